What follows belongs to an exercise in optimizing a design on an open flow for small area, a short achievable clock period and few clock cycles per item; a production flow would make more cautious choices. Only simulation tests tie the RTL to the original design; equivalence was not proved. Order is by start time. A run may have started before the one above it ended, and the first run may already hold edits. The series may have gaps, and a smaller design here may also do less where the tests do not look. Power is estimated from default activity; no workload was simulated.

$ cat design/flow/run.sh
#!/bin/bash
# synth_recipe.tcl (not shown) runs the flow's synth.tcl, then flattens the netlist and writes it again
# the make line also repeats each setting of config.mk as NAME=value (left out here)
make -C /OpenROAD-flow-scripts/flow DESIGN_CONFIG=/design/flow/config.mk WORK_HOME=/design/flow/orfs CLKGATE_MAP_FILE= SYNTH_SCRIPT=/design/flow/synth_recipe.tcl finish
$ cat design/flow/config.mk
export PLATFORM = sky130hd
export DESIGN_NAME = lenet5_conv2
export DESIGN_NICKNAME = lenet5_conv2
export VERILOG_FILES = /design/flow/design.v
export SDC_FILE = /design/flow/constraint.sdc
export NUM_CORES = 4
export LEC_CHECK = 0
export CAP_MARGIN = 20
export CORE_MARGIN = 2
export CORE_UTILIZATION = 45
export PLACE_DENSITY = 0.6
export SLEW_MARGIN = 20
$ cat design/flow/constraint.sdc
create_clock -name core_clock -period 10.0 [get_ports {clk}]
set_input_delay 2.0000 -clock core_clock [delete_from_list [all_inputs] [get_ports {clk}]]
set_output_delay 2.0000 -clock core_clock [all_outputs]
set_load 0.01 [all_outputs]
$ cat design/flow/design.v
module c2_dot5 (
    input  [7:0]  p0, p1, p2, p3, p4,
    input  [19:0] one, two, neg,
    input  [22:0] acc_in,
    output [22:0] r0,
    output [22:0] r1
);
wire pp1;
wire pp2;
wire pp3;
wire pp4;
wire pp5;
wire pp6;
wire pp7;
wire pp8;
wire pp9;
wire pn10;
wire pp11;
wire pp12;
wire pp13;
wire pp14;
wire pp15;
wire pp16;
wire pp17;
wire pp18;
wire pp19;
wire pn20;
wire pp21;
wire pp22;
wire pp23;
wire pp24;
wire pp25;
wire pp26;
wire pp27;
wire pp28;
wire pp29;
wire pn30;
wire pp31;
wire pp32;
wire pp33;
wire pp34;
wire pp35;
wire pp36;
wire pp37;
wire pp38;
wire pp39;
wire pn40;
wire pp41;
wire pp42;
wire pp43;
wire pp44;
wire pp45;
wire pp46;
wire pp47;
wire pp48;
wire pp49;
wire pn50;
wire pp51;
wire pp52;
wire pp53;
wire pp54;
wire pp55;
wire pp56;
wire pp57;
wire pp58;
wire pp59;
wire pn60;
wire pp61;
wire pp62;
wire pp63;
wire pp64;
wire pp65;
wire pp66;
wire pp67;
wire pp68;
wire pp69;
wire pn70;
wire pp71;
wire pp72;
wire pp73;
wire pp74;
wire pp75;
wire pp76;
wire pp77;
wire pp78;
wire pp79;
wire pn80;
wire pp81;
wire pp82;
wire pp83;
wire pp84;
wire pp85;
wire pp86;
wire pp87;
wire pp88;
wire pp89;
wire pn90;
wire pp91;
wire pp92;
wire pp93;
wire pp94;
wire pp95;
wire pp96;
wire pp97;
wire pp98;
wire pp99;
wire pn100;
wire pp101;
wire pp102;
wire pp103;
wire pp104;
wire pp105;
wire pp106;
wire pp107;
wire pp108;
wire pp109;
wire pn110;
wire pp111;
wire pp112;
wire pp113;
wire pp114;
wire pp115;
wire pp116;
wire pp117;
wire pp118;
wire pp119;
wire pn120;
wire pp121;
wire pp122;
wire pp123;
wire pp124;
wire pp125;
wire pp126;
wire pp127;
wire pp128;
wire pp129;
wire pn130;
wire pp131;
wire pp132;
wire pp133;
wire pp134;
wire pp135;
wire pp136;
wire pp137;
wire pp138;
wire pp139;
wire pn140;
wire pp141;
wire pp142;
wire pp143;
wire pp144;
wire pp145;
wire pp146;
wire pp147;
wire pp148;
wire pp149;
wire pn150;
wire pp151;
wire pp152;
wire pp153;
wire pp154;
wire pp155;
wire pp156;
wire pp157;
wire pp158;
wire pp159;
wire pn160;
wire pp161;
wire pp162;
wire pp163;
wire pp164;
wire pp165;
wire pp166;
wire pp167;
wire pp168;
wire pp169;
wire pn170;
wire pp171;
wire pp172;
wire pp173;
wire pp174;
wire pp175;
wire pp176;
wire pp177;
wire pp178;
wire pp179;
wire pn180;
wire pp181;
wire pp182;
wire pp183;
wire pp184;
wire pp185;
wire pp186;
wire pp187;
wire pp188;
wire pp189;
wire pn190;
wire pp191;
wire pp192;
wire pp193;
wire pp194;
wire pp195;
wire pp196;
wire pp197;
wire pp198;
wire pp199;
wire pn200;
wire fs201;
wire fc202;
wire fs203;
wire fc204;
wire fs205;
wire fc206;
wire fs207;
wire fc208;
wire hs209;
wire hc210;
wire fs211;
wire fc212;
wire fs213;
wire fc214;
wire fs215;
wire fc216;
wire fs217;
wire fc218;
wire hs219;
wire hc220;
wire fs221;
wire fc222;
wire fs223;
wire fc224;
wire fs225;
wire fc226;
wire fs227;
wire fc228;
wire fs229;
wire fc230;
wire fs231;
wire fc232;
wire fs233;
wire fc234;
wire fs235;
wire fc236;
wire fs237;
wire fc238;
wire hs239;
wire hc240;
wire fs241;
wire fc242;
wire fs243;
wire fc244;
wire fs245;
wire fc246;
wire fs247;
wire fc248;
wire fs249;
wire fc250;
wire fs251;
wire fc252;
wire fs253;
wire fc254;
wire fs255;
wire fc256;
wire fs257;
wire fc258;
wire hs259;
wire hc260;
wire fs261;
wire fc262;
wire fs263;
wire fc264;
wire fs265;
wire fc266;
wire fs267;
wire fc268;
wire fs269;
wire fc270;
wire fs271;
wire fc272;
wire fs273;
wire fc274;
wire fs275;
wire fc276;
wire fs277;
wire fc278;
wire fs279;
wire fc280;
wire fs281;
wire fc282;
wire fs283;
wire fc284;
wire fs285;
wire fc286;
wire fs287;
wire fc288;
wire hs289;
wire hc290;
wire fs291;
wire fc292;
wire fs293;
wire fc294;
wire fs295;
wire fc296;
wire fs297;
wire fc298;
wire fs299;
wire fc300;
wire fs301;
wire fc302;
wire fs303;
wire fc304;
wire fs305;
wire fc306;
wire fs307;
wire fc308;
wire fs309;
wire fc310;
wire fs311;
wire fc312;
wire fs313;
wire fc314;
wire fs315;
wire fc316;
wire fs317;
wire fc318;
wire hs319;
wire hc320;
wire fs321;
wire fc322;
wire fs323;
wire fc324;
wire fs325;
wire fc326;
wire fs327;
wire fc328;
wire fs329;
wire fc330;
wire fs331;
wire fc332;
wire fs333;
wire fc334;
wire fs335;
wire fc336;
wire fs337;
wire fc338;
wire fs339;
wire fc340;
wire fs341;
wire fc342;
wire fs343;
wire fc344;
wire fs345;
wire fc346;
wire fs347;
wire fc348;
wire fs349;
wire fc350;
wire fs351;
wire fc352;
wire fs353;
wire fc354;
wire fs355;
wire fc356;
wire fs357;
wire fc358;
wire hs359;
wire hc360;
wire fs361;
wire fc362;
wire fs363;
wire fc364;
wire fs365;
wire fc366;
wire fs367;
wire fc368;
wire fs369;
wire fc370;
wire fs371;
wire fc372;
wire fs373;
wire fc374;
wire fs375;
wire fc376;
wire fs377;
wire fc378;
wire fs379;
wire fc380;
wire fs381;
wire fc382;
wire fs383;
wire fc384;
wire fs385;
wire fc386;
wire fs387;
wire fc388;
wire fs389;
wire fc390;
wire fs391;
wire fc392;
wire fs393;
wire fc394;
wire fs395;
wire fc396;
wire fs397;
wire fc398;
wire fs399;
wire fc400;
wire fs401;
wire fc402;
wire fs403;
wire fc404;
wire fs405;
wire fc406;
wire fs407;
wire fc408;
wire fs409;
wire fc410;
wire fs411;
wire fc412;
wire fs413;
wire fc414;
wire fs415;
wire fc416;
wire fs417;
wire fc418;
wire fs419;
wire fc420;
wire fs421;
wire fc422;
wire fs423;
wire fc424;
wire fs425;
wire fc426;
wire fs427;
wire fc428;
wire fs429;
wire fc430;
wire fs431;
wire fc432;
wire fs433;
wire fc434;
wire fs435;
wire fc436;
wire fs437;
wire fc438;
wire hs439;
wire hc440;
wire fs441;
wire fc442;
wire fs443;
wire fc444;
wire fs445;
wire fc446;
wire fs447;
wire fc448;
wire fs449;
wire fc450;
wire fs451;
wire fc452;
wire fs453;
wire fc454;
wire fs455;
wire fc456;
wire fs457;
wire fc458;
wire fs459;
wire fc460;
wire fs461;
wire fc462;
wire fs463;
wire fc464;
wire fs465;
wire fc466;
wire fs467;
wire fc468;
wire fs469;
wire fc470;
wire fs471;
wire fc472;
wire fs473;
wire fc474;
wire hs475;
wire hc476;
wire fs477;
wire fc478;
wire fs479;
wire fc480;
wire fs481;
wire fc482;
wire fs483;
wire fc484;
wire fs485;
wire fc486;
wire fs487;
wire fc488;
wire fs489;
wire fc490;
wire fs491;
wire fc492;
wire fs493;
wire fc494;
wire fs495;
wire fc496;
wire fs497;
wire fc498;
wire fs499;
wire fc500;
wire fs501;
wire fc502;
wire fs503;
wire fc504;
wire fs505;
wire fc506;
wire fs507;
wire fc508;
wire hs509;
wire hc510;
wire fs511;
wire fc512;
wire fs513;
wire fc514;
wire fs515;
wire fc516;
wire fs517;
wire fc518;
wire fs519;
wire fc520;
wire fs521;
wire fc522;
wire fs523;
wire fc524;
wire fs525;
wire fc526;
wire fs527;
wire fc528;
wire fs529;
wire fc530;
wire fs531;
wire fc532;
wire fs533;
wire fc534;
wire fs535;
wire fc536;
wire hs537;
wire hc538;
wire fs539;
wire fc540;
wire fs541;
wire fc542;
wire fs543;
wire fc544;
wire fs545;
wire fc546;
wire fs547;
wire fc548;
wire fs549;
wire fc550;
wire fs551;
wire fc552;
wire fs553;
wire fc554;
wire fs555;
wire fc556;
wire fs557;
wire fc558;
wire fs559;
wire fc560;
wire hs561;
wire hc562;
wire fs563;
wire fc564;
wire fs565;
wire fc566;
wire fs567;
wire fc568;
wire fs569;
wire fc570;
wire fs571;
wire fc572;
wire fs573;
wire fc574;
wire fs575;
wire fc576;
wire fs577;
wire fc578;
wire fs579;
wire fc580;
wire fs581;
wire fc582;
wire fs583;
wire fc584;
wire fs585;
wire fc586;
wire fs587;
wire fc588;
wire fs589;
wire fc590;
wire hs591;
wire hc592;
wire fs593;
wire fc594;
wire fs595;
wire fc596;
wire fs597;
wire fc598;
wire hs599;
wire hc600;
wire fs601;
wire fc602;
wire fs603;
wire fc604;
wire hs605;
wire hc606;
wire hs607;
wire hc608;
assign pp1 = (one[0] & p0[0]) ^ neg[0];
assign pp2 = ((one[0] & p0[1]) | (two[0] & p0[0])) ^ neg[0];
assign pp3 = ((one[0] & p0[2]) | (two[0] & p0[1])) ^ neg[0];
assign pp4 = ((one[0] & p0[3]) | (two[0] & p0[2])) ^ neg[0];
assign pp5 = ((one[0] & p0[4]) | (two[0] & p0[3])) ^ neg[0];
assign pp6 = ((one[0] & p0[5]) | (two[0] & p0[4])) ^ neg[0];
assign pp7 = ((one[0] & p0[6]) | (two[0] & p0[5])) ^ neg[0];
assign pp8 = ((one[0] & p0[7]) | (two[0] & p0[6])) ^ neg[0];
assign pp9 = ((one[0] & p0[7]) | (two[0] & p0[7])) ^ neg[0];
assign pn10 = ~pp9;
assign pp11 = (one[1] & p0[0]) ^ neg[1];
assign pp12 = ((one[1] & p0[1]) | (two[1] & p0[0])) ^ neg[1];
assign pp13 = ((one[1] & p0[2]) | (two[1] & p0[1])) ^ neg[1];
assign pp14 = ((one[1] & p0[3]) | (two[1] & p0[2])) ^ neg[1];
assign pp15 = ((one[1] & p0[4]) | (two[1] & p0[3])) ^ neg[1];
assign pp16 = ((one[1] & p0[5]) | (two[1] & p0[4])) ^ neg[1];
assign pp17 = ((one[1] & p0[6]) | (two[1] & p0[5])) ^ neg[1];
assign pp18 = ((one[1] & p0[7]) | (two[1] & p0[6])) ^ neg[1];
assign pp19 = ((one[1] & p0[7]) | (two[1] & p0[7])) ^ neg[1];
assign pn20 = ~pp19;
assign pp21 = (one[2] & p0[0]) ^ neg[2];
assign pp22 = ((one[2] & p0[1]) | (two[2] & p0[0])) ^ neg[2];
assign pp23 = ((one[2] & p0[2]) | (two[2] & p0[1])) ^ neg[2];
assign pp24 = ((one[2] & p0[3]) | (two[2] & p0[2])) ^ neg[2];
assign pp25 = ((one[2] & p0[4]) | (two[2] & p0[3])) ^ neg[2];
assign pp26 = ((one[2] & p0[5]) | (two[2] & p0[4])) ^ neg[2];
assign pp27 = ((one[2] & p0[6]) | (two[2] & p0[5])) ^ neg[2];
assign pp28 = ((one[2] & p0[7]) | (two[2] & p0[6])) ^ neg[2];
assign pp29 = ((one[2] & p0[7]) | (two[2] & p0[7])) ^ neg[2];
assign pn30 = ~pp29;
assign pp31 = (one[3] & p0[0]) ^ neg[3];
assign pp32 = ((one[3] & p0[1]) | (two[3] & p0[0])) ^ neg[3];
assign pp33 = ((one[3] & p0[2]) | (two[3] & p0[1])) ^ neg[3];
assign pp34 = ((one[3] & p0[3]) | (two[3] & p0[2])) ^ neg[3];
assign pp35 = ((one[3] & p0[4]) | (two[3] & p0[3])) ^ neg[3];
assign pp36 = ((one[3] & p0[5]) | (two[3] & p0[4])) ^ neg[3];
assign pp37 = ((one[3] & p0[6]) | (two[3] & p0[5])) ^ neg[3];
assign pp38 = ((one[3] & p0[7]) | (two[3] & p0[6])) ^ neg[3];
assign pp39 = ((one[3] & p0[7]) | (two[3] & p0[7])) ^ neg[3];
assign pn40 = ~pp39;
assign pp41 = (one[4] & p1[0]) ^ neg[4];
assign pp42 = ((one[4] & p1[1]) | (two[4] & p1[0])) ^ neg[4];
assign pp43 = ((one[4] & p1[2]) | (two[4] & p1[1])) ^ neg[4];
assign pp44 = ((one[4] & p1[3]) | (two[4] & p1[2])) ^ neg[4];
assign pp45 = ((one[4] & p1[4]) | (two[4] & p1[3])) ^ neg[4];
assign pp46 = ((one[4] & p1[5]) | (two[4] & p1[4])) ^ neg[4];
assign pp47 = ((one[4] & p1[6]) | (two[4] & p1[5])) ^ neg[4];
assign pp48 = ((one[4] & p1[7]) | (two[4] & p1[6])) ^ neg[4];
assign pp49 = ((one[4] & p1[7]) | (two[4] & p1[7])) ^ neg[4];
assign pn50 = ~pp49;
assign pp51 = (one[5] & p1[0]) ^ neg[5];
assign pp52 = ((one[5] & p1[1]) | (two[5] & p1[0])) ^ neg[5];
assign pp53 = ((one[5] & p1[2]) | (two[5] & p1[1])) ^ neg[5];
assign pp54 = ((one[5] & p1[3]) | (two[5] & p1[2])) ^ neg[5];
assign pp55 = ((one[5] & p1[4]) | (two[5] & p1[3])) ^ neg[5];
assign pp56 = ((one[5] & p1[5]) | (two[5] & p1[4])) ^ neg[5];
assign pp57 = ((one[5] & p1[6]) | (two[5] & p1[5])) ^ neg[5];
assign pp58 = ((one[5] & p1[7]) | (two[5] & p1[6])) ^ neg[5];
assign pp59 = ((one[5] & p1[7]) | (two[5] & p1[7])) ^ neg[5];
assign pn60 = ~pp59;
assign pp61 = (one[6] & p1[0]) ^ neg[6];
assign pp62 = ((one[6] & p1[1]) | (two[6] & p1[0])) ^ neg[6];
assign pp63 = ((one[6] & p1[2]) | (two[6] & p1[1])) ^ neg[6];
assign pp64 = ((one[6] & p1[3]) | (two[6] & p1[2])) ^ neg[6];
assign pp65 = ((one[6] & p1[4]) | (two[6] & p1[3])) ^ neg[6];
assign pp66 = ((one[6] & p1[5]) | (two[6] & p1[4])) ^ neg[6];
assign pp67 = ((one[6] & p1[6]) | (two[6] & p1[5])) ^ neg[6];
assign pp68 = ((one[6] & p1[7]) | (two[6] & p1[6])) ^ neg[6];
assign pp69 = ((one[6] & p1[7]) | (two[6] & p1[7])) ^ neg[6];
assign pn70 = ~pp69;
assign pp71 = (one[7] & p1[0]) ^ neg[7];
assign pp72 = ((one[7] & p1[1]) | (two[7] & p1[0])) ^ neg[7];
assign pp73 = ((one[7] & p1[2]) | (two[7] & p1[1])) ^ neg[7];
assign pp74 = ((one[7] & p1[3]) | (two[7] & p1[2])) ^ neg[7];
assign pp75 = ((one[7] & p1[4]) | (two[7] & p1[3])) ^ neg[7];
assign pp76 = ((one[7] & p1[5]) | (two[7] & p1[4])) ^ neg[7];
assign pp77 = ((one[7] & p1[6]) | (two[7] & p1[5])) ^ neg[7];
assign pp78 = ((one[7] & p1[7]) | (two[7] & p1[6])) ^ neg[7];
assign pp79 = ((one[7] & p1[7]) | (two[7] & p1[7])) ^ neg[7];
assign pn80 = ~pp79;
assign pp81 = (one[8] & p2[0]) ^ neg[8];
assign pp82 = ((one[8] & p2[1]) | (two[8] & p2[0])) ^ neg[8];
assign pp83 = ((one[8] & p2[2]) | (two[8] & p2[1])) ^ neg[8];
assign pp84 = ((one[8] & p2[3]) | (two[8] & p2[2])) ^ neg[8];
assign pp85 = ((one[8] & p2[4]) | (two[8] & p2[3])) ^ neg[8];
assign pp86 = ((one[8] & p2[5]) | (two[8] & p2[4])) ^ neg[8];
assign pp87 = ((one[8] & p2[6]) | (two[8] & p2[5])) ^ neg[8];
assign pp88 = ((one[8] & p2[7]) | (two[8] & p2[6])) ^ neg[8];
assign pp89 = ((one[8] & p2[7]) | (two[8] & p2[7])) ^ neg[8];
assign pn90 = ~pp89;
assign pp91 = (one[9] & p2[0]) ^ neg[9];
assign pp92 = ((one[9] & p2[1]) | (two[9] & p2[0])) ^ neg[9];
assign pp93 = ((one[9] & p2[2]) | (two[9] & p2[1])) ^ neg[9];
assign pp94 = ((one[9] & p2[3]) | (two[9] & p2[2])) ^ neg[9];
assign pp95 = ((one[9] & p2[4]) | (two[9] & p2[3])) ^ neg[9];
assign pp96 = ((one[9] & p2[5]) | (two[9] & p2[4])) ^ neg[9];
assign pp97 = ((one[9] & p2[6]) | (two[9] & p2[5])) ^ neg[9];
assign pp98 = ((one[9] & p2[7]) | (two[9] & p2[6])) ^ neg[9];
assign pp99 = ((one[9] & p2[7]) | (two[9] & p2[7])) ^ neg[9];
assign pn100 = ~pp99;
assign pp101 = (one[10] & p2[0]) ^ neg[10];
assign pp102 = ((one[10] & p2[1]) | (two[10] & p2[0])) ^ neg[10];
assign pp103 = ((one[10] & p2[2]) | (two[10] & p2[1])) ^ neg[10];
assign pp104 = ((one[10] & p2[3]) | (two[10] & p2[2])) ^ neg[10];
assign pp105 = ((one[10] & p2[4]) | (two[10] & p2[3])) ^ neg[10];
assign pp106 = ((one[10] & p2[5]) | (two[10] & p2[4])) ^ neg[10];
assign pp107 = ((one[10] & p2[6]) | (two[10] & p2[5])) ^ neg[10];
assign pp108 = ((one[10] & p2[7]) | (two[10] & p2[6])) ^ neg[10];
assign pp109 = ((one[10] & p2[7]) | (two[10] & p2[7])) ^ neg[10];
assign pn110 = ~pp109;
assign pp111 = (one[11] & p2[0]) ^ neg[11];
assign pp112 = ((one[11] & p2[1]) | (two[11] & p2[0])) ^ neg[11];
assign pp113 = ((one[11] & p2[2]) | (two[11] & p2[1])) ^ neg[11];
assign pp114 = ((one[11] & p2[3]) | (two[11] & p2[2])) ^ neg[11];
assign pp115 = ((one[11] & p2[4]) | (two[11] & p2[3])) ^ neg[11];
assign pp116 = ((one[11] & p2[5]) | (two[11] & p2[4])) ^ neg[11];
assign pp117 = ((one[11] & p2[6]) | (two[11] & p2[5])) ^ neg[11];
assign pp118 = ((one[11] & p2[7]) | (two[11] & p2[6])) ^ neg[11];
assign pp119 = ((one[11] & p2[7]) | (two[11] & p2[7])) ^ neg[11];
assign pn120 = ~pp119;
assign pp121 = (one[12] & p3[0]) ^ neg[12];
assign pp122 = ((one[12] & p3[1]) | (two[12] & p3[0])) ^ neg[12];
assign pp123 = ((one[12] & p3[2]) | (two[12] & p3[1])) ^ neg[12];
assign pp124 = ((one[12] & p3[3]) | (two[12] & p3[2])) ^ neg[12];
assign pp125 = ((one[12] & p3[4]) | (two[12] & p3[3])) ^ neg[12];
assign pp126 = ((one[12] & p3[5]) | (two[12] & p3[4])) ^ neg[12];
assign pp127 = ((one[12] & p3[6]) | (two[12] & p3[5])) ^ neg[12];
assign pp128 = ((one[12] & p3[7]) | (two[12] & p3[6])) ^ neg[12];
assign pp129 = ((one[12] & p3[7]) | (two[12] & p3[7])) ^ neg[12];
assign pn130 = ~pp129;
assign pp131 = (one[13] & p3[0]) ^ neg[13];
assign pp132 = ((one[13] & p3[1]) | (two[13] & p3[0])) ^ neg[13];
assign pp133 = ((one[13] & p3[2]) | (two[13] & p3[1])) ^ neg[13];
assign pp134 = ((one[13] & p3[3]) | (two[13] & p3[2])) ^ neg[13];
assign pp135 = ((one[13] & p3[4]) | (two[13] & p3[3])) ^ neg[13];
assign pp136 = ((one[13] & p3[5]) | (two[13] & p3[4])) ^ neg[13];
assign pp137 = ((one[13] & p3[6]) | (two[13] & p3[5])) ^ neg[13];
assign pp138 = ((one[13] & p3[7]) | (two[13] & p3[6])) ^ neg[13];
assign pp139 = ((one[13] & p3[7]) | (two[13] & p3[7])) ^ neg[13];
assign pn140 = ~pp139;
assign pp141 = (one[14] & p3[0]) ^ neg[14];
assign pp142 = ((one[14] & p3[1]) | (two[14] & p3[0])) ^ neg[14];
assign pp143 = ((one[14] & p3[2]) | (two[14] & p3[1])) ^ neg[14];
assign pp144 = ((one[14] & p3[3]) | (two[14] & p3[2])) ^ neg[14];
assign pp145 = ((one[14] & p3[4]) | (two[14] & p3[3])) ^ neg[14];
assign pp146 = ((one[14] & p3[5]) | (two[14] & p3[4])) ^ neg[14];
assign pp147 = ((one[14] & p3[6]) | (two[14] & p3[5])) ^ neg[14];
assign pp148 = ((one[14] & p3[7]) | (two[14] & p3[6])) ^ neg[14];
assign pp149 = ((one[14] & p3[7]) | (two[14] & p3[7])) ^ neg[14];
assign pn150 = ~pp149;
assign pp151 = (one[15] & p3[0]) ^ neg[15];
assign pp152 = ((one[15] & p3[1]) | (two[15] & p3[0])) ^ neg[15];
assign pp153 = ((one[15] & p3[2]) | (two[15] & p3[1])) ^ neg[15];
assign pp154 = ((one[15] & p3[3]) | (two[15] & p3[2])) ^ neg[15];
assign pp155 = ((one[15] & p3[4]) | (two[15] & p3[3])) ^ neg[15];
assign pp156 = ((one[15] & p3[5]) | (two[15] & p3[4])) ^ neg[15];
assign pp157 = ((one[15] & p3[6]) | (two[15] & p3[5])) ^ neg[15];
assign pp158 = ((one[15] & p3[7]) | (two[15] & p3[6])) ^ neg[15];
assign pp159 = ((one[15] & p3[7]) | (two[15] & p3[7])) ^ neg[15];
assign pn160 = ~pp159;
assign pp161 = (one[16] & p4[0]) ^ neg[16];
assign pp162 = ((one[16] & p4[1]) | (two[16] & p4[0])) ^ neg[16];
assign pp163 = ((one[16] & p4[2]) | (two[16] & p4[1])) ^ neg[16];
assign pp164 = ((one[16] & p4[3]) | (two[16] & p4[2])) ^ neg[16];
assign pp165 = ((one[16] & p4[4]) | (two[16] & p4[3])) ^ neg[16];
assign pp166 = ((one[16] & p4[5]) | (two[16] & p4[4])) ^ neg[16];
assign pp167 = ((one[16] & p4[6]) | (two[16] & p4[5])) ^ neg[16];
assign pp168 = ((one[16] & p4[7]) | (two[16] & p4[6])) ^ neg[16];
assign pp169 = ((one[16] & p4[7]) | (two[16] & p4[7])) ^ neg[16];
assign pn170 = ~pp169;
assign pp171 = (one[17] & p4[0]) ^ neg[17];
assign pp172 = ((one[17] & p4[1]) | (two[17] & p4[0])) ^ neg[17];
assign pp173 = ((one[17] & p4[2]) | (two[17] & p4[1])) ^ neg[17];
assign pp174 = ((one[17] & p4[3]) | (two[17] & p4[2])) ^ neg[17];
assign pp175 = ((one[17] & p4[4]) | (two[17] & p4[3])) ^ neg[17];
assign pp176 = ((one[17] & p4[5]) | (two[17] & p4[4])) ^ neg[17];
assign pp177 = ((one[17] & p4[6]) | (two[17] & p4[5])) ^ neg[17];
assign pp178 = ((one[17] & p4[7]) | (two[17] & p4[6])) ^ neg[17];
assign pp179 = ((one[17] & p4[7]) | (two[17] & p4[7])) ^ neg[17];
assign pn180 = ~pp179;
assign pp181 = (one[18] & p4[0]) ^ neg[18];
assign pp182 = ((one[18] & p4[1]) | (two[18] & p4[0])) ^ neg[18];
assign pp183 = ((one[18] & p4[2]) | (two[18] & p4[1])) ^ neg[18];
assign pp184 = ((one[18] & p4[3]) | (two[18] & p4[2])) ^ neg[18];
assign pp185 = ((one[18] & p4[4]) | (two[18] & p4[3])) ^ neg[18];
assign pp186 = ((one[18] & p4[5]) | (two[18] & p4[4])) ^ neg[18];
assign pp187 = ((one[18] & p4[6]) | (two[18] & p4[5])) ^ neg[18];
assign pp188 = ((one[18] & p4[7]) | (two[18] & p4[6])) ^ neg[18];
assign pp189 = ((one[18] & p4[7]) | (two[18] & p4[7])) ^ neg[18];
assign pn190 = ~pp189;
assign pp191 = (one[19] & p4[0]) ^ neg[19];
assign pp192 = ((one[19] & p4[1]) | (two[19] & p4[0])) ^ neg[19];
assign pp193 = ((one[19] & p4[2]) | (two[19] & p4[1])) ^ neg[19];
assign pp194 = ((one[19] & p4[3]) | (two[19] & p4[2])) ^ neg[19];
assign pp195 = ((one[19] & p4[4]) | (two[19] & p4[3])) ^ neg[19];
assign pp196 = ((one[19] & p4[5]) | (two[19] & p4[4])) ^ neg[19];
assign pp197 = ((one[19] & p4[6]) | (two[19] & p4[5])) ^ neg[19];
assign pp198 = ((one[19] & p4[7]) | (two[19] & p4[6])) ^ neg[19];
assign pp199 = ((one[19] & p4[7]) | (two[19] & p4[7])) ^ neg[19];
assign pn200 = ~pp199;
assign fs201 = neg[0] ^ neg[4] ^ neg[8];
assign fc202 = (neg[0] & neg[4]) | (neg[0] & neg[8]) | (neg[4] & neg[8]);
assign fs203 = neg[12] ^ neg[16] ^ acc_in[0];
assign fc204 = (neg[12] & neg[16]) | (neg[12] & acc_in[0]) | (neg[16] & acc_in[0]);
assign fs205 = pp1 ^ pp41 ^ pp81;
assign fc206 = (pp1 & pp41) | (pp1 & pp81) | (pp41 & pp81);
assign fs207 = pp121 ^ pp161 ^ fs201;
assign fc208 = (pp121 & pp161) | (pp121 & fs201) | (pp161 & fs201);
assign hs209 = fs203 ^ fs205;
assign hc210 = fs203 & fs205;
assign fs211 = acc_in[1] ^ pp2 ^ pp42;
assign fc212 = (acc_in[1] & pp2) | (acc_in[1] & pp42) | (pp2 & pp42);
assign fs213 = pp82 ^ pp122 ^ pp162;
assign fc214 = (pp82 & pp122) | (pp82 & pp162) | (pp122 & pp162);
assign fs215 = fc202 ^ fc204 ^ fc206;
assign fc216 = (fc202 & fc204) | (fc202 & fc206) | (fc204 & fc206);
assign fs217 = fs211 ^ fs213 ^ fc208;
assign fc218 = (fs211 & fs213) | (fs211 & fc208) | (fs213 & fc208);
assign hs219 = hc210 ^ fs215;
assign hc220 = hc210 & fs215;
assign fs221 = neg[1] ^ neg[5] ^ neg[9];
assign fc222 = (neg[1] & neg[5]) | (neg[1] & neg[9]) | (neg[5] & neg[9]);
assign fs223 = neg[13] ^ neg[17] ^ acc_in[2];
assign fc224 = (neg[13] & neg[17]) | (neg[13] & acc_in[2]) | (neg[17] & acc_in[2]);
assign fs225 = pp3 ^ pp11 ^ pp43;
assign fc226 = (pp3 & pp11) | (pp3 & pp43) | (pp11 & pp43);
assign fs227 = pp51 ^ pp83 ^ pp91;
assign fc228 = (pp51 & pp83) | (pp51 & pp91) | (pp83 & pp91);
assign fs229 = pp123 ^ pp131 ^ pp163;
assign fc230 = (pp123 & pp131) | (pp123 & pp163) | (pp131 & pp163);
assign fs231 = pp171 ^ fs221 ^ fs223;
assign fc232 = (pp171 & fs221) | (pp171 & fs223) | (fs221 & fs223);
assign fs233 = fc212 ^ fc214 ^ fs225;
assign fc234 = (fc212 & fc214) | (fc212 & fs225) | (fc214 & fs225);
assign fs235 = fs227 ^ fs229 ^ fs231;
assign fc236 = (fs227 & fs229) | (fs227 & fs231) | (fs229 & fs231);
assign fs237 = fc216 ^ fs233 ^ fc218;
assign fc238 = (fc216 & fs233) | (fc216 & fc218) | (fs233 & fc218);
assign hs239 = hc220 ^ fs235;
assign hc240 = hc220 & fs235;
assign fs241 = acc_in[3] ^ pp4 ^ pp12;
assign fc242 = (acc_in[3] & pp4) | (acc_in[3] & pp12) | (pp4 & pp12);
assign fs243 = pp44 ^ pp52 ^ pp84;
assign fc244 = (pp44 & pp52) | (pp44 & pp84) | (pp52 & pp84);
assign fs245 = pp92 ^ pp124 ^ pp132;
assign fc246 = (pp92 & pp124) | (pp92 & pp132) | (pp124 & pp132);
assign fs247 = pp164 ^ pp172 ^ fc222;
assign fc248 = (pp164 & pp172) | (pp164 & fc222) | (pp172 & fc222);
assign fs249 = fc224 ^ fc226 ^ fc228;
assign fc250 = (fc224 & fc226) | (fc224 & fc228) | (fc226 & fc228);
assign fs251 = fc230 ^ fs241 ^ fs243;
assign fc252 = (fc230 & fs241) | (fc230 & fs243) | (fs241 & fs243);
assign fs253 = fs245 ^ fs247 ^ fc232;
assign fc254 = (fs245 & fs247) | (fs245 & fc232) | (fs247 & fc232);
assign fs255 = fc234 ^ fs249 ^ fs251;
assign fc256 = (fc234 & fs249) | (fc234 & fs251) | (fs249 & fs251);
assign fs257 = fc236 ^ fs253 ^ hc240;
assign fc258 = (fc236 & fs253) | (fc236 & hc240) | (fs253 & hc240);
assign hs259 = fc238 ^ fs255;
assign hc260 = fc238 & fs255;
assign fs261 = neg[2] ^ neg[6] ^ neg[10];
assign fc262 = (neg[2] & neg[6]) | (neg[2] & neg[10]) | (neg[6] & neg[10]);
assign fs263 = neg[14] ^ neg[18] ^ acc_in[4];
assign fc264 = (neg[14] & neg[18]) | (neg[14] & acc_in[4]) | (neg[18] & acc_in[4]);
assign fs265 = pp5 ^ pp13 ^ pp21;
assign fc266 = (pp5 & pp13) | (pp5 & pp21) | (pp13 & pp21);
assign fs267 = pp45 ^ pp53 ^ pp61;
assign fc268 = (pp45 & pp53) | (pp45 & pp61) | (pp53 & pp61);
assign fs269 = pp85 ^ pp93 ^ pp101;
assign fc270 = (pp85 & pp93) | (pp85 & pp101) | (pp93 & pp101);
assign fs271 = pp125 ^ pp133 ^ pp141;
assign fc272 = (pp125 & pp133) | (pp125 & pp141) | (pp133 & pp141);
assign fs273 = pp165 ^ pp173 ^ pp181;
assign fc274 = (pp165 & pp173) | (pp165 & pp181) | (pp173 & pp181);
assign fs275 = fs261 ^ fs263 ^ fc242;
assign fc276 = (fs261 & fs263) | (fs261 & fc242) | (fs263 & fc242);
assign fs277 = fc244 ^ fc246 ^ fs265;
assign fc278 = (fc244 & fc246) | (fc244 & fs265) | (fc246 & fs265);
assign fs279 = fs267 ^ fs269 ^ fs271;
assign fc280 = (fs267 & fs269) | (fs267 & fs271) | (fs269 & fs271);
assign fs281 = fs273 ^ fc248 ^ fc250;
assign fc282 = (fs273 & fc248) | (fs273 & fc250) | (fc248 & fc250);
assign fs283 = fc252 ^ fs275 ^ fs277;
assign fc284 = (fc252 & fs275) | (fc252 & fs277) | (fs275 & fs277);
assign fs285 = fs279 ^ fc254 ^ fs281;
assign fc286 = (fs279 & fc254) | (fs279 & fs281) | (fc254 & fs281);
assign fs287 = fc256 ^ fs283 ^ hc260;
assign fc288 = (fc256 & fs283) | (fc256 & hc260) | (fs283 & hc260);
assign hs289 = fc258 ^ fs285;
assign hc290 = fc258 & fs285;
assign fs291 = acc_in[5] ^ pp6 ^ pp14;
assign fc292 = (acc_in[5] & pp6) | (acc_in[5] & pp14) | (pp6 & pp14);
assign fs293 = pp22 ^ pp46 ^ pp54;
assign fc294 = (pp22 & pp46) | (pp22 & pp54) | (pp46 & pp54);
assign fs295 = pp62 ^ pp86 ^ pp94;
assign fc296 = (pp62 & pp86) | (pp62 & pp94) | (pp86 & pp94);
assign fs297 = pp102 ^ pp126 ^ pp134;
assign fc298 = (pp102 & pp126) | (pp102 & pp134) | (pp126 & pp134);
assign fs299 = pp142 ^ pp166 ^ pp174;
assign fc300 = (pp142 & pp166) | (pp142 & pp174) | (pp166 & pp174);
assign fs301 = pp182 ^ fc262 ^ fc264;
assign fc302 = (pp182 & fc262) | (pp182 & fc264) | (fc262 & fc264);
assign fs303 = fc266 ^ fc268 ^ fc270;
assign fc304 = (fc266 & fc268) | (fc266 & fc270) | (fc268 & fc270);
assign fs305 = fc272 ^ fc274 ^ fs291;
assign fc306 = (fc272 & fc274) | (fc272 & fs291) | (fc274 & fs291);
assign fs307 = fs293 ^ fs295 ^ fs297;
assign fc308 = (fs293 & fs295) | (fs293 & fs297) | (fs295 & fs297);
assign fs309 = fs299 ^ fs301 ^ fc276;
assign fc310 = (fs299 & fs301) | (fs299 & fc276) | (fs301 & fc276);
assign fs311 = fc278 ^ fc280 ^ fs303;
assign fc312 = (fc278 & fc280) | (fc278 & fs303) | (fc280 & fs303);
assign fs313 = fs305 ^ fs307 ^ fc282;
assign fc314 = (fs305 & fs307) | (fs305 & fc282) | (fs307 & fc282);
assign fs315 = fs309 ^ fc284 ^ fs311;
assign fc316 = (fs309 & fc284) | (fs309 & fs311) | (fc284 & fs311);
assign fs317 = fc286 ^ fs313 ^ fs315;
assign fc318 = (fc286 & fs313) | (fc286 & fs315) | (fs313 & fs315);
assign hs319 = hc290 ^ fc288;
assign hc320 = hc290 & fc288;
assign fs321 = neg[3] ^ neg[7] ^ neg[11];
assign fc322 = (neg[3] & neg[7]) | (neg[3] & neg[11]) | (neg[7] & neg[11]);
assign fs323 = neg[15] ^ neg[19] ^ acc_in[6];
assign fc324 = (neg[15] & neg[19]) | (neg[15] & acc_in[6]) | (neg[19] & acc_in[6]);
assign fs325 = pp7 ^ pp15 ^ pp23;
assign fc326 = (pp7 & pp15) | (pp7 & pp23) | (pp15 & pp23);
assign fs327 = pp31 ^ pp47 ^ pp55;
assign fc328 = (pp31 & pp47) | (pp31 & pp55) | (pp47 & pp55);
assign fs329 = pp63 ^ pp71 ^ pp87;
assign fc330 = (pp63 & pp71) | (pp63 & pp87) | (pp71 & pp87);
assign fs331 = pp95 ^ pp103 ^ pp111;
assign fc332 = (pp95 & pp103) | (pp95 & pp111) | (pp103 & pp111);
assign fs333 = pp127 ^ pp135 ^ pp143;
assign fc334 = (pp127 & pp135) | (pp127 & pp143) | (pp135 & pp143);
assign fs335 = pp151 ^ pp167 ^ pp175;
assign fc336 = (pp151 & pp167) | (pp151 & pp175) | (pp167 & pp175);
assign fs337 = pp183 ^ pp191 ^ fs321;
assign fc338 = (pp183 & pp191) | (pp183 & fs321) | (pp191 & fs321);
assign fs339 = fs323 ^ fc292 ^ fc294;
assign fc340 = (fs323 & fc292) | (fs323 & fc294) | (fc292 & fc294);
assign fs341 = fc296 ^ fc298 ^ fc300;
assign fc342 = (fc296 & fc298) | (fc296 & fc300) | (fc298 & fc300);
assign fs343 = fs325 ^ fs327 ^ fs329;
assign fc344 = (fs325 & fs327) | (fs325 & fs329) | (fs327 & fs329);
assign fs345 = fs331 ^ fs333 ^ fs335;
assign fc346 = (fs331 & fs333) | (fs331 & fs335) | (fs333 & fs335);
assign fs347 = fc302 ^ fs337 ^ fc304;
assign fc348 = (fc302 & fs337) | (fc302 & fc304) | (fs337 & fc304);
assign fs349 = fc306 ^ fc308 ^ fs339;
assign fc350 = (fc306 & fc308) | (fc306 & fs339) | (fc308 & fs339);
assign fs351 = fs341 ^ fs343 ^ fs345;
assign fc352 = (fs341 & fs343) | (fs341 & fs345) | (fs343 & fs345);
assign fs353 = fc310 ^ fc312 ^ fs347;
assign fc354 = (fc310 & fc312) | (fc310 & fs347) | (fc312 & fs347);
assign fs355 = fs349 ^ fs351 ^ fc314;
assign fc356 = (fs349 & fs351) | (fs349 & fc314) | (fs351 & fc314);
assign fs357 = fc316 ^ fs353 ^ fs355;
assign fc358 = (fc316 & fs353) | (fc316 & fs355) | (fs353 & fs355);
assign hs359 = fc318 ^ hc320;
assign hc360 = fc318 & hc320;
assign fs361 = 1'b1 ^ acc_in[7] ^ pp8;
assign fc362 = (1'b1 & acc_in[7]) | (1'b1 & pp8) | (acc_in[7] & pp8);
assign fs363 = pp16 ^ pp24 ^ pp32;
assign fc364 = (pp16 & pp24) | (pp16 & pp32) | (pp24 & pp32);
assign fs365 = pp48 ^ pp56 ^ pp64;
assign fc366 = (pp48 & pp56) | (pp48 & pp64) | (pp56 & pp64);
assign fs367 = pp72 ^ pp88 ^ pp96;
assign fc368 = (pp72 & pp88) | (pp72 & pp96) | (pp88 & pp96);
assign fs369 = pp104 ^ pp112 ^ pp128;
assign fc370 = (pp104 & pp112) | (pp104 & pp128) | (pp112 & pp128);
assign fs371 = pp136 ^ pp144 ^ pp152;
assign fc372 = (pp136 & pp144) | (pp136 & pp152) | (pp144 & pp152);
assign fs373 = pp168 ^ pp176 ^ pp184;
assign fc374 = (pp168 & pp176) | (pp168 & pp184) | (pp176 & pp184);
assign fs375 = pp192 ^ fc322 ^ fc324;
assign fc376 = (pp192 & fc322) | (pp192 & fc324) | (fc322 & fc324);
assign fs377 = fc326 ^ fc328 ^ fc330;
assign fc378 = (fc326 & fc328) | (fc326 & fc330) | (fc328 & fc330);
assign fs379 = fc332 ^ fc334 ^ fc336;
assign fc380 = (fc332 & fc334) | (fc332 & fc336) | (fc334 & fc336);
assign fs381 = fs361 ^ fs363 ^ fs365;
assign fc382 = (fs361 & fs363) | (fs361 & fs365) | (fs363 & fs365);
assign fs383 = fs367 ^ fs369 ^ fs371;
assign fc384 = (fs367 & fs369) | (fs367 & fs371) | (fs369 & fs371);
assign fs385 = fs373 ^ fs375 ^ fc338;
assign fc386 = (fs373 & fs375) | (fs373 & fc338) | (fs375 & fc338);
assign fs387 = fc340 ^ fc342 ^ fc344;
assign fc388 = (fc340 & fc342) | (fc340 & fc344) | (fc342 & fc344);
assign fs389 = fc346 ^ fs377 ^ fs379;
assign fc390 = (fc346 & fs377) | (fc346 & fs379) | (fs377 & fs379);
assign fs391 = fs381 ^ fs383 ^ fs385;
assign fc392 = (fs381 & fs383) | (fs381 & fs385) | (fs383 & fs385);
assign fs393 = fc348 ^ fc350 ^ fc352;
assign fc394 = (fc348 & fc350) | (fc348 & fc352) | (fc350 & fc352);
assign fs395 = fs387 ^ fs389 ^ fs391;
assign fc396 = (fs387 & fs389) | (fs387 & fs391) | (fs389 & fs391);
assign fs397 = fc354 ^ fs393 ^ fs395;
assign fc398 = (fc354 & fs393) | (fc354 & fs395) | (fs393 & fs395);
assign fs399 = fc356 ^ hc360 ^ fs397;
assign fc400 = (fc356 & hc360) | (fc356 & fs397) | (hc360 & fs397);
assign fs401 = acc_in[8] ^ pn10 ^ pp17;
assign fc402 = (acc_in[8] & pn10) | (acc_in[8] & pp17) | (pn10 & pp17);
assign fs403 = pp25 ^ pp33 ^ pn50;
assign fc404 = (pp25 & pp33) | (pp25 & pn50) | (pp33 & pn50);
assign fs405 = pp57 ^ pp65 ^ pp73;
assign fc406 = (pp57 & pp65) | (pp57 & pp73) | (pp65 & pp73);
assign fs407 = pn90 ^ pp97 ^ pp105;
assign fc408 = (pn90 & pp97) | (pn90 & pp105) | (pp97 & pp105);
assign fs409 = pp113 ^ pn130 ^ pp137;
assign fc410 = (pp113 & pn130) | (pp113 & pp137) | (pn130 & pp137);
assign fs411 = pp145 ^ pp153 ^ pn170;
assign fc412 = (pp145 & pp153) | (pp145 & pn170) | (pp153 & pn170);
assign fs413 = pp177 ^ pp185 ^ pp193;
assign fc414 = (pp177 & pp185) | (pp177 & pp193) | (pp185 & pp193);
assign fs415 = fc362 ^ fc364 ^ fc366;
assign fc416 = (fc362 & fc364) | (fc362 & fc366) | (fc364 & fc366);
assign fs417 = fc368 ^ fc370 ^ fc372;
assign fc418 = (fc368 & fc370) | (fc368 & fc372) | (fc370 & fc372);
assign fs419 = fc374 ^ fs401 ^ fs403;
assign fc420 = (fc374 & fs401) | (fc374 & fs403) | (fs401 & fs403);
assign fs421 = fs405 ^ fs407 ^ fs409;
assign fc422 = (fs405 & fs407) | (fs405 & fs409) | (fs407 & fs409);
assign fs423 = fs411 ^ fs413 ^ fc376;
assign fc424 = (fs411 & fs413) | (fs411 & fc376) | (fs413 & fc376);
assign fs425 = fc378 ^ fc380 ^ fc382;
assign fc426 = (fc378 & fc380) | (fc378 & fc382) | (fc380 & fc382);
assign fs427 = fc384 ^ fs415 ^ fs417;
assign fc428 = (fc384 & fs415) | (fc384 & fs417) | (fs415 & fs417);
assign fs429 = fs419 ^ fs421 ^ fc386;
assign fc430 = (fs419 & fs421) | (fs419 & fc386) | (fs421 & fc386);
assign fs431 = fs423 ^ fc388 ^ fc390;
assign fc432 = (fs423 & fc388) | (fs423 & fc390) | (fc388 & fc390);
assign fs433 = fs425 ^ fs427 ^ fc392;
assign fc434 = (fs425 & fs427) | (fs425 & fc392) | (fs427 & fc392);
assign fs435 = fs429 ^ fc394 ^ fs431;
assign fc436 = (fs429 & fc394) | (fs429 & fs431) | (fc394 & fs431);
assign fs437 = fc396 ^ fs433 ^ fs435;
assign fc438 = (fc396 & fs433) | (fc396 & fs435) | (fs433 & fs435);
assign hs439 = fc398 ^ fs437;
assign hc440 = fc398 & fs437;
assign fs441 = 1'b1 ^ acc_in[9] ^ pp18;
assign fc442 = (1'b1 & acc_in[9]) | (1'b1 & pp18) | (acc_in[9] & pp18);
assign fs443 = pp26 ^ pp34 ^ pp58;
assign fc444 = (pp26 & pp34) | (pp26 & pp58) | (pp34 & pp58);
assign fs445 = pp66 ^ pp74 ^ pp98;
assign fc446 = (pp66 & pp74) | (pp66 & pp98) | (pp74 & pp98);
assign fs447 = pp106 ^ pp114 ^ pp138;
assign fc448 = (pp106 & pp114) | (pp106 & pp138) | (pp114 & pp138);
assign fs449 = pp146 ^ pp154 ^ pp178;
assign fc450 = (pp146 & pp154) | (pp146 & pp178) | (pp154 & pp178);
assign fs451 = pp186 ^ pp194 ^ fc402;
assign fc452 = (pp186 & pp194) | (pp186 & fc402) | (pp194 & fc402);
assign fs453 = fc404 ^ fc406 ^ fc408;
assign fc454 = (fc404 & fc406) | (fc404 & fc408) | (fc406 & fc408);
assign fs455 = fc410 ^ fc412 ^ fc414;
assign fc456 = (fc410 & fc412) | (fc410 & fc414) | (fc412 & fc414);
assign fs457 = fs441 ^ fs443 ^ fs445;
assign fc458 = (fs441 & fs443) | (fs441 & fs445) | (fs443 & fs445);
assign fs459 = fs447 ^ fs449 ^ fc416;
assign fc460 = (fs447 & fs449) | (fs447 & fc416) | (fs449 & fc416);
assign fs461 = fc418 ^ fc420 ^ fc422;
assign fc462 = (fc418 & fc420) | (fc418 & fc422) | (fc420 & fc422);
assign fs463 = fs451 ^ fs453 ^ fs455;
assign fc464 = (fs451 & fs453) | (fs451 & fs455) | (fs453 & fs455);
assign fs465 = fc424 ^ fs457 ^ fc426;
assign fc466 = (fc424 & fs457) | (fc424 & fc426) | (fs457 & fc426);
assign fs467 = fc428 ^ fs459 ^ fs461;
assign fc468 = (fc428 & fs459) | (fc428 & fs461) | (fs459 & fs461);
assign fs469 = fs463 ^ fc430 ^ fc432;
assign fc470 = (fs463 & fc430) | (fs463 & fc432) | (fc430 & fc432);
assign fs471 = fs465 ^ fs467 ^ fc434;
assign fc472 = (fs465 & fs467) | (fs465 & fc434) | (fs467 & fc434);
assign fs473 = fc436 ^ fs469 ^ fs471;
assign fc474 = (fc436 & fs469) | (fc436 & fs471) | (fs469 & fs471);
assign hs475 = fc438 ^ fs473;
assign hc476 = fc438 & fs473;
assign fs477 = 1'b1 ^ acc_in[10] ^ pn20;
assign fc478 = (1'b1 & acc_in[10]) | (1'b1 & pn20) | (acc_in[10] & pn20);
assign fs479 = pp27 ^ pp35 ^ pn60;
assign fc480 = (pp27 & pp35) | (pp27 & pn60) | (pp35 & pn60);
assign fs481 = pp67 ^ pp75 ^ pn100;
assign fc482 = (pp67 & pp75) | (pp67 & pn100) | (pp75 & pn100);
assign fs483 = pp107 ^ pp115 ^ pn140;
assign fc484 = (pp107 & pp115) | (pp107 & pn140) | (pp115 & pn140);
assign fs485 = pp147 ^ pp155 ^ pn180;
assign fc486 = (pp147 & pp155) | (pp147 & pn180) | (pp155 & pn180);
assign fs487 = pp187 ^ pp195 ^ fc442;
assign fc488 = (pp187 & pp195) | (pp187 & fc442) | (pp195 & fc442);
assign fs489 = fc444 ^ fc446 ^ fc448;
assign fc490 = (fc444 & fc446) | (fc444 & fc448) | (fc446 & fc448);
assign fs491 = fc450 ^ fs477 ^ fs479;
assign fc492 = (fc450 & fs477) | (fc450 & fs479) | (fs477 & fs479);
assign fs493 = fs481 ^ fs483 ^ fs485;
assign fc494 = (fs481 & fs483) | (fs481 & fs485) | (fs483 & fs485);
assign fs495 = fc452 ^ fc454 ^ fc456;
assign fc496 = (fc452 & fc454) | (fc452 & fc456) | (fc454 & fc456);
assign fs497 = fc458 ^ fs487 ^ fs489;
assign fc498 = (fc458 & fs487) | (fc458 & fs489) | (fs487 & fs489);
assign fs499 = fs491 ^ fs493 ^ fc460;
assign fc500 = (fs491 & fs493) | (fs491 & fc460) | (fs493 & fc460);
assign fs501 = fc462 ^ fc464 ^ fs495;
assign fc502 = (fc462 & fc464) | (fc462 & fs495) | (fc464 & fs495);
assign fs503 = fs497 ^ fc466 ^ fs499;
assign fc504 = (fs497 & fc466) | (fs497 & fs499) | (fc466 & fs499);
assign fs505 = fc468 ^ fs501 ^ fc470;
assign fc506 = (fc468 & fs501) | (fc468 & fc470) | (fs501 & fc470);
assign fs507 = fs503 ^ fc472 ^ fs505;
assign fc508 = (fs503 & fc472) | (fs503 & fs505) | (fc472 & fs505);
assign hs509 = fc474 ^ hc476;
assign hc510 = fc474 & hc476;
assign fs511 = 1'b1 ^ acc_in[11] ^ pp28;
assign fc512 = (1'b1 & acc_in[11]) | (1'b1 & pp28) | (acc_in[11] & pp28);
assign fs513 = pp36 ^ pp68 ^ pp76;
assign fc514 = (pp36 & pp68) | (pp36 & pp76) | (pp68 & pp76);
assign fs515 = pp108 ^ pp116 ^ pp148;
assign fc516 = (pp108 & pp116) | (pp108 & pp148) | (pp116 & pp148);
assign fs517 = pp156 ^ pp188 ^ pp196;
assign fc518 = (pp156 & pp188) | (pp156 & pp196) | (pp188 & pp196);
assign fs519 = fc478 ^ fc480 ^ fc482;
assign fc520 = (fc478 & fc480) | (fc478 & fc482) | (fc480 & fc482);
assign fs521 = fc484 ^ fc486 ^ fs511;
assign fc522 = (fc484 & fc486) | (fc484 & fs511) | (fc486 & fs511);
assign fs523 = fs513 ^ fs515 ^ fs517;
assign fc524 = (fs513 & fs515) | (fs513 & fs517) | (fs515 & fs517);
assign fs525 = fc488 ^ fc490 ^ fc492;
assign fc526 = (fc488 & fc490) | (fc488 & fc492) | (fc490 & fc492);
assign fs527 = fc494 ^ fs519 ^ fs521;
assign fc528 = (fc494 & fs519) | (fc494 & fs521) | (fs519 & fs521);
assign fs529 = fs523 ^ fc496 ^ fc498;
assign fc530 = (fs523 & fc496) | (fs523 & fc498) | (fc496 & fc498);
assign fs531 = fs525 ^ fs527 ^ fc500;
assign fc532 = (fs525 & fs527) | (fs525 & fc500) | (fs527 & fc500);
assign fs533 = fc502 ^ fs529 ^ fc504;
assign fc534 = (fc502 & fs529) | (fc502 & fc504) | (fs529 & fc504);
assign fs535 = fs531 ^ fc506 ^ fs533;
assign fc536 = (fs531 & fc506) | (fs531 & fs533) | (fc506 & fs533);
assign hs537 = fc508 ^ fs535;
assign hc538 = fc508 & fs535;
assign fs539 = acc_in[12] ^ pn30 ^ pp37;
assign fc540 = (acc_in[12] & pn30) | (acc_in[12] & pp37) | (pn30 & pp37);
assign fs541 = pn70 ^ pp77 ^ pn110;
assign fc542 = (pn70 & pp77) | (pn70 & pn110) | (pp77 & pn110);
assign fs543 = pp117 ^ pn150 ^ pp157;
assign fc544 = (pp117 & pn150) | (pp117 & pp157) | (pn150 & pp157);
assign fs545 = pn190 ^ pp197 ^ fc512;
assign fc546 = (pn190 & pp197) | (pn190 & fc512) | (pp197 & fc512);
assign fs547 = fc514 ^ fc516 ^ fc518;
assign fc548 = (fc514 & fc516) | (fc514 & fc518) | (fc516 & fc518);
assign fs549 = fs539 ^ fs541 ^ fs543;
assign fc550 = (fs539 & fs541) | (fs539 & fs543) | (fs541 & fs543);
assign fs551 = fc520 ^ fc522 ^ fc524;
assign fc552 = (fc520 & fc522) | (fc520 & fc524) | (fc522 & fc524);
assign fs553 = fs545 ^ fs547 ^ fs549;
assign fc554 = (fs545 & fs547) | (fs545 & fs549) | (fs547 & fs549);
assign fs555 = fc526 ^ fc528 ^ fs551;
assign fc556 = (fc526 & fc528) | (fc526 & fs551) | (fc528 & fs551);
assign fs557 = fs553 ^ fc530 ^ fs555;
assign fc558 = (fs553 & fc530) | (fs553 & fs555) | (fc530 & fs555);
assign fs559 = fc532 ^ fs557 ^ fc534;
assign fc560 = (fc532 & fs557) | (fc532 & fc534) | (fs557 & fc534);
assign hs561 = fc536 ^ fs559;
assign hc562 = fc536 & fs559;
assign fs563 = acc_in[13] ^ pp38 ^ pp78;
assign fc564 = (acc_in[13] & pp38) | (acc_in[13] & pp78) | (pp38 & pp78);
assign fs565 = pp118 ^ pp158 ^ pp198;
assign fc566 = (pp118 & pp158) | (pp118 & pp198) | (pp158 & pp198);
assign fs567 = fc540 ^ fc542 ^ fc544;
assign fc568 = (fc540 & fc542) | (fc540 & fc544) | (fc542 & fc544);
assign fs569 = fs563 ^ fs565 ^ fc546;
assign fc570 = (fs563 & fs565) | (fs563 & fc546) | (fs565 & fc546);
assign fs571 = fc548 ^ fc550 ^ fs567;
assign fc572 = (fc548 & fc550) | (fc548 & fs567) | (fc550 & fs567);
assign fs573 = fc552 ^ fs569 ^ fc554;
assign fc574 = (fc552 & fs569) | (fc552 & fc554) | (fs569 & fc554);
assign fs575 = fs571 ^ fc556 ^ fs573;
assign fc576 = (fs571 & fc556) | (fs571 & fs573) | (fc556 & fs573);
assign fs577 = fc558 ^ fs575 ^ fc560;
assign fc578 = (fc558 & fs575) | (fc558 & fc560) | (fs575 & fc560);
assign fs579 = 1'b1 ^ acc_in[14] ^ pn40;
assign fc580 = (1'b1 & acc_in[14]) | (1'b1 & pn40) | (acc_in[14] & pn40);
assign fs581 = pn80 ^ pn120 ^ pn160;
assign fc582 = (pn80 & pn120) | (pn80 & pn160) | (pn120 & pn160);
assign fs583 = pn200 ^ fc564 ^ fc566;
assign fc584 = (pn200 & fc564) | (pn200 & fc566) | (fc564 & fc566);
assign fs585 = fs579 ^ fs581 ^ fc568;
assign fc586 = (fs579 & fs581) | (fs579 & fc568) | (fs581 & fc568);
assign fs587 = fs583 ^ fc570 ^ fc572;
assign fc588 = (fs583 & fc570) | (fs583 & fc572) | (fc570 & fc572);
assign fs589 = fs585 ^ fc574 ^ fs587;
assign fc590 = (fs585 & fc574) | (fs585 & fs587) | (fc574 & fs587);
assign hs591 = fc576 ^ fs589;
assign hc592 = fc576 & fs589;
assign fs593 = 1'b1 ^ acc_in[15] ^ fc580;
assign fc594 = (1'b1 & acc_in[15]) | (1'b1 & fc580) | (acc_in[15] & fc580);
assign fs595 = fc582 ^ fc584 ^ fs593;
assign fc596 = (fc582 & fc584) | (fc582 & fs593) | (fc584 & fs593);
assign fs597 = fc586 ^ fs595 ^ fc588;
assign fc598 = (fc586 & fs595) | (fc586 & fc588) | (fs595 & fc588);
assign hs599 = fc590 ^ fs597;
assign hc600 = fc590 & fs597;
assign fs601 = 1'b1 ^ acc_in[16] ^ fc594;
assign fc602 = (1'b1 & acc_in[16]) | (1'b1 & fc594) | (acc_in[16] & fc594);
assign fs603 = fc596 ^ fs601 ^ fc598;
assign fc604 = (fc596 & fs601) | (fc596 & fc598) | (fs601 & fc598);
assign hs605 = acc_in[17] ^ fc602;
assign hc606 = acc_in[17] & fc602;
assign hs607 = 1'b1 ^ acc_in[18];
assign hc608 = 1'b1 & acc_in[18];
assign r0 = {acc_in[22], acc_in[21], acc_in[20], acc_in[19], hc606, fc604, hc600, hc592, fc578, hc562, hc538, hc510, fs507, hc440, fc400, fc358, fs357, fs317, fs287, fs257, fs237, fs217, fs207};
assign r1 = {1'b0, 1'b1, 1'b1, hc608, hs607, hs605, fs603, hs599, hs591, fs577, hs561, hs537, hs509, hs475, hs439, fs399, hs359, hs319, hs289, hs259, hs239, hs219, hs209};
endmodule
 `timescale 1ns/10ps
module lenet5_conv2 (
    input          clk               ,
    input          areset            ,
    input          i_run             ,
    output         o_idle            ,
    output         o_run             ,
    output         o_en_err          ,
    output         o_n_ready         ,
    output         o_ot_done         ,
    output         o_ot_valid        ,
    output [0 : 0] o_ot_ox_b_idx     ,
    output [2 : 0] o_ot_ox_t_idx     ,
    output [3 : 0] o_ot_oy_idx       ,
    output [1 : 0] o_ot_och_b_idx    ,
    output [31: 0] o_ot_och_t_otfmap ,
    output [8 : 0] b_o_infmap_addr   ,
    output         b_o_infmap_ce     ,
    output         b_o_infmap_we     ,
    input  [31: 0] b_i_infmap_q      ,
    output [8 : 0] b_o_weight_addr   ,
    output         b_o_weight_ce     ,
    output         b_o_weight_we     ,
    input  [39: 0] b_i_weight_q      ,
    output [3 : 0] b_o_bias_addr     ,
    output         b_o_bias_ce       ,
    output         b_o_bias_we       ,
    input  [15: 0] b_i_bias_q
);
reg r_run;
reg r_en_err;
reg r_done;
reg r_n_ready;
always @(posedge clk) begin
    if (areset)
        r_run <= 1'b0;
    else if (i_run)
        r_run <= 1'b1;
    else if (r_done)
        r_run <= 1'b0;
end
always @(posedge clk) begin
    if (areset)
        r_en_err <= 1'b0;
    else if (r_run && i_run && !r_done)
        r_en_err <= 1'b1;
end
reg       pf_act;
reg [1:0] pf_j;
reg [2:0] pf_ky;
reg [2:0] pf_c;
reg [1:0] pf_b;
reg [3:0] pf_y;
reg [2:0] st_d;      
reg       wf_act;
reg [1:0] wf_j;
reg [2:0] wf_ky;
reg [2:0] wf_c;
reg [1:0] wf_b;
reg [3:0] wf_y;
wire pf_end = (pf_j == 2'd3) && (pf_ky == 3'd4) && (pf_c == 3'd5) &&
              (pf_b == 2'd3) && (pf_y == 4'd9);
wire wf_end = (wf_j == 2'd3) && (wf_ky == 3'd4) && (wf_c == 3'd5) &&
              (wf_b == 2'd3) && (wf_y == 4'd9);
always @(posedge clk) begin
    if (areset)
        pf_act <= 1'b0;
    else if (i_run)
        pf_act <= 1'b1;
    else if (pf_end)
        pf_act <= 1'b0;
end
always @(posedge clk) begin
    if (i_run || !pf_act) begin
        pf_j <= 2'd0; pf_ky <= 3'd0; pf_c <= 3'd0; pf_b <= 2'd0; pf_y <= 4'd0;
    end else begin
        pf_j <= pf_j + 2'd1;
        if (pf_j == 2'd3) begin
            pf_ky <= (pf_ky == 3'd4) ? 3'd0 : pf_ky + 3'd1;
            if (pf_ky == 3'd4) begin
                pf_c <= (pf_c == 3'd5) ? 3'd0 : pf_c + 3'd1;
                if (pf_c == 3'd5) begin
                    pf_b <= pf_b + 2'd1;
                    if (pf_b == 2'd3)
                        pf_y <= pf_y + 4'd1;
                end
            end
        end
    end
end
always @(posedge clk) begin
    if (areset)
        st_d <= 3'd0;
    else
        st_d <= {st_d[1:0], i_run};
end
always @(posedge clk) begin
    if (areset)
        wf_act <= 1'b0;
    else if (st_d[2])
        wf_act <= 1'b1;
    else if (wf_end)
        wf_act <= 1'b0;
end
always @(posedge clk) begin
    if (st_d[2] || !wf_act) begin
        wf_j <= 2'd0; wf_ky <= 3'd0; wf_c <= 3'd0; wf_b <= 2'd0; wf_y <= 4'd0;
    end else begin
        wf_j <= wf_j + 2'd1;
        if (wf_j == 2'd3) begin
            wf_ky <= (wf_ky == 3'd4) ? 3'd0 : wf_ky + 3'd1;
            if (wf_ky == 3'd4) begin
                wf_c <= (wf_c == 3'd5) ? 3'd0 : wf_c + 3'd1;
                if (wf_c == 3'd5) begin
                    wf_b <= wf_b + 2'd1;
                    if (wf_b == 2'd3)
                        wf_y <= wf_y + 4'd1;
                end
            end
        end
    end
end
wire [3:0] pf_r    = pf_y + {1'b0, pf_ky};
wire [6:0] pf_r7   = {pf_r, 3'b000} - {3'b000, pf_r};
wire [8:0] pf_addr = pf_c * 9'd49 + {3'b0, pf_r7[6:1]} + {7'b0, pf_j};
reg [8:0] r_i_addr;
reg       r_i_ce;
always @(posedge clk) begin
    r_i_addr <= pf_addr;
    if (areset)
        r_i_ce <= 1'b0;
    else
        r_i_ce <= pf_act;
end
wire [3:0] wf_o    = {wf_b, wf_j};
wire [8:0] wf_addr = wf_o * 9'd30 + wf_c * 9'd5 + {6'b0, wf_ky};
reg [8:0] r_w_addr;
reg       r_w_ce;
reg [3:0] r_b_addr;
reg       r_b_ce;
always @(posedge clk) begin
    r_w_addr <= wf_addr;
    r_b_addr <= wf_o;
    if (areset) begin
        r_w_ce <= 1'b0;
        r_b_ce <= 1'b0;
    end else begin
        r_w_ce <= wf_act;
        r_b_ce <= wf_act && (wf_c == 3'd0) && (wf_ky == 3'd0);
    end
end
assign b_o_infmap_addr = r_i_addr;
assign b_o_infmap_ce   = r_i_ce;
assign b_o_infmap_we   = 1'b0;
assign b_o_weight_addr = r_w_addr;
assign b_o_weight_ce   = r_w_ce;
assign b_o_weight_we   = 1'b0;
assign b_o_bias_addr   = r_b_addr;
assign b_o_bias_ce     = r_b_ce;
assign b_o_bias_we     = 1'b0;
reg [31:0] stg0, stg1, stg2;
always @(posedge clk) begin
    stg0 <= b_i_infmap_q;
    stg1 <= stg0;
    stg2 <= stg1;
end
reg [1:0] rl_d;      
reg [1:0] ro_d;      
always @(posedge clk) begin
    if (areset)
        rl_d <= 2'd0;
    else
        rl_d <= {rl_d[0], pf_act && (pf_j == 2'd3)};
    ro_d <= {ro_d[0], pf_r[0]};
end
reg  [111:0] row_r;
wire [127:0] row_w = {b_i_infmap_q, stg0, stg1, stg2};
always @(posedge clk) begin
    if (rl_d[1])
        row_r <= ro_d[1] ? row_w[127:16] : row_w[111:0];
end
reg [19:0] bo_one, bo_two, bo_neg;
reg [15:0] bias_r;
integer t, k;
reg b2, b1, b0;
always @(posedge clk) begin
    for (t = 0; t < 5; t = t + 1) begin
        for (k = 0; k < 4; k = k + 1) begin
            b2 = b_i_weight_q[8*t + 2*k + 1];
            b1 = b_i_weight_q[8*t + 2*k];
            b0 = (k == 0) ? 1'b0 : b_i_weight_q[8*t + 2*k - 1];
            bo_one[t*4+k] <= b1 ^ b0;
            bo_two[t*4+k] <= (b2 & ~b1 & ~b0) | (~b2 & b1 & b0);
            bo_neg[t*4+k] <= b2;
        end
    end
    bias_r <= b_i_bias_q;
end
reg [2:0] cf_d;      
reg [2:0] cl_d;      
reg [1:0] cj_d0, cj_d1, cj_d2;
always @(posedge clk) begin
    cf_d  <= {cf_d[1:0], (wf_c == 3'd0) && (wf_ky == 3'd0)};
    cj_d0 <= wf_j;
    cj_d1 <= cj_d0;
    cj_d2 <= cj_d1;
    if (areset)
        cl_d <= 3'd0;
    else
        cl_d <= {cl_d[1:0], wf_act && (wf_c == 3'd5) && (wf_ky == 3'd4)};
end
wire       c_first = cf_d[2];
wire       c_last  = cl_d[2];
wire [1:0] c_j     = cj_d2;
reg       cap_last_d1, cap_last_d2;
reg [1:0] cap_j_d1, cap_j_d2;
always @(posedge clk) begin
    if (areset) begin
        cap_last_d1 <= 1'b0;
        cap_last_d2 <= 1'b0;
    end else begin
        cap_last_d1 <= c_last;
        cap_last_d2 <= cap_last_d1;
    end
    cap_j_d1 <= c_j;
    cap_j_d2 <= cap_j_d1;
end
wire [22:0] bias_x = {{7{bias_r[15]}}, bias_r};
wire [7:0]  q_x [0:9];
genvar gx;
generate
for (gx = 0; gx < 10; gx = gx + 1) begin : u
    reg  [22:0] cs_s, cs_c, acc_a, acc_b, acc_c;
    wire [22:0] t_s, t_c;
    wire [22:0] acc_in = c_first ? bias_x : acc_c;
    c2_dot5 u_t (
        .p0 (row_r[8*gx      +: 8]),
        .p1 (row_r[8*gx +  8 +: 8]),
        .p2 (row_r[8*gx + 16 +: 8]),
        .p3 (row_r[8*gx + 24 +: 8]),
        .p4 (row_r[8*gx + 32 +: 8]),
        .one (bo_one), .two (bo_two), .neg (bo_neg),
        .acc_in (acc_in),
        .r0 (t_s), .r1 (t_c)
    );
    always @(posedge clk) begin
        cs_s  <= t_s;
        cs_c  <= t_c;
        acc_a <= cs_s + cs_c;
        acc_b <= acc_a;
        acc_c <= acc_b;
    end
    assign q_x[gx] = acc_a[22] ? 8'd0 :
                     (|acc_a[21:16]) ? 8'd127 : {1'b0, acc_a[15:9]};
end
endgenerate
reg [7:0] ln0 [0:9];
reg [7:0] ln1 [0:9];
reg [7:0] ln2 [0:9];
reg [7:0] ln3 [0:9];
reg [7:0] d0a, d0b, d0c, d1a, d1b, d2a;
wire cap0 = cap_last_d2 && (cap_j_d2 == 2'd0);
wire cap1 = cap_last_d2 && (cap_j_d2 == 2'd1);
wire cap2 = cap_last_d2 && (cap_j_d2 == 2'd2);
wire cap3 = cap_last_d2 && (cap_j_d2 == 2'd3);
integer x;
always @(posedge clk) begin
    for (x = 0; x < 10; x = x + 1) begin
        ln0[x] <= (cap0 || x == 9) ? q_x[x] : ln0[(x + 1) % 10];
        ln1[x] <= (cap1 || x == 9) ? q_x[x] : ln1[(x + 1) % 10];
        ln2[x] <= (cap2 || x == 9) ? q_x[x] : ln2[(x + 1) % 10];
        ln3[x] <= (cap3 || x == 9) ? q_x[x] : ln3[(x + 1) % 10];
    end
    d0a <= ln0[0]; d0b <= d0a; d0c <= d0b;
    d1a <= ln1[0]; d1b <= d1a;
    d2a <= ln2[0];
end
reg       r_valid;
reg [3:0] e_cnt;
reg       e_oxb;
reg [2:0] e_oxt;
reg [1:0] e_b;
reg [3:0] e_y;
wire e_lasttile = (e_b == 2'd3) && (e_y == 4'd9);
always @(posedge clk) begin
    if (areset) begin
        r_valid   <= 1'b0;
        e_cnt     <= 4'd0;
        e_oxb     <= 1'b0;
        e_oxt     <= 3'd0;
        e_b       <= 2'd0;
        e_y       <= 4'd0;
        r_done    <= 1'b0;
        r_n_ready <= 1'b0;
    end else begin
        r_done    <= r_valid && (e_cnt == 4'd8) && e_lasttile;
        r_n_ready <= r_valid && (e_cnt == 4'd7) && e_lasttile;
        if (cap3) begin
            r_valid <= 1'b1;
            e_cnt   <= 4'd0;
            e_oxb   <= 1'b0;
            e_oxt   <= 3'd0;
        end else if (r_valid) begin
            e_cnt <= e_cnt + 4'd1;
            e_oxt <= (e_oxt == 3'd4) ? 3'd0 : e_oxt + 3'd1;
            if (e_oxt == 3'd4)
                e_oxb <= ~e_oxb;
            if (e_cnt == 4'd9)
                r_valid <= 1'b0;
        end
        if (i_run) begin
            e_b <= 2'd0;
            e_y <= 4'd0;
        end else if (r_valid && (e_cnt == 4'd9)) begin
            e_b <= e_b + 2'd1;
            if (e_b == 2'd3)
                e_y <= e_y + 4'd1;
        end
    end
end
assign o_idle            = ~r_run;
assign o_run             = r_run;
assign o_en_err          = r_en_err;
assign o_n_ready         = r_n_ready;
assign o_ot_done         = r_done;
assign o_ot_valid        = r_valid;
assign o_ot_ox_b_idx     = e_oxb;
assign o_ot_ox_t_idx     = e_oxt;
assign o_ot_oy_idx       = e_y;
assign o_ot_och_b_idx    = e_b;
assign o_ot_och_t_otfmap = {ln3[0], d2a, d1b, d0c};
endmodule
`timescale 1ns/10ps
==> impl_metrics.yaml, run 1 <==
cells_and_area:
  nNetsFinal: 15146
  area_delta_synth_final_pct: 9.25
  final_area_sq_mm: 0.146
  drive_gt1_share_pct: 6.63
placement:
  dp_hpwl_um: 337000
  place.port_buffers: 159
  placed_area_sq_mm: 0.138
  gp_congestion: 0.939
critical_path:
  cp.arrival_ns: 7.30
  cp-start-kind: "flip-flop"
  crit_type: "flip-flop to flip-flop"
  rrSetupSlack_ns: 3.52
  worstPathRequired_ns: 10.81
  cp-end-kind: "flip-flop"
  worst-path-max-fanout: 24
floorplan:
  die-area_sq_mm: 0.301
  die_y_um: 548
  core_sq_mm: 0.295
  num_rows: 199
  ioPinCount: 167
  start_util_pct: 45.3
  dieWidth_um: 548
timing:
  grt_setup_unrepaired: "false"
  finalHoldViolations: 0
  min_period_over_period_pct: 64.8
  max_freq_mhz: 154
  post-route-min-period_ns: 6.48
  clock_skew_ns: 0.0557
  setup_viol: 0
  worst_pin_slew_ns: 1.34
  maxSlewHeadroom_pct: 9.15
  setup_tns_ns: 0
  finalMaxSlewViolations: 0
synthesis:
  syn_area_per_cell_sq_um: 10.1
  ys_seq_elements: 1802
  synth_largest_area_cell: "fa_1"
  synth_top_area_share_pct: 27.0
  ys.flop_type: "dfxtp_1"
  synth_common_cells: "inv_1, fa_1, dfxtp_1, a22oi_1, xnor2_1"
  ys_types: 91
  ys_async_sr_fraction_pct: 0
  yosysWarnings: 5
  synth_edf_count: 112
  syn_area_sq_mm: 0.133
  synthCells: 13177
  yosysMostFrequentCell: "inv_1"
  ys_seq_area_share_pct: 27.9
  synth_area_leaders: "fa_1, dfxtp_1, a22oi_1"
power:
  clkPwrFrac_pct: 15.1
  total_power_mw: 53.9
  power_density_mw_per_mm2: 370
  p_seq_share_pct: 22.6
  swShare_pct: 45.5
  p_leak_nw: 64.2
  pwr-share-comb_pct: 62.3
  p_int_mw: 29.4
  p_switching_mw: 24.5
  irDropWorstVdd_uv: 253
cts:
  cts.sinks: 1802
  cts_buffers: 209
  clkTransAtPathRegs_ns: 0.06
  htreeDepth: 4
  cts_hold_buf: 0
  cts_setup_buffers: 0
  ctsLongestPathBuffers: 4
  cts_tree: "built"
  cts_resized: 0
  clock_latency_ns: 0.94
  cts_root_buffer: "clkbuf_16"
detailed_routing:
  totalWireLength_um: 536000
  drt_iter0_drc: 12104
  routed_via_density: 6.06
  vias: 102434
  first_pass_iters: 8
  drtAntennaViolNets: 0
  wl_per_cell_um: 31.7
  drc: 0
global_route:
  grt_pass1_wl_um: 764000
  grt_pass1_vias: 108741
  antenna_found_initial: 18
  grt_start_max_net_pins: 83
  groute.usage.overall_pct: 35.3
  overflow: 0
job:
  drv_cap: 0
worst_hold_path:
  hold_class: "flip-flop to flip-flop"
run_status:
  status: "finished clean"
==> cells in the final DEF (no fill, tap or decap), types with 18 or more instances in the layout <==
cell / instances
a31oi_1: 22
dfxtp_4: 60
nand2_1: 764
clkdlybuf4s50_1: 159
fa_1: 1794
buf_12: 18
clkbuf_8: 26
nor2_1: 167
inv_1: 2064
nand4_1: 20
bufinv_16: 25
mux2_2: 113
nand3b_1: 18
o21bai_1: 97
nand3_1: 42
ha_1: 483
nor2b_1: 45
o21a_1: 30
or2_2: 27
a21o_1: 137
a211oi_1: 35
dfxtp_1: 1629
o21ai_0: 397
clkbuf_1: 27
a22oi_1: 1400
and3_1: 21
xor2_1: 1008
nand2b_1: 40
clkbuf_16: 213
xnor2_1: 1036
a21oi_1: 327
diode_2: 24
edfxtp_1: 112
buf_4: 230
clkinv_2: 41
nor3_1: 26
==> stage by stage <==
step	instances	hold slack, ns	setup slack [ns]	util, %
after floorplan	13183	0.310	4.56	-
after CTS	16868	0.296	3.69	49.4
after global routing	16878	0.311	3.51	49.5
final	16893	0.299	3.52	49.5
after global placement	16481	0.310	3.72	47.0
after detailed placement	16483	0.312	3.64	47.0
==> power groups by stage <==
| stage | combinational, mW | clock, mW | sequential, mW |
|---|---|---|---|
| 5_1_grt | 38.2 | 8.53 | 12.4 |
| 3_3_place_gp | 32.8 | 0 | 12.3 |
| 4_1_cts | 33.6 | 8.25 | 12.2 |
| 3_5_place_dp | 33.2 | 0 | 12.3 |
| 6_report | 33.6 | 8.13 | 12.2 |
| 2_1_floorplan | 22.6 | 0 | 11.5 |
==> final cells by class <==
class / count / area [sq um]
Fill cell: 26648 / 149000
Multi-Input combinational cell: 8282 / 84600
Sequential cell: 1802 / 37400
Inverter: 2071 / 7790
Clock buffer: 265 / 5760
Tap cell: 3919 / 4900
Timing Repair Buffer: 410 / 3720
Clock inverter: 120 / 1490
Antenna cell: 24 / 60.1
==> kinds of logic after synthesis <==
kind of cell / Yosys count / synth area share [%]
XOR/XNOR: 2045 / 13.4
other: 1 / 0.00281
AND/OR/NAND/NOR: 1250 / 4.12
adder cells (fa/ha/maj): 2279 / 31.5
buffers and inverters: 3099 / 8.77
AO/OA/AOI/OAI: 2578 / 13.3
multiplexers: 123 / 1.03
flip-flops: 1802 / 27.9
==> per-layer routing <==
| layer | vias up | track usage (%) | part of all wire, % |
|---|---|---|---|
| li1 | 41161 | - | - |
| met4 | 10 | 24.6 | 8.7 |
| met1 | 51078 | 42.1 | 35 |
| met3 | 2637 | 10.3 | 12 |
| met2 | 7548 | 54.8 | 44 |
| met5 | - | 0.0950 | 0.014 |
==> sequential cells by signal, indices dropped and copies added (netlist names), 32 cells and up <==
signal   count
u.acc_a    230
u.acc_c    230
stg1        32
u.cs_s     230
u.acc_b    230
row_r      112
ln0         70
stg2        32
ln2         63
ln1         63
ln3         63
u.cs_c     200
stg0        32
==> path summary, 6_finish.rpt <==
kind	to	depth (start not counted)	start
worst max register to register	u[4].cs_c[10]$_DFF_P_	11	bo_neg[3]$_DFF_P_
worst max-delay path	u[4].cs_c[10]$_DFF_P_	11	bo_neg[3]$_DFF_P_
worst min-delay path	u[3].acc_c[13]$_DFF_P_	0	u[3].acc_b[13]$_DFF_P_
worst min register to register	u[3].acc_c[13]$_DFF_P_	0	u[3].acc_b[13]$_DFF_P_
==> worst max-delay path: stages, from the launching register on <==
cell and delay [ns]:
dfxtp_4 0.77, fa_1 0.52, clkinv_1 1.02, fa_1 0.96
fa_1 0.47, fa_1 0.48, fa_1 0.51, fa_1 0.53
fa_1 0.55, inv_1 0.04, ha_1 0.19, ha_1 0.29
Testbench counts, summed over its fixed seeds: cycles 231,264, images 48.
==> run 2, diff against run 1 <==
==> design/flow/design.v (replaced) <==
module c2_dot5 (
    input  [7:0]  p0, p1, p2, p3, p4,
    input  [19:0] one, two, neg, negb,
    input  [22:0] acc_in,
    output [22:0] r0,
    output [22:0] r1,
    output [22:0] r2,
    output [22:0] r3
);
wire pp1;
wire pp2;
wire pp3;
wire pp4;
wire pp5;
wire pp6;
wire pp7;
wire pp8;
wire pp9;
wire pp10;
wire pp11;
wire pp12;
wire pp13;
wire pp14;
wire pp15;
wire pp16;
wire pp17;
wire pp18;
wire pp19;
wire pp20;
wire pp21;
wire pp22;
wire pp23;
wire pp24;
wire pp25;
wire pp26;
wire pp27;
wire pp28;
wire pp29;
wire pp30;
wire pp31;
wire pp32;
wire pp33;
wire pp34;
wire pp35;
wire pp36;
wire pp37;
wire pp38;
wire pp39;
wire pp40;
wire pp41;
wire pp42;
wire pp43;
wire pp44;
wire pp45;
wire pp46;
wire pp47;
wire pp48;
wire pp49;
wire pp50;
wire pp51;
wire pp52;
wire pp53;
wire pp54;
wire pp55;
wire pp56;
wire pp57;
wire pp58;
wire pp59;
wire pp60;
wire pp61;
wire pp62;
wire pp63;
wire pp64;
wire pp65;
wire pp66;
wire pp67;
wire pp68;
wire pp69;
wire pp70;
wire pp71;
wire pp72;
wire pp73;
wire pp74;
wire pp75;
wire pp76;
wire pp77;
wire pp78;
wire pp79;
wire pp80;
wire pp81;
wire pp82;
wire pp83;
wire pp84;
wire pp85;
wire pp86;
wire pp87;
wire pp88;
wire pp89;
wire pp90;
wire pp91;
wire pp92;
wire pp93;
wire pp94;
wire pp95;
wire pp96;
wire pp97;
wire pp98;
wire pp99;
wire pp100;
wire pp101;
wire pp102;
wire pp103;
wire pp104;
wire pp105;
wire pp106;
wire pp107;
wire pp108;
wire pp109;
wire pp110;
wire pp111;
wire pp112;
wire pp113;
wire pp114;
wire pp115;
wire pp116;
wire pp117;
wire pp118;
wire pp119;
wire pp120;
wire pp121;
wire pp122;
wire pp123;
wire pp124;
wire pp125;
wire pp126;
wire pp127;
wire pp128;
wire pp129;
wire pp130;
wire pp131;
wire pp132;
wire pp133;
wire pp134;
wire pp135;
wire pp136;
wire pp137;
wire pp138;
wire pp139;
wire pp140;
wire pp141;
wire pp142;
wire pp143;
wire pp144;
wire pp145;
wire pp146;
wire pp147;
wire pp148;
wire pp149;
wire pp150;
wire pp151;
wire pp152;
wire pp153;
wire pp154;
wire pp155;
wire pp156;
wire pp157;
wire pp158;
wire pp159;
wire pp160;
wire pp161;
wire pp162;
wire pp163;
wire pp164;
wire pp165;
wire pp166;
wire pp167;
wire pp168;
wire pp169;
wire pp170;
wire pp171;
wire pp172;
wire pp173;
wire pp174;
wire pp175;
wire pp176;
wire pp177;
wire pp178;
wire pp179;
wire pp180;
wire fs181;
wire fc182;
wire fs183;
wire fc184;
wire fs185;
wire fc186;
wire hs187;
wire hc188;
wire fs189;
wire fc190;
wire fs191;
wire fc192;
wire fs193;
wire fc194;
wire fs195;
wire fc196;
wire fs197;
wire fc198;
wire fs199;
wire fc200;
wire fs201;
wire fc202;
wire fs203;
wire fc204;
wire fs205;
wire fc206;
wire fs207;
wire fc208;
wire hs209;
wire hc210;
wire fs211;
wire fc212;
wire fs213;
wire fc214;
wire fs215;
wire fc216;
wire fs217;
wire fc218;
wire fs219;
wire fc220;
wire fs221;
wire fc222;
wire fs223;
wire fc224;
wire hs225;
wire hc226;
wire fs227;
wire fc228;
wire fs229;
wire fc230;
wire fs231;
wire fc232;
wire fs233;
wire fc234;
wire fs235;
wire fc236;
wire fs237;
wire fc238;
wire fs239;
wire fc240;
wire fs241;
wire fc242;
wire fs243;
wire fc244;
wire fs245;
wire fc246;
wire fs247;
wire fc248;
wire fs249;
wire fc250;
wire hs251;
wire hc252;
wire fs253;
wire fc254;
wire fs255;
wire fc256;
wire fs257;
wire fc258;
wire fs259;
wire fc260;
wire fs261;
wire fc262;
wire fs263;
wire fc264;
wire fs265;
wire fc266;
wire fs267;
wire fc268;
wire fs269;
wire fc270;
wire fs271;
wire fc272;
wire fs273;
wire fc274;
wire fs275;
wire fc276;
wire hs277;
wire hc278;
wire fs279;
wire fc280;
wire fs281;
wire fc282;
wire fs283;
wire fc284;
wire fs285;
wire fc286;
wire fs287;
wire fc288;
wire fs289;
wire fc290;
wire fs291;
wire fc292;
wire fs293;
wire fc294;
wire fs295;
wire fc296;
wire fs297;
wire fc298;
wire fs299;
wire fc300;
wire fs301;
wire fc302;
wire fs303;
wire fc304;
wire fs305;
wire fc306;
wire fs307;
wire fc308;
wire fs309;
wire fc310;
wire fs311;
wire fc312;
wire hs313;
wire hc314;
wire fs315;
wire fc316;
wire fs317;
wire fc318;
wire fs319;
wire fc320;
wire fs321;
wire fc322;
wire fs323;
wire fc324;
wire fs325;
wire fc326;
wire fs327;
wire fc328;
wire fs329;
wire fc330;
wire fs331;
wire fc332;
wire fs333;
wire fc334;
wire fs335;
wire fc336;
wire fs337;
wire fc338;
wire fs339;
wire fc340;
wire fs341;
wire fc342;
wire fs343;
wire fc344;
wire fs345;
wire fc346;
wire fs347;
wire fc348;
wire hs349;
wire hc350;
wire fs351;
wire fc352;
wire fs353;
wire fc354;
wire fs355;
wire fc356;
wire fs357;
wire fc358;
wire fs359;
wire fc360;
wire fs361;
wire fc362;
wire fs363;
wire fc364;
wire fs365;
wire fc366;
wire fs367;
wire fc368;
wire fs369;
wire fc370;
wire fs371;
wire fc372;
wire fs373;
wire fc374;
wire fs375;
wire fc376;
wire fs377;
wire fc378;
wire fs379;
wire fc380;
wire fs381;
wire fc382;
wire fs383;
wire fc384;
wire hs385;
wire hc386;
wire fs387;
wire fc388;
wire fs389;
wire fc390;
wire fs391;
wire fc392;
wire fs393;
wire fc394;
wire fs395;
wire fc396;
wire fs397;
wire fc398;
wire fs399;
wire fc400;
wire fs401;
wire fc402;
wire fs403;
wire fc404;
wire fs405;
wire fc406;
wire fs407;
wire fc408;
wire fs409;
wire fc410;
wire fs411;
wire fc412;
wire fs413;
wire fc414;
wire fs415;
wire fc416;
wire fs417;
wire fc418;
wire fs419;
wire fc420;
wire fs421;
wire fc422;
wire fs423;
wire fc424;
wire fs425;
wire fc426;
wire fs427;
wire fc428;
wire fs429;
wire fc430;
wire fs431;
wire fc432;
wire fs433;
wire fc434;
wire fs435;
wire fc436;
wire fs437;
wire fc438;
wire fs439;
wire fc440;
wire fs441;
wire fc442;
wire hs443;
wire hc444;
wire fs445;
wire fc446;
wire fs447;
wire fc448;
wire fs449;
wire fc450;
wire fs451;
wire fc452;
wire fs453;
wire fc454;
wire fs455;
wire fc456;
wire fs457;
wire fc458;
wire fs459;
wire fc460;
wire fs461;
wire fc462;
wire fs463;
wire fc464;
wire hs465;
wire hc466;
wire fs467;
wire fc468;
wire fs469;
wire fc470;
wire fs471;
wire fc472;
wire fs473;
wire fc474;
wire fs475;
wire fc476;
wire fs477;
wire fc478;
wire fs479;
wire fc480;
wire fs481;
wire fc482;
wire fs483;
wire fc484;
wire fs485;
wire fc486;
wire fs487;
wire fc488;
wire fs489;
wire fc490;
wire fs491;
wire fc492;
wire fs493;
wire fc494;
wire hs495;
wire hc496;
wire fs497;
wire fc498;
wire fs499;
wire fc500;
wire fs501;
wire fc502;
wire fs503;
wire fc504;
wire hs505;
wire hc506;
assign pp1 = (one[0] & p0[0]) ^ neg[0];
assign pp2 = ((one[0] & p0[1]) | (two[0] & p0[0])) ^ neg[0];
assign pp3 = ((one[0] & p0[2]) | (two[0] & p0[1])) ^ neg[0];
assign pp4 = ((one[0] & p0[3]) | (two[0] & p0[2])) ^ neg[0];
assign pp5 = ((one[0] & p0[4]) | (two[0] & p0[3])) ^ neg[0];
assign pp6 = ((one[0] & p0[5]) | (two[0] & p0[4])) ^ neg[0];
assign pp7 = ((one[0] & p0[6]) | (two[0] & p0[5])) ^ neg[0];
assign pp8 = ((one[0] & p0[7]) | (two[0] & p0[6])) ^ neg[0];
assign pp9 = ((one[0] & p0[7]) | (two[0] & p0[7])) ^ negb[0];
assign pp10 = (one[1] & p0[0]) ^ neg[1];
assign pp11 = ((one[1] & p0[1]) | (two[1] & p0[0])) ^ neg[1];
assign pp12 = ((one[1] & p0[2]) | (two[1] & p0[1])) ^ neg[1];
assign pp13 = ((one[1] & p0[3]) | (two[1] & p0[2])) ^ neg[1];
assign pp14 = ((one[1] & p0[4]) | (two[1] & p0[3])) ^ neg[1];
assign pp15 = ((one[1] & p0[5]) | (two[1] & p0[4])) ^ neg[1];
assign pp16 = ((one[1] & p0[6]) | (two[1] & p0[5])) ^ neg[1];
assign pp17 = ((one[1] & p0[7]) | (two[1] & p0[6])) ^ neg[1];
assign pp18 = ((one[1] & p0[7]) | (two[1] & p0[7])) ^ negb[1];
assign pp19 = (one[2] & p0[0]) ^ neg[2];
assign pp20 = ((one[2] & p0[1]) | (two[2] & p0[0])) ^ neg[2];
assign pp21 = ((one[2] & p0[2]) | (two[2] & p0[1])) ^ neg[2];
assign pp22 = ((one[2] & p0[3]) | (two[2] & p0[2])) ^ neg[2];
assign pp23 = ((one[2] & p0[4]) | (two[2] & p0[3])) ^ neg[2];
assign pp24 = ((one[2] & p0[5]) | (two[2] & p0[4])) ^ neg[2];
assign pp25 = ((one[2] & p0[6]) | (two[2] & p0[5])) ^ neg[2];
assign pp26 = ((one[2] & p0[7]) | (two[2] & p0[6])) ^ neg[2];
assign pp27 = ((one[2] & p0[7]) | (two[2] & p0[7])) ^ negb[2];
assign pp28 = (one[3] & p0[0]) ^ neg[3];
assign pp29 = ((one[3] & p0[1]) | (two[3] & p0[0])) ^ neg[3];
assign pp30 = ((one[3] & p0[2]) | (two[3] & p0[1])) ^ neg[3];
assign pp31 = ((one[3] & p0[3]) | (two[3] & p0[2])) ^ neg[3];
assign pp32 = ((one[3] & p0[4]) | (two[3] & p0[3])) ^ neg[3];
assign pp33 = ((one[3] & p0[5]) | (two[3] & p0[4])) ^ neg[3];
assign pp34 = ((one[3] & p0[6]) | (two[3] & p0[5])) ^ neg[3];
assign pp35 = ((one[3] & p0[7]) | (two[3] & p0[6])) ^ neg[3];
assign pp36 = ((one[3] & p0[7]) | (two[3] & p0[7])) ^ negb[3];
assign pp37 = (one[4] & p1[0]) ^ neg[4];
assign pp38 = ((one[4] & p1[1]) | (two[4] & p1[0])) ^ neg[4];
assign pp39 = ((one[4] & p1[2]) | (two[4] & p1[1])) ^ neg[4];
assign pp40 = ((one[4] & p1[3]) | (two[4] & p1[2])) ^ neg[4];
assign pp41 = ((one[4] & p1[4]) | (two[4] & p1[3])) ^ neg[4];
assign pp42 = ((one[4] & p1[5]) | (two[4] & p1[4])) ^ neg[4];
assign pp43 = ((one[4] & p1[6]) | (two[4] & p1[5])) ^ neg[4];
assign pp44 = ((one[4] & p1[7]) | (two[4] & p1[6])) ^ neg[4];
assign pp45 = ((one[4] & p1[7]) | (two[4] & p1[7])) ^ negb[4];
assign pp46 = (one[5] & p1[0]) ^ neg[5];
assign pp47 = ((one[5] & p1[1]) | (two[5] & p1[0])) ^ neg[5];
assign pp48 = ((one[5] & p1[2]) | (two[5] & p1[1])) ^ neg[5];
assign pp49 = ((one[5] & p1[3]) | (two[5] & p1[2])) ^ neg[5];
assign pp50 = ((one[5] & p1[4]) | (two[5] & p1[3])) ^ neg[5];
assign pp51 = ((one[5] & p1[5]) | (two[5] & p1[4])) ^ neg[5];
assign pp52 = ((one[5] & p1[6]) | (two[5] & p1[5])) ^ neg[5];
assign pp53 = ((one[5] & p1[7]) | (two[5] & p1[6])) ^ neg[5];
assign pp54 = ((one[5] & p1[7]) | (two[5] & p1[7])) ^ negb[5];
assign pp55 = (one[6] & p1[0]) ^ neg[6];
assign pp56 = ((one[6] & p1[1]) | (two[6] & p1[0])) ^ neg[6];
assign pp57 = ((one[6] & p1[2]) | (two[6] & p1[1])) ^ neg[6];
assign pp58 = ((one[6] & p1[3]) | (two[6] & p1[2])) ^ neg[6];
assign pp59 = ((one[6] & p1[4]) | (two[6] & p1[3])) ^ neg[6];
assign pp60 = ((one[6] & p1[5]) | (two[6] & p1[4])) ^ neg[6];
assign pp61 = ((one[6] & p1[6]) | (two[6] & p1[5])) ^ neg[6];
assign pp62 = ((one[6] & p1[7]) | (two[6] & p1[6])) ^ neg[6];
assign pp63 = ((one[6] & p1[7]) | (two[6] & p1[7])) ^ negb[6];
assign pp64 = (one[7] & p1[0]) ^ neg[7];
assign pp65 = ((one[7] & p1[1]) | (two[7] & p1[0])) ^ neg[7];
assign pp66 = ((one[7] & p1[2]) | (two[7] & p1[1])) ^ neg[7];
assign pp67 = ((one[7] & p1[3]) | (two[7] & p1[2])) ^ neg[7];
assign pp68 = ((one[7] & p1[4]) | (two[7] & p1[3])) ^ neg[7];
assign pp69 = ((one[7] & p1[5]) | (two[7] & p1[4])) ^ neg[7];
assign pp70 = ((one[7] & p1[6]) | (two[7] & p1[5])) ^ neg[7];
assign pp71 = ((one[7] & p1[7]) | (two[7] & p1[6])) ^ neg[7];
assign pp72 = ((one[7] & p1[7]) | (two[7] & p1[7])) ^ negb[7];
assign pp73 = (one[8] & p2[0]) ^ neg[8];
assign pp74 = ((one[8] & p2[1]) | (two[8] & p2[0])) ^ neg[8];
assign pp75 = ((one[8] & p2[2]) | (two[8] & p2[1])) ^ neg[8];
assign pp76 = ((one[8] & p2[3]) | (two[8] & p2[2])) ^ neg[8];
assign pp77 = ((one[8] & p2[4]) | (two[8] & p2[3])) ^ neg[8];
assign pp78 = ((one[8] & p2[5]) | (two[8] & p2[4])) ^ neg[8];
assign pp79 = ((one[8] & p2[6]) | (two[8] & p2[5])) ^ neg[8];
assign pp80 = ((one[8] & p2[7]) | (two[8] & p2[6])) ^ neg[8];
assign pp81 = ((one[8] & p2[7]) | (two[8] & p2[7])) ^ negb[8];
assign pp82 = (one[9] & p2[0]) ^ neg[9];
assign pp83 = ((one[9] & p2[1]) | (two[9] & p2[0])) ^ neg[9];
assign pp84 = ((one[9] & p2[2]) | (two[9] & p2[1])) ^ neg[9];
assign pp85 = ((one[9] & p2[3]) | (two[9] & p2[2])) ^ neg[9];
assign pp86 = ((one[9] & p2[4]) | (two[9] & p2[3])) ^ neg[9];
assign pp87 = ((one[9] & p2[5]) | (two[9] & p2[4])) ^ neg[9];
assign pp88 = ((one[9] & p2[6]) | (two[9] & p2[5])) ^ neg[9];
assign pp89 = ((one[9] & p2[7]) | (two[9] & p2[6])) ^ neg[9];
assign pp90 = ((one[9] & p2[7]) | (two[9] & p2[7])) ^ negb[9];
assign pp91 = (one[10] & p2[0]) ^ neg[10];
assign pp92 = ((one[10] & p2[1]) | (two[10] & p2[0])) ^ neg[10];
assign pp93 = ((one[10] & p2[2]) | (two[10] & p2[1])) ^ neg[10];
assign pp94 = ((one[10] & p2[3]) | (two[10] & p2[2])) ^ neg[10];
assign pp95 = ((one[10] & p2[4]) | (two[10] & p2[3])) ^ neg[10];
assign pp96 = ((one[10] & p2[5]) | (two[10] & p2[4])) ^ neg[10];
assign pp97 = ((one[10] & p2[6]) | (two[10] & p2[5])) ^ neg[10];
assign pp98 = ((one[10] & p2[7]) | (two[10] & p2[6])) ^ neg[10];
assign pp99 = ((one[10] & p2[7]) | (two[10] & p2[7])) ^ negb[10];
assign pp100 = (one[11] & p2[0]) ^ neg[11];
assign pp101 = ((one[11] & p2[1]) | (two[11] & p2[0])) ^ neg[11];
assign pp102 = ((one[11] & p2[2]) | (two[11] & p2[1])) ^ neg[11];
assign pp103 = ((one[11] & p2[3]) | (two[11] & p2[2])) ^ neg[11];
assign pp104 = ((one[11] & p2[4]) | (two[11] & p2[3])) ^ neg[11];
assign pp105 = ((one[11] & p2[5]) | (two[11] & p2[4])) ^ neg[11];
assign pp106 = ((one[11] & p2[6]) | (two[11] & p2[5])) ^ neg[11];
assign pp107 = ((one[11] & p2[7]) | (two[11] & p2[6])) ^ neg[11];
assign pp108 = ((one[11] & p2[7]) | (two[11] & p2[7])) ^ negb[11];
assign pp109 = (one[12] & p3[0]) ^ neg[12];
assign pp110 = ((one[12] & p3[1]) | (two[12] & p3[0])) ^ neg[12];
assign pp111 = ((one[12] & p3[2]) | (two[12] & p3[1])) ^ neg[12];
assign pp112 = ((one[12] & p3[3]) | (two[12] & p3[2])) ^ neg[12];
assign pp113 = ((one[12] & p3[4]) | (two[12] & p3[3])) ^ neg[12];
assign pp114 = ((one[12] & p3[5]) | (two[12] & p3[4])) ^ neg[12];
assign pp115 = ((one[12] & p3[6]) | (two[12] & p3[5])) ^ neg[12];
assign pp116 = ((one[12] & p3[7]) | (two[12] & p3[6])) ^ neg[12];
assign pp117 = ((one[12] & p3[7]) | (two[12] & p3[7])) ^ negb[12];
assign pp118 = (one[13] & p3[0]) ^ neg[13];
assign pp119 = ((one[13] & p3[1]) | (two[13] & p3[0])) ^ neg[13];
assign pp120 = ((one[13] & p3[2]) | (two[13] & p3[1])) ^ neg[13];
assign pp121 = ((one[13] & p3[3]) | (two[13] & p3[2])) ^ neg[13];
assign pp122 = ((one[13] & p3[4]) | (two[13] & p3[3])) ^ neg[13];
assign pp123 = ((one[13] & p3[5]) | (two[13] & p3[4])) ^ neg[13];
assign pp124 = ((one[13] & p3[6]) | (two[13] & p3[5])) ^ neg[13];
assign pp125 = ((one[13] & p3[7]) | (two[13] & p3[6])) ^ neg[13];
assign pp126 = ((one[13] & p3[7]) | (two[13] & p3[7])) ^ negb[13];
assign pp127 = (one[14] & p3[0]) ^ neg[14];
assign pp128 = ((one[14] & p3[1]) | (two[14] & p3[0])) ^ neg[14];
assign pp129 = ((one[14] & p3[2]) | (two[14] & p3[1])) ^ neg[14];
assign pp130 = ((one[14] & p3[3]) | (two[14] & p3[2])) ^ neg[14];
assign pp131 = ((one[14] & p3[4]) | (two[14] & p3[3])) ^ neg[14];
assign pp132 = ((one[14] & p3[5]) | (two[14] & p3[4])) ^ neg[14];
assign pp133 = ((one[14] & p3[6]) | (two[14] & p3[5])) ^ neg[14];
assign pp134 = ((one[14] & p3[7]) | (two[14] & p3[6])) ^ neg[14];
assign pp135 = ((one[14] & p3[7]) | (two[14] & p3[7])) ^ negb[14];
assign pp136 = (one[15] & p3[0]) ^ neg[15];
assign pp137 = ((one[15] & p3[1]) | (two[15] & p3[0])) ^ neg[15];
assign pp138 = ((one[15] & p3[2]) | (two[15] & p3[1])) ^ neg[15];
assign pp139 = ((one[15] & p3[3]) | (two[15] & p3[2])) ^ neg[15];
assign pp140 = ((one[15] & p3[4]) | (two[15] & p3[3])) ^ neg[15];
assign pp141 = ((one[15] & p3[5]) | (two[15] & p3[4])) ^ neg[15];
assign pp142 = ((one[15] & p3[6]) | (two[15] & p3[5])) ^ neg[15];
assign pp143 = ((one[15] & p3[7]) | (two[15] & p3[6])) ^ neg[15];
assign pp144 = ((one[15] & p3[7]) | (two[15] & p3[7])) ^ negb[15];
assign pp145 = (one[16] & p4[0]) ^ neg[16];
assign pp146 = ((one[16] & p4[1]) | (two[16] & p4[0])) ^ neg[16];
assign pp147 = ((one[16] & p4[2]) | (two[16] & p4[1])) ^ neg[16];
assign pp148 = ((one[16] & p4[3]) | (two[16] & p4[2])) ^ neg[16];
assign pp149 = ((one[16] & p4[4]) | (two[16] & p4[3])) ^ neg[16];
assign pp150 = ((one[16] & p4[5]) | (two[16] & p4[4])) ^ neg[16];
assign pp151 = ((one[16] & p4[6]) | (two[16] & p4[5])) ^ neg[16];
assign pp152 = ((one[16] & p4[7]) | (two[16] & p4[6])) ^ neg[16];
assign pp153 = ((one[16] & p4[7]) | (two[16] & p4[7])) ^ negb[16];
assign pp154 = (one[17] & p4[0]) ^ neg[17];
assign pp155 = ((one[17] & p4[1]) | (two[17] & p4[0])) ^ neg[17];
assign pp156 = ((one[17] & p4[2]) | (two[17] & p4[1])) ^ neg[17];
assign pp157 = ((one[17] & p4[3]) | (two[17] & p4[2])) ^ neg[17];
assign pp158 = ((one[17] & p4[4]) | (two[17] & p4[3])) ^ neg[17];
assign pp159 = ((one[17] & p4[5]) | (two[17] & p4[4])) ^ neg[17];
assign pp160 = ((one[17] & p4[6]) | (two[17] & p4[5])) ^ neg[17];
assign pp161 = ((one[17] & p4[7]) | (two[17] & p4[6])) ^ neg[17];
assign pp162 = ((one[17] & p4[7]) | (two[17] & p4[7])) ^ negb[17];
assign pp163 = (one[18] & p4[0]) ^ neg[18];
assign pp164 = ((one[18] & p4[1]) | (two[18] & p4[0])) ^ neg[18];
assign pp165 = ((one[18] & p4[2]) | (two[18] & p4[1])) ^ neg[18];
assign pp166 = ((one[18] & p4[3]) | (two[18] & p4[2])) ^ neg[18];
assign pp167 = ((one[18] & p4[4]) | (two[18] & p4[3])) ^ neg[18];
assign pp168 = ((one[18] & p4[5]) | (two[18] & p4[4])) ^ neg[18];
assign pp169 = ((one[18] & p4[6]) | (two[18] & p4[5])) ^ neg[18];
assign pp170 = ((one[18] & p4[7]) | (two[18] & p4[6])) ^ neg[18];
assign pp171 = ((one[18] & p4[7]) | (two[18] & p4[7])) ^ negb[18];
assign pp172 = (one[19] & p4[0]) ^ neg[19];
assign pp173 = ((one[19] & p4[1]) | (two[19] & p4[0])) ^ neg[19];
assign pp174 = ((one[19] & p4[2]) | (two[19] & p4[1])) ^ neg[19];
assign pp175 = ((one[19] & p4[3]) | (two[19] & p4[2])) ^ neg[19];
assign pp176 = ((one[19] & p4[4]) | (two[19] & p4[3])) ^ neg[19];
assign pp177 = ((one[19] & p4[5]) | (two[19] & p4[4])) ^ neg[19];
assign pp178 = ((one[19] & p4[6]) | (two[19] & p4[5])) ^ neg[19];
assign pp179 = ((one[19] & p4[7]) | (two[19] & p4[6])) ^ neg[19];
assign pp180 = ((one[19] & p4[7]) | (two[19] & p4[7])) ^ negb[19];
assign {fc182, fs181} = {1'b0, neg[0]} + {1'b0, neg[4]} + {1'b0, neg[8]};
assign {fc184, fs183} = {1'b0, neg[12]} + {1'b0, neg[16]} + {1'b0, acc_in[0]};
assign {fc186, fs185} = {1'b0, pp1} + {1'b0, pp37} + {1'b0, pp73};
assign {hc188, hs187} = {1'b0, pp109} + {1'b0, pp145};
assign {fc190, fs189} = {1'b0, acc_in[1]} + {1'b0, pp2} + {1'b0, pp38};
assign {fc192, fs191} = {1'b0, pp74} + {1'b0, pp110} + {1'b0, pp146};
assign {fc194, fs193} = {1'b0, fc182} + {1'b0, fc184} + {1'b0, hc188};
assign {fc196, fs195} = {1'b0, neg[1]} + {1'b0, neg[5]} + {1'b0, neg[9]};
assign {fc198, fs197} = {1'b0, neg[13]} + {1'b0, neg[17]} + {1'b0, acc_in[2]};
assign {fc200, fs199} = {1'b0, pp3} + {1'b0, pp10} + {1'b0, pp39};
assign {fc202, fs201} = {1'b0, pp46} + {1'b0, pp75} + {1'b0, pp82};
assign {fc204, fs203} = {1'b0, pp111} + {1'b0, pp118} + {1'b0, pp147};
assign {fc206, fs205} = {1'b0, pp154} + {1'b0, fs195} + {1'b0, fs197};
assign {fc208, fs207} = {1'b0, fc190} + {1'b0, fc192} + {1'b0, fs199};
assign {hc210, hs209} = {1'b0, fs201} + {1'b0, fs203};
assign {fc212, fs211} = {1'b0, acc_in[3]} + {1'b0, pp4} + {1'b0, pp11};
assign {fc214, fs213} = {1'b0, pp40} + {1'b0, pp47} + {1'b0, pp76};
assign {fc216, fs215} = {1'b0, pp83} + {1'b0, pp112} + {1'b0, pp119};
assign {fc218, fs217} = {1'b0, pp148} + {1'b0, pp155} + {1'b0, fc196};
assign {fc220, fs219} = {1'b0, fc198} + {1'b0, fc200} + {1'b0, fc202};
assign {fc222, fs221} = {1'b0, fc204} + {1'b0, fs211} + {1'b0, fs213};
assign {fc224, fs223} = {1'b0, fs215} + {1'b0, fc206} + {1'b0, hc210};
assign {hc226, hs225} = {1'b0, fs217} + {1'b0, fc208};
assign {fc228, fs227} = {1'b0, neg[2]} + {1'b0, neg[6]} + {1'b0, neg[10]};
assign {fc230, fs229} = {1'b0, neg[14]} + {1'b0, neg[18]} + {1'b0, acc_in[4]};
assign {fc232, fs231} = {1'b0, pp5} + {1'b0, pp12} + {1'b0, pp19};
assign {fc234, fs233} = {1'b0, pp41} + {1'b0, pp48} + {1'b0, pp55};
assign {fc236, fs235} = {1'b0, pp77} + {1'b0, pp84} + {1'b0, pp91};
assign {fc238, fs237} = {1'b0, pp113} + {1'b0, pp120} + {1'b0, pp127};
assign {fc240, fs239} = {1'b0, pp149} + {1'b0, pp156} + {1'b0, pp163};
assign {fc242, fs241} = {1'b0, fs227} + {1'b0, fs229} + {1'b0, fc212};
assign {fc244, fs243} = {1'b0, fc214} + {1'b0, fc216} + {1'b0, fs231};
assign {fc246, fs245} = {1'b0, fs233} + {1'b0, fs235} + {1'b0, fs237};
assign {fc248, fs247} = {1'b0, fs239} + {1'b0, fc218} + {1'b0, fc220};
assign {fc250, fs249} = {1'b0, fc222} + {1'b0, fs241} + {1'b0, fs243};
assign {hc252, hs251} = {1'b0, fs245} + {1'b0, fc224};
assign {fc254, fs253} = {1'b0, acc_in[5]} + {1'b0, pp6} + {1'b0, pp13};
assign {fc256, fs255} = {1'b0, pp20} + {1'b0, pp42} + {1'b0, pp49};
assign {fc258, fs257} = {1'b0, pp56} + {1'b0, pp78} + {1'b0, pp85};
assign {fc260, fs259} = {1'b0, pp92} + {1'b0, pp114} + {1'b0, pp121};
assign {fc262, fs261} = {1'b0, pp128} + {1'b0, pp150} + {1'b0, pp157};
assign {fc264, fs263} = {1'b0, pp164} + {1'b0, fc228} + {1'b0, fc230};
assign {fc266, fs265} = {1'b0, fc232} + {1'b0, fc234} + {1'b0, fc236};
assign {fc268, fs267} = {1'b0, fc238} + {1'b0, fc240} + {1'b0, fs253};
assign {fc270, fs269} = {1'b0, fs255} + {1'b0, fs257} + {1'b0, fs259};
assign {fc272, fs271} = {1'b0, fs261} + {1'b0, fs263} + {1'b0, fc242};
assign {fc274, fs273} = {1'b0, fc244} + {1'b0, fc246} + {1'b0, fs265};
assign {fc276, fs275} = {1'b0, fs267} + {1'b0, fs269} + {1'b0, fc248};
assign {hc278, hs277} = {1'b0, hc252} + {1'b0, fs271};
assign {fc280, fs279} = {1'b0, neg[3]} + {1'b0, neg[7]} + {1'b0, neg[11]};
assign {fc282, fs281} = {1'b0, neg[15]} + {1'b0, neg[19]} + {1'b0, acc_in[6]};
assign {fc284, fs283} = {1'b0, pp7} + {1'b0, pp14} + {1'b0, pp21};
assign {fc286, fs285} = {1'b0, pp28} + {1'b0, pp43} + {1'b0, pp50};
assign {fc288, fs287} = {1'b0, pp57} + {1'b0, pp64} + {1'b0, pp79};
assign {fc290, fs289} = {1'b0, pp86} + {1'b0, pp93} + {1'b0, pp100};
assign {fc292, fs291} = {1'b0, pp115} + {1'b0, pp122} + {1'b0, pp129};
assign {fc294, fs293} = {1'b0, pp136} + {1'b0, pp151} + {1'b0, pp158};
assign {fc296, fs295} = {1'b0, pp165} + {1'b0, pp172} + {1'b0, fs279};
assign {fc298, fs297} = {1'b0, fs281} + {1'b0, fc254} + {1'b0, fc256};
assign {fc300, fs299} = {1'b0, fc258} + {1'b0, fc260} + {1'b0, fc262};
assign {fc302, fs301} = {1'b0, fs283} + {1'b0, fs285} + {1'b0, fs287};
assign {fc304, fs303} = {1'b0, fs289} + {1'b0, fs291} + {1'b0, fs293};
assign {fc306, fs305} = {1'b0, fc264} + {1'b0, fs295} + {1'b0, fc266};
assign {fc308, fs307} = {1'b0, fc268} + {1'b0, fc270} + {1'b0, fs297};
assign {fc310, fs309} = {1'b0, fs299} + {1'b0, fs301} + {1'b0, fs303};
assign {fc312, fs311} = {1'b0, fc272} + {1'b0, fc274} + {1'b0, fs305};
assign {hc314, hs313} = {1'b0, fs307} + {1'b0, fs309};
assign {fc316, fs315} = {1'b0, acc_in[7]} + {1'b0, pp8} + {1'b0, pp15};
assign {fc318, fs317} = {1'b0, pp22} + {1'b0, pp29} + {1'b0, pp44};
assign {fc320, fs319} = {1'b0, pp51} + {1'b0, pp58} + {1'b0, pp65};
assign {fc322, fs321} = {1'b0, pp80} + {1'b0, pp87} + {1'b0, pp94};
assign {fc324, fs323} = {1'b0, pp101} + {1'b0, pp116} + {1'b0, pp123};
assign {fc326, fs325} = {1'b0, pp130} + {1'b0, pp137} + {1'b0, pp152};
assign {fc328, fs327} = {1'b0, pp159} + {1'b0, pp166} + {1'b0, pp173};
assign {fc330, fs329} = {1'b0, fc280} + {1'b0, fc282} + {1'b0, fc284};
assign {fc332, fs331} = {1'b0, fc286} + {1'b0, fc288} + {1'b0, fc290};
assign {fc334, fs333} = {1'b0, fc292} + {1'b0, fc294} + {1'b0, fs315};
assign {fc336, fs335} = {1'b0, fs317} + {1'b0, fs319} + {1'b0, fs321};
assign {fc338, fs337} = {1'b0, fs323} + {1'b0, fs325} + {1'b0, fs327};
assign {fc340, fs339} = {1'b0, fc296} + {1'b0, fc298} + {1'b0, fc300};
assign {fc342, fs341} = {1'b0, fc302} + {1'b0, fc304} + {1'b0, fs329};
assign {fc344, fs343} = {1'b0, fs331} + {1'b0, fs333} + {1'b0, fs335};
assign {fc346, fs345} = {1'b0, fs337} + {1'b0, fc306} + {1'b0, fc308};
assign {fc348, fs347} = {1'b0, fs339} + {1'b0, fc310} + {1'b0, fs341};
assign {hc350, hs349} = {1'b0, fs343} + {1'b0, hc314};
assign {fc352, fs351} = {1'b0, acc_in[8]} + {1'b0, pp9} + {1'b0, pp16};
assign {fc354, fs353} = {1'b0, pp23} + {1'b0, pp30} + {1'b0, pp45};
assign {fc356, fs355} = {1'b0, pp52} + {1'b0, pp59} + {1'b0, pp66};
assign {fc358, fs357} = {1'b0, pp81} + {1'b0, pp88} + {1'b0, pp95};
assign {fc360, fs359} = {1'b0, pp102} + {1'b0, pp117} + {1'b0, pp124};
assign {fc362, fs361} = {1'b0, pp131} + {1'b0, pp138} + {1'b0, pp153};
assign {fc364, fs363} = {1'b0, pp160} + {1'b0, pp167} + {1'b0, pp174};
assign {fc366, fs365} = {1'b0, fc316} + {1'b0, fc318} + {1'b0, fc320};
assign {fc368, fs367} = {1'b0, fc322} + {1'b0, fc324} + {1'b0, fc326};
assign {fc370, fs369} = {1'b0, fc328} + {1'b0, fs351} + {1'b0, fs353};
assign {fc372, fs371} = {1'b0, fs355} + {1'b0, fs357} + {1'b0, fs359};
assign {fc374, fs373} = {1'b0, fs361} + {1'b0, fs363} + {1'b0, fc330};
assign {fc376, fs375} = {1'b0, fc332} + {1'b0, fc334} + {1'b0, fc336};
assign {fc378, fs377} = {1'b0, fc338} + {1'b0, fs365} + {1'b0, fs367};
assign {fc380, fs379} = {1'b0, fs369} + {1'b0, fs371} + {1'b0, fc340};
assign {fc382, fs381} = {1'b0, fc342} + {1'b0, fs373} + {1'b0, fc344};
assign {fc384, fs383} = {1'b0, fs375} + {1'b0, fs377} + {1'b0, fc346};
assign {hc386, hs385} = {1'b0, fs379} + {1'b0, fc348};
assign {fc388, fs387} = {1'b0, acc_in[9]} + {1'b0, pp17} + {1'b0, pp24};
assign {fc390, fs389} = {1'b0, pp31} + {1'b0, pp53} + {1'b0, pp60};
assign {fc392, fs391} = {1'b0, pp67} + {1'b0, pp89} + {1'b0, pp96};
assign {fc394, fs393} = {1'b0, pp103} + {1'b0, pp125} + {1'b0, pp132};
assign {fc396, fs395} = {1'b0, pp139} + {1'b0, pp161} + {1'b0, pp168};
assign {fc398, fs397} = {1'b0, pp175} + {1'b0, fc352} + {1'b0, fc354};
assign {fc400, fs399} = {1'b0, fc356} + {1'b0, fc358} + {1'b0, fc360};
assign {fc402, fs401} = {1'b0, fc362} + {1'b0, fc364} + {1'b0, fs387};
assign {fc404, fs403} = {1'b0, fs389} + {1'b0, fs391} + {1'b0, fs393};
assign {fc406, fs405} = {1'b0, fs395} + {1'b0, fc366} + {1'b0, fc368};
assign {fc408, fs407} = {1'b0, fc370} + {1'b0, fc372} + {1'b0, fs397};
assign {fc410, fs409} = {1'b0, fs399} + {1'b0, fs401} + {1'b0, fs403};
assign {fc412, fs411} = {1'b0, fc374} + {1'b0, fc376} + {1'b0, fc378};
assign {fc414, fs413} = {1'b0, fs405} + {1'b0, fs407} + {1'b0, fs409};
assign {fc416, fs415} = {1'b0, fc380} + {1'b0, fc382} + {1'b0, fs411};
assign {fc418, fs417} = {1'b0, acc_in[10]} + {1'b0, pp18} + {1'b0, pp25};
assign {fc420, fs419} = {1'b0, pp32} + {1'b0, pp54} + {1'b0, pp61};
assign {fc422, fs421} = {1'b0, pp68} + {1'b0, pp90} + {1'b0, pp97};
assign {fc424, fs423} = {1'b0, pp104} + {1'b0, pp126} + {1'b0, pp133};
assign {fc426, fs425} = {1'b0, pp140} + {1'b0, pp162} + {1'b0, pp169};
assign {fc428, fs427} = {1'b0, pp176} + {1'b0, fc388} + {1'b0, fc390};
assign {fc430, fs429} = {1'b0, fc392} + {1'b0, fc394} + {1'b0, fc396};
assign {fc432, fs431} = {1'b0, fs417} + {1'b0, fs419} + {1'b0, fs421};
assign {fc434, fs433} = {1'b0, fs423} + {1'b0, fs425} + {1'b0, fc398};
assign {fc436, fs435} = {1'b0, fc400} + {1'b0, fc402} + {1'b0, fc404};
assign {fc438, fs437} = {1'b0, fs427} + {1'b0, fs429} + {1'b0, fs431};
assign {fc440, fs439} = {1'b0, fc406} + {1'b0, fc408} + {1'b0, fs433};
assign {fc442, fs441} = {1'b0, fc410} + {1'b0, fs435} + {1'b0, fs437};
assign {hc444, hs443} = {1'b0, fc412} + {1'b0, fs439};
assign {fc446, fs445} = {1'b0, acc_in[11]} + {1'b0, pp26} + {1'b0, pp33};
assign {fc448, fs447} = {1'b0, pp62} + {1'b0, pp69} + {1'b0, pp98};
assign {fc450, fs449} = {1'b0, pp105} + {1'b0, pp134} + {1'b0, pp141};
assign {fc452, fs451} = {1'b0, pp170} + {1'b0, pp177} + {1'b0, fc418};
assign {fc454, fs453} = {1'b0, fc420} + {1'b0, fc422} + {1'b0, fc424};
assign {fc456, fs455} = {1'b0, fc426} + {1'b0, fs445} + {1'b0, fs447};
assign {fc458, fs457} = {1'b0, fs449} + {1'b0, fc428} + {1'b0, fc430};
assign {fc460, fs459} = {1'b0, fc432} + {1'b0, fs451} + {1'b0, fs453};
assign {fc462, fs461} = {1'b0, fs455} + {1'b0, fc434} + {1'b0, fc436};
assign {fc464, fs463} = {1'b0, fs457} + {1'b0, fc438} + {1'b0, fs459};
assign {hc466, hs465} = {1'b0, fc440} + {1'b0, fs461};
assign {fc468, fs467} = {1'b0, acc_in[12]} + {1'b0, pp27} + {1'b0, pp34};
assign {fc470, fs469} = {1'b0, pp63} + {1'b0, pp70} + {1'b0, pp99};
assign {fc472, fs471} = {1'b0, pp106} + {1'b0, pp135} + {1'b0, pp142};
assign {fc474, fs473} = {1'b0, pp171} + {1'b0, pp178} + {1'b0, fc446};
assign {fc476, fs475} = {1'b0, fc448} + {1'b0, fc450} + {1'b0, fs467};
assign {fc478, fs477} = {1'b0, fs469} + {1'b0, fs471} + {1'b0, fc452};
assign {fc480, fs479} = {1'b0, fc454} + {1'b0, fc456} + {1'b0, fs473};
assign {fc482, fs481} = {1'b0, fs475} + {1'b0, fc458} + {1'b0, fc460};
assign {fc484, fs483} = {1'b0, fs477} + {1'b0, fs479} + {1'b0, fc462};
assign {fc486, fs485} = {1'b0, acc_in[13]} + {1'b0, pp35} + {1'b0, pp71};
assign {fc488, fs487} = {1'b0, pp107} + {1'b0, pp143} + {1'b0, pp179};
assign {fc490, fs489} = {1'b0, fc468} + {1'b0, fc470} + {1'b0, fc472};
assign {fc492, fs491} = {1'b0, fs485} + {1'b0, fs487} + {1'b0, fc474};
assign {fc494, fs493} = {1'b0, fc476} + {1'b0, fs489} + {1'b0, fc478};
assign {hc496, hs495} = {1'b0, fc480} + {1'b0, fs491};
assign {fc498, fs497} = {1'b0, acc_in[14]} + {1'b0, pp36} + {1'b0, pp72};
assign {fc500, fs499} = {1'b0, pp108} + {1'b0, pp144} + {1'b0, pp180};
assign {fc502, fs501} = {1'b0, fc486} + {1'b0, fc488} + {1'b0, fs497};
assign {fc504, fs503} = {1'b0, fs499} + {1'b0, fc490} + {1'b0, fs501};
assign {hc506, hs505} = {1'b0, acc_in[15]} + {1'b0, fc498};
assign r0 = {acc_in[22], acc_in[21], acc_in[20], acc_in[19], acc_in[18], acc_in[17], acc_in[16], fc500, fc492, fc482, fc464, fc442, fc414, fs413, hc350, fc312, hc278, fc250, hc226, fs219, fc194, fc186, fs181};
assign r1 = {1'b0, 1'b0, 1'b0, 1'b0, 1'b0, 1'b0, hc506, fc502, hc496, fs493, fs481, fs463, fs441, hc386, fs381, fs345, fc276, fs273, fs247, fs221, fs205, fs189, fs183};
assign r2 = {1'b0, 1'b0, 1'b0, 1'b0, 1'b0, 1'b0, 1'b0, fc504, fc494, fc484, hc466, hc444, fc416, fc384, fs383, fs347, fs311, fs275, fs249, fs223, fs207, fs191, fs185};
assign r3 = {1'b0, 1'b0, 1'b0, 1'b0, 1'b0, 1'b0, 1'b0, hs505, fs503, hs495, fs483, hs465, hs443, fs415, hs385, hs349, hs313, hs277, hs251, hs225, hs209, fs193, hs187};
endmodule
module c2_addn (
    input  [22:0] r0,
    input  [22:0] r1,
    input  [22:0] r2,
    input  [22:0] r3,
    output [22:0] s
);
wire afs1;
wire afc2;
wire afs3;
wire afc4;
wire ahs5;
wire ahc6;
wire afs7;
wire afc8;
wire afs9;
wire afc10;
wire afs11;
wire afc12;
wire afs13;
wire afc14;
wire afs15;
wire afc16;
wire afs17;
wire afc18;
wire afs19;
wire afc20;
wire afs21;
wire afc22;
wire afs23;
wire afc24;
wire afs25;
wire afc26;
wire afs27;
wire afc28;
wire afs29;
wire afc30;
wire afs31;
wire afc32;
wire afs33;
wire afc34;
wire afs35;
wire afc36;
wire afs37;
wire afc38;
wire afs39;
wire afc40;
wire afs41;
wire afc42;
wire afs43;
wire afc44;
wire afs45;
wire afc46;
wire afs47;
wire afc48;
wire afs49;
wire afc50;
wire afs51;
wire afc52;
wire afs53;
wire afc54;
wire afs55;
wire afc56;
wire afs57;
wire afc58;
wire afs59;
wire afc60;
wire afs61;
wire afc62;
wire afs63;
wire afc64;
assign {afc2, afs1} = {1'b0, r0[0]} + {1'b0, r1[0]} + {1'b0, r2[0]};
assign {afc4, afs3} = {1'b0, r0[1]} + {1'b0, r1[1]} + {1'b0, r2[1]};
assign {ahc6, ahs5} = {1'b0, r3[1]} + {1'b0, afc2};
assign {afc8, afs7} = {1'b0, r0[2]} + {1'b0, r1[2]} + {1'b0, r2[2]};
assign {afc10, afs9} = {1'b0, r3[2]} + {1'b0, afc4} + {1'b0, afs7};
assign {afc12, afs11} = {1'b0, r0[3]} + {1'b0, r1[3]} + {1'b0, r2[3]};
assign {afc14, afs13} = {1'b0, r3[3]} + {1'b0, afc8} + {1'b0, afs11};
assign {afc16, afs15} = {1'b0, r0[4]} + {1'b0, r1[4]} + {1'b0, r2[4]};
assign {afc18, afs17} = {1'b0, r3[4]} + {1'b0, afc12} + {1'b0, afs15};
assign {afc20, afs19} = {1'b0, r0[5]} + {1'b0, r1[5]} + {1'b0, r2[5]};
assign {afc22, afs21} = {1'b0, r3[5]} + {1'b0, afc16} + {1'b0, afs19};
assign {afc24, afs23} = {1'b0, r0[6]} + {1'b0, r1[6]} + {1'b0, r2[6]};
assign {afc26, afs25} = {1'b0, r3[6]} + {1'b0, afc20} + {1'b0, afs23};
assign {afc28, afs27} = {1'b0, r0[7]} + {1'b0, r1[7]} + {1'b0, r2[7]};
assign {afc30, afs29} = {1'b0, r3[7]} + {1'b0, afc24} + {1'b0, afs27};
assign {afc32, afs31} = {1'b0, r0[8]} + {1'b0, r1[8]} + {1'b0, r2[8]};
assign {afc34, afs33} = {1'b0, r3[8]} + {1'b0, afc28} + {1'b0, afs31};
assign {afc36, afs35} = {1'b0, r0[9]} + {1'b0, r1[9]} + {1'b0, r2[9]};
assign {afc38, afs37} = {1'b0, r3[9]} + {1'b0, afc32} + {1'b0, afs35};
assign {afc40, afs39} = {1'b0, r0[10]} + {1'b0, r1[10]} + {1'b0, r2[10]};
assign {afc42, afs41} = {1'b0, r3[10]} + {1'b0, afc36} + {1'b0, afs39};
assign {afc44, afs43} = {1'b0, r0[11]} + {1'b0, r1[11]} + {1'b0, r2[11]};
assign {afc46, afs45} = {1'b0, r3[11]} + {1'b0, afc40} + {1'b0, afs43};
assign {afc48, afs47} = {1'b0, r0[12]} + {1'b0, r1[12]} + {1'b0, r2[12]};
assign {afc50, afs49} = {1'b0, r3[12]} + {1'b0, afc44} + {1'b0, afs47};
assign {afc52, afs51} = {1'b0, r0[13]} + {1'b0, r1[13]} + {1'b0, r2[13]};
assign {afc54, afs53} = {1'b0, r3[13]} + {1'b0, afc48} + {1'b0, afs51};
assign {afc56, afs55} = {1'b0, r0[14]} + {1'b0, r1[14]} + {1'b0, r2[14]};
assign {afc58, afs57} = {1'b0, r3[14]} + {1'b0, afc52} + {1'b0, afs55};
assign {afc60, afs59} = {1'b0, r0[15]} + {1'b0, r1[15]} + {1'b0, r2[15]};
assign {afc62, afs61} = {1'b0, r3[15]} + {1'b0, afc56} + {1'b0, afs59};
assign {afc64, afs63} = {1'b0, r0[16]} + {1'b0, r1[16]} + {1'b0, afc60};
assign s = {r0[22], r0[21], r0[20], r0[19], r0[18], r0[17], afc62, afc58, afc54, afc50, afc46, afc42, afc38, afc34, afc30, afc26, afc22, afc18, afc14, afc10, ahc6, afs3, r3[0]} + {1'b0, 1'b0, 1'b0, 1'b0, 1'b0, afc64, afs63, afs61, afs57, afs53, afs49, afs45, afs41, afs37, afs33, afs29, afs25, afs21, afs17, afs13, afs9, ahs5, afs1};
endmodule
 `timescale 1ns/10ps
module lenet5_conv2 (
    input          clk               ,
    input          areset            ,
    input          i_run             ,
    output         o_idle            ,
    output         o_run             ,
    output         o_en_err          ,
    output         o_n_ready         ,
    output         o_ot_done         ,
    output         o_ot_valid        ,
    output [0 : 0] o_ot_ox_b_idx     ,
    output [2 : 0] o_ot_ox_t_idx     ,
    output [3 : 0] o_ot_oy_idx       ,
    output [1 : 0] o_ot_och_b_idx    ,
    output [31: 0] o_ot_och_t_otfmap ,
    output [8 : 0] b_o_infmap_addr   ,
    output         b_o_infmap_ce     ,
    output         b_o_infmap_we     ,
    input  [31: 0] b_i_infmap_q      ,
    output [8 : 0] b_o_weight_addr   ,
    output         b_o_weight_ce     ,
    output         b_o_weight_we     ,
    input  [39: 0] b_i_weight_q      ,
    output [3 : 0] b_o_bias_addr     ,
    output         b_o_bias_ce       ,
    output         b_o_bias_we       ,
    input  [15: 0] b_i_bias_q
);
reg r_run;
reg r_en_err;
reg r_done;
reg r_n_ready;
always @(posedge clk) begin
    if (areset)
        r_run <= 1'b0;
    else if (i_run)
        r_run <= 1'b1;
    else if (r_done)
        r_run <= 1'b0;
end
always @(posedge clk) begin
    if (areset)
        r_en_err <= 1'b0;
    else if (r_run && i_run && !r_done)
        r_en_err <= 1'b1;
end
reg       pf_act;
reg [1:0] pf_j;
reg [2:0] pf_ky;
reg [2:0] pf_c;
reg [1:0] pf_b;
reg [3:0] pf_y;
reg [1:0] st_d;      
reg       wf_act;
reg [1:0] wf_j;
reg [2:0] wf_ky;
reg [2:0] wf_c;
reg [1:0] wf_b;
reg [3:0] wf_y;
wire pf_end = (pf_j == 2'd3) && (pf_ky == 3'd4) && (pf_c == 3'd5) &&
              (pf_b == 2'd3) && (pf_y == 4'd9);
wire wf_end = (wf_j == 2'd3) && (wf_ky == 3'd4) && (wf_c == 3'd5) &&
              (wf_b == 2'd3) && (wf_y == 4'd9);
always @(posedge clk) begin
    if (areset)
        pf_act <= 1'b0;
    else if (i_run)
        pf_act <= 1'b1;
    else if (pf_end)
        pf_act <= 1'b0;
end
always @(posedge clk) begin
    if (i_run || !pf_act) begin
        pf_j <= 2'd0; pf_ky <= 3'd0; pf_c <= 3'd0; pf_b <= 2'd0; pf_y <= 4'd0;
    end else begin
        pf_j <= pf_j + 2'd1;
        if (pf_j == 2'd3) begin
            pf_ky <= (pf_ky == 3'd4) ? 3'd0 : pf_ky + 3'd1;
            if (pf_ky == 3'd4) begin
                pf_c <= (pf_c == 3'd5) ? 3'd0 : pf_c + 3'd1;
                if (pf_c == 3'd5) begin
                    pf_b <= pf_b + 2'd1;
                    if (pf_b == 2'd3)
                        pf_y <= pf_y + 4'd1;
                end
            end
        end
    end
end
always @(posedge clk) begin
    if (areset)
        st_d <= 2'd0;
    else
        st_d <= {st_d[0], i_run};
end
always @(posedge clk) begin
    if (areset)
        wf_act <= 1'b0;
    else if (st_d[1])
        wf_act <= 1'b1;
    else if (wf_end)
        wf_act <= 1'b0;
end
always @(posedge clk) begin
    if (st_d[1] || !wf_act) begin
        wf_j <= 2'd0; wf_ky <= 3'd0; wf_c <= 3'd0; wf_b <= 2'd0; wf_y <= 4'd0;
    end else begin
        wf_j <= wf_j + 2'd1;
        if (wf_j == 2'd3) begin
            wf_ky <= (wf_ky == 3'd4) ? 3'd0 : wf_ky + 3'd1;
            if (wf_ky == 3'd4) begin
                wf_c <= (wf_c == 3'd5) ? 3'd0 : wf_c + 3'd1;
                if (wf_c == 3'd5) begin
                    wf_b <= wf_b + 2'd1;
                    if (wf_b == 2'd3)
                        wf_y <= wf_y + 4'd1;
                end
            end
        end
    end
end
wire [3:0] pf_r    = pf_y + {1'b0, pf_ky};
wire [6:0] pf_r7   = {pf_r, 3'b000} - {3'b000, pf_r};
wire [8:0] pf_addr = pf_c * 9'd49 + {3'b0, pf_r7[6:1]} + {7'b0, pf_j};
reg [8:0] r_i_addr;
reg       r_i_ce;
always @(posedge clk) begin
    r_i_addr <= pf_addr;
    if (areset)
        r_i_ce <= 1'b0;
    else
        r_i_ce <= pf_act;
end
wire [3:0] wf_o    = {wf_b, wf_j};
wire [8:0] wf_addr = wf_o * 9'd30 + wf_c * 9'd5 + {6'b0, wf_ky};
reg [8:0] r_w_addr1, r_w_addr;
reg       r_w_ce1, r_w_ce;
reg [3:0] r_b_addr;
reg       r_b_ce;
always @(posedge clk) begin
    r_w_addr1 <= wf_addr;
    r_w_addr  <= r_w_addr1;
    r_b_addr  <= wf_o;
    if (areset) begin
        r_w_ce1 <= 1'b0;
        r_w_ce  <= 1'b0;
        r_b_ce  <= 1'b0;
    end else begin
        r_w_ce1 <= wf_act;
        r_w_ce  <= r_w_ce1;
        r_b_ce  <= wf_act && (wf_c == 3'd0) && (wf_ky == 3'd0);
    end
end
assign b_o_infmap_addr = r_i_addr;
assign b_o_infmap_ce   = r_i_ce;
assign b_o_infmap_we   = 1'b0;
assign b_o_weight_addr = r_w_addr;
assign b_o_weight_ce   = r_w_ce;
assign b_o_weight_we   = 1'b0;
assign b_o_bias_addr   = r_b_addr;
assign b_o_bias_ce     = r_b_ce;
assign b_o_bias_we     = 1'b0;
reg [31:0] stg0, stg1, stg2;
always @(posedge clk) begin
    stg0 <= b_i_infmap_q;
    stg1 <= stg0;
    stg2 <= stg1;
end
reg [1:0] rl_d;      
reg [1:0] ro_d;      
always @(posedge clk) begin
    if (areset)
        rl_d <= 2'd0;
    else
        rl_d <= {rl_d[0], pf_act && (pf_j == 2'd3)};
    ro_d <= {ro_d[0], pf_r[0]};
end
reg  [111:0] row_r;
wire [127:0] row_w = {b_i_infmap_q, stg0, stg1, stg2};
always @(posedge clk) begin
    if (rl_d[1])
        row_r <= ro_d[1] ? row_w[127:16] : row_w[111:0];
end
reg [19:0] bo_one, bo_two, bo_neg, bo_negb;
reg [15:0] bias_r;
integer t, k;
reg b2, b1, b0;
always @(posedge clk) begin
    for (t = 0; t < 5; t = t + 1) begin
        for (k = 0; k < 4; k = k + 1) begin
            b2 = b_i_weight_q[8*t + 2*k + 1];
            b1 = b_i_weight_q[8*t + 2*k];
            b0 = (k == 0) ? 1'b0 : b_i_weight_q[8*t + 2*k - 1];
            bo_one[t*4+k] <= b1 ^ b0;
            bo_two[t*4+k] <= (b2 & ~b1 & ~b0) | (~b2 & b1 & b0);
            bo_neg[t*4+k] <= b2;
            bo_negb[t*4+k] <= ~b2;
        end
    end
    bias_r <= b_i_bias_q;
end
reg [2:0] cf_d;      
reg [3:0] cl_d;      
reg [1:0] cj_d0, cj_d1, cj_d2, cj_d3;
always @(posedge clk) begin
    cf_d  <= {cf_d[1:0], (wf_c == 3'd0) && (wf_ky == 3'd0)};
    cj_d0 <= wf_j;
    cj_d1 <= cj_d0;
    cj_d2 <= cj_d1;
    cj_d3 <= cj_d2;
    if (areset)
        cl_d <= 4'd0;
    else
        cl_d <= {cl_d[2:0], wf_act && (wf_c == 3'd5) && (wf_ky == 3'd4)};
end
wire       c_first_m1 = cf_d[2];
wire       c_last     = cl_d[3];
wire [1:0] c_j        = cj_d3;
reg       cap_last_d1, cap_last_d2;
reg [1:0] cap_j_d1, cap_j_d2;
always @(posedge clk) begin
    if (areset) begin
        cap_last_d1 <= 1'b0;
        cap_last_d2 <= 1'b0;
    end else begin
        cap_last_d1 <= c_last;
        cap_last_d2 <= cap_last_d1;
    end
    cap_j_d1 <= c_j;
    cap_j_d2 <= cap_j_d1;
end
localparam [22:0] INIT_K = 23'd5124864;
wire [22:0] init_v = {{7{bias_r[15]}}, bias_r} + INIT_K;
wire [7:0]  q_x [0:9];
genvar gx;
generate
for (gx = 0; gx < 10; gx = gx + 1) begin : u
    reg  [22:0] cs0, cs1, cs2, cs3, acc_a, acc_b, acc_c;
    wire [22:0] t0, t1, t2, t3, t_sum;
    c2_dot5 u_t (
        .p0 (row_r[8*gx      +: 8]),
        .p1 (row_r[8*gx +  8 +: 8]),
        .p2 (row_r[8*gx + 16 +: 8]),
        .p3 (row_r[8*gx + 24 +: 8]),
        .p4 (row_r[8*gx + 32 +: 8]),
        .one (bo_one), .two (bo_two), .neg (bo_neg), .negb (bo_negb),
        .acc_in (acc_c),
        .r0 (t0), .r1 (t1), .r2 (t2), .r3 (t3)
    );
    c2_addn u_a (
        .r0 (cs0), .r1 (cs1), .r2 (cs2), .r3 (cs3),
        .s  (t_sum)
    );
    always @(posedge clk) begin
        cs0   <= t0;
        cs1   <= t1;
        cs2   <= t2;
        cs3   <= t3;
        acc_a <= t_sum;
        acc_b <= acc_a;
        acc_c <= c_first_m1 ? init_v : acc_b;
    end
    assign q_x[gx] = acc_a[22] ? 8'd0 :
                     (|acc_a[21:16]) ? 8'd127 : {1'b0, acc_a[15:9]};
end
endgenerate
reg [7:0] ln0 [0:9];
reg [7:0] ln1 [0:9];
reg [7:0] ln2 [0:9];
reg [7:0] ln3 [0:9];
reg [7:0] d0a, d0b, d0c, d1a, d1b, d2a;
wire cap0 = cap_last_d2 && (cap_j_d2 == 2'd0);
wire cap1 = cap_last_d2 && (cap_j_d2 == 2'd1);
wire cap2 = cap_last_d2 && (cap_j_d2 == 2'd2);
wire cap3 = cap_last_d2 && (cap_j_d2 == 2'd3);
integer x;
always @(posedge clk) begin
    for (x = 0; x < 10; x = x + 1) begin
        ln0[x] <= (cap0 || x == 9) ? q_x[x] : ln0[(x + 1) % 10];
        ln1[x] <= (cap1 || x == 9) ? q_x[x] : ln1[(x + 1) % 10];
        ln2[x] <= (cap2 || x == 9) ? q_x[x] : ln2[(x + 1) % 10];
        ln3[x] <= (cap3 || x == 9) ? q_x[x] : ln3[(x + 1) % 10];
    end
    d0a <= ln0[0]; d0b <= d0a; d0c <= d0b;
    d1a <= ln1[0]; d1b <= d1a;
    d2a <= ln2[0];
end
reg       r_valid;
reg [3:0] e_cnt;
reg       e_oxb;
reg [2:0] e_oxt;
reg [1:0] e_b;
reg [3:0] e_y;
wire e_lasttile = (e_b == 2'd3) && (e_y == 4'd9);
always @(posedge clk) begin
    if (areset) begin
        r_valid   <= 1'b0;
        e_cnt     <= 4'd0;
        e_oxb     <= 1'b0;
        e_oxt     <= 3'd0;
        e_b       <= 2'd0;
        e_y       <= 4'd0;
        r_done    <= 1'b0;
        r_n_ready <= 1'b0;
    end else begin
        r_done    <= r_valid && (e_cnt == 4'd8) && e_lasttile;
        r_n_ready <= r_valid && (e_cnt == 4'd7) && e_lasttile;
        if (cap3) begin
            r_valid <= 1'b1;
            e_cnt   <= 4'd0;
            e_oxb   <= 1'b0;
            e_oxt   <= 3'd0;
        end else if (r_valid) begin
            e_cnt <= e_cnt + 4'd1;
            e_oxt <= (e_oxt == 3'd4) ? 3'd0 : e_oxt + 3'd1;
            if (e_oxt == 3'd4)
                e_oxb <= ~e_oxb;
            if (e_cnt == 4'd9)
                r_valid <= 1'b0;
        end
        if (i_run) begin
            e_b <= 2'd0;
            e_y <= 4'd0;
        end else if (r_valid && (e_cnt == 4'd9)) begin
            e_b <= e_b + 2'd1;
            if (e_b == 2'd3)
                e_y <= e_y + 4'd1;
        end
    end
end
assign o_idle            = ~r_run;
assign o_run             = r_run;
assign o_en_err          = r_en_err;
assign o_n_ready         = r_n_ready;
assign o_ot_done         = r_done;
assign o_ot_valid        = r_valid;
assign o_ot_ox_b_idx     = e_oxb;
assign o_ot_ox_t_idx     = e_oxt;
assign o_ot_oy_idx       = e_y;
assign o_ot_och_b_idx    = e_b;
assign o_ot_och_t_otfmap = {ln3[0], d2a, d1b, d0c};
endmodule
`timescale 1ns/10ps
==> run 2 against run 1 <==
Compared with the run above:
- still clean on timing, DRC and antenna
- worst setup slack improved by 1.4 ns
- critical path depth fell by 1
- clock-buffer cell count rose by 53
- via count fell by 1.6%
- register-to-register slack improved by 1.4 ns
- die area rose by 1.6%
- sequential share of layout area rose by 3.7 points
- non-clock buffer count fell by 1
- utilization rose by 0.19 points
==> impl_metrics.yaml, run 2 <==
floorplan:
  dieWidth_um: 553
  num_rows: 201
  core_sq_mm: 0.300
  ioPinCount: 167
  die-area_sq_mm: 0.306
  die_y_um: 553
  start_util_pct: 45.2
cts:
  cts_root_buffer: "clkbuf_16"
  cts.sinks: 2115
  cts_setup_buffers: 0
  cts_tree: "built"
  clock_latency_ns: 0.98
  clkTransAtPathRegs_ns: 0.06
  cts_buffers: 236
  cts_resized: 0
  htreeDepth: 4
  cts_hold_buf: 0
  ctsLongestPathBuffers: 4
cells_and_area:
  layout_commonest_cell: "dfxtp_1"
  layout.cells.non_filler: 16572
  top_regs: "u.acc_a (230), u.acc_b (230), u.acc_c (230)"
  layout_common_cells: "dfxtp_1, fa_1, inv_1, a22oi_1, xor2_1"
  area_delta_synth_final_pct: 9.86
  drive_gt1_share_pct: 7.20
  n_fill_cell: 26892
  nNetsFinal: 14670
detailed_routing:
  first_pass_iters: 8
  drt_iter0_drc: 12974
  routed_via_density: 6.08
  drtAntennaViolNets: 0
  wl_per_cell_um: 33.5
  drc: 0
  totalWireLength_um: 555000
  vias: 100772
synthesis:
  yosysWarnings: 5
  synth_common_cells: "dfxtp_1, fa_1, inv_1, a22oi_1, xor2_1"
  syn_area_sq_mm: 0.136
  ys_async_sr_fraction_pct: 0
  ys_types: 80
  syn_area_per_cell_sq_um: 10.6
  ys_seq_elements: 2115
  yosysMostFrequentCell: "dfxtp_1"
  synth_area_leaders: "dfxtp_1, fa_1, a22oi_1"
  synth_edf_count: 112
  synthCells: 12745
  synth_largest_area_cell: "dfxtp_1"
  synth_top_area_share_pct: 29.6
  ys_seq_area_share_pct: 32.1
  ys.flop_type: "dfxtp_1"
timing:
  finalHoldViolations: 0
  grt_setup_unrepaired: "false"
  maxSlewHeadroom_pct: 12.3
  setup_tns_ns: 0
  min_period_over_period_pct: 51.2
  post-route-min-period_ns: 5.12
  worst_pin_slew_ns: 1.32
  fin_ws_ns: 4.88
  finalMaxSlewViolations: 0
  setup_viol: 0
  clock_skew_ns: 0.105
  max_freq_mhz: 195
critical_path:
  worst-path-max-fanout: 33
  crit_type: "flip-flop to flip-flop"
  cp-start-kind: "flip-flop"
  worstPathRequired_ns: 10.78
  cp-end-kind: "flip-flop"
  cp.arrival_ns: 5.90
run_status:
  status: "finished clean"
global_route:
  grt_pass1_vias: 107357
  antenna_found_initial: 22
  grt_pass1_wl_um: 782000
  grt_start_max_net_pins: 82
  groute.usage.overall_pct: 35.7
  overflow: 0
placement:
  gp_congestion: 0.994
  dp_hpwl_um: 364000
  dpl.cell_count: 16117
  place.port_buffers: 159
  pre_cts_ws_ns: 5.02
job:
  drv_cap: 0
worst_hold_path:
  hold_class: "flip-flop to flip-flop"
## run 2: cell types whose count changed in the layout (fill, tap and decap cells not counted), sizes merged, moves of 52 or more
cell,previous run,this run
xnor2,1036,929
ha,483,375
clkbuf,266,318
xor2,1008,1112
inv,2090,1531
a21o,138,69
a21oi,330,174
dfxtp,1690,2003
o21ai,404,533
## run 2: area by class of cell
cell class / count / area (sq um) / share of cell area [%]
Multi-Input combinational cell: 8111 / 82600 / 55.5
Timing Repair Buffer: 409 / 3650 / 2.45
Sequential cell: 2115 / 43700 / 29.3
Antenna cell: 15 / 37.5 / 0.0252
Clock inverter: 121 / 1390 / 0.934
Inverter: 1525 / 5750 / 3.86
Tap cell: 3958 / 4950 / 3.33
Clock buffer: 318 / 6810 / 4.58
## run 2: through the flow
stage	utilization (%)	hold WS (ns)	cell area [sq um]
after floorplan	-	0.310	136000
after global placement	46.9	0.310	141000
after detailed placement	46.9	0.312	141000
after CTS	49.6	0.296	149000
after global routing	49.7	0.309	149000
final	49.7	0.301	149000
## run 2: routing by layer
metal | global-route usage, % | vias to the layer above | share of wire, %
met5 | 0.0625 | - | 0.0092
met4 | 22.8 | 8 | 7.7
met3 | 10.4 | 2159 | 12
met2 | 54.9 | 7359 | 44
met1 | 44.0 | 50902 | 37
li1 | - | 40344 | -
## run 2: cells by family (layout without fill, tap and decap cells)
family / count (synthesis) / after routing / synth area share [%]
buffers and inverters: 2525 / 2373 / 7.02
AO/OA/AOI/OAI: 2454 / 2454 / 12.4
adder cells (fa/ha/maj): 2181 / 2181 / 30.1
flip-flops: 2115 / 2115 / 32.1
XOR/XNOR: 2042 / 2042 / 13.2
AND/OR/NAND/NOR: 1309 / 1309 / 4.23
multiplexers: 118 / 118 / 0.975
other: 1 / 22 / 0.00277
## run 2: worst paths after layout
| path | startpoint | end | slack [ns] | cells after the start |
|---|---|---|---|---|
| min reg2reg | u[5].acc_a[1]$_DFF_P_ | u[5].acc_b[1]$_DFF_P_ | 0.30 | 0 |
| min | u[5].acc_a[1]$_DFF_P_ | u[5].acc_b[1]$_DFF_P_ | 0.30 | 0 |
| max | bo_one[10]$_DFF_P_ | u[6].cs3[9]$_DFF_P_ | 4.88 | 10 |
| max reg2reg | bo_one[10]$_DFF_P_ | u[6].cs3[9]$_DFF_P_ | 4.88 | 10 |
## run 2: worst max-delay path: stages (launching register included)
cell and delay [ns]:
dfxtp_4 0.58, buf_4 0.59, buf_4 0.69, a22oi_1 0.22, xor2_1 0.20, fa_1 0.56, fa_1 0.56, inv_1 0.06
fa_1 0.45, fa_1 0.47, fa_1 0.46
Testbench counts for the RTL of run 2, summed over its fixed seeds: cycles 231,264, images 48.
Power of run 2 is not shown: the default activity estimate is doubtful for this run.
==> run 3, diff against run 2 <==
--- a/design/flow/design.v
+++ b/design/flow/design.v
@@ -3,2 +3,3 @@
     input  [19:0] one, two, neg, negb,
+    input  [8:0]  nsum,
     input  [22:0] acc_in,
@@ -191,10 +192,10 @@
 wire fc182;
-wire fs183;
-wire fc184;
+wire hs183;
+wire hc184;
 wire fs185;
 wire fc186;
-wire hs187;
-wire hc188;
-wire fs189;
-wire fc190;
+wire fs187;
+wire fc188;
+wire hs189;
+wire hc190;
 wire fs191;
@@ -209,4 +210,4 @@
 wire fc200;
-wire fs201;
-wire fc202;
+wire hs201;
+wire hc202;
 wire fs203;
@@ -217,4 +218,4 @@
 wire fc208;
-wire hs209;
-wire hc210;
+wire fs209;
+wire fc210;
 wire fs211;
@@ -233,4 +234,4 @@
 wire fc224;
-wire hs225;
-wire hc226;
+wire fs225;
+wire fc226;
 wire fs227;
@@ -259,4 +260,4 @@
 wire fc250;
-wire hs251;
-wire hc252;
+wire fs251;
+wire fc252;
 wire fs253;
@@ -267,4 +268,4 @@
 wire fc258;
-wire fs259;
-wire fc260;
+wire hs259;
+wire hc260;
 wire fs261;
@@ -285,4 +286,4 @@
 wire fc276;
-wire hs277;
-wire hc278;
+wire fs277;
+wire fc278;
 wire fs279;
@@ -321,4 +322,4 @@
 wire fc312;
-wire hs313;
-wire hc314;
+wire fs313;
+wire fc314;
 wire fs315;
@@ -331,4 +332,4 @@
 wire fc322;
-wire fs323;
-wire fc324;
+wire hs323;
+wire hc324;
 wire fs325;
@@ -357,4 +358,4 @@
 wire fc348;
-wire hs349;
-wire hc350;
+wire fs349;
+wire fc350;
 wire fs351;
@@ -367,4 +368,4 @@
 wire fc358;
-wire fs359;
-wire fc360;
+wire hs359;
+wire hc360;
 wire fs361;
@@ -393,4 +394,4 @@
 wire fc384;
-wire hs385;
-wire hc386;
+wire fs385;
+wire fc386;
 wire fs387;
@@ -425,4 +426,4 @@
 wire fc416;
-wire fs417;
-wire fc418;
+wire hs417;
+wire hc418;
 wire fs419;
@@ -447,8 +448,8 @@
 wire fc438;
-wire fs439;
-wire fc440;
+wire hs439;
+wire hc440;
 wire fs441;
 wire fc442;
-wire hs443;
-wire hc444;
+wire fs443;
+wire fc444;
 wire fs445;
@@ -473,8 +474,8 @@
 wire fc464;
-wire hs465;
-wire hc466;
+wire fs465;
+wire fc466;
 wire fs467;
 wire fc468;
-wire fs469;
-wire fc470;
+wire hs469;
+wire hc470;
 wire fs471;
@@ -487,30 +488,4 @@
 wire fc478;
-wire fs479;
-wire fc480;
-wire fs481;
-wire fc482;
-wire fs483;
-wire fc484;
-wire fs485;
-wire fc486;
-wire fs487;
-wire fc488;
-wire fs489;
-wire fc490;
-wire fs491;
-wire fc492;
-wire fs493;
-wire fc494;
-wire hs495;
-wire hc496;
-wire fs497;
-wire fc498;
-wire fs499;
-wire fc500;
-wire fs501;
-wire fc502;
-wire fs503;
-wire fc504;
-wire hs505;
-wire hc506;
+wire hs479;
+wire hc480;
 assign pp1 = (one[0] & p0[0]) ^ neg[0];
@@ -695,169 +670,156 @@
 assign pp180 = ((one[19] & p4[7]) | (two[19] & p4[7])) ^ negb[19];
-assign {fc182, fs181} = {1'b0, neg[0]} + {1'b0, neg[4]} + {1'b0, neg[8]};
-assign {fc184, fs183} = {1'b0, neg[12]} + {1'b0, neg[16]} + {1'b0, acc_in[0]};
-assign {fc186, fs185} = {1'b0, pp1} + {1'b0, pp37} + {1'b0, pp73};
-assign {hc188, hs187} = {1'b0, pp109} + {1'b0, pp145};
-assign {fc190, fs189} = {1'b0, acc_in[1]} + {1'b0, pp2} + {1'b0, pp38};
-assign {fc192, fs191} = {1'b0, pp74} + {1'b0, pp110} + {1'b0, pp146};
-assign {fc194, fs193} = {1'b0, fc182} + {1'b0, fc184} + {1'b0, hc188};
-assign {fc196, fs195} = {1'b0, neg[1]} + {1'b0, neg[5]} + {1'b0, neg[9]};
-assign {fc198, fs197} = {1'b0, neg[13]} + {1'b0, neg[17]} + {1'b0, acc_in[2]};
-assign {fc200, fs199} = {1'b0, pp3} + {1'b0, pp10} + {1'b0, pp39};
-assign {fc202, fs201} = {1'b0, pp46} + {1'b0, pp75} + {1'b0, pp82};
-assign {fc204, fs203} = {1'b0, pp111} + {1'b0, pp118} + {1'b0, pp147};
-assign {fc206, fs205} = {1'b0, pp154} + {1'b0, fs195} + {1'b0, fs197};
-assign {fc208, fs207} = {1'b0, fc190} + {1'b0, fc192} + {1'b0, fs199};
-assign {hc210, hs209} = {1'b0, fs201} + {1'b0, fs203};
-assign {fc212, fs211} = {1'b0, acc_in[3]} + {1'b0, pp4} + {1'b0, pp11};
-assign {fc214, fs213} = {1'b0, pp40} + {1'b0, pp47} + {1'b0, pp76};
-assign {fc216, fs215} = {1'b0, pp83} + {1'b0, pp112} + {1'b0, pp119};
-assign {fc218, fs217} = {1'b0, pp148} + {1'b0, pp155} + {1'b0, fc196};
-assign {fc220, fs219} = {1'b0, fc198} + {1'b0, fc200} + {1'b0, fc202};
-assign {fc222, fs221} = {1'b0, fc204} + {1'b0, fs211} + {1'b0, fs213};
-assign {fc224, fs223} = {1'b0, fs215} + {1'b0, fc206} + {1'b0, hc210};
-assign {hc226, hs225} = {1'b0, fs217} + {1'b0, fc208};
-assign {fc228, fs227} = {1'b0, neg[2]} + {1'b0, neg[6]} + {1'b0, neg[10]};
-assign {fc230, fs229} = {1'b0, neg[14]} + {1'b0, neg[18]} + {1'b0, acc_in[4]};
-assign {fc232, fs231} = {1'b0, pp5} + {1'b0, pp12} + {1'b0, pp19};
-assign {fc234, fs233} = {1'b0, pp41} + {1'b0, pp48} + {1'b0, pp55};
-assign {fc236, fs235} = {1'b0, pp77} + {1'b0, pp84} + {1'b0, pp91};
-assign {fc238, fs237} = {1'b0, pp113} + {1'b0, pp120} + {1'b0, pp127};
-assign {fc240, fs239} = {1'b0, pp149} + {1'b0, pp156} + {1'b0, pp163};
-assign {fc242, fs241} = {1'b0, fs227} + {1'b0, fs229} + {1'b0, fc212};
-assign {fc244, fs243} = {1'b0, fc214} + {1'b0, fc216} + {1'b0, fs231};
-assign {fc246, fs245} = {1'b0, fs233} + {1'b0, fs235} + {1'b0, fs237};
-assign {fc248, fs247} = {1'b0, fs239} + {1'b0, fc218} + {1'b0, fc220};
-assign {fc250, fs249} = {1'b0, fc222} + {1'b0, fs241} + {1'b0, fs243};
-assign {hc252, hs251} = {1'b0, fs245} + {1'b0, fc224};
-assign {fc254, fs253} = {1'b0, acc_in[5]} + {1'b0, pp6} + {1'b0, pp13};
-assign {fc256, fs255} = {1'b0, pp20} + {1'b0, pp42} + {1'b0, pp49};
-assign {fc258, fs257} = {1'b0, pp56} + {1'b0, pp78} + {1'b0, pp85};
-assign {fc260, fs259} = {1'b0, pp92} + {1'b0, pp114} + {1'b0, pp121};
-assign {fc262, fs261} = {1'b0, pp128} + {1'b0, pp150} + {1'b0, pp157};
-assign {fc264, fs263} = {1'b0, pp164} + {1'b0, fc228} + {1'b0, fc230};
-assign {fc266, fs265} = {1'b0, fc232} + {1'b0, fc234} + {1'b0, fc236};
-assign {fc268, fs267} = {1'b0, fc238} + {1'b0, fc240} + {1'b0, fs253};
-assign {fc270, fs269} = {1'b0, fs255} + {1'b0, fs257} + {1'b0, fs259};
-assign {fc272, fs271} = {1'b0, fs261} + {1'b0, fs263} + {1'b0, fc242};
-assign {fc274, fs273} = {1'b0, fc244} + {1'b0, fc246} + {1'b0, fs265};
-assign {fc276, fs275} = {1'b0, fs267} + {1'b0, fs269} + {1'b0, fc248};
-assign {hc278, hs277} = {1'b0, hc252} + {1'b0, fs271};
-assign {fc280, fs279} = {1'b0, neg[3]} + {1'b0, neg[7]} + {1'b0, neg[11]};
-assign {fc282, fs281} = {1'b0, neg[15]} + {1'b0, neg[19]} + {1'b0, acc_in[6]};
-assign {fc284, fs283} = {1'b0, pp7} + {1'b0, pp14} + {1'b0, pp21};
-assign {fc286, fs285} = {1'b0, pp28} + {1'b0, pp43} + {1'b0, pp50};
-assign {fc288, fs287} = {1'b0, pp57} + {1'b0, pp64} + {1'b0, pp79};
-assign {fc290, fs289} = {1'b0, pp86} + {1'b0, pp93} + {1'b0, pp100};
-assign {fc292, fs291} = {1'b0, pp115} + {1'b0, pp122} + {1'b0, pp129};
-assign {fc294, fs293} = {1'b0, pp136} + {1'b0, pp151} + {1'b0, pp158};
-assign {fc296, fs295} = {1'b0, pp165} + {1'b0, pp172} + {1'b0, fs279};
-assign {fc298, fs297} = {1'b0, fs281} + {1'b0, fc254} + {1'b0, fc256};
-assign {fc300, fs299} = {1'b0, fc258} + {1'b0, fc260} + {1'b0, fc262};
-assign {fc302, fs301} = {1'b0, fs283} + {1'b0, fs285} + {1'b0, fs287};
-assign {fc304, fs303} = {1'b0, fs289} + {1'b0, fs291} + {1'b0, fs293};
-assign {fc306, fs305} = {1'b0, fc264} + {1'b0, fs295} + {1'b0, fc266};
-assign {fc308, fs307} = {1'b0, fc268} + {1'b0, fc270} + {1'b0, fs297};
-assign {fc310, fs309} = {1'b0, fs299} + {1'b0, fs301} + {1'b0, fs303};
-assign {fc312, fs311} = {1'b0, fc272} + {1'b0, fc274} + {1'b0, fs305};
-assign {hc314, hs313} = {1'b0, fs307} + {1'b0, fs309};
-assign {fc316, fs315} = {1'b0, acc_in[7]} + {1'b0, pp8} + {1'b0, pp15};
-assign {fc318, fs317} = {1'b0, pp22} + {1'b0, pp29} + {1'b0, pp44};
-assign {fc320, fs319} = {1'b0, pp51} + {1'b0, pp58} + {1'b0, pp65};
-assign {fc322, fs321} = {1'b0, pp80} + {1'b0, pp87} + {1'b0, pp94};
-assign {fc324, fs323} = {1'b0, pp101} + {1'b0, pp116} + {1'b0, pp123};
-assign {fc326, fs325} = {1'b0, pp130} + {1'b0, pp137} + {1'b0, pp152};
-assign {fc328, fs327} = {1'b0, pp159} + {1'b0, pp166} + {1'b0, pp173};
-assign {fc330, fs329} = {1'b0, fc280} + {1'b0, fc282} + {1'b0, fc284};
-assign {fc332, fs331} = {1'b0, fc286} + {1'b0, fc288} + {1'b0, fc290};
-assign {fc334, fs333} = {1'b0, fc292} + {1'b0, fc294} + {1'b0, fs315};
-assign {fc336, fs335} = {1'b0, fs317} + {1'b0, fs319} + {1'b0, fs321};
-assign {fc338, fs337} = {1'b0, fs323} + {1'b0, fs325} + {1'b0, fs327};
-assign {fc340, fs339} = {1'b0, fc296} + {1'b0, fc298} + {1'b0, fc300};
-assign {fc342, fs341} = {1'b0, fc302} + {1'b0, fc304} + {1'b0, fs329};
-assign {fc344, fs343} = {1'b0, fs331} + {1'b0, fs333} + {1'b0, fs335};
-assign {fc346, fs345} = {1'b0, fs337} + {1'b0, fc306} + {1'b0, fc308};
-assign {fc348, fs347} = {1'b0, fs339} + {1'b0, fc310} + {1'b0, fs341};
-assign {hc350, hs349} = {1'b0, fs343} + {1'b0, hc314};
-assign {fc352, fs351} = {1'b0, acc_in[8]} + {1'b0, pp9} + {1'b0, pp16};
-assign {fc354, fs353} = {1'b0, pp23} + {1'b0, pp30} + {1'b0, pp45};
-assign {fc356, fs355} = {1'b0, pp52} + {1'b0, pp59} + {1'b0, pp66};
-assign {fc358, fs357} = {1'b0, pp81} + {1'b0, pp88} + {1'b0, pp95};
-assign {fc360, fs359} = {1'b0, pp102} + {1'b0, pp117} + {1'b0, pp124};
-assign {fc362, fs361} = {1'b0, pp131} + {1'b0, pp138} + {1'b0, pp153};
-assign {fc364, fs363} = {1'b0, pp160} + {1'b0, pp167} + {1'b0, pp174};
-assign {fc366, fs365} = {1'b0, fc316} + {1'b0, fc318} + {1'b0, fc320};
-assign {fc368, fs367} = {1'b0, fc322} + {1'b0, fc324} + {1'b0, fc326};
-assign {fc370, fs369} = {1'b0, fc328} + {1'b0, fs351} + {1'b0, fs353};
-assign {fc372, fs371} = {1'b0, fs355} + {1'b0, fs357} + {1'b0, fs359};
-assign {fc374, fs373} = {1'b0, fs361} + {1'b0, fs363} + {1'b0, fc330};
-assign {fc376, fs375} = {1'b0, fc332} + {1'b0, fc334} + {1'b0, fc336};
-assign {fc378, fs377} = {1'b0, fc338} + {1'b0, fs365} + {1'b0, fs367};
-assign {fc380, fs379} = {1'b0, fs369} + {1'b0, fs371} + {1'b0, fc340};
-assign {fc382, fs381} = {1'b0, fc342} + {1'b0, fs373} + {1'b0, fc344};
-assign {fc384, fs383} = {1'b0, fs375} + {1'b0, fs377} + {1'b0, fc346};
-assign {hc386, hs385} = {1'b0, fs379} + {1'b0, fc348};
-assign {fc388, fs387} = {1'b0, acc_in[9]} + {1'b0, pp17} + {1'b0, pp24};
-assign {fc390, fs389} = {1'b0, pp31} + {1'b0, pp53} + {1'b0, pp60};
-assign {fc392, fs391} = {1'b0, pp67} + {1'b0, pp89} + {1'b0, pp96};
-assign {fc394, fs393} = {1'b0, pp103} + {1'b0, pp125} + {1'b0, pp132};
-assign {fc396, fs395} = {1'b0, pp139} + {1'b0, pp161} + {1'b0, pp168};
-assign {fc398, fs397} = {1'b0, pp175} + {1'b0, fc352} + {1'b0, fc354};
-assign {fc400, fs399} = {1'b0, fc356} + {1'b0, fc358} + {1'b0, fc360};
-assign {fc402, fs401} = {1'b0, fc362} + {1'b0, fc364} + {1'b0, fs387};
-assign {fc404, fs403} = {1'b0, fs389} + {1'b0, fs391} + {1'b0, fs393};
-assign {fc406, fs405} = {1'b0, fs395} + {1'b0, fc366} + {1'b0, fc368};
-assign {fc408, fs407} = {1'b0, fc370} + {1'b0, fc372} + {1'b0, fs397};
-assign {fc410, fs409} = {1'b0, fs399} + {1'b0, fs401} + {1'b0, fs403};
-assign {fc412, fs411} = {1'b0, fc374} + {1'b0, fc376} + {1'b0, fc378};
-assign {fc414, fs413} = {1'b0, fs405} + {1'b0, fs407} + {1'b0, fs409};
-assign {fc416, fs415} = {1'b0, fc380} + {1'b0, fc382} + {1'b0, fs411};
-assign {fc418, fs417} = {1'b0, acc_in[10]} + {1'b0, pp18} + {1'b0, pp25};
-assign {fc420, fs419} = {1'b0, pp32} + {1'b0, pp54} + {1'b0, pp61};
-assign {fc422, fs421} = {1'b0, pp68} + {1'b0, pp90} + {1'b0, pp97};
-assign {fc424, fs423} = {1'b0, pp104} + {1'b0, pp126} + {1'b0, pp133};
-assign {fc426, fs425} = {1'b0, pp140} + {1'b0, pp162} + {1'b0, pp169};
-assign {fc428, fs427} = {1'b0, pp176} + {1'b0, fc388} + {1'b0, fc390};
-assign {fc430, fs429} = {1'b0, fc392} + {1'b0, fc394} + {1'b0, fc396};
-assign {fc432, fs431} = {1'b0, fs417} + {1'b0, fs419} + {1'b0, fs421};
-assign {fc434, fs433} = {1'b0, fs423} + {1'b0, fs425} + {1'b0, fc398};
-assign {fc436, fs435} = {1'b0, fc400} + {1'b0, fc402} + {1'b0, fc404};
-assign {fc438, fs437} = {1'b0, fs427} + {1'b0, fs429} + {1'b0, fs431};
-assign {fc440, fs439} = {1'b0, fc406} + {1'b0, fc408} + {1'b0, fs433};
-assign {fc442, fs441} = {1'b0, fc410} + {1'b0, fs435} + {1'b0, fs437};
-assign {hc444, hs443} = {1'b0, fc412} + {1'b0, fs439};
-assign {fc446, fs445} = {1'b0, acc_in[11]} + {1'b0, pp26} + {1'b0, pp33};
-assign {fc448, fs447} = {1'b0, pp62} + {1'b0, pp69} + {1'b0, pp98};
-assign {fc450, fs449} = {1'b0, pp105} + {1'b0, pp134} + {1'b0, pp141};
-assign {fc452, fs451} = {1'b0, pp170} + {1'b0, pp177} + {1'b0, fc418};
-assign {fc454, fs453} = {1'b0, fc420} + {1'b0, fc422} + {1'b0, fc424};
-assign {fc456, fs455} = {1'b0, fc426} + {1'b0, fs445} + {1'b0, fs447};
-assign {fc458, fs457} = {1'b0, fs449} + {1'b0, fc428} + {1'b0, fc430};
-assign {fc460, fs459} = {1'b0, fc432} + {1'b0, fs451} + {1'b0, fs453};
-assign {fc462, fs461} = {1'b0, fs455} + {1'b0, fc434} + {1'b0, fc436};
-assign {fc464, fs463} = {1'b0, fs457} + {1'b0, fc438} + {1'b0, fs459};
-assign {hc466, hs465} = {1'b0, fc440} + {1'b0, fs461};
-assign {fc468, fs467} = {1'b0, acc_in[12]} + {1'b0, pp27} + {1'b0, pp34};
-assign {fc470, fs469} = {1'b0, pp63} + {1'b0, pp70} + {1'b0, pp99};
-assign {fc472, fs471} = {1'b0, pp106} + {1'b0, pp135} + {1'b0, pp142};
-assign {fc474, fs473} = {1'b0, pp171} + {1'b0, pp178} + {1'b0, fc446};
-assign {fc476, fs475} = {1'b0, fc448} + {1'b0, fc450} + {1'b0, fs467};
-assign {fc478, fs477} = {1'b0, fs469} + {1'b0, fs471} + {1'b0, fc452};
-assign {fc480, fs479} = {1'b0, fc454} + {1'b0, fc456} + {1'b0, fs473};
-assign {fc482, fs481} = {1'b0, fs475} + {1'b0, fc458} + {1'b0, fc460};
-assign {fc484, fs483} = {1'b0, fs477} + {1'b0, fs479} + {1'b0, fc462};
-assign {fc486, fs485} = {1'b0, acc_in[13]} + {1'b0, pp35} + {1'b0, pp71};
-assign {fc488, fs487} = {1'b0, pp107} + {1'b0, pp143} + {1'b0, pp179};
-assign {fc490, fs489} = {1'b0, fc468} + {1'b0, fc470} + {1'b0, fc472};
-assign {fc492, fs491} = {1'b0, fs485} + {1'b0, fs487} + {1'b0, fc474};
-assign {fc494, fs493} = {1'b0, fc476} + {1'b0, fs489} + {1'b0, fc478};
-assign {hc496, hs495} = {1'b0, fc480} + {1'b0, fs491};
-assign {fc498, fs497} = {1'b0, acc_in[14]} + {1'b0, pp36} + {1'b0, pp72};
-assign {fc500, fs499} = {1'b0, pp108} + {1'b0, pp144} + {1'b0, pp180};
-assign {fc502, fs501} = {1'b0, fc486} + {1'b0, fc488} + {1'b0, fs497};
-assign {fc504, fs503} = {1'b0, fs499} + {1'b0, fc490} + {1'b0, fs501};
-assign {hc506, hs505} = {1'b0, acc_in[15]} + {1'b0, fc498};
-assign r0 = {acc_in[22], acc_in[21], acc_in[20], acc_in[19], acc_in[18], acc_in[17], acc_in[16], fc500, fc492, fc482, fc464, fc442, fc414, fs413, hc350, fc312, hc278, fc250, hc226, fs219, fc194, fc186, fs181};
-assign r1 = {1'b0, 1'b0, 1'b0, 1'b0, 1'b0, 1'b0, hc506, fc502, hc496, fs493, fs481, fs463, fs441, hc386, fs381, fs345, fc276, fs273, fs247, fs221, fs205, fs189, fs183};
-assign r2 = {1'b0, 1'b0, 1'b0, 1'b0, 1'b0, 1'b0, 1'b0, fc504, fc494, fc484, hc466, hc444, fc416, fc384, fs383, fs347, fs311, fs275, fs249, fs223, fs207, fs191, fs185};
-assign r3 = {1'b0, 1'b0, 1'b0, 1'b0, 1'b0, 1'b0, 1'b0, hs505, fs503, hs495, fs483, hs465, hs443, fs415, hs385, hs349, hs313, hs277, hs251, hs225, hs209, fs193, hs187};
+assign {fc182, fs181} = {1'b0, nsum[0]} + {1'b0, acc_in[0]} + {1'b0, pp1};
+assign {hc184, hs183} = {1'b0, pp37} + {1'b0, pp73};
+assign {fc186, fs185} = {1'b0, nsum[1]} + {1'b0, acc_in[1]} + {1'b0, pp2};
+assign {fc188, fs187} = {1'b0, pp38} + {1'b0, pp74} + {1'b0, pp110};
+assign {hc190, hs189} = {1'b0, pp146} + {1'b0, hc184};
+assign {fc192, fs191} = {1'b0, nsum[2]} + {1'b0, acc_in[2]} + {1'b0, pp3};
+assign {fc194, fs193} = {1'b0, pp10} + {1'b0, pp39} + {1'b0, pp46};
+assign {fc196, fs195} = {1'b0, pp75} + {1'b0, pp82} + {1'b0, pp111};
+assign {fc198, fs197} = {1'b0, pp118} + {1'b0, pp147} + {1'b0, pp154};
+assign {fc200, fs199} = {1'b0, hc190} + {1'b0, fc186} + {1'b0, fc188};
+assign {hc202, hs201} = {1'b0, fs191} + {1'b0, fs193};
+assign {fc204, fs203} = {1'b0, nsum[3]} + {1'b0, acc_in[3]} + {1'b0, pp4};
+assign {fc206, fs205} = {1'b0, pp11} + {1'b0, pp40} + {1'b0, pp47};
+assign {fc208, fs207} = {1'b0, pp76} + {1'b0, pp83} + {1'b0, pp112};
+assign {fc210, fs209} = {1'b0, pp119} + {1'b0, pp148} + {1'b0, pp155};
+assign {fc212, fs211} = {1'b0, fc192} + {1'b0, fc194} + {1'b0, fc196};
+assign {fc214, fs213} = {1'b0, fc198} + {1'b0, fs203} + {1'b0, fs205};
+assign {fc216, fs215} = {1'b0, fs207} + {1'b0, fs209} + {1'b0, hc202};
+assign {fc218, fs217} = {1'b0, nsum[4]} + {1'b0, acc_in[4]} + {1'b0, pp5};
+assign {fc220, fs219} = {1'b0, pp12} + {1'b0, pp19} + {1'b0, pp41};
+assign {fc222, fs221} = {1'b0, pp48} + {1'b0, pp55} + {1'b0, pp77};
+assign {fc224, fs223} = {1'b0, pp84} + {1'b0, pp91} + {1'b0, pp113};
+assign {fc226, fs225} = {1'b0, pp120} + {1'b0, pp127} + {1'b0, pp149};
+assign {fc228, fs227} = {1'b0, pp156} + {1'b0, pp163} + {1'b0, fc204};
+assign {fc230, fs229} = {1'b0, fc206} + {1'b0, fc208} + {1'b0, fc210};
+assign {fc232, fs231} = {1'b0, fs217} + {1'b0, fs219} + {1'b0, fs221};
+assign {fc234, fs233} = {1'b0, fs223} + {1'b0, fs225} + {1'b0, fc212};
+assign {fc236, fs235} = {1'b0, fc214} + {1'b0, fs227} + {1'b0, fs229};
+assign {fc238, fs237} = {1'b0, nsum[5]} + {1'b0, acc_in[5]} + {1'b0, pp6};
+assign {fc240, fs239} = {1'b0, pp13} + {1'b0, pp20} + {1'b0, pp42};
+assign {fc242, fs241} = {1'b0, pp49} + {1'b0, pp56} + {1'b0, pp78};
+assign {fc244, fs243} = {1'b0, pp85} + {1'b0, pp92} + {1'b0, pp114};
+assign {fc246, fs245} = {1'b0, pp121} + {1'b0, pp128} + {1'b0, pp150};
+assign {fc248, fs247} = {1'b0, pp157} + {1'b0, pp164} + {1'b0, fc218};
+assign {fc250, fs249} = {1'b0, fc220} + {1'b0, fc222} + {1'b0, fc224};
+assign {fc252, fs251} = {1'b0, fc226} + {1'b0, fs237} + {1'b0, fs239};
+assign {fc254, fs253} = {1'b0, fs241} + {1'b0, fs243} + {1'b0, fs245};
+assign {fc256, fs255} = {1'b0, fc228} + {1'b0, fc230} + {1'b0, fc232};
+assign {fc258, fs257} = {1'b0, fs247} + {1'b0, fs249} + {1'b0, fs251};
+assign {hc260, hs259} = {1'b0, fs253} + {1'b0, fc234};
+assign {fc262, fs261} = {1'b0, nsum[6]} + {1'b0, acc_in[6]} + {1'b0, pp7};
+assign {fc264, fs263} = {1'b0, pp14} + {1'b0, pp21} + {1'b0, pp28};
+assign {fc266, fs265} = {1'b0, pp43} + {1'b0, pp50} + {1'b0, pp57};
+assign {fc268, fs267} = {1'b0, pp64} + {1'b0, pp79} + {1'b0, pp86};
+assign {fc270, fs269} = {1'b0, pp93} + {1'b0, pp100} + {1'b0, pp115};
+assign {fc272, fs271} = {1'b0, pp122} + {1'b0, pp129} + {1'b0, pp136};
+assign {fc274, fs273} = {1'b0, pp151} + {1'b0, pp158} + {1'b0, pp165};
+assign {fc276, fs275} = {1'b0, pp172} + {1'b0, fc238} + {1'b0, fc240};
+assign {fc278, fs277} = {1'b0, fc242} + {1'b0, fc244} + {1'b0, fc246};
+assign {fc280, fs279} = {1'b0, fs261} + {1'b0, fs263} + {1'b0, fs265};
+assign {fc282, fs281} = {1'b0, fs267} + {1'b0, fs269} + {1'b0, fs271};
+assign {fc284, fs283} = {1'b0, fs273} + {1'b0, fc248} + {1'b0, fc250};
+assign {fc286, fs285} = {1'b0, fc252} + {1'b0, fc254} + {1'b0, fs275};
+assign {fc288, fs287} = {1'b0, fs277} + {1'b0, fs279} + {1'b0, fs281};
+assign {fc290, fs289} = {1'b0, fc256} + {1'b0, fs283} + {1'b0, fc258};
+assign {fc292, fs291} = {1'b0, nsum[7]} + {1'b0, acc_in[7]} + {1'b0, pp8};
+assign {fc294, fs293} = {1'b0, pp15} + {1'b0, pp22} + {1'b0, pp29};
+assign {fc296, fs295} = {1'b0, pp44} + {1'b0, pp51} + {1'b0, pp58};
+assign {fc298, fs297} = {1'b0, pp65} + {1'b0, pp80} + {1'b0, pp87};
+assign {fc300, fs299} = {1'b0, pp94} + {1'b0, pp101} + {1'b0, pp116};
+assign {fc302, fs301} = {1'b0, pp123} + {1'b0, pp130} + {1'b0, pp137};
+assign {fc304, fs303} = {1'b0, pp152} + {1'b0, pp159} + {1'b0, pp166};
+assign {fc306, fs305} = {1'b0, pp173} + {1'b0, fc262} + {1'b0, fc264};
+assign {fc308, fs307} = {1'b0, fc266} + {1'b0, fc268} + {1'b0, fc270};
+assign {fc310, fs309} = {1'b0, fc272} + {1'b0, fc274} + {1'b0, fs291};
+assign {fc312, fs311} = {1'b0, fs293} + {1'b0, fs295} + {1'b0, fs297};
+assign {fc314, fs313} = {1'b0, fs299} + {1'b0, fs301} + {1'b0, fs303};
+assign {fc316, fs315} = {1'b0, fc276} + {1'b0, fc278} + {1'b0, fc280};
+assign {fc318, fs317} = {1'b0, fc282} + {1'b0, fs305} + {1'b0, fs307};
+assign {fc320, fs319} = {1'b0, fs309} + {1'b0, fs311} + {1'b0, fs313};
+assign {fc322, fs321} = {1'b0, fc284} + {1'b0, fc286} + {1'b0, fc288};
+assign {hc324, hs323} = {1'b0, fs315} + {1'b0, fs317};
+assign {fc326, fs325} = {1'b0, nsum[8]} + {1'b0, acc_in[8]} + {1'b0, pp9};
+assign {fc328, fs327} = {1'b0, pp16} + {1'b0, pp23} + {1'b0, pp30};
+assign {fc330, fs329} = {1'b0, pp45} + {1'b0, pp52} + {1'b0, pp59};
+assign {fc332, fs331} = {1'b0, pp66} + {1'b0, pp81} + {1'b0, pp88};
+assign {fc334, fs333} = {1'b0, pp95} + {1'b0, pp102} + {1'b0, pp117};
+assign {fc336, fs335} = {1'b0, pp124} + {1'b0, pp131} + {1'b0, pp138};
+assign {fc338, fs337} = {1'b0, pp153} + {1'b0, pp160} + {1'b0, pp167};
+assign {fc340, fs339} = {1'b0, pp174} + {1'b0, fc292} + {1'b0, fc294};
+assign {fc342, fs341} = {1'b0, fc296} + {1'b0, fc298} + {1'b0, fc300};
+assign {fc344, fs343} = {1'b0, fc302} + {1'b0, fc304} + {1'b0, fs325};
+assign {fc346, fs345} = {1'b0, fs327} + {1'b0, fs329} + {1'b0, fs331};
+assign {fc348, fs347} = {1'b0, fs333} + {1'b0, fs335} + {1'b0, fs337};
+assign {fc350, fs349} = {1'b0, fc306} + {1'b0, fc308} + {1'b0, fc310};
+assign {fc352, fs351} = {1'b0, fc312} + {1'b0, fc314} + {1'b0, fs339};
+assign {fc354, fs353} = {1'b0, fs341} + {1'b0, fs343} + {1'b0, fs345};
+assign {fc356, fs355} = {1'b0, fs347} + {1'b0, fc316} + {1'b0, fc318};
+assign {fc358, fs357} = {1'b0, fc320} + {1'b0, fs349} + {1'b0, fs351};
+assign {hc360, hs359} = {1'b0, fs353} + {1'b0, hc324};
+assign {fc362, fs361} = {1'b0, acc_in[9]} + {1'b0, pp17} + {1'b0, pp24};
+assign {fc364, fs363} = {1'b0, pp31} + {1'b0, pp53} + {1'b0, pp60};
+assign {fc366, fs365} = {1'b0, pp67} + {1'b0, pp89} + {1'b0, pp96};
+assign {fc368, fs367} = {1'b0, pp103} + {1'b0, pp125} + {1'b0, pp132};
+assign {fc370, fs369} = {1'b0, pp139} + {1'b0, pp161} + {1'b0, pp168};
+assign {fc372, fs371} = {1'b0, pp175} + {1'b0, fc326} + {1'b0, fc328};
+assign {fc374, fs373} = {1'b0, fc330} + {1'b0, fc332} + {1'b0, fc334};
+assign {fc376, fs375} = {1'b0, fc336} + {1'b0, fc338} + {1'b0, fs361};
+assign {fc378, fs377} = {1'b0, fs363} + {1'b0, fs365} + {1'b0, fs367};
+assign {fc380, fs379} = {1'b0, fs369} + {1'b0, fc340} + {1'b0, fc342};
+assign {fc382, fs381} = {1'b0, fc344} + {1'b0, fc346} + {1'b0, fc348};
+assign {fc384, fs383} = {1'b0, fs371} + {1'b0, fs373} + {1'b0, fs375};
+assign {fc386, fs385} = {1'b0, fs377} + {1'b0, fc350} + {1'b0, fc352};
+assign {fc388, fs387} = {1'b0, fs379} + {1'b0, fc354} + {1'b0, fs381};
+assign {fc390, fs389} = {1'b0, fs383} + {1'b0, fc356} + {1'b0, hc360};
+assign {fc392, fs391} = {1'b0, acc_in[10]} + {1'b0, pp18} + {1'b0, pp25};
+assign {fc394, fs393} = {1'b0, pp32} + {1'b0, pp54} + {1'b0, pp61};
+assign {fc396, fs395} = {1'b0, pp68} + {1'b0, pp90} + {1'b0, pp97};
+assign {fc398, fs397} = {1'b0, pp104} + {1'b0, pp126} + {1'b0, pp133};
+assign {fc400, fs399} = {1'b0, pp140} + {1'b0, pp162} + {1'b0, pp169};
+assign {fc402, fs401} = {1'b0, pp176} + {1'b0, fc362} + {1'b0, fc364};
+assign {fc404, fs403} = {1'b0, fc366} + {1'b0, fc368} + {1'b0, fc370};
+assign {fc406, fs405} = {1'b0, fs391} + {1'b0, fs393} + {1'b0, fs395};
+assign {fc408, fs407} = {1'b0, fs397} + {1'b0, fs399} + {1'b0, fc372};
+assign {fc410, fs409} = {1'b0, fc374} + {1'b0, fc376} + {1'b0, fc378};
+assign {fc412, fs411} = {1'b0, fs401} + {1'b0, fs403} + {1'b0, fs405};
+assign {fc414, fs413} = {1'b0, fc380} + {1'b0, fc382} + {1'b0, fs407};
+assign {fc416, fs415} = {1'b0, fc384} + {1'b0, fs409} + {1'b0, fs411};
+assign {hc418, hs417} = {1'b0, fc386} + {1'b0, fc388};
+assign {fc420, fs419} = {1'b0, acc_in[11]} + {1'b0, pp26} + {1'b0, pp33};
+assign {fc422, fs421} = {1'b0, pp62} + {1'b0, pp69} + {1'b0, pp98};
+assign {fc424, fs423} = {1'b0, pp105} + {1'b0, pp134} + {1'b0, pp141};
+assign {fc426, fs425} = {1'b0, pp170} + {1'b0, pp177} + {1'b0, fc392};
+assign {fc428, fs427} = {1'b0, fc394} + {1'b0, fc396} + {1'b0, fc398};
+assign {fc430, fs429} = {1'b0, fc400} + {1'b0, fs419} + {1'b0, fs421};
+assign {fc432, fs431} = {1'b0, fs423} + {1'b0, fc402} + {1'b0, fc404};
+assign {fc434, fs433} = {1'b0, fc406} + {1'b0, fs425} + {1'b0, fs427};
+assign {fc436, fs435} = {1'b0, fs429} + {1'b0, fc408} + {1'b0, fc410};
+assign {fc438, fs437} = {1'b0, fs431} + {1'b0, fc412} + {1'b0, fs433};
+assign {hc440, hs439} = {1'b0, fc414} + {1'b0, fs435};
+assign {fc442, fs441} = {1'b0, acc_in[12]} + {1'b0, pp27} + {1'b0, pp34};
+assign {fc444, fs443} = {1'b0, pp63} + {1'b0, pp70} + {1'b0, pp99};
+assign {fc446, fs445} = {1'b0, pp106} + {1'b0, pp135} + {1'b0, pp142};
+assign {fc448, fs447} = {1'b0, pp171} + {1'b0, pp178} + {1'b0, fc420};
+assign {fc450, fs449} = {1'b0, fc422} + {1'b0, fc424} + {1'b0, fs441};
+assign {fc452, fs451} = {1'b0, fs443} + {1'b0, fs445} + {1'b0, fc426};
+assign {fc454, fs453} = {1'b0, fc428} + {1'b0, fc430} + {1'b0, fs447};
+assign {fc456, fs455} = {1'b0, fs449} + {1'b0, fc432} + {1'b0, fc434};
+assign {fc458, fs457} = {1'b0, fs451} + {1'b0, fs453} + {1'b0, fc436};
+assign {fc460, fs459} = {1'b0, acc_in[13]} + {1'b0, pp35} + {1'b0, pp71};
+assign {fc462, fs461} = {1'b0, pp107} + {1'b0, pp143} + {1'b0, pp179};
+assign {fc464, fs463} = {1'b0, fc442} + {1'b0, fc444} + {1'b0, fc446};
+assign {fc466, fs465} = {1'b0, fs459} + {1'b0, fs461} + {1'b0, fc448};
+assign {fc468, fs467} = {1'b0, fc450} + {1'b0, fs463} + {1'b0, fc452};
+assign {hc470, hs469} = {1'b0, fc454} + {1'b0, fs465};
+assign {fc472, fs471} = {1'b0, acc_in[14]} + {1'b0, pp36} + {1'b0, pp72};
+assign {fc474, fs473} = {1'b0, pp108} + {1'b0, pp144} + {1'b0, pp180};
+assign {fc476, fs475} = {1'b0, fc460} + {1'b0, fc462} + {1'b0, fs471};
+assign {fc478, fs477} = {1'b0, fs473} + {1'b0, fc464} + {1'b0, fs475};
+assign {hc480, hs479} = {1'b0, acc_in[15]} + {1'b0, fc472};
+assign r0 = {acc_in[22], acc_in[21], acc_in[20], acc_in[19], acc_in[18], acc_in[17], acc_in[16], fc474, fc466, fc456, fc438, fc416, fs413, fc358, fc322, fs319, fs285, fc236, fs231, fc200, fs195, fc182, pp109};
+assign r1 = {1'b0, 1'b0, 1'b0, 1'b0, 1'b0, 1'b0, hc480, fc476, hc470, fs467, fs455, fs437, fs415, fs385, fs355, fc290, fs287, fs255, fc216, fs211, fs197, fs185, pp145};
+assign r2 = {1'b0, 1'b0, 1'b0, 1'b0, 1'b0, 1'b0, 1'b0, fc478, fc468, fc458, hc440, hc418, fc390, fs387, fs357, fs321, hc260, fs257, fs233, fs213, fs199, fs187, fs181};
+assign r3 = {1'b0, 1'b0, 1'b0, 1'b0, 1'b0, 1'b0, 1'b0, hs479, fs477, hs469, fs457, hs439, hs417, fs389, hs359, hs323, fs289, hs259, fs235, fs215, hs201, hs189, hs183};
 endmodule
@@ -1154,2 +1116,3 @@
 reg [15:0] bias_r;
+reg [8:0]  bo_nsum;      
 integer t, k;
@@ -1169,2 +1132,7 @@
     bias_r <= b_i_bias_q;
+    bo_nsum <= {2'b0, b_i_weight_q[ 7], 1'b0, b_i_weight_q[ 5], 1'b0, b_i_weight_q[ 3], 1'b0, b_i_weight_q[ 1]}
+             + {2'b0, b_i_weight_q[15], 1'b0, b_i_weight_q[13], 1'b0, b_i_weight_q[11], 1'b0, b_i_weight_q[ 9]}
+             + {2'b0, b_i_weight_q[23], 1'b0, b_i_weight_q[21], 1'b0, b_i_weight_q[19], 1'b0, b_i_weight_q[17]}
+             + {2'b0, b_i_weight_q[31], 1'b0, b_i_weight_q[29], 1'b0, b_i_weight_q[27], 1'b0, b_i_weight_q[25]}
+             + {2'b0, b_i_weight_q[39], 1'b0, b_i_weight_q[37], 1'b0, b_i_weight_q[35], 1'b0, b_i_weight_q[33]};
 end
@@ -1215,2 +1183,3 @@
         .one (bo_one), .two (bo_two), .neg (bo_neg), .negb (bo_negb),
+        .nsum (bo_nsum),
         .acc_in (acc_c),
@@ -1262,2 +1231,3 @@
 reg [3:0] e_y;
+wire e_act      = (e_cnt != 4'd15);
 wire e_lasttile = (e_b == 2'd3) && (e_y == 4'd9);
@@ -1266,3 +1236,3 @@
         r_valid   <= 1'b0;
-        e_cnt     <= 4'd0;
+        e_cnt     <= 4'd15;
         e_oxb     <= 1'b0;
@@ -1274,6 +1244,6 @@
     end else begin
-        r_done    <= r_valid && (e_cnt == 4'd8) && e_lasttile;
-        r_n_ready <= r_valid && (e_cnt == 4'd7) && e_lasttile;
+        r_done    <= e_act && (e_cnt == 4'd8) && e_lasttile;
+        r_n_ready <= e_act && (e_cnt == 4'd7) && e_lasttile;
+        r_valid   <= cap3 || (e_act && (e_cnt != 4'd9));
         if (cap3) begin
-            r_valid <= 1'b1;
             e_cnt   <= 4'd0;
@@ -1281,4 +1251,4 @@
             e_oxt   <= 3'd0;
-        end else if (r_valid) begin
-            e_cnt <= e_cnt + 4'd1;
+        end else if (e_act) begin
+            e_cnt <= (e_cnt == 4'd9) ? 4'd15 : e_cnt + 4'd1;
             e_oxt <= (e_oxt == 3'd4) ? 3'd0 : e_oxt + 3'd1;
@@ -1286,4 +1256,2 @@
                 e_oxb <= ~e_oxb;
-            if (e_cnt == 4'd9)
-                r_valid <= 1'b0;
         end
@@ -1292,3 +1260,3 @@
             e_y <= 4'd0;
-        end else if (r_valid && (e_cnt == 4'd9)) begin
+        end else if (e_act && (e_cnt == 4'd9)) begin
             e_b <= e_b + 2'd1;
==> design/flow/flow/run.sh (new file) <==
#!/bin/bash
# The standard layout (standard.sh: ORFS synthesis to finish, unchanged),
# with a larger setup repair margin so that the resizer works on paths down
# to a 3.8 ns cycle instead of stopping at the 10 ns clock.  The clock and
# constraints are the standard flow's; only the repair target changes.  make's output
# goes to make.log here, each ORFS step's log to orfs/logs/.
set -euo pipefail
bash standard.sh SETUP_SLACK_MARGIN=6.2 finish > make.log 2>&1
==> design/flow/standard.sh (new file) <==
#!/bin/bash
# synth_recipe.tcl (not shown) runs the flow's synth.tcl, then flattens the netlist and writes it again
# the make line also repeats each setting of config.mk as NAME=value (left out here)
make -C /OpenROAD-flow-scripts/flow DESIGN_CONFIG=/design/flow/config.mk WORK_HOME=/design/flow/orfs CLKGATE_MAP_FILE= SYNTH_SCRIPT=/design/flow/synth_recipe.tcl "${@:-finish}"
--- a/design/flow/config.mk
+++ b/design/flow/config.mk
@@ -9,3 +9,3 @@
 export CORE_MARGIN = 2
-export CORE_UTILIZATION = 45
+export CORE_UTILIZATION = 40
 export PLACE_DENSITY = 0.6
removed: design/flow/run.sh
==> run 3 against run 2 <==
Compared with the run above:
- synthesized area shrank 1.3%
- final cell count grew 3.5%
- worst setup slack gained 1.2 ns
- maximum frequency grew 30%
- synthesized cell count shrank 1.6%
- die area grew 11%
- via count grew 1.9%
- hold slack gained 0.0036 ns
- critical path type unchanged
- critical endpoint is now u[8].cs1[11]$_DFF_P_
- highest routed layer unchanged
==> impl_metrics.yaml, run 3 <==
synthesis:
  synth_area_leaders: "dfxtp_1, fa_1, xor2_1"
  synth_largest_area_cell: "dfxtp_1"
  syn_area_per_cell_sq_um: 10.7
  synth_common_cells: "dfxtp_1, fa_1, xor2_1, a22oi_1, inv_1"
  synth_top_area_share_pct: 30.2
  synth_edf_count: 112
  syn_area_sq_mm: 0.134
  ys_seq_area_share_pct: 32.7
  ys_async_sr_fraction_pct: 0
  yosysWarnings: 5
  synthCells: 12537
  ys.flop_type: "dfxtp_1"
  ys_types: 74
  ys_seq_elements: 2133
  yosysMostFrequentCell: "dfxtp_1"
placement:
  gp_congestion: 0.940
  dp_hpwl_um: 330000
  place.port_buffers: 159
  dpl.cell_count: 16339
  pre_cts_ws_ns: 4.95
global_route:
  grt_pass1_vias: 105001
  antenna_found_initial: 37
  grt_start_max_net_pins: 117
  grt_pass1_wl_um: 772000
  groute.usage.overall_pct: 32.2
  overflow: 0
critical_path:
  critPathMaxStageDelay_ns: 0.69
  worstPathRequired_ns: 10.84
  critPathBufInv: 3
  crit_chain: "buf_4 > buf_4 > xor2_1 > fa_1 > fa_1 > fa_1 > inv_1"
  cpMostUsedCell: "fa_1"
  cp-start-kind: "flip-flop"
  cp-end-kind: "flip-flop"
  crit_type: "flip-flop to flip-flop"
  worst-path-max-fanout: 23
  critical-path-slowest-cell: "buf_4"
  critPathTopFamily: "adder cells"
  cp.arrival_ns: 4.76
cells_and_area:
  nNetsFinal: 14718
  area_delta_synth_final_pct: 15.2
  layout.cells.non_filler: 17144
  multi_input_area_sq_mm: 0.0822
  n_fill_cell: 30730
  drive_gt1_share_pct: 10.7
  ff_latch_area_sq_mm: 0.0441
  layout_common_cells: "dfxtp_1, fa_1, xor2_1, a22oi_1, inv_1"
  layout_commonest_cell: "dfxtp_1"
floorplan:
  start_util_pct: 40.2
  die-area_sq_mm: 0.339
  core_sq_mm: 0.333
  ioPinCount: 167
  die_y_um: 582
  dieWidth_um: 582
  num_rows: 212
detailed_routing:
  wl_per_cell_um: 32.6
  routed_via_density: 5.99
  drt_iter0_drc: 13959
  wl_met1_um: 196000
  route.met3.wl_um: 83300
  vias: 102732
  totalWireLength_um: 558000
  drc: 0
  dr_wl_met2_um: 230000
  drtAntennaViolNets: 0
  first_pass_iters: 10
  routed.top_layer: "met5"
timing:
  grt_setup_unrepaired: "true"
  post-route-min-period_ns: 3.93
  max_freq_mhz: 255
  setup_viol: 0
  maxSlewHeadroom_pct: 19.0
  clock_skew_ns: 0.0664
  setup_tns_ns: 0
  fin_ws_ns: 6.07
  finalMaxSlewViolations: 0
  worst_pin_slew_ns: 1.21
  finalHoldViolations: 0
  whs_ns: 0.304
  min_period_over_period_pct: 39.3
cts:
  cts_tree: "built"
  clkTransAtPathRegs_ns: 0.07
  cts_root_buffer: "clkbuf_16"
  ctsLongestPathBuffers: 4
  cts.sinks: 2133
  clock_latency_ns: 0.96
  cts_buffers: 234
  cts_hold_buf: 0
  htreeDepth: 4
worst_hold_path:
  hold_class: "flip-flop to flip-flop"
run_status:
  status: "finished clean"
job:
  drv_cap: 0
==> run 3: path summary, 6_finish.rpt <==
kind	startpoint	end	slack [ns]	cells after the start
max reg2reg	bo_neg[19]$_DFF_P_	u[8].cs1[11]$_DFF_P_	6.07	7
min reg2reg	u[0].acc_a[3]$_DFF_P_	u[0].acc_b[3]$_DFF_P_	0.30	0
max	bo_neg[19]$_DFF_P_	u[8].cs1[11]$_DFF_P_	6.07	7
min	u[0].acc_a[3]$_DFF_P_	u[0].acc_b[3]$_DFF_P_	0.30	0
==> run 3: metal layers <==
metal	vias to the layer above	GRT usage (%)
li1	40508	-
met1	50638	38.2
met2	8541	47.0
met3	3020	13.8
met4	25	21.9
met5	-	0.283
==> run 3: final cells by class <==
cell class	instances	area share (%)
well taps	4387	3.56
multi-input cells	8045	53.3
clock buffers	324	4.37
inverters	1372	3.34
diodes	50	0.0812
repair buffers	730	6.15
flip-flops and latches	2133	28.6
clock inverters	103	0.601
==> run 3: through the flow <==
step	area (sq um)	util, %
after floorplan	134000	-
after global placement	139000	41.8
after detailed placement	139000	41.8
after CTS	152000	45.7
after global routing	154000	46.2
final	154000	46.3
==> run 3: kinds of logic after synthesis <==
family	after synthesis	share of synthesized area [%]
simple gates	1327	4.30
fa+ha+maj	2111	29.5
xor+xnor	2051	13.4
other cells	1	0.00280
buf+inv	2369	6.68
compound gates	2427	12.4
flops	2133	32.7
mux	118	0.989
==> run 3: what timing repair did <==
action	4_1_cts	5_1_grt
pin swaps	30	67
setup endpoints to repair	535	121
gates resized for setup	505	215
endpoints found under the hold margin	0	0
buffers inserted	223	71
cloned	19	15
Testbench counts for the RTL of run 3, summed over its fixed seeds: cycles 231,264, images 48.
Power of run 3 is not shown: the default activity estimate is doubtful for this run.
==> run 4, diff against run 3 <==
--- a/design/flow/design.v
+++ b/design/flow/design.v
@@ -8,3 +8,4 @@
     output [22:0] r2,
-    output [22:0] r3
+    output [22:0] r3,
+    output [22:0] r4
 );
@@ -192,300 +193,268 @@
 wire fc182;
-wire hs183;
-wire hc184;
-wire fs185;
-wire fc186;
-wire fs187;
-wire fc188;
-wire hs189;
-wire hc190;
-wire fs191;
-wire fc192;
+wire fs184;
+wire fc185;
+wire hs187;
+wire hc188;
+wire fs190;
+wire fc191;
 wire fs193;
 wire fc194;
-wire fs195;
-wire fc196;
-wire fs197;
-wire fc198;
+wire fs196;
+wire fc197;
 wire fs199;
 wire fc200;
-wire hs201;
-wire hc202;
-wire fs203;
-wire fc204;
+wire hs202;
+wire hc203;
 wire fs205;
 wire fc206;
-wire fs207;
-wire fc208;
-wire fs209;
-wire fc210;
+wire fs208;
+wire fc209;
 wire fs211;
 wire fc212;
-wire fs213;
-wire fc214;
-wire fs215;
-wire fc216;
+wire fs214;
+wire fc215;
 wire fs217;
 wire fc218;
-wire fs219;
-wire fc220;
-wire fs221;
-wire fc222;
+wire fs220;
+wire fc221;
 wire fs223;
 wire fc224;
-wire fs225;
-wire fc226;
-wire fs227;
-wire fc228;
+wire fs226;
+wire fc227;
 wire fs229;
 wire fc230;
-wire fs231;
-wire fc232;
-wire fs233;
-wire fc234;
+wire fs232;
+wire fc233;
 wire fs235;
 wire fc236;
-wire fs237;
-wire fc238;
-wire fs239;
-wire fc240;
+wire fs238;
+wire fc239;
 wire fs241;
 wire fc242;
-wire fs243;
-wire fc244;
-wire fs245;
-wire fc246;
+wire fs244;
+wire fc245;
 wire fs247;
 wire fc248;
-wire fs249;
-wire fc250;
-wire fs251;
-wire fc252;
+wire fs250;
+wire fc251;
 wire fs253;
 wire fc254;
-wire fs255;
-wire fc256;
-wire fs257;
-wire fc258;
-wire hs259;
-wire hc260;
-wire fs261;
-wire fc262;
-wire fs263;
-wire fc264;
+wire fs256;
+wire fc257;
+wire fs259;
+wire fc260;
+wire fs262;
+wire fc263;
 wire fs265;
 wire fc266;
-wire fs267;
-wire fc268;
-wire fs269;
-wire fc270;
+wire fs268;
+wire fc269;
 wire fs271;
 wire fc272;
-wire fs273;
-wire fc274;
-wire fs275;
-wire fc276;
+wire fs274;
+wire fc275;
 wire fs277;
 wire fc278;
-wire fs279;
-wire fc280;
-wire fs281;
-wire fc282;
+wire hs280;
+wire hc281;
 wire fs283;
 wire fc284;
-wire fs285;
-wire fc286;
-wire fs287;
-wire fc288;
+wire fs286;
+wire fc287;
 wire fs289;
 wire fc290;
-wire fs291;
-wire fc292;
-wire fs293;
-wire fc294;
+wire fs292;
+wire fc293;
 wire fs295;
 wire fc296;
-wire fs297;
-wire fc298;
-wire fs299;
-wire fc300;
+wire fs298;
+wire fc299;
 wire fs301;
 wire fc302;
-wire fs303;
-wire fc304;
-wire fs305;
-wire fc306;
+wire fs304;
+wire fc305;
 wire fs307;
 wire fc308;
-wire fs309;
-wire fc310;
-wire fs311;
-wire fc312;
+wire fs310;
+wire fc311;
 wire fs313;
 wire fc314;
-wire fs315;
-wire fc316;
-wire fs317;
-wire fc318;
+wire fs316;
+wire fc317;
 wire fs319;
 wire fc320;
-wire fs321;
-wire fc322;
-wire hs323;
-wire hc324;
+wire fs322;
+wire fc323;
 wire fs325;
 wire fc326;
-wire fs327;
-wire fc328;
-wire fs329;
-wire fc330;
+wire fs328;
+wire fc329;
 wire fs331;
 wire fc332;
-wire fs333;
-wire fc334;
-wire fs335;
-wire fc336;
+wire fs334;
+wire fc335;
 wire fs337;
 wire fc338;
-wire fs339;
-wire fc340;
-wire fs341;
-wire fc342;
+wire fs340;
+wire fc341;
 wire fs343;
 wire fc344;
-wire fs345;
-wire fc346;
-wire fs347;
-wire fc348;
+wire fs346;
+wire fc347;
 wire fs349;
 wire fc350;
-wire fs351;
-wire fc352;
-wire fs353;
-wire fc354;
+wire fs352;
+wire fc353;
 wire fs355;
 wire fc356;
-wire fs357;
-wire fc358;
-wire hs359;
-wire hc360;
+wire fs358;
+wire fc359;
 wire fs361;
 wire fc362;
-wire fs363;
-wire fc364;
-wire fs365;
-wire fc366;
+wire fs364;
+wire fc365;
 wire fs367;
 wire fc368;
-wire fs369;
-wire fc370;
-wire fs371;
-wire fc372;
+wire hs370;
+wire hc371;
 wire fs373;
 wire fc374;
-wire fs375;
-wire fc376;
-wire fs377;
-wire fc378;
+wire fs376;
+wire fc377;
 wire fs379;
 wire fc380;
-wire fs381;
-wire fc382;
-wire fs383;
-wire fc384;
+wire fs382;
+wire fc383;
 wire fs385;
 wire fc386;
-wire fs387;
-wire fc388;
-wire fs389;
-wire fc390;
+wire fs388;
+wire fc389;
 wire fs391;
 wire fc392;
-wire fs393;
-wire fc394;
-wire fs395;
-wire fc396;
+wire fs394;
+wire fc395;
 wire fs397;
 wire fc398;
-wire fs399;
-wire fc400;
-wire fs401;
-wire fc402;
+wire fs400;
+wire fc401;
 wire fs403;
 wire fc404;
-wire fs405;
-wire fc406;
-wire fs407;
-wire fc408;
+wire fs406;
+wire fc407;
 wire fs409;
 wire fc410;
-wire fs411;
-wire fc412;
-wire fs413;
-wire fc414;
+wire fs412;
+wire fc413;
 wire fs415;
 wire fc416;
-wire hs417;
-wire hc418;
-wire fs419;
-wire fc420;
-wire fs421;
-wire fc422;
-wire fs423;
-wire fc424;
-wire fs425;
-wire fc426;
+wire fs418;
+wire fc419;
+wire hs421;
+wire hc422;
+wire fs424;
+wire fc425;
 wire fs427;
 wire fc428;
-wire fs429;
-wire fc430;
-wire fs431;
-wire fc432;
+wire fs430;
+wire fc431;
 wire fs433;
 wire fc434;
-wire fs435;
-wire fc436;
-wire fs437;
-wire fc438;
-wire hs439;
-wire hc440;
-wire fs441;
-wire fc442;
-wire fs443;
-wire fc444;
+wire fs436;
+wire fc437;
+wire fs439;
+wire fc440;
+wire fs442;
+wire fc443;
 wire fs445;
 wire fc446;
-wire fs447;
-wire fc448;
-wire fs449;
-wire fc450;
+wire fs448;
+wire fc449;
 wire fs451;
 wire fc452;
-wire fs453;
-wire fc454;
-wire fs455;
-wire fc456;
+wire fs454;
+wire fc455;
 wire fs457;
 wire fc458;
-wire fs459;
-wire fc460;
-wire fs461;
-wire fc462;
+wire fs460;
+wire fc461;
 wire fs463;
 wire fc464;
-wire fs465;
-wire fc466;
-wire fs467;
-wire fc468;
-wire hs469;
-wire hc470;
-wire fs471;
-wire fc472;
-wire fs473;
-wire fc474;
+wire fs466;
+wire fc467;
+wire fs469;
+wire fc470;
+wire fs472;
+wire fc473;
 wire fs475;
 wire fc476;
-wire fs477;
-wire fc478;
-wire hs479;
-wire hc480;
+wire fs478;
+wire fc479;
+wire fs481;
+wire fc482;
+wire fs484;
+wire fc485;
+wire fs487;
+wire fc488;
+wire fs490;
+wire fc491;
+wire fs493;
+wire fc494;
+wire fs496;
+wire fc497;
+wire fs499;
+wire fc500;
+wire hs502;
+wire hc503;
+wire fs505;
+wire fc506;
+wire fs508;
+wire fc509;
+wire fs511;
+wire fc512;
+wire fs514;
+wire fc515;
+wire fs517;
+wire fc518;
+wire fs520;
+wire fc521;
+wire fs523;
+wire fc524;
+wire fs526;
+wire fc527;
+wire fs529;
+wire fc530;
+wire hs532;
+wire hc533;
+wire fs535;
+wire fc536;
+wire fs538;
+wire fc539;
+wire fs541;
+wire fc542;
+wire fs544;
+wire fc545;
+wire fs547;
+wire fc548;
+wire fs550;
+wire fc551;
+wire fs553;
+wire fc554;
+wire fs556;
+wire fc557;
+wire fs559;
+wire fc560;
+wire fs562;
+wire fc563;
+wire fs565;
+wire fc566;
+wire fs568;
+wire fc569;
+wire hs571;
+wire hc572;
+wire fs574;
+wire fc575;
+wire fs577;
+wire fc578;
+wire fs580;
+wire fc581;
 assign pp1 = (one[0] & p0[0]) ^ neg[0];
@@ -670,156 +639,141 @@
 assign pp180 = ((one[19] & p4[7]) | (two[19] & p4[7])) ^ negb[19];
-assign {fc182, fs181} = {1'b0, nsum[0]} + {1'b0, acc_in[0]} + {1'b0, pp1};
-assign {hc184, hs183} = {1'b0, pp37} + {1'b0, pp73};
-assign {fc186, fs185} = {1'b0, nsum[1]} + {1'b0, acc_in[1]} + {1'b0, pp2};
-assign {fc188, fs187} = {1'b0, pp38} + {1'b0, pp74} + {1'b0, pp110};
-assign {hc190, hs189} = {1'b0, pp146} + {1'b0, hc184};
-assign {fc192, fs191} = {1'b0, nsum[2]} + {1'b0, acc_in[2]} + {1'b0, pp3};
-assign {fc194, fs193} = {1'b0, pp10} + {1'b0, pp39} + {1'b0, pp46};
-assign {fc196, fs195} = {1'b0, pp75} + {1'b0, pp82} + {1'b0, pp111};
-assign {fc198, fs197} = {1'b0, pp118} + {1'b0, pp147} + {1'b0, pp154};
-assign {fc200, fs199} = {1'b0, hc190} + {1'b0, fc186} + {1'b0, fc188};
-assign {hc202, hs201} = {1'b0, fs191} + {1'b0, fs193};
-assign {fc204, fs203} = {1'b0, nsum[3]} + {1'b0, acc_in[3]} + {1'b0, pp4};
-assign {fc206, fs205} = {1'b0, pp11} + {1'b0, pp40} + {1'b0, pp47};
-assign {fc208, fs207} = {1'b0, pp76} + {1'b0, pp83} + {1'b0, pp112};
-assign {fc210, fs209} = {1'b0, pp119} + {1'b0, pp148} + {1'b0, pp155};
-assign {fc212, fs211} = {1'b0, fc192} + {1'b0, fc194} + {1'b0, fc196};
-assign {fc214, fs213} = {1'b0, fc198} + {1'b0, fs203} + {1'b0, fs205};
-assign {fc216, fs215} = {1'b0, fs207} + {1'b0, fs209} + {1'b0, hc202};
-assign {fc218, fs217} = {1'b0, nsum[4]} + {1'b0, acc_in[4]} + {1'b0, pp5};
-assign {fc220, fs219} = {1'b0, pp12} + {1'b0, pp19} + {1'b0, pp41};
-assign {fc222, fs221} = {1'b0, pp48} + {1'b0, pp55} + {1'b0, pp77};
-assign {fc224, fs223} = {1'b0, pp84} + {1'b0, pp91} + {1'b0, pp113};
-assign {fc226, fs225} = {1'b0, pp120} + {1'b0, pp127} + {1'b0, pp149};
-assign {fc228, fs227} = {1'b0, pp156} + {1'b0, pp163} + {1'b0, fc204};
-assign {fc230, fs229} = {1'b0, fc206} + {1'b0, fc208} + {1'b0, fc210};
-assign {fc232, fs231} = {1'b0, fs217} + {1'b0, fs219} + {1'b0, fs221};
-assign {fc234, fs233} = {1'b0, fs223} + {1'b0, fs225} + {1'b0, fc212};
-assign {fc236, fs235} = {1'b0, fc214} + {1'b0, fs227} + {1'b0, fs229};
-assign {fc238, fs237} = {1'b0, nsum[5]} + {1'b0, acc_in[5]} + {1'b0, pp6};
-assign {fc240, fs239} = {1'b0, pp13} + {1'b0, pp20} + {1'b0, pp42};
-assign {fc242, fs241} = {1'b0, pp49} + {1'b0, pp56} + {1'b0, pp78};
-assign {fc244, fs243} = {1'b0, pp85} + {1'b0, pp92} + {1'b0, pp114};
-assign {fc246, fs245} = {1'b0, pp121} + {1'b0, pp128} + {1'b0, pp150};
-assign {fc248, fs247} = {1'b0, pp157} + {1'b0, pp164} + {1'b0, fc218};
-assign {fc250, fs249} = {1'b0, fc220} + {1'b0, fc222} + {1'b0, fc224};
-assign {fc252, fs251} = {1'b0, fc226} + {1'b0, fs237} + {1'b0, fs239};
-assign {fc254, fs253} = {1'b0, fs241} + {1'b0, fs243} + {1'b0, fs245};
-assign {fc256, fs255} = {1'b0, fc228} + {1'b0, fc230} + {1'b0, fc232};
-assign {fc258, fs257} = {1'b0, fs247} + {1'b0, fs249} + {1'b0, fs251};
-assign {hc260, hs259} = {1'b0, fs253} + {1'b0, fc234};
-assign {fc262, fs261} = {1'b0, nsum[6]} + {1'b0, acc_in[6]} + {1'b0, pp7};
-assign {fc264, fs263} = {1'b0, pp14} + {1'b0, pp21} + {1'b0, pp28};
-assign {fc266, fs265} = {1'b0, pp43} + {1'b0, pp50} + {1'b0, pp57};
-assign {fc268, fs267} = {1'b0, pp64} + {1'b0, pp79} + {1'b0, pp86};
-assign {fc270, fs269} = {1'b0, pp93} + {1'b0, pp100} + {1'b0, pp115};
-assign {fc272, fs271} = {1'b0, pp122} + {1'b0, pp129} + {1'b0, pp136};
-assign {fc274, fs273} = {1'b0, pp151} + {1'b0, pp158} + {1'b0, pp165};
-assign {fc276, fs275} = {1'b0, pp172} + {1'b0, fc238} + {1'b0, fc240};
-assign {fc278, fs277} = {1'b0, fc242} + {1'b0, fc244} + {1'b0, fc246};
-assign {fc280, fs279} = {1'b0, fs261} + {1'b0, fs263} + {1'b0, fs265};
-assign {fc282, fs281} = {1'b0, fs267} + {1'b0, fs269} + {1'b0, fs271};
-assign {fc284, fs283} = {1'b0, fs273} + {1'b0, fc248} + {1'b0, fc250};
-assign {fc286, fs285} = {1'b0, fc252} + {1'b0, fc254} + {1'b0, fs275};
-assign {fc288, fs287} = {1'b0, fs277} + {1'b0, fs279} + {1'b0, fs281};
-assign {fc290, fs289} = {1'b0, fc256} + {1'b0, fs283} + {1'b0, fc258};
-assign {fc292, fs291} = {1'b0, nsum[7]} + {1'b0, acc_in[7]} + {1'b0, pp8};
-assign {fc294, fs293} = {1'b0, pp15} + {1'b0, pp22} + {1'b0, pp29};
-assign {fc296, fs295} = {1'b0, pp44} + {1'b0, pp51} + {1'b0, pp58};
-assign {fc298, fs297} = {1'b0, pp65} + {1'b0, pp80} + {1'b0, pp87};
-assign {fc300, fs299} = {1'b0, pp94} + {1'b0, pp101} + {1'b0, pp116};
-assign {fc302, fs301} = {1'b0, pp123} + {1'b0, pp130} + {1'b0, pp137};
-assign {fc304, fs303} = {1'b0, pp152} + {1'b0, pp159} + {1'b0, pp166};
-assign {fc306, fs305} = {1'b0, pp173} + {1'b0, fc262} + {1'b0, fc264};
-assign {fc308, fs307} = {1'b0, fc266} + {1'b0, fc268} + {1'b0, fc270};
-assign {fc310, fs309} = {1'b0, fc272} + {1'b0, fc274} + {1'b0, fs291};
-assign {fc312, fs311} = {1'b0, fs293} + {1'b0, fs295} + {1'b0, fs297};
-assign {fc314, fs313} = {1'b0, fs299} + {1'b0, fs301} + {1'b0, fs303};
-assign {fc316, fs315} = {1'b0, fc276} + {1'b0, fc278} + {1'b0, fc280};
-assign {fc318, fs317} = {1'b0, fc282} + {1'b0, fs305} + {1'b0, fs307};
-assign {fc320, fs319} = {1'b0, fs309} + {1'b0, fs311} + {1'b0, fs313};
-assign {fc322, fs321} = {1'b0, fc284} + {1'b0, fc286} + {1'b0, fc288};
-assign {hc324, hs323} = {1'b0, fs315} + {1'b0, fs317};
-assign {fc326, fs325} = {1'b0, nsum[8]} + {1'b0, acc_in[8]} + {1'b0, pp9};
-assign {fc328, fs327} = {1'b0, pp16} + {1'b0, pp23} + {1'b0, pp30};
-assign {fc330, fs329} = {1'b0, pp45} + {1'b0, pp52} + {1'b0, pp59};
-assign {fc332, fs331} = {1'b0, pp66} + {1'b0, pp81} + {1'b0, pp88};
-assign {fc334, fs333} = {1'b0, pp95} + {1'b0, pp102} + {1'b0, pp117};
-assign {fc336, fs335} = {1'b0, pp124} + {1'b0, pp131} + {1'b0, pp138};
-assign {fc338, fs337} = {1'b0, pp153} + {1'b0, pp160} + {1'b0, pp167};
-assign {fc340, fs339} = {1'b0, pp174} + {1'b0, fc292} + {1'b0, fc294};
-assign {fc342, fs341} = {1'b0, fc296} + {1'b0, fc298} + {1'b0, fc300};
-assign {fc344, fs343} = {1'b0, fc302} + {1'b0, fc304} + {1'b0, fs325};
-assign {fc346, fs345} = {1'b0, fs327} + {1'b0, fs329} + {1'b0, fs331};
-assign {fc348, fs347} = {1'b0, fs333} + {1'b0, fs335} + {1'b0, fs337};
-assign {fc350, fs349} = {1'b0, fc306} + {1'b0, fc308} + {1'b0, fc310};
-assign {fc352, fs351} = {1'b0, fc312} + {1'b0, fc314} + {1'b0, fs339};
-assign {fc354, fs353} = {1'b0, fs341} + {1'b0, fs343} + {1'b0, fs345};
-assign {fc356, fs355} = {1'b0, fs347} + {1'b0, fc316} + {1'b0, fc318};
-assign {fc358, fs357} = {1'b0, fc320} + {1'b0, fs349} + {1'b0, fs351};
-assign {hc360, hs359} = {1'b0, fs353} + {1'b0, hc324};
-assign {fc362, fs361} = {1'b0, acc_in[9]} + {1'b0, pp17} + {1'b0, pp24};
-assign {fc364, fs363} = {1'b0, pp31} + {1'b0, pp53} + {1'b0, pp60};
-assign {fc366, fs365} = {1'b0, pp67} + {1'b0, pp89} + {1'b0, pp96};
-assign {fc368, fs367} = {1'b0, pp103} + {1'b0, pp125} + {1'b0, pp132};
-assign {fc370, fs369} = {1'b0, pp139} + {1'b0, pp161} + {1'b0, pp168};
-assign {fc372, fs371} = {1'b0, pp175} + {1'b0, fc326} + {1'b0, fc328};
-assign {fc374, fs373} = {1'b0, fc330} + {1'b0, fc332} + {1'b0, fc334};
-assign {fc376, fs375} = {1'b0, fc336} + {1'b0, fc338} + {1'b0, fs361};
-assign {fc378, fs377} = {1'b0, fs363} + {1'b0, fs365} + {1'b0, fs367};
-assign {fc380, fs379} = {1'b0, fs369} + {1'b0, fc340} + {1'b0, fc342};
-assign {fc382, fs381} = {1'b0, fc344} + {1'b0, fc346} + {1'b0, fc348};
-assign {fc384, fs383} = {1'b0, fs371} + {1'b0, fs373} + {1'b0, fs375};
-assign {fc386, fs385} = {1'b0, fs377} + {1'b0, fc350} + {1'b0, fc352};
-assign {fc388, fs387} = {1'b0, fs379} + {1'b0, fc354} + {1'b0, fs381};
-assign {fc390, fs389} = {1'b0, fs383} + {1'b0, fc356} + {1'b0, hc360};
-assign {fc392, fs391} = {1'b0, acc_in[10]} + {1'b0, pp18} + {1'b0, pp25};
-assign {fc394, fs393} = {1'b0, pp32} + {1'b0, pp54} + {1'b0, pp61};
-assign {fc396, fs395} = {1'b0, pp68} + {1'b0, pp90} + {1'b0, pp97};
-assign {fc398, fs397} = {1'b0, pp104} + {1'b0, pp126} + {1'b0, pp133};
-assign {fc400, fs399} = {1'b0, pp140} + {1'b0, pp162} + {1'b0, pp169};
-assign {fc402, fs401} = {1'b0, pp176} + {1'b0, fc362} + {1'b0, fc364};
-assign {fc404, fs403} = {1'b0, fc366} + {1'b0, fc368} + {1'b0, fc370};
-assign {fc406, fs405} = {1'b0, fs391} + {1'b0, fs393} + {1'b0, fs395};
-assign {fc408, fs407} = {1'b0, fs397} + {1'b0, fs399} + {1'b0, fc372};
-assign {fc410, fs409} = {1'b0, fc374} + {1'b0, fc376} + {1'b0, fc378};
-assign {fc412, fs411} = {1'b0, fs401} + {1'b0, fs403} + {1'b0, fs405};
-assign {fc414, fs413} = {1'b0, fc380} + {1'b0, fc382} + {1'b0, fs407};
-assign {fc416, fs415} = {1'b0, fc384} + {1'b0, fs409} + {1'b0, fs411};
-assign {hc418, hs417} = {1'b0, fc386} + {1'b0, fc388};
-assign {fc420, fs419} = {1'b0, acc_in[11]} + {1'b0, pp26} + {1'b0, pp33};
-assign {fc422, fs421} = {1'b0, pp62} + {1'b0, pp69} + {1'b0, pp98};
-assign {fc424, fs423} = {1'b0, pp105} + {1'b0, pp134} + {1'b0, pp141};
-assign {fc426, fs425} = {1'b0, pp170} + {1'b0, pp177} + {1'b0, fc392};
-assign {fc428, fs427} = {1'b0, fc394} + {1'b0, fc396} + {1'b0, fc398};
-assign {fc430, fs429} = {1'b0, fc400} + {1'b0, fs419} + {1'b0, fs421};
-assign {fc432, fs431} = {1'b0, fs423} + {1'b0, fc402} + {1'b0, fc404};
-assign {fc434, fs433} = {1'b0, fc406} + {1'b0, fs425} + {1'b0, fs427};
-assign {fc436, fs435} = {1'b0, fs429} + {1'b0, fc408} + {1'b0, fc410};
-assign {fc438, fs437} = {1'b0, fs431} + {1'b0, fc412} + {1'b0, fs433};
-assign {hc440, hs439} = {1'b0, fc414} + {1'b0, fs435};
-assign {fc442, fs441} = {1'b0, acc_in[12]} + {1'b0, pp27} + {1'b0, pp34};
-assign {fc444, fs443} = {1'b0, pp63} + {1'b0, pp70} + {1'b0, pp99};
-assign {fc446, fs445} = {1'b0, pp106} + {1'b0, pp135} + {1'b0, pp142};
-assign {fc448, fs447} = {1'b0, pp171} + {1'b0, pp178} + {1'b0, fc420};
-assign {fc450, fs449} = {1'b0, fc422} + {1'b0, fc424} + {1'b0, fs441};
-assign {fc452, fs451} = {1'b0, fs443} + {1'b0, fs445} + {1'b0, fc426};
-assign {fc454, fs453} = {1'b0, fc428} + {1'b0, fc430} + {1'b0, fs447};
-assign {fc456, fs455} = {1'b0, fs449} + {1'b0, fc432} + {1'b0, fc434};
-assign {fc458, fs457} = {1'b0, fs451} + {1'b0, fs453} + {1'b0, fc436};
-assign {fc460, fs459} = {1'b0, acc_in[13]} + {1'b0, pp35} + {1'b0, pp71};
-assign {fc462, fs461} = {1'b0, pp107} + {1'b0, pp143} + {1'b0, pp179};
-assign {fc464, fs463} = {1'b0, fc442} + {1'b0, fc444} + {1'b0, fc446};
-assign {fc466, fs465} = {1'b0, fs459} + {1'b0, fs461} + {1'b0, fc448};
-assign {fc468, fs467} = {1'b0, fc450} + {1'b0, fs463} + {1'b0, fc452};
-assign {hc470, hs469} = {1'b0, fc454} + {1'b0, fs465};
-assign {fc472, fs471} = {1'b0, acc_in[14]} + {1'b0, pp36} + {1'b0, pp72};
-assign {fc474, fs473} = {1'b0, pp108} + {1'b0, pp144} + {1'b0, pp180};
-assign {fc476, fs475} = {1'b0, fc460} + {1'b0, fc462} + {1'b0, fs471};
-assign {fc478, fs477} = {1'b0, fs473} + {1'b0, fc464} + {1'b0, fs475};
-assign {hc480, hs479} = {1'b0, acc_in[15]} + {1'b0, fc472};
-assign r0 = {acc_in[22], acc_in[21], acc_in[20], acc_in[19], acc_in[18], acc_in[17], acc_in[16], fc474, fc466, fc456, fc438, fc416, fs413, fc358, fc322, fs319, fs285, fc236, fs231, fc200, fs195, fc182, pp109};
-assign r1 = {1'b0, 1'b0, 1'b0, 1'b0, 1'b0, 1'b0, hc480, fc476, hc470, fs467, fs455, fs437, fs415, fs385, fs355, fc290, fs287, fs255, fc216, fs211, fs197, fs185, pp145};
-assign r2 = {1'b0, 1'b0, 1'b0, 1'b0, 1'b0, 1'b0, 1'b0, fc478, fc468, fc458, hc440, hc418, fc390, fs387, fs357, fs321, hc260, fs257, fs233, fs213, fs199, fs187, fs181};
-assign r3 = {1'b0, 1'b0, 1'b0, 1'b0, 1'b0, 1'b0, 1'b0, hs479, fs477, hs469, fs457, hs439, hs417, fs389, hs359, hs323, fs289, hs259, fs235, fs215, hs201, hs189, hs183};
+c2_fa f183 (.a(nsum[0]), .b(acc_in[0]), .c(pp1), .s(fs181), .co(fc182));
+c2_fa f186 (.a(nsum[1]), .b(acc_in[1]), .c(pp2), .s(fs184), .co(fc185));
+c2_ha h189 (.a(pp38), .b(pp74), .s(hs187), .co(hc188));
+c2_fa f192 (.a(nsum[2]), .b(acc_in[2]), .c(pp3), .s(fs190), .co(fc191));
+c2_fa f195 (.a(pp10), .b(pp39), .c(pp46), .s(fs193), .co(fc194));
+c2_fa f198 (.a(pp75), .b(pp82), .c(pp111), .s(fs196), .co(fc197));
+c2_fa f201 (.a(pp118), .b(pp147), .c(pp154), .s(fs199), .co(fc200));
+c2_ha h204 (.a(hc188), .b(fc185), .s(hs202), .co(hc203));
+c2_fa f207 (.a(nsum[3]), .b(acc_in[3]), .c(pp4), .s(fs205), .co(fc206));
+c2_fa f210 (.a(pp11), .b(pp40), .c(pp47), .s(fs208), .co(fc209));
+c2_fa f213 (.a(pp76), .b(pp83), .c(pp112), .s(fs211), .co(fc212));
+c2_fa f216 (.a(pp119), .b(pp148), .c(pp155), .s(fs214), .co(fc215));
+c2_fa f219 (.a(fc191), .b(fc194), .c(fc197), .s(fs217), .co(fc218));
+c2_fa f222 (.a(fc200), .b(fs205), .c(fs208), .s(fs220), .co(fc221));
+c2_fa f225 (.a(nsum[4]), .b(acc_in[4]), .c(pp5), .s(fs223), .co(fc224));
+c2_fa f228 (.a(pp12), .b(pp19), .c(pp41), .s(fs226), .co(fc227));
+c2_fa f231 (.a(pp48), .b(pp55), .c(pp77), .s(fs229), .co(fc230));
+c2_fa f234 (.a(pp84), .b(pp91), .c(pp113), .s(fs232), .co(fc233));
+c2_fa f237 (.a(pp120), .b(pp127), .c(pp149), .s(fs235), .co(fc236));
+c2_fa f240 (.a(pp156), .b(pp163), .c(fc206), .s(fs238), .co(fc239));
+c2_fa f243 (.a(fc209), .b(fc212), .c(fc215), .s(fs241), .co(fc242));
+c2_fa f246 (.a(fs223), .b(fs226), .c(fs229), .s(fs244), .co(fc245));
+c2_fa f249 (.a(fs232), .b(fs235), .c(fc218), .s(fs247), .co(fc248));
+c2_fa f252 (.a(nsum[5]), .b(acc_in[5]), .c(pp6), .s(fs250), .co(fc251));
+c2_fa f255 (.a(pp13), .b(pp20), .c(pp42), .s(fs253), .co(fc254));
+c2_fa f258 (.a(pp49), .b(pp56), .c(pp78), .s(fs256), .co(fc257));
+c2_fa f261 (.a(pp85), .b(pp92), .c(pp114), .s(fs259), .co(fc260));
+c2_fa f264 (.a(pp121), .b(pp128), .c(pp150), .s(fs262), .co(fc263));
+c2_fa f267 (.a(pp157), .b(pp164), .c(fc224), .s(fs265), .co(fc266));
+c2_fa f270 (.a(fc227), .b(fc230), .c(fc233), .s(fs268), .co(fc269));
+c2_fa f273 (.a(fc236), .b(fs250), .c(fs253), .s(fs271), .co(fc272));
+c2_fa f276 (.a(fs256), .b(fs259), .c(fs262), .s(fs274), .co(fc275));
+c2_fa f279 (.a(fc239), .b(fc242), .c(fc245), .s(fs277), .co(fc278));
+c2_ha h282 (.a(fs265), .b(fs268), .s(hs280), .co(hc281));
+c2_fa f285 (.a(nsum[6]), .b(acc_in[6]), .c(pp7), .s(fs283), .co(fc284));
+c2_fa f288 (.a(pp14), .b(pp21), .c(pp28), .s(fs286), .co(fc287));
+c2_fa f291 (.a(pp43), .b(pp50), .c(pp57), .s(fs289), .co(fc290));
+c2_fa f294 (.a(pp64), .b(pp79), .c(pp86), .s(fs292), .co(fc293));
+c2_fa f297 (.a(pp93), .b(pp100), .c(pp115), .s(fs295), .co(fc296));
+c2_fa f300 (.a(pp122), .b(pp129), .c(pp136), .s(fs298), .co(fc299));
+c2_fa f303 (.a(pp151), .b(pp158), .c(pp165), .s(fs301), .co(fc302));
+c2_fa f306 (.a(pp172), .b(fc251), .c(fc254), .s(fs304), .co(fc305));
+c2_fa f309 (.a(fc257), .b(fc260), .c(fc263), .s(fs307), .co(fc308));
+c2_fa f312 (.a(fs283), .b(fs286), .c(fs289), .s(fs310), .co(fc311));
+c2_fa f315 (.a(fs292), .b(fs295), .c(fs298), .s(fs313), .co(fc314));
+c2_fa f318 (.a(fs301), .b(fc266), .c(fc269), .s(fs316), .co(fc317));
+c2_fa f321 (.a(fc272), .b(fc275), .c(fs304), .s(fs319), .co(fc320));
+c2_fa f324 (.a(fs307), .b(fs310), .c(fs313), .s(fs322), .co(fc323));
+c2_fa f327 (.a(nsum[7]), .b(acc_in[7]), .c(pp8), .s(fs325), .co(fc326));
+c2_fa f330 (.a(pp15), .b(pp22), .c(pp29), .s(fs328), .co(fc329));
+c2_fa f333 (.a(pp44), .b(pp51), .c(pp58), .s(fs331), .co(fc332));
+c2_fa f336 (.a(pp65), .b(pp80), .c(pp87), .s(fs334), .co(fc335));
+c2_fa f339 (.a(pp94), .b(pp101), .c(pp116), .s(fs337), .co(fc338));
+c2_fa f342 (.a(pp123), .b(pp130), .c(pp137), .s(fs340), .co(fc341));
+c2_fa f345 (.a(pp152), .b(pp159), .c(pp166), .s(fs343), .co(fc344));
+c2_fa f348 (.a(pp173), .b(fc284), .c(fc287), .s(fs346), .co(fc347));
+c2_fa f351 (.a(fc290), .b(fc293), .c(fc296), .s(fs349), .co(fc350));
+c2_fa f354 (.a(fc299), .b(fc302), .c(fs325), .s(fs352), .co(fc353));
+c2_fa f357 (.a(fs328), .b(fs331), .c(fs334), .s(fs355), .co(fc356));
+c2_fa f360 (.a(fs337), .b(fs340), .c(fs343), .s(fs358), .co(fc359));
+c2_fa f363 (.a(fc305), .b(fc308), .c(fc311), .s(fs361), .co(fc362));
+c2_fa f366 (.a(fc314), .b(fs346), .c(fs349), .s(fs364), .co(fc365));
+c2_fa f369 (.a(fs352), .b(fs355), .c(fs358), .s(fs367), .co(fc368));
+c2_ha h372 (.a(fc317), .b(fc320), .s(hs370), .co(hc371));
+c2_fa f375 (.a(nsum[8]), .b(acc_in[8]), .c(pp9), .s(fs373), .co(fc374));
+c2_fa f378 (.a(pp16), .b(pp23), .c(pp30), .s(fs376), .co(fc377));
+c2_fa f381 (.a(pp45), .b(pp52), .c(pp59), .s(fs379), .co(fc380));
+c2_fa f384 (.a(pp66), .b(pp81), .c(pp88), .s(fs382), .co(fc383));
+c2_fa f387 (.a(pp95), .b(pp102), .c(pp117), .s(fs385), .co(fc386));
+c2_fa f390 (.a(pp124), .b(pp131), .c(pp138), .s(fs388), .co(fc389));
+c2_fa f393 (.a(pp153), .b(pp160), .c(pp167), .s(fs391), .co(fc392));
+c2_fa f396 (.a(pp174), .b(fc326), .c(fc329), .s(fs394), .co(fc395));
+c2_fa f399 (.a(fc332), .b(fc335), .c(fc338), .s(fs397), .co(fc398));
+c2_fa f402 (.a(fc341), .b(fc344), .c(fs373), .s(fs400), .co(fc401));
+c2_fa f405 (.a(fs376), .b(fs379), .c(fs382), .s(fs403), .co(fc404));
+c2_fa f408 (.a(fs385), .b(fs388), .c(fs391), .s(fs406), .co(fc407));
+c2_fa f411 (.a(fc347), .b(fc350), .c(fc353), .s(fs409), .co(fc410));
+c2_fa f414 (.a(fc356), .b(fc359), .c(fs394), .s(fs412), .co(fc413));
+c2_fa f417 (.a(fs397), .b(fs400), .c(fs403), .s(fs415), .co(fc416));
+c2_fa f420 (.a(fs406), .b(fc362), .c(fc365), .s(fs418), .co(fc419));
+c2_ha h423 (.a(fc368), .b(fs409), .s(hs421), .co(hc422));
+c2_fa f426 (.a(acc_in[9]), .b(pp17), .c(pp24), .s(fs424), .co(fc425));
+c2_fa f429 (.a(pp31), .b(pp53), .c(pp60), .s(fs427), .co(fc428));
+c2_fa f432 (.a(pp67), .b(pp89), .c(pp96), .s(fs430), .co(fc431));
+c2_fa f435 (.a(pp103), .b(pp125), .c(pp132), .s(fs433), .co(fc434));
+c2_fa f438 (.a(pp139), .b(pp161), .c(pp168), .s(fs436), .co(fc437));
+c2_fa f441 (.a(pp175), .b(fc374), .c(fc377), .s(fs439), .co(fc440));
+c2_fa f444 (.a(fc380), .b(fc383), .c(fc386), .s(fs442), .co(fc443));
+c2_fa f447 (.a(fc389), .b(fc392), .c(fs424), .s(fs445), .co(fc446));
+c2_fa f450 (.a(fs427), .b(fs430), .c(fs433), .s(fs448), .co(fc449));
+c2_fa f453 (.a(fs436), .b(fc395), .c(fc398), .s(fs451), .co(fc452));
+c2_fa f456 (.a(fc401), .b(fc404), .c(fc407), .s(fs454), .co(fc455));
+c2_fa f459 (.a(fs439), .b(fs442), .c(fs445), .s(fs457), .co(fc458));
+c2_fa f462 (.a(fs448), .b(fc410), .c(fc413), .s(fs460), .co(fc461));
+c2_fa f465 (.a(fs451), .b(fc416), .c(fs454), .s(fs463), .co(fc464));
+c2_fa f468 (.a(acc_in[10]), .b(pp18), .c(pp25), .s(fs466), .co(fc467));
+c2_fa f471 (.a(pp32), .b(pp54), .c(pp61), .s(fs469), .co(fc470));
+c2_fa f474 (.a(pp68), .b(pp90), .c(pp97), .s(fs472), .co(fc473));
+c2_fa f477 (.a(pp104), .b(pp126), .c(pp133), .s(fs475), .co(fc476));
+c2_fa f480 (.a(pp140), .b(pp162), .c(pp169), .s(fs478), .co(fc479));
+c2_fa f483 (.a(pp176), .b(fc425), .c(fc428), .s(fs481), .co(fc482));
+c2_fa f486 (.a(fc431), .b(fc434), .c(fc437), .s(fs484), .co(fc485));
+c2_fa f489 (.a(fs466), .b(fs469), .c(fs472), .s(fs487), .co(fc488));
+c2_fa f492 (.a(fs475), .b(fs478), .c(fc440), .s(fs490), .co(fc491));
+c2_fa f495 (.a(fc443), .b(fc446), .c(fc449), .s(fs493), .co(fc494));
+c2_fa f498 (.a(fs481), .b(fs484), .c(fs487), .s(fs496), .co(fc497));
+c2_fa f501 (.a(fc452), .b(fc455), .c(fs490), .s(fs499), .co(fc500));
+c2_ha h504 (.a(fc458), .b(fs493), .s(hs502), .co(hc503));
+c2_fa f507 (.a(acc_in[11]), .b(pp26), .c(pp33), .s(fs505), .co(fc506));
+c2_fa f510 (.a(pp62), .b(pp69), .c(pp98), .s(fs508), .co(fc509));
+c2_fa f513 (.a(pp105), .b(pp134), .c(pp141), .s(fs511), .co(fc512));
+c2_fa f516 (.a(pp170), .b(pp177), .c(fc467), .s(fs514), .co(fc515));
+c2_fa f519 (.a(fc470), .b(fc473), .c(fc476), .s(fs517), .co(fc518));
+c2_fa f522 (.a(fc479), .b(fs505), .c(fs508), .s(fs520), .co(fc521));
+c2_fa f525 (.a(fs511), .b(fc482), .c(fc485), .s(fs523), .co(fc524));
+c2_fa f528 (.a(fc488), .b(fs514), .c(fs517), .s(fs526), .co(fc527));
+c2_fa f531 (.a(fs520), .b(fc491), .c(fc494), .s(fs529), .co(fc530));
+c2_ha h534 (.a(fs523), .b(fc497), .s(hs532), .co(hc533));
+c2_fa f537 (.a(acc_in[12]), .b(pp27), .c(pp34), .s(fs535), .co(fc536));
+c2_fa f540 (.a(pp63), .b(pp70), .c(pp99), .s(fs538), .co(fc539));
+c2_fa f543 (.a(pp106), .b(pp135), .c(pp142), .s(fs541), .co(fc542));
+c2_fa f546 (.a(pp171), .b(pp178), .c(fc506), .s(fs544), .co(fc545));
+c2_fa f549 (.a(fc509), .b(fc512), .c(fs535), .s(fs547), .co(fc548));
+c2_fa f552 (.a(fs538), .b(fs541), .c(fc515), .s(fs550), .co(fc551));
+c2_fa f555 (.a(fc518), .b(fc521), .c(fs544), .s(fs553), .co(fc554));
+c2_fa f558 (.a(fs547), .b(fc524), .c(fc527), .s(fs556), .co(fc557));
+c2_fa f561 (.a(acc_in[13]), .b(pp35), .c(pp71), .s(fs559), .co(fc560));
+c2_fa f564 (.a(pp107), .b(pp143), .c(pp179), .s(fs562), .co(fc563));
+c2_fa f567 (.a(fc536), .b(fc539), .c(fc542), .s(fs565), .co(fc566));
+c2_fa f570 (.a(fs559), .b(fs562), .c(fc545), .s(fs568), .co(fc569));
+c2_ha h573 (.a(fc548), .b(fs565), .s(hs571), .co(hc572));
+c2_fa f576 (.a(acc_in[14]), .b(pp36), .c(pp72), .s(fs574), .co(fc575));
+c2_fa f579 (.a(pp108), .b(pp144), .c(pp180), .s(fs577), .co(fc578));
+c2_fa f582 (.a(fc560), .b(fc563), .c(fs574), .s(fs580), .co(fc581));
+assign r0 = {acc_in[22], acc_in[21], acc_in[20], acc_in[19], acc_in[18], acc_in[17], acc_in[16], acc_in[15], fs577, fc551, fs550, fs526, fs496, fs457, fs412, fc323, hc281, fs271, fc221, fs211, fs190, pp110, pp37};
+assign r1 = {1'b0, 1'b0, 1'b0, 1'b0, 1'b0, 1'b0, 1'b0, fc575, fc566, fc554, fs553, hc503, fc461, hc422, fs415, fs361, fc278, fs274, fs238, fs214, fs193, pp146, pp73};
+assign r2 = {1'b0, 1'b0, 1'b0, 1'b0, 1'b0, 1'b0, 1'b0, fc578, hc572, fs568, hc533, fc500, fc464, fc419, hc371, fs364, fs316, fc248, fs241, hc203, fs196, fc182, pp109};
+assign r3 = {1'b0, 1'b0, 1'b0, 1'b0, 1'b0, 1'b0, 1'b0, fc581, fc569, fc557, fc530, fs529, fs499, fs460, fs418, fs367, fs319, fs277, fs244, fs217, fs199, fs184, pp145};
+assign r4 = {1'b0, 1'b0, 1'b0, 1'b0, 1'b0, 1'b0, 1'b0, 1'b0, fs580, hs571, fs556, hs532, hs502, fs463, hs421, hs370, fs322, hs280, fs247, fs220, hs202, hs187, fs181};
 endmodule
@@ -830,2 +784,3 @@
     input  [22:0] r3,
+    input  [22:0] r4,
     output [22:0] s
@@ -834,97 +789,153 @@
 wire afc2;
-wire afs3;
-wire afc4;
-wire ahs5;
-wire ahc6;
+wire ahs4;
+wire ahc5;
 wire afs7;
 wire afc8;
-wire afs9;
-wire afc10;
-wire afs11;
-wire afc12;
-wire afs13;
-wire afc14;
-wire afs15;
-wire afc16;
-wire afs17;
-wire afc18;
+wire afs10;
+wire afc11;
+wire ahs13;
+wire ahc14;
+wire afs16;
+wire afc17;
 wire afs19;
 wire afc20;
-wire afs21;
-wire afc22;
-wire afs23;
-wire afc24;
+wire afs22;
+wire afc23;
 wire afs25;
 wire afc26;
-wire afs27;
-wire afc28;
-wire afs29;
-wire afc30;
+wire afs28;
+wire afc29;
 wire afs31;
 wire afc32;
-wire afs33;
-wire afc34;
-wire afs35;
-wire afc36;
+wire afs34;
+wire afc35;
 wire afs37;
 wire afc38;
-wire afs39;
-wire afc40;
-wire afs41;
-wire afc42;
+wire afs40;
+wire afc41;
 wire afs43;
 wire afc44;
-wire afs45;
-wire afc46;
-wire afs47;
-wire afc48;
+wire afs46;
+wire afc47;
 wire afs49;
 wire afc50;
-wire afs51;
-wire afc52;
-wire afs53;
-wire afc54;
+wire afs52;
+wire afc53;
 wire afs55;
 wire afc56;
-wire afs57;
-wire afc58;
-wire afs59;
-wire afc60;
+wire afs58;
+wire afc59;
 wire afs61;
 wire afc62;
-wire afs63;
-wire afc64;
-assign {afc2, afs1} = {1'b0, r0[0]} + {1'b0, r1[0]} + {1'b0, r2[0]};
-assign {afc4, afs3} = {1'b0, r0[1]} + {1'b0, r1[1]} + {1'b0, r2[1]};
-assign {ahc6, ahs5} = {1'b0, r3[1]} + {1'b0, afc2};
-assign {afc8, afs7} = {1'b0, r0[2]} + {1'b0, r1[2]} + {1'b0, r2[2]};
-assign {afc10, afs9} = {1'b0, r3[2]} + {1'b0, afc4} + {1'b0, afs7};
-assign {afc12, afs11} = {1'b0, r0[3]} + {1'b0, r1[3]} + {1'b0, r2[3]};
-assign {afc14, afs13} = {1'b0, r3[3]} + {1'b0, afc8} + {1'b0, afs11};
-assign {afc16, afs15} = {1'b0, r0[4]} + {1'b0, r1[4]} + {1'b0, r2[4]};
-assign {afc18, afs17} = {1'b0, r3[4]} + {1'b0, afc12} + {1'b0, afs15};
-assign {afc20, afs19} = {1'b0, r0[5]} + {1'b0, r1[5]} + {1'b0, r2[5]};
-assign {afc22, afs21} = {1'b0, r3[5]} + {1'b0, afc16} + {1'b0, afs19};
-assign {afc24, afs23} = {1'b0, r0[6]} + {1'b0, r1[6]} + {1'b0, r2[6]};
-assign {afc26, afs25} = {1'b0, r3[6]} + {1'b0, afc20} + {1'b0, afs23};
-assign {afc28, afs27} = {1'b0, r0[7]} + {1'b0, r1[7]} + {1'b0, r2[7]};
-assign {afc30, afs29} = {1'b0, r3[7]} + {1'b0, afc24} + {1'b0, afs27};
-assign {afc32, afs31} = {1'b0, r0[8]} + {1'b0, r1[8]} + {1'b0, r2[8]};
-assign {afc34, afs33} = {1'b0, r3[8]} + {1'b0, afc28} + {1'b0, afs31};
-assign {afc36, afs35} = {1'b0, r0[9]} + {1'b0, r1[9]} + {1'b0, r2[9]};
-assign {afc38, afs37} = {1'b0, r3[9]} + {1'b0, afc32} + {1'b0, afs35};
-assign {afc40, afs39} = {1'b0, r0[10]} + {1'b0, r1[10]} + {1'b0, r2[10]};
-assign {afc42, afs41} = {1'b0, r3[10]} + {1'b0, afc36} + {1'b0, afs39};
-assign {afc44, afs43} = {1'b0, r0[11]} + {1'b0, r1[11]} + {1'b0, r2[11]};
-assign {afc46, afs45} = {1'b0, r3[11]} + {1'b0, afc40} + {1'b0, afs43};
-assign {afc48, afs47} = {1'b0, r0[12]} + {1'b0, r1[12]} + {1'b0, r2[12]};
-assign {afc50, afs49} = {1'b0, r3[12]} + {1'b0, afc44} + {1'b0, afs47};
-assign {afc52, afs51} = {1'b0, r0[13]} + {1'b0, r1[13]} + {1'b0, r2[13]};
-assign {afc54, afs53} = {1'b0, r3[13]} + {1'b0, afc48} + {1'b0, afs51};
-assign {afc56, afs55} = {1'b0, r0[14]} + {1'b0, r1[14]} + {1'b0, r2[14]};
-assign {afc58, afs57} = {1'b0, r3[14]} + {1'b0, afc52} + {1'b0, afs55};
-assign {afc60, afs59} = {1'b0, r0[15]} + {1'b0, r1[15]} + {1'b0, r2[15]};
-assign {afc62, afs61} = {1'b0, r3[15]} + {1'b0, afc56} + {1'b0, afs59};
-assign {afc64, afs63} = {1'b0, r0[16]} + {1'b0, r1[16]} + {1'b0, afc60};
-assign s = {r0[22], r0[21], r0[20], r0[19], r0[18], r0[17], afc62, afc58, afc54, afc50, afc46, afc42, afc38, afc34, afc30, afc26, afc22, afc18, afc14, afc10, ahc6, afs3, r3[0]} + {1'b0, 1'b0, 1'b0, 1'b0, 1'b0, afc64, afs63, afs61, afs57, afs53, afs49, afs45, afs41, afs37, afs33, afs29, afs25, afs21, afs17, afs13, afs9, ahs5, afs1};
+wire afs64;
+wire afc65;
+wire afs67;
+wire afc68;
+wire afs70;
+wire afc71;
+wire afs73;
+wire afc74;
+wire afs76;
+wire afc77;
+wire afs79;
+wire afc80;
+wire afs82;
+wire afc83;
+wire afs85;
+wire afc86;
+wire afs88;
+wire afc89;
+wire afs91;
+wire afc92;
+wire afs94;
+wire afc95;
+wire afs97;
+wire afc98;
+wire afs100;
+wire afc101;
+wire afs103;
+wire afc104;
+wire afs106;
+wire afc107;
+wire afs109;
+wire afc110;
+wire afs112;
+wire afc113;
+wire afs115;
+wire afc116;
+wire afs118;
+wire afc119;
+wire afs121;
+wire afc122;
+wire afs124;
+wire afc125;
+wire afs127;
+wire afc128;
+wire afs130;
+wire afc131;
+wire afs133;
+wire afc134;
+wire afs136;
+wire afc137;
+wire ahs139;
+wire ahc140;
+wire afs142;
+wire afc143;
+c2_fa af3 (.a(r0[0]), .b(r1[0]), .c(r2[0]), .s(afs1), .co(afc2));
+c2_ha ah6 (.a(r3[0]), .b(r4[0]), .s(ahs4), .co(ahc5));
+c2_fa af9 (.a(r0[1]), .b(r1[1]), .c(r2[1]), .s(afs7), .co(afc8));
+c2_fa af12 (.a(r3[1]), .b(r4[1]), .c(ahc5), .s(afs10), .co(afc11));
+c2_ha ah15 (.a(afc2), .b(afs7), .s(ahs13), .co(ahc14));
+c2_fa af18 (.a(r0[2]), .b(r1[2]), .c(r2[2]), .s(afs16), .co(afc17));
+c2_fa af21 (.a(r3[2]), .b(r4[2]), .c(afc8), .s(afs19), .co(afc20));
+c2_fa af24 (.a(afs16), .b(afc11), .c(ahc14), .s(afs22), .co(afc23));
+c2_fa af27 (.a(r0[3]), .b(r1[3]), .c(r2[3]), .s(afs25), .co(afc26));
+c2_fa af30 (.a(r3[3]), .b(r4[3]), .c(afc17), .s(afs28), .co(afc29));
+c2_fa af33 (.a(afs25), .b(afc20), .c(afs28), .s(afs31), .co(afc32));
+c2_fa af36 (.a(r0[4]), .b(r1[4]), .c(r2[4]), .s(afs34), .co(afc35));
+c2_fa af39 (.a(r3[4]), .b(r4[4]), .c(afc26), .s(afs37), .co(afc38));
+c2_fa af42 (.a(afs34), .b(afc29), .c(afs37), .s(afs40), .co(afc41));
+c2_fa af45 (.a(r0[5]), .b(r1[5]), .c(r2[5]), .s(afs43), .co(afc44));
+c2_fa af48 (.a(r3[5]), .b(r4[5]), .c(afc35), .s(afs46), .co(afc47));
+c2_fa af51 (.a(afs43), .b(afc38), .c(afs46), .s(afs49), .co(afc50));
+c2_fa af54 (.a(r0[6]), .b(r1[6]), .c(r2[6]), .s(afs52), .co(afc53));
+c2_fa af57 (.a(r3[6]), .b(r4[6]), .c(afc44), .s(afs55), .co(afc56));
+c2_fa af60 (.a(afs52), .b(afc47), .c(afs55), .s(afs58), .co(afc59));
+c2_fa af63 (.a(r0[7]), .b(r1[7]), .c(r2[7]), .s(afs61), .co(afc62));
+c2_fa af66 (.a(r3[7]), .b(r4[7]), .c(afc53), .s(afs64), .co(afc65));
+c2_fa af69 (.a(afs61), .b(afc56), .c(afs64), .s(afs67), .co(afc68));
+c2_fa af72 (.a(r0[8]), .b(r1[8]), .c(r2[8]), .s(afs70), .co(afc71));
+c2_fa af75 (.a(r3[8]), .b(r4[8]), .c(afc62), .s(afs73), .co(afc74));
+c2_fa af78 (.a(afs70), .b(afc65), .c(afs73), .s(afs76), .co(afc77));
+c2_fa af81 (.a(r0[9]), .b(r1[9]), .c(r2[9]), .s(afs79), .co(afc80));
+c2_fa af84 (.a(r3[9]), .b(r4[9]), .c(afc71), .s(afs82), .co(afc83));
+c2_fa af87 (.a(afs79), .b(afc74), .c(afs82), .s(afs85), .co(afc86));
+c2_fa af90 (.a(r0[10]), .b(r1[10]), .c(r2[10]), .s(afs88), .co(afc89));
+c2_fa af93 (.a(r3[10]), .b(r4[10]), .c(afc80), .s(afs91), .co(afc92));
+c2_fa af96 (.a(afs88), .b(afc83), .c(afs91), .s(afs94), .co(afc95));
+c2_fa af99 (.a(r0[11]), .b(r1[11]), .c(r2[11]), .s(afs97), .co(afc98));
+c2_fa af102 (.a(r3[11]), .b(r4[11]), .c(afc89), .s(afs100), .co(afc101));
+c2_fa af105 (.a(afs97), .b(afc92), .c(afs100), .s(afs103), .co(afc104));
+c2_fa af108 (.a(r0[12]), .b(r1[12]), .c(r2[12]), .s(afs106), .co(afc107));
+c2_fa af111 (.a(r3[12]), .b(r4[12]), .c(afc98), .s(afs109), .co(afc110));
+c2_fa af114 (.a(afs106), .b(afc101), .c(afs109), .s(afs112), .co(afc113));
+c2_fa af117 (.a(r0[13]), .b(r1[13]), .c(r2[13]), .s(afs115), .co(afc116));
+c2_fa af120 (.a(r3[13]), .b(r4[13]), .c(afc107), .s(afs118), .co(afc119));
+c2_fa af123 (.a(afs115), .b(afc110), .c(afs118), .s(afs121), .co(afc122));
+c2_fa af126 (.a(r0[14]), .b(r1[14]), .c(r2[14]), .s(afs124), .co(afc125));
+c2_fa af129 (.a(r3[14]), .b(r4[14]), .c(afc116), .s(afs127), .co(afc128));
+c2_fa af132 (.a(afs124), .b(afc119), .c(afs127), .s(afs130), .co(afc131));
+c2_fa af135 (.a(r0[15]), .b(r1[15]), .c(r2[15]), .s(afs133), .co(afc134));
+c2_fa af138 (.a(r3[15]), .b(afc125), .c(afs133), .s(afs136), .co(afc137));
+c2_ha ah141 (.a(afc128), .b(afs136), .s(ahs139), .co(ahc140));
+c2_fa af144 (.a(r0[16]), .b(afc134), .c(afc137), .s(afs142), .co(afc143));
+assign s = {r0[22], r0[21], r0[20], r0[19], r0[18], r0[17], ahc140, afc131, afc122, afc113, afc104, afc95, afc86, afc77, afc68, afc59, afc50, afc41, afc32, afc23, afs19, afs10, afs1} + {1'b0, 1'b0, 1'b0, 1'b0, 1'b0, afc143, afs142, ahs139, afs130, afs121, afs112, afs103, afs94, afs85, afs76, afs67, afs58, afs49, afs40, afs31, afs22, ahs13, ahs4};
+endmodule
+module c2_fa (input a, b, c, output s, co);
+assign s  = a ^ b ^ c;
+assign co = (a & b) | (a & c) | (b & c);
+endmodule
+module c2_ha (input a, b, output s, co);
+assign s  = a ^ b;
+assign co = a & b;
 endmodule
@@ -1170,3 +1181,3 @@
 wire [22:0] init_v = {{7{bias_r[15]}}, bias_r} + INIT_K;
-wire [7:0]  q_x [0:9];
+wire [6:0]  q_x [0:9];      
 genvar gx;
@@ -1174,4 +1185,4 @@
 for (gx = 0; gx < 10; gx = gx + 1) begin : u
-    reg  [22:0] cs0, cs1, cs2, cs3, acc_a, acc_b, acc_c;
-    wire [22:0] t0, t1, t2, t3, t_sum;
+    reg  [22:0] cs0, cs1, cs2, cs3, cs4, acc_a, acc_b, acc_c;
+    wire [22:0] t0, t1, t2, t3, t4, t_sum;
     c2_dot5 u_t (
@@ -1185,6 +1196,6 @@
         .acc_in (acc_c),
-        .r0 (t0), .r1 (t1), .r2 (t2), .r3 (t3)
+        .r0 (t0), .r1 (t1), .r2 (t2), .r3 (t3), .r4 (t4)
     );
     c2_addn u_a (
-        .r0 (cs0), .r1 (cs1), .r2 (cs2), .r3 (cs3),
+        .r0 (cs0), .r1 (cs1), .r2 (cs2), .r3 (cs3), .r4 (cs4),
         .s  (t_sum)
@@ -1193,5 +1204,6 @@
         cs0   <= t0;
-        cs1   <= t1;
-        cs2   <= t2;
-        cs3   <= t3;
+        cs1   <= t1 & 23'h00ffff;
+        cs2   <= t2 & 23'h00ffff;
+        cs3   <= t3 & 23'h00ffff;
+        cs4   <= t4 & 23'h007fff;
         acc_a <= t_sum;
@@ -1200,11 +1212,11 @@
     end
-    assign q_x[gx] = acc_a[22] ? 8'd0 :
-                     (|acc_a[21:16]) ? 8'd127 : {1'b0, acc_a[15:9]};
+    assign q_x[gx] = acc_a[22] ? 7'd0 :
+                     (|acc_a[21:16]) ? 7'd127 : acc_a[15:9];
 end
 endgenerate
-reg [7:0] ln0 [0:9];
-reg [7:0] ln1 [0:9];
-reg [7:0] ln2 [0:9];
-reg [7:0] ln3 [0:9];
-reg [7:0] d0a, d0b, d0c, d1a, d1b, d2a;
+reg [6:0] ln0 [0:9];
+reg [6:0] ln1 [0:9];
+reg [6:0] ln2 [0:9];
+reg [6:0] ln3 [0:9];
+reg [6:0] d0a, d0b, d0c, d1a, d1b, d2a;
 wire cap0 = cap_last_d2 && (cap_j_d2 == 2'd0);
@@ -1277,3 +1289,3 @@
 assign o_ot_och_b_idx    = e_b;
-assign o_ot_och_t_otfmap = {ln3[0], d2a, d1b, d0c};
+assign o_ot_och_t_otfmap = {1'b0, ln3[0], 1'b0, d2a, 1'b0, d1b, 1'b0, d0c};
 endmodule
==> design/flow/flow/run.sh (replaced) <==
#!/bin/bash
# The standard layout (standard.sh: ORFS synthesis to finish, unchanged),
# with a larger setup repair margin so that the resizer works on paths down
# to a 3.5 ns cycle instead of stopping at the 10 ns clock.  The clock and
# constraints are the standard flow's; only the repair target changes.  make's output
# goes to make.log here, each ORFS step's log to orfs/logs/.
set -euo pipefail
bash standard.sh SETUP_SLACK_MARGIN=6.5 finish > make.log 2>&1
--- a/design/flow/config.mk
+++ b/design/flow/config.mk
@@ -12 +12,3 @@
 export SLEW_MARGIN = 20
+export SYNTH_HIERARCHICAL = 1
+export SYNTH_MINIMUM_KEEP_SIZE = 0
==> run 4 against run 3 <==
Compared with the run above:
- global-route usage down 1.4 points
- via count up 0.49%
- worst setup slack better by 0.24 ns
- first-iteration DRC count up 3.5%
- clock-buffer cell count up 55
- flip-flop and latch count up 140
- critical path depth up 5
- maximum frequency up 6.5%
- final cell count down 2.1%
- register-to-register slack better by 0.24 ns
- largest cell class unchanged
==> impl_metrics.yaml, run 4 <==
run_status:
  status: "finished clean"
global_route:
  grt_start_max_net_pins: 81
  grt_pass1_vias: 103892
  overflow: 0
  grt_pass1_wl_um: 794000
  groute.usage.overall_pct: 30.8
  antenna_found_initial: 57
placement:
  place.port_buffers: 159
  dp_hpwl_um: 328000
  gp_congestion: 0.966
timing:
  setup_tns_ns: 0
  finalMaxSlewViolations: 0
  max_freq_mhz: 271
  maxSlewHeadroom_pct: 14.1
  setup_viol: 0
  finalHoldViolations: 0
  worst_pin_slew_ns: 1.29
  post-route-min-period_ns: 3.69
  grt_setup_unrepaired: "true"
  clock_skew_ns: 0.105
  min_period_over_period_pct: 36.9
floorplan:
  die-area_sq_mm: 0.367
  num_rows: 221
  die_y_um: 606
  core_sq_mm: 0.362
  start_util_pct: 40.1
  dieWidth_um: 606
  ioPinCount: 167
cts:
  clock_latency_ns: 0.99
  ctsLongestPathBuffers: 4
  cts_buffers: 262
  cts_tree: "built"
  htreeDepth: 5
  cts.sinks: 2273
  clkTransAtPathRegs_ns: 0.06
  cts_root_buffer: "clkbuf_16"
job:
  drv_cap: 0
critical_path:
  crit_chain: "fa_2 > fa_1 > fa_1 > ha_4 > a21o_4 > a21oi_4 > buf_12 > a211oi_4 > buf_6 > o311ai_4 > nand2_1 > xor2_1"
  worst-path-max-fanout: 4
  worstPathRequired_ns: 10.77
  r2r-end: "u[4].acc_a[18]$_DFF_P_"
  critical-path-slowest-cell: "fa_1"
  cp-start-kind: "flip-flop"
  rrSetupSlack_ns: 6.31
  cp-end-kind: "flip-flop"
  cp.arrival_ns: 4.45
  rr_startpoint: "u[4].cs2[3]$_DFF_P_"
  crit_type: "flip-flop to flip-flop"
  cpMostUsedCell: "fa_1"
  crit_end: "u[4].acc_a[18]$_DFF_P_"
  critPathLaunch: "u[4].cs2[3]$_DFF_P_"
  critPathMaxStageDelay_ns: 0.59
  rr_worst_depth: 12
detailed_routing:
  drtAntennaViolNets: 0
  routed_via_density: 6.15
  first_pass_iters: 9
  dr_wl_met2_um: 244000
  totalWireLength_um: 582000
  vias: 103239
  wl_met1_um: 199000
  route.met3.wl_um: 81400
  routed.top_layer: "met5"
  drc: 0
  drt_iter0_drc: 14446
  wl_per_cell_um: 34.7
cells_and_area:
  multi_input_area_sq_mm: 0.0864
  ff_latch_area_sq_mm: 0.0470
  area_delta_synth_final_pct: 9.16
  n_fill_cell: 33348
  layout_common_cells: "dfxtp_1, xnor2_1, fa_1, a22oi_1, o21ai_0"
  nNetsFinal: 13936
  drive_gt1_share_pct: 16.2
  layout_commonest_cell: "dfxtp_1"
synthesis:
  synthCells: 12668
  syn_area_sq_mm: 0.145
  yosysWarnings: 11
  syn_area_per_cell_sq_um: 11.4
worst_hold_path:
  hold_class: "flip-flop to flip-flop"
-- run 4: metal layers --
metal / vias up / global-route usage [%]
li1: 39606 / -
met1: 51553 / 35.3
met2: 8838 / 45.2
met3: 3208 / 12.8
met4: 34 / 24.5
met5: - / 0.444
-- run 4: worst min-delay path by stage --
stage | from | to | slack, ns | cells after the start
4_1_cts | u[7].acc_c[22]$_DFF_P_ | u[7].cs0[22]$_DFF_P_ | 0.29 | 0
6_report | u[7].acc_c[22]$_DFF_P_ | u[7].cs0[22]$_DFF_P_ | 0.29 | 0
2_1_floorplan | cj_d3[0]$_DFF_P_ | cap_j_d1[0]$_DFF_P_ | 0.31 | 0
5_1_grt | u[7].acc_c[22]$_DFF_P_ | u[7].cs0[22]$_DFF_P_ | 0.30 | 0
3_3_place_gp | u[1].acc_a[5]$_DFF_P_ | u[1].acc_b[5]$_DFF_P_ | 0.31 | 0
3_5_place_dp | u[4].acc_c[19]$_DFF_P_ | u[4].cs0[19]$_DFF_P_ | 0.31 | 0
-- run 4: area by class of cell --
class / count / share of cell area (%)
Antenna cell: 54 / 0.0853
Clock buffer: 379 / 4.94
Clock inverter: 89 / 0.699
Tap cell: 4794 / 3.79
Timing Repair Buffer: 739 / 5.56
Sequential cell: 2273 / 29.7
Multi-Input combinational cell: 8159 / 54.6
Inverter: 300 / 0.711
-- run 4: what timing repair did --
action / 4_1_cts / 5_1_grt
buffers inserted: 207 / 142
hold buffers: 0 / 0
setup endpoints to repair: 680 / 277
cloned: 4 / 7
pin swaps: 129 / 216
hold endpoints to repair: 0 / 0
gates resized for setup: 910 / 331
-- run 4: metrics by stage --
| step | utilization, % | hold WS (ns) | instance area (sq um) | cells | setup WS, ns |
|---|---|---|---|---|---|
| finish | 43.8 | 0.293 | 158000 | 16787 | 6.31 |
| floorplan | - | 0.310 | 145000 | 12674 | 5.86 |
| global route | 43.7 | 0.304 | 158000 | 16748 | 6.23 |
| detailed placement | 38.8 | 0.312 | 140000 | 15905 | 5.10 |
| global placement | 38.8 | 0.310 | 140000 | 15905 | 4.99 |
| CTS | 42.9 | 0.288 | 155000 | 16584 | 6.35 |
-- run 4: worst max-delay path, delay by kind of cell, from the launching register on --
kind	cells	cell delay, ns
buffers and inverters	2	0.31
DFF	1	0.34
AOI/OAI and AO/OA	4	0.83
xor gates and xnor gates	1	0.16
and+or+nand+nor	1	0.11
adders and majority gates	4	1.77
Testbench counts for the RTL of run 4, summed over its fixed seeds: cycles 231,264, images 48.
Power of run 4 is left out: the tool's default activity adds up to more than one toggle a clock period on the data nets, which glitch-free logic cannot reach.
==> run 5, diff against run 4 <==
--- a/design/flow/design.v
+++ b/design/flow/design.v
@@ -994,3 +994,3 @@
 reg [3:0] pf_y;
-reg [1:0] st_d;      
+reg [2:0] st_d;      
 reg       wf_act;
@@ -1033,5 +1033,5 @@
     if (areset)
-        st_d <= 2'd0;
+        st_d <= 3'd0;
     else
-        st_d <= {st_d[0], i_run};
+        st_d <= {st_d[1:0], i_run};
 end
@@ -1040,3 +1040,3 @@
         wf_act <= 1'b0;
-    else if (st_d[1])
+    else if (st_d[2])
         wf_act <= 1'b1;
@@ -1046,3 +1046,3 @@
 always @(posedge clk) begin
-    if (st_d[1] || !wf_act) begin
+    if (st_d[2] || !wf_act) begin
         wf_j <= 2'd0; wf_ky <= 3'd0; wf_c <= 3'd0; wf_b <= 2'd0; wf_y <= 4'd0;
@@ -1065,15 +1065,22 @@
 wire [6:0] pf_r7   = {pf_r, 3'b000} - {3'b000, pf_r};
-wire [8:0] pf_addr = pf_c * 9'd49 + {3'b0, pf_r7[6:1]} + {7'b0, pf_j};
+reg [8:0] pa_c;
+reg [5:0] pa_r;
 reg [8:0] r_i_addr;
-reg       r_i_ce;
+reg       pa_ce, r_i_ce;
 always @(posedge clk) begin
-    r_i_addr <= pf_addr;
-    if (areset)
+    pa_c     <= pf_c * 9'd49 + {7'b0, pf_j};
+    pa_r     <= pf_r7[6:1];
+    r_i_addr <= pa_c + {3'b0, pa_r};
+    if (areset) begin
+        pa_ce  <= 1'b0;
         r_i_ce <= 1'b0;
-    else
-        r_i_ce <= pf_act;
+    end else begin
+        pa_ce  <= pf_act;
+        r_i_ce <= pa_ce;
+    end
 end
 wire [3:0] wf_o    = {wf_b, wf_j};
-wire [8:0] wf_addr = wf_o * 9'd30 + wf_c * 9'd5 + {6'b0, wf_ky};
-reg [8:0] r_w_addr1, r_w_addr;
+reg [8:0] wa_o;
+reg [4:0] wa_ck;
+reg [8:0] r_w_addr;
 reg       r_w_ce1, r_w_ce;
@@ -1082,4 +1089,5 @@
 always @(posedge clk) begin
-    r_w_addr1 <= wf_addr;
-    r_w_addr  <= r_w_addr1;
+    wa_o      <= wf_o * 9'd30;
+    wa_ck     <= wf_c * 5'd5 + {2'b0, wf_ky};
+    r_w_addr  <= wa_o + {4'b0, wa_ck};
     r_b_addr  <= wf_o;
@@ -1110,10 +1118,10 @@
 end
-reg [1:0] rl_d;      
-reg [1:0] ro_d;      
+reg [2:0] rl_d;      
+reg [2:0] ro_d;      
 always @(posedge clk) begin
     if (areset)
-        rl_d <= 2'd0;
+        rl_d <= 3'd0;
     else
-        rl_d <= {rl_d[0], pf_act && (pf_j == 2'd3)};
-    ro_d <= {ro_d[0], pf_r[0]};
+        rl_d <= {rl_d[1:0], pf_act && (pf_j == 2'd3)};
+    ro_d <= {ro_d[1:0], pf_r[0]};
 end
@@ -1122,4 +1130,4 @@
 always @(posedge clk) begin
-    if (rl_d[1])
-        row_r <= ro_d[1] ? row_w[127:16] : row_w[111:0];
+    if (rl_d[2])
+        row_r <= ro_d[2] ? row_w[127:16] : row_w[111:0];
 end
--- a/design/flow/config.mk
+++ b/design/flow/config.mk
@@ -10,3 +10,3 @@
 export CORE_UTILIZATION = 40
-export PLACE_DENSITY = 0.6
+export PLACE_DENSITY = 0.5
 export SLEW_MARGIN = 20
==> run 5 against run 4 <==
Compared with the run above:
- still clean on timing, DRC and antenna
- die area rose by 0.30%
- synthesized area is 0.30% higher
- register-to-register slack gained 0.06 ns
- cell area is 1.5% higher
- via count is 0.59% higher
- critical path type unchanged
==> impl_metrics.yaml, run 5 <==
run_status:
  status: "finished clean"
floorplan:
  dieWidth_um: 607
  core_sq_mm: 0.362
  start_util_pct: 40.2
  die-area_sq_mm: 0.369
  num_rows: 221
  die_y_um: 607
  ioPinCount: 167
timing:
  min_period_over_period_pct: 36.2
  clock_skew_ns: 0.0692
  grt_setup_unrepaired: "true"
  setup_viol: 0
  max_freq_mhz: 276
  finalHoldViolations: 0
  finalMaxSlewViolations: 0
  worst_pin_slew_ns: 1.25
  post-route-min-period_ns: 3.62
  maxSlewHeadroom_pct: 16.8
  setup_tns_ns: 0
critical_path:
  cp-end-kind: "flip-flop"
  crit_type: "flip-flop to flip-flop"
  cp.arrival_ns: 4.40
  worstPathRequired_ns: 10.78
  cp-start-kind: "flip-flop"
  worst-path-max-fanout: 4
detailed_routing:
  first_pass_iters: 10
  drt_iter0_drc: 13559
  wl_met1_um: 233000
  drc: 0
  drtAntennaViolNets: 0
  routed.top_layer: "met5"
  vias: 103851
  dr_wl_met2_um: 275000
  route.met3.wl_um: 78500
  wl_per_cell_um: 38.2
  totalWireLength_um: 645000
  routed_via_density: 6.15
placement:
  dp_hpwl_um: 366000
  gp_congestion: 0.948
  place.port_buffers: 159
cts:
  clkTransAtPathRegs_ns: 0.06
  htreeDepth: 5
  clock_latency_ns: 0.95
  cts_tree: "built"
  cts_hold_buf: 0
  cts.sinks: 2295
  cts_buffers: 277
  cts_root_buffer: "clkbuf_16"
  ctsLongestPathBuffers: 4
cells_and_area:
  layout_commonest_cell: "dfxtp_1"
  nNetsFinal: 14049
  layout_common_cells: "dfxtp_1, xnor2_1, fa_1, a22oi_1, nand2_1"
  area_delta_synth_final_pct: 10.5
  drive_gt1_share_pct: 16.9
  ff_latch_area_sq_mm: 0.0474
  n_fill_cell: 33037
  multi_input_area_sq_mm: 0.0862
global_route:
  antenna_found_initial: 54
  grt_start_max_net_pins: 108
  grt_pass1_wl_um: 868000
  overflow: 0
  grt_pass1_vias: 108065
  groute.usage.overall_pct: 34.2
job:
  drv_cap: 0
synthesis:
  syn_area_sq_mm: 0.145
  syn_area_per_cell_sq_um: 11.5
  synthCells: 12674
  yosysWarnings: 11
worst_hold_path:
  hold_class: "flip-flop to flip-flop"
## run 5: what timing repair did
item	4_1_cts	5_1_grt
setup buffers	268	111
endpoints found under the setup margin	787	226
gates resized for setup	1039	277
endpoints found under the hold margin	0	0
cloned	26	11
pin swaps	167	188
## run 5: stage by stage
stage	cells	util [%]	worst slack (ns)	area [sq um]	hold slack, ns
CTS	16737	43.7	6.40	158000	0.274
detailed placement	15947	39.0	4.86	141000	0.312
floorplan	12680	-	5.80	146000	0.310
global route	16871	44.4	6.39	161000	0.287
global placement	15947	39.0	4.65	141000	0.310
finish	16899	44.4	6.38	161000	0.279
## run 5: critical path, cell delays in order (launching register included)
cell and delay (ns):
dfxtp_2 0.33, fa_2 0.40, fa_1 0.51, fa_1 0.52, ha_4 0.34, nand4_1 0.27
or3_4 0.47, o211ai_4 0.18, buf_12 0.16, a41oi_2 0.13, xnor2_1 0.15
## run 5: final timing paths
path	depth (start not counted)	slack, ns	endpoint	startpoint
worst max-delay path	10	6.38	u[3].acc_a[19]$_DFF_P_	u[3].cs1[8]$_DFF_P_
worst min-delay path	0	0.28	u[8].cs0[22]$_DFF_P_	u[8].acc_c[22]$_DFF_P_
worst max register to register	10	6.38	u[3].acc_a[19]$_DFF_P_	u[3].cs1[8]$_DFF_P_
worst min register to register	0	0.28	u[8].cs0[22]$_DFF_P_	u[8].acc_c[22]$_DFF_P_
## run 5: layout make-up
| cell class | instances | share of cell area, % |
|---|---|---|
| Multi-Input combinational cell | 8174 | 53.6 |
| Sequential cell | 2295 | 29.5 |
| Timing Repair Buffer | 833 | 6.50 |
| Clock buffer | 378 | 4.96 |
| Tap cell | 4794 | 3.73 |
| Clock inverter | 118 | 1.03 |
| Inverter | 270 | 0.638 |
| Antenna cell | 37 | 0.0576 |
## run 5: layer usage
metal | global-route usage (%) | vias up
li1 | - | 39896
met1 | 40.7 | 53023
met2 | 51.7 | 8156
met3 | 11.4 | 2756
met4 | 24.3 | 20
met5 | 0.405 | -
Testbench counts for the RTL of run 5, summed over its fixed seeds: cycles 231,312, images 48.
Power of run 5 is left out for the same reason.
==> run 6, diff against run 5 <==
--- a/design/flow/design.v
+++ b/design/flow/design.v
@@ -8,4 +8,3 @@
     output [22:0] r2,
-    output [22:0] r3,
-    output [22:0] r4
+    output [22:0] r3
 );
@@ -193,10 +192,10 @@
 wire fc182;
-wire fs184;
-wire fc185;
-wire hs187;
-wire hc188;
+wire hs184;
+wire hc185;
+wire fs187;
+wire fc188;
 wire fs190;
 wire fc191;
-wire fs193;
-wire fc194;
+wire hs193;
+wire hc194;
 wire fs196;
@@ -205,4 +204,4 @@
 wire fc200;
-wire hs202;
-wire hc203;
+wire fs202;
+wire fc203;
 wire fs205;
@@ -211,4 +210,4 @@
 wire fc209;
-wire fs211;
-wire fc212;
+wire hs211;
+wire hc212;
 wire fs214;
@@ -257,4 +256,4 @@
 wire fc278;
-wire hs280;
-wire hc281;
+wire fs280;
+wire fc281;
 wire fs283;
@@ -269,4 +268,4 @@
 wire fc296;
-wire fs298;
-wire fc299;
+wire hs298;
+wire hc299;
 wire fs301;
@@ -317,4 +316,4 @@
 wire fc368;
-wire hs370;
-wire hc371;
+wire fs370;
+wire fc371;
 wire fs373;
@@ -333,4 +332,4 @@
 wire fc392;
-wire fs394;
-wire fc395;
+wire hs394;
+wire hc395;
 wire fs397;
@@ -351,4 +350,4 @@
 wire fc419;
-wire hs421;
-wire hc422;
+wire fs421;
+wire fc422;
 wire fs424;
@@ -369,4 +368,4 @@
 wire fc446;
-wire fs448;
-wire fc449;
+wire hs448;
+wire hc449;
 wire fs451;
@@ -405,4 +404,4 @@
 wire fc500;
-wire hs502;
-wire hc503;
+wire fs502;
+wire fc503;
 wire fs505;
@@ -425,6 +424,6 @@
 wire fc530;
-wire hs532;
-wire hc533;
-wire fs535;
-wire fc536;
+wire fs532;
+wire fc533;
+wire hs535;
+wire hc536;
 wire fs538;
@@ -449,6 +448,6 @@
 wire fc566;
-wire fs568;
-wire fc569;
-wire hs571;
-wire hc572;
+wire hs568;
+wire hc569;
+wire fs571;
+wire fc572;
 wire fs574;
@@ -459,2 +458,34 @@
 wire fc581;
+wire fs583;
+wire fc584;
+wire fs586;
+wire fc587;
+wire fs589;
+wire fc590;
+wire fs592;
+wire fc593;
+wire fs595;
+wire fc596;
+wire fs598;
+wire fc599;
+wire fs601;
+wire fc602;
+wire fs604;
+wire fc605;
+wire fs607;
+wire fc608;
+wire fs610;
+wire fc611;
+wire hs613;
+wire hc614;
+wire fs616;
+wire fc617;
+wire fs619;
+wire fc620;
+wire fs622;
+wire fc623;
+wire fs625;
+wire fc626;
+wire hs628;
+wire hc629;
 assign pp1 = (one[0] & p0[0]) ^ neg[0];
@@ -640,140 +671,155 @@
 c2_fa f183 (.a(nsum[0]), .b(acc_in[0]), .c(pp1), .s(fs181), .co(fc182));
-c2_fa f186 (.a(nsum[1]), .b(acc_in[1]), .c(pp2), .s(fs184), .co(fc185));
-c2_ha h189 (.a(pp38), .b(pp74), .s(hs187), .co(hc188));
-c2_fa f192 (.a(nsum[2]), .b(acc_in[2]), .c(pp3), .s(fs190), .co(fc191));
-c2_fa f195 (.a(pp10), .b(pp39), .c(pp46), .s(fs193), .co(fc194));
-c2_fa f198 (.a(pp75), .b(pp82), .c(pp111), .s(fs196), .co(fc197));
-c2_fa f201 (.a(pp118), .b(pp147), .c(pp154), .s(fs199), .co(fc200));
-c2_ha h204 (.a(hc188), .b(fc185), .s(hs202), .co(hc203));
-c2_fa f207 (.a(nsum[3]), .b(acc_in[3]), .c(pp4), .s(fs205), .co(fc206));
-c2_fa f210 (.a(pp11), .b(pp40), .c(pp47), .s(fs208), .co(fc209));
-c2_fa f213 (.a(pp76), .b(pp83), .c(pp112), .s(fs211), .co(fc212));
-c2_fa f216 (.a(pp119), .b(pp148), .c(pp155), .s(fs214), .co(fc215));
-c2_fa f219 (.a(fc191), .b(fc194), .c(fc197), .s(fs217), .co(fc218));
-c2_fa f222 (.a(fc200), .b(fs205), .c(fs208), .s(fs220), .co(fc221));
-c2_fa f225 (.a(nsum[4]), .b(acc_in[4]), .c(pp5), .s(fs223), .co(fc224));
-c2_fa f228 (.a(pp12), .b(pp19), .c(pp41), .s(fs226), .co(fc227));
-c2_fa f231 (.a(pp48), .b(pp55), .c(pp77), .s(fs229), .co(fc230));
-c2_fa f234 (.a(pp84), .b(pp91), .c(pp113), .s(fs232), .co(fc233));
-c2_fa f237 (.a(pp120), .b(pp127), .c(pp149), .s(fs235), .co(fc236));
-c2_fa f240 (.a(pp156), .b(pp163), .c(fc206), .s(fs238), .co(fc239));
-c2_fa f243 (.a(fc209), .b(fc212), .c(fc215), .s(fs241), .co(fc242));
-c2_fa f246 (.a(fs223), .b(fs226), .c(fs229), .s(fs244), .co(fc245));
-c2_fa f249 (.a(fs232), .b(fs235), .c(fc218), .s(fs247), .co(fc248));
-c2_fa f252 (.a(nsum[5]), .b(acc_in[5]), .c(pp6), .s(fs250), .co(fc251));
-c2_fa f255 (.a(pp13), .b(pp20), .c(pp42), .s(fs253), .co(fc254));
-c2_fa f258 (.a(pp49), .b(pp56), .c(pp78), .s(fs256), .co(fc257));
-c2_fa f261 (.a(pp85), .b(pp92), .c(pp114), .s(fs259), .co(fc260));
-c2_fa f264 (.a(pp121), .b(pp128), .c(pp150), .s(fs262), .co(fc263));
-c2_fa f267 (.a(pp157), .b(pp164), .c(fc224), .s(fs265), .co(fc266));
-c2_fa f270 (.a(fc227), .b(fc230), .c(fc233), .s(fs268), .co(fc269));
-c2_fa f273 (.a(fc236), .b(fs250), .c(fs253), .s(fs271), .co(fc272));
-c2_fa f276 (.a(fs256), .b(fs259), .c(fs262), .s(fs274), .co(fc275));
-c2_fa f279 (.a(fc239), .b(fc242), .c(fc245), .s(fs277), .co(fc278));
-c2_ha h282 (.a(fs265), .b(fs268), .s(hs280), .co(hc281));
-c2_fa f285 (.a(nsum[6]), .b(acc_in[6]), .c(pp7), .s(fs283), .co(fc284));
-c2_fa f288 (.a(pp14), .b(pp21), .c(pp28), .s(fs286), .co(fc287));
-c2_fa f291 (.a(pp43), .b(pp50), .c(pp57), .s(fs289), .co(fc290));
-c2_fa f294 (.a(pp64), .b(pp79), .c(pp86), .s(fs292), .co(fc293));
-c2_fa f297 (.a(pp93), .b(pp100), .c(pp115), .s(fs295), .co(fc296));
-c2_fa f300 (.a(pp122), .b(pp129), .c(pp136), .s(fs298), .co(fc299));
-c2_fa f303 (.a(pp151), .b(pp158), .c(pp165), .s(fs301), .co(fc302));
-c2_fa f306 (.a(pp172), .b(fc251), .c(fc254), .s(fs304), .co(fc305));
-c2_fa f309 (.a(fc257), .b(fc260), .c(fc263), .s(fs307), .co(fc308));
-c2_fa f312 (.a(fs283), .b(fs286), .c(fs289), .s(fs310), .co(fc311));
-c2_fa f315 (.a(fs292), .b(fs295), .c(fs298), .s(fs313), .co(fc314));
-c2_fa f318 (.a(fs301), .b(fc266), .c(fc269), .s(fs316), .co(fc317));
-c2_fa f321 (.a(fc272), .b(fc275), .c(fs304), .s(fs319), .co(fc320));
-c2_fa f324 (.a(fs307), .b(fs310), .c(fs313), .s(fs322), .co(fc323));
-c2_fa f327 (.a(nsum[7]), .b(acc_in[7]), .c(pp8), .s(fs325), .co(fc326));
-c2_fa f330 (.a(pp15), .b(pp22), .c(pp29), .s(fs328), .co(fc329));
-c2_fa f333 (.a(pp44), .b(pp51), .c(pp58), .s(fs331), .co(fc332));
-c2_fa f336 (.a(pp65), .b(pp80), .c(pp87), .s(fs334), .co(fc335));
-c2_fa f339 (.a(pp94), .b(pp101), .c(pp116), .s(fs337), .co(fc338));
-c2_fa f342 (.a(pp123), .b(pp130), .c(pp137), .s(fs340), .co(fc341));
-c2_fa f345 (.a(pp152), .b(pp159), .c(pp166), .s(fs343), .co(fc344));
-c2_fa f348 (.a(pp173), .b(fc284), .c(fc287), .s(fs346), .co(fc347));
-c2_fa f351 (.a(fc290), .b(fc293), .c(fc296), .s(fs349), .co(fc350));
-c2_fa f354 (.a(fc299), .b(fc302), .c(fs325), .s(fs352), .co(fc353));
-c2_fa f357 (.a(fs328), .b(fs331), .c(fs334), .s(fs355), .co(fc356));
-c2_fa f360 (.a(fs337), .b(fs340), .c(fs343), .s(fs358), .co(fc359));
-c2_fa f363 (.a(fc305), .b(fc308), .c(fc311), .s(fs361), .co(fc362));
-c2_fa f366 (.a(fc314), .b(fs346), .c(fs349), .s(fs364), .co(fc365));
-c2_fa f369 (.a(fs352), .b(fs355), .c(fs358), .s(fs367), .co(fc368));
-c2_ha h372 (.a(fc317), .b(fc320), .s(hs370), .co(hc371));
-c2_fa f375 (.a(nsum[8]), .b(acc_in[8]), .c(pp9), .s(fs373), .co(fc374));
-c2_fa f378 (.a(pp16), .b(pp23), .c(pp30), .s(fs376), .co(fc377));
-c2_fa f381 (.a(pp45), .b(pp52), .c(pp59), .s(fs379), .co(fc380));
-c2_fa f384 (.a(pp66), .b(pp81), .c(pp88), .s(fs382), .co(fc383));
-c2_fa f387 (.a(pp95), .b(pp102), .c(pp117), .s(fs385), .co(fc386));
-c2_fa f390 (.a(pp124), .b(pp131), .c(pp138), .s(fs388), .co(fc389));
-c2_fa f393 (.a(pp153), .b(pp160), .c(pp167), .s(fs391), .co(fc392));
-c2_fa f396 (.a(pp174), .b(fc326), .c(fc329), .s(fs394), .co(fc395));
-c2_fa f399 (.a(fc332), .b(fc335), .c(fc338), .s(fs397), .co(fc398));
-c2_fa f402 (.a(fc341), .b(fc344), .c(fs373), .s(fs400), .co(fc401));
-c2_fa f405 (.a(fs376), .b(fs379), .c(fs382), .s(fs403), .co(fc404));
-c2_fa f408 (.a(fs385), .b(fs388), .c(fs391), .s(fs406), .co(fc407));
-c2_fa f411 (.a(fc347), .b(fc350), .c(fc353), .s(fs409), .co(fc410));
-c2_fa f414 (.a(fc356), .b(fc359), .c(fs394), .s(fs412), .co(fc413));
-c2_fa f417 (.a(fs397), .b(fs400), .c(fs403), .s(fs415), .co(fc416));
-c2_fa f420 (.a(fs406), .b(fc362), .c(fc365), .s(fs418), .co(fc419));
-c2_ha h423 (.a(fc368), .b(fs409), .s(hs421), .co(hc422));
-c2_fa f426 (.a(acc_in[9]), .b(pp17), .c(pp24), .s(fs424), .co(fc425));
-c2_fa f429 (.a(pp31), .b(pp53), .c(pp60), .s(fs427), .co(fc428));
-c2_fa f432 (.a(pp67), .b(pp89), .c(pp96), .s(fs430), .co(fc431));
-c2_fa f435 (.a(pp103), .b(pp125), .c(pp132), .s(fs433), .co(fc434));
-c2_fa f438 (.a(pp139), .b(pp161), .c(pp168), .s(fs436), .co(fc437));
-c2_fa f441 (.a(pp175), .b(fc374), .c(fc377), .s(fs439), .co(fc440));
-c2_fa f444 (.a(fc380), .b(fc383), .c(fc386), .s(fs442), .co(fc443));
-c2_fa f447 (.a(fc389), .b(fc392), .c(fs424), .s(fs445), .co(fc446));
-c2_fa f450 (.a(fs427), .b(fs430), .c(fs433), .s(fs448), .co(fc449));
-c2_fa f453 (.a(fs436), .b(fc395), .c(fc398), .s(fs451), .co(fc452));
-c2_fa f456 (.a(fc401), .b(fc404), .c(fc407), .s(fs454), .co(fc455));
-c2_fa f459 (.a(fs439), .b(fs442), .c(fs445), .s(fs457), .co(fc458));
-c2_fa f462 (.a(fs448), .b(fc410), .c(fc413), .s(fs460), .co(fc461));
-c2_fa f465 (.a(fs451), .b(fc416), .c(fs454), .s(fs463), .co(fc464));
-c2_fa f468 (.a(acc_in[10]), .b(pp18), .c(pp25), .s(fs466), .co(fc467));
-c2_fa f471 (.a(pp32), .b(pp54), .c(pp61), .s(fs469), .co(fc470));
-c2_fa f474 (.a(pp68), .b(pp90), .c(pp97), .s(fs472), .co(fc473));
-c2_fa f477 (.a(pp104), .b(pp126), .c(pp133), .s(fs475), .co(fc476));
-c2_fa f480 (.a(pp140), .b(pp162), .c(pp169), .s(fs478), .co(fc479));
-c2_fa f483 (.a(pp176), .b(fc425), .c(fc428), .s(fs481), .co(fc482));
-c2_fa f486 (.a(fc431), .b(fc434), .c(fc437), .s(fs484), .co(fc485));
-c2_fa f489 (.a(fs466), .b(fs469), .c(fs472), .s(fs487), .co(fc488));
-c2_fa f492 (.a(fs475), .b(fs478), .c(fc440), .s(fs490), .co(fc491));
-c2_fa f495 (.a(fc443), .b(fc446), .c(fc449), .s(fs493), .co(fc494));
-c2_fa f498 (.a(fs481), .b(fs484), .c(fs487), .s(fs496), .co(fc497));
-c2_fa f501 (.a(fc452), .b(fc455), .c(fs490), .s(fs499), .co(fc500));
-c2_ha h504 (.a(fc458), .b(fs493), .s(hs502), .co(hc503));
-c2_fa f507 (.a(acc_in[11]), .b(pp26), .c(pp33), .s(fs505), .co(fc506));
-c2_fa f510 (.a(pp62), .b(pp69), .c(pp98), .s(fs508), .co(fc509));
-c2_fa f513 (.a(pp105), .b(pp134), .c(pp141), .s(fs511), .co(fc512));
-c2_fa f516 (.a(pp170), .b(pp177), .c(fc467), .s(fs514), .co(fc515));
-c2_fa f519 (.a(fc470), .b(fc473), .c(fc476), .s(fs517), .co(fc518));
-c2_fa f522 (.a(fc479), .b(fs505), .c(fs508), .s(fs520), .co(fc521));
-c2_fa f525 (.a(fs511), .b(fc482), .c(fc485), .s(fs523), .co(fc524));
-c2_fa f528 (.a(fc488), .b(fs514), .c(fs517), .s(fs526), .co(fc527));
-c2_fa f531 (.a(fs520), .b(fc491), .c(fc494), .s(fs529), .co(fc530));
-c2_ha h534 (.a(fs523), .b(fc497), .s(hs532), .co(hc533));
-c2_fa f537 (.a(acc_in[12]), .b(pp27), .c(pp34), .s(fs535), .co(fc536));
-c2_fa f540 (.a(pp63), .b(pp70), .c(pp99), .s(fs538), .co(fc539));
-c2_fa f543 (.a(pp106), .b(pp135), .c(pp142), .s(fs541), .co(fc542));
-c2_fa f546 (.a(pp171), .b(pp178), .c(fc506), .s(fs544), .co(fc545));
-c2_fa f549 (.a(fc509), .b(fc512), .c(fs535), .s(fs547), .co(fc548));
-c2_fa f552 (.a(fs538), .b(fs541), .c(fc515), .s(fs550), .co(fc551));
-c2_fa f555 (.a(fc518), .b(fc521), .c(fs544), .s(fs553), .co(fc554));
-c2_fa f558 (.a(fs547), .b(fc524), .c(fc527), .s(fs556), .co(fc557));
-c2_fa f561 (.a(acc_in[13]), .b(pp35), .c(pp71), .s(fs559), .co(fc560));
-c2_fa f564 (.a(pp107), .b(pp143), .c(pp179), .s(fs562), .co(fc563));
-c2_fa f567 (.a(fc536), .b(fc539), .c(fc542), .s(fs565), .co(fc566));
-c2_fa f570 (.a(fs559), .b(fs562), .c(fc545), .s(fs568), .co(fc569));
-c2_ha h573 (.a(fc548), .b(fs565), .s(hs571), .co(hc572));
-c2_fa f576 (.a(acc_in[14]), .b(pp36), .c(pp72), .s(fs574), .co(fc575));
-c2_fa f579 (.a(pp108), .b(pp144), .c(pp180), .s(fs577), .co(fc578));
-c2_fa f582 (.a(fc560), .b(fc563), .c(fs574), .s(fs580), .co(fc581));
-assign r0 = {acc_in[22], acc_in[21], acc_in[20], acc_in[19], acc_in[18], acc_in[17], acc_in[16], acc_in[15], fs577, fc551, fs550, fs526, fs496, fs457, fs412, fc323, hc281, fs271, fc221, fs211, fs190, pp110, pp37};
-assign r1 = {1'b0, 1'b0, 1'b0, 1'b0, 1'b0, 1'b0, 1'b0, fc575, fc566, fc554, fs553, hc503, fc461, hc422, fs415, fs361, fc278, fs274, fs238, fs214, fs193, pp146, pp73};
-assign r2 = {1'b0, 1'b0, 1'b0, 1'b0, 1'b0, 1'b0, 1'b0, fc578, hc572, fs568, hc533, fc500, fc464, fc419, hc371, fs364, fs316, fc248, fs241, hc203, fs196, fc182, pp109};
-assign r3 = {1'b0, 1'b0, 1'b0, 1'b0, 1'b0, 1'b0, 1'b0, fc581, fc569, fc557, fc530, fs529, fs499, fs460, fs418, fs367, fs319, fs277, fs244, fs217, fs199, fs184, pp145};
-assign r4 = {1'b0, 1'b0, 1'b0, 1'b0, 1'b0, 1'b0, 1'b0, 1'b0, fs580, hs571, fs556, hs532, hs502, fs463, hs421, hs370, fs322, hs280, fs247, fs220, hs202, hs187, fs181};
+c2_ha h186 (.a(pp37), .b(pp73), .s(hs184), .co(hc185));
+c2_fa f189 (.a(nsum[1]), .b(acc_in[1]), .c(pp2), .s(fs187), .co(fc188));
+c2_fa f192 (.a(pp38), .b(pp74), .c(pp110), .s(fs190), .co(fc191));
+c2_ha h195 (.a(pp146), .b(hc185), .s(hs193), .co(hc194));
+c2_fa f198 (.a(nsum[2]), .b(acc_in[2]), .c(pp3), .s(fs196), .co(fc197));
+c2_fa f201 (.a(pp10), .b(pp39), .c(pp46), .s(fs199), .co(fc200));
+c2_fa f204 (.a(pp75), .b(pp82), .c(pp111), .s(fs202), .co(fc203));
+c2_fa f207 (.a(pp118), .b(pp147), .c(pp154), .s(fs205), .co(fc206));
+c2_fa f210 (.a(hc194), .b(fc188), .c(fc191), .s(fs208), .co(fc209));
+c2_ha h213 (.a(fs196), .b(fs199), .s(hs211), .co(hc212));
+c2_fa f216 (.a(nsum[3]), .b(acc_in[3]), .c(pp4), .s(fs214), .co(fc215));
+c2_fa f219 (.a(pp11), .b(pp40), .c(pp47), .s(fs217), .co(fc218));
+c2_fa f222 (.a(pp76), .b(pp83), .c(pp112), .s(fs220), .co(fc221));
+c2_fa f225 (.a(pp119), .b(pp148), .c(pp155), .s(fs223), .co(fc224));
+c2_fa f228 (.a(fc197), .b(fc200), .c(fc203), .s(fs226), .co(fc227));
+c2_fa f231 (.a(fc206), .b(fs214), .c(fs217), .s(fs229), .co(fc230));
+c2_fa f234 (.a(fs220), .b(fs223), .c(hc212), .s(fs232), .co(fc233));
+c2_fa f237 (.a(nsum[4]), .b(acc_in[4]), .c(pp5), .s(fs235), .co(fc236));
+c2_fa f240 (.a(pp12), .b(pp19), .c(pp41), .s(fs238), .co(fc239));
+c2_fa f243 (.a(pp48), .b(pp55), .c(pp77), .s(fs241), .co(fc242));
+c2_fa f246 (.a(pp84), .b(pp91), .c(pp113), .s(fs244), .co(fc245));
+c2_fa f249 (.a(pp120), .b(pp127), .c(pp149), .s(fs247), .co(fc248));
+c2_fa f252 (.a(pp156), .b(pp163), .c(fc215), .s(fs250), .co(fc251));
+c2_fa f255 (.a(fc218), .b(fc221), .c(fc224), .s(fs253), .co(fc254));
+c2_fa f258 (.a(fs235), .b(fs238), .c(fs241), .s(fs256), .co(fc257));
+c2_fa f261 (.a(fs244), .b(fs247), .c(fc227), .s(fs259), .co(fc260));
+c2_fa f264 (.a(fc230), .b(fs250), .c(fs253), .s(fs262), .co(fc263));
+c2_fa f267 (.a(nsum[5]), .b(acc_in[5]), .c(pp6), .s(fs265), .co(fc266));
+c2_fa f270 (.a(pp13), .b(pp20), .c(pp42), .s(fs268), .co(fc269));
+c2_fa f273 (.a(pp49), .b(pp56), .c(pp78), .s(fs271), .co(fc272));
+c2_fa f276 (.a(pp85), .b(pp92), .c(pp114), .s(fs274), .co(fc275));
+c2_fa f279 (.a(pp121), .b(pp128), .c(pp150), .s(fs277), .co(fc278));
+c2_fa f282 (.a(pp157), .b(pp164), .c(fc236), .s(fs280), .co(fc281));
+c2_fa f285 (.a(fc239), .b(fc242), .c(fc245), .s(fs283), .co(fc284));
+c2_fa f288 (.a(fc248), .b(fs265), .c(fs268), .s(fs286), .co(fc287));
+c2_fa f291 (.a(fs271), .b(fs274), .c(fs277), .s(fs289), .co(fc290));
+c2_fa f294 (.a(fc251), .b(fc254), .c(fc257), .s(fs292), .co(fc293));
+c2_fa f297 (.a(fs280), .b(fs283), .c(fs286), .s(fs295), .co(fc296));
+c2_ha h300 (.a(fs289), .b(fc260), .s(hs298), .co(hc299));
+c2_fa f303 (.a(nsum[6]), .b(acc_in[6]), .c(pp7), .s(fs301), .co(fc302));
+c2_fa f306 (.a(pp14), .b(pp21), .c(pp28), .s(fs304), .co(fc305));
+c2_fa f309 (.a(pp43), .b(pp50), .c(pp57), .s(fs307), .co(fc308));
+c2_fa f312 (.a(pp64), .b(pp79), .c(pp86), .s(fs310), .co(fc311));
+c2_fa f315 (.a(pp93), .b(pp100), .c(pp115), .s(fs313), .co(fc314));
+c2_fa f318 (.a(pp122), .b(pp129), .c(pp136), .s(fs316), .co(fc317));
+c2_fa f321 (.a(pp151), .b(pp158), .c(pp165), .s(fs319), .co(fc320));
+c2_fa f324 (.a(pp172), .b(fc266), .c(fc269), .s(fs322), .co(fc323));
+c2_fa f327 (.a(fc272), .b(fc275), .c(fc278), .s(fs325), .co(fc326));
+c2_fa f330 (.a(fs301), .b(fs304), .c(fs307), .s(fs328), .co(fc329));
+c2_fa f333 (.a(fs310), .b(fs313), .c(fs316), .s(fs331), .co(fc332));
+c2_fa f336 (.a(fs319), .b(fc281), .c(fc284), .s(fs334), .co(fc335));
+c2_fa f339 (.a(fc287), .b(fc290), .c(fs322), .s(fs337), .co(fc338));
+c2_fa f342 (.a(fs325), .b(fs328), .c(fs331), .s(fs340), .co(fc341));
+c2_fa f345 (.a(fc293), .b(fs334), .c(fc296), .s(fs343), .co(fc344));
+c2_fa f348 (.a(nsum[7]), .b(acc_in[7]), .c(pp8), .s(fs346), .co(fc347));
+c2_fa f351 (.a(pp15), .b(pp22), .c(pp29), .s(fs349), .co(fc350));
+c2_fa f354 (.a(pp44), .b(pp51), .c(pp58), .s(fs352), .co(fc353));
+c2_fa f357 (.a(pp65), .b(pp80), .c(pp87), .s(fs355), .co(fc356));
+c2_fa f360 (.a(pp94), .b(pp101), .c(pp116), .s(fs358), .co(fc359));
+c2_fa f363 (.a(pp123), .b(pp130), .c(pp137), .s(fs361), .co(fc362));
+c2_fa f366 (.a(pp152), .b(pp159), .c(pp166), .s(fs364), .co(fc365));
+c2_fa f369 (.a(pp173), .b(fc302), .c(fc305), .s(fs367), .co(fc368));
+c2_fa f372 (.a(fc308), .b(fc311), .c(fc314), .s(fs370), .co(fc371));
+c2_fa f375 (.a(fc317), .b(fc320), .c(fs346), .s(fs373), .co(fc374));
+c2_fa f378 (.a(fs349), .b(fs352), .c(fs355), .s(fs376), .co(fc377));
+c2_fa f381 (.a(fs358), .b(fs361), .c(fs364), .s(fs379), .co(fc380));
+c2_fa f384 (.a(fc323), .b(fc326), .c(fc329), .s(fs382), .co(fc383));
+c2_fa f387 (.a(fc332), .b(fs367), .c(fs370), .s(fs385), .co(fc386));
+c2_fa f390 (.a(fs373), .b(fs376), .c(fs379), .s(fs388), .co(fc389));
+c2_fa f393 (.a(fc335), .b(fc338), .c(fc341), .s(fs391), .co(fc392));
+c2_ha h396 (.a(fs382), .b(fs385), .s(hs394), .co(hc395));
+c2_fa f399 (.a(nsum[8]), .b(acc_in[8]), .c(pp9), .s(fs397), .co(fc398));
+c2_fa f402 (.a(pp16), .b(pp23), .c(pp30), .s(fs400), .co(fc401));
+c2_fa f405 (.a(pp45), .b(pp52), .c(pp59), .s(fs403), .co(fc404));
+c2_fa f408 (.a(pp66), .b(pp81), .c(pp88), .s(fs406), .co(fc407));
+c2_fa f411 (.a(pp95), .b(pp102), .c(pp117), .s(fs409), .co(fc410));
+c2_fa f414 (.a(pp124), .b(pp131), .c(pp138), .s(fs412), .co(fc413));
+c2_fa f417 (.a(pp153), .b(pp160), .c(pp167), .s(fs415), .co(fc416));
+c2_fa f420 (.a(pp174), .b(fc347), .c(fc350), .s(fs418), .co(fc419));
+c2_fa f423 (.a(fc353), .b(fc356), .c(fc359), .s(fs421), .co(fc422));
+c2_fa f426 (.a(fc362), .b(fc365), .c(fs397), .s(fs424), .co(fc425));
+c2_fa f429 (.a(fs400), .b(fs403), .c(fs406), .s(fs427), .co(fc428));
+c2_fa f432 (.a(fs409), .b(fs412), .c(fs415), .s(fs430), .co(fc431));
+c2_fa f435 (.a(fc368), .b(fc371), .c(fc374), .s(fs433), .co(fc434));
+c2_fa f438 (.a(fc377), .b(fc380), .c(fs418), .s(fs436), .co(fc437));
+c2_fa f441 (.a(fs421), .b(fs424), .c(fs427), .s(fs439), .co(fc440));
+c2_fa f444 (.a(fs430), .b(fc383), .c(fc386), .s(fs442), .co(fc443));
+c2_fa f447 (.a(fc389), .b(fs433), .c(fs436), .s(fs445), .co(fc446));
+c2_ha h450 (.a(fs439), .b(hc395), .s(hs448), .co(hc449));
+c2_fa f453 (.a(acc_in[9]), .b(pp17), .c(pp24), .s(fs451), .co(fc452));
+c2_fa f456 (.a(pp31), .b(pp53), .c(pp60), .s(fs454), .co(fc455));
+c2_fa f459 (.a(pp67), .b(pp89), .c(pp96), .s(fs457), .co(fc458));
+c2_fa f462 (.a(pp103), .b(pp125), .c(pp132), .s(fs460), .co(fc461));
+c2_fa f465 (.a(pp139), .b(pp161), .c(pp168), .s(fs463), .co(fc464));
+c2_fa f468 (.a(pp175), .b(fc398), .c(fc401), .s(fs466), .co(fc467));
+c2_fa f471 (.a(fc404), .b(fc407), .c(fc410), .s(fs469), .co(fc470));
+c2_fa f474 (.a(fc413), .b(fc416), .c(fs451), .s(fs472), .co(fc473));
+c2_fa f477 (.a(fs454), .b(fs457), .c(fs460), .s(fs475), .co(fc476));
+c2_fa f480 (.a(fs463), .b(fc419), .c(fc422), .s(fs478), .co(fc479));
+c2_fa f483 (.a(fc425), .b(fc428), .c(fc431), .s(fs481), .co(fc482));
+c2_fa f486 (.a(fs466), .b(fs469), .c(fs472), .s(fs484), .co(fc485));
+c2_fa f489 (.a(fs475), .b(fc434), .c(fc437), .s(fs487), .co(fc488));
+c2_fa f492 (.a(fs478), .b(fc440), .c(fs481), .s(fs490), .co(fc491));
+c2_fa f495 (.a(fs484), .b(fc443), .c(hc449), .s(fs493), .co(fc494));
+c2_fa f498 (.a(acc_in[10]), .b(pp18), .c(pp25), .s(fs496), .co(fc497));
+c2_fa f501 (.a(pp32), .b(pp54), .c(pp61), .s(fs499), .co(fc500));
+c2_fa f504 (.a(pp68), .b(pp90), .c(pp97), .s(fs502), .co(fc503));
+c2_fa f507 (.a(pp104), .b(pp126), .c(pp133), .s(fs505), .co(fc506));
+c2_fa f510 (.a(pp140), .b(pp162), .c(pp169), .s(fs508), .co(fc509));
+c2_fa f513 (.a(pp176), .b(fc452), .c(fc455), .s(fs511), .co(fc512));
+c2_fa f516 (.a(fc458), .b(fc461), .c(fc464), .s(fs514), .co(fc515));
+c2_fa f519 (.a(fs496), .b(fs499), .c(fs502), .s(fs517), .co(fc518));
+c2_fa f522 (.a(fs505), .b(fs508), .c(fc467), .s(fs520), .co(fc521));
+c2_fa f525 (.a(fc470), .b(fc473), .c(fc476), .s(fs523), .co(fc524));
+c2_fa f528 (.a(fs511), .b(fs514), .c(fs517), .s(fs526), .co(fc527));
+c2_fa f531 (.a(fc479), .b(fc482), .c(fs520), .s(fs529), .co(fc530));
+c2_fa f534 (.a(fc485), .b(fs523), .c(fs526), .s(fs532), .co(fc533));
+c2_ha h537 (.a(fc488), .b(fc491), .s(hs535), .co(hc536));
+c2_fa f540 (.a(acc_in[11]), .b(pp26), .c(pp33), .s(fs538), .co(fc539));
+c2_fa f543 (.a(pp62), .b(pp69), .c(pp98), .s(fs541), .co(fc542));
+c2_fa f546 (.a(pp105), .b(pp134), .c(pp141), .s(fs544), .co(fc545));
+c2_fa f549 (.a(pp170), .b(pp177), .c(fc497), .s(fs547), .co(fc548));
+c2_fa f552 (.a(fc500), .b(fc503), .c(fc506), .s(fs550), .co(fc551));
+c2_fa f555 (.a(fc509), .b(fs538), .c(fs541), .s(fs553), .co(fc554));
+c2_fa f558 (.a(fs544), .b(fc512), .c(fc515), .s(fs556), .co(fc557));
+c2_fa f561 (.a(fc518), .b(fs547), .c(fs550), .s(fs559), .co(fc560));
+c2_fa f564 (.a(fs553), .b(fc521), .c(fc524), .s(fs562), .co(fc563));
+c2_fa f567 (.a(fs556), .b(fc527), .c(fs559), .s(fs565), .co(fc566));
+c2_ha h570 (.a(fc530), .b(fs562), .s(hs568), .co(hc569));
+c2_fa f573 (.a(acc_in[12]), .b(pp27), .c(pp34), .s(fs571), .co(fc572));
+c2_fa f576 (.a(pp63), .b(pp70), .c(pp99), .s(fs574), .co(fc575));
+c2_fa f579 (.a(pp106), .b(pp135), .c(pp142), .s(fs577), .co(fc578));
+c2_fa f582 (.a(pp171), .b(pp178), .c(fc539), .s(fs580), .co(fc581));
+c2_fa f585 (.a(fc542), .b(fc545), .c(fs571), .s(fs583), .co(fc584));
+c2_fa f588 (.a(fs574), .b(fs577), .c(fc548), .s(fs586), .co(fc587));
+c2_fa f591 (.a(fc551), .b(fc554), .c(fs580), .s(fs589), .co(fc590));
+c2_fa f594 (.a(fs583), .b(fc557), .c(fc560), .s(fs592), .co(fc593));
+c2_fa f597 (.a(fs586), .b(fs589), .c(fc563), .s(fs595), .co(fc596));
+c2_fa f600 (.a(acc_in[13]), .b(pp35), .c(pp71), .s(fs598), .co(fc599));
+c2_fa f603 (.a(pp107), .b(pp143), .c(pp179), .s(fs601), .co(fc602));
+c2_fa f606 (.a(fc572), .b(fc575), .c(fc578), .s(fs604), .co(fc605));
+c2_fa f609 (.a(fs598), .b(fs601), .c(fc581), .s(fs607), .co(fc608));
+c2_fa f612 (.a(fc584), .b(fs604), .c(fc587), .s(fs610), .co(fc611));
+c2_ha h615 (.a(fc590), .b(fs607), .s(hs613), .co(hc614));
+c2_fa f618 (.a(acc_in[14]), .b(pp36), .c(pp72), .s(fs616), .co(fc617));
+c2_fa f621 (.a(pp108), .b(pp144), .c(pp180), .s(fs619), .co(fc620));
+c2_fa f624 (.a(fc599), .b(fc602), .c(fs616), .s(fs622), .co(fc623));
+c2_fa f627 (.a(fs619), .b(fc605), .c(fs622), .s(fs625), .co(fc626));
+c2_ha h630 (.a(acc_in[15]), .b(fc617), .s(hs628), .co(hc629));
+assign r0 = {acc_in[22], acc_in[21], acc_in[20], acc_in[19], acc_in[18], acc_in[17], acc_in[16], fc620, fc608, fc593, fc566, fc533, fs529, fc446, fc392, fs388, fs337, fc263, fs256, fc209, fs202, fc182, pp109};
+assign r1 = {1'b0, 1'b0, 1'b0, 1'b0, 1'b0, 1'b0, hc629, fc623, hc614, fs610, fs592, fs565, fs532, fs487, fs442, fc344, fs340, fs292, fc233, fs226, fs205, fs187, pp145};
+assign r2 = {1'b0, 1'b0, 1'b0, 1'b0, 1'b0, 1'b0, 1'b0, fc626, fc611, fc596, hc569, hc536, fc494, fs490, fs445, fs391, hc299, fs295, fs259, fs229, fs208, fs190, fs181};
+assign r3 = {1'b0, 1'b0, 1'b0, 1'b0, 1'b0, 1'b0, 1'b0, hs628, fs625, hs613, fs595, hs568, hs535, fs493, hs448, hs394, fs343, hs298, fs262, fs232, hs211, hs193, hs184};
 endmodule
@@ -784,3 +830,2 @@
     input  [22:0] r3,
-    input  [22:0] r4,
     output [22:0] s
@@ -789,10 +834,10 @@
 wire afc2;
-wire ahs4;
-wire ahc5;
-wire afs7;
-wire afc8;
+wire afs4;
+wire afc5;
+wire ahs7;
+wire ahc8;
 wire afs10;
 wire afc11;
-wire ahs13;
-wire ahc14;
+wire afs13;
+wire afc14;
 wire afs16;
@@ -851,83 +896,35 @@
 wire afc95;
-wire afs97;
-wire afc98;
-wire afs100;
-wire afc101;
-wire afs103;
-wire afc104;
-wire afs106;
-wire afc107;
-wire afs109;
-wire afc110;
-wire afs112;
-wire afc113;
-wire afs115;
-wire afc116;
-wire afs118;
-wire afc119;
-wire afs121;
-wire afc122;
-wire afs124;
-wire afc125;
-wire afs127;
-wire afc128;
-wire afs130;
-wire afc131;
-wire afs133;
-wire afc134;
-wire afs136;
-wire afc137;
-wire ahs139;
-wire ahc140;
-wire afs142;
-wire afc143;
 c2_fa af3 (.a(r0[0]), .b(r1[0]), .c(r2[0]), .s(afs1), .co(afc2));
-c2_ha ah6 (.a(r3[0]), .b(r4[0]), .s(ahs4), .co(ahc5));
-c2_fa af9 (.a(r0[1]), .b(r1[1]), .c(r2[1]), .s(afs7), .co(afc8));
-c2_fa af12 (.a(r3[1]), .b(r4[1]), .c(ahc5), .s(afs10), .co(afc11));
-c2_ha ah15 (.a(afc2), .b(afs7), .s(ahs13), .co(ahc14));
-c2_fa af18 (.a(r0[2]), .b(r1[2]), .c(r2[2]), .s(afs16), .co(afc17));
-c2_fa af21 (.a(r3[2]), .b(r4[2]), .c(afc8), .s(afs19), .co(afc20));
-c2_fa af24 (.a(afs16), .b(afc11), .c(ahc14), .s(afs22), .co(afc23));
-c2_fa af27 (.a(r0[3]), .b(r1[3]), .c(r2[3]), .s(afs25), .co(afc26));
-c2_fa af30 (.a(r3[3]), .b(r4[3]), .c(afc17), .s(afs28), .co(afc29));
-c2_fa af33 (.a(afs25), .b(afc20), .c(afs28), .s(afs31), .co(afc32));
-c2_fa af36 (.a(r0[4]), .b(r1[4]), .c(r2[4]), .s(afs34), .co(afc35));
-c2_fa af39 (.a(r3[4]), .b(r4[4]), .c(afc26), .s(afs37), .co(afc38));
-c2_fa af42 (.a(afs34), .b(afc29), .c(afs37), .s(afs40), .co(afc41));
-c2_fa af45 (.a(r0[5]), .b(r1[5]), .c(r2[5]), .s(afs43), .co(afc44));
-c2_fa af48 (.a(r3[5]), .b(r4[5]), .c(afc35), .s(afs46), .co(afc47));
-c2_fa af51 (.a(afs43), .b(afc38), .c(afs46), .s(afs49), .co(afc50));
-c2_fa af54 (.a(r0[6]), .b(r1[6]), .c(r2[6]), .s(afs52), .co(afc53));
-c2_fa af57 (.a(r3[6]), .b(r4[6]), .c(afc44), .s(afs55), .co(afc56));
-c2_fa af60 (.a(afs52), .b(afc47), .c(afs55), .s(afs58), .co(afc59));
-c2_fa af63 (.a(r0[7]), .b(r1[7]), .c(r2[7]), .s(afs61), .co(afc62));
-c2_fa af66 (.a(r3[7]), .b(r4[7]), .c(afc53), .s(afs64), .co(afc65));
-c2_fa af69 (.a(afs61), .b(afc56), .c(afs64), .s(afs67), .co(afc68));
-c2_fa af72 (.a(r0[8]), .b(r1[8]), .c(r2[8]), .s(afs70), .co(afc71));
-c2_fa af75 (.a(r3[8]), .b(r4[8]), .c(afc62), .s(afs73), .co(afc74));
-c2_fa af78 (.a(afs70), .b(afc65), .c(afs73), .s(afs76), .co(afc77));
-c2_fa af81 (.a(r0[9]), .b(r1[9]), .c(r2[9]), .s(afs79), .co(afc80));
-c2_fa af84 (.a(r3[9]), .b(r4[9]), .c(afc71), .s(afs82), .co(afc83));
-c2_fa af87 (.a(afs79), .b(afc74), .c(afs82), .s(afs85), .co(afc86));
-c2_fa af90 (.a(r0[10]), .b(r1[10]), .c(r2[10]), .s(afs88), .co(afc89));
-c2_fa af93 (.a(r3[10]), .b(r4[10]), .c(afc80), .s(afs91), .co(afc92));
-c2_fa af96 (.a(afs88), .b(afc83), .c(afs91), .s(afs94), .co(afc95));
-c2_fa af99 (.a(r0[11]), .b(r1[11]), .c(r2[11]), .s(afs97), .co(afc98));
-c2_fa af102 (.a(r3[11]), .b(r4[11]), .c(afc89), .s(afs100), .co(afc101));
-c2_fa af105 (.a(afs97), .b(afc92), .c(afs100), .s(afs103), .co(afc104));
-c2_fa af108 (.a(r0[12]), .b(r1[12]), .c(r2[12]), .s(afs106), .co(afc107));
-c2_fa af111 (.a(r3[12]), .b(r4[12]), .c(afc98), .s(afs109), .co(afc110));
-c2_fa af114 (.a(afs106), .b(afc101), .c(afs109), .s(afs112), .co(afc113));
-c2_fa af117 (.a(r0[13]), .b(r1[13]), .c(r2[13]), .s(afs115), .co(afc116));
-c2_fa af120 (.a(r3[13]), .b(r4[13]), .c(afc107), .s(afs118), .co(afc119));
-c2_fa af123 (.a(afs115), .b(afc110), .c(afs118), .s(afs121), .co(afc122));
-c2_fa af126 (.a(r0[14]), .b(r1[14]), .c(r2[14]), .s(afs124), .co(afc125));
-c2_fa af129 (.a(r3[14]), .b(r4[14]), .c(afc116), .s(afs127), .co(afc128));
-c2_fa af132 (.a(afs124), .b(afc119), .c(afs127), .s(afs130), .co(afc131));
-c2_fa af135 (.a(r0[15]), .b(r1[15]), .c(r2[15]), .s(afs133), .co(afc134));
-c2_fa af138 (.a(r3[15]), .b(afc125), .c(afs133), .s(afs136), .co(afc137));
-c2_ha ah141 (.a(afc128), .b(afs136), .s(ahs139), .co(ahc140));
-c2_fa af144 (.a(r0[16]), .b(afc134), .c(afc137), .s(afs142), .co(afc143));
-assign s = {r0[22], r0[21], r0[20], r0[19], r0[18], r0[17], ahc140, afc131, afc122, afc113, afc104, afc95, afc86, afc77, afc68, afc59, afc50, afc41, afc32, afc23, afs19, afs10, afs1} + {1'b0, 1'b0, 1'b0, 1'b0, 1'b0, afc143, afs142, ahs139, afs130, afs121, afs112, afs103, afs94, afs85, afs76, afs67, afs58, afs49, afs40, afs31, afs22, ahs13, ahs4};
+c2_fa af6 (.a(r0[1]), .b(r1[1]), .c(r2[1]), .s(afs4), .co(afc5));
+c2_ha ah9 (.a(r3[1]), .b(afc2), .s(ahs7), .co(ahc8));
+c2_fa af12 (.a(r0[2]), .b(r1[2]), .c(r2[2]), .s(afs10), .co(afc11));
+c2_fa af15 (.a(r3[2]), .b(afc5), .c(afs10), .s(afs13), .co(afc14));
+c2_fa af18 (.a(r0[3]), .b(r1[3]), .c(r2[3]), .s(afs16), .co(afc17));
+c2_fa af21 (.a(r3[3]), .b(afc11), .c(afs16), .s(afs19), .co(afc20));
+c2_fa af24 (.a(r0[4]), .b(r1[4]), .c(r2[4]), .s(afs22), .co(afc23));
+c2_fa af27 (.a(r3[4]), .b(afc17), .c(afs22), .s(afs25), .co(afc26));
+c2_fa af30 (.a(r0[5]), .b(r1[5]), .c(r2[5]), .s(afs28), .co(afc29));
+c2_fa af33 (.a(r3[5]), .b(afc23), .c(afs28), .s(afs31), .co(afc32));
+c2_fa af36 (.a(r0[6]), .b(r1[6]), .c(r2[6]), .s(afs34), .co(afc35));
+c2_fa af39 (.a(r3[6]), .b(afc29), .c(afs34), .s(afs37), .co(afc38));
+c2_fa af42 (.a(r0[7]), .b(r1[7]), .c(r2[7]), .s(afs40), .co(afc41));
+c2_fa af45 (.a(r3[7]), .b(afc35), .c(afs40), .s(afs43), .co(afc44));
+c2_fa af48 (.a(r0[8]), .b(r1[8]), .c(r2[8]), .s(afs46), .co(afc47));
+c2_fa af51 (.a(r3[8]), .b(afc41), .c(afs46), .s(afs49), .co(afc50));
+c2_fa af54 (.a(r0[9]), .b(r1[9]), .c(r2[9]), .s(afs52), .co(afc53));
+c2_fa af57 (.a(r3[9]), .b(afc47), .c(afs52), .s(afs55), .co(afc56));
+c2_fa af60 (.a(r0[10]), .b(r1[10]), .c(r2[10]), .s(afs58), .co(afc59));
+c2_fa af63 (.a(r3[10]), .b(afc53), .c(afs58), .s(afs61), .co(afc62));
+c2_fa af66 (.a(r0[11]), .b(r1[11]), .c(r2[11]), .s(afs64), .co(afc65));
+c2_fa af69 (.a(r3[11]), .b(afc59), .c(afs64), .s(afs67), .co(afc68));
+c2_fa af72 (.a(r0[12]), .b(r1[12]), .c(r2[12]), .s(afs70), .co(afc71));
+c2_fa af75 (.a(r3[12]), .b(afc65), .c(afs70), .s(afs73), .co(afc74));
+c2_fa af78 (.a(r0[13]), .b(r1[13]), .c(r2[13]), .s(afs76), .co(afc77));
+c2_fa af81 (.a(r3[13]), .b(afc71), .c(afs76), .s(afs79), .co(afc80));
+c2_fa af84 (.a(r0[14]), .b(r1[14]), .c(r2[14]), .s(afs82), .co(afc83));
+c2_fa af87 (.a(r3[14]), .b(afc77), .c(afs82), .s(afs85), .co(afc86));
+c2_fa af90 (.a(r0[15]), .b(r1[15]), .c(r2[15]), .s(afs88), .co(afc89));
+c2_fa af93 (.a(r3[15]), .b(afc83), .c(afs88), .s(afs91), .co(afc92));
+c2_fa af96 (.a(r0[16]), .b(r1[16]), .c(afc89), .s(afs94), .co(afc95));
+assign s = {r0[22], r0[21], r0[20], r0[19], r0[18], r0[17], afc92, afc86, afc80, afc74, afc68, afc62, afc56, afc50, afc44, afc38, afc32, afc26, afc20, afc14, ahc8, afs4, r3[0]} + {1'b0, 1'b0, 1'b0, 1'b0, 1'b0, afc95, afs94, afs91, afs85, afs79, afs73, afs67, afs61, afs55, afs49, afs43, afs37, afs31, afs25, afs19, afs13, ahs7, afs1};
 endmodule
@@ -1193,4 +1190,4 @@
 for (gx = 0; gx < 10; gx = gx + 1) begin : u
-    reg  [22:0] cs0, cs1, cs2, cs3, cs4, acc_a, acc_b, acc_c;
-    wire [22:0] t0, t1, t2, t3, t4, t_sum;
+    reg  [22:0] cs0, cs1, cs2, cs3, acc_a, acc_b, acc_c;
+    wire [22:0] t0, t1, t2, t3, t_sum;
     c2_dot5 u_t (
@@ -1204,6 +1201,6 @@
         .acc_in (acc_c),
-        .r0 (t0), .r1 (t1), .r2 (t2), .r3 (t3), .r4 (t4)
+        .r0 (t0), .r1 (t1), .r2 (t2), .r3 (t3)
     );
     c2_addn u_a (
-        .r0 (cs0), .r1 (cs1), .r2 (cs2), .r3 (cs3), .r4 (cs4),
+        .r0 (cs0), .r1 (cs1), .r2 (cs2), .r3 (cs3),
         .s  (t_sum)
@@ -1212,6 +1209,5 @@
         cs0   <= t0;
-        cs1   <= t1 & 23'h00ffff;
+        cs1   <= t1 & 23'h01ffff;
         cs2   <= t2 & 23'h00ffff;
         cs3   <= t3 & 23'h00ffff;
-        cs4   <= t4 & 23'h007fff;
         acc_a <= t_sum;
==> run 6 against run 5 <==
Compared with the run above:
- still clean
- sequential share of layout area fell by 2.3 points
- non-clock buffer count is 203 higher
- final cell count up 0.27%
- register-to-register slack lost 0.24 ns
- synthesized area is 2.6% lower
- flip-flop and latch count fell by 140
- clock-buffer cell count decreased by 26
- critical endpoint is now u[5].cs3[9]$_DFF_P_
==> impl_metrics.yaml, run 6 <==
cells_and_area:
  area_delta_synth_final_pct: 15.6
  final_area_sq_mm: 0.164
  drive_gt1_share_pct: 21.2
  layout_commonest_cell: "dfxtp_1"
  nNetsFinal: 14134
  layout_common_cells: "dfxtp_1, xnor2_1, fa_1, a22oi_1, nand2_1"
floorplan:
  start_util_pct: 40.2
  die_y_um: 599
  die-area_sq_mm: 0.359
  num_rows: 218
  ioPinCount: 167
  core_sq_mm: 0.353
  dieWidth_um: 599
synthesis:
  syn_area_sq_mm: 0.142
  yosysWarnings: 11
  synthCells: 12428
  syn_area_per_cell_sq_um: 11.4
critical_path:
  critPathMaxStageDelay_ns: 0.57
  cp-end-kind: "flip-flop"
  worst-path-max-fanout: 7
  critical-path-slowest-cell: "dfxtp_4"
  crit_chain: "buf_16 > buf_6 > buf_16 > a22oi_2 > xnor2_1 > fa_1 > fa_2 > fa_1 > ha_4 > ha_4 > fa_2"
  worstPathRequired_ns: 10.95
  cp.arrival_ns: 4.81
  cp-start-kind: "flip-flop"
  crit_type: "flip-flop to flip-flop"
cts:
  cts.sinks: 2155
  cts_hold_buf: 0
  cts_root_buffer: "clkbuf_16"
  htreeDepth: 5
  ctsLongestPathBuffers: 4
  clock_latency_ns: 1.00
  cts_tree: "built"
  cts_buffers: 263
  clkTransAtPathRegs_ns: 0.06
worst_hold_path:
  hold_class: "flip-flop to flip-flop"
global_route:
  grt_pass1_wl_um: 923000
  groute.usage.overall_pct: 37.8
  grt_pass1_vias: 109461
  grt_start_max_net_pins: 103
  overflow: 0
  antenna_found_initial: 70
detailed_routing:
  wl_per_cell_um: 41.0
  first_pass_iters: 14
  vias: 108875
  drc: 0
  drtAntennaViolNets: 0
  drt_iter0_drc: 17152
  routed_via_density: 6.43
  totalWireLength_um: 695000
run_status:
  status: "finished clean"
job:
  drv_cap: 0
timing:
  setup_viol: 0
  maxSlewHeadroom_pct: 22.1
  finalMaxSlewViolations: 0
  min_period_over_period_pct: 38.6
  finalHoldViolations: 0
  whs_ns: 0.311
  grt_setup_unrepaired: "true"
  max_freq_mhz: 259
  post-route-min-period_ns: 3.86
  setup_tns_ns: 0
  worst_pin_slew_ns: 1.17
  clock_skew_ns: 0.107
placement:
  gp_congestion: 0.950
  dp_hpwl_um: 360000
  placed_area_sq_mm: 0.139
  place.port_buffers: 159
run 6: cell types whose count changed in the layout (fill, tap and decap cells not counted), moves of 69 or more:
cell     change
a21oi_1     +69
a22oi_1    -177
a22oi_2    +177
buf_12     +133
buf_16      +89
dfxtp_1    -133
fa_1       -301
fa_2       +301
xnor2_1     -73
xnor2_2     +72
run 6: critical path: cells and delay by family, from the launching register on:
kind	cells	cell delay [ns]
buffers and inverters	3	0.52
adder cells (fa/ha/maj)	6	2.30
AO/OA/AOI/OAI	1	0.09
flip-flops	1	0.57
XOR/XNOR	1	0.29
run 6: worst paths after layout:
| kind | start | endpoint | slack [ns] | cells after the start |
|---|---|---|---|---|
| max reg2reg | bo_one[10]$_DFF_P_ | u[5].cs3[9]$_DFF_P_ | 6.14 | 11 |
| max | bo_one[10]$_DFF_P_ | u[5].cs3[9]$_DFF_P_ | 6.14 | 11 |
| min reg2reg | u[1].acc_c[16]$_DFF_P_ | u[1].cs0[16]$_DFF_P_ | 0.31 | 0 |
| min | u[1].acc_c[16]$_DFF_P_ | u[1].cs0[16]$_DFF_P_ | 0.31 | 0 |
run 6: routing by layer:
metal | vias to the layer above | share of wire (%) | track usage (%)
met5 | - | 0.20 | 1.71
met4 | 72 | 10 | 29.9
met3 | 3862 | 15 | 19.4
met2 | 10270 | 40 | 52.7
met1 | 54609 | 34 | 43.2
li1 | 40062 | - | -
run 6: what timing repair did:
item	4_1_cts	5_1_grt
endpoints found under the setup margin	622	267
gates resized for setup	1199	562
cloned	105	18
setup buffers	403	114
pin swaps	234	385
run 6: cell type report:
cell class	count	area (sq um)
diodes	69	173
clock buffers	352	7520
clock inverters	122	1770
fillers	31550	189000
inverters	291	1100
multi-input cells	8189	86500
flip-flops and latches	2155	44600
well taps	4730	5920
repair buffers	1036	16300
run 6: through the flow:
| step | setup slack, ns | utilization, % | std cells |
|---|---|---|---|
| final | 6.14 | 46.5 | 16944 |
| after global placement | 4.99 | 39.3 | 15759 |
| after CTS | 6.34 | 45.3 | 16743 |
| after global routing | 6.20 | 46.4 | 16894 |
| after detailed placement | 4.98 | 39.3 | 15761 |
| after floorplan | 5.96 | - | 12434 |
Testbench counts for the RTL of run 6, summed over its fixed seeds: cycles 231,312, images 48.
Power of run 6 is not shown: the default activity estimate is doubtful for this run.
==> run 7, diff against run 6 <==
--- a/design/flow/design.v
+++ b/design/flow/design.v
@@ -3,3 +3,2 @@
     input  [19:0] one, two, neg, negb,
-    input  [8:0]  nsum,
     input  [22:0] acc_in,
@@ -8,3 +7,4 @@
     output [22:0] r2,
-    output [22:0] r3
+    output [22:0] r3,
+    output [22:0] r4
 );
@@ -192,4 +192,4 @@
 wire fc182;
-wire hs184;
-wire hc185;
+wire fs184;
+wire fc185;
 wire fs187;
@@ -198,4 +198,4 @@
 wire fc191;
-wire hs193;
-wire hc194;
+wire fs193;
+wire fc194;
 wire fs196;
@@ -210,6 +210,6 @@
 wire fc209;
-wire hs211;
-wire hc212;
-wire fs214;
-wire fc215;
+wire fs211;
+wire fc212;
+wire hs214;
+wire hc215;
 wire fs217;
@@ -226,4 +226,4 @@
 wire fc233;
-wire fs235;
-wire fc236;
+wire hs235;
+wire hc236;
 wire fs238;
@@ -250,4 +250,4 @@
 wire fc269;
-wire fs271;
-wire fc272;
+wire hs271;
+wire hc272;
 wire fs274;
@@ -268,4 +268,4 @@
 wire fc296;
-wire hs298;
-wire hc299;
+wire fs298;
+wire fc299;
 wire fs301;
@@ -274,4 +274,4 @@
 wire fc305;
-wire fs307;
-wire fc308;
+wire hs307;
+wire hc308;
 wire fs310;
@@ -308,4 +308,4 @@
 wire fc356;
-wire fs358;
-wire fc359;
+wire hs358;
+wire hc359;
 wire fs361;
@@ -332,4 +332,4 @@
 wire fc392;
-wire hs394;
-wire hc395;
+wire fs394;
+wire fc395;
 wire fs397;
@@ -342,4 +342,4 @@
 wire fc407;
-wire fs409;
-wire fc410;
+wire hs409;
+wire hc410;
 wire fs412;
@@ -368,4 +368,4 @@
 wire fc446;
-wire hs448;
-wire hc449;
+wire fs448;
+wire fc449;
 wire fs451;
@@ -376,4 +376,4 @@
 wire fc458;
-wire fs460;
-wire fc461;
+wire hs460;
+wire hc461;
 wire fs463;
@@ -426,8 +426,8 @@
 wire fc533;
-wire hs535;
-wire hc536;
+wire fs535;
+wire fc536;
 wire fs538;
 wire fc539;
-wire fs541;
-wire fc542;
+wire hs541;
+wire hc542;
 wire fs544;
@@ -448,6 +448,6 @@
 wire fc566;
-wire hs568;
-wire hc569;
-wire fs571;
-wire fc572;
+wire fs568;
+wire fc569;
+wire hs571;
+wire hc572;
 wire fs574;
@@ -476,6 +476,6 @@
 wire fc608;
-wire fs610;
-wire fc611;
-wire hs613;
-wire hc614;
+wire hs610;
+wire hc611;
+wire fs613;
+wire fc614;
 wire fs616;
@@ -484,8 +484,2 @@
 wire fc620;
-wire fs622;
-wire fc623;
-wire fs625;
-wire fc626;
-wire hs628;
-wire hc629;
 assign pp1 = (one[0] & p0[0]) ^ neg[0];
@@ -670,156 +664,154 @@
 assign pp180 = ((one[19] & p4[7]) | (two[19] & p4[7])) ^ negb[19];
-c2_fa f183 (.a(nsum[0]), .b(acc_in[0]), .c(pp1), .s(fs181), .co(fc182));
-c2_ha h186 (.a(pp37), .b(pp73), .s(hs184), .co(hc185));
-c2_fa f189 (.a(nsum[1]), .b(acc_in[1]), .c(pp2), .s(fs187), .co(fc188));
-c2_fa f192 (.a(pp38), .b(pp74), .c(pp110), .s(fs190), .co(fc191));
-c2_ha h195 (.a(pp146), .b(hc185), .s(hs193), .co(hc194));
-c2_fa f198 (.a(nsum[2]), .b(acc_in[2]), .c(pp3), .s(fs196), .co(fc197));
-c2_fa f201 (.a(pp10), .b(pp39), .c(pp46), .s(fs199), .co(fc200));
-c2_fa f204 (.a(pp75), .b(pp82), .c(pp111), .s(fs202), .co(fc203));
-c2_fa f207 (.a(pp118), .b(pp147), .c(pp154), .s(fs205), .co(fc206));
-c2_fa f210 (.a(hc194), .b(fc188), .c(fc191), .s(fs208), .co(fc209));
-c2_ha h213 (.a(fs196), .b(fs199), .s(hs211), .co(hc212));
-c2_fa f216 (.a(nsum[3]), .b(acc_in[3]), .c(pp4), .s(fs214), .co(fc215));
-c2_fa f219 (.a(pp11), .b(pp40), .c(pp47), .s(fs217), .co(fc218));
-c2_fa f222 (.a(pp76), .b(pp83), .c(pp112), .s(fs220), .co(fc221));
-c2_fa f225 (.a(pp119), .b(pp148), .c(pp155), .s(fs223), .co(fc224));
-c2_fa f228 (.a(fc197), .b(fc200), .c(fc203), .s(fs226), .co(fc227));
-c2_fa f231 (.a(fc206), .b(fs214), .c(fs217), .s(fs229), .co(fc230));
-c2_fa f234 (.a(fs220), .b(fs223), .c(hc212), .s(fs232), .co(fc233));
-c2_fa f237 (.a(nsum[4]), .b(acc_in[4]), .c(pp5), .s(fs235), .co(fc236));
-c2_fa f240 (.a(pp12), .b(pp19), .c(pp41), .s(fs238), .co(fc239));
-c2_fa f243 (.a(pp48), .b(pp55), .c(pp77), .s(fs241), .co(fc242));
-c2_fa f246 (.a(pp84), .b(pp91), .c(pp113), .s(fs244), .co(fc245));
-c2_fa f249 (.a(pp120), .b(pp127), .c(pp149), .s(fs247), .co(fc248));
-c2_fa f252 (.a(pp156), .b(pp163), .c(fc215), .s(fs250), .co(fc251));
-c2_fa f255 (.a(fc218), .b(fc221), .c(fc224), .s(fs253), .co(fc254));
-c2_fa f258 (.a(fs235), .b(fs238), .c(fs241), .s(fs256), .co(fc257));
-c2_fa f261 (.a(fs244), .b(fs247), .c(fc227), .s(fs259), .co(fc260));
-c2_fa f264 (.a(fc230), .b(fs250), .c(fs253), .s(fs262), .co(fc263));
-c2_fa f267 (.a(nsum[5]), .b(acc_in[5]), .c(pp6), .s(fs265), .co(fc266));
-c2_fa f270 (.a(pp13), .b(pp20), .c(pp42), .s(fs268), .co(fc269));
-c2_fa f273 (.a(pp49), .b(pp56), .c(pp78), .s(fs271), .co(fc272));
-c2_fa f276 (.a(pp85), .b(pp92), .c(pp114), .s(fs274), .co(fc275));
-c2_fa f279 (.a(pp121), .b(pp128), .c(pp150), .s(fs277), .co(fc278));
-c2_fa f282 (.a(pp157), .b(pp164), .c(fc236), .s(fs280), .co(fc281));
-c2_fa f285 (.a(fc239), .b(fc242), .c(fc245), .s(fs283), .co(fc284));
-c2_fa f288 (.a(fc248), .b(fs265), .c(fs268), .s(fs286), .co(fc287));
-c2_fa f291 (.a(fs271), .b(fs274), .c(fs277), .s(fs289), .co(fc290));
-c2_fa f294 (.a(fc251), .b(fc254), .c(fc257), .s(fs292), .co(fc293));
-c2_fa f297 (.a(fs280), .b(fs283), .c(fs286), .s(fs295), .co(fc296));
-c2_ha h300 (.a(fs289), .b(fc260), .s(hs298), .co(hc299));
-c2_fa f303 (.a(nsum[6]), .b(acc_in[6]), .c(pp7), .s(fs301), .co(fc302));
-c2_fa f306 (.a(pp14), .b(pp21), .c(pp28), .s(fs304), .co(fc305));
-c2_fa f309 (.a(pp43), .b(pp50), .c(pp57), .s(fs307), .co(fc308));
-c2_fa f312 (.a(pp64), .b(pp79), .c(pp86), .s(fs310), .co(fc311));
-c2_fa f315 (.a(pp93), .b(pp100), .c(pp115), .s(fs313), .co(fc314));
-c2_fa f318 (.a(pp122), .b(pp129), .c(pp136), .s(fs316), .co(fc317));
-c2_fa f321 (.a(pp151), .b(pp158), .c(pp165), .s(fs319), .co(fc320));
-c2_fa f324 (.a(pp172), .b(fc266), .c(fc269), .s(fs322), .co(fc323));
-c2_fa f327 (.a(fc272), .b(fc275), .c(fc278), .s(fs325), .co(fc326));
-c2_fa f330 (.a(fs301), .b(fs304), .c(fs307), .s(fs328), .co(fc329));
-c2_fa f333 (.a(fs310), .b(fs313), .c(fs316), .s(fs331), .co(fc332));
-c2_fa f336 (.a(fs319), .b(fc281), .c(fc284), .s(fs334), .co(fc335));
-c2_fa f339 (.a(fc287), .b(fc290), .c(fs322), .s(fs337), .co(fc338));
-c2_fa f342 (.a(fs325), .b(fs328), .c(fs331), .s(fs340), .co(fc341));
-c2_fa f345 (.a(fc293), .b(fs334), .c(fc296), .s(fs343), .co(fc344));
-c2_fa f348 (.a(nsum[7]), .b(acc_in[7]), .c(pp8), .s(fs346), .co(fc347));
-c2_fa f351 (.a(pp15), .b(pp22), .c(pp29), .s(fs349), .co(fc350));
-c2_fa f354 (.a(pp44), .b(pp51), .c(pp58), .s(fs352), .co(fc353));
-c2_fa f357 (.a(pp65), .b(pp80), .c(pp87), .s(fs355), .co(fc356));
-c2_fa f360 (.a(pp94), .b(pp101), .c(pp116), .s(fs358), .co(fc359));
-c2_fa f363 (.a(pp123), .b(pp130), .c(pp137), .s(fs361), .co(fc362));
-c2_fa f366 (.a(pp152), .b(pp159), .c(pp166), .s(fs364), .co(fc365));
-c2_fa f369 (.a(pp173), .b(fc302), .c(fc305), .s(fs367), .co(fc368));
-c2_fa f372 (.a(fc308), .b(fc311), .c(fc314), .s(fs370), .co(fc371));
-c2_fa f375 (.a(fc317), .b(fc320), .c(fs346), .s(fs373), .co(fc374));
-c2_fa f378 (.a(fs349), .b(fs352), .c(fs355), .s(fs376), .co(fc377));
-c2_fa f381 (.a(fs358), .b(fs361), .c(fs364), .s(fs379), .co(fc380));
-c2_fa f384 (.a(fc323), .b(fc326), .c(fc329), .s(fs382), .co(fc383));
-c2_fa f387 (.a(fc332), .b(fs367), .c(fs370), .s(fs385), .co(fc386));
-c2_fa f390 (.a(fs373), .b(fs376), .c(fs379), .s(fs388), .co(fc389));
-c2_fa f393 (.a(fc335), .b(fc338), .c(fc341), .s(fs391), .co(fc392));
-c2_ha h396 (.a(fs382), .b(fs385), .s(hs394), .co(hc395));
-c2_fa f399 (.a(nsum[8]), .b(acc_in[8]), .c(pp9), .s(fs397), .co(fc398));
-c2_fa f402 (.a(pp16), .b(pp23), .c(pp30), .s(fs400), .co(fc401));
-c2_fa f405 (.a(pp45), .b(pp52), .c(pp59), .s(fs403), .co(fc404));
-c2_fa f408 (.a(pp66), .b(pp81), .c(pp88), .s(fs406), .co(fc407));
-c2_fa f411 (.a(pp95), .b(pp102), .c(pp117), .s(fs409), .co(fc410));
-c2_fa f414 (.a(pp124), .b(pp131), .c(pp138), .s(fs412), .co(fc413));
-c2_fa f417 (.a(pp153), .b(pp160), .c(pp167), .s(fs415), .co(fc416));
-c2_fa f420 (.a(pp174), .b(fc347), .c(fc350), .s(fs418), .co(fc419));
-c2_fa f423 (.a(fc353), .b(fc356), .c(fc359), .s(fs421), .co(fc422));
-c2_fa f426 (.a(fc362), .b(fc365), .c(fs397), .s(fs424), .co(fc425));
-c2_fa f429 (.a(fs400), .b(fs403), .c(fs406), .s(fs427), .co(fc428));
-c2_fa f432 (.a(fs409), .b(fs412), .c(fs415), .s(fs430), .co(fc431));
-c2_fa f435 (.a(fc368), .b(fc371), .c(fc374), .s(fs433), .co(fc434));
-c2_fa f438 (.a(fc377), .b(fc380), .c(fs418), .s(fs436), .co(fc437));
-c2_fa f441 (.a(fs421), .b(fs424), .c(fs427), .s(fs439), .co(fc440));
-c2_fa f444 (.a(fs430), .b(fc383), .c(fc386), .s(fs442), .co(fc443));
-c2_fa f447 (.a(fc389), .b(fs433), .c(fs436), .s(fs445), .co(fc446));
-c2_ha h450 (.a(fs439), .b(hc395), .s(hs448), .co(hc449));
-c2_fa f453 (.a(acc_in[9]), .b(pp17), .c(pp24), .s(fs451), .co(fc452));
-c2_fa f456 (.a(pp31), .b(pp53), .c(pp60), .s(fs454), .co(fc455));
-c2_fa f459 (.a(pp67), .b(pp89), .c(pp96), .s(fs457), .co(fc458));
-c2_fa f462 (.a(pp103), .b(pp125), .c(pp132), .s(fs460), .co(fc461));
-c2_fa f465 (.a(pp139), .b(pp161), .c(pp168), .s(fs463), .co(fc464));
-c2_fa f468 (.a(pp175), .b(fc398), .c(fc401), .s(fs466), .co(fc467));
-c2_fa f471 (.a(fc404), .b(fc407), .c(fc410), .s(fs469), .co(fc470));
-c2_fa f474 (.a(fc413), .b(fc416), .c(fs451), .s(fs472), .co(fc473));
-c2_fa f477 (.a(fs454), .b(fs457), .c(fs460), .s(fs475), .co(fc476));
-c2_fa f480 (.a(fs463), .b(fc419), .c(fc422), .s(fs478), .co(fc479));
-c2_fa f483 (.a(fc425), .b(fc428), .c(fc431), .s(fs481), .co(fc482));
-c2_fa f486 (.a(fs466), .b(fs469), .c(fs472), .s(fs484), .co(fc485));
-c2_fa f489 (.a(fs475), .b(fc434), .c(fc437), .s(fs487), .co(fc488));
-c2_fa f492 (.a(fs478), .b(fc440), .c(fs481), .s(fs490), .co(fc491));
-c2_fa f495 (.a(fs484), .b(fc443), .c(hc449), .s(fs493), .co(fc494));
-c2_fa f498 (.a(acc_in[10]), .b(pp18), .c(pp25), .s(fs496), .co(fc497));
-c2_fa f501 (.a(pp32), .b(pp54), .c(pp61), .s(fs499), .co(fc500));
-c2_fa f504 (.a(pp68), .b(pp90), .c(pp97), .s(fs502), .co(fc503));
-c2_fa f507 (.a(pp104), .b(pp126), .c(pp133), .s(fs505), .co(fc506));
-c2_fa f510 (.a(pp140), .b(pp162), .c(pp169), .s(fs508), .co(fc509));
-c2_fa f513 (.a(pp176), .b(fc452), .c(fc455), .s(fs511), .co(fc512));
-c2_fa f516 (.a(fc458), .b(fc461), .c(fc464), .s(fs514), .co(fc515));
-c2_fa f519 (.a(fs496), .b(fs499), .c(fs502), .s(fs517), .co(fc518));
-c2_fa f522 (.a(fs505), .b(fs508), .c(fc467), .s(fs520), .co(fc521));
+c2_fa f183 (.a(neg[0]), .b(neg[4]), .c(neg[8]), .s(fs181), .co(fc182));
+c2_fa f186 (.a(neg[12]), .b(neg[16]), .c(acc_in[0]), .s(fs184), .co(fc185));
+c2_fa f189 (.a(pp1), .b(pp37), .c(pp73), .s(fs187), .co(fc188));
+c2_fa f192 (.a(acc_in[1]), .b(pp2), .c(pp38), .s(fs190), .co(fc191));
+c2_fa f195 (.a(pp74), .b(pp110), .c(pp146), .s(fs193), .co(fc194));
+c2_fa f198 (.a(neg[1]), .b(neg[5]), .c(neg[9]), .s(fs196), .co(fc197));
+c2_fa f201 (.a(neg[13]), .b(neg[17]), .c(acc_in[2]), .s(fs199), .co(fc200));
+c2_fa f204 (.a(pp3), .b(pp10), .c(pp39), .s(fs202), .co(fc203));
+c2_fa f207 (.a(pp46), .b(pp75), .c(pp82), .s(fs205), .co(fc206));
+c2_fa f210 (.a(pp111), .b(pp118), .c(pp147), .s(fs208), .co(fc209));
+c2_fa f213 (.a(pp154), .b(fs196), .c(fs199), .s(fs211), .co(fc212));
+c2_ha h216 (.a(fc191), .b(fc194), .s(hs214), .co(hc215));
+c2_fa f219 (.a(acc_in[3]), .b(pp4), .c(pp11), .s(fs217), .co(fc218));
+c2_fa f222 (.a(pp40), .b(pp47), .c(pp76), .s(fs220), .co(fc221));
+c2_fa f225 (.a(pp83), .b(pp112), .c(pp119), .s(fs223), .co(fc224));
+c2_fa f228 (.a(pp148), .b(pp155), .c(fc197), .s(fs226), .co(fc227));
+c2_fa f231 (.a(fc200), .b(fc203), .c(fc206), .s(fs229), .co(fc230));
+c2_fa f234 (.a(fc209), .b(fs217), .c(fs220), .s(fs232), .co(fc233));
+c2_ha h237 (.a(fs223), .b(hc215), .s(hs235), .co(hc236));
+c2_fa f240 (.a(neg[2]), .b(neg[6]), .c(neg[10]), .s(fs238), .co(fc239));
+c2_fa f243 (.a(neg[14]), .b(neg[18]), .c(acc_in[4]), .s(fs241), .co(fc242));
+c2_fa f246 (.a(pp5), .b(pp12), .c(pp19), .s(fs244), .co(fc245));
+c2_fa f249 (.a(pp41), .b(pp48), .c(pp55), .s(fs247), .co(fc248));
+c2_fa f252 (.a(pp77), .b(pp84), .c(pp91), .s(fs250), .co(fc251));
+c2_fa f255 (.a(pp113), .b(pp120), .c(pp127), .s(fs253), .co(fc254));
+c2_fa f258 (.a(pp149), .b(pp156), .c(pp163), .s(fs256), .co(fc257));
+c2_fa f261 (.a(fs238), .b(fs241), .c(fc218), .s(fs259), .co(fc260));
+c2_fa f264 (.a(fc221), .b(fc224), .c(fs244), .s(fs262), .co(fc263));
+c2_fa f267 (.a(fs247), .b(fs250), .c(fs253), .s(fs265), .co(fc266));
+c2_fa f270 (.a(fs256), .b(fc227), .c(hc236), .s(fs268), .co(fc269));
+c2_ha h273 (.a(fc230), .b(fc233), .s(hs271), .co(hc272));
+c2_fa f276 (.a(acc_in[5]), .b(pp6), .c(pp13), .s(fs274), .co(fc275));
+c2_fa f279 (.a(pp20), .b(pp42), .c(pp49), .s(fs277), .co(fc278));
+c2_fa f282 (.a(pp56), .b(pp78), .c(pp85), .s(fs280), .co(fc281));
+c2_fa f285 (.a(pp92), .b(pp114), .c(pp121), .s(fs283), .co(fc284));
+c2_fa f288 (.a(pp128), .b(pp150), .c(pp157), .s(fs286), .co(fc287));
+c2_fa f291 (.a(pp164), .b(fc239), .c(fc242), .s(fs289), .co(fc290));
+c2_fa f294 (.a(fc245), .b(fc248), .c(fc251), .s(fs292), .co(fc293));
+c2_fa f297 (.a(fc254), .b(fc257), .c(fs274), .s(fs295), .co(fc296));
+c2_fa f300 (.a(fs277), .b(fs280), .c(fs283), .s(fs298), .co(fc299));
+c2_fa f303 (.a(fs286), .b(fs289), .c(fc260), .s(fs301), .co(fc302));
+c2_fa f306 (.a(fc263), .b(fc266), .c(fs292), .s(fs304), .co(fc305));
+c2_ha h309 (.a(fs295), .b(fs298), .s(hs307), .co(hc308));
+c2_fa f312 (.a(neg[3]), .b(neg[7]), .c(neg[11]), .s(fs310), .co(fc311));
+c2_fa f315 (.a(neg[15]), .b(neg[19]), .c(acc_in[6]), .s(fs313), .co(fc314));
+c2_fa f318 (.a(pp7), .b(pp14), .c(pp21), .s(fs316), .co(fc317));
+c2_fa f321 (.a(pp28), .b(pp43), .c(pp50), .s(fs319), .co(fc320));
+c2_fa f324 (.a(pp57), .b(pp64), .c(pp79), .s(fs322), .co(fc323));
+c2_fa f327 (.a(pp86), .b(pp93), .c(pp100), .s(fs325), .co(fc326));
+c2_fa f330 (.a(pp115), .b(pp122), .c(pp129), .s(fs328), .co(fc329));
+c2_fa f333 (.a(pp136), .b(pp151), .c(pp158), .s(fs331), .co(fc332));
+c2_fa f336 (.a(pp165), .b(pp172), .c(fs310), .s(fs334), .co(fc335));
+c2_fa f339 (.a(fs313), .b(fc275), .c(fc278), .s(fs337), .co(fc338));
+c2_fa f342 (.a(fc281), .b(fc284), .c(fc287), .s(fs340), .co(fc341));
+c2_fa f345 (.a(fs316), .b(fs319), .c(fs322), .s(fs343), .co(fc344));
+c2_fa f348 (.a(fs325), .b(fs328), .c(fs331), .s(fs346), .co(fc347));
+c2_fa f351 (.a(fc290), .b(fs334), .c(fc293), .s(fs349), .co(fc350));
+c2_fa f354 (.a(fc296), .b(fc299), .c(fs337), .s(fs352), .co(fc353));
+c2_fa f357 (.a(fs340), .b(fs343), .c(fs346), .s(fs355), .co(fc356));
+c2_ha h360 (.a(hc308), .b(fc302), .s(hs358), .co(hc359));
+c2_fa f363 (.a(acc_in[7]), .b(pp8), .c(pp15), .s(fs361), .co(fc362));
+c2_fa f366 (.a(pp22), .b(pp29), .c(pp44), .s(fs364), .co(fc365));
+c2_fa f369 (.a(pp51), .b(pp58), .c(pp65), .s(fs367), .co(fc368));
+c2_fa f372 (.a(pp80), .b(pp87), .c(pp94), .s(fs370), .co(fc371));
+c2_fa f375 (.a(pp101), .b(pp116), .c(pp123), .s(fs373), .co(fc374));
+c2_fa f378 (.a(pp130), .b(pp137), .c(pp152), .s(fs376), .co(fc377));
+c2_fa f381 (.a(pp159), .b(pp166), .c(pp173), .s(fs379), .co(fc380));
+c2_fa f384 (.a(fc311), .b(fc314), .c(fc317), .s(fs382), .co(fc383));
+c2_fa f387 (.a(fc320), .b(fc323), .c(fc326), .s(fs385), .co(fc386));
+c2_fa f390 (.a(fc329), .b(fc332), .c(fs361), .s(fs388), .co(fc389));
+c2_fa f393 (.a(fs364), .b(fs367), .c(fs370), .s(fs391), .co(fc392));
+c2_fa f396 (.a(fs373), .b(fs376), .c(fs379), .s(fs394), .co(fc395));
+c2_fa f399 (.a(fc335), .b(fc338), .c(fc341), .s(fs397), .co(fc398));
+c2_fa f402 (.a(fc344), .b(fc347), .c(fs382), .s(fs400), .co(fc401));
+c2_fa f405 (.a(fs385), .b(fs388), .c(fs391), .s(fs403), .co(fc404));
+c2_fa f408 (.a(fs394), .b(fc350), .c(fc353), .s(fs406), .co(fc407));
+c2_ha h411 (.a(fs397), .b(fc356), .s(hs409), .co(hc410));
+c2_fa f414 (.a(acc_in[8]), .b(pp9), .c(pp16), .s(fs412), .co(fc413));
+c2_fa f417 (.a(pp23), .b(pp30), .c(pp45), .s(fs415), .co(fc416));
+c2_fa f420 (.a(pp52), .b(pp59), .c(pp66), .s(fs418), .co(fc419));
+c2_fa f423 (.a(pp81), .b(pp88), .c(pp95), .s(fs421), .co(fc422));
+c2_fa f426 (.a(pp102), .b(pp117), .c(pp124), .s(fs424), .co(fc425));
+c2_fa f429 (.a(pp131), .b(pp138), .c(pp153), .s(fs427), .co(fc428));
+c2_fa f432 (.a(pp160), .b(pp167), .c(pp174), .s(fs430), .co(fc431));
+c2_fa f435 (.a(fc362), .b(fc365), .c(fc368), .s(fs433), .co(fc434));
+c2_fa f438 (.a(fc371), .b(fc374), .c(fc377), .s(fs436), .co(fc437));
+c2_fa f441 (.a(fc380), .b(fs412), .c(fs415), .s(fs439), .co(fc440));
+c2_fa f444 (.a(fs418), .b(fs421), .c(fs424), .s(fs442), .co(fc443));
+c2_fa f447 (.a(fs427), .b(fs430), .c(fc383), .s(fs445), .co(fc446));
+c2_fa f450 (.a(fc386), .b(fc389), .c(fc392), .s(fs448), .co(fc449));
+c2_fa f453 (.a(fc395), .b(fs433), .c(fs436), .s(fs451), .co(fc452));
+c2_fa f456 (.a(fs439), .b(fs442), .c(fc398), .s(fs454), .co(fc455));
+c2_fa f459 (.a(fc401), .b(fs445), .c(fc404), .s(fs457), .co(fc458));
+c2_ha h462 (.a(fs448), .b(fs451), .s(hs460), .co(hc461));
+c2_fa f465 (.a(acc_in[9]), .b(pp17), .c(pp24), .s(fs463), .co(fc464));
+c2_fa f468 (.a(pp31), .b(pp53), .c(pp60), .s(fs466), .co(fc467));
+c2_fa f471 (.a(pp67), .b(pp89), .c(pp96), .s(fs469), .co(fc470));
+c2_fa f474 (.a(pp103), .b(pp125), .c(pp132), .s(fs472), .co(fc473));
+c2_fa f477 (.a(pp139), .b(pp161), .c(pp168), .s(fs475), .co(fc476));
+c2_fa f480 (.a(pp175), .b(fc413), .c(fc416), .s(fs478), .co(fc479));
+c2_fa f483 (.a(fc419), .b(fc422), .c(fc425), .s(fs481), .co(fc482));
+c2_fa f486 (.a(fc428), .b(fc431), .c(fs463), .s(fs484), .co(fc485));
+c2_fa f489 (.a(fs466), .b(fs469), .c(fs472), .s(fs487), .co(fc488));
+c2_fa f492 (.a(fs475), .b(fc434), .c(fc437), .s(fs490), .co(fc491));
+c2_fa f495 (.a(fc440), .b(fc443), .c(fs478), .s(fs493), .co(fc494));
+c2_fa f498 (.a(fs481), .b(fs484), .c(fs487), .s(fs496), .co(fc497));
+c2_fa f501 (.a(fc446), .b(fc449), .c(fc452), .s(fs499), .co(fc500));
+c2_fa f504 (.a(fs490), .b(fs493), .c(fs496), .s(fs502), .co(fc503));
+c2_fa f507 (.a(acc_in[10]), .b(pp18), .c(pp25), .s(fs505), .co(fc506));
+c2_fa f510 (.a(pp32), .b(pp54), .c(pp61), .s(fs508), .co(fc509));
+c2_fa f513 (.a(pp68), .b(pp90), .c(pp97), .s(fs511), .co(fc512));
+c2_fa f516 (.a(pp104), .b(pp126), .c(pp133), .s(fs514), .co(fc515));
+c2_fa f519 (.a(pp140), .b(pp162), .c(pp169), .s(fs517), .co(fc518));
+c2_fa f522 (.a(pp176), .b(fc464), .c(fc467), .s(fs520), .co(fc521));
 c2_fa f525 (.a(fc470), .b(fc473), .c(fc476), .s(fs523), .co(fc524));
-c2_fa f528 (.a(fs511), .b(fs514), .c(fs517), .s(fs526), .co(fc527));
-c2_fa f531 (.a(fc479), .b(fc482), .c(fs520), .s(fs529), .co(fc530));
-c2_fa f534 (.a(fc485), .b(fs523), .c(fs526), .s(fs532), .co(fc533));
-c2_ha h537 (.a(fc488), .b(fc491), .s(hs535), .co(hc536));
-c2_fa f540 (.a(acc_in[11]), .b(pp26), .c(pp33), .s(fs538), .co(fc539));
-c2_fa f543 (.a(pp62), .b(pp69), .c(pp98), .s(fs541), .co(fc542));
-c2_fa f546 (.a(pp105), .b(pp134), .c(pp141), .s(fs544), .co(fc545));
-c2_fa f549 (.a(pp170), .b(pp177), .c(fc497), .s(fs547), .co(fc548));
-c2_fa f552 (.a(fc500), .b(fc503), .c(fc506), .s(fs550), .co(fc551));
-c2_fa f555 (.a(fc509), .b(fs538), .c(fs541), .s(fs553), .co(fc554));
-c2_fa f558 (.a(fs544), .b(fc512), .c(fc515), .s(fs556), .co(fc557));
-c2_fa f561 (.a(fc518), .b(fs547), .c(fs550), .s(fs559), .co(fc560));
-c2_fa f564 (.a(fs553), .b(fc521), .c(fc524), .s(fs562), .co(fc563));
-c2_fa f567 (.a(fs556), .b(fc527), .c(fs559), .s(fs565), .co(fc566));
-c2_ha h570 (.a(fc530), .b(fs562), .s(hs568), .co(hc569));
-c2_fa f573 (.a(acc_in[12]), .b(pp27), .c(pp34), .s(fs571), .co(fc572));
-c2_fa f576 (.a(pp63), .b(pp70), .c(pp99), .s(fs574), .co(fc575));
-c2_fa f579 (.a(pp106), .b(pp135), .c(pp142), .s(fs577), .co(fc578));
-c2_fa f582 (.a(pp171), .b(pp178), .c(fc539), .s(fs580), .co(fc581));
-c2_fa f585 (.a(fc542), .b(fc545), .c(fs571), .s(fs583), .co(fc584));
-c2_fa f588 (.a(fs574), .b(fs577), .c(fc548), .s(fs586), .co(fc587));
-c2_fa f591 (.a(fc551), .b(fc554), .c(fs580), .s(fs589), .co(fc590));
-c2_fa f594 (.a(fs583), .b(fc557), .c(fc560), .s(fs592), .co(fc593));
-c2_fa f597 (.a(fs586), .b(fs589), .c(fc563), .s(fs595), .co(fc596));
+c2_fa f528 (.a(fs505), .b(fs508), .c(fs511), .s(fs526), .co(fc527));
+c2_fa f531 (.a(fs514), .b(fs517), .c(fc479), .s(fs529), .co(fc530));
+c2_fa f534 (.a(fc482), .b(fc485), .c(fc488), .s(fs532), .co(fc533));
+c2_fa f537 (.a(fs520), .b(fs523), .c(fs526), .s(fs535), .co(fc536));
+c2_fa f540 (.a(fc491), .b(fc494), .c(fs529), .s(fs538), .co(fc539));
+c2_ha h543 (.a(fc497), .b(fs532), .s(hs541), .co(hc542));
+c2_fa f546 (.a(acc_in[11]), .b(pp26), .c(pp33), .s(fs544), .co(fc545));
+c2_fa f549 (.a(pp62), .b(pp69), .c(pp98), .s(fs547), .co(fc548));
+c2_fa f552 (.a(pp105), .b(pp134), .c(pp141), .s(fs550), .co(fc551));
+c2_fa f555 (.a(pp170), .b(pp177), .c(fc506), .s(fs553), .co(fc554));
+c2_fa f558 (.a(fc509), .b(fc512), .c(fc515), .s(fs556), .co(fc557));
+c2_fa f561 (.a(fc518), .b(fs544), .c(fs547), .s(fs559), .co(fc560));
+c2_fa f564 (.a(fs550), .b(fc521), .c(fc524), .s(fs562), .co(fc563));
+c2_fa f567 (.a(fc527), .b(fs553), .c(fs556), .s(fs565), .co(fc566));
+c2_fa f570 (.a(fs559), .b(fc530), .c(fc533), .s(fs568), .co(fc569));
+c2_ha h573 (.a(fs562), .b(fc536), .s(hs571), .co(hc572));
+c2_fa f576 (.a(acc_in[12]), .b(pp27), .c(pp34), .s(fs574), .co(fc575));
+c2_fa f579 (.a(pp63), .b(pp70), .c(pp99), .s(fs577), .co(fc578));
+c2_fa f582 (.a(pp106), .b(pp135), .c(pp142), .s(fs580), .co(fc581));
+c2_fa f585 (.a(pp171), .b(pp178), .c(fc545), .s(fs583), .co(fc584));
+c2_fa f588 (.a(fc548), .b(fc551), .c(fs574), .s(fs586), .co(fc587));
+c2_fa f591 (.a(fs577), .b(fs580), .c(fc554), .s(fs589), .co(fc590));
+c2_fa f594 (.a(fc557), .b(fc560), .c(fs583), .s(fs592), .co(fc593));
+c2_fa f597 (.a(fs586), .b(fc563), .c(fc566), .s(fs595), .co(fc596));
 c2_fa f600 (.a(acc_in[13]), .b(pp35), .c(pp71), .s(fs598), .co(fc599));
 c2_fa f603 (.a(pp107), .b(pp143), .c(pp179), .s(fs601), .co(fc602));
-c2_fa f606 (.a(fc572), .b(fc575), .c(fc578), .s(fs604), .co(fc605));
-c2_fa f609 (.a(fs598), .b(fs601), .c(fc581), .s(fs607), .co(fc608));
-c2_fa f612 (.a(fc584), .b(fs604), .c(fc587), .s(fs610), .co(fc611));
-c2_ha h615 (.a(fc590), .b(fs607), .s(hs613), .co(hc614));
-c2_fa f618 (.a(acc_in[14]), .b(pp36), .c(pp72), .s(fs616), .co(fc617));
-c2_fa f621 (.a(pp108), .b(pp144), .c(pp180), .s(fs619), .co(fc620));
-c2_fa f624 (.a(fc599), .b(fc602), .c(fs616), .s(fs622), .co(fc623));
-c2_fa f627 (.a(fs619), .b(fc605), .c(fs622), .s(fs625), .co(fc626));
-c2_ha h630 (.a(acc_in[15]), .b(fc617), .s(hs628), .co(hc629));
-assign r0 = {acc_in[22], acc_in[21], acc_in[20], acc_in[19], acc_in[18], acc_in[17], acc_in[16], fc620, fc608, fc593, fc566, fc533, fs529, fc446, fc392, fs388, fs337, fc263, fs256, fc209, fs202, fc182, pp109};
-assign r1 = {1'b0, 1'b0, 1'b0, 1'b0, 1'b0, 1'b0, hc629, fc623, hc614, fs610, fs592, fs565, fs532, fs487, fs442, fc344, fs340, fs292, fc233, fs226, fs205, fs187, pp145};
-assign r2 = {1'b0, 1'b0, 1'b0, 1'b0, 1'b0, 1'b0, 1'b0, fc626, fc611, fc596, hc569, hc536, fc494, fs490, fs445, fs391, hc299, fs295, fs259, fs229, fs208, fs190, fs181};
-assign r3 = {1'b0, 1'b0, 1'b0, 1'b0, 1'b0, 1'b0, 1'b0, hs628, fs625, hs613, fs595, hs568, hs535, fs493, hs448, hs394, fs343, hs298, fs262, fs232, hs211, hs193, hs184};
+c2_fa f606 (.a(fc575), .b(fc578), .c(fc581), .s(fs604), .co(fc605));
+c2_fa f609 (.a(fs598), .b(fs601), .c(fc584), .s(fs607), .co(fc608));
+c2_ha h612 (.a(fc587), .b(fs604), .s(hs610), .co(hc611));
+c2_fa f615 (.a(acc_in[14]), .b(pp36), .c(pp72), .s(fs613), .co(fc614));
+c2_fa f618 (.a(pp108), .b(pp144), .c(pp180), .s(fs616), .co(fc617));
+c2_fa f621 (.a(fc599), .b(fc602), .c(fs613), .s(fs619), .co(fc620));
+assign r0 = {acc_in[22], acc_in[21], acc_in[20], acc_in[19], acc_in[18], acc_in[17], acc_in[16], acc_in[15], fs616, fc590, fs589, fs565, fs535, hc461, hc410, fs400, fc305, hc272, fs259, fc212, fs202, fc182, pp109};
+assign r1 = {1'b0, 1'b0, 1'b0, 1'b0, 1'b0, 1'b0, 1'b0, fc614, fc605, fc593, fs592, hc542, fc500, fc455, fc407, fs403, fs349, fc269, fs262, fs226, fs205, fc185, pp145};
+assign r2 = {1'b0, 1'b0, 1'b0, 1'b0, 1'b0, 1'b0, 1'b0, fc617, hc611, fs607, hc572, fc539, fs538, fc458, fs454, hc359, fs352, fs301, fs265, fs229, fs208, fc188, fs181};
+assign r3 = {1'b0, 1'b0, 1'b0, 1'b0, 1'b0, 1'b0, 1'b0, fc620, fc608, fc596, fc569, fs568, fc503, fs499, fs457, fs406, fs355, fs304, fs268, fs232, fs211, fs190, fs184};
+assign r4 = {1'b0, 1'b0, 1'b0, 1'b0, 1'b0, 1'b0, 1'b0, 1'b0, fs619, hs610, fs595, hs571, hs541, fs502, hs460, hs409, hs358, hs307, hs271, hs235, hs214, fs193, fs187};
 endmodule
@@ -830,2 +822,3 @@
     input  [22:0] r3,
+    input  [22:0] r4,
     output [22:0] s
@@ -834,10 +827,10 @@
 wire afc2;
-wire afs4;
-wire afc5;
-wire ahs7;
-wire ahc8;
+wire ahs4;
+wire ahc5;
+wire afs7;
+wire afc8;
 wire afs10;
 wire afc11;
-wire afs13;
-wire afc14;
+wire ahs13;
+wire ahc14;
 wire afs16;
@@ -896,35 +889,83 @@
 wire afc95;
+wire afs97;
+wire afc98;
+wire afs100;
+wire afc101;
+wire afs103;
+wire afc104;
+wire afs106;
+wire afc107;
+wire afs109;
+wire afc110;
+wire afs112;
+wire afc113;
+wire afs115;
+wire afc116;
+wire afs118;
+wire afc119;
+wire afs121;
+wire afc122;
+wire afs124;
+wire afc125;
+wire afs127;
+wire afc128;
+wire afs130;
+wire afc131;
+wire afs133;
+wire afc134;
+wire afs136;
+wire afc137;
+wire ahs139;
+wire ahc140;
+wire afs142;
+wire afc143;
 c2_fa af3 (.a(r0[0]), .b(r1[0]), .c(r2[0]), .s(afs1), .co(afc2));
-c2_fa af6 (.a(r0[1]), .b(r1[1]), .c(r2[1]), .s(afs4), .co(afc5));
-c2_ha ah9 (.a(r3[1]), .b(afc2), .s(ahs7), .co(ahc8));
-c2_fa af12 (.a(r0[2]), .b(r1[2]), .c(r2[2]), .s(afs10), .co(afc11));
-c2_fa af15 (.a(r3[2]), .b(afc5), .c(afs10), .s(afs13), .co(afc14));
-c2_fa af18 (.a(r0[3]), .b(r1[3]), .c(r2[3]), .s(afs16), .co(afc17));
-c2_fa af21 (.a(r3[3]), .b(afc11), .c(afs16), .s(afs19), .co(afc20));
-c2_fa af24 (.a(r0[4]), .b(r1[4]), .c(r2[4]), .s(afs22), .co(afc23));
-c2_fa af27 (.a(r3[4]), .b(afc17), .c(afs22), .s(afs25), .co(afc26));
-c2_fa af30 (.a(r0[5]), .b(r1[5]), .c(r2[5]), .s(afs28), .co(afc29));
-c2_fa af33 (.a(r3[5]), .b(afc23), .c(afs28), .s(afs31), .co(afc32));
-c2_fa af36 (.a(r0[6]), .b(r1[6]), .c(r2[6]), .s(afs34), .co(afc35));
-c2_fa af39 (.a(r3[6]), .b(afc29), .c(afs34), .s(afs37), .co(afc38));
-c2_fa af42 (.a(r0[7]), .b(r1[7]), .c(r2[7]), .s(afs40), .co(afc41));
-c2_fa af45 (.a(r3[7]), .b(afc35), .c(afs40), .s(afs43), .co(afc44));
-c2_fa af48 (.a(r0[8]), .b(r1[8]), .c(r2[8]), .s(afs46), .co(afc47));
-c2_fa af51 (.a(r3[8]), .b(afc41), .c(afs46), .s(afs49), .co(afc50));
-c2_fa af54 (.a(r0[9]), .b(r1[9]), .c(r2[9]), .s(afs52), .co(afc53));
-c2_fa af57 (.a(r3[9]), .b(afc47), .c(afs52), .s(afs55), .co(afc56));
-c2_fa af60 (.a(r0[10]), .b(r1[10]), .c(r2[10]), .s(afs58), .co(afc59));
-c2_fa af63 (.a(r3[10]), .b(afc53), .c(afs58), .s(afs61), .co(afc62));
-c2_fa af66 (.a(r0[11]), .b(r1[11]), .c(r2[11]), .s(afs64), .co(afc65));
-c2_fa af69 (.a(r3[11]), .b(afc59), .c(afs64), .s(afs67), .co(afc68));
-c2_fa af72 (.a(r0[12]), .b(r1[12]), .c(r2[12]), .s(afs70), .co(afc71));
-c2_fa af75 (.a(r3[12]), .b(afc65), .c(afs70), .s(afs73), .co(afc74));
-c2_fa af78 (.a(r0[13]), .b(r1[13]), .c(r2[13]), .s(afs76), .co(afc77));
-c2_fa af81 (.a(r3[13]), .b(afc71), .c(afs76), .s(afs79), .co(afc80));
-c2_fa af84 (.a(r0[14]), .b(r1[14]), .c(r2[14]), .s(afs82), .co(afc83));
-c2_fa af87 (.a(r3[14]), .b(afc77), .c(afs82), .s(afs85), .co(afc86));
-c2_fa af90 (.a(r0[15]), .b(r1[15]), .c(r2[15]), .s(afs88), .co(afc89));
-c2_fa af93 (.a(r3[15]), .b(afc83), .c(afs88), .s(afs91), .co(afc92));
-c2_fa af96 (.a(r0[16]), .b(r1[16]), .c(afc89), .s(afs94), .co(afc95));
-assign s = {r0[22], r0[21], r0[20], r0[19], r0[18], r0[17], afc92, afc86, afc80, afc74, afc68, afc62, afc56, afc50, afc44, afc38, afc32, afc26, afc20, afc14, ahc8, afs4, r3[0]} + {1'b0, 1'b0, 1'b0, 1'b0, 1'b0, afc95, afs94, afs91, afs85, afs79, afs73, afs67, afs61, afs55, afs49, afs43, afs37, afs31, afs25, afs19, afs13, ahs7, afs1};
+c2_ha ah6 (.a(r3[0]), .b(r4[0]), .s(ahs4), .co(ahc5));
+c2_fa af9 (.a(r0[1]), .b(r1[1]), .c(r2[1]), .s(afs7), .co(afc8));
+c2_fa af12 (.a(r3[1]), .b(r4[1]), .c(ahc5), .s(afs10), .co(afc11));
+c2_ha ah15 (.a(afc2), .b(afs7), .s(ahs13), .co(ahc14));
+c2_fa af18 (.a(r0[2]), .b(r1[2]), .c(r2[2]), .s(afs16), .co(afc17));
+c2_fa af21 (.a(r3[2]), .b(r4[2]), .c(afc8), .s(afs19), .co(afc20));
+c2_fa af24 (.a(afs16), .b(afc11), .c(ahc14), .s(afs22), .co(afc23));
+c2_fa af27 (.a(r0[3]), .b(r1[3]), .c(r2[3]), .s(afs25), .co(afc26));
+c2_fa af30 (.a(r3[3]), .b(r4[3]), .c(afc17), .s(afs28), .co(afc29));
+c2_fa af33 (.a(afs25), .b(afc20), .c(afs28), .s(afs31), .co(afc32));
+c2_fa af36 (.a(r0[4]), .b(r1[4]), .c(r2[4]), .s(afs34), .co(afc35));
+c2_fa af39 (.a(r3[4]), .b(r4[4]), .c(afc26), .s(afs37), .co(afc38));
+c2_fa af42 (.a(afs34), .b(afc29), .c(afs37), .s(afs40), .co(afc41));
+c2_fa af45 (.a(r0[5]), .b(r1[5]), .c(r2[5]), .s(afs43), .co(afc44));
+c2_fa af48 (.a(r3[5]), .b(r4[5]), .c(afc35), .s(afs46), .co(afc47));
+c2_fa af51 (.a(afs43), .b(afc38), .c(afs46), .s(afs49), .co(afc50));
+c2_fa af54 (.a(r0[6]), .b(r1[6]), .c(r2[6]), .s(afs52), .co(afc53));
+c2_fa af57 (.a(r3[6]), .b(r4[6]), .c(afc44), .s(afs55), .co(afc56));
+c2_fa af60 (.a(afs52), .b(afc47), .c(afs55), .s(afs58), .co(afc59));
+c2_fa af63 (.a(r0[7]), .b(r1[7]), .c(r2[7]), .s(afs61), .co(afc62));
+c2_fa af66 (.a(r3[7]), .b(r4[7]), .c(afc53), .s(afs64), .co(afc65));
+c2_fa af69 (.a(afs61), .b(afc56), .c(afs64), .s(afs67), .co(afc68));
+c2_fa af72 (.a(r0[8]), .b(r1[8]), .c(r2[8]), .s(afs70), .co(afc71));
+c2_fa af75 (.a(r3[8]), .b(r4[8]), .c(afc62), .s(afs73), .co(afc74));
+c2_fa af78 (.a(afs70), .b(afc65), .c(afs73), .s(afs76), .co(afc77));
+c2_fa af81 (.a(r0[9]), .b(r1[9]), .c(r2[9]), .s(afs79), .co(afc80));
+c2_fa af84 (.a(r3[9]), .b(r4[9]), .c(afc71), .s(afs82), .co(afc83));
+c2_fa af87 (.a(afs79), .b(afc74), .c(afs82), .s(afs85), .co(afc86));
+c2_fa af90 (.a(r0[10]), .b(r1[10]), .c(r2[10]), .s(afs88), .co(afc89));
+c2_fa af93 (.a(r3[10]), .b(r4[10]), .c(afc80), .s(afs91), .co(afc92));
+c2_fa af96 (.a(afs88), .b(afc83), .c(afs91), .s(afs94), .co(afc95));
+c2_fa af99 (.a(r0[11]), .b(r1[11]), .c(r2[11]), .s(afs97), .co(afc98));
+c2_fa af102 (.a(r3[11]), .b(r4[11]), .c(afc89), .s(afs100), .co(afc101));
+c2_fa af105 (.a(afs97), .b(afc92), .c(afs100), .s(afs103), .co(afc104));
+c2_fa af108 (.a(r0[12]), .b(r1[12]), .c(r2[12]), .s(afs106), .co(afc107));
+c2_fa af111 (.a(r3[12]), .b(r4[12]), .c(afc98), .s(afs109), .co(afc110));
+c2_fa af114 (.a(afs106), .b(afc101), .c(afs109), .s(afs112), .co(afc113));
+c2_fa af117 (.a(r0[13]), .b(r1[13]), .c(r2[13]), .s(afs115), .co(afc116));
+c2_fa af120 (.a(r3[13]), .b(r4[13]), .c(afc107), .s(afs118), .co(afc119));
+c2_fa af123 (.a(afs115), .b(afc110), .c(afs118), .s(afs121), .co(afc122));
+c2_fa af126 (.a(r0[14]), .b(r1[14]), .c(r2[14]), .s(afs124), .co(afc125));
+c2_fa af129 (.a(r3[14]), .b(r4[14]), .c(afc116), .s(afs127), .co(afc128));
+c2_fa af132 (.a(afs124), .b(afc119), .c(afs127), .s(afs130), .co(afc131));
+c2_fa af135 (.a(r0[15]), .b(r1[15]), .c(r2[15]), .s(afs133), .co(afc134));
+c2_fa af138 (.a(r3[15]), .b(afc125), .c(afs133), .s(afs136), .co(afc137));
+c2_ha ah141 (.a(afc128), .b(afs136), .s(ahs139), .co(ahc140));
+c2_fa af144 (.a(r0[16]), .b(afc134), .c(afc137), .s(afs142), .co(afc143));
+assign s = {r0[22], r0[21], r0[20], r0[19], r0[18], r0[17], ahc140, afc131, afc122, afc113, afc104, afc95, afc86, afc77, afc68, afc59, afc50, afc41, afc32, afc23, afs19, afs10, afs1} + {1'b0, 1'b0, 1'b0, 1'b0, 1'b0, afc143, afs142, ahs139, afs130, afs121, afs112, afs103, afs94, afs85, afs76, afs67, afs58, afs49, afs40, afs31, afs22, ahs13, ahs4};
 endmodule
@@ -1132,3 +1173,2 @@
 reg [15:0] bias_r;
-reg [8:0]  bo_nsum;      
 integer t, k;
@@ -1148,7 +1188,2 @@
     bias_r <= b_i_bias_q;
-    bo_nsum <= {2'b0, b_i_weight_q[ 7], 1'b0, b_i_weight_q[ 5], 1'b0, b_i_weight_q[ 3], 1'b0, b_i_weight_q[ 1]}
-             + {2'b0, b_i_weight_q[15], 1'b0, b_i_weight_q[13], 1'b0, b_i_weight_q[11], 1'b0, b_i_weight_q[ 9]}
-             + {2'b0, b_i_weight_q[23], 1'b0, b_i_weight_q[21], 1'b0, b_i_weight_q[19], 1'b0, b_i_weight_q[17]}
-             + {2'b0, b_i_weight_q[31], 1'b0, b_i_weight_q[29], 1'b0, b_i_weight_q[27], 1'b0, b_i_weight_q[25]}
-             + {2'b0, b_i_weight_q[39], 1'b0, b_i_weight_q[37], 1'b0, b_i_weight_q[35], 1'b0, b_i_weight_q[33]};
 end
@@ -1190,4 +1225,4 @@
 for (gx = 0; gx < 10; gx = gx + 1) begin : u
-    reg  [22:0] cs0, cs1, cs2, cs3, acc_a, acc_b, acc_c;
-    wire [22:0] t0, t1, t2, t3, t_sum;
+    reg  [22:0] cs0, cs1, cs2, cs3, cs4, acc_a, acc_b, acc_c;
+    wire [22:0] t0, t1, t2, t3, t4, t_sum;
     c2_dot5 u_t (
@@ -1199,8 +1234,7 @@
         .one (bo_one), .two (bo_two), .neg (bo_neg), .negb (bo_negb),
-        .nsum (bo_nsum),
         .acc_in (acc_c),
-        .r0 (t0), .r1 (t1), .r2 (t2), .r3 (t3)
+        .r0 (t0), .r1 (t1), .r2 (t2), .r3 (t3), .r4 (t4)
     );
     c2_addn u_a (
-        .r0 (cs0), .r1 (cs1), .r2 (cs2), .r3 (cs3),
+        .r0 (cs0), .r1 (cs1), .r2 (cs2), .r3 (cs3), .r4 (cs4),
         .s  (t_sum)
@@ -1209,5 +1243,6 @@
         cs0   <= t0;
-        cs1   <= t1 & 23'h01ffff;
+        cs1   <= t1 & 23'h00ffff;
         cs2   <= t2 & 23'h00ffff;
         cs3   <= t3 & 23'h00ffff;
+        cs4   <= t4 & 23'h007fff;
         acc_a <= t_sum;
--- a/design/flow/config.mk
+++ b/design/flow/config.mk
@@ -9,4 +9,6 @@
 export CORE_MARGIN = 2
-export CORE_UTILIZATION = 40
-export PLACE_DENSITY = 0.5
+export CORE_UTILIZATION = 45
+export CTS_CLUSTER_DIAMETER = 80
+export CTS_CLUSTER_SIZE = 20
+export PLACE_DENSITY = 0.6
 export SLEW_MARGIN = 20
==> run 7 against run 6 <==
Compared with the run above:
- final cell count fell by 3.7%
- synthesized area rose by 4.0%
- sequential share of layout area increased by 2.7 points
- maximum frequency increased by 3.7%
- flip-flop and latch count up 131
- global-route usage down 0.46 points
- critical path depth shrank 1
- still clean
- hold slack lost 0.0017 ns
==> impl_metrics.yaml, run 7 <==
detailed_routing:
  drc: 0
  drt_iter0_drc: 16550
  drtAntennaViolNets: 0
  routed_via_density: 6.57
  wl_per_cell_um: 38.8
  totalWireLength_um: 633000
  first_pass_iters: 10
  vias: 107225
cts:
  htreeDepth: 4
  cts_buffers: 165
  cts_root_buffer: "clkbuf_16"
  ctsLongestPathBuffers: 4
  clock_latency_ns: 0.98
  cts.sinks: 2286
  clkTransAtPathRegs_ns: 0.08
  cts_tree: "built"
worst_hold_path:
  hold_class: "flip-flop to flip-flop"
global_route:
  groute.usage.overall_pct: 37.4
  grt_util_met2_pct: 54.1
  grt_most_used_layer: "met2"
  grt_start_max_net_pins: 87
  grt_pass1_wl_um: 866000
  met1_usage_pct: 42.5
  antenna_found_initial: 54
  grt_pass1_vias: 111489
  overflow: 0
  gr-usage-met3_pct: 15.8
timing:
  fin_ws_ns: 6.28
  setup_viol: 0
  max_freq_mhz: 269
  setup_tns_ns: 0
  grt_setup_unrepaired: "true"
  finalMaxSlewViolations: 0
  clock_skew_ns: 0.0865
  post-route-min-period_ns: 3.72
  finalHoldViolations: 0
  min_period_over_period_pct: 37.2
  maxSlewHeadroom_pct: 13.1
  worst_pin_slew_ns: 1.30
placement:
  place.port_buffers: 159
  dpl.cell_count: 15579
  pre_cts_ws_ns: 5.37
  dp_hpwl_um: 355000
  gp_congestion: 1.00
cells_and_area:
  nNetsFinal: 14116
  area_delta_synth_final_pct: 7.15
  layout.cells.non_filler: 16317
  n_fill_cell: 28615
  layout_common_cells: "dfxtp_1, xnor2_1, fa_1, a22oi_1, nand2_1"
  drive_gt1_share_pct: 15.7
  layout_commonest_cell: "dfxtp_1"
  final_core_util_pct: 48.3
critical_path:
  worstPathRequired_ns: 10.85
  cp-start-kind: "flip-flop"
  critPathMaxStageDelay_ns: 0.58
  crit_chain: "fa_2 > fa_1 > fa_1 > ha_4 > nand4_1 > or3_4 > o211ai_4 > buf_12 > a41oi_2 > xnor2_1"
  cp-end-kind: "flip-flop"
  cpMostUsedCell: "fa_1"
  critical-path-slowest-cell: "fa_1"
  worst-path-max-fanout: 5
  cp.arrival_ns: 4.58
  crit_type: "flip-flop to flip-flop"
floorplan:
  dieWidth_um: 576
  ioPinCount: 167
  core_sq_mm: 0.327
  start_util_pct: 45.1
  die_y_um: 576
  num_rows: 210
  die-area_sq_mm: 0.332
synthesis:
  synthCells: 12763
  syn_area_sq_mm: 0.147
  yosysWarnings: 11
  syn_area_per_cell_sq_um: 11.5
job:
  drv_cap: 0
run_status:
  status: "finished clean"
[run 7: per-layer routing]
metal  part of all wire (%)  up-vias
met5                  0.096        -
met4                     11       25
met3                     14     3701
li1                       -    39818
met2                     41    10023
met1                     33    53658
[run 7: worst max-delay path, delay by kind of cell (launching register included)]
kind / cells / cell delay, ns
compound gates: 2 / 0.28
xor+xnor: 1 / 0.22
fa+ha+maj: 4 / 1.81
buf+inv: 1 / 0.16
flops: 1 / 0.33
simple gates: 2 / 0.80
[run 7: per-stage QoR]
step	area (sq um)	hold slack (ns)
6_report	158000	0.309
5_1_grt	158000	0.313
4_1_cts	155000	0.303
3_5_place_dp	142000	0.312
3_3_place_gp	142000	0.310
2_1_floorplan	147000	0.310
[run 7: worst paths after layout]
check	cells after the start	slack, ns	to	start
hold / removal	0	0.31	u[7].cs0[21]$_DFF_P_	u[7].acc_c[21]$_SDFF_PP0_
setup / recovery	10	6.28	u[8].acc_a[19]$_DFF_P_	u[8].cs2[8]$_DFF_P_
hold reg to reg	0	0.31	u[7].cs0[21]$_DFF_P_	u[7].acc_c[21]$_SDFF_PP0_
setup reg to reg	10	6.28	u[8].acc_a[19]$_DFF_P_	u[8].cs2[8]$_DFF_P_
[run 7: layout make-up]
type	instances	area, sq um	share of cell area (%)
Timing Repair Buffer	818	10100	6.43
Sequential cell	2286	47200	29.9
Clock buffer	201	4420	2.80
Tap cell	4346	5440	3.44
Multi-Input combinational cell	8271	88500	56.1
Antenna cell	53	133	0.0840
Inverter	270	1010	0.642
Clock inverter	72	952	0.603
[run 7: repair_timing]
action | in CTS | in global routing
hold buffers | 0 | 0
buffers inserted | 273 | 120
hold endpoints to repair | 0 | 0
pin swaps | 146 | 251
gates cloned | 10 | 9
setup endpoints to repair | 747 | 228
resized for setup | 954 | 438
Testbench counts for the RTL of run 7, summed over its fixed seeds: cycles 231,312, images 48.
Power of run 7 is left out: the tool's default activity adds up to more than one toggle a clock period on the data nets, which glitch-free logic cannot reach.

-- static timing again, ports no longer ideal --
Ports are ideal in the flow. The routed layouts listed here were re-timed in OpenROAD. Step 1, drivers: a clkbuf_16 drives clk and a buf_2 each remaining input, both assumed. Step 2 times the ports against the registers' clock, not the clock port: input delays grow and output delays shrink by t, the midpoint of the rising clock arrivals with the driver on. Three values: no drivers, after step 1, after step 2; two values: the first two.
| run | t, ns | setup WS [ns] | worst setup path at the end | worst register clock-pin slew, ns | worst data-port slew with drivers (ns) |
|---|---|---|---|---|---|
| run 1 | 1.031 | 3.515 / 3.515 / 3.515 | register to register | 0.07 / 0.07 | 0.16 |
| run 2 | 1.037 | 4.877 / 4.877 / 4.877 | register to register | 0.08 / 0.08 | 0.18 |
| run 3 | 1.031 | 6.074 / 6.074 / 5.243 | input to register | 0.09 / 0.09 | 0.15 |
| run 4 | 1.034 | 6.314 / 6.314 / 5.543 | input to register | 0.07 / 0.07 | 0.10 |
| run 5 | 1.035 | 6.377 / 6.377 / 5.584 | input to register | 0.07 / 0.07 | 0.12 |
| run 6 | 1.069 | 6.138 / 6.138 / 5.549 | input to register | 0.07 / 0.07 | 0.07 |
| run 7 | 1.044 | 6.276 / 6.276 / 6.135 | input to register | 0.09 / 0.09 | 0.13 |
After both steps setup and hold are still met in every run listed. For run 3, which loses most, drivers alone change the setup slack by 0.000 ns; drivers and shift together by -0.831 ns.
